This is an optimization exercise on Yosys and OpenROAD, whose aim is small area, a short achievable clock period and few clock cycles, not a production implementation.
RTL that was checked went through simulation tests only; none was proved equivalent to the original.
Runs are listed by start time; runs that overlapped did not see each other's results, and the first one shown may already differ from the original design.
Not every run is shown, and edits may drop behaviour that the tests do not exercise.
For runs 2 to 9, only the layout was checked, not whether the RTL still works.

==> flow/design.v <==
module LASER (
    input        CLK,
    input        RST,
    input  [3:0] X,
    input  [3:0] Y,
    output [3:0] C1X,
    output [3:0] C1Y,
    output [3:0] C2X,
    output [3:0] C2Y,
    output DONE
);
integer i;
genvar j;
parameter S_IN  = 0;
parameter S_TRV = 1;
parameter S_NEW = 2;
parameter S_END = 3;
parameter TS_R = 0;
parameter TS_L = 1;
parameter TS_D = 2;
parameter TS_CALC = 3;
parameter TS_END  = 4;
reg  [1:0] state, next_state;
reg  [2:0] trv_state, next_trv_state;
wire converge;
wire calc_end, trv_end;
reg  [5:0] in_count, next_in_count;
reg  [1:0] cvg_count, next_cvg_count;
reg  [3:0] points_x [0:39], next_points_x [0:39];
reg  [3:0] points_y [0:39], next_points_y [0:39];
reg  is_valid [0:39], next_is_valid [0:39];
reg  [3:0] x, next_x;
reg  [3:0] y, next_y;
reg  [5:0] cover_num, next_cover_num;
wire [3:0] calc_tmp;
reg  [2:0] calc_count, next_calc_count;
reg  [5:0] max_cover, next_max_cover;
reg  [3:0] max_x, next_max_x;
reg  [3:0] max_y, next_max_y;
wire cv_out [0:7];
reg  valid_cv_out [0:7];
wire [3:0] cv_cx, cv_cy;
reg  [3:0] cx1, next_cx1;
reg  [3:0] cy1, next_cy1;
reg  [3:0] cx2, next_cx2;
reg  [3:0] cy2, next_cy2;
assign C1X = cx1;
assign C1Y = cy1;
assign C2X = cx2;
assign C2Y = cy2;
assign DONE = (state == S_END);
assign cv_cx = (state == S_TRV) ? x : max_x;
assign cv_cy = (state == S_TRV) ? y : max_y;
generate
    for (j = 0; j < 8; j = j + 1) begin
        is_covered cv0 (
            .ci(cv_cx), .cj(cv_cy), 
            .pi(points_x[j]), .pj(points_y[j]), 
            .covered(cv_out[j])
            );
    end
endgenerate
always @(*) begin
    case (state)
        S_IN : next_state = (in_count == 39) ? S_TRV : S_IN;
        S_TRV: next_state = (trv_end) ? S_NEW : S_TRV;
        S_NEW: begin
            if (calc_end) begin
                next_state = (converge && cvg_count >= 2) ? S_END : S_TRV;
            end
            else begin
                next_state = S_NEW;
            end
        end
        S_END: next_state = S_IN;
        default: next_state = S_IN;
    endcase
    if (state == S_TRV) begin
        case (trv_state)
            TS_R: next_trv_state = TS_CALC;
            TS_L: next_trv_state = TS_CALC;
            TS_D: next_trv_state = TS_CALC;
            TS_CALC: next_trv_state = (calc_end) ? TS_END : TS_CALC;
            TS_END: begin
                if (y[0]) begin   
                    if (x == 0) next_trv_state = TS_D;
                    else        next_trv_state = TS_L;
                end
                else begin   
                    if (x == 15) next_trv_state = TS_D;
                    else         next_trv_state = TS_R;
                end
            end
            default: next_trv_state = TS_CALC;
        endcase
    end
    else begin
        next_trv_state = TS_CALC;
    end
end
always @(posedge CLK or posedge RST) begin
    if (RST) begin
        state <= S_IN;
        trv_state <= TS_CALC;
    end
    else begin
        state <= next_state;
        trv_state <= next_trv_state;
    end
end
assign converge = (state == S_NEW && max_x == cx1 && max_y == cy1);
assign calc_end = (calc_count == 4);
assign trv_end = (x == 0 && y == 15 && trv_state == TS_END);
always @(*) begin
    if (state == S_IN) begin
        next_in_count = in_count + 1;
    end
    else begin
        next_in_count = 0;
    end
    if (state == S_IN) begin
        next_cvg_count = 0;
    end
    else if (trv_end && cvg_count < 2) begin
        next_cvg_count = cvg_count + 1;
    end
    else begin
        next_cvg_count = cvg_count;
    end
end
always @(*) begin
    case (state)
        S_IN: begin
            next_points_x[0] = X;
            next_points_y[0] = Y;
            for (i = 1; i < 40; i = i + 1) begin
                next_points_x[i] = points_x[i-1];
                next_points_y[i] = points_y[i-1];
            end
            for (i = 0; i < 40; i = i + 1) begin
                next_is_valid[i] = 1;
            end
        end
        S_TRV: begin
            if (trv_state == TS_CALC) begin
                for (i = 0; i < 8; i = i + 1) begin
                    next_points_x[i] = points_x[i+32];
                    next_points_y[i] = points_y[i+32];
                    next_is_valid[i] = is_valid[i+32];
                end
                for (i = 8; i < 40; i = i + 1) begin
                    next_points_x[i] = points_x[i-8];
                    next_points_y[i] = points_y[i-8];
                    next_is_valid[i] = is_valid[i-8];
                end
            end
            else begin
                for (i = 0; i < 40; i = i + 1) begin
                    next_points_x[i] = points_x[i];
                    next_points_y[i] = points_y[i];
                    next_is_valid[i] = is_valid[i];
                end
            end
        end
        S_NEW: begin
            for (i = 0; i < 8; i = i + 1) begin
                next_points_x[i] = points_x[i+32];
                next_points_y[i] = points_y[i+32];
            end
            for (i = 8; i < 40; i = i + 1) begin
                next_points_x[i] = points_x[i-8];
                next_points_y[i] = points_y[i-8];
            end
            for (i = 0; i < 8; i = i + 1) begin
                next_is_valid[i] = is_valid[i+32];
            end
            for (i = 8; i < 16; i = i + 1) begin
                next_is_valid[i] = ~cv_out[i-8];
            end
            for (i = 16; i < 40; i = i + 1) begin
                next_is_valid[i] = is_valid[i-8];
            end
        end
        default: begin
            for (i = 0; i < 40; i = i + 1) begin
                next_points_x[i] = points_x[i];
                next_points_y[i] = points_y[i];
                next_is_valid[i] = is_valid[i];
            end
        end
    endcase
end
always @(*) begin
    for (i = 0; i < 8; i = i + 1) begin
        valid_cv_out[i] = cv_out[i] & is_valid[i];
    end
end
assign calc_tmp = valid_cv_out[0] + valid_cv_out[1] 
                + valid_cv_out[2] + valid_cv_out[3] 
                + valid_cv_out[4] + valid_cv_out[5] 
                + valid_cv_out[6] + valid_cv_out[7];
always @(*) begin
    if (state == S_TRV) begin
        case (trv_state)
            TS_R: begin
                next_x = x + 1;
                next_y = y;
            end
            TS_L: begin
                next_x = x - 1;
                next_y = y;
            end
            TS_D: begin
                next_x = x;
                next_y = y + 1;
            end
            default: begin
                next_x = x;
                next_y = y;
            end
        endcase
    end
    else begin
        next_x = 0;
        next_y = 0;
    end
    if (state == S_TRV) begin
        case (trv_state)
            TS_CALC: next_calc_count = calc_count + 1;
            TS_END : next_calc_count = 0;
            default: next_calc_count = calc_count;
        endcase
    end
    else if (state == S_NEW) begin
        next_calc_count = (calc_end) ? 0 : calc_count + 1;
    end
    else begin
        next_calc_count = 0;
    end
    if (state == S_TRV) begin
        case (trv_state)
            TS_CALC: next_cover_num = cover_num + calc_tmp;
            TS_END : next_cover_num = 0;
            default: next_cover_num = cover_num;
        endcase
    end
    else begin
        next_cover_num = 0;
    end
    case (state)
        S_TRV: begin
            if (trv_state == TS_END) begin
                next_max_cover = (max_cover > cover_num) ? max_cover : cover_num;
                next_max_x = (max_cover > cover_num) ? max_x : x;
                next_max_y = (max_cover > cover_num) ? max_y : y;
            end
            else begin
                next_max_cover = max_cover;
                next_max_x = max_x;
                next_max_y = max_y;
            end
        end
        S_NEW: begin
            if (calc_end) begin
                next_max_cover = 0;
                next_max_x = 0;
                next_max_y = 0;
            end
            else begin
                next_max_cover = max_cover;
                next_max_x = max_x;
                next_max_y = max_y;
            end
        end
        default: begin
            next_max_cover = max_cover;
            next_max_x = max_x;
            next_max_y = max_y;
        end
    endcase
end
always @(*) begin
    case (state)
        S_IN: begin
            next_cx1 = 0;
            next_cy1 = 0;
            next_cx2 = 0;
            next_cy2 = 0;
        end
        S_NEW: begin
            if (calc_end) begin
                next_cx1 = cx2;
                next_cy1 = cy2;
                next_cx2 = max_x;
                next_cy2 = max_y;
            end
            else begin
                next_cx1 = cx1;
                next_cy1 = cy1;
                next_cx2 = cx2;
                next_cy2 = cy2;
            end
        end
        default: begin
            next_cx1 = cx1;
            next_cy1 = cy1;
            next_cx2 = cx2;
            next_cy2 = cy2;
        end
    endcase
end
always @(posedge CLK or posedge RST) begin
    if (RST) begin
        in_count <= 0;
        cvg_count <= 0;
        for (i = 0; i < 40; i = i + 1) begin
            points_x[i] <= 0;
            points_y[i] <= 0;
            is_valid[i] <= 0;
        end
        x <= 0; y <= 0;
        cover_num <= 0;
        calc_count <= 0;
        max_cover <= 0;
        max_x <= 0; max_y <= 0;
        cx1 <= 0; cy1 <= 0;
        cx2 <= 0; cy2 <= 0;
    end
    else begin
        in_count <= next_in_count;
        cvg_count <= next_cvg_count;
        for (i = 0; i < 40; i = i + 1) begin
            points_x[i] <= next_points_x[i];
            points_y[i] <= next_points_y[i];
            is_valid[i] <= next_is_valid[i];
        end
        x <= next_x; y <= next_y;
        cover_num <= next_cover_num;
        calc_count <= next_calc_count;
        max_cover <= next_max_cover;
        max_x <= next_max_x; max_y <= next_max_y;
        cx1 <= next_cx1; cy1 <= next_cy1;
        cx2 <= next_cx2; cy2 <= next_cy2;
    end
end
endmodule
module is_covered (
    input  [3:0] ci,
    input  [3:0] cj,
    input  [3:0] pi,
    input  [3:0] pj,
    output covered
);
wire [3:0] diff_i, diff_j;
wire [3:0] valid;
assign covered = |valid;
assign diff_i = (ci > pi) ? (ci - pi) : (pi - ci);
assign diff_j = (cj > pj) ? (cj - pj) : (pj - cj);
assign valid[0] = (diff_i == 0) & (diff_j <= 4);
assign valid[1] = (diff_i <= 2) & (diff_j <= 3);
assign valid[2] = (diff_i <= 3) & (diff_j <= 2);
assign valid[3] = (diff_i <= 4) & (diff_j == 0);
endmodule
==> flow/run.sh <==
#!/bin/bash
# synth_recipe.tcl (not shown) runs the flow's synth.tcl, then flattens the netlist and writes it again
# the make line also repeats each setting of config.mk as NAME=value (left out here)
make -C /OpenROAD-flow-scripts/flow DESIGN_CONFIG=/design/flow/config.mk WORK_HOME=/design/flow/orfs CLKGATE_MAP_FILE= SYNTH_SCRIPT=/design/flow/synth_recipe.tcl finish
==> flow/config.mk <==
export PLATFORM = sky130hd
export DESIGN_NAME = LASER
export DESIGN_NICKNAME = LASER
export VERILOG_FILES = /design/flow/design.v
export SDC_FILE = /design/flow/constraint.sdc
export NUM_CORES = 4
export LEC_CHECK = 0
export CAP_MARGIN = 20
export CORE_MARGIN = 2
export CORE_UTILIZATION = 40
export SLEW_MARGIN = 20
==> flow/constraint.sdc <==
create_clock -name core_clock -period 8.0 [get_ports {CLK}]
set_input_delay 1.6000 -clock core_clock [delete_from_list [all_inputs] [get_ports {CLK}]]
set_output_delay 1.6000 -clock core_clock [all_outputs]
set_load 0.01 [all_outputs]
==> results of run 1 <==
[per-stage QoR]
stage	hold slack [ns]	cell area [µm²]	setup WS [ns]	cells	util (%)
after floorplan	0.432	24200	0.736	2463	-
after global routing	0.474	26900	0.494	3240	44.7
final	0.466	26900	0.940	3241	44.7
after global placement	0.455	25200	1.17	3153	41.9
after detailed placement	0.455	25200	0.973	3153	41.9
after CTS	0.463	26800	0.950	3237	44.6
[final timing paths]
path | startpoint | to | slack (ns) | cells past startpoint
min reg2reg | in_count[0] | in_count[0] | 0.47 | 1
max reg2reg | state[1] | cover_num[5] | 0.94 | 26
min | in_count[0] | in_count[0] | 0.47 | 1
max in group asynchronous | RST | points_y[19][1] | 5.13 | 4
min in group asynchronous | RST | points_x[23][1] | 1.34 | 2
max | state[1] | cover_num[5] | 0.94 | 26
[layout make-up]
| type | count | area, µm² |
|---|---|---|
| flip-flops and latches | 420 | 10500 |
| clock buffers | 72 | 1440 |
| well taps | 782 | 978 |
| inverters | 168 | 637 |
| clock inverters | 12 | 169 |
| fillers | 5608 | 33300 |
| multi-input cells | 1743 | 12600 |
| repair buffers | 43 | 515 |
| diodes | 1 | 2.50 |
[flip-flops by register name (all words and copies together), names as in the netlist]
name / cells
calc_count: 3
cover_num: 6
cvg_count: 2
cx1: 4
cx2: 4
cy1: 4
cy2: 4
in_count: 6
is_valid: 40
max_cover: 6
max_x: 4
max_y: 4
points_x: 160
points_y: 160
state: 2
trv_state: 3
x: 4
y: 4
[kinds of logic (layout without fill, tap and decap cells)]
family	count (synthesis)	after routing
AOI/OAI and AO/OA	604	604
and+or+nand+nor	550	550
DFF	420	420
muxes	371	371
buffers and inverters	300	295
adders and majority gates	174	174
xor gates and xnor gates	44	44
other	0	1
[Yosys cell counts (all sizes together), types with 6 or more instances]
master    n
buf      19
nand2b    8
a31oi    35
clkbuf  113
mux2i   349
nor4      7
inv     168
and4     10
nand4     6
a21oi    80
o21ai   351
o211ai    7
nor3     11
nor3b    16
nor2     55
o22ai     9
and3     14
nor2b    24
ha      147
a21o     20
xnor2    28
nand3b   12
nand3    12
dfrtp   418
a211o     7
a22oi     6
and2      9
mux2     22
a22o     35
xor2     16
nand2   352
fa       26
[per-layer routing]
layer	wire [µm]	track usage, %	vias to the layer above	part of all wire [%]
met3	2120	3.19	86	3.9
li1	-	-	8513	-
met4	1730	6.26	0	3.2
met5	0	0	-	0
met1	26000	24.4	8353	47
met2	24900	27.6	268	46
[worst max-delay path, delay by kind of cell, from the launching register on]
kind            cells  cell delay [ns]
fa+ha+maj           7             2.96
mux                 2             0.79
buf+inv             4             0.46
compound gates      7             1.16
flops               1             0.38
simple gates        6             1.19
==> flow_metrics.py, run 1 <==
metrics = {
    "yosys": {
        "synth_xor_area_share_pct": 1.59,
        "synth_top_area_share_pct": 43.2,
        "synth_compound_area_share_pct": 14.8,
        "synth_fp_nets": 2646,
        "yosysUniqueCellTypes": 78,
        "ys_ff_latch": 420,
        "synthFlopType": "dfrtp_1",
        "synthAdderAreaFrac_pct": 9.78,
        "syn_inst": 2463,
        "yosysTopAreaCell": "dfrtp_1",
        "synth_top_family_by_area": "multiplexers",
        "synth_edf_count": 0,
        "ys_warn_count": 15,
        "synthTopCellsByArea": "dfrtp_1, mux2i_1, ha_1",
        "yosysSeqAreaShare_pct": 43.4,
        "synth-async-reset-ratio_pct": 100,
        "avgSynthCellArea_um2": 9.84,
        "muxShareOfSynthArea_pct": 15.5,
        "synthSimpleGateAreaFrac_pct": 10.2,
        "syn-cell-area_um2": 24200,
    },
    "critical_path": {
        "critPathSlowestCell": "fa_1",
        "critical_path_class": "flip-flop to flip-flop",
        "setup.worst_path.end_class": "flip-flop",
        "critPathMostFrequentCell": "fa_1",
        "cp_max_fo": 15,
        "crit_required_ns": 8.50,
        "critPathMaxStageDelay_ns": 0.53,
        "crit_arrival_ns": 7.56,
        "worstSetupStartpointType": "flip-flop",
    },
    "cts": {
        "cts_resized": 0,
        "post_cts.repair.setup_buffers": 0,
        "clk_pin_slew_ns": 0.06,
        "cts.sinks": 420,
        "cts_max_path_buffers": 3,
        "cts_root_buf": "clkbuf_16",
        "clk_latency_ns": 0.60,
        "cts_buffers": 48,
        "postCtsHoldBufs": 0,
        "cts_tree": "yes",
        "h-tree-depth": 2,
    },
    "job": {
        "cap_violations": 0,
    },
    "placed_design": {
        "post-dp-hpwl_um": 37600,
        "place.gp.congestion": 0.884,
        "io_buffers": 26,
    },
    "floorplanning": {
        "rows": 90,
        "die_x_um": 250,
        "floorplan.initialDensity_pct": 40.3,
        "io_pins": 27,
        "dieHeight_um": 250,
        "die_area_um2": 62600,
        "core_area_um2": 60100,
    },
    "sta": {
        "fin_crit_sh_pct": 88.2,
        "rsz0062_at_grt": "false",
        "hold_viol_final": 0,
        "relSlewSlack_pct": 25.3,
        "fmax_mhz": 142,
        "layout_min_cycle_time_ns": 7.06,
        "tns_ns": 0,
        "drv_slew": 0,
        "setup_viol": 0,
        "skew_ns": 0.0319,
        "worst_pin_slew_ns": 1.12,
    },
    "global_route": {
        "grt_max_degree": 293,
        "track_usage_pct": 17.6,
        "grt_pass1_vias": 16900,
        "overflow": 0,
        "grt_pass1_wl_um": 90300,
        "antenna_found_initial": 1,
    },
    "drt": {
        "via_per_inst": 5.31,
        "dr.pass1.iters": 9,
        "first_iter_violations": 1390,
        "wl_per_cell_um": 16.9,
        "ant_nets": 0,
        "vias": 17200,
        "drc": 0,
        "drt-total-wl_um": 54700,
    },
    "run_status": {
        "status": "complete, no violations",
    },
    "finish": {
        "layout_common_cells": "dfrtp_1, nand2_1, o21ai_0",
        "nets": 2607,
        "drive_gt1_share_pct": 5.90,
        "area_growth_pct": 10.9,
        "final_common_cell": "dfrtp_1",
    },
    "hold_path": {
        "hold_path.class": "flip-flop to flip-flop",
    },
}
Testbench counts, summed over its fixed seeds: cycles 956,644.
Power of run 1 is not shown: the default activity estimate is doubtful for this run.
==> run 2, diff against run 1 <==
==> flow/design.v (replaced) <==
module LASER (
    input        CLK,
    input        RST,
    input  [3:0] X,
    input  [3:0] Y,
    output [3:0] C1X,
    output [3:0] C1Y,
    output [3:0] C2X,
    output [3:0] C2Y,
    output       DONE
);
integer i;
localparam S_IN = 2'd0, S_RUN = 2'd1, S_DONE = 2'd2;
reg  [1:0] state;
reg  [5:0] in_cnt;
reg  [4:0] ph;         
reg        k2;         
reg        done_r;
reg  [3:0] px [0:39];
reg  [3:0] py [0:39];
reg        pv [0:39];
reg  [3:0] ax, ay, bx, by;
reg  [5:0] cnt_r [0:15];
reg  [3:0] y1;
reg  [5:0] best;
reg  [3:0] mx, my;
assign C1X  = ax;
assign C1Y  = ay;
assign C2X  = bx;
assign C2Y  = by;
assign DONE = done_r;
wire in_last  = (state == S_IN) && (in_cnt == 6'd39);
wire pass_end = (state == S_RUN) && (ph == 5'd17);
wire conv     = k2 && (mx == ax) && (my == ay);
function [3:0] absdiff;
    input [3:0] a, b;
    absdiff = (a > b) ? (a - b) : (b - a);
endfunction
function covered;
    input [3:0] cx, cy, qx, qy;
    reg [3:0] dx, dy;
    begin
        dx = absdiff(cx, qx);
        dy = absdiff(cy, qy);
        covered = ((dx == 0) && (dy <= 4)) || ((dx <= 2) && (dy <= 3)) ||
                  ((dx <= 3) && (dy <= 2)) || ((dx <= 4) && (dy == 0));
    end
endfunction
wire [3:0] cy = ph[3:0];
reg  [15:0] msk [0:39];
reg  [5:0]  cnt [0:15];
integer x;
always @(*) begin
    for (i = 0; i < 40; i = i + 1)
        for (x = 0; x < 16; x = x + 1)
            msk[i][x] = pv[i] & covered(x[3:0], cy, px[i], py[i]);
    for (x = 0; x < 16; x = x + 1) begin
        cnt[x] = 6'd0;
        for (i = 0; i < 40; i = i + 1)
            cnt[x] = cnt[x] + {5'd0, msk[i][x]};
    end
end
wire odd = y1[0];
reg  [5:0] l1c [0:7];  reg [0:0] l1x [0:7];
reg  [5:0] l2c [0:3];  reg [1:0] l2x [0:3];
reg  [5:0] l3c [0:1];  reg [2:0] l3x [0:1];
reg  [5:0] rc;         reg [3:0] rx;
reg        tr;
always @(*) begin
    for (i = 0; i < 8; i = i + 1) begin
        tr = odd ? (cnt_r[2*i+1] > cnt_r[2*i]) : (cnt_r[2*i+1] >= cnt_r[2*i]);
        l1c[i] = tr ? cnt_r[2*i+1] : cnt_r[2*i];
        l1x[i] = tr;
    end
    for (i = 0; i < 4; i = i + 1) begin
        tr = odd ? (l1c[2*i+1] > l1c[2*i]) : (l1c[2*i+1] >= l1c[2*i]);
        l2c[i] = tr ? l1c[2*i+1] : l1c[2*i];
        l2x[i] = tr ? {1'b1, l1x[2*i+1]} : {1'b0, l1x[2*i]};
    end
    for (i = 0; i < 2; i = i + 1) begin
        tr = odd ? (l2c[2*i+1] > l2c[2*i]) : (l2c[2*i+1] >= l2c[2*i]);
        l3c[i] = tr ? l2c[2*i+1] : l2c[2*i];
        l3x[i] = tr ? {1'b1, l2x[2*i+1]} : {1'b0, l2x[2*i]};
    end
    tr = odd ? (l3c[1] > l3c[0]) : (l3c[1] >= l3c[0]);
    rc = tr ? l3c[1] : l3c[0];
    rx = tr ? {1'b1, l3x[1]} : {1'b0, l3x[0]};
end
always @(posedge CLK or posedge RST) begin
    if (RST) begin
        state  <= S_IN;
        in_cnt <= 6'd0;
        ph     <= 5'd0;
        done_r <= 1'b0;
    end else begin
        done_r <= 1'b0;
        case (state)
            S_IN: begin
                in_cnt <= in_cnt + 6'd1;
                ph     <= 5'd0;
                if (in_last) state <= S_RUN;
            end
            S_RUN: begin
                in_cnt <= 6'd0;
                if (pass_end) begin
                    ph <= 5'd0;
                    if (conv) begin
                        state  <= S_DONE;
                        done_r <= 1'b1;
                    end
                end else begin
                    ph <= ph + 5'd1;
                end
            end
            default: begin
                state  <= S_IN;
                in_cnt <= 6'd0;
                ph     <= 5'd0;
            end
        endcase
    end
end
always @(posedge CLK) begin
    px[0] <= (state == S_IN) ? X : px[39];
    py[0] <= (state == S_IN) ? Y : py[39];
    for (i = 1; i < 40; i = i + 1) begin
        px[i] <= px[i-1];
        py[i] <= py[i-1];
    end
end
always @(posedge CLK) begin
    for (i = 0; i < 40; i = i + 1) begin
        if (state != S_RUN)
            pv[i] <= 1'b1;
        else if (pass_end)
            pv[i] <= ~covered(mx, my, px[(i+39)%40], py[(i+39)%40]);
        else
            pv[i] <= pv[(i+39)%40];
    end
end
always @(posedge CLK) begin
    for (x = 0; x < 16; x = x + 1)
        cnt_r[x] <= cnt[x];
    y1 <= cy;
end
always @(posedge CLK) begin
    if (state == S_IN) begin
        ax <= 4'd0; ay <= 4'd0;
        bx <= 4'd0; by <= 4'd0;
        k2 <= 1'b0;
    end else if (pass_end) begin
        ax <= bx; ay <= by;
        bx <= mx; by <= my;
        k2 <= 1'b1;
    end
    if (state == S_RUN && ph >= 5'd1 && ph <= 5'd16 &&
        (ph == 5'd1 || rc >= best)) begin
        best <= rc;
        mx   <= rx;
        my   <= y1;
    end
end
endmodule
==> flow_metrics.py, run 2 <==
metrics = {
    "yosys": {
        "syn_inst": 16000,
        "synth_top_area_share_pct": 19.0,
        "yosysSeqAreaShare_pct": 8.51,
        "yosysUniqueCellTypes": 102,
        "synth_edf_count": 14,
        "synth_common_cells": "ha_1, a21oi_1, o21ai_0, nand2_1, inv_1",
        "synthFlopType": "dfxtp_1",
        "synthTopCellsByArea": "ha_1, fa_1, dfxtp_1",
        "ys_warn_count": 13,
        "synth-async-reset-ratio_pct": 2.77,
        "avgSynthCellArea_um2": 7.60,
        "yosysTopAreaCell": "ha_1",
        "ys_ff_latch": 505,
        "yosysMostFrequentCell": "ha_1",
        "synth_fp_nets": 18600,
        "syn-cell-area_um2": 121000,
    },
    "sta": {
        "hold_viol_final": 0,
        "rsz0062_at_grt": "true",
        "worst_pin_slew_ns": 1.18,
        "skew_ns": 0.0478,
        "fmax_mhz": 114,
        "whs_ns": 0.351,
        "fin_ws_ns": -0.737,
        "tns_ns": -41.07,
        "setup_viol": 95,
        "drv_slew": 0,
        "relSlewSlack_pct": 21.2,
        "fin_crit_sh_pct": 109,
        "layout_min_cycle_time_ns": 8.74,
    },
    "drt": {
        "dr.pass1.iters": 7,
        "first_iter_violations": 14700,
        "drc": 0,
        "drt-total-wl_um": 562000,
        "wl_per_cell_um": 26.2,
        "vias": 128000,
        "ant_nets": 0,
        "via_per_inst": 5.97,
    },
    "cts": {
        "cts.sinks": 505,
        "cts_root_buf": "clkbuf_16",
        "cts_buffers": 84,
        "cts_tree": "yes",
        "clk_latency_ns": 0.85,
        "cts_max_path_buffers": 4,
        "postCtsHoldBufs": 0,
        "clk_pin_slew_ns": 0.06,
        "h-tree-depth": 3,
    },
    "critical_path": {
        "crit_required_ns": 8.70,
        "critPathTopFamily": "adder cells",
        "crit_buf_inv": 13,
        "cp_max_fo": 5,
        "critPathMostFrequentCell": "fa_2",
        "setup.worst_path.end_class": "flip-flop",
        "critPathMaxStageDelay_ns": 0.63,
        "critPathSlowestCell": "fa_2",
        "worstSetupStartpointType": "flip-flop",
        "critical_path_class": "flip-flop to flip-flop",
        "crit_arrival_ns": 9.43,
    },
    "hold_path": {
        "hold_path.class": "flip-flop to flip-flop",
    },
    "finish": {
        "final_common_cell": "buf_4",
        "layout.cells.non_filler": 21400,
        "layout_common_cells": "buf_4, ha_1, a21oi_1",
        "final_util_pct": 49.6,
        "nets": 20000,
        "drive_gt1_share_pct": 19.9,
        "area_growth_pct": 23.5,
    },
    "placed_design": {
        "post-dp-hpwl_um": 434000,
        "place.gp.congestion": 1.07,
        "placedCellCount": 21100,
        "io_buffers": 26,
    },
    "floorplanning": {
        "io_pins": 27,
        "floorplan.initialDensity_pct": 40.1,
        "core_area_um2": 302000,
        "die_area_um2": 308000,
        "die_x_um": 555,
        "dieHeight_um": 555,
        "rows": 202,
    },
    "global_route": {
        "grt_pass1_wl_um": 814000,
        "overflow": 0,
        "grt_pass1_vias": 120000,
        "antenna_found_initial": 29,
        "grt_max_degree": 47,
        "track_usage_pct": 35.0,
    },
    "run_status": {
        "status": "failed layout checks",
        "violatedChecks": "setup timing",
    },
    "job": {
        "cap_violations": 0,
    },
}
[run 2: cells by family (layout without fill, tap and decap cells)]
logic type / count (synthesis) / in the layout / share of synthesized area, %
simple gates: 3986 / 3986 / 14.9
flops: 505 / 505 / 8.51
fa+ha+maj: 2585 / 2585 / 31.2
buf+inv: 2074 / 3557 / 6.43
compound gates: 5003 / 5003 / 24.8
other cells: 0 / 11 / 0
mux: 931 / 931 / 7.74
xor+xnor: 887 / 887 / 6.40
[run 2: worst reg2reg max path: cells and delay by family, from the launching register on]
family	cells	cell delay (ns)
AND/OR/NAND/NOR	1	0.24
multiplexers	1	0.31
flip-flops	1	0.52
XOR/XNOR	2	0.29
AO/OA/AOI/OAI	7	1.22
adder cells (fa/ha/maj)	11	4.67
buffers and inverters	13	1.36
[run 2: stage by stage]
| stage | setup WS, ns | instance area [µm²] |
|---|---|---|
| 2_1_floorplan | -2.25 | 124000 |
| 3_3_place_gp | -0.857 | 142000 |
| 3_5_place_dp | -0.908 | 142000 |
| 4_1_cts | -0.609 | 148000 |
| 5_1_grt | -0.966 | 150000 |
| 6_report | -0.737 | 150000 |
[run 2: cell type report]
class                      instances  area, µm²
tap                             3978       4980
fill                           29500     152000
inverter                        1309       4990
sequential                       505      10300
antenna                           11       27.5
timing repair buffer            2102      17400
clock buffer                      99       2270
multi-input combinational      13400     109000
clock inverter                    47        457
[run 2: path summary, 6_finish.rpt]
kind / start / endpoint / slack [ns] / depth (start not counted)
worst max-delay path: ph[0] / cnt_r[8][4] / -0.74 / 35
worst min-delay path: py[10][3] / py[11][3] / 0.35 / 0
worst max register to register: ph[0] / cnt_r[8][4] / -0.74 / 35
worst min register to register: py[10][3] / py[11][3] / 0.35 / 0
max in group asynchronous: RST / ph[3] / 5.98 / 2
min in group asynchronous: RST / ph[4] / 1.38 / 2
[run 2: layer usage]
layer | share of wire (%) | up-vias | track usage (%)
li1 | - | 59100 | -
met5 | 0.0098 | - | 0
met2 | 41 | 6418 | 51.4
met3 | 10 | 1253 | 7.67
met1 | 42 | 61300 | 46.9
met4 | 7.1 | 8 | 20.3
[run 2: repair_timing]
item	CTS	global route
pin swaps	408	324
buffers inserted	124	82
gates cloned	2	0
gates resized for setup	687	378
setup endpoints to repair	107	108
Power of run 2 is not shown: the default activity estimate is doubtful for this run.
--- run 3: outline of the changes from run 2 ---
flow/design.v: 163 -> 3349 lines; modules unchanged: 0
  LASER: edited, 163 -> 3349 lines, shown in part
==> module LASER, changes in run 3, first 58 of 3359 lines <==
@@ -13,15 +13,15 @@
 localparam S_IN = 2'd0, S_RUN = 2'd1, S_DONE = 2'd2;
 reg  [1:0] state;
 reg  [5:0] in_cnt;
-reg  [4:0] ph;         
+reg  [4:0] ph;
 reg        k2;         
 reg        done_r;
 reg  [3:0] px [0:39];
 reg  [3:0] py [0:39];
-reg        pv [0:39];
+reg        pv [0:39];      
+reg        pk [0:39];      
+reg  [1:0] pr [0:39];      
 reg  [3:0] ax, ay, bx, by;
-reg  [5:0] cnt_r [0:15];
-reg  [3:0] y1;
 reg  [5:0] best;
 reg  [3:0] mx, my;
 assign C1X  = ax;
@@ -30,61 +30,3220 @@
 assign C2Y  = by;
 assign DONE = done_r;
 wire in_last  = (state == S_IN) && (in_cnt == 6'd39);
-wire pass_end = (state == S_RUN) && (ph == 5'd17);
+wire pass_end = (state == S_RUN) && (ph == 5'd18);
+wire vupd     = (state == S_RUN) && (ph == 5'd0) && k2;
 wire conv     = k2 && (mx == ax) && (my == ay);
-function [3:0] absdiff;
-    input [3:0] a, b;
-    absdiff = (a > b) ? (a - b) : (b - a);
-endfunction
-function covered;
-    input [3:0] cx, cy, qx, qy;
-    reg [3:0] dx, dy;
-    begin
-        dx = absdiff(cx, qx);
-        dy = absdiff(cy, qy);
-        covered = ((dx == 0) && (dy <= 4)) || ((dx <= 2) && (dy <= 3)) ||
-                  ((dx <= 3) && (dy <= 2)) || ((dx <= 4) && (dy == 0));
-    end
-endfunction
-wire [3:0] cy = ph[3:0];
-reg  [15:0] msk [0:39];
-reg  [5:0]  cnt [0:15];
-integer x;
-always @(*) begin
-    for (i = 0; i < 40; i = i + 1)
-        for (x = 0; x < 16; x = x + 1)
-            msk[i][x] = pv[i] & covered(x[3:0], cy, px[i], py[i]);
-    for (x = 0; x < 16; x = x + 1) begin
-        cnt[x] = 6'd0;
-        for (i = 0; i < 40; i = i + 1)
-            cnt[x] = cnt[x] + {5'd0, msk[i][x]};
-    end
+wire [3:0] cy = pass_end ? my : ph[3:0];
+wire [4:0] s0 = {1'b0, py[39]} - {1'b0, cy};
+wire [3:0] d0 = s0[4] ? (4'd0 - s0[3:0]) : s0[3:0];
==> flow_metrics.py, run 3 <==
metrics = {
    "placed_design": {
        "post-dp-hpwl_um": 186000,
        "io_buffers": 26,
        "placedCellCount": 9931,
        "place.gp.congestion": 1.08,
        "dpl_cell_area_um2": 71300,
        "pre_cts_ws_ns": -0.0339,
    },
    "global_route": {
        "overflow": 0,
        "track_usage_pct": 25.7,
        "top_usage_layer": "met2",
        "gr-usage-met2_pct": 39.8,
        "met1_usage_pct": 35.0,
        "use_met3_pct": 4.30,
        "grt_max_degree": 55,
        "grt_pass1_vias": 55700,
        "grt_pass1_wl_um": 339000,
        "antenna_found_initial": 7,
    },
    "drt": {
        "dr.pass1.iters": 8,
        "drc": 0,
        "first_iter_violations": 5498,
        "vias": 56200,
        "ant_nets": 0,
        "via_per_inst": 5.57,
        "drt-total-wl_um": 224000,
        "wl_per_cell_um": 22.2,
    },
    "cts": {
        "clk_pin_slew_ns": 0.06,
        "cts_tree": "yes",
        "postCtsHoldBufs": 0,
        "cts_buffers": 79,
        "clk_latency_ns": 0.73,
        "cts_max_path_buffers": 3,
        "cts_root_buf": "clkbuf_16",
        "h-tree-depth": 3,
        "cts.sinks": 621,
    },
    "yosys": {
        "yosysUniqueCellTypes": 83,
        "yosysTopAreaCell": "fa_1",
        "ys_warn_count": 15,
        "synth-async-reset-ratio_pct": 2.25,
        "synth_fp_nets": 9339,
        "synthTopCellsByArea": "fa_1, ha_1, dfxtp_1",
        "yosysSeqAreaShare_pct": 18.7,
        "synthFlopType": "dfxtp_1",
        "synth_common_cells": "inv_1, ha_1, fa_1, dfxtp_1, nor2_1",
        "avgSynthCellArea_um2": 8.80,
        "syn_inst": 7692,
        "syn-cell-area_um2": 67700,
        "synth_edf_count": 14,
        "yosysMostFrequentCell": "inv_1",
        "synth_top_area_share_pct": 19.2,
        "ys_ff_latch": 621,
    },
    "finish": {
        "nets": 9474,
        "area_growth_pct": 10.3,
        "n_fill_cell": 16300,
        "n_antenna_cell": 0,
        "final_common_cell": "inv_1",
        "layout_common_cells": "inv_1, ha_1, fa_1",
        "final_cell_area_um2": 74700,
        "layout.cells.non_filler": 10100,
        "drive_gt1_share_pct": 6.22,
    },
    "sta": {
        "fmax_mhz": 133,
        "setup_viol": 0,
        "fin_ws_ns": 0.476,
        "fin_crit_sh_pct": 94.0,
        "hold_viol_final": 0,
        "drv_slew": 0,
        "tns_ns": 0,
        "layout_min_cycle_time_ns": 7.52,
        "relSlewSlack_pct": 36.1,
        "skew_ns": 0.0575,
        "worst_pin_slew_ns": 0.958,
    },
    "critical_path": {
        "crit_required_ns": 8.45,
        "critPathSlowestCell": "or3_1",
        "critPathMaxStageDelay_ns": 0.41,
        "critical_path_class": "flip-flop to flip-flop",
        "worstSetupStartpointType": "flip-flop",
        "cp_max_fo": 7,
        "setup.worst_path.end_class": "flip-flop",
        "critPathMostFrequentCell": "buf_4",
        "crit_arrival_ns": 7.98,
    },
    "floorplanning": {
        "rows": 150,
        "io_pins": 27,
        "die_area_um2": 172000,
        "floorplan.initialDensity_pct": 40.4,
        "core_area_um2": 168000,
        "dieHeight_um": 415,
        "die_x_um": 415,
    },
    "job": {
        "cap_violations": 0,
    },
    "hold_path": {
        "hold_path.class": "flip-flop to flip-flop",
    },
    "run_status": {
        "status": "complete, no violations",
    },
}
## run 3: metal layers
metal | up-vias | routed length [µm]
met4 | 2 | 11200
met2 | 2131 | 96800
li1 | 26400 | -
met5 | - | 13
met1 | 27200 | 99300
met3 | 402 | 16500
## run 3: through the flow
step | hold WS [ns] | utilization, %
floorplan | 0.326 | -
global placement | 0.340 | 42.5
detailed placement | 0.341 | 42.6
CTS | 0.351 | 44.2
global route | 0.357 | 44.5
finish | 0.351 | 44.5
## run 3: cell type report
cell class | count | area [µm²] | share of cell area, %
sequential | 621 | 12600 | 16.9
tap | 2204 | 2760 | 3.69
inverter | 1273 | 4790 | 6.41
multi-input combinational | 5675 | 50200 | 67.3
timing repair buffer | 177 | 1450 | 1.94
clock inverter | 35 | 586 | 0.784
clock buffer | 107 | 2210 | 2.96
## run 3: path summary, 6_finish.rpt
kind | depth (start not counted) | slack, ns | end | start
min in group asynchronous | 2 | 1.26 | in_cnt[2] | RST
max in group asynchronous | 2 | 6.32 | state[1] | RST
worst max-delay path | 41 | 0.48 | best[4] | cnt_r[5][0]
worst min register to register | 0 | 0.35 | py[38][0] | py[37][0]
worst min-delay path | 0 | 0.35 | py[38][0] | py[37][0]
worst max register to register | 41 | 0.48 | best[4] | cnt_r[5][0]
## run 3: critical path, delay by kind of cell, from the launching register on
family | cells | cell delay [ns]
AO/OA/AOI/OAI | 15 | 2.43
AND/OR/NAND/NOR | 11 | 1.42
adder cells (fa/ha/maj) | 5 | 1.35
buffers and inverters | 8 | 1.09
multiplexers | 2 | 0.66
flip-flops | 1 | 0.31
## run 3: kinds of logic (layout without fill, tap and decap cells)
family / Yosys count / count (layout) / share of synthesized area (%)
buf+inv: 1397 / 1592 / 7.77
fa+ha+maj: 1637 / 1637 / 37.5
compound gates: 1753 / 1753 / 17.1
mux: 90 / 90 / 1.34
simple gates: 1857 / 1858 / 13.3
xor+xnor: 337 / 337 / 4.36
flops: 621 / 621 / 18.7
## run 3: repair_timing
item,4_1_cts,5_1_grt
cloned,0,2
resized for setup,1,91
setup endpoints to repair,14,14
pin swaps,0,28
setup buffers,1,16
Power of run 3 is not shown: the default activity estimate is doubtful for this run.
--- run 4: outline of the changes from run 3 ---
flow/design.v: 3349 -> 2618 lines; modules unchanged: 0
  LASER: edited, 3349 -> 2618 lines, shown in part
==> module LASER as of run 4, first 63 of 2618 lines <==
module LASER (
    input        CLK,
    input        RST,
    input  [3:0] X,
    input  [3:0] Y,
    output [3:0] C1X,
    output [3:0] C1Y,
    output [3:0] C2X,
    output [3:0] C2Y,
    output       DONE
);
integer i;
localparam S_IN = 2'd0, S_RUN = 2'd1, S_DONE = 2'd2;
reg  [1:0] state;
reg  [5:0] in_cnt;
reg  [4:0] ph;
reg        k2;         
reg        done_r;
reg  [3:0] px [0:39];
reg  [3:0] py [0:39];
reg        pv [0:39];      
reg        pk [0:39];      
reg  [1:0] pr [0:39];      
reg  [3:0] ax, ay, bx, by;
reg  [5:0] best;
reg  [3:0] mx, my;
assign C1X  = ax;
assign C1Y  = ay;
assign C2X  = bx;
assign C2Y  = by;
assign DONE = done_r;
wire in_last  = (state == S_IN) && (in_cnt == 6'd39);
wire pass_end = (state == S_RUN) && (ph == 5'd20);
wire vupd     = (state == S_RUN) && (ph == 5'd0) && k2;
wire conv     = k2 && (mx == ax) && (my == ay);
wire [3:0] cy = pass_end ? my : ph[3:0];
wire [4:0] ncy = 5'd0 - {1'b0, cy};
function [2:0] cls;
    input [4:0] s;
    case (s)
        5'd0:            cls = 3'b111;
        5'd1,  5'd2,
        5'd31, 5'd30:    cls = 3'b110;
        5'd3,  5'd29:    cls = 3'b101;
        5'd4,  5'd28:    cls = 3'b100;
        default:         cls = 3'b000;
    endcase
endfunction
wire [4:0] s0 = {1'b0, py[39]} + ncy;
wire [4:0] s1 = {1'b0, py[0]} + ncy;
wire [4:0] s2 = {1'b0, py[1]} + ncy;
wire [4:0] s3 = {1'b0, py[2]} + ncy;
wire [4:0] s4 = {1'b0, py[3]} + ncy;
wire [4:0] s5 = {1'b0, py[4]} + ncy;
wire [4:0] s6 = {1'b0, py[5]} + ncy;
wire [4:0] s7 = {1'b0, py[6]} + ncy;
wire [4:0] s8 = {1'b0, py[7]} + ncy;
wire [4:0] s9 = {1'b0, py[8]} + ncy;
wire [4:0] s10 = {1'b0, py[9]} + ncy;
wire [4:0] s11 = {1'b0, py[10]} + ncy;
wire [4:0] s12 = {1'b0, py[11]} + ncy;
wire [4:0] s13 = {1'b0, py[12]} + ncy;
wire [4:0] s14 = {1'b0, py[13]} + ncy;
==> flow_metrics.py, run 4 <==
metrics = {
    "drt": {
        "drc": 0,
        "dr.pass1.iters": 7,
        "via_per_inst": 6.38,
        "drt-total-wl_um": 344000,
        "ant_nets": 0,
        "wl_per_cell_um": 29.3,
        "first_iter_violations": 11300,
        "vias": 75100,
    },
    "yosys": {
        "synth_compound_area_share_pct": 25.5,
        "synth_fp_nets": 10600,
        "synth_top_family_by_area": "compound AO/OA/AOI/OAI gates",
        "syn-cell-area_um2": 76900,
        "synth-async-reset-ratio_pct": 1.63,
        "yosysSeqAreaShare_pct": 22.7,
        "ys_ff_latch": 861,
        "synth_edf_count": 14,
        "muxShareOfSynthArea_pct": 1.85,
        "yosysMostFrequentCell": "inv_1",
        "avgSynthCellArea_um2": 8.04,
        "synthAdderAreaFrac_pct": 22.0,
        "syn_inst": 9560,
        "yosysUniqueCellTypes": 112,
        "ys_warn_count": 15,
        "synth_common_cells": "inv_1, dfxtp_1, o21ai_0, nand2_1, a21oi_1",
        "synth_xor_area_share_pct": 2.16,
        "synth_top_area_share_pct": 21.7,
        "synthTopCellsByArea": "dfxtp_1, fa_1, ha_1",
        "synthFlopType": "dfxtp_1",
        "synthSimpleGateAreaFrac_pct": 17.5,
        "yosysTopAreaCell": "dfxtp_1",
    },
    "cts": {
        "clk_pin_slew_ns": 0.07,
        "cts_resized": 0,
        "postCtsHoldBufs": 0,
        "cts.sinks": 861,
        "post_cts.repair.setup_buffers": 0,
        "cts_max_path_buffers": 3,
        "cts_tree": "yes",
        "cts_buffers": 104,
        "h-tree-depth": 3,
        "cts_root_buf": "clkbuf_16",
        "clk_latency_ns": 0.83,
    },
    "sta": {
        "layout_min_cycle_time_ns": 5.78,
        "relSlewSlack_pct": 14.7,
        "fmax_mhz": 173,
        "skew_ns": 0.0666,
        "drv_slew": 0,
        "fin_crit_sh_pct": 72.2,
        "tns_ns": 0,
        "setup_viol": 0,
        "rsz0062_at_grt": "false",
        "hold_viol_final": 0,
        "worst_pin_slew_ns": 1.27,
    },
    "floorplanning": {
        "floorplan.initialDensity_pct": 40.3,
        "die_area_um2": 196000,
        "rows": 160,
        "die_x_um": 442,
        "io_pins": 27,
        "dieHeight_um": 442,
        "core_area_um2": 191000,
    },
    "finish": {
        "nets": 10200,
        "area_growth_pct": 7.65,
        "n_fill_cell": 18900,
        "layout.area.seq_um2": 17400,
        "layout_common_cells": "inv_1, dfxtp_1, o21ai_0",
        "final_common_cell": "inv_1",
        "drive_gt1_share_pct": 5.13,
        "multi_input_area_um2": 53300,
    },
    "global_route": {
        "grt_pass1_wl_um": 492000,
        "antenna_found_initial": 31,
        "grt_pass1_vias": 69300,
        "grt_max_degree": 35,
        "overflow": 0,
        "track_usage_pct": 34.0,
    },
    "critical_path": {
        "critPathSlowestCell": "a2111oi_1",
        "cp_max_fo": 28,
        "crit_buf_inv": 4,
        "critPathMaxStageDelay_ns": 1.01,
        "reg2reg_from": "ph[0]",
        "critPathTopFamily": "adder cells",
        "setup.worst_path.end_class": "flip-flop",
        "crit_required_ns": 8.70,
        "worstSetupStartpointType": "flip-flop",
        "reg2reg_to": "col2_61r",
        "r2r_slack_ns": 2.22,
        "r2r.worst_path.cells": 12,
        "critical_path_class": "flip-flop to flip-flop",
        "path_cells": "inv_1 -> ha_1 -> nand4b_1 -> nor2_4 -> buf_4 -> o21ai_2 -> a2111oi_1 -> fa_1 -> inv_1 -> fa_1 -> inv_1 -> fa_1",
        "crit_arrival_ns": 6.47,
    },
    "hold_path": {
        "hold-path-endpoint": "py[25][0]",
        "hold_path.class": "flip-flop to flip-flop",
        "min_path_cells": 0,
        "min_from": "py[24][0]",
    },
    "placed_design": {
        "post-dp-hpwl_um": 263000,
        "place.gp.congestion": 1.07,
        "io_buffers": 26,
    },
    "job": {
        "cap_violations": 0,
    },
    "run_status": {
        "status": "complete, no violations",
    },
}
-- run 4: cell count changes after synthesis, moves of 142 or more --
cell and delta:
o21ai_0 +362, o22ai_1 +149, nor2_1 +142, dfxtp_1 +240, ha_1 -558, clkbuf_1 +437
nand2_1 +225, a21oi_1 +245, inv_1 -293
-- run 4: cell families after synthesis --
family,Yosys count
xor gates and xnor gates,190
DFF,861
buffers and inverters,1661
adders and majority gates,1017
AOI/OAI and AO/OA,2988
and+or+nand+nor,2702
muxes,141
-- run 4: through the flow --
step / utilization, % / std cells / worst slack (ns) / hold slack (ns) / cell area [µm²]
final: 43.4 / 11800 / 2.22 / 0.341 / 82800
after global placement: 41.4 / 11600 / 2.10 / 0.345 / 78800
after global routing: 43.4 / 11800 / 2.21 / 0.344 / 82700
after floorplan: - / 9560 / 2.77 / 0.326 / 76900
after detailed placement: 41.4 / 11600 / 2.51 / 0.346 / 78800
after CTS: 43.4 / 11800 / 2.47 / 0.357 / 82700
-- run 4: worst max path at each step --
stage | startpoint | to | slack (ns) | cells after the start
floorplan | ph[0] | pr[10][1] | 2.77 | 18
global placement | q2c[0][3] | my[2] | 2.10 | 26
detailed placement | ph[0] | col8_55r | 2.51 | 12
CTS | ph[0] | col8_55r | 2.47 | 12
global route | q2c[0][3] | best[1] | 2.21 | 26
finish | ph[0] | col2_61r | 2.22 | 12
-- run 4: final cells by class --
class / instances / area share [%]
Antenna cell: 12 / 0.0363
Clock buffer: 132 / 3.43
Clock inverter: 61 / 1.30
Inverter: 1002 / 4.54
Multi-Input combinational cell: 7038 / 64.4
Sequential cell: 861 / 21.1
Tap cell: 2511 / 3.80
Timing Repair Buffer: 145 / 1.44
-- run 4: metal layers --
| layer | track usage [%] | vias to the layer above | wire length, µm |
|---|---|---|---|
| li1 | - | 32900 | - |
| met1 | 45.4 | 36300 | 138000 |
| met2 | 49.1 | 4885 | 142000 |
| met3 | 8.70 | 994 | 40300 |
| met4 | 20.2 | 4 | 24300 |
| met5 | 0 | - | 27 |
Power of run 4 is not shown: the default activity estimate is doubtful for this run.
==> run 5, diff against run 4 <==
--- a/flow/design.v
+++ b/flow/design.v
@@ -30,7 +30,7 @@
 assign C2Y  = by;
 assign DONE = done_r;
 wire in_last  = (state == S_IN) && (in_cnt == 6'd39);
-wire pass_end = (state == S_RUN) && (ph == 5'd20);
+wire pass_end = (state == S_RUN) && (ph == 5'd18);
 wire vupd     = (state == S_RUN) && (ph == 5'd0) && k2;
 wire conv     = k2 && (mx == ax) && (my == ay);
 wire [3:0] cy = pass_end ? my : ph[3:0];
@@ -967,19 +967,6 @@
 wire m39_14 = A39[3] & F39[2] | A39[2] & F39[6];
 wire m39_15 = A39[3] & F39[3] | A39[2] & F39[7];
 wire c39 = |({m39_15, m39_14, m39_13, m39_12, m39_11, m39_10, m39_9, m39_8, m39_7, m39_6, m39_5, m39_4, m39_3, m39_2, m39_1, m39_0} & mxo);
-reg col0_55r;
-reg col0_56r;
-reg col0_57r;
-reg col0_58r;
-reg col0_59r;
-reg col0_60r;
-reg col0_61r;
-reg col0_62r;
-reg col0_63r;
-reg col0_64r;
-reg col0_65r;
-reg col0_66r;
-reg col0_67r;
 wire col0_1 = m0_0 ^ m1_0 ^ m2_0;
 wire col0_2 = (m0_0 & m1_0) | (m0_0 & m2_0) | (m1_0 & m2_0);
 wire col0_3 = m3_0 ^ m4_0 ^ m5_0;
@@ -1034,32 +1021,19 @@
 wire col0_52 = (col0_39 & col0_41) | (col0_39 & col0_26) | (col0_41 & col0_26);
 wire col0_53 = col0_36 ^ col0_38 ^ col0_40;
 wire col0_54 = (col0_36 & col0_38) | (col0_36 & col0_40) | (col0_38 & col0_40);
-wire col0_68 = col0_57r ^ col0_58r ^ col0_59r;
-wire col0_69 = (col0_57r & col0_58r) | (col0_57r & col0_59r) | (col0_58r & col0_59r);
-wire col0_70 = col0_62r ^ col0_63r ^ col0_64r;
-wire col0_71 = (col0_62r & col0_63r) | (col0_62r & col0_64r) | (col0_63r & col0_64r);
-wire col0_72 = col0_68 ^ col0_60r ^ col0_61r;
-wire col0_73 = (col0_68 & col0_60r) | (col0_68 & col0_61r) | (col0_60r & col0_61r);
-wire col0_74 = col0_69 ^ col0_70 ^ col0_65r;
-wire col0_75 = (col0_69 & col0_70) | (col0_69 & col0_65r) | (col0_70 & col0_65r);
-wire col0_76 = col0_73 ^ col0_74 ^ col0_66r;
-wire col0_77 = (col0_73 & col0_74) | (col0_73 & col0_66r) | (col0_74 & col0_66r);
-wire col0_78 = col0_75 ^ col0_71 ^ col0_67r;
-wire col0_79 = (col0_75 & col0_71) | (col0_75 & col0_67r) | (col0_71 & col0_67r);
-wire [5:0] col0 = {1'b0, col0_79, col0_77, col0_76, col0_72, col0_55r} + {1'b0, 1'b0, col0_78, 1'b0, 1'b0, col0_56r};
-reg col1_55r;
-reg col1_56r;
-reg col1_57r;
-reg col1_58r;
-reg col1_59r;
-reg col1_60r;
-reg col1_61r;
-reg col1_62r;
-reg col1_63r;
-reg col1_64r;
-reg col1_65r;
-reg col1_66r;
-reg col1_67r;
+wire col0_55 = col0_44 ^ col0_46 ^ col0_47;
+wire col0_56 = (col0_44 & col0_46) | (col0_44 & col0_47) | (col0_46 & col0_47);
+wire col0_57 = col0_48 ^ col0_50 ^ col0_52;
+wire col0_58 = (col0_48 & col0_50) | (col0_48 & col0_52) | (col0_50 & col0_52);
+wire col0_59 = col0_55 ^ col0_49 ^ col0_51;
+wire col0_60 = (col0_55 & col0_49) | (col0_55 & col0_51) | (col0_49 & col0_51);
+wire col0_61 = col0_56 ^ col0_57 ^ col0_53;
+wire col0_62 = (col0_56 & col0_57) | (col0_56 & col0_53) | (col0_57 & col0_53);
+wire col0_63 = col0_60 ^ col0_61 ^ col0_42;
+wire col0_64 = (col0_60 & col0_61) | (col0_60 & col0_42) | (col0_61 & col0_42);
+wire col0_65 = col0_62 ^ col0_58 ^ col0_54;
+wire col0_66 = (col0_62 & col0_58) | (col0_62 & col0_54) | (col0_58 & col0_54);
+wire [5:0] col0 = {1'b0, col0_66, col0_64, col0_63, col0_59, col0_43} + {1'b0, 1'b0, col0_65, 1'b0, 1'b0, col0_45};
 wire col1_1 = m0_1 ^ m1_1 ^ m2_1;
 wire col1_2 = (m0_1 & m1_1) | (m0_1 & m2_1) | (m1_1 & m2_1);
 wire col1_3 = m3_1 ^ m4_1 ^ m5_1;
@@ -1114,32 +1088,19 @@
 wire col1_52 = (col1_39 & col1_41) | (col1_39 & col1_26) | (col1_41 & col1_26);
 wire col1_53 = col1_36 ^ col1_38 ^ col1_40;
 wire col1_54 = (col1_36 & col1_38) | (col1_36 & col1_40) | (col1_38 & col1_40);
-wire col1_68 = col1_57r ^ col1_58r ^ col1_59r;
-wire col1_69 = (col1_57r & col1_58r) | (col1_57r & col1_59r) | (col1_58r & col1_59r);
-wire col1_70 = col1_62r ^ col1_63r ^ col1_64r;
-wire col1_71 = (col1_62r & col1_63r) | (col1_62r & col1_64r) | (col1_63r & col1_64r);
-wire col1_72 = col1_68 ^ col1_60r ^ col1_61r;
-wire col1_73 = (col1_68 & col1_60r) | (col1_68 & col1_61r) | (col1_60r & col1_61r);
-wire col1_74 = col1_69 ^ col1_70 ^ col1_65r;
-wire col1_75 = (col1_69 & col1_70) | (col1_69 & col1_65r) | (col1_70 & col1_65r);
-wire col1_76 = col1_73 ^ col1_74 ^ col1_66r;
-wire col1_77 = (col1_73 & col1_74) | (col1_73 & col1_66r) | (col1_74 & col1_66r);
-wire col1_78 = col1_75 ^ col1_71 ^ col1_67r;
-wire col1_79 = (col1_75 & col1_71) | (col1_75 & col1_67r) | (col1_71 & col1_67r);
-wire [5:0] col1 = {1'b0, col1_79, col1_77, col1_76, col1_72, col1_55r} + {1'b0, 1'b0, col1_78, 1'b0, 1'b0, col1_56r};
-reg col2_55r;
-reg col2_56r;
-reg col2_57r;
-reg col2_58r;
-reg col2_59r;
-reg col2_60r;
-reg col2_61r;
-reg col2_62r;
-reg col2_63r;
-reg col2_64r;
-reg col2_65r;
-reg col2_66r;
-reg col2_67r;
+wire col1_55 = col1_44 ^ col1_46 ^ col1_47;
+wire col1_56 = (col1_44 & col1_46) | (col1_44 & col1_47) | (col1_46 & col1_47);
+wire col1_57 = col1_48 ^ col1_50 ^ col1_52;
+wire col1_58 = (col1_48 & col1_50) | (col1_48 & col1_52) | (col1_50 & col1_52);
+wire col1_59 = col1_55 ^ col1_49 ^ col1_51;
+wire col1_60 = (col1_55 & col1_49) | (col1_55 & col1_51) | (col1_49 & col1_51);
+wire col1_61 = col1_56 ^ col1_57 ^ col1_53;
+wire col1_62 = (col1_56 & col1_57) | (col1_56 & col1_53) | (col1_57 & col1_53);
+wire col1_63 = col1_60 ^ col1_61 ^ col1_42;
+wire col1_64 = (col1_60 & col1_61) | (col1_60 & col1_42) | (col1_61 & col1_42);
+wire col1_65 = col1_62 ^ col1_58 ^ col1_54;
+wire col1_66 = (col1_62 & col1_58) | (col1_62 & col1_54) | (col1_58 & col1_54);
+wire [5:0] col1 = {1'b0, col1_66, col1_64, col1_63, col1_59, col1_43} + {1'b0, 1'b0, col1_65, 1'b0, 1'b0, col1_45};
 wire col2_1 = m0_2 ^ m1_2 ^ m2_2;
 wire col2_2 = (m0_2 & m1_2) | (m0_2 & m2_2) | (m1_2 & m2_2);
 wire col2_3 = m3_2 ^ m4_2 ^ m5_2;
@@ -1194,32 +1155,19 @@
 wire col2_52 = (col2_39 & col2_41) | (col2_39 & col2_26) | (col2_41 & col2_26);
 wire col2_53 = col2_36 ^ col2_38 ^ col2_40;
 wire col2_54 = (col2_36 & col2_38) | (col2_36 & col2_40) | (col2_38 & col2_40);
-wire col2_68 = col2_57r ^ col2_58r ^ col2_59r;
-wire col2_69 = (col2_57r & col2_58r) | (col2_57r & col2_59r) | (col2_58r & col2_59r);
-wire col2_70 = col2_62r ^ col2_63r ^ col2_64r;
-wire col2_71 = (col2_62r & col2_63r) | (col2_62r & col2_64r) | (col2_63r & col2_64r);
-wire col2_72 = col2_68 ^ col2_60r ^ col2_61r;
-wire col2_73 = (col2_68 & col2_60r) | (col2_68 & col2_61r) | (col2_60r & col2_61r);
-wire col2_74 = col2_69 ^ col2_70 ^ col2_65r;
-wire col2_75 = (col2_69 & col2_70) | (col2_69 & col2_65r) | (col2_70 & col2_65r);
-wire col2_76 = col2_73 ^ col2_74 ^ col2_66r;
-wire col2_77 = (col2_73 & col2_74) | (col2_73 & col2_66r) | (col2_74 & col2_66r);
-wire col2_78 = col2_75 ^ col2_71 ^ col2_67r;
-wire col2_79 = (col2_75 & col2_71) | (col2_75 & col2_67r) | (col2_71 & col2_67r);
-wire [5:0] col2 = {1'b0, col2_79, col2_77, col2_76, col2_72, col2_55r} + {1'b0, 1'b0, col2_78, 1'b0, 1'b0, col2_56r};
-reg col3_55r;
-reg col3_56r;
-reg col3_57r;
-reg col3_58r;
-reg col3_59r;
-reg col3_60r;
-reg col3_61r;
-reg col3_62r;
-reg col3_63r;
-reg col3_64r;
-reg col3_65r;
-reg col3_66r;
-reg col3_67r;
+wire col2_55 = col2_44 ^ col2_46 ^ col2_47;
+wire col2_56 = (col2_44 & col2_46) | (col2_44 & col2_47) | (col2_46 & col2_47);
+wire col2_57 = col2_48 ^ col2_50 ^ col2_52;
+wire col2_58 = (col2_48 & col2_50) | (col2_48 & col2_52) | (col2_50 & col2_52);
+wire col2_59 = col2_55 ^ col2_49 ^ col2_51;
+wire col2_60 = (col2_55 & col2_49) | (col2_55 & col2_51) | (col2_49 & col2_51);
+wire col2_61 = col2_56 ^ col2_57 ^ col2_53;
+wire col2_62 = (col2_56 & col2_57) | (col2_56 & col2_53) | (col2_57 & col2_53);
+wire col2_63 = col2_60 ^ col2_61 ^ col2_42;
+wire col2_64 = (col2_60 & col2_61) | (col2_60 & col2_42) | (col2_61 & col2_42);
+wire col2_65 = col2_62 ^ col2_58 ^ col2_54;
+wire col2_66 = (col2_62 & col2_58) | (col2_62 & col2_54) | (col2_58 & col2_54);
+wire [5:0] col2 = {1'b0, col2_66, col2_64, col2_63, col2_59, col2_43} + {1'b0, 1'b0, col2_65, 1'b0, 1'b0, col2_45};
 wire col3_1 = m0_3 ^ m1_3 ^ m2_3;
 wire col3_2 = (m0_3 & m1_3) | (m0_3 & m2_3) | (m1_3 & m2_3);
 wire col3_3 = m3_3 ^ m4_3 ^ m5_3;
@@ -1274,32 +1222,19 @@
 wire col3_52 = (col3_39 & col3_41) | (col3_39 & col3_26) | (col3_41 & col3_26);
 wire col3_53 = col3_36 ^ col3_38 ^ col3_40;
 wire col3_54 = (col3_36 & col3_38) | (col3_36 & col3_40) | (col3_38 & col3_40);
-wire col3_68 = col3_57r ^ col3_58r ^ col3_59r;
-wire col3_69 = (col3_57r & col3_58r) | (col3_57r & col3_59r) | (col3_58r & col3_59r);
-wire col3_70 = col3_62r ^ col3_63r ^ col3_64r;
-wire col3_71 = (col3_62r & col3_63r) | (col3_62r & col3_64r) | (col3_63r & col3_64r);
-wire col3_72 = col3_68 ^ col3_60r ^ col3_61r;
-wire col3_73 = (col3_68 & col3_60r) | (col3_68 & col3_61r) | (col3_60r & col3_61r);
-wire col3_74 = col3_69 ^ col3_70 ^ col3_65r;
-wire col3_75 = (col3_69 & col3_70) | (col3_69 & col3_65r) | (col3_70 & col3_65r);
-wire col3_76 = col3_73 ^ col3_74 ^ col3_66r;
-wire col3_77 = (col3_73 & col3_74) | (col3_73 & col3_66r) | (col3_74 & col3_66r);
-wire col3_78 = col3_75 ^ col3_71 ^ col3_67r;
-wire col3_79 = (col3_75 & col3_71) | (col3_75 & col3_67r) | (col3_71 & col3_67r);
-wire [5:0] col3 = {1'b0, col3_79, col3_77, col3_76, col3_72, col3_55r} + {1'b0, 1'b0, col3_78, 1'b0, 1'b0, col3_56r};
-reg col4_55r;
-reg col4_56r;
-reg col4_57r;
-reg col4_58r;
-reg col4_59r;
-reg col4_60r;
-reg col4_61r;
-reg col4_62r;
-reg col4_63r;
-reg col4_64r;
-reg col4_65r;
-reg col4_66r;
-reg col4_67r;
+wire col3_55 = col3_44 ^ col3_46 ^ col3_47;
+wire col3_56 = (col3_44 & col3_46) | (col3_44 & col3_47) | (col3_46 & col3_47);
+wire col3_57 = col3_48 ^ col3_50 ^ col3_52;
+wire col3_58 = (col3_48 & col3_50) | (col3_48 & col3_52) | (col3_50 & col3_52);
+wire col3_59 = col3_55 ^ col3_49 ^ col3_51;
+wire col3_60 = (col3_55 & col3_49) | (col3_55 & col3_51) | (col3_49 & col3_51);
+wire col3_61 = col3_56 ^ col3_57 ^ col3_53;
+wire col3_62 = (col3_56 & col3_57) | (col3_56 & col3_53) | (col3_57 & col3_53);
+wire col3_63 = col3_60 ^ col3_61 ^ col3_42;
+wire col3_64 = (col3_60 & col3_61) | (col3_60 & col3_42) | (col3_61 & col3_42);
+wire col3_65 = col3_62 ^ col3_58 ^ col3_54;
+wire col3_66 = (col3_62 & col3_58) | (col3_62 & col3_54) | (col3_58 & col3_54);
+wire [5:0] col3 = {1'b0, col3_66, col3_64, col3_63, col3_59, col3_43} + {1'b0, 1'b0, col3_65, 1'b0, 1'b0, col3_45};
 wire col4_1 = m0_4 ^ m1_4 ^ m2_4;
 wire col4_2 = (m0_4 & m1_4) | (m0_4 & m2_4) | (m1_4 & m2_4);
 wire col4_3 = m3_4 ^ m4_4 ^ m5_4;
@@ -1354,32 +1289,19 @@
 wire col4_52 = (col4_39 & col4_41) | (col4_39 & col4_26) | (col4_41 & col4_26);
 wire col4_53 = col4_36 ^ col4_38 ^ col4_40;
 wire col4_54 = (col4_36 & col4_38) | (col4_36 & col4_40) | (col4_38 & col4_40);
-wire col4_68 = col4_57r ^ col4_58r ^ col4_59r;
-wire col4_69 = (col4_57r & col4_58r) | (col4_57r & col4_59r) | (col4_58r & col4_59r);
-wire col4_70 = col4_62r ^ col4_63r ^ col4_64r;
-wire col4_71 = (col4_62r & col4_63r) | (col4_62r & col4_64r) | (col4_63r & col4_64r);
-wire col4_72 = col4_68 ^ col4_60r ^ col4_61r;
-wire col4_73 = (col4_68 & col4_60r) | (col4_68 & col4_61r) | (col4_60r & col4_61r);
-wire col4_74 = col4_69 ^ col4_70 ^ col4_65r;
-wire col4_75 = (col4_69 & col4_70) | (col4_69 & col4_65r) | (col4_70 & col4_65r);
-wire col4_76 = col4_73 ^ col4_74 ^ col4_66r;
-wire col4_77 = (col4_73 & col4_74) | (col4_73 & col4_66r) | (col4_74 & col4_66r);
-wire col4_78 = col4_75 ^ col4_71 ^ col4_67r;
-wire col4_79 = (col4_75 & col4_71) | (col4_75 & col4_67r) | (col4_71 & col4_67r);
-wire [5:0] col4 = {1'b0, col4_79, col4_77, col4_76, col4_72, col4_55r} + {1'b0, 1'b0, col4_78, 1'b0, 1'b0, col4_56r};
-reg col5_55r;
-reg col5_56r;
-reg col5_57r;
-reg col5_58r;
-reg col5_59r;
-reg col5_60r;
-reg col5_61r;
-reg col5_62r;
-reg col5_63r;
-reg col5_64r;
-reg col5_65r;
-reg col5_66r;
-reg col5_67r;
+wire col4_55 = col4_44 ^ col4_46 ^ col4_47;
+wire col4_56 = (col4_44 & col4_46) | (col4_44 & col4_47) | (col4_46 & col4_47);
+wire col4_57 = col4_48 ^ col4_50 ^ col4_52;
+wire col4_58 = (col4_48 & col4_50) | (col4_48 & col4_52) | (col4_50 & col4_52);
+wire col4_59 = col4_55 ^ col4_49 ^ col4_51;
+wire col4_60 = (col4_55 & col4_49) | (col4_55 & col4_51) | (col4_49 & col4_51);
+wire col4_61 = col4_56 ^ col4_57 ^ col4_53;
+wire col4_62 = (col4_56 & col4_57) | (col4_56 & col4_53) | (col4_57 & col4_53);
+wire col4_63 = col4_60 ^ col4_61 ^ col4_42;
+wire col4_64 = (col4_60 & col4_61) | (col4_60 & col4_42) | (col4_61 & col4_42);
+wire col4_65 = col4_62 ^ col4_58 ^ col4_54;
+wire col4_66 = (col4_62 & col4_58) | (col4_62 & col4_54) | (col4_58 & col4_54);
+wire [5:0] col4 = {1'b0, col4_66, col4_64, col4_63, col4_59, col4_43} + {1'b0, 1'b0, col4_65, 1'b0, 1'b0, col4_45};
 wire col5_1 = m0_5 ^ m1_5 ^ m2_5;
 wire col5_2 = (m0_5 & m1_5) | (m0_5 & m2_5) | (m1_5 & m2_5);
 wire col5_3 = m3_5 ^ m4_5 ^ m5_5;
@@ -1434,32 +1356,19 @@
 wire col5_52 = (col5_39 & col5_41) | (col5_39 & col5_26) | (col5_41 & col5_26);
 wire col5_53 = col5_36 ^ col5_38 ^ col5_40;
 wire col5_54 = (col5_36 & col5_38) | (col5_36 & col5_40) | (col5_38 & col5_40);
-wire col5_68 = col5_57r ^ col5_58r ^ col5_59r;
-wire col5_69 = (col5_57r & col5_58r) | (col5_57r & col5_59r) | (col5_58r & col5_59r);
-wire col5_70 = col5_62r ^ col5_63r ^ col5_64r;
-wire col5_71 = (col5_62r & col5_63r) | (col5_62r & col5_64r) | (col5_63r & col5_64r);
-wire col5_72 = col5_68 ^ col5_60r ^ col5_61r;
-wire col5_73 = (col5_68 & col5_60r) | (col5_68 & col5_61r) | (col5_60r & col5_61r);
-wire col5_74 = col5_69 ^ col5_70 ^ col5_65r;
-wire col5_75 = (col5_69 & col5_70) | (col5_69 & col5_65r) | (col5_70 & col5_65r);
-wire col5_76 = col5_73 ^ col5_74 ^ col5_66r;
-wire col5_77 = (col5_73 & col5_74) | (col5_73 & col5_66r) | (col5_74 & col5_66r);
-wire col5_78 = col5_75 ^ col5_71 ^ col5_67r;
-wire col5_79 = (col5_75 & col5_71) | (col5_75 & col5_67r) | (col5_71 & col5_67r);
-wire [5:0] col5 = {1'b0, col5_79, col5_77, col5_76, col5_72, col5_55r} + {1'b0, 1'b0, col5_78, 1'b0, 1'b0, col5_56r};
-reg col6_55r;
-reg col6_56r;
-reg col6_57r;
-reg col6_58r;
-reg col6_59r;
-reg col6_60r;
-reg col6_61r;
-reg col6_62r;
-reg col6_63r;
-reg col6_64r;
-reg col6_65r;
-reg col6_66r;
-reg col6_67r;
+wire col5_55 = col5_44 ^ col5_46 ^ col5_47;
+wire col5_56 = (col5_44 & col5_46) | (col5_44 & col5_47) | (col5_46 & col5_47);
+wire col5_57 = col5_48 ^ col5_50 ^ col5_52;
+wire col5_58 = (col5_48 & col5_50) | (col5_48 & col5_52) | (col5_50 & col5_52);
+wire col5_59 = col5_55 ^ col5_49 ^ col5_51;
+wire col5_60 = (col5_55 & col5_49) | (col5_55 & col5_51) | (col5_49 & col5_51);
+wire col5_61 = col5_56 ^ col5_57 ^ col5_53;
+wire col5_62 = (col5_56 & col5_57) | (col5_56 & col5_53) | (col5_57 & col5_53);
+wire col5_63 = col5_60 ^ col5_61 ^ col5_42;
+wire col5_64 = (col5_60 & col5_61) | (col5_60 & col5_42) | (col5_61 & col5_42);
+wire col5_65 = col5_62 ^ col5_58 ^ col5_54;
+wire col5_66 = (col5_62 & col5_58) | (col5_62 & col5_54) | (col5_58 & col5_54);
+wire [5:0] col5 = {1'b0, col5_66, col5_64, col5_63, col5_59, col5_43} + {1'b0, 1'b0, col5_65, 1'b0, 1'b0, col5_45};
 wire col6_1 = m0_6 ^ m1_6 ^ m2_6;
 wire col6_2 = (m0_6 & m1_6) | (m0_6 & m2_6) | (m1_6 & m2_6);
 wire col6_3 = m3_6 ^ m4_6 ^ m5_6;
@@ -1514,32 +1423,19 @@
 wire col6_52 = (col6_39 & col6_41) | (col6_39 & col6_26) | (col6_41 & col6_26);
 wire col6_53 = col6_36 ^ col6_38 ^ col6_40;
 wire col6_54 = (col6_36 & col6_38) | (col6_36 & col6_40) | (col6_38 & col6_40);
-wire col6_68 = col6_57r ^ col6_58r ^ col6_59r;
-wire col6_69 = (col6_57r & col6_58r) | (col6_57r & col6_59r) | (col6_58r & col6_59r);
-wire col6_70 = col6_62r ^ col6_63r ^ col6_64r;
-wire col6_71 = (col6_62r & col6_63r) | (col6_62r & col6_64r) | (col6_63r & col6_64r);
-wire col6_72 = col6_68 ^ col6_60r ^ col6_61r;
-wire col6_73 = (col6_68 & col6_60r) | (col6_68 & col6_61r) | (col6_60r & col6_61r);
-wire col6_74 = col6_69 ^ col6_70 ^ col6_65r;
-wire col6_75 = (col6_69 & col6_70) | (col6_69 & col6_65r) | (col6_70 & col6_65r);
-wire col6_76 = col6_73 ^ col6_74 ^ col6_66r;
-wire col6_77 = (col6_73 & col6_74) | (col6_73 & col6_66r) | (col6_74 & col6_66r);
-wire col6_78 = col6_75 ^ col6_71 ^ col6_67r;
-wire col6_79 = (col6_75 & col6_71) | (col6_75 & col6_67r) | (col6_71 & col6_67r);
-wire [5:0] col6 = {1'b0, col6_79, col6_77, col6_76, col6_72, col6_55r} + {1'b0, 1'b0, col6_78, 1'b0, 1'b0, col6_56r};
-reg col7_55r;
-reg col7_56r;
-reg col7_57r;
-reg col7_58r;
-reg col7_59r;
-reg col7_60r;
-reg col7_61r;
-reg col7_62r;
-reg col7_63r;
-reg col7_64r;
-reg col7_65r;
-reg col7_66r;
-reg col7_67r;
+wire col6_55 = col6_44 ^ col6_46 ^ col6_47;
+wire col6_56 = (col6_44 & col6_46) | (col6_44 & col6_47) | (col6_46 & col6_47);
+wire col6_57 = col6_48 ^ col6_50 ^ col6_52;
+wire col6_58 = (col6_48 & col6_50) | (col6_48 & col6_52) | (col6_50 & col6_52);
+wire col6_59 = col6_55 ^ col6_49 ^ col6_51;
+wire col6_60 = (col6_55 & col6_49) | (col6_55 & col6_51) | (col6_49 & col6_51);
+wire col6_61 = col6_56 ^ col6_57 ^ col6_53;
+wire col6_62 = (col6_56 & col6_57) | (col6_56 & col6_53) | (col6_57 & col6_53);
+wire col6_63 = col6_60 ^ col6_61 ^ col6_42;
+wire col6_64 = (col6_60 & col6_61) | (col6_60 & col6_42) | (col6_61 & col6_42);
+wire col6_65 = col6_62 ^ col6_58 ^ col6_54;
+wire col6_66 = (col6_62 & col6_58) | (col6_62 & col6_54) | (col6_58 & col6_54);
+wire [5:0] col6 = {1'b0, col6_66, col6_64, col6_63, col6_59, col6_43} + {1'b0, 1'b0, col6_65, 1'b0, 1'b0, col6_45};
 wire col7_1 = m0_7 ^ m1_7 ^ m2_7;
 wire col7_2 = (m0_7 & m1_7) | (m0_7 & m2_7) | (m1_7 & m2_7);
 wire col7_3 = m3_7 ^ m4_7 ^ m5_7;
@@ -1594,32 +1490,19 @@
 wire col7_52 = (col7_39 & col7_41) | (col7_39 & col7_26) | (col7_41 & col7_26);
 wire col7_53 = col7_36 ^ col7_38 ^ col7_40;
 wire col7_54 = (col7_36 & col7_38) | (col7_36 & col7_40) | (col7_38 & col7_40);
-wire col7_68 = col7_57r ^ col7_58r ^ col7_59r;
-wire col7_69 = (col7_57r & col7_58r) | (col7_57r & col7_59r) | (col7_58r & col7_59r);
-wire col7_70 = col7_62r ^ col7_63r ^ col7_64r;
-wire col7_71 = (col7_62r & col7_63r) | (col7_62r & col7_64r) | (col7_63r & col7_64r);
-wire col7_72 = col7_68 ^ col7_60r ^ col7_61r;
-wire col7_73 = (col7_68 & col7_60r) | (col7_68 & col7_61r) | (col7_60r & col7_61r);
-wire col7_74 = col7_69 ^ col7_70 ^ col7_65r;
-wire col7_75 = (col7_69 & col7_70) | (col7_69 & col7_65r) | (col7_70 & col7_65r);
-wire col7_76 = col7_73 ^ col7_74 ^ col7_66r;
-wire col7_77 = (col7_73 & col7_74) | (col7_73 & col7_66r) | (col7_74 & col7_66r);
-wire col7_78 = col7_75 ^ col7_71 ^ col7_67r;
-wire col7_79 = (col7_75 & col7_71) | (col7_75 & col7_67r) | (col7_71 & col7_67r);
-wire [5:0] col7 = {1'b0, col7_79, col7_77, col7_76, col7_72, col7_55r} + {1'b0, 1'b0, col7_78, 1'b0, 1'b0, col7_56r};
-reg col8_55r;
-reg col8_56r;
-reg col8_57r;
-reg col8_58r;
-reg col8_59r;
-reg col8_60r;
-reg col8_61r;
-reg col8_62r;
-reg col8_63r;
-reg col8_64r;
-reg col8_65r;
-reg col8_66r;
-reg col8_67r;
+wire col7_55 = col7_44 ^ col7_46 ^ col7_47;
+wire col7_56 = (col7_44 & col7_46) | (col7_44 & col7_47) | (col7_46 & col7_47);
+wire col7_57 = col7_48 ^ col7_50 ^ col7_52;
+wire col7_58 = (col7_48 & col7_50) | (col7_48 & col7_52) | (col7_50 & col7_52);
+wire col7_59 = col7_55 ^ col7_49 ^ col7_51;
+wire col7_60 = (col7_55 & col7_49) | (col7_55 & col7_51) | (col7_49 & col7_51);
+wire col7_61 = col7_56 ^ col7_57 ^ col7_53;
+wire col7_62 = (col7_56 & col7_57) | (col7_56 & col7_53) | (col7_57 & col7_53);
+wire col7_63 = col7_60 ^ col7_61 ^ col7_42;
+wire col7_64 = (col7_60 & col7_61) | (col7_60 & col7_42) | (col7_61 & col7_42);
+wire col7_65 = col7_62 ^ col7_58 ^ col7_54;
+wire col7_66 = (col7_62 & col7_58) | (col7_62 & col7_54) | (col7_58 & col7_54);
+wire [5:0] col7 = {1'b0, col7_66, col7_64, col7_63, col7_59, col7_43} + {1'b0, 1'b0, col7_65, 1'b0, 1'b0, col7_45};
 wire col8_1 = m0_8 ^ m1_8 ^ m2_8;
 wire col8_2 = (m0_8 & m1_8) | (m0_8 & m2_8) | (m1_8 & m2_8);
 wire col8_3 = m3_8 ^ m4_8 ^ m5_8;
@@ -1674,32 +1557,19 @@
 wire col8_52 = (col8_39 & col8_41) | (col8_39 & col8_26) | (col8_41 & col8_26);
 wire col8_53 = col8_36 ^ col8_38 ^ col8_40;
 wire col8_54 = (col8_36 & col8_38) | (col8_36 & col8_40) | (col8_38 & col8_40);
-wire col8_68 = col8_57r ^ col8_58r ^ col8_59r;
-wire col8_69 = (col8_57r & col8_58r) | (col8_57r & col8_59r) | (col8_58r & col8_59r);
-wire col8_70 = col8_62r ^ col8_63r ^ col8_64r;
-wire col8_71 = (col8_62r & col8_63r) | (col8_62r & col8_64r) | (col8_63r & col8_64r);
-wire col8_72 = col8_68 ^ col8_60r ^ col8_61r;
-wire col8_73 = (col8_68 & col8_60r) | (col8_68 & col8_61r) | (col8_60r & col8_61r);
-wire col8_74 = col8_69 ^ col8_70 ^ col8_65r;
-wire col8_75 = (col8_69 & col8_70) | (col8_69 & col8_65r) | (col8_70 & col8_65r);
-wire col8_76 = col8_73 ^ col8_74 ^ col8_66r;
-wire col8_77 = (col8_73 & col8_74) | (col8_73 & col8_66r) | (col8_74 & col8_66r);
-wire col8_78 = col8_75 ^ col8_71 ^ col8_67r;
-wire col8_79 = (col8_75 & col8_71) | (col8_75 & col8_67r) | (col8_71 & col8_67r);
-wire [5:0] col8 = {1'b0, col8_79, col8_77, col8_76, col8_72, col8_55r} + {1'b0, 1'b0, col8_78, 1'b0, 1'b0, col8_56r};
-reg col9_55r;
-reg col9_56r;
-reg col9_57r;
-reg col9_58r;
-reg col9_59r;
-reg col9_60r;
-reg col9_61r;
-reg col9_62r;
-reg col9_63r;
-reg col9_64r;
-reg col9_65r;
-reg col9_66r;
-reg col9_67r;
+wire col8_55 = col8_44 ^ col8_46 ^ col8_47;
+wire col8_56 = (col8_44 & col8_46) | (col8_44 & col8_47) | (col8_46 & col8_47);
+wire col8_57 = col8_48 ^ col8_50 ^ col8_52;
+wire col8_58 = (col8_48 & col8_50) | (col8_48 & col8_52) | (col8_50 & col8_52);
+wire col8_59 = col8_55 ^ col8_49 ^ col8_51;
+wire col8_60 = (col8_55 & col8_49) | (col8_55 & col8_51) | (col8_49 & col8_51);
+wire col8_61 = col8_56 ^ col8_57 ^ col8_53;
+wire col8_62 = (col8_56 & col8_57) | (col8_56 & col8_53) | (col8_57 & col8_53);
+wire col8_63 = col8_60 ^ col8_61 ^ col8_42;
+wire col8_64 = (col8_60 & col8_61) | (col8_60 & col8_42) | (col8_61 & col8_42);
+wire col8_65 = col8_62 ^ col8_58 ^ col8_54;
+wire col8_66 = (col8_62 & col8_58) | (col8_62 & col8_54) | (col8_58 & col8_54);
+wire [5:0] col8 = {1'b0, col8_66, col8_64, col8_63, col8_59, col8_43} + {1'b0, 1'b0, col8_65, 1'b0, 1'b0, col8_45};
 wire col9_1 = m0_9 ^ m1_9 ^ m2_9;
 wire col9_2 = (m0_9 & m1_9) | (m0_9 & m2_9) | (m1_9 & m2_9);
 wire col9_3 = m3_9 ^ m4_9 ^ m5_9;
@@ -1754,32 +1624,19 @@
 wire col9_52 = (col9_39 & col9_41) | (col9_39 & col9_26) | (col9_41 & col9_26);
 wire col9_53 = col9_36 ^ col9_38 ^ col9_40;
 wire col9_54 = (col9_36 & col9_38) | (col9_36 & col9_40) | (col9_38 & col9_40);
-wire col9_68 = col9_57r ^ col9_58r ^ col9_59r;
-wire col9_69 = (col9_57r & col9_58r) | (col9_57r & col9_59r) | (col9_58r & col9_59r);
-wire col9_70 = col9_62r ^ col9_63r ^ col9_64r;
-wire col9_71 = (col9_62r & col9_63r) | (col9_62r & col9_64r) | (col9_63r & col9_64r);
-wire col9_72 = col9_68 ^ col9_60r ^ col9_61r;
-wire col9_73 = (col9_68 & col9_60r) | (col9_68 & col9_61r) | (col9_60r & col9_61r);
-wire col9_74 = col9_69 ^ col9_70 ^ col9_65r;
-wire col9_75 = (col9_69 & col9_70) | (col9_69 & col9_65r) | (col9_70 & col9_65r);
-wire col9_76 = col9_73 ^ col9_74 ^ col9_66r;
-wire col9_77 = (col9_73 & col9_74) | (col9_73 & col9_66r) | (col9_74 & col9_66r);
-wire col9_78 = col9_75 ^ col9_71 ^ col9_67r;
-wire col9_79 = (col9_75 & col9_71) | (col9_75 & col9_67r) | (col9_71 & col9_67r);
-wire [5:0] col9 = {1'b0, col9_79, col9_77, col9_76, col9_72, col9_55r} + {1'b0, 1'b0, col9_78, 1'b0, 1'b0, col9_56r};
-reg col10_55r;
-reg col10_56r;
-reg col10_57r;
-reg col10_58r;
-reg col10_59r;
-reg col10_60r;
-reg col10_61r;
-reg col10_62r;
-reg col10_63r;
-reg col10_64r;
-reg col10_65r;
-reg col10_66r;
-reg col10_67r;
+wire col9_55 = col9_44 ^ col9_46 ^ col9_47;
+wire col9_56 = (col9_44 & col9_46) | (col9_44 & col9_47) | (col9_46 & col9_47);
+wire col9_57 = col9_48 ^ col9_50 ^ col9_52;
+wire col9_58 = (col9_48 & col9_50) | (col9_48 & col9_52) | (col9_50 & col9_52);
+wire col9_59 = col9_55 ^ col9_49 ^ col9_51;
+wire col9_60 = (col9_55 & col9_49) | (col9_55 & col9_51) | (col9_49 & col9_51);
+wire col9_61 = col9_56 ^ col9_57 ^ col9_53;
+wire col9_62 = (col9_56 & col9_57) | (col9_56 & col9_53) | (col9_57 & col9_53);
+wire col9_63 = col9_60 ^ col9_61 ^ col9_42;
+wire col9_64 = (col9_60 & col9_61) | (col9_60 & col9_42) | (col9_61 & col9_42);
+wire col9_65 = col9_62 ^ col9_58 ^ col9_54;
+wire col9_66 = (col9_62 & col9_58) | (col9_62 & col9_54) | (col9_58 & col9_54);
+wire [5:0] col9 = {1'b0, col9_66, col9_64, col9_63, col9_59, col9_43} + {1'b0, 1'b0, col9_65, 1'b0, 1'b0, col9_45};
 wire col10_1 = m0_10 ^ m1_10 ^ m2_10;
 wire col10_2 = (m0_10 & m1_10) | (m0_10 & m2_10) | (m1_10 & m2_10);
 wire col10_3 = m3_10 ^ m4_10 ^ m5_10;
@@ -1834,32 +1691,19 @@
 wire col10_52 = (col10_39 & col10_41) | (col10_39 & col10_26) | (col10_41 & col10_26);
 wire col10_53 = col10_36 ^ col10_38 ^ col10_40;
 wire col10_54 = (col10_36 & col10_38) | (col10_36 & col10_40) | (col10_38 & col10_40);
-wire col10_68 = col10_57r ^ col10_58r ^ col10_59r;
-wire col10_69 = (col10_57r & col10_58r) | (col10_57r & col10_59r) | (col10_58r & col10_59r);
-wire col10_70 = col10_62r ^ col10_63r ^ col10_64r;
-wire col10_71 = (col10_62r & col10_63r) | (col10_62r & col10_64r) | (col10_63r & col10_64r);
-wire col10_72 = col10_68 ^ col10_60r ^ col10_61r;
-wire col10_73 = (col10_68 & col10_60r) | (col10_68 & col10_61r) | (col10_60r & col10_61r);
-wire col10_74 = col10_69 ^ col10_70 ^ col10_65r;
-wire col10_75 = (col10_69 & col10_70) | (col10_69 & col10_65r) | (col10_70 & col10_65r);
-wire col10_76 = col10_73 ^ col10_74 ^ col10_66r;
-wire col10_77 = (col10_73 & col10_74) | (col10_73 & col10_66r) | (col10_74 & col10_66r);
-wire col10_78 = col10_75 ^ col10_71 ^ col10_67r;
-wire col10_79 = (col10_75 & col10_71) | (col10_75 & col10_67r) | (col10_71 & col10_67r);
-wire [5:0] col10 = {1'b0, col10_79, col10_77, col10_76, col10_72, col10_55r} + {1'b0, 1'b0, col10_78, 1'b0, 1'b0, col10_56r};
-reg col11_55r;
-reg col11_56r;
-reg col11_57r;
-reg col11_58r;
-reg col11_59r;
-reg col11_60r;
-reg col11_61r;
-reg col11_62r;
-reg col11_63r;
-reg col11_64r;
-reg col11_65r;
-reg col11_66r;
-reg col11_67r;
+wire col10_55 = col10_44 ^ col10_46 ^ col10_47;
+wire col10_56 = (col10_44 & col10_46) | (col10_44 & col10_47) | (col10_46 & col10_47);
+wire col10_57 = col10_48 ^ col10_50 ^ col10_52;
+wire col10_58 = (col10_48 & col10_50) | (col10_48 & col10_52) | (col10_50 & col10_52);
+wire col10_59 = col10_55 ^ col10_49 ^ col10_51;
+wire col10_60 = (col10_55 & col10_49) | (col10_55 & col10_51) | (col10_49 & col10_51);
+wire col10_61 = col10_56 ^ col10_57 ^ col10_53;
+wire col10_62 = (col10_56 & col10_57) | (col10_56 & col10_53) | (col10_57 & col10_53);
+wire col10_63 = col10_60 ^ col10_61 ^ col10_42;
+wire col10_64 = (col10_60 & col10_61) | (col10_60 & col10_42) | (col10_61 & col10_42);
+wire col10_65 = col10_62 ^ col10_58 ^ col10_54;
+wire col10_66 = (col10_62 & col10_58) | (col10_62 & col10_54) | (col10_58 & col10_54);
+wire [5:0] col10 = {1'b0, col10_66, col10_64, col10_63, col10_59, col10_43} + {1'b0, 1'b0, col10_65, 1'b0, 1'b0, col10_45};
 wire col11_1 = m0_11 ^ m1_11 ^ m2_11;
 wire col11_2 = (m0_11 & m1_11) | (m0_11 & m2_11) | (m1_11 & m2_11);
 wire col11_3 = m3_11 ^ m4_11 ^ m5_11;
@@ -1914,32 +1758,19 @@
 wire col11_52 = (col11_39 & col11_41) | (col11_39 & col11_26) | (col11_41 & col11_26);
 wire col11_53 = col11_36 ^ col11_38 ^ col11_40;
 wire col11_54 = (col11_36 & col11_38) | (col11_36 & col11_40) | (col11_38 & col11_40);
-wire col11_68 = col11_57r ^ col11_58r ^ col11_59r;
-wire col11_69 = (col11_57r & col11_58r) | (col11_57r & col11_59r) | (col11_58r & col11_59r);
-wire col11_70 = col11_62r ^ col11_63r ^ col11_64r;
-wire col11_71 = (col11_62r & col11_63r) | (col11_62r & col11_64r) | (col11_63r & col11_64r);
-wire col11_72 = col11_68 ^ col11_60r ^ col11_61r;
-wire col11_73 = (col11_68 & col11_60r) | (col11_68 & col11_61r) | (col11_60r & col11_61r);
-wire col11_74 = col11_69 ^ col11_70 ^ col11_65r;
-wire col11_75 = (col11_69 & col11_70) | (col11_69 & col11_65r) | (col11_70 & col11_65r);
-wire col11_76 = col11_73 ^ col11_74 ^ col11_66r;
-wire col11_77 = (col11_73 & col11_74) | (col11_73 & col11_66r) | (col11_74 & col11_66r);
-wire col11_78 = col11_75 ^ col11_71 ^ col11_67r;
-wire col11_79 = (col11_75 & col11_71) | (col11_75 & col11_67r) | (col11_71 & col11_67r);
-wire [5:0] col11 = {1'b0, col11_79, col11_77, col11_76, col11_72, col11_55r} + {1'b0, 1'b0, col11_78, 1'b0, 1'b0, col11_56r};
-reg col12_55r;
-reg col12_56r;
-reg col12_57r;
-reg col12_58r;
-reg col12_59r;
-reg col12_60r;
-reg col12_61r;
-reg col12_62r;
-reg col12_63r;
-reg col12_64r;
-reg col12_65r;
-reg col12_66r;
-reg col12_67r;
+wire col11_55 = col11_44 ^ col11_46 ^ col11_47;
+wire col11_56 = (col11_44 & col11_46) | (col11_44 & col11_47) | (col11_46 & col11_47);
+wire col11_57 = col11_48 ^ col11_50 ^ col11_52;
+wire col11_58 = (col11_48 & col11_50) | (col11_48 & col11_52) | (col11_50 & col11_52);
+wire col11_59 = col11_55 ^ col11_49 ^ col11_51;
+wire col11_60 = (col11_55 & col11_49) | (col11_55 & col11_51) | (col11_49 & col11_51);
+wire col11_61 = col11_56 ^ col11_57 ^ col11_53;
+wire col11_62 = (col11_56 & col11_57) | (col11_56 & col11_53) | (col11_57 & col11_53);
+wire col11_63 = col11_60 ^ col11_61 ^ col11_42;
+wire col11_64 = (col11_60 & col11_61) | (col11_60 & col11_42) | (col11_61 & col11_42);
+wire col11_65 = col11_62 ^ col11_58 ^ col11_54;
+wire col11_66 = (col11_62 & col11_58) | (col11_62 & col11_54) | (col11_58 & col11_54);
+wire [5:0] col11 = {1'b0, col11_66, col11_64, col11_63, col11_59, col11_43} + {1'b0, 1'b0, col11_65, 1'b0, 1'b0, col11_45};
 wire col12_1 = m0_12 ^ m1_12 ^ m2_12;
 wire col12_2 = (m0_12 & m1_12) | (m0_12 & m2_12) | (m1_12 & m2_12);
 wire col12_3 = m3_12 ^ m4_12 ^ m5_12;
@@ -1994,32 +1825,19 @@
 wire col12_52 = (col12_39 & col12_41) | (col12_39 & col12_26) | (col12_41 & col12_26);
 wire col12_53 = col12_36 ^ col12_38 ^ col12_40;
 wire col12_54 = (col12_36 & col12_38) | (col12_36 & col12_40) | (col12_38 & col12_40);
-wire col12_68 = col12_57r ^ col12_58r ^ col12_59r;
-wire col12_69 = (col12_57r & col12_58r) | (col12_57r & col12_59r) | (col12_58r & col12_59r);
-wire col12_70 = col12_62r ^ col12_63r ^ col12_64r;
-wire col12_71 = (col12_62r & col12_63r) | (col12_62r & col12_64r) | (col12_63r & col12_64r);
-wire col12_72 = col12_68 ^ col12_60r ^ col12_61r;
-wire col12_73 = (col12_68 & col12_60r) | (col12_68 & col12_61r) | (col12_60r & col12_61r);
-wire col12_74 = col12_69 ^ col12_70 ^ col12_65r;
-wire col12_75 = (col12_69 & col12_70) | (col12_69 & col12_65r) | (col12_70 & col12_65r);
-wire col12_76 = col12_73 ^ col12_74 ^ col12_66r;
-wire col12_77 = (col12_73 & col12_74) | (col12_73 & col12_66r) | (col12_74 & col12_66r);
-wire col12_78 = col12_75 ^ col12_71 ^ col12_67r;
-wire col12_79 = (col12_75 & col12_71) | (col12_75 & col12_67r) | (col12_71 & col12_67r);
-wire [5:0] col12 = {1'b0, col12_79, col12_77, col12_76, col12_72, col12_55r} + {1'b0, 1'b0, col12_78, 1'b0, 1'b0, col12_56r};
-reg col13_55r;
-reg col13_56r;
-reg col13_57r;
-reg col13_58r;
-reg col13_59r;
-reg col13_60r;
-reg col13_61r;
-reg col13_62r;
-reg col13_63r;
-reg col13_64r;
-reg col13_65r;
-reg col13_66r;
-reg col13_67r;
+wire col12_55 = col12_44 ^ col12_46 ^ col12_47;
+wire col12_56 = (col12_44 & col12_46) | (col12_44 & col12_47) | (col12_46 & col12_47);
+wire col12_57 = col12_48 ^ col12_50 ^ col12_52;
+wire col12_58 = (col12_48 & col12_50) | (col12_48 & col12_52) | (col12_50 & col12_52);
+wire col12_59 = col12_55 ^ col12_49 ^ col12_51;
+wire col12_60 = (col12_55 & col12_49) | (col12_55 & col12_51) | (col12_49 & col12_51);
+wire col12_61 = col12_56 ^ col12_57 ^ col12_53;
+wire col12_62 = (col12_56 & col12_57) | (col12_56 & col12_53) | (col12_57 & col12_53);
+wire col12_63 = col12_60 ^ col12_61 ^ col12_42;
+wire col12_64 = (col12_60 & col12_61) | (col12_60 & col12_42) | (col12_61 & col12_42);
+wire col12_65 = col12_62 ^ col12_58 ^ col12_54;
+wire col12_66 = (col12_62 & col12_58) | (col12_62 & col12_54) | (col12_58 & col12_54);
+wire [5:0] col12 = {1'b0, col12_66, col12_64, col12_63, col12_59, col12_43} + {1'b0, 1'b0, col12_65, 1'b0, 1'b0, col12_45};
 wire col13_1 = m0_13 ^ m1_13 ^ m2_13;
 wire col13_2 = (m0_13 & m1_13) | (m0_13 & m2_13) | (m1_13 & m2_13);
 wire col13_3 = m3_13 ^ m4_13 ^ m5_13;
@@ -2074,32 +1892,19 @@
 wire col13_52 = (col13_39 & col13_41) | (col13_39 & col13_26) | (col13_41 & col13_26);
 wire col13_53 = col13_36 ^ col13_38 ^ col13_40;
 wire col13_54 = (col13_36 & col13_38) | (col13_36 & col13_40) | (col13_38 & col13_40);
-wire col13_68 = col13_57r ^ col13_58r ^ col13_59r;
-wire col13_69 = (col13_57r & col13_58r) | (col13_57r & col13_59r) | (col13_58r & col13_59r);
-wire col13_70 = col13_62r ^ col13_63r ^ col13_64r;
-wire col13_71 = (col13_62r & col13_63r) | (col13_62r & col13_64r) | (col13_63r & col13_64r);
-wire col13_72 = col13_68 ^ col13_60r ^ col13_61r;
-wire col13_73 = (col13_68 & col13_60r) | (col13_68 & col13_61r) | (col13_60r & col13_61r);
-wire col13_74 = col13_69 ^ col13_70 ^ col13_65r;
-wire col13_75 = (col13_69 & col13_70) | (col13_69 & col13_65r) | (col13_70 & col13_65r);
-wire col13_76 = col13_73 ^ col13_74 ^ col13_66r;
-wire col13_77 = (col13_73 & col13_74) | (col13_73 & col13_66r) | (col13_74 & col13_66r);
-wire col13_78 = col13_75 ^ col13_71 ^ col13_67r;
-wire col13_79 = (col13_75 & col13_71) | (col13_75 & col13_67r) | (col13_71 & col13_67r);
-wire [5:0] col13 = {1'b0, col13_79, col13_77, col13_76, col13_72, col13_55r} + {1'b0, 1'b0, col13_78, 1'b0, 1'b0, col13_56r};
-reg col14_55r;
-reg col14_56r;
-reg col14_57r;
-reg col14_58r;
-reg col14_59r;
-reg col14_60r;
-reg col14_61r;
-reg col14_62r;
-reg col14_63r;
-reg col14_64r;
-reg col14_65r;
-reg col14_66r;
-reg col14_67r;
+wire col13_55 = col13_44 ^ col13_46 ^ col13_47;
+wire col13_56 = (col13_44 & col13_46) | (col13_44 & col13_47) | (col13_46 & col13_47);
+wire col13_57 = col13_48 ^ col13_50 ^ col13_52;
+wire col13_58 = (col13_48 & col13_50) | (col13_48 & col13_52) | (col13_50 & col13_52);
+wire col13_59 = col13_55 ^ col13_49 ^ col13_51;
+wire col13_60 = (col13_55 & col13_49) | (col13_55 & col13_51) | (col13_49 & col13_51);
+wire col13_61 = col13_56 ^ col13_57 ^ col13_53;
+wire col13_62 = (col13_56 & col13_57) | (col13_56 & col13_53) | (col13_57 & col13_53);
+wire col13_63 = col13_60 ^ col13_61 ^ col13_42;
+wire col13_64 = (col13_60 & col13_61) | (col13_60 & col13_42) | (col13_61 & col13_42);
+wire col13_65 = col13_62 ^ col13_58 ^ col13_54;
+wire col13_66 = (col13_62 & col13_58) | (col13_62 & col13_54) | (col13_58 & col13_54);
+wire [5:0] col13 = {1'b0, col13_66, col13_64, col13_63, col13_59, col13_43} + {1'b0, 1'b0, col13_65, 1'b0, 1'b0, col13_45};
 wire col14_1 = m0_14 ^ m1_14 ^ m2_14;
 wire col14_2 = (m0_14 & m1_14) | (m0_14 & m2_14) | (m1_14 & m2_14);
 wire col14_3 = m3_14 ^ m4_14 ^ m5_14;
@@ -2154,32 +1959,19 @@
 wire col14_52 = (col14_39 & col14_41) | (col14_39 & col14_26) | (col14_41 & col14_26);
 wire col14_53 = col14_36 ^ col14_38 ^ col14_40;
 wire col14_54 = (col14_36 & col14_38) | (col14_36 & col14_40) | (col14_38 & col14_40);
-wire col14_68 = col14_57r ^ col14_58r ^ col14_59r;
-wire col14_69 = (col14_57r & col14_58r) | (col14_57r & col14_59r) | (col14_58r & col14_59r);
-wire col14_70 = col14_62r ^ col14_63r ^ col14_64r;
-wire col14_71 = (col14_62r & col14_63r) | (col14_62r & col14_64r) | (col14_63r & col14_64r);
-wire col14_72 = col14_68 ^ col14_60r ^ col14_61r;
-wire col14_73 = (col14_68 & col14_60r) | (col14_68 & col14_61r) | (col14_60r & col14_61r);
-wire col14_74 = col14_69 ^ col14_70 ^ col14_65r;
-wire col14_75 = (col14_69 & col14_70) | (col14_69 & col14_65r) | (col14_70 & col14_65r);
-wire col14_76 = col14_73 ^ col14_74 ^ col14_66r;
-wire col14_77 = (col14_73 & col14_74) | (col14_73 & col14_66r) | (col14_74 & col14_66r);
-wire col14_78 = col14_75 ^ col14_71 ^ col14_67r;
-wire col14_79 = (col14_75 & col14_71) | (col14_75 & col14_67r) | (col14_71 & col14_67r);
-wire [5:0] col14 = {1'b0, col14_79, col14_77, col14_76, col14_72, col14_55r} + {1'b0, 1'b0, col14_78, 1'b0, 1'b0, col14_56r};
-reg col15_55r;
-reg col15_56r;
-reg col15_57r;
-reg col15_58r;
-reg col15_59r;
-reg col15_60r;
-reg col15_61r;
-reg col15_62r;
-reg col15_63r;
-reg col15_64r;
-reg col15_65r;
-reg col15_66r;
-reg col15_67r;
+wire col14_55 = col14_44 ^ col14_46 ^ col14_47;
+wire col14_56 = (col14_44 & col14_46) | (col14_44 & col14_47) | (col14_46 & col14_47);
+wire col14_57 = col14_48 ^ col14_50 ^ col14_52;
+wire col14_58 = (col14_48 & col14_50) | (col14_48 & col14_52) | (col14_50 & col14_52);
+wire col14_59 = col14_55 ^ col14_49 ^ col14_51;
+wire col14_60 = (col14_55 & col14_49) | (col14_55 & col14_51) | (col14_49 & col14_51);
+wire col14_61 = col14_56 ^ col14_57 ^ col14_53;
+wire col14_62 = (col14_56 & col14_57) | (col14_56 & col14_53) | (col14_57 & col14_53);
+wire col14_63 = col14_60 ^ col14_61 ^ col14_42;
+wire col14_64 = (col14_60 & col14_61) | (col14_60 & col14_42) | (col14_61 & col14_42);
+wire col14_65 = col14_62 ^ col14_58 ^ col14_54;
+wire col14_66 = (col14_62 & col14_58) | (col14_62 & col14_54) | (col14_58 & col14_54);
+wire [5:0] col14 = {1'b0, col14_66, col14_64, col14_63, col14_59, col14_43} + {1'b0, 1'b0, col14_65, 1'b0, 1'b0, col14_45};
 wire col15_1 = m0_15 ^ m1_15 ^ m2_15;
 wire col15_2 = (m0_15 & m1_15) | (m0_15 & m2_15) | (m1_15 & m2_15);
 wire col15_3 = m3_15 ^ m4_15 ^ m5_15;
@@ -2234,229 +2026,19 @@
 wire col15_52 = (col15_39 & col15_41) | (col15_39 & col15_26) | (col15_41 & col15_26);
 wire col15_53 = col15_36 ^ col15_38 ^ col15_40;
 wire col15_54 = (col15_36 & col15_38) | (col15_36 & col15_40) | (col15_38 & col15_40);
-wire col15_68 = col15_57r ^ col15_58r ^ col15_59r;
-wire col15_69 = (col15_57r & col15_58r) | (col15_57r & col15_59r) | (col15_58r & col15_59r);
-wire col15_70 = col15_62r ^ col15_63r ^ col15_64r;
-wire col15_71 = (col15_62r & col15_63r) | (col15_62r & col15_64r) | (col15_63r & col15_64r);
-wire col15_72 = col15_68 ^ col15_60r ^ col15_61r;
-wire col15_73 = (col15_68 & col15_60r) | (col15_68 & col15_61r) | (col15_60r & col15_61r);
-wire col15_74 = col15_69 ^ col15_70 ^ col15_65r;
-wire col15_75 = (col15_69 & col15_70) | (col15_69 & col15_65r) | (col15_70 & col15_65r);
-wire col15_76 = col15_73 ^ col15_74 ^ col15_66r;
-wire col15_77 = (col15_73 & col15_74) | (col15_73 & col15_66r) | (col15_74 & col15_66r);
-wire col15_78 = col15_75 ^ col15_71 ^ col15_67r;
-wire col15_79 = (col15_75 & col15_71) | (col15_75 & col15_67r) | (col15_71 & col15_67r);
-wire [5:0] col15 = {1'b0, col15_79, col15_77, col15_76, col15_72, col15_55r} + {1'b0, 1'b0, col15_78, 1'b0, 1'b0, col15_56r};
-always @(posedge CLK) begin
-    col0_55r <= col0_43;
-    col0_56r <= col0_45;
-    col0_57r <= col0_44;
-    col0_58r <= col0_46;
-    col0_59r <= col0_47;
-    col0_60r <= col0_49;
-    col0_61r <= col0_51;
-    col0_62r <= col0_48;
-    col0_63r <= col0_50;
-    col0_64r <= col0_52;
-    col0_65r <= col0_53;
-    col0_66r <= col0_42;
-    col0_67r <= col0_54;
-    col1_55r <= col1_43;
-    col1_56r <= col1_45;
-    col1_57r <= col1_44;
-    col1_58r <= col1_46;
-    col1_59r <= col1_47;
-    col1_60r <= col1_49;
-    col1_61r <= col1_51;
-    col1_62r <= col1_48;
-    col1_63r <= col1_50;
-    col1_64r <= col1_52;
-    col1_65r <= col1_53;
-    col1_66r <= col1_42;
-    col1_67r <= col1_54;
-    col2_55r <= col2_43;
-    col2_56r <= col2_45;
-    col2_57r <= col2_44;
-    col2_58r <= col2_46;
-    col2_59r <= col2_47;
-    col2_60r <= col2_49;
-    col2_61r <= col2_51;
-    col2_62r <= col2_48;
-    col2_63r <= col2_50;
-    col2_64r <= col2_52;
-    col2_65r <= col2_53;
-    col2_66r <= col2_42;
-    col2_67r <= col2_54;
-    col3_55r <= col3_43;
-    col3_56r <= col3_45;
-    col3_57r <= col3_44;
-    col3_58r <= col3_46;
-    col3_59r <= col3_47;
-    col3_60r <= col3_49;
-    col3_61r <= col3_51;
-    col3_62r <= col3_48;
-    col3_63r <= col3_50;
-    col3_64r <= col3_52;
-    col3_65r <= col3_53;
-    col3_66r <= col3_42;
-    col3_67r <= col3_54;
-    col4_55r <= col4_43;
-    col4_56r <= col4_45;
-    col4_57r <= col4_44;
-    col4_58r <= col4_46;
-    col4_59r <= col4_47;
-    col4_60r <= col4_49;
-    col4_61r <= col4_51;
-    col4_62r <= col4_48;
-    col4_63r <= col4_50;
-    col4_64r <= col4_52;
-    col4_65r <= col4_53;
-    col4_66r <= col4_42;
-    col4_67r <= col4_54;
-    col5_55r <= col5_43;
-    col5_56r <= col5_45;
-    col5_57r <= col5_44;
-    col5_58r <= col5_46;
-    col5_59r <= col5_47;
-    col5_60r <= col5_49;
-    col5_61r <= col5_51;
-    col5_62r <= col5_48;
-    col5_63r <= col5_50;
-    col5_64r <= col5_52;
-    col5_65r <= col5_53;
-    col5_66r <= col5_42;
-    col5_67r <= col5_54;
-    col6_55r <= col6_43;
-    col6_56r <= col6_45;
-    col6_57r <= col6_44;
-    col6_58r <= col6_46;
-    col6_59r <= col6_47;
-    col6_60r <= col6_49;
-    col6_61r <= col6_51;
-    col6_62r <= col6_48;
-    col6_63r <= col6_50;
-    col6_64r <= col6_52;
-    col6_65r <= col6_53;
-    col6_66r <= col6_42;
-    col6_67r <= col6_54;
-    col7_55r <= col7_43;
-    col7_56r <= col7_45;
-    col7_57r <= col7_44;
-    col7_58r <= col7_46;
-    col7_59r <= col7_47;
-    col7_60r <= col7_49;
-    col7_61r <= col7_51;
-    col7_62r <= col7_48;
-    col7_63r <= col7_50;
-    col7_64r <= col7_52;
-    col7_65r <= col7_53;
-    col7_66r <= col7_42;
-    col7_67r <= col7_54;
-    col8_55r <= col8_43;
-    col8_56r <= col8_45;
-    col8_57r <= col8_44;
-    col8_58r <= col8_46;
-    col8_59r <= col8_47;
-    col8_60r <= col8_49;
-    col8_61r <= col8_51;
-    col8_62r <= col8_48;
-    col8_63r <= col8_50;
-    col8_64r <= col8_52;
-    col8_65r <= col8_53;
-    col8_66r <= col8_42;
-    col8_67r <= col8_54;
-    col9_55r <= col9_43;
-    col9_56r <= col9_45;
-    col9_57r <= col9_44;
-    col9_58r <= col9_46;
-    col9_59r <= col9_47;
-    col9_60r <= col9_49;
-    col9_61r <= col9_51;
-    col9_62r <= col9_48;
-    col9_63r <= col9_50;
-    col9_64r <= col9_52;
-    col9_65r <= col9_53;
-    col9_66r <= col9_42;
-    col9_67r <= col9_54;
-    col10_55r <= col10_43;
-    col10_56r <= col10_45;
-    col10_57r <= col10_44;
-    col10_58r <= col10_46;
-    col10_59r <= col10_47;
-    col10_60r <= col10_49;
-    col10_61r <= col10_51;
-    col10_62r <= col10_48;
-    col10_63r <= col10_50;
-    col10_64r <= col10_52;
-    col10_65r <= col10_53;
-    col10_66r <= col10_42;
-    col10_67r <= col10_54;
-    col11_55r <= col11_43;
-    col11_56r <= col11_45;
-    col11_57r <= col11_44;
-    col11_58r <= col11_46;
-    col11_59r <= col11_47;
-    col11_60r <= col11_49;
-    col11_61r <= col11_51;
-    col11_62r <= col11_48;
-    col11_63r <= col11_50;
-    col11_64r <= col11_52;
-    col11_65r <= col11_53;
-    col11_66r <= col11_42;
-    col11_67r <= col11_54;
-    col12_55r <= col12_43;
-    col12_56r <= col12_45;
-    col12_57r <= col12_44;
-    col12_58r <= col12_46;
-    col12_59r <= col12_47;
-    col12_60r <= col12_49;
-    col12_61r <= col12_51;
-    col12_62r <= col12_48;
-    col12_63r <= col12_50;
-    col12_64r <= col12_52;
-    col12_65r <= col12_53;
-    col12_66r <= col12_42;
-    col12_67r <= col12_54;
-    col13_55r <= col13_43;
-    col13_56r <= col13_45;
-    col13_57r <= col13_44;
-    col13_58r <= col13_46;
-    col13_59r <= col13_47;
-    col13_60r <= col13_49;
-    col13_61r <= col13_51;
-    col13_62r <= col13_48;
-    col13_63r <= col13_50;
-    col13_64r <= col13_52;
-    col13_65r <= col13_53;
-    col13_66r <= col13_42;
-    col13_67r <= col13_54;
-    col14_55r <= col14_43;
-    col14_56r <= col14_45;
-    col14_57r <= col14_44;
-    col14_58r <= col14_46;
-    col14_59r <= col14_47;
-    col14_60r <= col14_49;
-    col14_61r <= col14_51;
-    col14_62r <= col14_48;
-    col14_63r <= col14_50;
-    col14_64r <= col14_52;
-    col14_65r <= col14_53;
-    col14_66r <= col14_42;
-    col14_67r <= col14_54;
-    col15_55r <= col15_43;
-    col15_56r <= col15_45;
-    col15_57r <= col15_44;
-    col15_58r <= col15_46;
-    col15_59r <= col15_47;
-    col15_60r <= col15_49;
-    col15_61r <= col15_51;
-    col15_62r <= col15_48;
-    col15_63r <= col15_50;
-    col15_64r <= col15_52;
-    col15_65r <= col15_53;
-    col15_66r <= col15_42;
-    col15_67r <= col15_54;
-end
+wire col15_55 = col15_44 ^ col15_46 ^ col15_47;
+wire col15_56 = (col15_44 & col15_46) | (col15_44 & col15_47) | (col15_46 & col15_47);
+wire col15_57 = col15_48 ^ col15_50 ^ col15_52;
+wire col15_58 = (col15_48 & col15_50) | (col15_48 & col15_52) | (col15_50 & col15_52);
+wire col15_59 = col15_55 ^ col15_49 ^ col15_51;
+wire col15_60 = (col15_55 & col15_49) | (col15_55 & col15_51) | (col15_49 & col15_51);
+wire col15_61 = col15_56 ^ col15_57 ^ col15_53;
+wire col15_62 = (col15_56 & col15_57) | (col15_56 & col15_53) | (col15_57 & col15_53);
+wire col15_63 = col15_60 ^ col15_61 ^ col15_42;
+wire col15_64 = (col15_60 & col15_61) | (col15_60 & col15_42) | (col15_61 & col15_42);
+wire col15_65 = col15_62 ^ col15_58 ^ col15_54;
+wire col15_66 = (col15_62 & col15_58) | (col15_62 & col15_54) | (col15_58 & col15_54);
+wire [5:0] col15 = {1'b0, col15_66, col15_64, col15_63, col15_59, col15_43} + {1'b0, 1'b0, col15_65, 1'b0, 1'b0, col15_45};
 reg [5:0] cnt_r [0:15];
 always @(posedge CLK) begin
     cnt_r[0] <= col0;
@@ -2476,8 +2058,8 @@
     cnt_r[14] <= col14;
     cnt_r[15] <= col15;
 end
-wire [4:0] rowA = ph - 5'd3;    
-wire [4:0] rowB = ph - 5'd4;         
+wire [4:0] rowA = ph - 5'd2;    
+wire [4:0] rowB = ph - 5'd2;         
 wire oddA = rowA[0];
 wire oddB = rowB[0];
 reg  [5:0] l1c [0:7];  reg [0:0] l1x [0:7];
@@ -2498,10 +2080,10 @@
         l2x[i] = t2 ? {1'b1, l1x[2*i+1]} : {1'b0, l1x[2*i]};
     end
 end
-always @(posedge CLK) begin
+always @(*) begin
     for (i = 0; i < 4; i = i + 1) begin
-        q2c[i] <= l2c[i];
-        q2x[i] <= l2x[i];
+        q2c[i] = l2c[i];
+        q2x[i] = l2x[i];
     end
 end
 always @(*) begin
@@ -2608,8 +2190,8 @@
         bx <= mx; by <= my;
         k2 <= 1'b1;
     end
-    if (state == S_RUN && ph >= 5'd4 && ph <= 5'd19 &&
-        (ph == 5'd4 || rc >= best)) begin
+    if (state == S_RUN && ph >= 5'd2 && ph <= 5'd17 &&
+        (ph == 5'd2 || rc >= best)) begin
         best <= rc;
         mx   <= rx;
         my   <= rowB[3:0];
==> flow_metrics.py, run 5 <==
metrics = {
    "cts": {
        "postCtsHoldBufs": 0,
        "h-tree-depth": 3,
        "cts_buffers": 82,
        "cts_root_buf": "clkbuf_16",
        "clk_pin_slew_ns": 0.07,
        "cts_max_path_buffers": 3,
        "cts.sinks": 621,
        "cts_tree": "yes",
        "clk_latency_ns": 0.76,
    },
    "sta": {
        "whs_ns": 0.341,
        "setup_viol": 14,
        "skew_ns": 0.0611,
        "fin_ws_ns": -0.0488,
        "relSlewSlack_pct": 21.3,
        "worst_pin_slew_ns": 1.18,
        "rsz0062_at_grt": "true",
        "layout_min_cycle_time_ns": 8.05,
        "fmax_mhz": 124,
        "fin_crit_sh_pct": 101,
        "drv_slew": 0,
        "hold_viol_final": 0,
    },
    "yosys": {
        "synth_top_area_share_pct": 17.8,
        "ys_warn_count": 15,
        "synth_fp_nets": 9746,
        "yosysTopAreaCell": "dfxtp_1",
        "yosysUniqueCellTypes": 94,
        "avgSynthCellArea_um2": 7.62,
        "syn_inst": 8744,
        "synthTopCellsByArea": "dfxtp_1, fa_1, ha_1",
        "synth-async-reset-ratio_pct": 2.25,
        "syn-cell-area_um2": 66600,
        "yosysSeqAreaShare_pct": 19.0,
        "synth_edf_count": 14,
        "yosysMostFrequentCell": "inv_1",
        "synthFlopType": "dfxtp_1",
        "synth_common_cells": "inv_1, nor2_1, nand2_1, a21oi_1, o21ai_0",
        "ys_ff_latch": 621,
    },
    "finish": {
        "nets": 9679,
        "area_growth_pct": 11.1,
        "layout_common_cells": "inv_1, nor2_1, nand2_1",
        "layout.cells.non_filler": 10900,
        "final_common_cell": "inv_1",
        "n_fill_cell": 16600,
        "drive_gt1_share_pct": 8.36,
        "final_cell_area_um2": 74000,
    },
    "critical_path": {
        "cp_max_fo": 7,
        "worstSetupStartpointType": "flip-flop",
        "r2r_slack_ns": -0.05,
        "setup.worst_path.end_class": "flip-flop",
        "crit_path_end": "my[2]",
        "reg2reg_from": "cnt_r[6][0]",
        "critPathMostFrequentCell": "a21oi_2",
        "critPathMaxStageDelay_ns": 0.47,
        "r2r.worst_path.cells": 43,
        "reg2reg_to": "my[2]",
        "crit_arrival_ns": 8.57,
        "critPathSlowestCell": "or4_1",
        "critical_path_class": "flip-flop to flip-flop",
        "crit_required_ns": 8.52,
        "crit_start": "cnt_r[6][0]",
    },
    "placed_design": {
        "io_buffers": 26,
        "pre_cts_ws_ns": -0.622,
        "dpl_cell_area_um2": 70200,
        "placedCellCount": 10700,
        "post-dp-hpwl_um": 219000,
        "place.gp.congestion": 1.05,
    },
    "drt": {
        "dr.pass1.iters": 7,
        "vias": 66800,
        "wl_per_cell_um": 25.5,
        "drc": 0,
        "drt-total-wl_um": 279000,
        "first_iter_violations": 9591,
        "ant_nets": 0,
        "via_per_inst": 6.11,
    },
    "global_route": {
        "overflow": 0,
        "grt_max_degree": 43,
        "antenna_found_initial": 10,
        "track_usage_pct": 31.9,
        "grt_pass1_wl_um": 408000,
        "grt_pass1_vias": 62200,
    },
    "floorplanning": {
        "rows": 149,
        "core_area_um2": 165000,
        "floorplan.initialDensity_pct": 40.3,
        "die_x_um": 412,
        "die_area_um2": 170000,
        "dieHeight_um": 412,
        "io_pins": 27,
    },
    "hold_path": {
        "hold_path.class": "flip-flop to flip-flop",
        "min_from": "py[9][2]",
    },
    "run_status": {
        "violatedChecks": "setup timing",
        "status": "failed layout checks",
    },
    "job": {
        "cap_violations": 0,
    },
}
-- run 5: cell types whose count changed after synthesis, sizes merged, moves of 100 or more --
cell,previous run,this run
nand2,689,811
nor2,627,874
nand2b,184,84
nor2b,166,63
o22ai,184,285
a21oi,674,796
nand3,234,134
dfxtp,833,593
-- run 5: final cells by class --
cell class              count  area [µm²]  area share [%]
multi-input cells        6512       48600            65.7
flip-flops and latches    621       12600            17.1
inverters                1081        4060            5.49
repair buffers            379        2970            4.02
well taps                2189        2740            3.70
clock buffers             114        2330            3.15
clock inverters            36         599           0.810
diodes                      5        12.5          0.0169
-- run 5: logic make-up after synthesis --
| logic type | count (synthesis) | synth area share [%] |
|---|---|---|
| AO/OA/AOI/OAI | 2823 | 27.0 |
| adder cells (fa/ha/maj) | 997 | 25.1 |
| AND/OR/NAND/NOR | 2433 | 16.2 |
| flip-flops | 621 | 19.0 |
| buffers and inverters | 1611 | 9.13 |
| XOR/XNOR | 188 | 2.47 |
| multiplexers | 71 | 1.10 |
-- run 5: worst min-delay path by stage --
stage,to,cells after the start
6_report,py[10][2],0
5_1_grt,py[10][2],0
4_1_cts,py[10][2],0
3_5_place_dp,py[12][0],0
3_3_place_gp,py[11][3],0
2_1_floorplan,px[10][2],0
-- run 5: worst max-delay path, delay by kind of cell, from the launching register on --
family	cells	cell delay (ns)
fa+ha+maj	6	1.66
flops	1	0.34
buf+inv	3	0.35
mux	2	0.66
compound gates	20	3.16
simple gates	12	1.58
-- run 5: through the flow --
stage / util, % / setup TNS (ns)
3_3_place_gp: 42.5 / -7.41
5_1_grt: 44.8 / -5.87
6_report: 44.8 / -0.588
4_1_cts: 44.5 / 0
3_5_place_dp: 42.5 / -8.70
2_1_floorplan: - / 0
-- run 5: what timing repair did --
action / 4_1_cts / 5_1_grt
setup endpoints to repair: 14 / 15
gates resized for setup: 35 / 73
cloned: 1 / 0
setup buffers: 28 / 10
pin swaps: 37 / 54
-- run 5: metal layers --
layer  wire length (µm)  global-route usage [%]  up-vias
met5                 13                       0        -
met4              15600                    15.4        2
met3              29900                    8.32      700
met2             117000                    47.1     3973
met1             116000                    43.2    31800
li1                   -                       -    30300
Power of run 5 is not shown: the default activity estimate is doubtful for this run.
==> run 6: too many edits to list; what changed since run 5 <==
flow/design.v: 2200 -> 2704 lines; modules unchanged: 0
  LASER: edited, 2200 -> 2704 lines, shown in part
==> module LASER, changes in run 6, first 79 of 1632 lines <==
@@ -30,10 +30,52 @@
 assign C2Y  = by;
 assign DONE = done_r;
 wire in_last  = (state == S_IN) && (in_cnt == 6'd39);
-wire pass_end = (state == S_RUN) && (ph == 5'd18);
-wire vupd     = (state == S_RUN) && (ph == 5'd0) && k2;
+reg  pe_r;      
+reg  vu_r;      
+wire pass_end = pe_r;
+wire vupd     = vu_r;
 wire conv     = k2 && (mx == ax) && (my == ay);
 wire [3:0] cy = pass_end ? my : ph[3:0];
+wire pvn0;
+wire pvn1;
+wire pvn2;
+wire pvn3;
+wire pvn4;
+wire pvn5;
+wire pvn6;
+wire pvn7;
+wire pvn8;
+wire pvn9;
+wire pvn10;
+wire pvn11;
+wire pvn12;
+wire pvn13;
+wire pvn14;
+wire pvn15;
+wire pvn16;
+wire pvn17;
+wire pvn18;
+wire pvn19;
+wire pvn20;
+wire pvn21;
+wire pvn22;
+wire pvn23;
+wire pvn24;
+wire pvn25;
+wire pvn26;
+wire pvn27;
+wire pvn28;
+wire pvn29;
+wire pvn30;
+wire pvn31;
+wire pvn32;
+wire pvn33;
+wire pvn34;
+wire pvn35;
+wire pvn36;
+wire pvn37;
+wire pvn38;
+wire pvn39;
 wire [4:0] ncy = 5'd0 - {1'b0, cy};
 function [2:0] cls;
     input [4:0] s;
@@ -87,46 +129,46 @@
 wire [4:0] s38 = {1'b0, py[37]} + ncy;
 wire [4:0] s39 = {1'b0, py[38]} + ncy;
 always @(posedge CLK) begin
-    {pk[0], pr[0]} <= cls(s0);
-    {pk[1], pr[1]} <= cls(s1);
-    {pk[2], pr[2]} <= cls(s2);
-    {pk[3], pr[3]} <= cls(s3);
-    {pk[4], pr[4]} <= cls(s4);
-    {pk[5], pr[5]} <= cls(s5);
-    {pk[6], pr[6]} <= cls(s6);
-    {pk[7], pr[7]} <= cls(s7);
-    {pk[8], pr[8]} <= cls(s8);
-    {pk[9], pr[9]} <= cls(s9);
-    {pk[10], pr[10]} <= cls(s10);
-    {pk[11], pr[11]} <= cls(s11);
-    {pk[12], pr[12]} <= cls(s12);
-    {pk[13], pr[13]} <= cls(s13);
-    {pk[14], pr[14]} <= cls(s14);
-    {pk[15], pr[15]} <= cls(s15);
-    {pk[16], pr[16]} <= cls(s16);
-    {pk[17], pr[17]} <= cls(s17);
-    {pk[18], pr[18]} <= cls(s18);
-    {pk[19], pr[19]} <= cls(s19);
==> flow_metrics.py, run 6 <==
metrics = {
    "critical_path": {
        "worstSetupStartpointType": "flip-flop",
        "setup.worst_path.end_class": "flip-flop",
        "critical_path_class": "flip-flop to flip-flop",
        "crit_arrival_ns": 6.45,
        "crit_required_ns": 8.72,
        "cp_max_fo": 39,
    },
    "drt": {
        "drt-total-wl_um": 284000,
        "via_per_inst": 5.87,
        "dr.pass1.iters": 7,
        "vias": 61100,
        "drc": 0,
        "ant_nets": 0,
        "wl_per_cell_um": 27.3,
        "first_iter_violations": 6978,
    },
    "yosys": {
        "yosysSeqAreaShare_pct": 33.2,
        "syn_inst": 7805,
        "synthFlopType": "dfxtp_1",
        "ys_ff_latch": 1263,
        "synth_top_area_share_pct": 32.1,
        "synth_fp_nets": 8814,
        "ys_warn_count": 15,
        "synth-async-reset-ratio_pct": 1.27,
        "synthTopCellsByArea": "dfxtp_1, fa_1, ha_1",
        "synth_edf_count": 14,
        "yosysTopAreaCell": "dfxtp_1",
        "yosysMostFrequentCell": "dfxtp_1",
        "yosysUniqueCellTypes": 98,
        "synth_common_cells": "dfxtp_1, inv_1, fa_1, nand2_1, ha_1",
        "avgSynthCellArea_um2": 9.84,
        "syn-cell-area_um2": 76800,
    },
    "placed_design": {
        "io_buffers": 26,
        "pre_cts_ws_ns": 2.29,
        "post-dp-hpwl_um": 222000,
        "place.gp.congestion": 1.08,
    },
    "cts": {
        "cts_resized": 0,
        "cts_buffers": 144,
        "h-tree-depth": 4,
        "cts_max_path_buffers": 3,
        "post_cts.repair.setup_buffers": 0,
        "cts_root_buf": "clkbuf_16",
        "postCtsHoldBufs": 0,
        "cts.sinks": 1263,
        "clk_pin_slew_ns": 0.06,
        "cts_tree": "yes",
        "clk_latency_ns": 0.81,
    },
    "global_route": {
        "grt_max_degree": 40,
        "track_usage_pct": 28.4,
        "antenna_found_initial": 20,
        "overflow": 0,
        "grt_pass1_vias": 59100,
        "grt_pass1_wl_um": 407000,
    },
    "floorplanning": {
        "die_area_um2": 195000,
        "floorplan.initialDensity_pct": 40.3,
        "core_area_um2": 190000,
        "io_pins": 27,
        "dieHeight_um": 442,
        "die_x_um": 442,
        "rows": 160,
    },
    "finish": {
        "final_common_cell": "dfxtp_1",
        "drive_gt1_share_pct": 10.1,
        "area_growth_pct": 10.2,
        "layout_common_cells": "dfxtp_1, inv_1, fa_1",
        "n_fill_cell": 17800,
        "nets": 8788,
    },
    "sta": {
        "fin_ws_ns": 2.27,
        "rsz0062_at_grt": "false",
        "whs_ns": 0.354,
        "fmax_mhz": 174,
        "hold_viol_final": 0,
        "relSlewSlack_pct": 15.4,
        "skew_ns": 0.0302,
        "tns_ns": 0,
        "drv_slew": 0,
        "setup_viol": 0,
        "worst_pin_slew_ns": 1.26,
        "fin_crit_sh_pct": 71.7,
        "layout_min_cycle_time_ns": 5.73,
    },
    "job": {
        "cap_violations": 0,
    },
    "hold_path": {
        "hold_path.class": "flip-flop to flip-flop",
    },
    "run_status": {
        "status": "complete, no violations",
    },
}
[run 6: cell count changes after synthesis, moves of 292 or more]
| cell | previous run | this run |
|---|---|---|
| a21oi_1 | 796 | 226 |
| dfxtp_1 | 593 | 1233 |
| clkbuf_1 | 485 | 193 |
| nand2_1 | 811 | 446 |
| nor2_1 | 873 | 350 |
| o21ai_0 | 648 | 231 |
[run 6: worst max-delay path, stage by stage (launching register included)]
cell and delay (ns):
dfrtp_4 0.69, buf_4 0.73, mux2i_1 0.51, nand3_1 0.19, xnor2_2 0.16, buf_4 0.42
buf_4 0.76, ha_1 0.30, nor2_1 0.05, a21oi_1 0.23, xor2_1 0.39, mux2i_1 0.54
nor3_1 0.20, a311oi_1 0.26
[run 6: area by class of cell]
type	count	area (µm²)	area share, %
inverter	945	3550	4.19
timing repair buffer	88	751	0.887
tap	2511	3140	3.71
multi-input combinational	5337	46700	55.2
antenna	9	22.5	0.0266
clock inverter	66	856	1.01
sequential	1263	25500	30.1
clock buffer	194	4120	4.86
[run 6: metrics by stage]
step	cells	area [µm²]	util [%]
CTS	10400	84600	44.4
finish	10400	84600	44.4
floorplan	7805	76800	-
global placement	10100	79600	41.8
detailed placement	10100	79600	41.8
global route	10400	84600	44.4
[run 6: final timing paths]
check	cells after the start	slack, ns	endpoint	start
min in group asynchronous	2	1.21	ph[4]	RST
max reg2reg	13	2.27	F0[11]	pe_r
min	0	0.35	py[37][2]	py[36][2]
min reg2reg	0	0.35	py[37][2]	py[36][2]
max	13	2.27	F0[11]	pe_r
max in group asynchronous	2	6.26	pe_r	RST
[run 6: per-layer routing]
layer / routed length [µm] / GRT usage, % / up-vias
met5: 259 / 0 / -
li1: - / - / 27500
met1: 117000 / 37.2 / 29900
met4: 15800 / 13.6 / 18
met3: 27900 / 7.46 / 764
met2: 123000 / 43.5 / 3034
[run 6: kinds of logic (layout without fill, tap and decap cells)]
group	count (synthesis)	in the layout	synth area share, %
AOI/OAI and AO/OA	1454	1454	13.6
other	0	9	0
and+or+nand+nor	2160	2160	15.4
xor gates and xnor gates	208	208	2.61
muxes	498	498	6.94
DFF	1263	1263	33.2
buffers and inverters	1205	1293	6.14
adders and majority gates	1017	1017	22.1
Power of run 6 is not shown: the default activity estimate is doubtful for this run.
==> run 7, diff against run 6 <==
--- a/flow/design.v
+++ b/flow/design.v
@@ -1009,10 +1009,6 @@
 wire m39_14 = A39[3] & F39[2] | A39[2] & F39[6];
 wire m39_15 = A39[3] & F39[3] | A39[2] & F39[7];
 wire c39 = |({m39_15, m39_14, m39_13, m39_12, m39_11, m39_10, m39_9, m39_8, m39_7, m39_6, m39_5, m39_4, m39_3, m39_2, m39_1, m39_0} & mxo);
-reg col0_55r;
-reg col0_56r;
-reg col0_57r;
-reg col0_58r;
 reg col0_59r;
 reg col0_60r;
 reg col0_61r;
@@ -1022,6 +1018,8 @@
 reg col0_65r;
 reg col0_66r;
 reg col0_67r;
+reg col0_68r;
+reg col0_69r;
 wire col0_1 = m0_0 ^ m1_0 ^ m2_0;
 wire col0_2 = (m0_0 & m1_0) | (m0_0 & m2_0) | (m1_0 & m2_0);
 wire col0_3 = m3_0 ^ m4_0 ^ m5_0;
@@ -1076,23 +1074,19 @@
 wire col0_52 = (col0_39 & col0_41) | (col0_39 & col0_26) | (col0_41 & col0_26);
 wire col0_53 = col0_36 ^ col0_38 ^ col0_40;
 wire col0_54 = (col0_36 & col0_38) | (col0_36 & col0_40) | (col0_38 & col0_40);
-wire col0_68 = col0_57r ^ col0_58r ^ col0_59r;
-wire col0_69 = (col0_57r & col0_58r) | (col0_57r & col0_59r) | (col0_58r & col0_59r);
-wire col0_70 = col0_62r ^ col0_63r ^ col0_64r;
-wire col0_71 = (col0_62r & col0_63r) | (col0_62r & col0_64r) | (col0_63r & col0_64r);
-wire col0_72 = col0_68 ^ col0_60r ^ col0_61r;
-wire col0_73 = (col0_68 & col0_60r) | (col0_68 & col0_61r) | (col0_60r & col0_61r);
-wire col0_74 = col0_69 ^ col0_70 ^ col0_65r;
-wire col0_75 = (col0_69 & col0_70) | (col0_69 & col0_65r) | (col0_70 & col0_65r);
-wire col0_76 = col0_73 ^ col0_74 ^ col0_66r;
-wire col0_77 = (col0_73 & col0_74) | (col0_73 & col0_66r) | (col0_74 & col0_66r);
-wire col0_78 = col0_75 ^ col0_71 ^ col0_67r;
-wire col0_79 = (col0_75 & col0_71) | (col0_75 & col0_67r) | (col0_71 & col0_67r);
-wire [5:0] col0 = {1'b0, col0_79, col0_77, col0_76, col0_72, col0_55r} + {1'b0, 1'b0, col0_78, 1'b0, 1'b0, col0_56r};
-reg col1_55r;
-reg col1_56r;
-reg col1_57r;
-reg col1_58r;
+wire col0_55 = col0_44 ^ col0_46 ^ col0_47;
+wire col0_56 = (col0_44 & col0_46) | (col0_44 & col0_47) | (col0_46 & col0_47);
+wire col0_57 = col0_48 ^ col0_50 ^ col0_52;
+wire col0_58 = (col0_48 & col0_50) | (col0_48 & col0_52) | (col0_50 & col0_52);
+wire col0_70 = col0_61r ^ col0_62r ^ col0_63r;
+wire col0_71 = (col0_61r & col0_62r) | (col0_61r & col0_63r) | (col0_62r & col0_63r);
+wire col0_72 = col0_64r ^ col0_65r ^ col0_66r;
+wire col0_73 = (col0_64r & col0_65r) | (col0_64r & col0_66r) | (col0_65r & col0_66r);
+wire col0_74 = col0_71 ^ col0_72 ^ col0_67r;
+wire col0_75 = (col0_71 & col0_72) | (col0_71 & col0_67r) | (col0_72 & col0_67r);
+wire col0_76 = col0_73 ^ col0_68r ^ col0_69r;
+wire col0_77 = (col0_73 & col0_68r) | (col0_73 & col0_69r) | (col0_68r & col0_69r);
+wire [5:0] col0 = {1'b0, col0_77, col0_75, col0_74, col0_70, col0_59r} + {1'b0, 1'b0, col0_76, 1'b0, 1'b0, col0_60r};
 reg col1_59r;
 reg col1_60r;
 reg col1_61r;
@@ -1102,6 +1096,8 @@
 reg col1_65r;
 reg col1_66r;
 reg col1_67r;
+reg col1_68r;
+reg col1_69r;
 wire col1_1 = m0_1 ^ m1_1 ^ m2_1;
 wire col1_2 = (m0_1 & m1_1) | (m0_1 & m2_1) | (m1_1 & m2_1);
 wire col1_3 = m3_1 ^ m4_1 ^ m5_1;
@@ -1156,23 +1152,19 @@
 wire col1_52 = (col1_39 & col1_41) | (col1_39 & col1_26) | (col1_41 & col1_26);
 wire col1_53 = col1_36 ^ col1_38 ^ col1_40;
 wire col1_54 = (col1_36 & col1_38) | (col1_36 & col1_40) | (col1_38 & col1_40);
-wire col1_68 = col1_57r ^ col1_58r ^ col1_59r;
-wire col1_69 = (col1_57r & col1_58r) | (col1_57r & col1_59r) | (col1_58r & col1_59r);
-wire col1_70 = col1_62r ^ col1_63r ^ col1_64r;
-wire col1_71 = (col1_62r & col1_63r) | (col1_62r & col1_64r) | (col1_63r & col1_64r);
-wire col1_72 = col1_68 ^ col1_60r ^ col1_61r;
-wire col1_73 = (col1_68 & col1_60r) | (col1_68 & col1_61r) | (col1_60r & col1_61r);
-wire col1_74 = col1_69 ^ col1_70 ^ col1_65r;
-wire col1_75 = (col1_69 & col1_70) | (col1_69 & col1_65r) | (col1_70 & col1_65r);
-wire col1_76 = col1_73 ^ col1_74 ^ col1_66r;
-wire col1_77 = (col1_73 & col1_74) | (col1_73 & col1_66r) | (col1_74 & col1_66r);
-wire col1_78 = col1_75 ^ col1_71 ^ col1_67r;
-wire col1_79 = (col1_75 & col1_71) | (col1_75 & col1_67r) | (col1_71 & col1_67r);
-wire [5:0] col1 = {1'b0, col1_79, col1_77, col1_76, col1_72, col1_55r} + {1'b0, 1'b0, col1_78, 1'b0, 1'b0, col1_56r};
-reg col2_55r;
-reg col2_56r;
-reg col2_57r;
-reg col2_58r;
+wire col1_55 = col1_44 ^ col1_46 ^ col1_47;
+wire col1_56 = (col1_44 & col1_46) | (col1_44 & col1_47) | (col1_46 & col1_47);
+wire col1_57 = col1_48 ^ col1_50 ^ col1_52;
+wire col1_58 = (col1_48 & col1_50) | (col1_48 & col1_52) | (col1_50 & col1_52);
+wire col1_70 = col1_61r ^ col1_62r ^ col1_63r;
+wire col1_71 = (col1_61r & col1_62r) | (col1_61r & col1_63r) | (col1_62r & col1_63r);
+wire col1_72 = col1_64r ^ col1_65r ^ col1_66r;
+wire col1_73 = (col1_64r & col1_65r) | (col1_64r & col1_66r) | (col1_65r & col1_66r);
+wire col1_74 = col1_71 ^ col1_72 ^ col1_67r;
+wire col1_75 = (col1_71 & col1_72) | (col1_71 & col1_67r) | (col1_72 & col1_67r);
+wire col1_76 = col1_73 ^ col1_68r ^ col1_69r;
+wire col1_77 = (col1_73 & col1_68r) | (col1_73 & col1_69r) | (col1_68r & col1_69r);
+wire [5:0] col1 = {1'b0, col1_77, col1_75, col1_74, col1_70, col1_59r} + {1'b0, 1'b0, col1_76, 1'b0, 1'b0, col1_60r};
 reg col2_59r;
 reg col2_60r;
 reg col2_61r;
@@ -1182,6 +1174,8 @@
 reg col2_65r;
 reg col2_66r;
 reg col2_67r;
+reg col2_68r;
+reg col2_69r;
 wire col2_1 = m0_2 ^ m1_2 ^ m2_2;
 wire col2_2 = (m0_2 & m1_2) | (m0_2 & m2_2) | (m1_2 & m2_2);
 wire col2_3 = m3_2 ^ m4_2 ^ m5_2;
@@ -1236,23 +1230,19 @@
 wire col2_52 = (col2_39 & col2_41) | (col2_39 & col2_26) | (col2_41 & col2_26);
 wire col2_53 = col2_36 ^ col2_38 ^ col2_40;
 wire col2_54 = (col2_36 & col2_38) | (col2_36 & col2_40) | (col2_38 & col2_40);
-wire col2_68 = col2_57r ^ col2_58r ^ col2_59r;
-wire col2_69 = (col2_57r & col2_58r) | (col2_57r & col2_59r) | (col2_58r & col2_59r);
-wire col2_70 = col2_62r ^ col2_63r ^ col2_64r;
-wire col2_71 = (col2_62r & col2_63r) | (col2_62r & col2_64r) | (col2_63r & col2_64r);
-wire col2_72 = col2_68 ^ col2_60r ^ col2_61r;
-wire col2_73 = (col2_68 & col2_60r) | (col2_68 & col2_61r) | (col2_60r & col2_61r);
-wire col2_74 = col2_69 ^ col2_70 ^ col2_65r;
-wire col2_75 = (col2_69 & col2_70) | (col2_69 & col2_65r) | (col2_70 & col2_65r);
-wire col2_76 = col2_73 ^ col2_74 ^ col2_66r;
-wire col2_77 = (col2_73 & col2_74) | (col2_73 & col2_66r) | (col2_74 & col2_66r);
-wire col2_78 = col2_75 ^ col2_71 ^ col2_67r;
-wire col2_79 = (col2_75 & col2_71) | (col2_75 & col2_67r) | (col2_71 & col2_67r);
-wire [5:0] col2 = {1'b0, col2_79, col2_77, col2_76, col2_72, col2_55r} + {1'b0, 1'b0, col2_78, 1'b0, 1'b0, col2_56r};
-reg col3_55r;
-reg col3_56r;
-reg col3_57r;
-reg col3_58r;
+wire col2_55 = col2_44 ^ col2_46 ^ col2_47;
+wire col2_56 = (col2_44 & col2_46) | (col2_44 & col2_47) | (col2_46 & col2_47);
+wire col2_57 = col2_48 ^ col2_50 ^ col2_52;
+wire col2_58 = (col2_48 & col2_50) | (col2_48 & col2_52) | (col2_50 & col2_52);
+wire col2_70 = col2_61r ^ col2_62r ^ col2_63r;
+wire col2_71 = (col2_61r & col2_62r) | (col2_61r & col2_63r) | (col2_62r & col2_63r);
+wire col2_72 = col2_64r ^ col2_65r ^ col2_66r;
+wire col2_73 = (col2_64r & col2_65r) | (col2_64r & col2_66r) | (col2_65r & col2_66r);
+wire col2_74 = col2_71 ^ col2_72 ^ col2_67r;
+wire col2_75 = (col2_71 & col2_72) | (col2_71 & col2_67r) | (col2_72 & col2_67r);
+wire col2_76 = col2_73 ^ col2_68r ^ col2_69r;
+wire col2_77 = (col2_73 & col2_68r) | (col2_73 & col2_69r) | (col2_68r & col2_69r);
+wire [5:0] col2 = {1'b0, col2_77, col2_75, col2_74, col2_70, col2_59r} + {1'b0, 1'b0, col2_76, 1'b0, 1'b0, col2_60r};
 reg col3_59r;
 reg col3_60r;
 reg col3_61r;
@@ -1262,6 +1252,8 @@
 reg col3_65r;
 reg col3_66r;
 reg col3_67r;
+reg col3_68r;
+reg col3_69r;
 wire col3_1 = m0_3 ^ m1_3 ^ m2_3;
 wire col3_2 = (m0_3 & m1_3) | (m0_3 & m2_3) | (m1_3 & m2_3);
 wire col3_3 = m3_3 ^ m4_3 ^ m5_3;
@@ -1316,23 +1308,19 @@
 wire col3_52 = (col3_39 & col3_41) | (col3_39 & col3_26) | (col3_41 & col3_26);
 wire col3_53 = col3_36 ^ col3_38 ^ col3_40;
 wire col3_54 = (col3_36 & col3_38) | (col3_36 & col3_40) | (col3_38 & col3_40);
-wire col3_68 = col3_57r ^ col3_58r ^ col3_59r;
-wire col3_69 = (col3_57r & col3_58r) | (col3_57r & col3_59r) | (col3_58r & col3_59r);
-wire col3_70 = col3_62r ^ col3_63r ^ col3_64r;
-wire col3_71 = (col3_62r & col3_63r) | (col3_62r & col3_64r) | (col3_63r & col3_64r);
-wire col3_72 = col3_68 ^ col3_60r ^ col3_61r;
-wire col3_73 = (col3_68 & col3_60r) | (col3_68 & col3_61r) | (col3_60r & col3_61r);
-wire col3_74 = col3_69 ^ col3_70 ^ col3_65r;
-wire col3_75 = (col3_69 & col3_70) | (col3_69 & col3_65r) | (col3_70 & col3_65r);
-wire col3_76 = col3_73 ^ col3_74 ^ col3_66r;
-wire col3_77 = (col3_73 & col3_74) | (col3_73 & col3_66r) | (col3_74 & col3_66r);
-wire col3_78 = col3_75 ^ col3_71 ^ col3_67r;
-wire col3_79 = (col3_75 & col3_71) | (col3_75 & col3_67r) | (col3_71 & col3_67r);
-wire [5:0] col3 = {1'b0, col3_79, col3_77, col3_76, col3_72, col3_55r} + {1'b0, 1'b0, col3_78, 1'b0, 1'b0, col3_56r};
-reg col4_55r;
-reg col4_56r;
-reg col4_57r;
-reg col4_58r;
+wire col3_55 = col3_44 ^ col3_46 ^ col3_47;
+wire col3_56 = (col3_44 & col3_46) | (col3_44 & col3_47) | (col3_46 & col3_47);
+wire col3_57 = col3_48 ^ col3_50 ^ col3_52;
+wire col3_58 = (col3_48 & col3_50) | (col3_48 & col3_52) | (col3_50 & col3_52);
+wire col3_70 = col3_61r ^ col3_62r ^ col3_63r;
+wire col3_71 = (col3_61r & col3_62r) | (col3_61r & col3_63r) | (col3_62r & col3_63r);
+wire col3_72 = col3_64r ^ col3_65r ^ col3_66r;
+wire col3_73 = (col3_64r & col3_65r) | (col3_64r & col3_66r) | (col3_65r & col3_66r);
+wire col3_74 = col3_71 ^ col3_72 ^ col3_67r;
+wire col3_75 = (col3_71 & col3_72) | (col3_71 & col3_67r) | (col3_72 & col3_67r);
+wire col3_76 = col3_73 ^ col3_68r ^ col3_69r;
+wire col3_77 = (col3_73 & col3_68r) | (col3_73 & col3_69r) | (col3_68r & col3_69r);
+wire [5:0] col3 = {1'b0, col3_77, col3_75, col3_74, col3_70, col3_59r} + {1'b0, 1'b0, col3_76, 1'b0, 1'b0, col3_60r};
 reg col4_59r;
 reg col4_60r;
 reg col4_61r;
@@ -1342,6 +1330,8 @@
 reg col4_65r;
 reg col4_66r;
 reg col4_67r;
+reg col4_68r;
+reg col4_69r;
 wire col4_1 = m0_4 ^ m1_4 ^ m2_4;
 wire col4_2 = (m0_4 & m1_4) | (m0_4 & m2_4) | (m1_4 & m2_4);
 wire col4_3 = m3_4 ^ m4_4 ^ m5_4;
@@ -1396,23 +1386,19 @@
 wire col4_52 = (col4_39 & col4_41) | (col4_39 & col4_26) | (col4_41 & col4_26);
 wire col4_53 = col4_36 ^ col4_38 ^ col4_40;
 wire col4_54 = (col4_36 & col4_38) | (col4_36 & col4_40) | (col4_38 & col4_40);
-wire col4_68 = col4_57r ^ col4_58r ^ col4_59r;
-wire col4_69 = (col4_57r & col4_58r) | (col4_57r & col4_59r) | (col4_58r & col4_59r);
-wire col4_70 = col4_62r ^ col4_63r ^ col4_64r;
-wire col4_71 = (col4_62r & col4_63r) | (col4_62r & col4_64r) | (col4_63r & col4_64r);
-wire col4_72 = col4_68 ^ col4_60r ^ col4_61r;
-wire col4_73 = (col4_68 & col4_60r) | (col4_68 & col4_61r) | (col4_60r & col4_61r);
-wire col4_74 = col4_69 ^ col4_70 ^ col4_65r;
-wire col4_75 = (col4_69 & col4_70) | (col4_69 & col4_65r) | (col4_70 & col4_65r);
-wire col4_76 = col4_73 ^ col4_74 ^ col4_66r;
-wire col4_77 = (col4_73 & col4_74) | (col4_73 & col4_66r) | (col4_74 & col4_66r);
-wire col4_78 = col4_75 ^ col4_71 ^ col4_67r;
-wire col4_79 = (col4_75 & col4_71) | (col4_75 & col4_67r) | (col4_71 & col4_67r);
-wire [5:0] col4 = {1'b0, col4_79, col4_77, col4_76, col4_72, col4_55r} + {1'b0, 1'b0, col4_78, 1'b0, 1'b0, col4_56r};
-reg col5_55r;
-reg col5_56r;
-reg col5_57r;
-reg col5_58r;
+wire col4_55 = col4_44 ^ col4_46 ^ col4_47;
+wire col4_56 = (col4_44 & col4_46) | (col4_44 & col4_47) | (col4_46 & col4_47);
+wire col4_57 = col4_48 ^ col4_50 ^ col4_52;
+wire col4_58 = (col4_48 & col4_50) | (col4_48 & col4_52) | (col4_50 & col4_52);
+wire col4_70 = col4_61r ^ col4_62r ^ col4_63r;
+wire col4_71 = (col4_61r & col4_62r) | (col4_61r & col4_63r) | (col4_62r & col4_63r);
+wire col4_72 = col4_64r ^ col4_65r ^ col4_66r;
+wire col4_73 = (col4_64r & col4_65r) | (col4_64r & col4_66r) | (col4_65r & col4_66r);
+wire col4_74 = col4_71 ^ col4_72 ^ col4_67r;
+wire col4_75 = (col4_71 & col4_72) | (col4_71 & col4_67r) | (col4_72 & col4_67r);
+wire col4_76 = col4_73 ^ col4_68r ^ col4_69r;
+wire col4_77 = (col4_73 & col4_68r) | (col4_73 & col4_69r) | (col4_68r & col4_69r);
+wire [5:0] col4 = {1'b0, col4_77, col4_75, col4_74, col4_70, col4_59r} + {1'b0, 1'b0, col4_76, 1'b0, 1'b0, col4_60r};
 reg col5_59r;
 reg col5_60r;
 reg col5_61r;
@@ -1422,6 +1408,8 @@
 reg col5_65r;
 reg col5_66r;
 reg col5_67r;
+reg col5_68r;
+reg col5_69r;
 wire col5_1 = m0_5 ^ m1_5 ^ m2_5;
 wire col5_2 = (m0_5 & m1_5) | (m0_5 & m2_5) | (m1_5 & m2_5);
 wire col5_3 = m3_5 ^ m4_5 ^ m5_5;
@@ -1476,23 +1464,19 @@
 wire col5_52 = (col5_39 & col5_41) | (col5_39 & col5_26) | (col5_41 & col5_26);
 wire col5_53 = col5_36 ^ col5_38 ^ col5_40;
 wire col5_54 = (col5_36 & col5_38) | (col5_36 & col5_40) | (col5_38 & col5_40);
-wire col5_68 = col5_57r ^ col5_58r ^ col5_59r;
-wire col5_69 = (col5_57r & col5_58r) | (col5_57r & col5_59r) | (col5_58r & col5_59r);
-wire col5_70 = col5_62r ^ col5_63r ^ col5_64r;
-wire col5_71 = (col5_62r & col5_63r) | (col5_62r & col5_64r) | (col5_63r & col5_64r);
-wire col5_72 = col5_68 ^ col5_60r ^ col5_61r;
-wire col5_73 = (col5_68 & col5_60r) | (col5_68 & col5_61r) | (col5_60r & col5_61r);
-wire col5_74 = col5_69 ^ col5_70 ^ col5_65r;
-wire col5_75 = (col5_69 & col5_70) | (col5_69 & col5_65r) | (col5_70 & col5_65r);
-wire col5_76 = col5_73 ^ col5_74 ^ col5_66r;
-wire col5_77 = (col5_73 & col5_74) | (col5_73 & col5_66r) | (col5_74 & col5_66r);
-wire col5_78 = col5_75 ^ col5_71 ^ col5_67r;
-wire col5_79 = (col5_75 & col5_71) | (col5_75 & col5_67r) | (col5_71 & col5_67r);
-wire [5:0] col5 = {1'b0, col5_79, col5_77, col5_76, col5_72, col5_55r} + {1'b0, 1'b0, col5_78, 1'b0, 1'b0, col5_56r};
-reg col6_55r;
-reg col6_56r;
-reg col6_57r;
-reg col6_58r;
+wire col5_55 = col5_44 ^ col5_46 ^ col5_47;
+wire col5_56 = (col5_44 & col5_46) | (col5_44 & col5_47) | (col5_46 & col5_47);
+wire col5_57 = col5_48 ^ col5_50 ^ col5_52;
+wire col5_58 = (col5_48 & col5_50) | (col5_48 & col5_52) | (col5_50 & col5_52);
+wire col5_70 = col5_61r ^ col5_62r ^ col5_63r;
+wire col5_71 = (col5_61r & col5_62r) | (col5_61r & col5_63r) | (col5_62r & col5_63r);
+wire col5_72 = col5_64r ^ col5_65r ^ col5_66r;
+wire col5_73 = (col5_64r & col5_65r) | (col5_64r & col5_66r) | (col5_65r & col5_66r);
+wire col5_74 = col5_71 ^ col5_72 ^ col5_67r;
+wire col5_75 = (col5_71 & col5_72) | (col5_71 & col5_67r) | (col5_72 & col5_67r);
+wire col5_76 = col5_73 ^ col5_68r ^ col5_69r;
+wire col5_77 = (col5_73 & col5_68r) | (col5_73 & col5_69r) | (col5_68r & col5_69r);
+wire [5:0] col5 = {1'b0, col5_77, col5_75, col5_74, col5_70, col5_59r} + {1'b0, 1'b0, col5_76, 1'b0, 1'b0, col5_60r};
 reg col6_59r;
 reg col6_60r;
 reg col6_61r;
@@ -1502,6 +1486,8 @@
 reg col6_65r;
 reg col6_66r;
 reg col6_67r;
+reg col6_68r;
+reg col6_69r;
 wire col6_1 = m0_6 ^ m1_6 ^ m2_6;
 wire col6_2 = (m0_6 & m1_6) | (m0_6 & m2_6) | (m1_6 & m2_6);
 wire col6_3 = m3_6 ^ m4_6 ^ m5_6;
@@ -1556,23 +1542,19 @@
 wire col6_52 = (col6_39 & col6_41) | (col6_39 & col6_26) | (col6_41 & col6_26);
 wire col6_53 = col6_36 ^ col6_38 ^ col6_40;
 wire col6_54 = (col6_36 & col6_38) | (col6_36 & col6_40) | (col6_38 & col6_40);
-wire col6_68 = col6_57r ^ col6_58r ^ col6_59r;
-wire col6_69 = (col6_57r & col6_58r) | (col6_57r & col6_59r) | (col6_58r & col6_59r);
-wire col6_70 = col6_62r ^ col6_63r ^ col6_64r;
-wire col6_71 = (col6_62r & col6_63r) | (col6_62r & col6_64r) | (col6_63r & col6_64r);
-wire col6_72 = col6_68 ^ col6_60r ^ col6_61r;
-wire col6_73 = (col6_68 & col6_60r) | (col6_68 & col6_61r) | (col6_60r & col6_61r);
-wire col6_74 = col6_69 ^ col6_70 ^ col6_65r;
-wire col6_75 = (col6_69 & col6_70) | (col6_69 & col6_65r) | (col6_70 & col6_65r);
-wire col6_76 = col6_73 ^ col6_74 ^ col6_66r;
-wire col6_77 = (col6_73 & col6_74) | (col6_73 & col6_66r) | (col6_74 & col6_66r);
-wire col6_78 = col6_75 ^ col6_71 ^ col6_67r;
-wire col6_79 = (col6_75 & col6_71) | (col6_75 & col6_67r) | (col6_71 & col6_67r);
-wire [5:0] col6 = {1'b0, col6_79, col6_77, col6_76, col6_72, col6_55r} + {1'b0, 1'b0, col6_78, 1'b0, 1'b0, col6_56r};
-reg col7_55r;
-reg col7_56r;
-reg col7_57r;
-reg col7_58r;
+wire col6_55 = col6_44 ^ col6_46 ^ col6_47;
+wire col6_56 = (col6_44 & col6_46) | (col6_44 & col6_47) | (col6_46 & col6_47);
+wire col6_57 = col6_48 ^ col6_50 ^ col6_52;
+wire col6_58 = (col6_48 & col6_50) | (col6_48 & col6_52) | (col6_50 & col6_52);
+wire col6_70 = col6_61r ^ col6_62r ^ col6_63r;
+wire col6_71 = (col6_61r & col6_62r) | (col6_61r & col6_63r) | (col6_62r & col6_63r);
+wire col6_72 = col6_64r ^ col6_65r ^ col6_66r;
+wire col6_73 = (col6_64r & col6_65r) | (col6_64r & col6_66r) | (col6_65r & col6_66r);
+wire col6_74 = col6_71 ^ col6_72 ^ col6_67r;
+wire col6_75 = (col6_71 & col6_72) | (col6_71 & col6_67r) | (col6_72 & col6_67r);
+wire col6_76 = col6_73 ^ col6_68r ^ col6_69r;
+wire col6_77 = (col6_73 & col6_68r) | (col6_73 & col6_69r) | (col6_68r & col6_69r);
+wire [5:0] col6 = {1'b0, col6_77, col6_75, col6_74, col6_70, col6_59r} + {1'b0, 1'b0, col6_76, 1'b0, 1'b0, col6_60r};
 reg col7_59r;
 reg col7_60r;
 reg col7_61r;
@@ -1582,6 +1564,8 @@
 reg col7_65r;
 reg col7_66r;
 reg col7_67r;
+reg col7_68r;
+reg col7_69r;
 wire col7_1 = m0_7 ^ m1_7 ^ m2_7;
 wire col7_2 = (m0_7 & m1_7) | (m0_7 & m2_7) | (m1_7 & m2_7);
 wire col7_3 = m3_7 ^ m4_7 ^ m5_7;
@@ -1636,23 +1620,19 @@
 wire col7_52 = (col7_39 & col7_41) | (col7_39 & col7_26) | (col7_41 & col7_26);
 wire col7_53 = col7_36 ^ col7_38 ^ col7_40;
 wire col7_54 = (col7_36 & col7_38) | (col7_36 & col7_40) | (col7_38 & col7_40);
-wire col7_68 = col7_57r ^ col7_58r ^ col7_59r;
-wire col7_69 = (col7_57r & col7_58r) | (col7_57r & col7_59r) | (col7_58r & col7_59r);
-wire col7_70 = col7_62r ^ col7_63r ^ col7_64r;
-wire col7_71 = (col7_62r & col7_63r) | (col7_62r & col7_64r) | (col7_63r & col7_64r);
-wire col7_72 = col7_68 ^ col7_60r ^ col7_61r;
-wire col7_73 = (col7_68 & col7_60r) | (col7_68 & col7_61r) | (col7_60r & col7_61r);
-wire col7_74 = col7_69 ^ col7_70 ^ col7_65r;
-wire col7_75 = (col7_69 & col7_70) | (col7_69 & col7_65r) | (col7_70 & col7_65r);
-wire col7_76 = col7_73 ^ col7_74 ^ col7_66r;
-wire col7_77 = (col7_73 & col7_74) | (col7_73 & col7_66r) | (col7_74 & col7_66r);
-wire col7_78 = col7_75 ^ col7_71 ^ col7_67r;
-wire col7_79 = (col7_75 & col7_71) | (col7_75 & col7_67r) | (col7_71 & col7_67r);
-wire [5:0] col7 = {1'b0, col7_79, col7_77, col7_76, col7_72, col7_55r} + {1'b0, 1'b0, col7_78, 1'b0, 1'b0, col7_56r};
-reg col8_55r;
-reg col8_56r;
-reg col8_57r;
-reg col8_58r;
+wire col7_55 = col7_44 ^ col7_46 ^ col7_47;
+wire col7_56 = (col7_44 & col7_46) | (col7_44 & col7_47) | (col7_46 & col7_47);
+wire col7_57 = col7_48 ^ col7_50 ^ col7_52;
+wire col7_58 = (col7_48 & col7_50) | (col7_48 & col7_52) | (col7_50 & col7_52);
+wire col7_70 = col7_61r ^ col7_62r ^ col7_63r;
+wire col7_71 = (col7_61r & col7_62r) | (col7_61r & col7_63r) | (col7_62r & col7_63r);
+wire col7_72 = col7_64r ^ col7_65r ^ col7_66r;
+wire col7_73 = (col7_64r & col7_65r) | (col7_64r & col7_66r) | (col7_65r & col7_66r);
+wire col7_74 = col7_71 ^ col7_72 ^ col7_67r;
+wire col7_75 = (col7_71 & col7_72) | (col7_71 & col7_67r) | (col7_72 & col7_67r);
+wire col7_76 = col7_73 ^ col7_68r ^ col7_69r;
+wire col7_77 = (col7_73 & col7_68r) | (col7_73 & col7_69r) | (col7_68r & col7_69r);
+wire [5:0] col7 = {1'b0, col7_77, col7_75, col7_74, col7_70, col7_59r} + {1'b0, 1'b0, col7_76, 1'b0, 1'b0, col7_60r};
 reg col8_59r;
 reg col8_60r;
 reg col8_61r;
@@ -1662,6 +1642,8 @@
 reg col8_65r;
 reg col8_66r;
 reg col8_67r;
+reg col8_68r;
+reg col8_69r;
 wire col8_1 = m0_8 ^ m1_8 ^ m2_8;
 wire col8_2 = (m0_8 & m1_8) | (m0_8 & m2_8) | (m1_8 & m2_8);
 wire col8_3 = m3_8 ^ m4_8 ^ m5_8;
@@ -1716,23 +1698,19 @@
 wire col8_52 = (col8_39 & col8_41) | (col8_39 & col8_26) | (col8_41 & col8_26);
 wire col8_53 = col8_36 ^ col8_38 ^ col8_40;
 wire col8_54 = (col8_36 & col8_38) | (col8_36 & col8_40) | (col8_38 & col8_40);
-wire col8_68 = col8_57r ^ col8_58r ^ col8_59r;
-wire col8_69 = (col8_57r & col8_58r) | (col8_57r & col8_59r) | (col8_58r & col8_59r);
-wire col8_70 = col8_62r ^ col8_63r ^ col8_64r;
-wire col8_71 = (col8_62r & col8_63r) | (col8_62r & col8_64r) | (col8_63r & col8_64r);
-wire col8_72 = col8_68 ^ col8_60r ^ col8_61r;
-wire col8_73 = (col8_68 & col8_60r) | (col8_68 & col8_61r) | (col8_60r & col8_61r);
-wire col8_74 = col8_69 ^ col8_70 ^ col8_65r;
-wire col8_75 = (col8_69 & col8_70) | (col8_69 & col8_65r) | (col8_70 & col8_65r);
-wire col8_76 = col8_73 ^ col8_74 ^ col8_66r;
-wire col8_77 = (col8_73 & col8_74) | (col8_73 & col8_66r) | (col8_74 & col8_66r);
-wire col8_78 = col8_75 ^ col8_71 ^ col8_67r;
-wire col8_79 = (col8_75 & col8_71) | (col8_75 & col8_67r) | (col8_71 & col8_67r);
-wire [5:0] col8 = {1'b0, col8_79, col8_77, col8_76, col8_72, col8_55r} + {1'b0, 1'b0, col8_78, 1'b0, 1'b0, col8_56r};
-reg col9_55r;
-reg col9_56r;
-reg col9_57r;
-reg col9_58r;
+wire col8_55 = col8_44 ^ col8_46 ^ col8_47;
+wire col8_56 = (col8_44 & col8_46) | (col8_44 & col8_47) | (col8_46 & col8_47);
+wire col8_57 = col8_48 ^ col8_50 ^ col8_52;
+wire col8_58 = (col8_48 & col8_50) | (col8_48 & col8_52) | (col8_50 & col8_52);
+wire col8_70 = col8_61r ^ col8_62r ^ col8_63r;
+wire col8_71 = (col8_61r & col8_62r) | (col8_61r & col8_63r) | (col8_62r & col8_63r);
+wire col8_72 = col8_64r ^ col8_65r ^ col8_66r;
+wire col8_73 = (col8_64r & col8_65r) | (col8_64r & col8_66r) | (col8_65r & col8_66r);
+wire col8_74 = col8_71 ^ col8_72 ^ col8_67r;
+wire col8_75 = (col8_71 & col8_72) | (col8_71 & col8_67r) | (col8_72 & col8_67r);
+wire col8_76 = col8_73 ^ col8_68r ^ col8_69r;
+wire col8_77 = (col8_73 & col8_68r) | (col8_73 & col8_69r) | (col8_68r & col8_69r);
+wire [5:0] col8 = {1'b0, col8_77, col8_75, col8_74, col8_70, col8_59r} + {1'b0, 1'b0, col8_76, 1'b0, 1'b0, col8_60r};
 reg col9_59r;
 reg col9_60r;
 reg col9_61r;
@@ -1742,6 +1720,8 @@
 reg col9_65r;
 reg col9_66r;
 reg col9_67r;
+reg col9_68r;
+reg col9_69r;
 wire col9_1 = m0_9 ^ m1_9 ^ m2_9;
 wire col9_2 = (m0_9 & m1_9) | (m0_9 & m2_9) | (m1_9 & m2_9);
 wire col9_3 = m3_9 ^ m4_9 ^ m5_9;
@@ -1796,23 +1776,19 @@
 wire col9_52 = (col9_39 & col9_41) | (col9_39 & col9_26) | (col9_41 & col9_26);
 wire col9_53 = col9_36 ^ col9_38 ^ col9_40;
 wire col9_54 = (col9_36 & col9_38) | (col9_36 & col9_40) | (col9_38 & col9_40);
-wire col9_68 = col9_57r ^ col9_58r ^ col9_59r;
-wire col9_69 = (col9_57r & col9_58r) | (col9_57r & col9_59r) | (col9_58r & col9_59r);
-wire col9_70 = col9_62r ^ col9_63r ^ col9_64r;
-wire col9_71 = (col9_62r & col9_63r) | (col9_62r & col9_64r) | (col9_63r & col9_64r);
-wire col9_72 = col9_68 ^ col9_60r ^ col9_61r;
-wire col9_73 = (col9_68 & col9_60r) | (col9_68 & col9_61r) | (col9_60r & col9_61r);
-wire col9_74 = col9_69 ^ col9_70 ^ col9_65r;
-wire col9_75 = (col9_69 & col9_70) | (col9_69 & col9_65r) | (col9_70 & col9_65r);
-wire col9_76 = col9_73 ^ col9_74 ^ col9_66r;
-wire col9_77 = (col9_73 & col9_74) | (col9_73 & col9_66r) | (col9_74 & col9_66r);
-wire col9_78 = col9_75 ^ col9_71 ^ col9_67r;
-wire col9_79 = (col9_75 & col9_71) | (col9_75 & col9_67r) | (col9_71 & col9_67r);
-wire [5:0] col9 = {1'b0, col9_79, col9_77, col9_76, col9_72, col9_55r} + {1'b0, 1'b0, col9_78, 1'b0, 1'b0, col9_56r};
-reg col10_55r;
-reg col10_56r;
-reg col10_57r;
-reg col10_58r;
+wire col9_55 = col9_44 ^ col9_46 ^ col9_47;
+wire col9_56 = (col9_44 & col9_46) | (col9_44 & col9_47) | (col9_46 & col9_47);
+wire col9_57 = col9_48 ^ col9_50 ^ col9_52;
+wire col9_58 = (col9_48 & col9_50) | (col9_48 & col9_52) | (col9_50 & col9_52);
+wire col9_70 = col9_61r ^ col9_62r ^ col9_63r;
+wire col9_71 = (col9_61r & col9_62r) | (col9_61r & col9_63r) | (col9_62r & col9_63r);
+wire col9_72 = col9_64r ^ col9_65r ^ col9_66r;
+wire col9_73 = (col9_64r & col9_65r) | (col9_64r & col9_66r) | (col9_65r & col9_66r);
+wire col9_74 = col9_71 ^ col9_72 ^ col9_67r;
+wire col9_75 = (col9_71 & col9_72) | (col9_71 & col9_67r) | (col9_72 & col9_67r);
+wire col9_76 = col9_73 ^ col9_68r ^ col9_69r;
+wire col9_77 = (col9_73 & col9_68r) | (col9_73 & col9_69r) | (col9_68r & col9_69r);
+wire [5:0] col9 = {1'b0, col9_77, col9_75, col9_74, col9_70, col9_59r} + {1'b0, 1'b0, col9_76, 1'b0, 1'b0, col9_60r};
 reg col10_59r;
 reg col10_60r;
 reg col10_61r;
@@ -1822,6 +1798,8 @@
 reg col10_65r;
 reg col10_66r;
 reg col10_67r;
+reg col10_68r;
+reg col10_69r;
 wire col10_1 = m0_10 ^ m1_10 ^ m2_10;
 wire col10_2 = (m0_10 & m1_10) | (m0_10 & m2_10) | (m1_10 & m2_10);
 wire col10_3 = m3_10 ^ m4_10 ^ m5_10;
@@ -1876,23 +1854,19 @@
 wire col10_52 = (col10_39 & col10_41) | (col10_39 & col10_26) | (col10_41 & col10_26);
 wire col10_53 = col10_36 ^ col10_38 ^ col10_40;
 wire col10_54 = (col10_36 & col10_38) | (col10_36 & col10_40) | (col10_38 & col10_40);
-wire col10_68 = col10_57r ^ col10_58r ^ col10_59r;
-wire col10_69 = (col10_57r & col10_58r) | (col10_57r & col10_59r) | (col10_58r & col10_59r);
-wire col10_70 = col10_62r ^ col10_63r ^ col10_64r;
-wire col10_71 = (col10_62r & col10_63r) | (col10_62r & col10_64r) | (col10_63r & col10_64r);
-wire col10_72 = col10_68 ^ col10_60r ^ col10_61r;
-wire col10_73 = (col10_68 & col10_60r) | (col10_68 & col10_61r) | (col10_60r & col10_61r);
-wire col10_74 = col10_69 ^ col10_70 ^ col10_65r;
-wire col10_75 = (col10_69 & col10_70) | (col10_69 & col10_65r) | (col10_70 & col10_65r);
-wire col10_76 = col10_73 ^ col10_74 ^ col10_66r;
-wire col10_77 = (col10_73 & col10_74) | (col10_73 & col10_66r) | (col10_74 & col10_66r);
-wire col10_78 = col10_75 ^ col10_71 ^ col10_67r;
-wire col10_79 = (col10_75 & col10_71) | (col10_75 & col10_67r) | (col10_71 & col10_67r);
-wire [5:0] col10 = {1'b0, col10_79, col10_77, col10_76, col10_72, col10_55r} + {1'b0, 1'b0, col10_78, 1'b0, 1'b0, col10_56r};
-reg col11_55r;
-reg col11_56r;
-reg col11_57r;
-reg col11_58r;
+wire col10_55 = col10_44 ^ col10_46 ^ col10_47;
+wire col10_56 = (col10_44 & col10_46) | (col10_44 & col10_47) | (col10_46 & col10_47);
+wire col10_57 = col10_48 ^ col10_50 ^ col10_52;
+wire col10_58 = (col10_48 & col10_50) | (col10_48 & col10_52) | (col10_50 & col10_52);
+wire col10_70 = col10_61r ^ col10_62r ^ col10_63r;
+wire col10_71 = (col10_61r & col10_62r) | (col10_61r & col10_63r) | (col10_62r & col10_63r);
+wire col10_72 = col10_64r ^ col10_65r ^ col10_66r;
+wire col10_73 = (col10_64r & col10_65r) | (col10_64r & col10_66r) | (col10_65r & col10_66r);
+wire col10_74 = col10_71 ^ col10_72 ^ col10_67r;
+wire col10_75 = (col10_71 & col10_72) | (col10_71 & col10_67r) | (col10_72 & col10_67r);
+wire col10_76 = col10_73 ^ col10_68r ^ col10_69r;
+wire col10_77 = (col10_73 & col10_68r) | (col10_73 & col10_69r) | (col10_68r & col10_69r);
+wire [5:0] col10 = {1'b0, col10_77, col10_75, col10_74, col10_70, col10_59r} + {1'b0, 1'b0, col10_76, 1'b0, 1'b0, col10_60r};
 reg col11_59r;
 reg col11_60r;
 reg col11_61r;
@@ -1902,6 +1876,8 @@
 reg col11_65r;
 reg col11_66r;
 reg col11_67r;
+reg col11_68r;
+reg col11_69r;
 wire col11_1 = m0_11 ^ m1_11 ^ m2_11;
 wire col11_2 = (m0_11 & m1_11) | (m0_11 & m2_11) | (m1_11 & m2_11);
 wire col11_3 = m3_11 ^ m4_11 ^ m5_11;
@@ -1956,23 +1932,19 @@
 wire col11_52 = (col11_39 & col11_41) | (col11_39 & col11_26) | (col11_41 & col11_26);
 wire col11_53 = col11_36 ^ col11_38 ^ col11_40;
 wire col11_54 = (col11_36 & col11_38) | (col11_36 & col11_40) | (col11_38 & col11_40);
-wire col11_68 = col11_57r ^ col11_58r ^ col11_59r;
-wire col11_69 = (col11_57r & col11_58r) | (col11_57r & col11_59r) | (col11_58r & col11_59r);
-wire col11_70 = col11_62r ^ col11_63r ^ col11_64r;
-wire col11_71 = (col11_62r & col11_63r) | (col11_62r & col11_64r) | (col11_63r & col11_64r);
-wire col11_72 = col11_68 ^ col11_60r ^ col11_61r;
-wire col11_73 = (col11_68 & col11_60r) | (col11_68 & col11_61r) | (col11_60r & col11_61r);
-wire col11_74 = col11_69 ^ col11_70 ^ col11_65r;
-wire col11_75 = (col11_69 & col11_70) | (col11_69 & col11_65r) | (col11_70 & col11_65r);
-wire col11_76 = col11_73 ^ col11_74 ^ col11_66r;
-wire col11_77 = (col11_73 & col11_74) | (col11_73 & col11_66r) | (col11_74 & col11_66r);
-wire col11_78 = col11_75 ^ col11_71 ^ col11_67r;
-wire col11_79 = (col11_75 & col11_71) | (col11_75 & col11_67r) | (col11_71 & col11_67r);
-wire [5:0] col11 = {1'b0, col11_79, col11_77, col11_76, col11_72, col11_55r} + {1'b0, 1'b0, col11_78, 1'b0, 1'b0, col11_56r};
-reg col12_55r;
-reg col12_56r;
-reg col12_57r;
-reg col12_58r;
+wire col11_55 = col11_44 ^ col11_46 ^ col11_47;
+wire col11_56 = (col11_44 & col11_46) | (col11_44 & col11_47) | (col11_46 & col11_47);
+wire col11_57 = col11_48 ^ col11_50 ^ col11_52;
+wire col11_58 = (col11_48 & col11_50) | (col11_48 & col11_52) | (col11_50 & col11_52);
+wire col11_70 = col11_61r ^ col11_62r ^ col11_63r;
+wire col11_71 = (col11_61r & col11_62r) | (col11_61r & col11_63r) | (col11_62r & col11_63r);
+wire col11_72 = col11_64r ^ col11_65r ^ col11_66r;
+wire col11_73 = (col11_64r & col11_65r) | (col11_64r & col11_66r) | (col11_65r & col11_66r);
+wire col11_74 = col11_71 ^ col11_72 ^ col11_67r;
+wire col11_75 = (col11_71 & col11_72) | (col11_71 & col11_67r) | (col11_72 & col11_67r);
+wire col11_76 = col11_73 ^ col11_68r ^ col11_69r;
+wire col11_77 = (col11_73 & col11_68r) | (col11_73 & col11_69r) | (col11_68r & col11_69r);
+wire [5:0] col11 = {1'b0, col11_77, col11_75, col11_74, col11_70, col11_59r} + {1'b0, 1'b0, col11_76, 1'b0, 1'b0, col11_60r};
 reg col12_59r;
 reg col12_60r;
 reg col12_61r;
@@ -1982,6 +1954,8 @@
 reg col12_65r;
 reg col12_66r;
 reg col12_67r;
+reg col12_68r;
+reg col12_69r;
 wire col12_1 = m0_12 ^ m1_12 ^ m2_12;
 wire col12_2 = (m0_12 & m1_12) | (m0_12 & m2_12) | (m1_12 & m2_12);
 wire col12_3 = m3_12 ^ m4_12 ^ m5_12;
@@ -2036,23 +2010,19 @@
 wire col12_52 = (col12_39 & col12_41) | (col12_39 & col12_26) | (col12_41 & col12_26);
 wire col12_53 = col12_36 ^ col12_38 ^ col12_40;
 wire col12_54 = (col12_36 & col12_38) | (col12_36 & col12_40) | (col12_38 & col12_40);
-wire col12_68 = col12_57r ^ col12_58r ^ col12_59r;
-wire col12_69 = (col12_57r & col12_58r) | (col12_57r & col12_59r) | (col12_58r & col12_59r);
-wire col12_70 = col12_62r ^ col12_63r ^ col12_64r;
-wire col12_71 = (col12_62r & col12_63r) | (col12_62r & col12_64r) | (col12_63r & col12_64r);
-wire col12_72 = col12_68 ^ col12_60r ^ col12_61r;
-wire col12_73 = (col12_68 & col12_60r) | (col12_68 & col12_61r) | (col12_60r & col12_61r);
-wire col12_74 = col12_69 ^ col12_70 ^ col12_65r;
-wire col12_75 = (col12_69 & col12_70) | (col12_69 & col12_65r) | (col12_70 & col12_65r);
-wire col12_76 = col12_73 ^ col12_74 ^ col12_66r;
-wire col12_77 = (col12_73 & col12_74) | (col12_73 & col12_66r) | (col12_74 & col12_66r);
-wire col12_78 = col12_75 ^ col12_71 ^ col12_67r;
-wire col12_79 = (col12_75 & col12_71) | (col12_75 & col12_67r) | (col12_71 & col12_67r);
-wire [5:0] col12 = {1'b0, col12_79, col12_77, col12_76, col12_72, col12_55r} + {1'b0, 1'b0, col12_78, 1'b0, 1'b0, col12_56r};
-reg col13_55r;
-reg col13_56r;
-reg col13_57r;
-reg col13_58r;
+wire col12_55 = col12_44 ^ col12_46 ^ col12_47;
+wire col12_56 = (col12_44 & col12_46) | (col12_44 & col12_47) | (col12_46 & col12_47);
+wire col12_57 = col12_48 ^ col12_50 ^ col12_52;
+wire col12_58 = (col12_48 & col12_50) | (col12_48 & col12_52) | (col12_50 & col12_52);
+wire col12_70 = col12_61r ^ col12_62r ^ col12_63r;
+wire col12_71 = (col12_61r & col12_62r) | (col12_61r & col12_63r) | (col12_62r & col12_63r);
+wire col12_72 = col12_64r ^ col12_65r ^ col12_66r;
+wire col12_73 = (col12_64r & col12_65r) | (col12_64r & col12_66r) | (col12_65r & col12_66r);
+wire col12_74 = col12_71 ^ col12_72 ^ col12_67r;
+wire col12_75 = (col12_71 & col12_72) | (col12_71 & col12_67r) | (col12_72 & col12_67r);
+wire col12_76 = col12_73 ^ col12_68r ^ col12_69r;
+wire col12_77 = (col12_73 & col12_68r) | (col12_73 & col12_69r) | (col12_68r & col12_69r);
+wire [5:0] col12 = {1'b0, col12_77, col12_75, col12_74, col12_70, col12_59r} + {1'b0, 1'b0, col12_76, 1'b0, 1'b0, col12_60r};
 reg col13_59r;
 reg col13_60r;
 reg col13_61r;
@@ -2062,6 +2032,8 @@
 reg col13_65r;
 reg col13_66r;
 reg col13_67r;
+reg col13_68r;
+reg col13_69r;
 wire col13_1 = m0_13 ^ m1_13 ^ m2_13;
 wire col13_2 = (m0_13 & m1_13) | (m0_13 & m2_13) | (m1_13 & m2_13);
 wire col13_3 = m3_13 ^ m4_13 ^ m5_13;
@@ -2116,23 +2088,19 @@
 wire col13_52 = (col13_39 & col13_41) | (col13_39 & col13_26) | (col13_41 & col13_26);
 wire col13_53 = col13_36 ^ col13_38 ^ col13_40;
 wire col13_54 = (col13_36 & col13_38) | (col13_36 & col13_40) | (col13_38 & col13_40);
-wire col13_68 = col13_57r ^ col13_58r ^ col13_59r;
-wire col13_69 = (col13_57r & col13_58r) | (col13_57r & col13_59r) | (col13_58r & col13_59r);
-wire col13_70 = col13_62r ^ col13_63r ^ col13_64r;
-wire col13_71 = (col13_62r & col13_63r) | (col13_62r & col13_64r) | (col13_63r & col13_64r);
-wire col13_72 = col13_68 ^ col13_60r ^ col13_61r;
-wire col13_73 = (col13_68 & col13_60r) | (col13_68 & col13_61r) | (col13_60r & col13_61r);
-wire col13_74 = col13_69 ^ col13_70 ^ col13_65r;
-wire col13_75 = (col13_69 & col13_70) | (col13_69 & col13_65r) | (col13_70 & col13_65r);
-wire col13_76 = col13_73 ^ col13_74 ^ col13_66r;
-wire col13_77 = (col13_73 & col13_74) | (col13_73 & col13_66r) | (col13_74 & col13_66r);
-wire col13_78 = col13_75 ^ col13_71 ^ col13_67r;
-wire col13_79 = (col13_75 & col13_71) | (col13_75 & col13_67r) | (col13_71 & col13_67r);
-wire [5:0] col13 = {1'b0, col13_79, col13_77, col13_76, col13_72, col13_55r} + {1'b0, 1'b0, col13_78, 1'b0, 1'b0, col13_56r};
-reg col14_55r;
-reg col14_56r;
-reg col14_57r;
-reg col14_58r;
+wire col13_55 = col13_44 ^ col13_46 ^ col13_47;
+wire col13_56 = (col13_44 & col13_46) | (col13_44 & col13_47) | (col13_46 & col13_47);
+wire col13_57 = col13_48 ^ col13_50 ^ col13_52;
+wire col13_58 = (col13_48 & col13_50) | (col13_48 & col13_52) | (col13_50 & col13_52);
+wire col13_70 = col13_61r ^ col13_62r ^ col13_63r;
+wire col13_71 = (col13_61r & col13_62r) | (col13_61r & col13_63r) | (col13_62r & col13_63r);
+wire col13_72 = col13_64r ^ col13_65r ^ col13_66r;
+wire col13_73 = (col13_64r & col13_65r) | (col13_64r & col13_66r) | (col13_65r & col13_66r);
+wire col13_74 = col13_71 ^ col13_72 ^ col13_67r;
+wire col13_75 = (col13_71 & col13_72) | (col13_71 & col13_67r) | (col13_72 & col13_67r);
+wire col13_76 = col13_73 ^ col13_68r ^ col13_69r;
+wire col13_77 = (col13_73 & col13_68r) | (col13_73 & col13_69r) | (col13_68r & col13_69r);
+wire [5:0] col13 = {1'b0, col13_77, col13_75, col13_74, col13_70, col13_59r} + {1'b0, 1'b0, col13_76, 1'b0, 1'b0, col13_60r};
 reg col14_59r;
 reg col14_60r;
 reg col14_61r;
@@ -2142,6 +2110,8 @@
 reg col14_65r;
 reg col14_66r;
 reg col14_67r;
+reg col14_68r;
+reg col14_69r;
 wire col14_1 = m0_14 ^ m1_14 ^ m2_14;
 wire col14_2 = (m0_14 & m1_14) | (m0_14 & m2_14) | (m1_14 & m2_14);
 wire col14_3 = m3_14 ^ m4_14 ^ m5_14;
@@ -2196,23 +2166,19 @@
 wire col14_52 = (col14_39 & col14_41) | (col14_39 & col14_26) | (col14_41 & col14_26);
 wire col14_53 = col14_36 ^ col14_38 ^ col14_40;
 wire col14_54 = (col14_36 & col14_38) | (col14_36 & col14_40) | (col14_38 & col14_40);
-wire col14_68 = col14_57r ^ col14_58r ^ col14_59r;
-wire col14_69 = (col14_57r & col14_58r) | (col14_57r & col14_59r) | (col14_58r & col14_59r);
-wire col14_70 = col14_62r ^ col14_63r ^ col14_64r;
-wire col14_71 = (col14_62r & col14_63r) | (col14_62r & col14_64r) | (col14_63r & col14_64r);
-wire col14_72 = col14_68 ^ col14_60r ^ col14_61r;
-wire col14_73 = (col14_68 & col14_60r) | (col14_68 & col14_61r) | (col14_60r & col14_61r);
-wire col14_74 = col14_69 ^ col14_70 ^ col14_65r;
-wire col14_75 = (col14_69 & col14_70) | (col14_69 & col14_65r) | (col14_70 & col14_65r);
-wire col14_76 = col14_73 ^ col14_74 ^ col14_66r;
-wire col14_77 = (col14_73 & col14_74) | (col14_73 & col14_66r) | (col14_74 & col14_66r);
-wire col14_78 = col14_75 ^ col14_71 ^ col14_67r;
-wire col14_79 = (col14_75 & col14_71) | (col14_75 & col14_67r) | (col14_71 & col14_67r);
-wire [5:0] col14 = {1'b0, col14_79, col14_77, col14_76, col14_72, col14_55r} + {1'b0, 1'b0, col14_78, 1'b0, 1'b0, col14_56r};
-reg col15_55r;
-reg col15_56r;
-reg col15_57r;
-reg col15_58r;
+wire col14_55 = col14_44 ^ col14_46 ^ col14_47;
+wire col14_56 = (col14_44 & col14_46) | (col14_44 & col14_47) | (col14_46 & col14_47);
+wire col14_57 = col14_48 ^ col14_50 ^ col14_52;
+wire col14_58 = (col14_48 & col14_50) | (col14_48 & col14_52) | (col14_50 & col14_52);
+wire col14_70 = col14_61r ^ col14_62r ^ col14_63r;
+wire col14_71 = (col14_61r & col14_62r) | (col14_61r & col14_63r) | (col14_62r & col14_63r);
+wire col14_72 = col14_64r ^ col14_65r ^ col14_66r;
+wire col14_73 = (col14_64r & col14_65r) | (col14_64r & col14_66r) | (col14_65r & col14_66r);
+wire col14_74 = col14_71 ^ col14_72 ^ col14_67r;
+wire col14_75 = (col14_71 & col14_72) | (col14_71 & col14_67r) | (col14_72 & col14_67r);
+wire col14_76 = col14_73 ^ col14_68r ^ col14_69r;
+wire col14_77 = (col14_73 & col14_68r) | (col14_73 & col14_69r) | (col14_68r & col14_69r);
+wire [5:0] col14 = {1'b0, col14_77, col14_75, col14_74, col14_70, col14_59r} + {1'b0, 1'b0, col14_76, 1'b0, 1'b0, col14_60r};
 reg col15_59r;
 reg col15_60r;
 reg col15_61r;
@@ -2222,6 +2188,8 @@
 reg col15_65r;
 reg col15_66r;
 reg col15_67r;
+reg col15_68r;
+reg col15_69r;
 wire col15_1 = m0_15 ^ m1_15 ^ m2_15;
 wire col15_2 = (m0_15 & m1_15) | (m0_15 & m2_15) | (m1_15 & m2_15);
 wire col15_3 = m3_15 ^ m4_15 ^ m5_15;
@@ -2276,228 +2244,196 @@
 wire col15_52 = (col15_39 & col15_41) | (col15_39 & col15_26) | (col15_41 & col15_26);
 wire col15_53 = col15_36 ^ col15_38 ^ col15_40;
 wire col15_54 = (col15_36 & col15_38) | (col15_36 & col15_40) | (col15_38 & col15_40);
-wire col15_68 = col15_57r ^ col15_58r ^ col15_59r;
-wire col15_69 = (col15_57r & col15_58r) | (col15_57r & col15_59r) | (col15_58r & col15_59r);
-wire col15_70 = col15_62r ^ col15_63r ^ col15_64r;
-wire col15_71 = (col15_62r & col15_63r) | (col15_62r & col15_64r) | (col15_63r & col15_64r);
-wire col15_72 = col15_68 ^ col15_60r ^ col15_61r;
-wire col15_73 = (col15_68 & col15_60r) | (col15_68 & col15_61r) | (col15_60r & col15_61r);
-wire col15_74 = col15_69 ^ col15_70 ^ col15_65r;
-wire col15_75 = (col15_69 & col15_70) | (col15_69 & col15_65r) | (col15_70 & col15_65r);
-wire col15_76 = col15_73 ^ col15_74 ^ col15_66r;
-wire col15_77 = (col15_73 & col15_74) | (col15_73 & col15_66r) | (col15_74 & col15_66r);
-wire col15_78 = col15_75 ^ col15_71 ^ col15_67r;
-wire col15_79 = (col15_75 & col15_71) | (col15_75 & col15_67r) | (col15_71 & col15_67r);
-wire [5:0] col15 = {1'b0, col15_79, col15_77, col15_76, col15_72, col15_55r} + {1'b0, 1'b0, col15_78, 1'b0, 1'b0, col15_56r};
+wire col15_55 = col15_44 ^ col15_46 ^ col15_47;
+wire col15_56 = (col15_44 & col15_46) | (col15_44 & col15_47) | (col15_46 & col15_47);
+wire col15_57 = col15_48 ^ col15_50 ^ col15_52;
+wire col15_58 = (col15_48 & col15_50) | (col15_48 & col15_52) | (col15_50 & col15_52);
+wire col15_70 = col15_61r ^ col15_62r ^ col15_63r;
+wire col15_71 = (col15_61r & col15_62r) | (col15_61r & col15_63r) | (col15_62r & col15_63r);
+wire col15_72 = col15_64r ^ col15_65r ^ col15_66r;
+wire col15_73 = (col15_64r & col15_65r) | (col15_64r & col15_66r) | (col15_65r & col15_66r);
+wire col15_74 = col15_71 ^ col15_72 ^ col15_67r;
+wire col15_75 = (col15_71 & col15_72) | (col15_71 & col15_67r) | (col15_72 & col15_67r);
+wire col15_76 = col15_73 ^ col15_68r ^ col15_69r;
+wire col15_77 = (col15_73 & col15_68r) | (col15_73 & col15_69r) | (col15_68r & col15_69r);
+wire [5:0] col15 = {1'b0, col15_77, col15_75, col15_74, col15_70, col15_59r} + {1'b0, 1'b0, col15_76, 1'b0, 1'b0, col15_60r};
 always @(posedge CLK) begin
-    col0_55r <= col0_43;
-    col0_56r <= col0_45;
-    col0_57r <= col0_44;
-    col0_58r <= col0_46;
-    col0_59r <= col0_47;
-    col0_60r <= col0_49;
-    col0_61r <= col0_51;
-    col0_62r <= col0_48;
-    col0_63r <= col0_50;
-    col0_64r <= col0_52;
-    col0_65r <= col0_53;
-    col0_66r <= col0_42;
-    col0_67r <= col0_54;
-    col1_55r <= col1_43;
-    col1_56r <= col1_45;
-    col1_57r <= col1_44;
-    col1_58r <= col1_46;
-    col1_59r <= col1_47;
-    col1_60r <= col1_49;
-    col1_61r <= col1_51;
-    col1_62r <= col1_48;
-    col1_63r <= col1_50;
-    col1_64r <= col1_52;
-    col1_65r <= col1_53;
-    col1_66r <= col1_42;
-    col1_67r <= col1_54;
-    col2_55r <= col2_43;
-    col2_56r <= col2_45;
-    col2_57r <= col2_44;
-    col2_58r <= col2_46;
-    col2_59r <= col2_47;
-    col2_60r <= col2_49;
-    col2_61r <= col2_51;
-    col2_62r <= col2_48;
-    col2_63r <= col2_50;
-    col2_64r <= col2_52;
-    col2_65r <= col2_53;
-    col2_66r <= col2_42;
-    col2_67r <= col2_54;
-    col3_55r <= col3_43;
-    col3_56r <= col3_45;
-    col3_57r <= col3_44;
-    col3_58r <= col3_46;
-    col3_59r <= col3_47;
-    col3_60r <= col3_49;
-    col3_61r <= col3_51;
-    col3_62r <= col3_48;
-    col3_63r <= col3_50;
-    col3_64r <= col3_52;
-    col3_65r <= col3_53;
-    col3_66r <= col3_42;
-    col3_67r <= col3_54;
-    col4_55r <= col4_43;
-    col4_56r <= col4_45;
-    col4_57r <= col4_44;
-    col4_58r <= col4_46;
-    col4_59r <= col4_47;
-    col4_60r <= col4_49;
-    col4_61r <= col4_51;
-    col4_62r <= col4_48;
-    col4_63r <= col4_50;
-    col4_64r <= col4_52;
-    col4_65r <= col4_53;
-    col4_66r <= col4_42;
-    col4_67r <= col4_54;
-    col5_55r <= col5_43;
-    col5_56r <= col5_45;
-    col5_57r <= col5_44;
-    col5_58r <= col5_46;
-    col5_59r <= col5_47;
-    col5_60r <= col5_49;
-    col5_61r <= col5_51;
-    col5_62r <= col5_48;
-    col5_63r <= col5_50;
-    col5_64r <= col5_52;
-    col5_65r <= col5_53;
-    col5_66r <= col5_42;
-    col5_67r <= col5_54;
-    col6_55r <= col6_43;
-    col6_56r <= col6_45;
-    col6_57r <= col6_44;
-    col6_58r <= col6_46;
-    col6_59r <= col6_47;
-    col6_60r <= col6_49;
-    col6_61r <= col6_51;
-    col6_62r <= col6_48;
-    col6_63r <= col6_50;
-    col6_64r <= col6_52;
-    col6_65r <= col6_53;
-    col6_66r <= col6_42;
-    col6_67r <= col6_54;
-    col7_55r <= col7_43;
-    col7_56r <= col7_45;
-    col7_57r <= col7_44;
-    col7_58r <= col7_46;
-    col7_59r <= col7_47;
-    col7_60r <= col7_49;
-    col7_61r <= col7_51;
-    col7_62r <= col7_48;
-    col7_63r <= col7_50;
-    col7_64r <= col7_52;
-    col7_65r <= col7_53;
-    col7_66r <= col7_42;
-    col7_67r <= col7_54;
-    col8_55r <= col8_43;
-    col8_56r <= col8_45;
-    col8_57r <= col8_44;
-    col8_58r <= col8_46;
-    col8_59r <= col8_47;
-    col8_60r <= col8_49;
-    col8_61r <= col8_51;
-    col8_62r <= col8_48;
-    col8_63r <= col8_50;
-    col8_64r <= col8_52;
-    col8_65r <= col8_53;
-    col8_66r <= col8_42;
-    col8_67r <= col8_54;
-    col9_55r <= col9_43;
-    col9_56r <= col9_45;
-    col9_57r <= col9_44;
-    col9_58r <= col9_46;
-    col9_59r <= col9_47;
-    col9_60r <= col9_49;
-    col9_61r <= col9_51;
-    col9_62r <= col9_48;
-    col9_63r <= col9_50;
-    col9_64r <= col9_52;
-    col9_65r <= col9_53;
-    col9_66r <= col9_42;
-    col9_67r <= col9_54;
-    col10_55r <= col10_43;
-    col10_56r <= col10_45;
-    col10_57r <= col10_44;
-    col10_58r <= col10_46;
-    col10_59r <= col10_47;
-    col10_60r <= col10_49;
-    col10_61r <= col10_51;
-    col10_62r <= col10_48;
-    col10_63r <= col10_50;
-    col10_64r <= col10_52;
-    col10_65r <= col10_53;
-    col10_66r <= col10_42;
-    col10_67r <= col10_54;
-    col11_55r <= col11_43;
-    col11_56r <= col11_45;
-    col11_57r <= col11_44;
-    col11_58r <= col11_46;
-    col11_59r <= col11_47;
-    col11_60r <= col11_49;
-    col11_61r <= col11_51;
-    col11_62r <= col11_48;
-    col11_63r <= col11_50;
-    col11_64r <= col11_52;
-    col11_65r <= col11_53;
-    col11_66r <= col11_42;
-    col11_67r <= col11_54;
-    col12_55r <= col12_43;
-    col12_56r <= col12_45;
-    col12_57r <= col12_44;
-    col12_58r <= col12_46;
-    col12_59r <= col12_47;
-    col12_60r <= col12_49;
-    col12_61r <= col12_51;
-    col12_62r <= col12_48;
-    col12_63r <= col12_50;
-    col12_64r <= col12_52;
-    col12_65r <= col12_53;
-    col12_66r <= col12_42;
-    col12_67r <= col12_54;
-    col13_55r <= col13_43;
-    col13_56r <= col13_45;
-    col13_57r <= col13_44;
-    col13_58r <= col13_46;
-    col13_59r <= col13_47;
-    col13_60r <= col13_49;
-    col13_61r <= col13_51;
-    col13_62r <= col13_48;
-    col13_63r <= col13_50;
-    col13_64r <= col13_52;
-    col13_65r <= col13_53;
-    col13_66r <= col13_42;
-    col13_67r <= col13_54;
-    col14_55r <= col14_43;
-    col14_56r <= col14_45;
-    col14_57r <= col14_44;
-    col14_58r <= col14_46;
-    col14_59r <= col14_47;
-    col14_60r <= col14_49;
-    col14_61r <= col14_51;
-    col14_62r <= col14_48;
-    col14_63r <= col14_50;
-    col14_64r <= col14_52;
-    col14_65r <= col14_53;
-    col14_66r <= col14_42;
-    col14_67r <= col14_54;
-    col15_55r <= col15_43;
-    col15_56r <= col15_45;
-    col15_57r <= col15_44;
-    col15_58r <= col15_46;
-    col15_59r <= col15_47;
-    col15_60r <= col15_49;
-    col15_61r <= col15_51;
-    col15_62r <= col15_48;
-    col15_63r <= col15_50;
-    col15_64r <= col15_52;
-    col15_65r <= col15_53;
-    col15_66r <= col15_42;
-    col15_67r <= col15_54;
+    col0_59r <= col0_43;
+    col0_60r <= col0_45;
+    col0_61r <= col0_55;
+    col0_62r <= col0_49;
+    col0_63r <= col0_51;
+    col0_64r <= col0_56;
+    col0_65r <= col0_57;
+    col0_66r <= col0_53;
+    col0_67r <= col0_42;
+    col0_68r <= col0_58;
+    col0_69r <= col0_54;
+    col1_59r <= col1_43;
+    col1_60r <= col1_45;
+    col1_61r <= col1_55;
+    col1_62r <= col1_49;
+    col1_63r <= col1_51;
+    col1_64r <= col1_56;
+    col1_65r <= col1_57;
+    col1_66r <= col1_53;
+    col1_67r <= col1_42;
+    col1_68r <= col1_58;
+    col1_69r <= col1_54;
+    col2_59r <= col2_43;
+    col2_60r <= col2_45;
+    col2_61r <= col2_55;
+    col2_62r <= col2_49;
+    col2_63r <= col2_51;
+    col2_64r <= col2_56;
+    col2_65r <= col2_57;
+    col2_66r <= col2_53;
+    col2_67r <= col2_42;
+    col2_68r <= col2_58;
+    col2_69r <= col2_54;
+    col3_59r <= col3_43;
+    col3_60r <= col3_45;
+    col3_61r <= col3_55;
+    col3_62r <= col3_49;
+    col3_63r <= col3_51;
+    col3_64r <= col3_56;
+    col3_65r <= col3_57;
+    col3_66r <= col3_53;
+    col3_67r <= col3_42;
+    col3_68r <= col3_58;
+    col3_69r <= col3_54;
+    col4_59r <= col4_43;
+    col4_60r <= col4_45;
+    col4_61r <= col4_55;
+    col4_62r <= col4_49;
+    col4_63r <= col4_51;
+    col4_64r <= col4_56;
+    col4_65r <= col4_57;
+    col4_66r <= col4_53;
+    col4_67r <= col4_42;
+    col4_68r <= col4_58;
+    col4_69r <= col4_54;
+    col5_59r <= col5_43;
+    col5_60r <= col5_45;
+    col5_61r <= col5_55;
+    col5_62r <= col5_49;
+    col5_63r <= col5_51;
+    col5_64r <= col5_56;
+    col5_65r <= col5_57;
+    col5_66r <= col5_53;
+    col5_67r <= col5_42;
+    col5_68r <= col5_58;
+    col5_69r <= col5_54;
+    col6_59r <= col6_43;
+    col6_60r <= col6_45;
+    col6_61r <= col6_55;
+    col6_62r <= col6_49;
+    col6_63r <= col6_51;
+    col6_64r <= col6_56;
+    col6_65r <= col6_57;
+    col6_66r <= col6_53;
+    col6_67r <= col6_42;
+    col6_68r <= col6_58;
+    col6_69r <= col6_54;
+    col7_59r <= col7_43;
+    col7_60r <= col7_45;
+    col7_61r <= col7_55;
+    col7_62r <= col7_49;
+    col7_63r <= col7_51;
+    col7_64r <= col7_56;
+    col7_65r <= col7_57;
+    col7_66r <= col7_53;
+    col7_67r <= col7_42;
+    col7_68r <= col7_58;
+    col7_69r <= col7_54;
+    col8_59r <= col8_43;
+    col8_60r <= col8_45;
+    col8_61r <= col8_55;
+    col8_62r <= col8_49;
+    col8_63r <= col8_51;
+    col8_64r <= col8_56;
+    col8_65r <= col8_57;
+    col8_66r <= col8_53;
+    col8_67r <= col8_42;
+    col8_68r <= col8_58;
+    col8_69r <= col8_54;
+    col9_59r <= col9_43;
+    col9_60r <= col9_45;
+    col9_61r <= col9_55;
+    col9_62r <= col9_49;
+    col9_63r <= col9_51;
+    col9_64r <= col9_56;
+    col9_65r <= col9_57;
+    col9_66r <= col9_53;
+    col9_67r <= col9_42;
+    col9_68r <= col9_58;
+    col9_69r <= col9_54;
+    col10_59r <= col10_43;
+    col10_60r <= col10_45;
+    col10_61r <= col10_55;
+    col10_62r <= col10_49;
+    col10_63r <= col10_51;
+    col10_64r <= col10_56;
+    col10_65r <= col10_57;
+    col10_66r <= col10_53;
+    col10_67r <= col10_42;
+    col10_68r <= col10_58;
+    col10_69r <= col10_54;
+    col11_59r <= col11_43;
+    col11_60r <= col11_45;
+    col11_61r <= col11_55;
+    col11_62r <= col11_49;
+    col11_63r <= col11_51;
+    col11_64r <= col11_56;
+    col11_65r <= col11_57;
+    col11_66r <= col11_53;
+    col11_67r <= col11_42;
+    col11_68r <= col11_58;
+    col11_69r <= col11_54;
+    col12_59r <= col12_43;
+    col12_60r <= col12_45;
+    col12_61r <= col12_55;
+    col12_62r <= col12_49;
+    col12_63r <= col12_51;
+    col12_64r <= col12_56;
+    col12_65r <= col12_57;
+    col12_66r <= col12_53;
+    col12_67r <= col12_42;
+    col12_68r <= col12_58;
+    col12_69r <= col12_54;
+    col13_59r <= col13_43;
+    col13_60r <= col13_45;
+    col13_61r <= col13_55;
+    col13_62r <= col13_49;
+    col13_63r <= col13_51;
+    col13_64r <= col13_56;
+    col13_65r <= col13_57;
+    col13_66r <= col13_53;
+    col13_67r <= col13_42;
+    col13_68r <= col13_58;
+    col13_69r <= col13_54;
+    col14_59r <= col14_43;
+    col14_60r <= col14_45;
+    col14_61r <= col14_55;
+    col14_62r <= col14_49;
+    col14_63r <= col14_51;
+    col14_64r <= col14_56;
+    col14_65r <= col14_57;
+    col14_66r <= col14_53;
+    col14_67r <= col14_42;
+    col14_68r <= col14_58;
+    col14_69r <= col14_54;
+    col15_59r <= col15_43;
+    col15_60r <= col15_45;
+    col15_61r <= col15_55;
+    col15_62r <= col15_49;
+    col15_63r <= col15_51;
+    col15_64r <= col15_56;
+    col15_65r <= col15_57;
+    col15_66r <= col15_53;
+    col15_67r <= col15_42;
+    col15_68r <= col15_58;
+    col15_69r <= col15_54;
 end
 reg [5:0] cnt_r [0:15];
 always @(posedge CLK) begin
==> flow_metrics.py, run 7 <==
metrics = {
    "run_status": {
        "status": "complete, no violations",
    },
    "critical_path": {
        "crit_buf_inv": 2,
        "path_cells": "mux2i_1 -> ha_4 -> xor2_4 -> buf_4 -> ha_1 -> xnor2_1 -> inv_1 -> or3_1 -> nor3_1 -> nor2_1 -> a211oi_1",
        "cp_max_fo": 20,
        "critPathTopFamily": "XOR/XNOR gates",
        "critPathMaxStageDelay_ns": 0.85,
        "reg2reg_from": "pe_r",
        "worstSetupStartpointType": "flip-flop",
        "crit_required_ns": 8.72,
        "setup.worst_path.end_class": "flip-flop",
        "critical_path_class": "flip-flop to flip-flop",
        "crit_start": "pe_r",
        "critPathSlowestCell": "xor2_4",
        "crit_arrival_ns": 6.27,
    },
    "cts": {
        "clk_latency_ns": 0.82,
        "post_cts.repair.setup_buffers": 0,
        "clk_pin_slew_ns": 0.06,
        "h-tree-depth": 4,
        "cts_tree": "yes",
        "postCtsHoldBufs": 0,
        "cts_max_path_buffers": 3,
        "cts_buffers": 142,
        "cts_resized": 0,
        "cts.sinks": 1231,
        "cts_root_buf": "clkbuf_16",
    },
    "yosys": {
        "synth_top_area_share_pct": 31.6,
        "synth_common_cells": "dfxtp_1, inv_1, fa_1, nand2_1, ha_1",
        "syn_inst": 7871,
        "yosysSeqAreaShare_pct": 32.7,
        "synthFlopType": "dfxtp_1",
        "ys_warn_count": 15,
        "synthTopCellsByArea": "dfxtp_1, fa_1, ha_1",
        "muxShareOfSynthArea_pct": 6.96,
        "synthSimpleGateAreaFrac_pct": 15.8,
        "synth_compound_area_share_pct": 13.3,
        "yosysUniqueCellTypes": 88,
        "synthAdderAreaFrac_pct": 22.5,
        "syn-cell-area_um2": 76000,
        "synth_top_family_by_area": "adder cells",
        "ys_ff_latch": 1231,
        "synth_xor_area_share_pct": 2.51,
        "yosysMostFrequentCell": "dfxtp_1",
        "synth_fp_nets": 8880,
        "avgSynthCellArea_um2": 9.65,
        "synth-async-reset-ratio_pct": 1.30,
        "synth_edf_count": 14,
        "yosysTopAreaCell": "dfxtp_1",
    },
    "finish": {
        "layout_common_cells": "dfxtp_1, inv_1, fa_1",
        "layout.cells.non_filler": 10500,
        "nets": 8849,
        "area_growth_pct": 10.5,
        "drive_gt1_share_pct": 8.70,
        "layout.area.seq_um2": 24900,
        "n_fill_cell": 17900,
        "final_common_cell": "dfxtp_1",
        "final_cell_area_um2": 83900,
        "multi_input_area_um2": 46500,
    },
    "hold_path": {
        "hold_path.class": "flip-flop to flip-flop",
        "min_from": "py[38][0]",
    },
    "placed_design": {
        "placedCellCount": 10200,
        "place.gp.congestion": 1.07,
        "io_buffers": 26,
        "dpl_cell_area_um2": 78900,
        "post-dp-hpwl_um": 215000,
    },
    "sta": {
        "skew_ns": 0.0339,
        "fin_crit_sh_pct": 69.4,
        "worst_pin_slew_ns": 1.29,
        "hold_viol_final": 0,
        "rsz0062_at_grt": "false",
        "setup_viol": 0,
        "relSlewSlack_pct": 14.3,
        "fmax_mhz": 180,
        "tns_ns": 0,
        "whs_ns": 0.346,
        "layout_min_cycle_time_ns": 5.55,
        "drv_slew": 0,
    },
    "drt": {
        "ant_nets": 0,
        "drt-total-wl_um": 275000,
        "via_per_inst": 5.84,
        "vias": 61100,
        "wl_per_cell_um": 26.3,
        "drc": 0,
        "dr.pass1.iters": 7,
        "first_iter_violations": 6857,
    },
    "floorplanning": {
        "dieHeight_um": 440,
        "floorplan.initialDensity_pct": 40.4,
        "io_pins": 27,
        "rows": 159,
        "die_x_um": 440,
        "core_area_um2": 188000,
        "die_area_um2": 193000,
    },
    "global_route": {
        "grt_pass1_vias": 58700,
        "grt_pass1_wl_um": 393000,
        "overflow": 0,
        "antenna_found_initial": 14,
        "track_usage_pct": 27.8,
        "grt_max_degree": 75,
    },
    "job": {
        "cap_violations": 0,
    },
}
run 7: cells by family (layout without fill, tap and decap cells):
family          count (synthesis)  count (layout)
simple gates                 2253            2253
fa+ha+maj                    1030            1030
buf+inv                      1232            1315
xor+xnor                      213             213
flops                        1231            1231
other cells                     0               3
compound gates               1408            1408
mux                           504             504
run 7: stage by stage:
step | utilization, % | worst slack, ns
6_report | 44.6 | 2.45
3_3_place_gp | 41.9 | 1.97
4_1_cts | 44.6 | 1.90
5_1_grt | 44.6 | 2.10
2_1_floorplan | - | 1.90
3_5_place_dp | 41.9 | 1.94
run 7: cell type report:
class,instances,area share [%]
diodes,3,0.00895
clock buffers,184,4.77
clock inverters,74,1.23
inverters,967,4.33
multi-input cells,5408,55.4
flip-flops and latches,1231,29.6
well taps,2495,3.72
repair buffers,90,0.912
run 7: path summary, 6_finish.rpt:
check | to | slack, ns | cells after the start
min reg2reg | py[39][0] | 0.35 | 0
min | py[39][0] | 0.35 | 0
max | F17[11] | 2.45 | 11
min in group asynchronous | in_cnt[4] | 1.23 | 2
max reg2reg | F17[11] | 2.45 | 11
max in group asynchronous | pe_r | 6.22 | 2
run 7: layer usage:
metal	GRT usage (%)	part of all wire [%]	vias up
li1	-	-	27600
met2	40.6	42	3145
met5	0	0.019	-
met4	15.6	6.3	8
met3	7.55	10	655
met1	37.1	42	29700
Power of run 7 is not shown: the default activity estimate is doubtful for this run.
==> run 8, diff against run 7 <==
--- a/flow/design.v
+++ b/flow/design.v
@@ -35,7 +35,7 @@
 wire pass_end = pe_r;
 wire vupd     = vu_r;
 wire conv     = k2 && (mx == ax) && (my == ay);
-wire [3:0] cy = pass_end ? my : ph[3:0];
+reg  [3:0] cy;      
 wire pvn0;
 wire pvn1;
 wire pvn2;
@@ -79,14 +79,12 @@
 wire [4:0] ncy = 5'd0 - {1'b0, cy};
 function [2:0] cls;
     input [4:0] s;
-    case (s)
-        5'd0:            cls = 3'b111;
-        5'd1,  5'd2,
-        5'd31, 5'd30:    cls = 3'b110;
-        5'd3,  5'd29:    cls = 3'b101;
-        5'd4,  5'd28:    cls = 3'b100;
-        default:         cls = 3'b000;
-    endcase
+    begin
+        cls[2] = (s == 5'd0) | (s == 5'd1) | (s == 5'd2) | (s == 5'd3) | (s == 5'd4) |
+                 (s == 5'd31) | (s == 5'd30) | (s == 5'd29) | (s == 5'd28);
+        cls[1] = (s == 5'd0) | (s == 5'd1) | (s == 5'd2) | (s == 5'd31) | (s == 5'd30);
+        cls[0] = (s == 5'd0) | (s == 5'd3) | (s == 5'd29);
+    end
 endfunction
 wire [4:0] s0 = {1'b0, py[39]} + ncy;
 wire [4:0] s1 = {1'b0, py[0]} + ncy;
@@ -172,25 +170,20 @@
 end
 function [11:0] ftab;    
     input [3:0] rb;
-    case (rb)
-        4'd0: ftab = {4'd0, 4'd0, 4'd1};
-        4'd1: ftab = {4'd0, 4'd0, 4'd2};
-        4'd2: ftab = {4'd0, 4'd0, 4'd4};
-        4'd3: ftab = {4'd0, 4'd0, 4'd8};
-        4'd4: ftab = {4'd12, 4'd0, 4'd7};
-        4'd5: ftab = {4'd8, 4'd0, 4'd15};
-        4'd6: ftab = {4'd0, 4'd1, 4'd15};
-        4'd7: ftab = {4'd0, 4'd3, 4'd14};
-        4'd8: ftab = {4'd14, 4'd0, 4'd15};
-        4'd9: ftab = {4'd12, 4'd1, 4'd15};
-        4'd10: ftab = {4'd8, 4'd3, 4'd15};
-        4'd11: ftab = {4'd0, 4'd7, 4'd15};
-        4'd12: ftab = {4'd15, 4'd1, 4'd15};
-        4'd13: ftab = {4'd14, 4'd3, 4'd15};
-        4'd14: ftab = {4'd12, 4'd7, 4'd15};
-        4'd15: ftab = {4'd8, 4'd15, 4'd15};
-        default: ftab = 12'd0;
-    endcase
+    begin
+        ftab[0] = (rb == 4'd0) | (rb == 4'd4) | (rb == 4'd5) | (rb == 4'd6) | (rb == 4'd8) | (rb == 4'd9) | (rb == 4'd10) | (rb == 4'd11) | (rb == 4'd12) | (rb == 4'd13) | (rb == 4'd14) | (rb == 4'd15);
+        ftab[1] = (rb == 4'd1) | (rb == 4'd4) | (rb == 4'd5) | (rb == 4'd6) | (rb == 4'd7) | (rb == 4'd8) | (rb == 4'd9) | (rb == 4'd10) | (rb == 4'd11) | (rb == 4'd12) | (rb == 4'd13) | (rb == 4'd14) | (rb == 4'd15);
+        ftab[2] = (rb == 4'd2) | (rb == 4'd4) | (rb == 4'd5) | (rb == 4'd6) | (rb == 4'd7) | (rb == 4'd8) | (rb == 4'd9) | (rb == 4'd10) | (rb == 4'd11) | (rb == 4'd12) | (rb == 4'd13) | (rb == 4'd14) | (rb == 4'd15);
+        ftab[3] = (rb == 4'd3) | (rb == 4'd5) | (rb == 4'd6) | (rb == 4'd7) | (rb == 4'd8) | (rb == 4'd9) | (rb == 4'd10) | (rb == 4'd11) | (rb == 4'd12) | (rb == 4'd13) | (rb == 4'd14) | (rb == 4'd15);
+        ftab[4] = (rb == 4'd6) | (rb == 4'd7) | (rb == 4'd9) | (rb == 4'd10) | (rb == 4'd11) | (rb == 4'd12) | (rb == 4'd13) | (rb == 4'd14) | (rb == 4'd15);
+        ftab[5] = (rb == 4'd7) | (rb == 4'd10) | (rb == 4'd11) | (rb == 4'd13) | (rb == 4'd14) | (rb == 4'd15);
+        ftab[6] = (rb == 4'd11) | (rb == 4'd14) | (rb == 4'd15);
+        ftab[7] = (rb == 4'd15);
+        ftab[8] = (rb == 4'd12);
+        ftab[9] = (rb == 4'd8) | (rb == 4'd12) | (rb == 4'd13);
+        ftab[10] = (rb == 4'd4) | (rb == 4'd8) | (rb == 4'd9) | (rb == 4'd12) | (rb == 4'd13) | (rb == 4'd14);
+        ftab[11] = (rb == 4'd4) | (rb == 4'd5) | (rb == 4'd8) | (rb == 4'd9) | (rb == 4'd10) | (rb == 4'd12) | (rb == 4'd13) | (rb == 4'd14) | (rb == 4'd15);
+    end
 endfunction
 wire [15:0] mxo;
 assign mxo[0] = ~mx[3] & ~mx[2] & ~mx[1] & ~mx[0];
@@ -2492,6 +2485,9 @@
     rc = t4 ? l3c[1] : l3c[0];
     rx = t4 ? {1'b1, l3x[1]} : {1'b0, l3x[0]};
 end
+wire mwin = state == S_RUN && ph >= 5'd4 && ph <= 5'd19 &&
+            (ph == 5'd4 || rc >= best);
+wire [3:0] my_d = mwin ? rowB[3:0] : my;
 always @(posedge CLK or posedge RST) begin
     if (RST) begin
         state  <= S_IN;
@@ -2630,11 +2626,12 @@
         bx <= mx; by <= my;
         k2 <= 1'b1;
     end
-    if (state == S_RUN && ph >= 5'd4 && ph <= 5'd19 &&
-        (ph == 5'd4 || rc >= best)) begin
+    if (mwin) begin
         best <= rc;
         mx   <= rx;
         my   <= rowB[3:0];
     end
+    cy <= (state == S_RUN && ph == 5'd19) ? my_d :
+          (state == S_RUN && !pass_end) ? ph[3:0] + 4'd1 : 4'd0;
 end
 endmodule
==> flow_metrics.py, run 8 <==
metrics = {
    "placed_design": {
        "io_buffers": 26,
        "post-dp-hpwl_um": 268000,
        "place.gp.congestion": 1.07,
    },
    "global_route": {
        "antenna_found_initial": 26,
        "grt_max_degree": 38,
        "grt_pass1_vias": 70900,
        "overflow": 0,
        "grt_pass1_wl_um": 508000,
        "track_usage_pct": 35.2,
    },
    "sta": {
        "worst_pin_slew_ns": 1.22,
        "fmax_mhz": 180,
        "rsz0062_at_grt": "false",
        "relSlewSlack_pct": 18.1,
        "hold_viol_final": 0,
        "tns_ns": 0,
        "drv_slew": 0,
        "fin_crit_sh_pct": 69.4,
        "skew_ns": 0.0628,
        "layout_min_cycle_time_ns": 5.55,
        "setup_viol": 0,
    },
    "cts": {
        "h-tree-depth": 3,
        "clk_latency_ns": 0.81,
        "cts_max_path_buffers": 3,
        "cts_tree": "yes",
        "clk_pin_slew_ns": 0.06,
        "cts_resized": 0,
        "postCtsHoldBufs": 0,
        "cts_buffers": 106,
        "cts.sinks": 835,
        "cts_root_buf": "clkbuf_16",
        "post_cts.repair.setup_buffers": 0,
    },
    "run_status": {
        "status": "complete, no violations",
    },
    "critical_path": {
        "r2r_slack_ns": 2.45,
        "r2r.worst_path.cells": 25,
        "crit_start": "q2c[3][0]",
        "worstSetupStartpointType": "flip-flop",
        "crit_arrival_ns": 6.23,
        "reg2reg_from": "q2c[3][0]",
        "crit_required_ns": 8.68,
        "setup.worst_path.end_class": "flip-flop",
        "reg2reg_to": "cy[1]",
        "critical_path_class": "flip-flop to flip-flop",
        "cp_max_fo": 17,
        "crit_path_end": "cy[1]",
    },
    "yosys": {
        "syn-cell-area_um2": 77100,
        "avgSynthCellArea_um2": 7.80,
        "yosysUniqueCellTypes": 110,
        "synth_fp_nets": 10800,
        "yosysTopAreaCell": "dfxtp_1",
        "yosysMostFrequentCell": "nand2_1",
        "ys_ff_latch": 835,
        "synth_common_cells": "nand2_1, inv_1, dfxtp_1, nor2_1, o21ai_0",
        "synth_top_area_share_pct": 21.0,
        "synth_edf_count": 10,
        "synthFlopType": "dfxtp_1",
        "synthTopCellsByArea": "dfxtp_1, fa_1, ha_1",
        "yosysSeqAreaShare_pct": 21.9,
        "ys_warn_count": 15,
        "syn_inst": 9885,
        "synth-async-reset-ratio_pct": 1.92,
    },
    "finish": {
        "layout_common_cells": "nand2_1, inv_1, dfxtp_1",
        "final_common_cell": "nand2_1",
        "area_growth_pct": 6.63,
        "drive_gt1_share_pct": 4.87,
        "nets": 10300,
    },
    "floorplanning": {
        "core_area_um2": 192000,
        "rows": 161,
        "floorplan.initialDensity_pct": 40.2,
        "die_x_um": 443,
        "die_area_um2": 196000,
        "dieHeight_um": 443,
        "io_pins": 27,
    },
    "drt": {
        "drc": 0,
        "via_per_inst": 6.41,
        "first_iter_violations": 13300,
        "wl_per_cell_um": 29.8,
        "dr.pass1.iters": 8,
        "vias": 77100,
        "drt-total-wl_um": 358000,
        "ant_nets": 0,
    },
    "hold_path": {
        "hold_path.class": "flip-flop to flip-flop",
    },
    "job": {
        "cap_violations": 0,
    },
}
==> run 8: cell types whose count changed after synthesis, moves of 146 or more <==
cell,delta
nand2_1,+399
nor2_1,+384
dfxtp_1,-392
clkbuf_1,+304
mux2i_1,-207
nor2b_1,+188
o21ai_0,+564
mux2_2,-146
a21oi_1,+545
nor3_1,-209
==> run 8: area by class of cell <==
class	count	area (µm²)
multi-input combinational	7461	54100
sequential	835	16900
clock buffer	138	2920
fill	19200	110000
tap	2526	3160
inverter	874	3280
timing repair buffer	130	1040
antenna	6	15.0
clock inverter	57	790
==> run 8: how the worst min path moves through the flow <==
stage               startpoint         to  slack [ns]  cells past startpoint
detailed placement   py[14][3]  py[15][3]        0.35                      0
finish                py[3][3]   py[4][3]        0.35                      0
floorplan            px[14][1]  px[15][1]        0.33                      0
CTS                   py[3][2]   py[4][2]        0.36                      0
global placement     py[24][0]  py[25][0]        0.34                      0
global route         py[12][2]  py[13][2]        0.36                      0
==> run 8: worst max-delay path, cell delays in order (launching register included) <==
cell and delay (ns):
dfxtp_1 0.32, inv_1 0.04, ha_1 0.28, nand2b_1 0.15
a21o_1 0.17, a21oi_1 0.13, o21ai_0 0.08, o21ai_1 0.44
mux2i_1 0.35, ha_1 0.29, nand2b_1 0.14, a21o_1 0.18
a21oi_1 0.15, o21ai_0 0.11, o21ai_2 0.27, inv_1 0.17
o21ai_0 0.24, ha_1 0.26, nand2b_1 0.14, a21o_1 0.18
a21o_1 0.18, a21oi_1 0.15, o221ai_1 0.12, nand3_1 0.25
mux2_2 0.38, mux2_2 0.26
==> run 8: logic make-up after synthesis <==
kind of cell	Yosys count	synth area share, %
flops	835	21.9
buf+inv	1589	8.14
compound gates	3165	26.4
fa+ha+maj	921	20.3
simple gates	3020	18.8
xor+xnor	203	2.31
mux	152	2.07
==> run 8: stage by stage <==
step	hold WS [ns]	cells	instance area (µm²)	setup slack [ns]	utilization, %
CTS	0.356	12000	82200	2.05	42.8
global placement	0.342	11800	78500	1.73	40.9
detailed placement	0.345	11800	78500	2.09	40.9
finish	0.352	12000	82200	2.45	42.8
global route	0.359	12000	82200	1.85	42.8
floorplan	0.326	9885	77100	2.94	-
==> run 8: routing by layer <==
metal  global-route usage (%)  vias up  routed length (µm)
met5                        0        -                  85
met4                     22.0       12               26600
met3                     9.17     1158               43000
met2                     49.1     5228              143000
met1                     48.1    36900              145000
li1                         -    33800                   -
Power of run 8 is not shown: the default activity estimate is doubtful for this run.
==> run 9, diff against run 8 <==
--- a/flow/design.v
+++ b/flow/design.v
@@ -1002,6 +1002,10 @@
 wire m39_14 = A39[3] & F39[2] | A39[2] & F39[6];
 wire m39_15 = A39[3] & F39[3] | A39[2] & F39[7];
 wire c39 = |({m39_15, m39_14, m39_13, m39_12, m39_11, m39_10, m39_9, m39_8, m39_7, m39_6, m39_5, m39_4, m39_3, m39_2, m39_1, m39_0} & mxo);
+reg col0_55r;
+reg col0_56r;
+reg col0_57r;
+reg col0_58r;
 reg col0_59r;
 reg col0_60r;
 reg col0_61r;
@@ -1011,8 +1015,6 @@
 reg col0_65r;
 reg col0_66r;
 reg col0_67r;
-reg col0_68r;
-reg col0_69r;
 wire col0_1 = m0_0 ^ m1_0 ^ m2_0;
 wire col0_2 = (m0_0 & m1_0) | (m0_0 & m2_0) | (m1_0 & m2_0);
 wire col0_3 = m3_0 ^ m4_0 ^ m5_0;
@@ -1067,19 +1069,23 @@
 wire col0_52 = (col0_39 & col0_41) | (col0_39 & col0_26) | (col0_41 & col0_26);
 wire col0_53 = col0_36 ^ col0_38 ^ col0_40;
 wire col0_54 = (col0_36 & col0_38) | (col0_36 & col0_40) | (col0_38 & col0_40);
-wire col0_55 = col0_44 ^ col0_46 ^ col0_47;
-wire col0_56 = (col0_44 & col0_46) | (col0_44 & col0_47) | (col0_46 & col0_47);
-wire col0_57 = col0_48 ^ col0_50 ^ col0_52;
-wire col0_58 = (col0_48 & col0_50) | (col0_48 & col0_52) | (col0_50 & col0_52);
-wire col0_70 = col0_61r ^ col0_62r ^ col0_63r;
-wire col0_71 = (col0_61r & col0_62r) | (col0_61r & col0_63r) | (col0_62r & col0_63r);
-wire col0_72 = col0_64r ^ col0_65r ^ col0_66r;
-wire col0_73 = (col0_64r & col0_65r) | (col0_64r & col0_66r) | (col0_65r & col0_66r);
-wire col0_74 = col0_71 ^ col0_72 ^ col0_67r;
-wire col0_75 = (col0_71 & col0_72) | (col0_71 & col0_67r) | (col0_72 & col0_67r);
-wire col0_76 = col0_73 ^ col0_68r ^ col0_69r;
-wire col0_77 = (col0_73 & col0_68r) | (col0_73 & col0_69r) | (col0_68r & col0_69r);
-wire [5:0] col0 = {1'b0, col0_77, col0_75, col0_74, col0_70, col0_59r} + {1'b0, 1'b0, col0_76, 1'b0, 1'b0, col0_60r};
+wire col0_68 = col0_57r ^ col0_58r ^ col0_59r;
+wire col0_69 = (col0_57r & col0_58r) | (col0_57r & col0_59r) | (col0_58r & col0_59r);
+wire col0_70 = col0_62r ^ col0_63r ^ col0_64r;
+wire col0_71 = (col0_62r & col0_63r) | (col0_62r & col0_64r) | (col0_63r & col0_64r);
+wire col0_72 = col0_68 ^ col0_60r ^ col0_61r;
+wire col0_73 = (col0_68 & col0_60r) | (col0_68 & col0_61r) | (col0_60r & col0_61r);
+wire col0_74 = col0_69 ^ col0_70 ^ col0_65r;
+wire col0_75 = (col0_69 & col0_70) | (col0_69 & col0_65r) | (col0_70 & col0_65r);
+wire col0_76 = col0_73 ^ col0_74 ^ col0_66r;
+wire col0_77 = (col0_73 & col0_74) | (col0_73 & col0_66r) | (col0_74 & col0_66r);
+wire col0_78 = col0_75 ^ col0_71 ^ col0_67r;
+wire col0_79 = (col0_75 & col0_71) | (col0_75 & col0_67r) | (col0_71 & col0_67r);
+wire [5:0] col0 = {1'b0, col0_79, col0_77, col0_76, col0_72, col0_55r} + {1'b0, 1'b0, col0_78, 1'b0, 1'b0, col0_56r};
+reg col1_55r;
+reg col1_56r;
+reg col1_57r;
+reg col1_58r;
 reg col1_59r;
 reg col1_60r;
 reg col1_61r;
@@ -1089,8 +1095,6 @@
 reg col1_65r;
 reg col1_66r;
 reg col1_67r;
-reg col1_68r;
-reg col1_69r;
 wire col1_1 = m0_1 ^ m1_1 ^ m2_1;
 wire col1_2 = (m0_1 & m1_1) | (m0_1 & m2_1) | (m1_1 & m2_1);
 wire col1_3 = m3_1 ^ m4_1 ^ m5_1;
@@ -1145,19 +1149,23 @@
 wire col1_52 = (col1_39 & col1_41) | (col1_39 & col1_26) | (col1_41 & col1_26);
 wire col1_53 = col1_36 ^ col1_38 ^ col1_40;
 wire col1_54 = (col1_36 & col1_38) | (col1_36 & col1_40) | (col1_38 & col1_40);
-wire col1_55 = col1_44 ^ col1_46 ^ col1_47;
-wire col1_56 = (col1_44 & col1_46) | (col1_44 & col1_47) | (col1_46 & col1_47);
-wire col1_57 = col1_48 ^ col1_50 ^ col1_52;
-wire col1_58 = (col1_48 & col1_50) | (col1_48 & col1_52) | (col1_50 & col1_52);
-wire col1_70 = col1_61r ^ col1_62r ^ col1_63r;
-wire col1_71 = (col1_61r & col1_62r) | (col1_61r & col1_63r) | (col1_62r & col1_63r);
-wire col1_72 = col1_64r ^ col1_65r ^ col1_66r;
-wire col1_73 = (col1_64r & col1_65r) | (col1_64r & col1_66r) | (col1_65r & col1_66r);
-wire col1_74 = col1_71 ^ col1_72 ^ col1_67r;
-wire col1_75 = (col1_71 & col1_72) | (col1_71 & col1_67r) | (col1_72 & col1_67r);
-wire col1_76 = col1_73 ^ col1_68r ^ col1_69r;
-wire col1_77 = (col1_73 & col1_68r) | (col1_73 & col1_69r) | (col1_68r & col1_69r);
-wire [5:0] col1 = {1'b0, col1_77, col1_75, col1_74, col1_70, col1_59r} + {1'b0, 1'b0, col1_76, 1'b0, 1'b0, col1_60r};
+wire col1_68 = col1_57r ^ col1_58r ^ col1_59r;
+wire col1_69 = (col1_57r & col1_58r) | (col1_57r & col1_59r) | (col1_58r & col1_59r);
+wire col1_70 = col1_62r ^ col1_63r ^ col1_64r;
+wire col1_71 = (col1_62r & col1_63r) | (col1_62r & col1_64r) | (col1_63r & col1_64r);
+wire col1_72 = col1_68 ^ col1_60r ^ col1_61r;
+wire col1_73 = (col1_68 & col1_60r) | (col1_68 & col1_61r) | (col1_60r & col1_61r);
+wire col1_74 = col1_69 ^ col1_70 ^ col1_65r;
+wire col1_75 = (col1_69 & col1_70) | (col1_69 & col1_65r) | (col1_70 & col1_65r);
+wire col1_76 = col1_73 ^ col1_74 ^ col1_66r;
+wire col1_77 = (col1_73 & col1_74) | (col1_73 & col1_66r) | (col1_74 & col1_66r);
+wire col1_78 = col1_75 ^ col1_71 ^ col1_67r;
+wire col1_79 = (col1_75 & col1_71) | (col1_75 & col1_67r) | (col1_71 & col1_67r);
+wire [5:0] col1 = {1'b0, col1_79, col1_77, col1_76, col1_72, col1_55r} + {1'b0, 1'b0, col1_78, 1'b0, 1'b0, col1_56r};
+reg col2_55r;
+reg col2_56r;
+reg col2_57r;
+reg col2_58r;
 reg col2_59r;
 reg col2_60r;
 reg col2_61r;
@@ -1167,8 +1175,6 @@
 reg col2_65r;
 reg col2_66r;
 reg col2_67r;
-reg col2_68r;
-reg col2_69r;
 wire col2_1 = m0_2 ^ m1_2 ^ m2_2;
 wire col2_2 = (m0_2 & m1_2) | (m0_2 & m2_2) | (m1_2 & m2_2);
 wire col2_3 = m3_2 ^ m4_2 ^ m5_2;
@@ -1223,19 +1229,23 @@
 wire col2_52 = (col2_39 & col2_41) | (col2_39 & col2_26) | (col2_41 & col2_26);
 wire col2_53 = col2_36 ^ col2_38 ^ col2_40;
 wire col2_54 = (col2_36 & col2_38) | (col2_36 & col2_40) | (col2_38 & col2_40);
-wire col2_55 = col2_44 ^ col2_46 ^ col2_47;
-wire col2_56 = (col2_44 & col2_46) | (col2_44 & col2_47) | (col2_46 & col2_47);
-wire col2_57 = col2_48 ^ col2_50 ^ col2_52;
-wire col2_58 = (col2_48 & col2_50) | (col2_48 & col2_52) | (col2_50 & col2_52);
-wire col2_70 = col2_61r ^ col2_62r ^ col2_63r;
-wire col2_71 = (col2_61r & col2_62r) | (col2_61r & col2_63r) | (col2_62r & col2_63r);
-wire col2_72 = col2_64r ^ col2_65r ^ col2_66r;
-wire col2_73 = (col2_64r & col2_65r) | (col2_64r & col2_66r) | (col2_65r & col2_66r);
-wire col2_74 = col2_71 ^ col2_72 ^ col2_67r;
-wire col2_75 = (col2_71 & col2_72) | (col2_71 & col2_67r) | (col2_72 & col2_67r);
-wire col2_76 = col2_73 ^ col2_68r ^ col2_69r;
-wire col2_77 = (col2_73 & col2_68r) | (col2_73 & col2_69r) | (col2_68r & col2_69r);
-wire [5:0] col2 = {1'b0, col2_77, col2_75, col2_74, col2_70, col2_59r} + {1'b0, 1'b0, col2_76, 1'b0, 1'b0, col2_60r};
+wire col2_68 = col2_57r ^ col2_58r ^ col2_59r;
+wire col2_69 = (col2_57r & col2_58r) | (col2_57r & col2_59r) | (col2_58r & col2_59r);
+wire col2_70 = col2_62r ^ col2_63r ^ col2_64r;
+wire col2_71 = (col2_62r & col2_63r) | (col2_62r & col2_64r) | (col2_63r & col2_64r);
+wire col2_72 = col2_68 ^ col2_60r ^ col2_61r;
+wire col2_73 = (col2_68 & col2_60r) | (col2_68 & col2_61r) | (col2_60r & col2_61r);
+wire col2_74 = col2_69 ^ col2_70 ^ col2_65r;
+wire col2_75 = (col2_69 & col2_70) | (col2_69 & col2_65r) | (col2_70 & col2_65r);
+wire col2_76 = col2_73 ^ col2_74 ^ col2_66r;
+wire col2_77 = (col2_73 & col2_74) | (col2_73 & col2_66r) | (col2_74 & col2_66r);
+wire col2_78 = col2_75 ^ col2_71 ^ col2_67r;
+wire col2_79 = (col2_75 & col2_71) | (col2_75 & col2_67r) | (col2_71 & col2_67r);
+wire [5:0] col2 = {1'b0, col2_79, col2_77, col2_76, col2_72, col2_55r} + {1'b0, 1'b0, col2_78, 1'b0, 1'b0, col2_56r};
+reg col3_55r;
+reg col3_56r;
+reg col3_57r;
+reg col3_58r;
 reg col3_59r;
 reg col3_60r;
 reg col3_61r;
@@ -1245,8 +1255,6 @@
 reg col3_65r;
 reg col3_66r;
 reg col3_67r;
-reg col3_68r;
-reg col3_69r;
 wire col3_1 = m0_3 ^ m1_3 ^ m2_3;
 wire col3_2 = (m0_3 & m1_3) | (m0_3 & m2_3) | (m1_3 & m2_3);
 wire col3_3 = m3_3 ^ m4_3 ^ m5_3;
@@ -1301,19 +1309,23 @@
 wire col3_52 = (col3_39 & col3_41) | (col3_39 & col3_26) | (col3_41 & col3_26);
 wire col3_53 = col3_36 ^ col3_38 ^ col3_40;
 wire col3_54 = (col3_36 & col3_38) | (col3_36 & col3_40) | (col3_38 & col3_40);
-wire col3_55 = col3_44 ^ col3_46 ^ col3_47;
-wire col3_56 = (col3_44 & col3_46) | (col3_44 & col3_47) | (col3_46 & col3_47);
-wire col3_57 = col3_48 ^ col3_50 ^ col3_52;
-wire col3_58 = (col3_48 & col3_50) | (col3_48 & col3_52) | (col3_50 & col3_52);
-wire col3_70 = col3_61r ^ col3_62r ^ col3_63r;
-wire col3_71 = (col3_61r & col3_62r) | (col3_61r & col3_63r) | (col3_62r & col3_63r);
-wire col3_72 = col3_64r ^ col3_65r ^ col3_66r;
-wire col3_73 = (col3_64r & col3_65r) | (col3_64r & col3_66r) | (col3_65r & col3_66r);
-wire col3_74 = col3_71 ^ col3_72 ^ col3_67r;
-wire col3_75 = (col3_71 & col3_72) | (col3_71 & col3_67r) | (col3_72 & col3_67r);
-wire col3_76 = col3_73 ^ col3_68r ^ col3_69r;
-wire col3_77 = (col3_73 & col3_68r) | (col3_73 & col3_69r) | (col3_68r & col3_69r);
-wire [5:0] col3 = {1'b0, col3_77, col3_75, col3_74, col3_70, col3_59r} + {1'b0, 1'b0, col3_76, 1'b0, 1'b0, col3_60r};
+wire col3_68 = col3_57r ^ col3_58r ^ col3_59r;
+wire col3_69 = (col3_57r & col3_58r) | (col3_57r & col3_59r) | (col3_58r & col3_59r);
+wire col3_70 = col3_62r ^ col3_63r ^ col3_64r;
+wire col3_71 = (col3_62r & col3_63r) | (col3_62r & col3_64r) | (col3_63r & col3_64r);
+wire col3_72 = col3_68 ^ col3_60r ^ col3_61r;
+wire col3_73 = (col3_68 & col3_60r) | (col3_68 & col3_61r) | (col3_60r & col3_61r);
+wire col3_74 = col3_69 ^ col3_70 ^ col3_65r;
+wire col3_75 = (col3_69 & col3_70) | (col3_69 & col3_65r) | (col3_70 & col3_65r);
+wire col3_76 = col3_73 ^ col3_74 ^ col3_66r;
+wire col3_77 = (col3_73 & col3_74) | (col3_73 & col3_66r) | (col3_74 & col3_66r);
+wire col3_78 = col3_75 ^ col3_71 ^ col3_67r;
+wire col3_79 = (col3_75 & col3_71) | (col3_75 & col3_67r) | (col3_71 & col3_67r);
+wire [5:0] col3 = {1'b0, col3_79, col3_77, col3_76, col3_72, col3_55r} + {1'b0, 1'b0, col3_78, 1'b0, 1'b0, col3_56r};
+reg col4_55r;
+reg col4_56r;
+reg col4_57r;
+reg col4_58r;
 reg col4_59r;
 reg col4_60r;
 reg col4_61r;
@@ -1323,8 +1335,6 @@
 reg col4_65r;
 reg col4_66r;
 reg col4_67r;
-reg col4_68r;
-reg col4_69r;
 wire col4_1 = m0_4 ^ m1_4 ^ m2_4;
 wire col4_2 = (m0_4 & m1_4) | (m0_4 & m2_4) | (m1_4 & m2_4);
 wire col4_3 = m3_4 ^ m4_4 ^ m5_4;
@@ -1379,19 +1389,23 @@
 wire col4_52 = (col4_39 & col4_41) | (col4_39 & col4_26) | (col4_41 & col4_26);
 wire col4_53 = col4_36 ^ col4_38 ^ col4_40;
 wire col4_54 = (col4_36 & col4_38) | (col4_36 & col4_40) | (col4_38 & col4_40);
-wire col4_55 = col4_44 ^ col4_46 ^ col4_47;
-wire col4_56 = (col4_44 & col4_46) | (col4_44 & col4_47) | (col4_46 & col4_47);
-wire col4_57 = col4_48 ^ col4_50 ^ col4_52;
-wire col4_58 = (col4_48 & col4_50) | (col4_48 & col4_52) | (col4_50 & col4_52);
-wire col4_70 = col4_61r ^ col4_62r ^ col4_63r;
-wire col4_71 = (col4_61r & col4_62r) | (col4_61r & col4_63r) | (col4_62r & col4_63r);
-wire col4_72 = col4_64r ^ col4_65r ^ col4_66r;
-wire col4_73 = (col4_64r & col4_65r) | (col4_64r & col4_66r) | (col4_65r & col4_66r);
-wire col4_74 = col4_71 ^ col4_72 ^ col4_67r;
-wire col4_75 = (col4_71 & col4_72) | (col4_71 & col4_67r) | (col4_72 & col4_67r);
-wire col4_76 = col4_73 ^ col4_68r ^ col4_69r;
-wire col4_77 = (col4_73 & col4_68r) | (col4_73 & col4_69r) | (col4_68r & col4_69r);
-wire [5:0] col4 = {1'b0, col4_77, col4_75, col4_74, col4_70, col4_59r} + {1'b0, 1'b0, col4_76, 1'b0, 1'b0, col4_60r};
+wire col4_68 = col4_57r ^ col4_58r ^ col4_59r;
+wire col4_69 = (col4_57r & col4_58r) | (col4_57r & col4_59r) | (col4_58r & col4_59r);
+wire col4_70 = col4_62r ^ col4_63r ^ col4_64r;
+wire col4_71 = (col4_62r & col4_63r) | (col4_62r & col4_64r) | (col4_63r & col4_64r);
+wire col4_72 = col4_68 ^ col4_60r ^ col4_61r;
+wire col4_73 = (col4_68 & col4_60r) | (col4_68 & col4_61r) | (col4_60r & col4_61r);
+wire col4_74 = col4_69 ^ col4_70 ^ col4_65r;
+wire col4_75 = (col4_69 & col4_70) | (col4_69 & col4_65r) | (col4_70 & col4_65r);
+wire col4_76 = col4_73 ^ col4_74 ^ col4_66r;
+wire col4_77 = (col4_73 & col4_74) | (col4_73 & col4_66r) | (col4_74 & col4_66r);
+wire col4_78 = col4_75 ^ col4_71 ^ col4_67r;
+wire col4_79 = (col4_75 & col4_71) | (col4_75 & col4_67r) | (col4_71 & col4_67r);
+wire [5:0] col4 = {1'b0, col4_79, col4_77, col4_76, col4_72, col4_55r} + {1'b0, 1'b0, col4_78, 1'b0, 1'b0, col4_56r};
+reg col5_55r;
+reg col5_56r;
+reg col5_57r;
+reg col5_58r;
 reg col5_59r;
 reg col5_60r;
 reg col5_61r;
@@ -1401,8 +1415,6 @@
 reg col5_65r;
 reg col5_66r;
 reg col5_67r;
-reg col5_68r;
-reg col5_69r;
 wire col5_1 = m0_5 ^ m1_5 ^ m2_5;
 wire col5_2 = (m0_5 & m1_5) | (m0_5 & m2_5) | (m1_5 & m2_5);
 wire col5_3 = m3_5 ^ m4_5 ^ m5_5;
@@ -1457,19 +1469,23 @@
 wire col5_52 = (col5_39 & col5_41) | (col5_39 & col5_26) | (col5_41 & col5_26);
 wire col5_53 = col5_36 ^ col5_38 ^ col5_40;
 wire col5_54 = (col5_36 & col5_38) | (col5_36 & col5_40) | (col5_38 & col5_40);
-wire col5_55 = col5_44 ^ col5_46 ^ col5_47;
-wire col5_56 = (col5_44 & col5_46) | (col5_44 & col5_47) | (col5_46 & col5_47);
-wire col5_57 = col5_48 ^ col5_50 ^ col5_52;
-wire col5_58 = (col5_48 & col5_50) | (col5_48 & col5_52) | (col5_50 & col5_52);
-wire col5_70 = col5_61r ^ col5_62r ^ col5_63r;
-wire col5_71 = (col5_61r & col5_62r) | (col5_61r & col5_63r) | (col5_62r & col5_63r);
-wire col5_72 = col5_64r ^ col5_65r ^ col5_66r;
-wire col5_73 = (col5_64r & col5_65r) | (col5_64r & col5_66r) | (col5_65r & col5_66r);
-wire col5_74 = col5_71 ^ col5_72 ^ col5_67r;
-wire col5_75 = (col5_71 & col5_72) | (col5_71 & col5_67r) | (col5_72 & col5_67r);
-wire col5_76 = col5_73 ^ col5_68r ^ col5_69r;
-wire col5_77 = (col5_73 & col5_68r) | (col5_73 & col5_69r) | (col5_68r & col5_69r);
-wire [5:0] col5 = {1'b0, col5_77, col5_75, col5_74, col5_70, col5_59r} + {1'b0, 1'b0, col5_76, 1'b0, 1'b0, col5_60r};
+wire col5_68 = col5_57r ^ col5_58r ^ col5_59r;
+wire col5_69 = (col5_57r & col5_58r) | (col5_57r & col5_59r) | (col5_58r & col5_59r);
+wire col5_70 = col5_62r ^ col5_63r ^ col5_64r;
+wire col5_71 = (col5_62r & col5_63r) | (col5_62r & col5_64r) | (col5_63r & col5_64r);
+wire col5_72 = col5_68 ^ col5_60r ^ col5_61r;
+wire col5_73 = (col5_68 & col5_60r) | (col5_68 & col5_61r) | (col5_60r & col5_61r);
+wire col5_74 = col5_69 ^ col5_70 ^ col5_65r;
+wire col5_75 = (col5_69 & col5_70) | (col5_69 & col5_65r) | (col5_70 & col5_65r);
+wire col5_76 = col5_73 ^ col5_74 ^ col5_66r;
+wire col5_77 = (col5_73 & col5_74) | (col5_73 & col5_66r) | (col5_74 & col5_66r);
+wire col5_78 = col5_75 ^ col5_71 ^ col5_67r;
+wire col5_79 = (col5_75 & col5_71) | (col5_75 & col5_67r) | (col5_71 & col5_67r);
+wire [5:0] col5 = {1'b0, col5_79, col5_77, col5_76, col5_72, col5_55r} + {1'b0, 1'b0, col5_78, 1'b0, 1'b0, col5_56r};
+reg col6_55r;
+reg col6_56r;
+reg col6_57r;
+reg col6_58r;
 reg col6_59r;
 reg col6_60r;
 reg col6_61r;
@@ -1479,8 +1495,6 @@
 reg col6_65r;
 reg col6_66r;
 reg col6_67r;
-reg col6_68r;
-reg col6_69r;
 wire col6_1 = m0_6 ^ m1_6 ^ m2_6;
 wire col6_2 = (m0_6 & m1_6) | (m0_6 & m2_6) | (m1_6 & m2_6);
 wire col6_3 = m3_6 ^ m4_6 ^ m5_6;
@@ -1535,19 +1549,23 @@
 wire col6_52 = (col6_39 & col6_41) | (col6_39 & col6_26) | (col6_41 & col6_26);
 wire col6_53 = col6_36 ^ col6_38 ^ col6_40;
 wire col6_54 = (col6_36 & col6_38) | (col6_36 & col6_40) | (col6_38 & col6_40);
-wire col6_55 = col6_44 ^ col6_46 ^ col6_47;
-wire col6_56 = (col6_44 & col6_46) | (col6_44 & col6_47) | (col6_46 & col6_47);
-wire col6_57 = col6_48 ^ col6_50 ^ col6_52;
-wire col6_58 = (col6_48 & col6_50) | (col6_48 & col6_52) | (col6_50 & col6_52);
-wire col6_70 = col6_61r ^ col6_62r ^ col6_63r;
-wire col6_71 = (col6_61r & col6_62r) | (col6_61r & col6_63r) | (col6_62r & col6_63r);
-wire col6_72 = col6_64r ^ col6_65r ^ col6_66r;
-wire col6_73 = (col6_64r & col6_65r) | (col6_64r & col6_66r) | (col6_65r & col6_66r);
-wire col6_74 = col6_71 ^ col6_72 ^ col6_67r;
-wire col6_75 = (col6_71 & col6_72) | (col6_71 & col6_67r) | (col6_72 & col6_67r);
-wire col6_76 = col6_73 ^ col6_68r ^ col6_69r;
-wire col6_77 = (col6_73 & col6_68r) | (col6_73 & col6_69r) | (col6_68r & col6_69r);
-wire [5:0] col6 = {1'b0, col6_77, col6_75, col6_74, col6_70, col6_59r} + {1'b0, 1'b0, col6_76, 1'b0, 1'b0, col6_60r};
+wire col6_68 = col6_57r ^ col6_58r ^ col6_59r;
+wire col6_69 = (col6_57r & col6_58r) | (col6_57r & col6_59r) | (col6_58r & col6_59r);
+wire col6_70 = col6_62r ^ col6_63r ^ col6_64r;
+wire col6_71 = (col6_62r & col6_63r) | (col6_62r & col6_64r) | (col6_63r & col6_64r);
+wire col6_72 = col6_68 ^ col6_60r ^ col6_61r;
+wire col6_73 = (col6_68 & col6_60r) | (col6_68 & col6_61r) | (col6_60r & col6_61r);
+wire col6_74 = col6_69 ^ col6_70 ^ col6_65r;
+wire col6_75 = (col6_69 & col6_70) | (col6_69 & col6_65r) | (col6_70 & col6_65r);
+wire col6_76 = col6_73 ^ col6_74 ^ col6_66r;
+wire col6_77 = (col6_73 & col6_74) | (col6_73 & col6_66r) | (col6_74 & col6_66r);
+wire col6_78 = col6_75 ^ col6_71 ^ col6_67r;
+wire col6_79 = (col6_75 & col6_71) | (col6_75 & col6_67r) | (col6_71 & col6_67r);
+wire [5:0] col6 = {1'b0, col6_79, col6_77, col6_76, col6_72, col6_55r} + {1'b0, 1'b0, col6_78, 1'b0, 1'b0, col6_56r};
+reg col7_55r;
+reg col7_56r;
+reg col7_57r;
+reg col7_58r;
 reg col7_59r;
 reg col7_60r;
 reg col7_61r;
@@ -1557,8 +1575,6 @@
 reg col7_65r;
 reg col7_66r;
 reg col7_67r;
-reg col7_68r;
-reg col7_69r;
 wire col7_1 = m0_7 ^ m1_7 ^ m2_7;
 wire col7_2 = (m0_7 & m1_7) | (m0_7 & m2_7) | (m1_7 & m2_7);
 wire col7_3 = m3_7 ^ m4_7 ^ m5_7;
@@ -1613,19 +1629,23 @@
 wire col7_52 = (col7_39 & col7_41) | (col7_39 & col7_26) | (col7_41 & col7_26);
 wire col7_53 = col7_36 ^ col7_38 ^ col7_40;
 wire col7_54 = (col7_36 & col7_38) | (col7_36 & col7_40) | (col7_38 & col7_40);
-wire col7_55 = col7_44 ^ col7_46 ^ col7_47;
-wire col7_56 = (col7_44 & col7_46) | (col7_44 & col7_47) | (col7_46 & col7_47);
-wire col7_57 = col7_48 ^ col7_50 ^ col7_52;
-wire col7_58 = (col7_48 & col7_50) | (col7_48 & col7_52) | (col7_50 & col7_52);
-wire col7_70 = col7_61r ^ col7_62r ^ col7_63r;
-wire col7_71 = (col7_61r & col7_62r) | (col7_61r & col7_63r) | (col7_62r & col7_63r);
-wire col7_72 = col7_64r ^ col7_65r ^ col7_66r;
-wire col7_73 = (col7_64r & col7_65r) | (col7_64r & col7_66r) | (col7_65r & col7_66r);
-wire col7_74 = col7_71 ^ col7_72 ^ col7_67r;
-wire col7_75 = (col7_71 & col7_72) | (col7_71 & col7_67r) | (col7_72 & col7_67r);
-wire col7_76 = col7_73 ^ col7_68r ^ col7_69r;
-wire col7_77 = (col7_73 & col7_68r) | (col7_73 & col7_69r) | (col7_68r & col7_69r);
-wire [5:0] col7 = {1'b0, col7_77, col7_75, col7_74, col7_70, col7_59r} + {1'b0, 1'b0, col7_76, 1'b0, 1'b0, col7_60r};
+wire col7_68 = col7_57r ^ col7_58r ^ col7_59r;
+wire col7_69 = (col7_57r & col7_58r) | (col7_57r & col7_59r) | (col7_58r & col7_59r);
+wire col7_70 = col7_62r ^ col7_63r ^ col7_64r;
+wire col7_71 = (col7_62r & col7_63r) | (col7_62r & col7_64r) | (col7_63r & col7_64r);
+wire col7_72 = col7_68 ^ col7_60r ^ col7_61r;
+wire col7_73 = (col7_68 & col7_60r) | (col7_68 & col7_61r) | (col7_60r & col7_61r);
+wire col7_74 = col7_69 ^ col7_70 ^ col7_65r;
+wire col7_75 = (col7_69 & col7_70) | (col7_69 & col7_65r) | (col7_70 & col7_65r);
+wire col7_76 = col7_73 ^ col7_74 ^ col7_66r;
+wire col7_77 = (col7_73 & col7_74) | (col7_73 & col7_66r) | (col7_74 & col7_66r);
+wire col7_78 = col7_75 ^ col7_71 ^ col7_67r;
+wire col7_79 = (col7_75 & col7_71) | (col7_75 & col7_67r) | (col7_71 & col7_67r);
+wire [5:0] col7 = {1'b0, col7_79, col7_77, col7_76, col7_72, col7_55r} + {1'b0, 1'b0, col7_78, 1'b0, 1'b0, col7_56r};
+reg col8_55r;
+reg col8_56r;
+reg col8_57r;
+reg col8_58r;
 reg col8_59r;
 reg col8_60r;
 reg col8_61r;
@@ -1635,8 +1655,6 @@
 reg col8_65r;
 reg col8_66r;
 reg col8_67r;
-reg col8_68r;
-reg col8_69r;
 wire col8_1 = m0_8 ^ m1_8 ^ m2_8;
 wire col8_2 = (m0_8 & m1_8) | (m0_8 & m2_8) | (m1_8 & m2_8);
 wire col8_3 = m3_8 ^ m4_8 ^ m5_8;
@@ -1691,19 +1709,23 @@
 wire col8_52 = (col8_39 & col8_41) | (col8_39 & col8_26) | (col8_41 & col8_26);
 wire col8_53 = col8_36 ^ col8_38 ^ col8_40;
 wire col8_54 = (col8_36 & col8_38) | (col8_36 & col8_40) | (col8_38 & col8_40);
-wire col8_55 = col8_44 ^ col8_46 ^ col8_47;
-wire col8_56 = (col8_44 & col8_46) | (col8_44 & col8_47) | (col8_46 & col8_47);
-wire col8_57 = col8_48 ^ col8_50 ^ col8_52;
-wire col8_58 = (col8_48 & col8_50) | (col8_48 & col8_52) | (col8_50 & col8_52);
-wire col8_70 = col8_61r ^ col8_62r ^ col8_63r;
-wire col8_71 = (col8_61r & col8_62r) | (col8_61r & col8_63r) | (col8_62r & col8_63r);
-wire col8_72 = col8_64r ^ col8_65r ^ col8_66r;
-wire col8_73 = (col8_64r & col8_65r) | (col8_64r & col8_66r) | (col8_65r & col8_66r);
-wire col8_74 = col8_71 ^ col8_72 ^ col8_67r;
-wire col8_75 = (col8_71 & col8_72) | (col8_71 & col8_67r) | (col8_72 & col8_67r);
-wire col8_76 = col8_73 ^ col8_68r ^ col8_69r;
-wire col8_77 = (col8_73 & col8_68r) | (col8_73 & col8_69r) | (col8_68r & col8_69r);
-wire [5:0] col8 = {1'b0, col8_77, col8_75, col8_74, col8_70, col8_59r} + {1'b0, 1'b0, col8_76, 1'b0, 1'b0, col8_60r};
+wire col8_68 = col8_57r ^ col8_58r ^ col8_59r;
+wire col8_69 = (col8_57r & col8_58r) | (col8_57r & col8_59r) | (col8_58r & col8_59r);
+wire col8_70 = col8_62r ^ col8_63r ^ col8_64r;
+wire col8_71 = (col8_62r & col8_63r) | (col8_62r & col8_64r) | (col8_63r & col8_64r);
+wire col8_72 = col8_68 ^ col8_60r ^ col8_61r;
+wire col8_73 = (col8_68 & col8_60r) | (col8_68 & col8_61r) | (col8_60r & col8_61r);
+wire col8_74 = col8_69 ^ col8_70 ^ col8_65r;
+wire col8_75 = (col8_69 & col8_70) | (col8_69 & col8_65r) | (col8_70 & col8_65r);
+wire col8_76 = col8_73 ^ col8_74 ^ col8_66r;
+wire col8_77 = (col8_73 & col8_74) | (col8_73 & col8_66r) | (col8_74 & col8_66r);
+wire col8_78 = col8_75 ^ col8_71 ^ col8_67r;
+wire col8_79 = (col8_75 & col8_71) | (col8_75 & col8_67r) | (col8_71 & col8_67r);
+wire [5:0] col8 = {1'b0, col8_79, col8_77, col8_76, col8_72, col8_55r} + {1'b0, 1'b0, col8_78, 1'b0, 1'b0, col8_56r};
+reg col9_55r;
+reg col9_56r;
+reg col9_57r;
+reg col9_58r;
 reg col9_59r;
 reg col9_60r;
 reg col9_61r;
@@ -1713,8 +1735,6 @@
 reg col9_65r;
 reg col9_66r;
 reg col9_67r;
-reg col9_68r;
-reg col9_69r;
 wire col9_1 = m0_9 ^ m1_9 ^ m2_9;
 wire col9_2 = (m0_9 & m1_9) | (m0_9 & m2_9) | (m1_9 & m2_9);
 wire col9_3 = m3_9 ^ m4_9 ^ m5_9;
@@ -1769,19 +1789,23 @@
 wire col9_52 = (col9_39 & col9_41) | (col9_39 & col9_26) | (col9_41 & col9_26);
 wire col9_53 = col9_36 ^ col9_38 ^ col9_40;
 wire col9_54 = (col9_36 & col9_38) | (col9_36 & col9_40) | (col9_38 & col9_40);
-wire col9_55 = col9_44 ^ col9_46 ^ col9_47;
-wire col9_56 = (col9_44 & col9_46) | (col9_44 & col9_47) | (col9_46 & col9_47);
-wire col9_57 = col9_48 ^ col9_50 ^ col9_52;
-wire col9_58 = (col9_48 & col9_50) | (col9_48 & col9_52) | (col9_50 & col9_52);
-wire col9_70 = col9_61r ^ col9_62r ^ col9_63r;
-wire col9_71 = (col9_61r & col9_62r) | (col9_61r & col9_63r) | (col9_62r & col9_63r);
-wire col9_72 = col9_64r ^ col9_65r ^ col9_66r;
-wire col9_73 = (col9_64r & col9_65r) | (col9_64r & col9_66r) | (col9_65r & col9_66r);
-wire col9_74 = col9_71 ^ col9_72 ^ col9_67r;
-wire col9_75 = (col9_71 & col9_72) | (col9_71 & col9_67r) | (col9_72 & col9_67r);
-wire col9_76 = col9_73 ^ col9_68r ^ col9_69r;
-wire col9_77 = (col9_73 & col9_68r) | (col9_73 & col9_69r) | (col9_68r & col9_69r);
-wire [5:0] col9 = {1'b0, col9_77, col9_75, col9_74, col9_70, col9_59r} + {1'b0, 1'b0, col9_76, 1'b0, 1'b0, col9_60r};
+wire col9_68 = col9_57r ^ col9_58r ^ col9_59r;
+wire col9_69 = (col9_57r & col9_58r) | (col9_57r & col9_59r) | (col9_58r & col9_59r);
+wire col9_70 = col9_62r ^ col9_63r ^ col9_64r;
+wire col9_71 = (col9_62r & col9_63r) | (col9_62r & col9_64r) | (col9_63r & col9_64r);
+wire col9_72 = col9_68 ^ col9_60r ^ col9_61r;
+wire col9_73 = (col9_68 & col9_60r) | (col9_68 & col9_61r) | (col9_60r & col9_61r);
+wire col9_74 = col9_69 ^ col9_70 ^ col9_65r;
+wire col9_75 = (col9_69 & col9_70) | (col9_69 & col9_65r) | (col9_70 & col9_65r);
+wire col9_76 = col9_73 ^ col9_74 ^ col9_66r;
+wire col9_77 = (col9_73 & col9_74) | (col9_73 & col9_66r) | (col9_74 & col9_66r);
+wire col9_78 = col9_75 ^ col9_71 ^ col9_67r;
+wire col9_79 = (col9_75 & col9_71) | (col9_75 & col9_67r) | (col9_71 & col9_67r);
+wire [5:0] col9 = {1'b0, col9_79, col9_77, col9_76, col9_72, col9_55r} + {1'b0, 1'b0, col9_78, 1'b0, 1'b0, col9_56r};
+reg col10_55r;
+reg col10_56r;
+reg col10_57r;
+reg col10_58r;
 reg col10_59r;
 reg col10_60r;
 reg col10_61r;
@@ -1791,8 +1815,6 @@
 reg col10_65r;
 reg col10_66r;
 reg col10_67r;
-reg col10_68r;
-reg col10_69r;
 wire col10_1 = m0_10 ^ m1_10 ^ m2_10;
 wire col10_2 = (m0_10 & m1_10) | (m0_10 & m2_10) | (m1_10 & m2_10);
 wire col10_3 = m3_10 ^ m4_10 ^ m5_10;
@@ -1847,19 +1869,23 @@
 wire col10_52 = (col10_39 & col10_41) | (col10_39 & col10_26) | (col10_41 & col10_26);
 wire col10_53 = col10_36 ^ col10_38 ^ col10_40;
 wire col10_54 = (col10_36 & col10_38) | (col10_36 & col10_40) | (col10_38 & col10_40);
-wire col10_55 = col10_44 ^ col10_46 ^ col10_47;
-wire col10_56 = (col10_44 & col10_46) | (col10_44 & col10_47) | (col10_46 & col10_47);
-wire col10_57 = col10_48 ^ col10_50 ^ col10_52;
-wire col10_58 = (col10_48 & col10_50) | (col10_48 & col10_52) | (col10_50 & col10_52);
-wire col10_70 = col10_61r ^ col10_62r ^ col10_63r;
-wire col10_71 = (col10_61r & col10_62r) | (col10_61r & col10_63r) | (col10_62r & col10_63r);
-wire col10_72 = col10_64r ^ col10_65r ^ col10_66r;
-wire col10_73 = (col10_64r & col10_65r) | (col10_64r & col10_66r) | (col10_65r & col10_66r);
-wire col10_74 = col10_71 ^ col10_72 ^ col10_67r;
-wire col10_75 = (col10_71 & col10_72) | (col10_71 & col10_67r) | (col10_72 & col10_67r);
-wire col10_76 = col10_73 ^ col10_68r ^ col10_69r;
-wire col10_77 = (col10_73 & col10_68r) | (col10_73 & col10_69r) | (col10_68r & col10_69r);
-wire [5:0] col10 = {1'b0, col10_77, col10_75, col10_74, col10_70, col10_59r} + {1'b0, 1'b0, col10_76, 1'b0, 1'b0, col10_60r};
+wire col10_68 = col10_57r ^ col10_58r ^ col10_59r;
+wire col10_69 = (col10_57r & col10_58r) | (col10_57r & col10_59r) | (col10_58r & col10_59r);
+wire col10_70 = col10_62r ^ col10_63r ^ col10_64r;
+wire col10_71 = (col10_62r & col10_63r) | (col10_62r & col10_64r) | (col10_63r & col10_64r);
+wire col10_72 = col10_68 ^ col10_60r ^ col10_61r;
+wire col10_73 = (col10_68 & col10_60r) | (col10_68 & col10_61r) | (col10_60r & col10_61r);
+wire col10_74 = col10_69 ^ col10_70 ^ col10_65r;
+wire col10_75 = (col10_69 & col10_70) | (col10_69 & col10_65r) | (col10_70 & col10_65r);
+wire col10_76 = col10_73 ^ col10_74 ^ col10_66r;
+wire col10_77 = (col10_73 & col10_74) | (col10_73 & col10_66r) | (col10_74 & col10_66r);
+wire col10_78 = col10_75 ^ col10_71 ^ col10_67r;
+wire col10_79 = (col10_75 & col10_71) | (col10_75 & col10_67r) | (col10_71 & col10_67r);
+wire [5:0] col10 = {1'b0, col10_79, col10_77, col10_76, col10_72, col10_55r} + {1'b0, 1'b0, col10_78, 1'b0, 1'b0, col10_56r};
+reg col11_55r;
+reg col11_56r;
+reg col11_57r;
+reg col11_58r;
 reg col11_59r;
 reg col11_60r;
 reg col11_61r;
@@ -1869,8 +1895,6 @@
 reg col11_65r;
 reg col11_66r;
 reg col11_67r;
-reg col11_68r;
-reg col11_69r;
 wire col11_1 = m0_11 ^ m1_11 ^ m2_11;
 wire col11_2 = (m0_11 & m1_11) | (m0_11 & m2_11) | (m1_11 & m2_11);
 wire col11_3 = m3_11 ^ m4_11 ^ m5_11;
@@ -1925,19 +1949,23 @@
 wire col11_52 = (col11_39 & col11_41) | (col11_39 & col11_26) | (col11_41 & col11_26);
 wire col11_53 = col11_36 ^ col11_38 ^ col11_40;
 wire col11_54 = (col11_36 & col11_38) | (col11_36 & col11_40) | (col11_38 & col11_40);
-wire col11_55 = col11_44 ^ col11_46 ^ col11_47;
-wire col11_56 = (col11_44 & col11_46) | (col11_44 & col11_47) | (col11_46 & col11_47);
-wire col11_57 = col11_48 ^ col11_50 ^ col11_52;
-wire col11_58 = (col11_48 & col11_50) | (col11_48 & col11_52) | (col11_50 & col11_52);
-wire col11_70 = col11_61r ^ col11_62r ^ col11_63r;
-wire col11_71 = (col11_61r & col11_62r) | (col11_61r & col11_63r) | (col11_62r & col11_63r);
-wire col11_72 = col11_64r ^ col11_65r ^ col11_66r;
-wire col11_73 = (col11_64r & col11_65r) | (col11_64r & col11_66r) | (col11_65r & col11_66r);
-wire col11_74 = col11_71 ^ col11_72 ^ col11_67r;
-wire col11_75 = (col11_71 & col11_72) | (col11_71 & col11_67r) | (col11_72 & col11_67r);
-wire col11_76 = col11_73 ^ col11_68r ^ col11_69r;
-wire col11_77 = (col11_73 & col11_68r) | (col11_73 & col11_69r) | (col11_68r & col11_69r);
-wire [5:0] col11 = {1'b0, col11_77, col11_75, col11_74, col11_70, col11_59r} + {1'b0, 1'b0, col11_76, 1'b0, 1'b0, col11_60r};
+wire col11_68 = col11_57r ^ col11_58r ^ col11_59r;
+wire col11_69 = (col11_57r & col11_58r) | (col11_57r & col11_59r) | (col11_58r & col11_59r);
+wire col11_70 = col11_62r ^ col11_63r ^ col11_64r;
+wire col11_71 = (col11_62r & col11_63r) | (col11_62r & col11_64r) | (col11_63r & col11_64r);
+wire col11_72 = col11_68 ^ col11_60r ^ col11_61r;
+wire col11_73 = (col11_68 & col11_60r) | (col11_68 & col11_61r) | (col11_60r & col11_61r);
+wire col11_74 = col11_69 ^ col11_70 ^ col11_65r;
+wire col11_75 = (col11_69 & col11_70) | (col11_69 & col11_65r) | (col11_70 & col11_65r);
+wire col11_76 = col11_73 ^ col11_74 ^ col11_66r;
+wire col11_77 = (col11_73 & col11_74) | (col11_73 & col11_66r) | (col11_74 & col11_66r);
+wire col11_78 = col11_75 ^ col11_71 ^ col11_67r;
+wire col11_79 = (col11_75 & col11_71) | (col11_75 & col11_67r) | (col11_71 & col11_67r);
+wire [5:0] col11 = {1'b0, col11_79, col11_77, col11_76, col11_72, col11_55r} + {1'b0, 1'b0, col11_78, 1'b0, 1'b0, col11_56r};
+reg col12_55r;
+reg col12_56r;
+reg col12_57r;
+reg col12_58r;
 reg col12_59r;
 reg col12_60r;
 reg col12_61r;
@@ -1947,8 +1975,6 @@
 reg col12_65r;
 reg col12_66r;
 reg col12_67r;
-reg col12_68r;
-reg col12_69r;
 wire col12_1 = m0_12 ^ m1_12 ^ m2_12;
 wire col12_2 = (m0_12 & m1_12) | (m0_12 & m2_12) | (m1_12 & m2_12);
 wire col12_3 = m3_12 ^ m4_12 ^ m5_12;
@@ -2003,19 +2029,23 @@
 wire col12_52 = (col12_39 & col12_41) | (col12_39 & col12_26) | (col12_41 & col12_26);
 wire col12_53 = col12_36 ^ col12_38 ^ col12_40;
 wire col12_54 = (col12_36 & col12_38) | (col12_36 & col12_40) | (col12_38 & col12_40);
-wire col12_55 = col12_44 ^ col12_46 ^ col12_47;
-wire col12_56 = (col12_44 & col12_46) | (col12_44 & col12_47) | (col12_46 & col12_47);
-wire col12_57 = col12_48 ^ col12_50 ^ col12_52;
-wire col12_58 = (col12_48 & col12_50) | (col12_48 & col12_52) | (col12_50 & col12_52);
-wire col12_70 = col12_61r ^ col12_62r ^ col12_63r;
-wire col12_71 = (col12_61r & col12_62r) | (col12_61r & col12_63r) | (col12_62r & col12_63r);
-wire col12_72 = col12_64r ^ col12_65r ^ col12_66r;
-wire col12_73 = (col12_64r & col12_65r) | (col12_64r & col12_66r) | (col12_65r & col12_66r);
-wire col12_74 = col12_71 ^ col12_72 ^ col12_67r;
-wire col12_75 = (col12_71 & col12_72) | (col12_71 & col12_67r) | (col12_72 & col12_67r);
-wire col12_76 = col12_73 ^ col12_68r ^ col12_69r;
-wire col12_77 = (col12_73 & col12_68r) | (col12_73 & col12_69r) | (col12_68r & col12_69r);
-wire [5:0] col12 = {1'b0, col12_77, col12_75, col12_74, col12_70, col12_59r} + {1'b0, 1'b0, col12_76, 1'b0, 1'b0, col12_60r};
+wire col12_68 = col12_57r ^ col12_58r ^ col12_59r;
+wire col12_69 = (col12_57r & col12_58r) | (col12_57r & col12_59r) | (col12_58r & col12_59r);
+wire col12_70 = col12_62r ^ col12_63r ^ col12_64r;
+wire col12_71 = (col12_62r & col12_63r) | (col12_62r & col12_64r) | (col12_63r & col12_64r);
+wire col12_72 = col12_68 ^ col12_60r ^ col12_61r;
+wire col12_73 = (col12_68 & col12_60r) | (col12_68 & col12_61r) | (col12_60r & col12_61r);
+wire col12_74 = col12_69 ^ col12_70 ^ col12_65r;
+wire col12_75 = (col12_69 & col12_70) | (col12_69 & col12_65r) | (col12_70 & col12_65r);
+wire col12_76 = col12_73 ^ col12_74 ^ col12_66r;
+wire col12_77 = (col12_73 & col12_74) | (col12_73 & col12_66r) | (col12_74 & col12_66r);
+wire col12_78 = col12_75 ^ col12_71 ^ col12_67r;
+wire col12_79 = (col12_75 & col12_71) | (col12_75 & col12_67r) | (col12_71 & col12_67r);
+wire [5:0] col12 = {1'b0, col12_79, col12_77, col12_76, col12_72, col12_55r} + {1'b0, 1'b0, col12_78, 1'b0, 1'b0, col12_56r};
+reg col13_55r;
+reg col13_56r;
+reg col13_57r;
+reg col13_58r;
 reg col13_59r;
 reg col13_60r;
 reg col13_61r;
@@ -2025,8 +2055,6 @@
 reg col13_65r;
 reg col13_66r;
 reg col13_67r;
-reg col13_68r;
-reg col13_69r;
 wire col13_1 = m0_13 ^ m1_13 ^ m2_13;
 wire col13_2 = (m0_13 & m1_13) | (m0_13 & m2_13) | (m1_13 & m2_13);
 wire col13_3 = m3_13 ^ m4_13 ^ m5_13;
@@ -2081,19 +2109,23 @@
 wire col13_52 = (col13_39 & col13_41) | (col13_39 & col13_26) | (col13_41 & col13_26);
 wire col13_53 = col13_36 ^ col13_38 ^ col13_40;
 wire col13_54 = (col13_36 & col13_38) | (col13_36 & col13_40) | (col13_38 & col13_40);
-wire col13_55 = col13_44 ^ col13_46 ^ col13_47;
-wire col13_56 = (col13_44 & col13_46) | (col13_44 & col13_47) | (col13_46 & col13_47);
-wire col13_57 = col13_48 ^ col13_50 ^ col13_52;
-wire col13_58 = (col13_48 & col13_50) | (col13_48 & col13_52) | (col13_50 & col13_52);
-wire col13_70 = col13_61r ^ col13_62r ^ col13_63r;
-wire col13_71 = (col13_61r & col13_62r) | (col13_61r & col13_63r) | (col13_62r & col13_63r);
-wire col13_72 = col13_64r ^ col13_65r ^ col13_66r;
-wire col13_73 = (col13_64r & col13_65r) | (col13_64r & col13_66r) | (col13_65r & col13_66r);
-wire col13_74 = col13_71 ^ col13_72 ^ col13_67r;
-wire col13_75 = (col13_71 & col13_72) | (col13_71 & col13_67r) | (col13_72 & col13_67r);
-wire col13_76 = col13_73 ^ col13_68r ^ col13_69r;
-wire col13_77 = (col13_73 & col13_68r) | (col13_73 & col13_69r) | (col13_68r & col13_69r);
-wire [5:0] col13 = {1'b0, col13_77, col13_75, col13_74, col13_70, col13_59r} + {1'b0, 1'b0, col13_76, 1'b0, 1'b0, col13_60r};
+wire col13_68 = col13_57r ^ col13_58r ^ col13_59r;
+wire col13_69 = (col13_57r & col13_58r) | (col13_57r & col13_59r) | (col13_58r & col13_59r);
+wire col13_70 = col13_62r ^ col13_63r ^ col13_64r;
+wire col13_71 = (col13_62r & col13_63r) | (col13_62r & col13_64r) | (col13_63r & col13_64r);
+wire col13_72 = col13_68 ^ col13_60r ^ col13_61r;
+wire col13_73 = (col13_68 & col13_60r) | (col13_68 & col13_61r) | (col13_60r & col13_61r);
+wire col13_74 = col13_69 ^ col13_70 ^ col13_65r;
+wire col13_75 = (col13_69 & col13_70) | (col13_69 & col13_65r) | (col13_70 & col13_65r);
+wire col13_76 = col13_73 ^ col13_74 ^ col13_66r;
+wire col13_77 = (col13_73 & col13_74) | (col13_73 & col13_66r) | (col13_74 & col13_66r);
+wire col13_78 = col13_75 ^ col13_71 ^ col13_67r;
+wire col13_79 = (col13_75 & col13_71) | (col13_75 & col13_67r) | (col13_71 & col13_67r);
+wire [5:0] col13 = {1'b0, col13_79, col13_77, col13_76, col13_72, col13_55r} + {1'b0, 1'b0, col13_78, 1'b0, 1'b0, col13_56r};
+reg col14_55r;
+reg col14_56r;
+reg col14_57r;
+reg col14_58r;
 reg col14_59r;
 reg col14_60r;
 reg col14_61r;
@@ -2103,8 +2135,6 @@
 reg col14_65r;
 reg col14_66r;
 reg col14_67r;
-reg col14_68r;
-reg col14_69r;
 wire col14_1 = m0_14 ^ m1_14 ^ m2_14;
 wire col14_2 = (m0_14 & m1_14) | (m0_14 & m2_14) | (m1_14 & m2_14);
 wire col14_3 = m3_14 ^ m4_14 ^ m5_14;
@@ -2159,19 +2189,23 @@
 wire col14_52 = (col14_39 & col14_41) | (col14_39 & col14_26) | (col14_41 & col14_26);
 wire col14_53 = col14_36 ^ col14_38 ^ col14_40;
 wire col14_54 = (col14_36 & col14_38) | (col14_36 & col14_40) | (col14_38 & col14_40);
-wire col14_55 = col14_44 ^ col14_46 ^ col14_47;
-wire col14_56 = (col14_44 & col14_46) | (col14_44 & col14_47) | (col14_46 & col14_47);
-wire col14_57 = col14_48 ^ col14_50 ^ col14_52;
-wire col14_58 = (col14_48 & col14_50) | (col14_48 & col14_52) | (col14_50 & col14_52);
-wire col14_70 = col14_61r ^ col14_62r ^ col14_63r;
-wire col14_71 = (col14_61r & col14_62r) | (col14_61r & col14_63r) | (col14_62r & col14_63r);
-wire col14_72 = col14_64r ^ col14_65r ^ col14_66r;
-wire col14_73 = (col14_64r & col14_65r) | (col14_64r & col14_66r) | (col14_65r & col14_66r);
-wire col14_74 = col14_71 ^ col14_72 ^ col14_67r;
-wire col14_75 = (col14_71 & col14_72) | (col14_71 & col14_67r) | (col14_72 & col14_67r);
-wire col14_76 = col14_73 ^ col14_68r ^ col14_69r;
-wire col14_77 = (col14_73 & col14_68r) | (col14_73 & col14_69r) | (col14_68r & col14_69r);
-wire [5:0] col14 = {1'b0, col14_77, col14_75, col14_74, col14_70, col14_59r} + {1'b0, 1'b0, col14_76, 1'b0, 1'b0, col14_60r};
+wire col14_68 = col14_57r ^ col14_58r ^ col14_59r;
+wire col14_69 = (col14_57r & col14_58r) | (col14_57r & col14_59r) | (col14_58r & col14_59r);
+wire col14_70 = col14_62r ^ col14_63r ^ col14_64r;
+wire col14_71 = (col14_62r & col14_63r) | (col14_62r & col14_64r) | (col14_63r & col14_64r);
+wire col14_72 = col14_68 ^ col14_60r ^ col14_61r;
+wire col14_73 = (col14_68 & col14_60r) | (col14_68 & col14_61r) | (col14_60r & col14_61r);
+wire col14_74 = col14_69 ^ col14_70 ^ col14_65r;
+wire col14_75 = (col14_69 & col14_70) | (col14_69 & col14_65r) | (col14_70 & col14_65r);
+wire col14_76 = col14_73 ^ col14_74 ^ col14_66r;
+wire col14_77 = (col14_73 & col14_74) | (col14_73 & col14_66r) | (col14_74 & col14_66r);
+wire col14_78 = col14_75 ^ col14_71 ^ col14_67r;
+wire col14_79 = (col14_75 & col14_71) | (col14_75 & col14_67r) | (col14_71 & col14_67r);
+wire [5:0] col14 = {1'b0, col14_79, col14_77, col14_76, col14_72, col14_55r} + {1'b0, 1'b0, col14_78, 1'b0, 1'b0, col14_56r};
+reg col15_55r;
+reg col15_56r;
+reg col15_57r;
+reg col15_58r;
 reg col15_59r;
 reg col15_60r;
 reg col15_61r;
@@ -2181,8 +2215,6 @@
 reg col15_65r;
 reg col15_66r;
 reg col15_67r;
-reg col15_68r;
-reg col15_69r;
 wire col15_1 = m0_15 ^ m1_15 ^ m2_15;
 wire col15_2 = (m0_15 & m1_15) | (m0_15 & m2_15) | (m1_15 & m2_15);
 wire col15_3 = m3_15 ^ m4_15 ^ m5_15;
@@ -2237,196 +2269,228 @@
 wire col15_52 = (col15_39 & col15_41) | (col15_39 & col15_26) | (col15_41 & col15_26);
 wire col15_53 = col15_36 ^ col15_38 ^ col15_40;
 wire col15_54 = (col15_36 & col15_38) | (col15_36 & col15_40) | (col15_38 & col15_40);
-wire col15_55 = col15_44 ^ col15_46 ^ col15_47;
-wire col15_56 = (col15_44 & col15_46) | (col15_44 & col15_47) | (col15_46 & col15_47);
-wire col15_57 = col15_48 ^ col15_50 ^ col15_52;
-wire col15_58 = (col15_48 & col15_50) | (col15_48 & col15_52) | (col15_50 & col15_52);
-wire col15_70 = col15_61r ^ col15_62r ^ col15_63r;
-wire col15_71 = (col15_61r & col15_62r) | (col15_61r & col15_63r) | (col15_62r & col15_63r);
-wire col15_72 = col15_64r ^ col15_65r ^ col15_66r;
-wire col15_73 = (col15_64r & col15_65r) | (col15_64r & col15_66r) | (col15_65r & col15_66r);
-wire col15_74 = col15_71 ^ col15_72 ^ col15_67r;
-wire col15_75 = (col15_71 & col15_72) | (col15_71 & col15_67r) | (col15_72 & col15_67r);
-wire col15_76 = col15_73 ^ col15_68r ^ col15_69r;
-wire col15_77 = (col15_73 & col15_68r) | (col15_73 & col15_69r) | (col15_68r & col15_69r);
-wire [5:0] col15 = {1'b0, col15_77, col15_75, col15_74, col15_70, col15_59r} + {1'b0, 1'b0, col15_76, 1'b0, 1'b0, col15_60r};
+wire col15_68 = col15_57r ^ col15_58r ^ col15_59r;
+wire col15_69 = (col15_57r & col15_58r) | (col15_57r & col15_59r) | (col15_58r & col15_59r);
+wire col15_70 = col15_62r ^ col15_63r ^ col15_64r;
+wire col15_71 = (col15_62r & col15_63r) | (col15_62r & col15_64r) | (col15_63r & col15_64r);
+wire col15_72 = col15_68 ^ col15_60r ^ col15_61r;
+wire col15_73 = (col15_68 & col15_60r) | (col15_68 & col15_61r) | (col15_60r & col15_61r);
+wire col15_74 = col15_69 ^ col15_70 ^ col15_65r;
+wire col15_75 = (col15_69 & col15_70) | (col15_69 & col15_65r) | (col15_70 & col15_65r);
+wire col15_76 = col15_73 ^ col15_74 ^ col15_66r;
+wire col15_77 = (col15_73 & col15_74) | (col15_73 & col15_66r) | (col15_74 & col15_66r);
+wire col15_78 = col15_75 ^ col15_71 ^ col15_67r;
+wire col15_79 = (col15_75 & col15_71) | (col15_75 & col15_67r) | (col15_71 & col15_67r);
+wire [5:0] col15 = {1'b0, col15_79, col15_77, col15_76, col15_72, col15_55r} + {1'b0, 1'b0, col15_78, 1'b0, 1'b0, col15_56r};
 always @(posedge CLK) begin
-    col0_59r <= col0_43;
-    col0_60r <= col0_45;
-    col0_61r <= col0_55;
-    col0_62r <= col0_49;
-    col0_63r <= col0_51;
-    col0_64r <= col0_56;
-    col0_65r <= col0_57;
-    col0_66r <= col0_53;
-    col0_67r <= col0_42;
-    col0_68r <= col0_58;
-    col0_69r <= col0_54;
-    col1_59r <= col1_43;
-    col1_60r <= col1_45;
-    col1_61r <= col1_55;
-    col1_62r <= col1_49;
-    col1_63r <= col1_51;
-    col1_64r <= col1_56;
-    col1_65r <= col1_57;
-    col1_66r <= col1_53;
-    col1_67r <= col1_42;
-    col1_68r <= col1_58;
-    col1_69r <= col1_54;
-    col2_59r <= col2_43;
-    col2_60r <= col2_45;
-    col2_61r <= col2_55;
-    col2_62r <= col2_49;
-    col2_63r <= col2_51;
-    col2_64r <= col2_56;
-    col2_65r <= col2_57;
-    col2_66r <= col2_53;
-    col2_67r <= col2_42;
-    col2_68r <= col2_58;
-    col2_69r <= col2_54;
-    col3_59r <= col3_43;
-    col3_60r <= col3_45;
-    col3_61r <= col3_55;
-    col3_62r <= col3_49;
-    col3_63r <= col3_51;
-    col3_64r <= col3_56;
-    col3_65r <= col3_57;
-    col3_66r <= col3_53;
-    col3_67r <= col3_42;
-    col3_68r <= col3_58;
-    col3_69r <= col3_54;
-    col4_59r <= col4_43;
-    col4_60r <= col4_45;
-    col4_61r <= col4_55;
-    col4_62r <= col4_49;
-    col4_63r <= col4_51;
-    col4_64r <= col4_56;
-    col4_65r <= col4_57;
-    col4_66r <= col4_53;
-    col4_67r <= col4_42;
-    col4_68r <= col4_58;
-    col4_69r <= col4_54;
-    col5_59r <= col5_43;
-    col5_60r <= col5_45;
-    col5_61r <= col5_55;
-    col5_62r <= col5_49;
-    col5_63r <= col5_51;
-    col5_64r <= col5_56;
-    col5_65r <= col5_57;
-    col5_66r <= col5_53;
-    col5_67r <= col5_42;
-    col5_68r <= col5_58;
-    col5_69r <= col5_54;
-    col6_59r <= col6_43;
-    col6_60r <= col6_45;
-    col6_61r <= col6_55;
-    col6_62r <= col6_49;
-    col6_63r <= col6_51;
-    col6_64r <= col6_56;
-    col6_65r <= col6_57;
-    col6_66r <= col6_53;
-    col6_67r <= col6_42;
-    col6_68r <= col6_58;
-    col6_69r <= col6_54;
-    col7_59r <= col7_43;
-    col7_60r <= col7_45;
-    col7_61r <= col7_55;
-    col7_62r <= col7_49;
-    col7_63r <= col7_51;
-    col7_64r <= col7_56;
-    col7_65r <= col7_57;
-    col7_66r <= col7_53;
-    col7_67r <= col7_42;
-    col7_68r <= col7_58;
-    col7_69r <= col7_54;
-    col8_59r <= col8_43;
-    col8_60r <= col8_45;
-    col8_61r <= col8_55;
-    col8_62r <= col8_49;
-    col8_63r <= col8_51;
-    col8_64r <= col8_56;
-    col8_65r <= col8_57;
-    col8_66r <= col8_53;
-    col8_67r <= col8_42;
-    col8_68r <= col8_58;
-    col8_69r <= col8_54;
-    col9_59r <= col9_43;
-    col9_60r <= col9_45;
-    col9_61r <= col9_55;
-    col9_62r <= col9_49;
-    col9_63r <= col9_51;
-    col9_64r <= col9_56;
-    col9_65r <= col9_57;
-    col9_66r <= col9_53;
-    col9_67r <= col9_42;
-    col9_68r <= col9_58;
-    col9_69r <= col9_54;
-    col10_59r <= col10_43;
-    col10_60r <= col10_45;
-    col10_61r <= col10_55;
-    col10_62r <= col10_49;
-    col10_63r <= col10_51;
-    col10_64r <= col10_56;
-    col10_65r <= col10_57;
-    col10_66r <= col10_53;
-    col10_67r <= col10_42;
-    col10_68r <= col10_58;
-    col10_69r <= col10_54;
-    col11_59r <= col11_43;
-    col11_60r <= col11_45;
-    col11_61r <= col11_55;
-    col11_62r <= col11_49;
-    col11_63r <= col11_51;
-    col11_64r <= col11_56;
-    col11_65r <= col11_57;
-    col11_66r <= col11_53;
-    col11_67r <= col11_42;
-    col11_68r <= col11_58;
-    col11_69r <= col11_54;
-    col12_59r <= col12_43;
-    col12_60r <= col12_45;
-    col12_61r <= col12_55;
-    col12_62r <= col12_49;
-    col12_63r <= col12_51;
-    col12_64r <= col12_56;
-    col12_65r <= col12_57;
-    col12_66r <= col12_53;
-    col12_67r <= col12_42;
-    col12_68r <= col12_58;
-    col12_69r <= col12_54;
-    col13_59r <= col13_43;
-    col13_60r <= col13_45;
-    col13_61r <= col13_55;
-    col13_62r <= col13_49;
-    col13_63r <= col13_51;
-    col13_64r <= col13_56;
-    col13_65r <= col13_57;
-    col13_66r <= col13_53;
-    col13_67r <= col13_42;
-    col13_68r <= col13_58;
-    col13_69r <= col13_54;
-    col14_59r <= col14_43;
-    col14_60r <= col14_45;
-    col14_61r <= col14_55;
-    col14_62r <= col14_49;
-    col14_63r <= col14_51;
-    col14_64r <= col14_56;
-    col14_65r <= col14_57;
-    col14_66r <= col14_53;
-    col14_67r <= col14_42;
-    col14_68r <= col14_58;
-    col14_69r <= col14_54;
-    col15_59r <= col15_43;
-    col15_60r <= col15_45;
-    col15_61r <= col15_55;
-    col15_62r <= col15_49;
-    col15_63r <= col15_51;
-    col15_64r <= col15_56;
-    col15_65r <= col15_57;
-    col15_66r <= col15_53;
-    col15_67r <= col15_42;
-    col15_68r <= col15_58;
-    col15_69r <= col15_54;
+    col0_55r <= col0_43;
+    col0_56r <= col0_45;
+    col0_57r <= col0_44;
+    col0_58r <= col0_46;
+    col0_59r <= col0_47;
+    col0_60r <= col0_49;
+    col0_61r <= col0_51;
+    col0_62r <= col0_48;
+    col0_63r <= col0_50;
+    col0_64r <= col0_52;
+    col0_65r <= col0_53;
+    col0_66r <= col0_42;
+    col0_67r <= col0_54;
+    col1_55r <= col1_43;
+    col1_56r <= col1_45;
+    col1_57r <= col1_44;
+    col1_58r <= col1_46;
+    col1_59r <= col1_47;
+    col1_60r <= col1_49;
+    col1_61r <= col1_51;
+    col1_62r <= col1_48;
+    col1_63r <= col1_50;
+    col1_64r <= col1_52;
+    col1_65r <= col1_53;
+    col1_66r <= col1_42;
+    col1_67r <= col1_54;
+    col2_55r <= col2_43;
+    col2_56r <= col2_45;
+    col2_57r <= col2_44;
+    col2_58r <= col2_46;
+    col2_59r <= col2_47;
+    col2_60r <= col2_49;
+    col2_61r <= col2_51;
+    col2_62r <= col2_48;
+    col2_63r <= col2_50;
+    col2_64r <= col2_52;
+    col2_65r <= col2_53;
+    col2_66r <= col2_42;
+    col2_67r <= col2_54;
+    col3_55r <= col3_43;
+    col3_56r <= col3_45;
+    col3_57r <= col3_44;
+    col3_58r <= col3_46;
+    col3_59r <= col3_47;
+    col3_60r <= col3_49;
+    col3_61r <= col3_51;
+    col3_62r <= col3_48;
+    col3_63r <= col3_50;
+    col3_64r <= col3_52;
+    col3_65r <= col3_53;
+    col3_66r <= col3_42;
+    col3_67r <= col3_54;
+    col4_55r <= col4_43;
+    col4_56r <= col4_45;
+    col4_57r <= col4_44;
+    col4_58r <= col4_46;
+    col4_59r <= col4_47;
+    col4_60r <= col4_49;
+    col4_61r <= col4_51;
+    col4_62r <= col4_48;
+    col4_63r <= col4_50;
+    col4_64r <= col4_52;
+    col4_65r <= col4_53;
+    col4_66r <= col4_42;
+    col4_67r <= col4_54;
+    col5_55r <= col5_43;
+    col5_56r <= col5_45;
+    col5_57r <= col5_44;
+    col5_58r <= col5_46;
+    col5_59r <= col5_47;
+    col5_60r <= col5_49;
+    col5_61r <= col5_51;
+    col5_62r <= col5_48;
+    col5_63r <= col5_50;
+    col5_64r <= col5_52;
+    col5_65r <= col5_53;
+    col5_66r <= col5_42;
+    col5_67r <= col5_54;
+    col6_55r <= col6_43;
+    col6_56r <= col6_45;
+    col6_57r <= col6_44;
+    col6_58r <= col6_46;
+    col6_59r <= col6_47;
+    col6_60r <= col6_49;
+    col6_61r <= col6_51;
+    col6_62r <= col6_48;
+    col6_63r <= col6_50;
+    col6_64r <= col6_52;
+    col6_65r <= col6_53;
+    col6_66r <= col6_42;
+    col6_67r <= col6_54;
+    col7_55r <= col7_43;
+    col7_56r <= col7_45;
+    col7_57r <= col7_44;
+    col7_58r <= col7_46;
+    col7_59r <= col7_47;
+    col7_60r <= col7_49;
+    col7_61r <= col7_51;
+    col7_62r <= col7_48;
+    col7_63r <= col7_50;
+    col7_64r <= col7_52;
+    col7_65r <= col7_53;
+    col7_66r <= col7_42;
+    col7_67r <= col7_54;
+    col8_55r <= col8_43;
+    col8_56r <= col8_45;
+    col8_57r <= col8_44;
+    col8_58r <= col8_46;
+    col8_59r <= col8_47;
+    col8_60r <= col8_49;
+    col8_61r <= col8_51;
+    col8_62r <= col8_48;
+    col8_63r <= col8_50;
+    col8_64r <= col8_52;
+    col8_65r <= col8_53;
+    col8_66r <= col8_42;
+    col8_67r <= col8_54;
+    col9_55r <= col9_43;
+    col9_56r <= col9_45;
+    col9_57r <= col9_44;
+    col9_58r <= col9_46;
+    col9_59r <= col9_47;
+    col9_60r <= col9_49;
+    col9_61r <= col9_51;
+    col9_62r <= col9_48;
+    col9_63r <= col9_50;
+    col9_64r <= col9_52;
+    col9_65r <= col9_53;
+    col9_66r <= col9_42;
+    col9_67r <= col9_54;
+    col10_55r <= col10_43;
+    col10_56r <= col10_45;
+    col10_57r <= col10_44;
+    col10_58r <= col10_46;
+    col10_59r <= col10_47;
+    col10_60r <= col10_49;
+    col10_61r <= col10_51;
+    col10_62r <= col10_48;
+    col10_63r <= col10_50;
+    col10_64r <= col10_52;
+    col10_65r <= col10_53;
+    col10_66r <= col10_42;
+    col10_67r <= col10_54;
+    col11_55r <= col11_43;
+    col11_56r <= col11_45;
+    col11_57r <= col11_44;
+    col11_58r <= col11_46;
+    col11_59r <= col11_47;
+    col11_60r <= col11_49;
+    col11_61r <= col11_51;
+    col11_62r <= col11_48;
+    col11_63r <= col11_50;
+    col11_64r <= col11_52;
+    col11_65r <= col11_53;
+    col11_66r <= col11_42;
+    col11_67r <= col11_54;
+    col12_55r <= col12_43;
+    col12_56r <= col12_45;
+    col12_57r <= col12_44;
+    col12_58r <= col12_46;
+    col12_59r <= col12_47;
+    col12_60r <= col12_49;
+    col12_61r <= col12_51;
+    col12_62r <= col12_48;
+    col12_63r <= col12_50;
+    col12_64r <= col12_52;
+    col12_65r <= col12_53;
+    col12_66r <= col12_42;
+    col12_67r <= col12_54;
+    col13_55r <= col13_43;
+    col13_56r <= col13_45;
+    col13_57r <= col13_44;
+    col13_58r <= col13_46;
+    col13_59r <= col13_47;
+    col13_60r <= col13_49;
+    col13_61r <= col13_51;
+    col13_62r <= col13_48;
+    col13_63r <= col13_50;
+    col13_64r <= col13_52;
+    col13_65r <= col13_53;
+    col13_66r <= col13_42;
+    col13_67r <= col13_54;
+    col14_55r <= col14_43;
+    col14_56r <= col14_45;
+    col14_57r <= col14_44;
+    col14_58r <= col14_46;
+    col14_59r <= col14_47;
+    col14_60r <= col14_49;
+    col14_61r <= col14_51;
+    col14_62r <= col14_48;
+    col14_63r <= col14_50;
+    col14_64r <= col14_52;
+    col14_65r <= col14_53;
+    col14_66r <= col14_42;
+    col14_67r <= col14_54;
+    col15_55r <= col15_43;
+    col15_56r <= col15_45;
+    col15_57r <= col15_44;
+    col15_58r <= col15_46;
+    col15_59r <= col15_47;
+    col15_60r <= col15_49;
+    col15_61r <= col15_51;
+    col15_62r <= col15_48;
+    col15_63r <= col15_50;
+    col15_64r <= col15_52;
+    col15_65r <= col15_53;
+    col15_66r <= col15_42;
+    col15_67r <= col15_54;
 end
 reg [5:0] cnt_r [0:15];
 always @(posedge CLK) begin
==> flow_metrics.py, run 9 <==
metrics = {
    "floorplanning": {
        "floorplan.initialDensity_pct": 40.3,
        "core_area_um2": 191000,
        "die_x_um": 442,
        "rows": 160,
        "die_area_um2": 196000,
        "io_pins": 27,
        "dieHeight_um": 442,
    },
    "yosys": {
        "synth_fp_nets": 10700,
        "avgSynthCellArea_um2": 7.87,
        "yosysUniqueCellTypes": 103,
        "ys_warn_count": 15,
        "synthFlopType": "dfxtp_1",
        "ys_ff_latch": 867,
        "synth_edf_count": 10,
        "syn_inst": 9770,
        "synthTopCellsByArea": "dfxtp_1, fa_1, ha_1",
        "yosysTopAreaCell": "dfxtp_1",
        "synth-async-reset-ratio_pct": 1.85,
        "yosysMostFrequentCell": "nand2_1",
        "yosysSeqAreaShare_pct": 22.8,
        "synth_common_cells": "nand2_1, inv_1, dfxtp_1, o21ai_0, nor2_1",
        "syn-cell-area_um2": 76900,
        "synth_top_area_share_pct": 21.9,
    },
    "sta": {
        "fmax_mhz": 183,
        "tns_ns": 0,
        "relSlewSlack_pct": 18.7,
        "rsz0062_at_grt": "false",
        "fin_crit_sh_pct": 68.4,
        "hold_viol_final": 0,
        "setup_viol": 0,
        "skew_ns": 0.0894,
        "worst_pin_slew_ns": 1.22,
        "drv_slew": 0,
        "layout_min_cycle_time_ns": 5.47,
    },
    "critical_path": {
        "setup.worst_path.end_class": "flip-flop",
        "cp_max_fo": 16,
        "critical_path_class": "flip-flop to flip-flop",
        "worstSetupStartpointType": "flip-flop",
        "crit_arrival_ns": 6.15,
        "crit_required_ns": 8.67,
    },
    "cts": {
        "cts.sinks": 867,
        "clk_pin_slew_ns": 0.06,
        "cts_tree": "yes",
        "cts_resized": 0,
        "h-tree-depth": 3,
        "cts_root_buf": "clkbuf_16",
        "clk_latency_ns": 0.81,
        "post_cts.repair.setup_buffers": 0,
        "cts_buffers": 105,
        "cts_max_path_buffers": 3,
        "postCtsHoldBufs": 0,
    },
    "placed_design": {
        "post-dp-hpwl_um": 279000,
        "place.gp.congestion": 1.09,
        "io_buffers": 26,
    },
    "drt": {
        "drt-total-wl_um": 370000,
        "dr.pass1.iters": 7,
        "first_iter_violations": 12600,
        "ant_nets": 0,
        "drc": 0,
        "vias": 77500,
        "via_per_inst": 6.48,
        "wl_per_cell_um": 30.9,
    },
    "global_route": {
        "overflow": 0,
        "grt_pass1_vias": 70800,
        "grt_pass1_wl_um": 520000,
        "grt_max_degree": 45,
        "track_usage_pct": 36.4,
        "antenna_found_initial": 29,
    },
    "finish": {
        "final_common_cell": "nand2_1",
        "drive_gt1_share_pct": 5.05,
        "n_fill_cell": 19200,
        "layout_common_cells": "nand2_1, inv_1, dfxtp_1",
        "nets": 10200,
        "area_growth_pct": 7.60,
    },
    "job": {
        "cap_violations": 0,
    },
    "run_status": {
        "status": "complete, no violations",
    },
    "hold_path": {
        "hold_path.class": "flip-flop to flip-flop",
    },
}
-- run 9: cell count changes after synthesis, moves of 34 or more --
cell	delta
a211oi_1	-48
a21oi_1	-99
buf_2	-54
clkbuf_1	+34
inv_1	+58
nand2_1	+54
nor2_1	-120
o21ai_1	-34
xnor2_1	+47
-- run 9: kinds of logic (layout without fill, tap and decap cells) --
family	after synthesis	after routing	synth area share, %
AND/OR/NAND/NOR	2998	2998	18.9
AO/OA/AOI/OAI	2994	2994	25.3
XOR/XNOR	222	222	2.53
other	0	28	0
multiplexers	151	151	2.04
adder cells (fa/ha/maj)	921	921	20.3
flip-flops	867	867	22.8
buffers and inverters	1617	1279	8.08
-- run 9: area by class of cell --
cell class	instances	area (µm²)	share of cell area, %
diodes	28	70.1	0.0847
clock buffers	140	2990	3.61
clock inverters	58	913	1.10
inverters	930	3490	4.22
multi-input cells	7286	53300	64.4
flip-flops and latches	867	17500	21.2
well taps	2511	3140	3.80
repair buffers	151	1270	1.53
-- run 9: path summary, 6_finish.rpt --
kind,startpoint,to,slack [ns],cells past startpoint
worst min register to register,py[3][2],py[4][2],0.35,0
worst min-delay path,py[3][2],py[4][2],0.35,0
max in group asynchronous,RST,ph[3],6.45,3
min in group asynchronous,RST,done_r,1.19,3
worst max-delay path,ph[0],cy[1],2.53,19
worst max register to register,ph[0],cy[1],2.53,19
-- run 9: through the flow --
stage / util, % / hold WS (ns) / setup WS (ns) / std cells / area (µm²)
3_3_place_gp: 41.3 / 0.344 / 2.23 / 11700 / 78700
2_1_floorplan: - / 0.326 / 1.60 / 9770 / 76900
4_1_cts: 43.4 / 0.355 / 2.42 / 11900 / 82700
3_5_place_dp: 41.3 / 0.345 / 2.47 / 11700 / 78800
6_report: 43.4 / 0.354 / 2.53 / 12000 / 82700
5_1_grt: 43.4 / 0.359 / 1.99 / 11900 / 82700
-- run 9: layer usage --
metal / share of wire [%] / global-route usage (%) / vias to the layer above
met5: 0.016 / 0 / -
met4: 7.1 / 22.3 / 8
met3: 12 / 9.32 / 1086
met2: 41 / 51.6 / 5396
met1: 41 / 49.3 / 37400
li1: - / - / 33600
-- run 9: worst max-delay path: stages, from the launching register on --
cell and delay (ns):
dfrtp_1 0.76, nand4_1 0.17, o21ai_1 0.76, mux2i_1 0.37, ha_1 0.29, nand2b_1 0.14
a21o_1 0.17, a21oi_1 0.13, o21ai_0 0.08, o21ai_1 0.11, buf_4 0.24, nor2_1 0.07
a21oi_1 0.22, ha_1 0.18, nand2_1 0.05, o21ai_0 0.22, a31oi_1 0.15, a2111oi_2 0.55
mux2_2 0.42, mux2_2 0.26
Power of run 9 is not shown: the default activity estimate is doubtful for this run.
==> run 10, diff against run 9 <==
--- a/flow/design.v
+++ b/flow/design.v
@@ -2511,8 +2511,11 @@
     cnt_r[14] <= col14;
     cnt_r[15] <= col15;
 end
-wire [4:0] rowA = ph - 5'd3;    
-wire [4:0] rowB = ph - 5'd4;         
+reg  [4:0] rowA;       
+reg  [4:0] rowB;       
+reg        mact;       
+reg        mfst;       
+reg        lmrg;       
 wire oddA = rowA[0];
 wire oddB = rowB[0];
 reg  [5:0] l1c [0:7];  reg [0:0] l1x [0:7];
@@ -2549,8 +2552,24 @@
     rc = t4 ? l3c[1] : l3c[0];
     rx = t4 ? {1'b1, l3x[1]} : {1'b0, l3x[0]};
 end
-wire mwin = state == S_RUN && ph >= 5'd4 && ph <= 5'd19 &&
-            (ph == 5'd4 || rc >= best);
+wire mwin = mact && (mfst || rc >= best);
+wire       run_nx = (state == S_IN && in_last) || (state == S_RUN && !(pass_end && conv));
+wire [4:0] ph_nx  = (state == S_RUN && !pass_end) ? ph + 5'd1 : 5'd0;
+always @(posedge CLK or posedge RST) begin
+    if (RST) begin
+        rowA <= 5'd0;
+        rowB <= 5'd0;
+        mact <= 1'b0;
+        mfst <= 1'b0;
+        lmrg <= 1'b0;
+    end else begin
+        rowA <= ph_nx - 5'd3;
+        rowB <= ph_nx - 5'd4;
+        mact <= run_nx && ph_nx >= 5'd4 && ph_nx <= 5'd19;
+        mfst <= run_nx && ph_nx == 5'd4;
+        lmrg <= run_nx && ph_nx == 5'd19;
+    end
+end
 wire [3:0] my_d = mwin ? rowB[3:0] : my;
 always @(posedge CLK or posedge RST) begin
     if (RST) begin
@@ -2562,7 +2581,7 @@
         vu_r   <= 1'b0;
     end else begin
         done_r <= 1'b0;
-        pe_r   <= (state == S_RUN) && (ph == 5'd19);
+        pe_r   <= lmrg;
         vu_r   <= pass_end && !conv;
         case (state)
             S_IN: begin
@@ -2695,7 +2714,6 @@
         mx   <= rx;
         my   <= rowB[3:0];
     end
-    cy <= (state == S_RUN && ph == 5'd19) ? my_d :
-          (state == S_RUN && !pass_end) ? ph[3:0] + 4'd1 : 4'd0;
+    cy <= lmrg ? my_d : ph_nx[3:0];
 end
 endmodule
==> flow_metrics.py, run 10 <==
metrics = {
    "cts": {
        "cts_tree": "yes",
        "cts_buffers": 108,
        "cts_max_path_buffers": 3,
        "cts_resized": 0,
        "clk_latency_ns": 0.81,
        "cts.sinks": 875,
        "postCtsHoldBufs": 0,
        "cts_root_buf": "clkbuf_16",
        "post_cts.repair.setup_buffers": 0,
        "clk_pin_slew_ns": 0.06,
        "h-tree-depth": 3,
    },
    "job": {
        "cap_violations": 0,
    },
    "drt": {
        "drc": 0,
        "ant_nets": 0,
        "vias": 79400,
        "via_per_inst": 6.47,
        "wl_per_cell_um": 30.8,
        "first_iter_violations": 13100,
        "dr.pass1.iters": 7,
        "drt-total-wl_um": 378000,
    },
    "critical_path": {
        "reg2reg_to": "cy[0]",
        "r2r.worst_path.cells": 25,
        "cp_max_fo": 14,
        "reg2reg_from": "q2c[3][0]",
        "setup.worst_path.end_class": "flip-flop",
        "worstSetupStartpointType": "flip-flop",
        "crit_required_ns": 8.68,
        "crit_arrival_ns": 5.98,
        "critical_path_class": "flip-flop to flip-flop",
        "r2r_slack_ns": 2.70,
    },
    "yosys": {
        "syn-cell-area_um2": 79500,
        "synthFlopType": "dfxtp_1",
        "avgSynthCellArea_um2": 7.96,
        "synth_common_cells": "inv_1, dfxtp_1, nand2_1, o21ai_0, clkbuf_1",
        "syn_inst": 9985,
        "yosysMostFrequentCell": "inv_1",
        "ys_ff_latch": 875,
        "synth_fp_nets": 10900,
        "synthTopCellsByArea": "dfxtp_1, fa_1, ha_1",
        "synth_top_family_by_area": "compound AO/OA/AOI/OAI gates",
        "synth_compound_area_share_pct": 25.0,
        "synthSimpleGateAreaFrac_pct": 19.9,
        "yosysSeqAreaShare_pct": 22.3,
        "synth_top_area_share_pct": 21.2,
        "yosysUniqueCellTypes": 100,
        "synth-async-reset-ratio_pct": 2.74,
        "synthAdderAreaFrac_pct": 19.7,
        "yosysTopAreaCell": "dfxtp_1",
        "ys_warn_count": 15,
        "synth_xor_area_share_pct": 2.44,
        "synth_edf_count": 10,
        "muxShareOfSynthArea_pct": 2.46,
    },
    "global_route": {
        "grt_pass1_wl_um": 536000,
        "grt_max_degree": 56,
        "overflow": 0,
        "grt_pass1_vias": 73400,
        "antenna_found_initial": 29,
        "track_usage_pct": 36.0,
    },
    "sta": {
        "layout_min_cycle_time_ns": 5.30,
        "setup_viol": 0,
        "fmax_mhz": 189,
        "tns_ns": 0,
        "skew_ns": 0.0614,
        "whs_ns": 0.316,
        "rsz0062_at_grt": "false",
        "fin_crit_sh_pct": 66.3,
        "relSlewSlack_pct": 26.3,
        "drv_slew": 0,
        "hold_viol_final": 0,
        "worst_pin_slew_ns": 1.10,
    },
    "finish": {
        "layout_common_cells": "inv_1, dfxtp_1, nand2_1",
        "nets": 10400,
        "layout.area.seq_um2": 17700,
        "drive_gt1_share_pct": 5.06,
        "multi_input_area_um2": 55500,
        "n_fill_cell": 20000,
        "area_growth_pct": 7.39,
        "final_common_cell": "inv_1",
    },
    "run_status": {
        "status": "complete, no violations",
    },
    "placed_design": {
        "place.gp.congestion": 1.06,
        "post-dp-hpwl_um": 281000,
        "io_buffers": 26,
    },
    "floorplanning": {
        "die_area_um2": 202000,
        "floorplan.initialDensity_pct": 40.3,
        "rows": 163,
        "die_x_um": 450,
        "core_area_um2": 197000,
        "io_pins": 27,
        "dieHeight_um": 450,
    },
    "hold_path": {
        "hold_path.class": "flip-flop to flip-flop",
        "min_from": "py[6][3]",
        "hold-path-endpoint": "py[7][3]",
        "min_path_cells": 0,
    },
}
==> run 10: cell types whose count changed after synthesis, moves of 44 or more <==
cell	before	now
nand2_1	916	778
clkbuf_1	539	622
o21ai_0	747	666
mux2i_1	103	182
nor2_1	687	615
nand2b_1	220	285
a21oi_1	657	598
o22ai_1	263	204
a211oi_1	58	105
nand3b_1	25	69
==> run 10: stage by stage <==
stage | area (µm²) | worst slack (ns) | util [%] | cells
final | 85300 | 2.70 | 43.2 | 12300
after detailed placement | 81400 | 2.67 | 41.2 | 12000
after global routing | 85300 | 2.23 | 43.2 | 12200
after global placement | 81400 | 2.44 | 41.2 | 12000
after floorplan | 79500 | 2.63 | - | 9985
after CTS | 85300 | 2.62 | 43.2 | 12200
==> run 10: area by class of cell <==
cell class / count / area share [%]
Antenna cell: 15 / 0.0440
Clock inverter: 66 / 1.02
Sequential cell: 875 / 20.8
Clock buffer: 137 / 3.50
Multi-Input combinational cell: 7413 / 65.0
Inverter: 952 / 4.19
Timing Repair Buffer: 163 / 1.59
Tap cell: 2640 / 3.87
==> run 10: cells by family (layout without fill, tap and decap cells) <==
kind of cell | count (synthesis) | count (layout)
AO/OA/AOI/OAI | 2977 | 2977
XOR/XNOR | 221 | 221
other | 0 | 15
AND/OR/NAND/NOR | 3095 | 3095
adder cells (fa/ha/maj) | 926 | 926
buffers and inverters | 1697 | 1318
multiplexers | 194 | 194
flip-flops | 875 | 875
==> run 10: worst max path at each step <==
stage | from | to
2_1_floorplan | q2c[1][0] | cy[0]
3_3_place_gp | q2c[3][0] | cy[0]
3_5_place_dp | q2c[3][0] | cy[3]
4_1_cts | q2c[3][0] | cy[0]
5_1_grt | q2c[3][0] | cy[0]
6_report | q2c[3][0] | cy[0]
==> run 10: layer usage <==
layer	wire (µm)	track usage (%)	vias up
met5	79	0	-
met4	29400	23.9	10
met3	43200	8.54	1142
met2	154000	51.6	5391
met1	151000	48.0	38300
li1	-	-	34500
==> run 10: worst max-delay path, stage by stage (launching register included) <==
cell,delay [ns]
dfxtp_1,0.33
inv_1,0.05
ha_1,0.28
nand2b_1,0.14
a21o_1,0.17
a21oi_1,0.13
o21ai_0,0.08
o21ai_0,0.25
buf_4,0.28
mux2i_1,0.27
inv_1,0.07
ha_1,0.31
nand3_1,0.09
o21ai_0,0.15
o21ai_0,0.16
inv_2,0.26
mux2_2,0.37
ha_1,0.26
nand2b_1,0.14
a21o_1,0.18
a21o_1,0.18
a21oi_1,0.17
o21ai_1,0.09
buf_4,0.20
mux2_2,0.29
mux2_2,0.27
Testbench counts for the RTL of run 10, summed over its fixed seeds: cycles 17,669.
Power of run 10 is not shown: the default activity estimate is doubtful for this run.
==> run 11, diff against run 10 <==
--- a/flow/config.mk
+++ b/flow/config.mk
@@ -8,4 +8,5 @@
 export CAP_MARGIN = 20
 export CORE_MARGIN = 2
 export CORE_UTILIZATION = 40
+export SETUP_SLACK_MARGIN = 3.5
 export SLEW_MARGIN = 20
==> flow_metrics.py, run 11 <==
metrics = {
    "run_status": {
        "status": "complete, no violations",
    },
    "cts": {
        "cts_tree": "yes",
        "cts.sinks": 875,
        "clk_pin_slew_ns": 0.06,
        "cts_max_path_buffers": 3,
        "cts_root_buf": "clkbuf_16",
        "clk_latency_ns": 0.83,
        "cts_buffers": 110,
        "h-tree-depth": 3,
        "postCtsHoldBufs": 0,
    },
    "sta": {
        "hold_viol_final": 0,
        "worst_pin_slew_ns": 1.16,
        "whs_ns": 0.332,
        "drv_slew": 0,
        "fmax_mhz": 219,
        "tns_ns": 0,
        "setup_viol": 0,
        "rsz0062_at_grt": "true",
        "skew_ns": 0.0585,
        "fin_crit_sh_pct": 57.0,
        "relSlewSlack_pct": 22.6,
        "layout_min_cycle_time_ns": 4.56,
    },
    "hold_path": {
        "hold_path.class": "flip-flop to flip-flop",
        "min_path_cells": 0,
        "min_from": "py[7][2]",
        "hold-path-endpoint": "py[8][2]",
    },
    "finish": {
        "nets": 10400,
        "multi_input_area_um2": 55800,
        "layout_common_cells": "inv_1, dfxtp_1, nand2_1",
        "final_common_cell": "inv_1",
        "layout.area.seq_um2": 17800,
        "n_fill_cell": 19700,
        "drive_gt1_share_pct": 5.79,
        "area_growth_pct": 8.06,
    },
    "drt": {
        "dr.pass1.iters": 12,
        "wl_per_cell_um": 30.7,
        "drc": 0,
        "ant_nets": 0,
        "via_per_inst": 6.48,
        "vias": 79700,
        "first_iter_violations": 14100,
        "drt-total-wl_um": 377000,
    },
    "critical_path": {
        "r2r_slack_ns": 3.44,
        "worstSetupStartpointType": "flip-flop",
        "r2r.worst_path.cells": 26,
        "crit_required_ns": 8.68,
        "cp_max_fo": 6,
        "reg2reg_to": "cy[1]",
        "crit_arrival_ns": 5.24,
        "reg2reg_from": "q2c[3][0]",
        "setup.worst_path.end_class": "flip-flop",
        "critical_path_class": "flip-flop to flip-flop",
    },
    "yosys": {
        "ys_warn_count": 15,
        "avgSynthCellArea_um2": 7.96,
        "syn_inst": 9985,
        "synthFlopType": "dfxtp_1",
        "synth_fp_nets": 10900,
        "synth_common_cells": "inv_1, dfxtp_1, nand2_1, o21ai_0, clkbuf_1",
        "yosysSeqAreaShare_pct": 22.3,
        "yosysTopAreaCell": "dfxtp_1",
        "yosysMostFrequentCell": "inv_1",
        "yosysUniqueCellTypes": 100,
        "ys_ff_latch": 875,
        "synth_edf_count": 10,
        "synth-async-reset-ratio_pct": 2.74,
        "syn-cell-area_um2": 79500,
        "synth_top_area_share_pct": 21.2,
        "synthTopCellsByArea": "dfxtp_1, fa_1, ha_1",
    },
    "floorplanning": {
        "die_x_um": 450,
        "io_pins": 27,
        "die_area_um2": 202000,
        "floorplan.initialDensity_pct": 40.3,
        "rows": 163,
        "dieHeight_um": 450,
        "core_area_um2": 197000,
    },
    "global_route": {
        "track_usage_pct": 35.9,
        "antenna_found_initial": 36,
        "grt_max_degree": 53,
        "overflow": 0,
        "grt_pass1_wl_um": 534000,
        "grt_pass1_vias": 73300,
    },
    "job": {
        "cap_violations": 0,
    },
    "placed_design": {
        "place.gp.congestion": 1.05,
        "post-dp-hpwl_um": 279000,
        "io_buffers": 26,
    },
}
==> run 11: cell count changes in the layout (fill, tap and decap cells not counted), moves of 8 or more <==
cell	previous run	this run
buf_4	131	155
dfxtp_1	839	831
dfxtp_2	2	10
ha_1	308	300
ha_4	0	8
mux2_2	12	4
mux2_4	0	8
mux2i_1	182	173
==> run 11: cell type report <==
type	count	area share [%]
Clock buffer	139	3.51
Timing Repair Buffer	189	1.79
Clock inverter	66	0.991
Inverter	952	4.17
Tap cell	2640	3.85
Multi-Input combinational cell	7413	65.0
Sequential cell	875	20.7
Antenna cell	21	0.0612
==> run 11: repair_timing <==
item                                    in CTS  in global routing
pin swaps                                   18                 12
endpoints found under the setup margin      21                 26
hold endpoints to repair                     0                  0
buffers inserted                            22                  6
resized for setup                           39                 20
==> run 11: kinds of logic (layout without fill, tap and decap cells) <==
logic type / Yosys count / in the layout / synth area share, %
other cells: 0 / 21 / 0
simple gates: 3095 / 3095 / 19.9
mux: 194 / 194 / 2.46
xor+xnor: 221 / 221 / 2.44
fa+ha+maj: 926 / 926 / 19.7
compound gates: 2977 / 2977 / 25.0
flops: 875 / 875 / 22.3
buf+inv: 1697 / 1346 / 8.15
==> run 11: critical path: stages, from the launching register on <==
cell and delay, ns:
dfxtp_2 0.33, inv_2 0.04, ha_4 0.20, nand2b_4 0.13
a21o_1 0.15, a21oi_1 0.15, o21ai_1 0.09, o21ai_2 0.12
buf_6 0.18, mux2i_2 0.24, inv_1 0.10, ha_4 0.25
a21o_1 0.17, a21oi_2 0.16, o21ai_2 0.08, o21ai_2 0.08
inv_2 0.08, mux2_4 0.31, ha_4 0.21, nand2b_4 0.13
a21o_1 0.15, a21o_1 0.16, a21oi_2 0.16, o21ai_4 0.07
buf_12 0.14, mux2_4 0.30, mux2_4 0.25
==> run 11: how the worst max path moves through the flow <==
stage	start	endpoint	slack (ns)	depth (start not counted)
final	q2c[3][0]	cy[1]	3.44	26
after CTS	q2c[1][0]	cy[2]	3.38	26
after global routing	q2c[3][0]	cy[1]	3.29	26
after global placement	q2c[1][0]	cy[2]	2.45	25
after floorplan	q2c[1][0]	cy[0]	3.36	26
after detailed placement	q2c[1][0]	cy[2]	2.51	25
==> run 11: per-layer routing <==
| layer | wire length [µm] | GRT usage, % |
|---|---|---|
| met2 | 152000 | 50.6 |
| met3 | 44800 | 9.23 |
| met1 | 150000 | 47.8 |
| met5 | 163 | 0 |
| met4 | 30300 | 24.2 |
==> run 11: metrics by stage <==
stage	instance area [µm²]	utilization, %	setup slack (ns)	std cells
global route	85800	43.5	3.29	12300
finish	85900	43.5	3.44	12300
detailed placement	81500	41.3	2.51	12000
floorplan	79500	-	3.36	9985
global placement	81400	41.2	2.45	12000
CTS	85700	43.4	3.38	12300
Power of run 11 is not shown: the default activity estimate is doubtful for this run.
==> run 12, diff against run 11 <==
--- a/flow/design.v
+++ b/flow/design.v
@@ -30,11 +30,15 @@
 assign C2Y  = by;
 assign DONE = done_r;
 wire in_last  = (state == S_IN) && (in_cnt == 6'd39);
-reg  pe_r;      
 reg  vu_r;      
-wire pass_end = pe_r;
+reg  g0_r;      
+reg  prev;      
+reg  rd;        
+reg  [3:0] gx, gy;    
 wire vupd     = vu_r;
+wire chk      = (state == S_RUN) && !rd && prev && (ph == 5'd3);
 wire conv     = k2 && (mx == ax) && (my == ay);
+wire miss     = (mx != gx) || (my != gy);
 reg  [3:0] cy;      
 wire pvn0;
 wire pvn1;
@@ -127,46 +131,46 @@
 wire [4:0] s38 = {1'b0, py[37]} + ncy;
 wire [4:0] s39 = {1'b0, py[38]} + ncy;
 always @(posedge CLK) begin
-    {pk[0], pr[0]} <= cls(s0) & {pass_end | pvn0, 2'b11};
-    {pk[1], pr[1]} <= cls(s1) & {pass_end | pvn1, 2'b11};
-    {pk[2], pr[2]} <= cls(s2) & {pass_end | pvn2, 2'b11};
-    {pk[3], pr[3]} <= cls(s3) & {pass_end | pvn3, 2'b11};
-    {pk[4], pr[4]} <= cls(s4) & {pass_end | pvn4, 2'b11};
-    {pk[5], pr[5]} <= cls(s5) & {pass_end | pvn5, 2'b11};
-    {pk[6], pr[6]} <= cls(s6) & {pass_end | pvn6, 2'b11};
-    {pk[7], pr[7]} <= cls(s7) & {pass_end | pvn7, 2'b11};
-    {pk[8], pr[8]} <= cls(s8) & {pass_end | pvn8, 2'b11};
-    {pk[9], pr[9]} <= cls(s9) & {pass_end | pvn9, 2'b11};
-    {pk[10], pr[10]} <= cls(s10) & {pass_end | pvn10, 2'b11};
-    {pk[11], pr[11]} <= cls(s11) & {pass_end | pvn11, 2'b11};
-    {pk[12], pr[12]} <= cls(s12) & {pass_end | pvn12, 2'b11};
-    {pk[13], pr[13]} <= cls(s13) & {pass_end | pvn13, 2'b11};
-    {pk[14], pr[14]} <= cls(s14) & {pass_end | pvn14, 2'b11};
-    {pk[15], pr[15]} <= cls(s15) & {pass_end | pvn15, 2'b11};
-    {pk[16], pr[16]} <= cls(s16) & {pass_end | pvn16, 2'b11};
-    {pk[17], pr[17]} <= cls(s17) & {pass_end | pvn17, 2'b11};
-    {pk[18], pr[18]} <= cls(s18) & {pass_end | pvn18, 2'b11};
-    {pk[19], pr[19]} <= cls(s19) & {pass_end | pvn19, 2'b11};
-    {pk[20], pr[20]} <= cls(s20) & {pass_end | pvn20, 2'b11};
-    {pk[21], pr[21]} <= cls(s21) & {pass_end | pvn21, 2'b11};
-    {pk[22], pr[22]} <= cls(s22) & {pass_end | pvn22, 2'b11};
-    {pk[23], pr[23]} <= cls(s23) & {pass_end | pvn23, 2'b11};
-    {pk[24], pr[24]} <= cls(s24) & {pass_end | pvn24, 2'b11};
-    {pk[25], pr[25]} <= cls(s25) & {pass_end | pvn25, 2'b11};
-    {pk[26], pr[26]} <= cls(s26) & {pass_end | pvn26, 2'b11};
-    {pk[27], pr[27]} <= cls(s27) & {pass_end | pvn27, 2'b11};
-    {pk[28], pr[28]} <= cls(s28) & {pass_end | pvn28, 2'b11};
-    {pk[29], pr[29]} <= cls(s29) & {pass_end | pvn29, 2'b11};
-    {pk[30], pr[30]} <= cls(s30) & {pass_end | pvn30, 2'b11};
-    {pk[31], pr[31]} <= cls(s31) & {pass_end | pvn31, 2'b11};
-    {pk[32], pr[32]} <= cls(s32) & {pass_end | pvn32, 2'b11};
-    {pk[33], pr[33]} <= cls(s33) & {pass_end | pvn33, 2'b11};
-    {pk[34], pr[34]} <= cls(s34) & {pass_end | pvn34, 2'b11};
-    {pk[35], pr[35]} <= cls(s35) & {pass_end | pvn35, 2'b11};
-    {pk[36], pr[36]} <= cls(s36) & {pass_end | pvn36, 2'b11};
-    {pk[37], pr[37]} <= cls(s37) & {pass_end | pvn37, 2'b11};
-    {pk[38], pr[38]} <= cls(s38) & {pass_end | pvn38, 2'b11};
-    {pk[39], pr[39]} <= cls(s39) & {pass_end | pvn39, 2'b11};
+    {pk[0], pr[0]} <= cls(s0) & {g0_r | pvn0, 2'b11};
+    {pk[1], pr[1]} <= cls(s1) & {g0_r | pvn1, 2'b11};
+    {pk[2], pr[2]} <= cls(s2) & {g0_r | pvn2, 2'b11};
+    {pk[3], pr[3]} <= cls(s3) & {g0_r | pvn3, 2'b11};
+    {pk[4], pr[4]} <= cls(s4) & {g0_r | pvn4, 2'b11};
+    {pk[5], pr[5]} <= cls(s5) & {g0_r | pvn5, 2'b11};
+    {pk[6], pr[6]} <= cls(s6) & {g0_r | pvn6, 2'b11};
+    {pk[7], pr[7]} <= cls(s7) & {g0_r | pvn7, 2'b11};
+    {pk[8], pr[8]} <= cls(s8) & {g0_r | pvn8, 2'b11};
+    {pk[9], pr[9]} <= cls(s9) & {g0_r | pvn9, 2'b11};
+    {pk[10], pr[10]} <= cls(s10) & {g0_r | pvn10, 2'b11};
+    {pk[11], pr[11]} <= cls(s11) & {g0_r | pvn11, 2'b11};
+    {pk[12], pr[12]} <= cls(s12) & {g0_r | pvn12, 2'b11};
+    {pk[13], pr[13]} <= cls(s13) & {g0_r | pvn13, 2'b11};
+    {pk[14], pr[14]} <= cls(s14) & {g0_r | pvn14, 2'b11};
+    {pk[15], pr[15]} <= cls(s15) & {g0_r | pvn15, 2'b11};
+    {pk[16], pr[16]} <= cls(s16) & {g0_r | pvn16, 2'b11};
+    {pk[17], pr[17]} <= cls(s17) & {g0_r | pvn17, 2'b11};
+    {pk[18], pr[18]} <= cls(s18) & {g0_r | pvn18, 2'b11};
+    {pk[19], pr[19]} <= cls(s19) & {g0_r | pvn19, 2'b11};
+    {pk[20], pr[20]} <= cls(s20) & {g0_r | pvn20, 2'b11};
+    {pk[21], pr[21]} <= cls(s21) & {g0_r | pvn21, 2'b11};
+    {pk[22], pr[22]} <= cls(s22) & {g0_r | pvn22, 2'b11};
+    {pk[23], pr[23]} <= cls(s23) & {g0_r | pvn23, 2'b11};
+    {pk[24], pr[24]} <= cls(s24) & {g0_r | pvn24, 2'b11};
+    {pk[25], pr[25]} <= cls(s25) & {g0_r | pvn25, 2'b11};
+    {pk[26], pr[26]} <= cls(s26) & {g0_r | pvn26, 2'b11};
+    {pk[27], pr[27]} <= cls(s27) & {g0_r | pvn27, 2'b11};
+    {pk[28], pr[28]} <= cls(s28) & {g0_r | pvn28, 2'b11};
+    {pk[29], pr[29]} <= cls(s29) & {g0_r | pvn29, 2'b11};
+    {pk[30], pr[30]} <= cls(s30) & {g0_r | pvn30, 2'b11};
+    {pk[31], pr[31]} <= cls(s31) & {g0_r | pvn31, 2'b11};
+    {pk[32], pr[32]} <= cls(s32) & {g0_r | pvn32, 2'b11};
+    {pk[33], pr[33]} <= cls(s33) & {g0_r | pvn33, 2'b11};
+    {pk[34], pr[34]} <= cls(s34) & {g0_r | pvn34, 2'b11};
+    {pk[35], pr[35]} <= cls(s35) & {g0_r | pvn35, 2'b11};
+    {pk[36], pr[36]} <= cls(s36) & {g0_r | pvn36, 2'b11};
+    {pk[37], pr[37]} <= cls(s37) & {g0_r | pvn37, 2'b11};
+    {pk[38], pr[38]} <= cls(s38) & {g0_r | pvn38, 2'b11};
+    {pk[39], pr[39]} <= cls(s39) & {g0_r | pvn39, 2'b11};
 end
 function [11:0] ftab;    
     input [3:0] rb;
@@ -186,22 +190,22 @@
     end
 endfunction
 wire [15:0] mxo;
-assign mxo[0] = ~mx[3] & ~mx[2] & ~mx[1] & ~mx[0];
-assign mxo[1] = ~mx[3] & ~mx[2] & ~mx[1] & mx[0];
-assign mxo[2] = ~mx[3] & ~mx[2] & mx[1] & ~mx[0];
-assign mxo[3] = ~mx[3] & ~mx[2] & mx[1] & mx[0];
-assign mxo[4] = ~mx[3] & mx[2] & ~mx[1] & ~mx[0];
-assign mxo[5] = ~mx[3] & mx[2] & ~mx[1] & mx[0];
-assign mxo[6] = ~mx[3] & mx[2] & mx[1] & ~mx[0];
-assign mxo[7] = ~mx[3] & mx[2] & mx[1] & mx[0];
-assign mxo[8] = mx[3] & ~mx[2] & ~mx[1] & ~mx[0];
-assign mxo[9] = mx[3] & ~mx[2] & ~mx[1] & mx[0];
-assign mxo[10] = mx[3] & ~mx[2] & mx[1] & ~mx[0];
-assign mxo[11] = mx[3] & ~mx[2] & mx[1] & mx[0];
-assign mxo[12] = mx[3] & mx[2] & ~mx[1] & ~mx[0];
-assign mxo[13] = mx[3] & mx[2] & ~mx[1] & mx[0];
-assign mxo[14] = mx[3] & mx[2] & mx[1] & ~mx[0];
-assign mxo[15] = mx[3] & mx[2] & mx[1] & mx[0];
+assign mxo[0] = ~gx[3] & ~gx[2] & ~gx[1] & ~gx[0];
+assign mxo[1] = ~gx[3] & ~gx[2] & ~gx[1] & gx[0];
+assign mxo[2] = ~gx[3] & ~gx[2] & gx[1] & ~gx[0];
+assign mxo[3] = ~gx[3] & ~gx[2] & gx[1] & gx[0];
+assign mxo[4] = ~gx[3] & gx[2] & ~gx[1] & ~gx[0];
+assign mxo[5] = ~gx[3] & gx[2] & ~gx[1] & gx[0];
+assign mxo[6] = ~gx[3] & gx[2] & gx[1] & ~gx[0];
+assign mxo[7] = ~gx[3] & gx[2] & gx[1] & gx[0];
+assign mxo[8] = gx[3] & ~gx[2] & ~gx[1] & ~gx[0];
+assign mxo[9] = gx[3] & ~gx[2] & ~gx[1] & gx[0];
+assign mxo[10] = gx[3] & ~gx[2] & gx[1] & ~gx[0];
+assign mxo[11] = gx[3] & ~gx[2] & gx[1] & gx[0];
+assign mxo[12] = gx[3] & gx[2] & ~gx[1] & ~gx[0];
+assign mxo[13] = gx[3] & gx[2] & ~gx[1] & gx[0];
+assign mxo[14] = gx[3] & gx[2] & gx[1] & ~gx[0];
+assign mxo[15] = gx[3] & gx[2] & gx[1] & gx[0];
 wire e0 = pk[0];
 wire [3:0] A0 = {e0 & px[0][3] & px[0][2], e0 & px[0][3] & ~px[0][2], e0 & ~px[0][3] & px[0][2], e0 & ~px[0][3] & ~px[0][2]};
 wire [11:0] F0 = ftab({pr[0], px[0][1:0]});
@@ -2553,8 +2557,34 @@
     rx = t4 ? {1'b1, l3x[1]} : {1'b0, l3x[0]};
 end
 wire mwin = mact && (mfst || rc >= best);
-wire       run_nx = (state == S_IN && in_last) || (state == S_RUN && !(pass_end && conv));
-wire [4:0] ph_nx  = (state == S_RUN && !pass_end) ? ph + 5'd1 : 5'd0;
+reg        run_nx, rd_nx, prev_nx, done_nx;
+reg  [4:0] ph_nx;
+always @(*) begin
+    run_nx  = 1'b0;
+    rd_nx   = 1'b0;
+    prev_nx = 1'b0;
+    done_nx = 1'b0;
+    ph_nx   = 5'd0;
+    case (state)
+        S_IN:  run_nx = in_last;
+        S_RUN: begin
+            if (rd) begin
+                run_nx = 1'b1;
+            end else if (chk && conv) begin
+                done_nx = 1'b1;
+            end else if (chk && miss) begin
+                run_nx = 1'b1;
+                rd_nx  = 1'b1;
+            end else begin
+                run_nx  = 1'b1;
+                ph_nx   = (ph == 5'd16) ? 5'd0 : ph + 5'd1;
+                prev_nx = (ph == 5'd16) ? 1'b1 : prev;
+            end
+        end
+        default: ;
+    endcase
+end
+wire nrow = run_nx && !rd_nx;
 always @(posedge CLK or posedge RST) begin
     if (RST) begin
         rowA <= 5'd0;
@@ -2563,13 +2593,14 @@
         mfst <= 1'b0;
         lmrg <= 1'b0;
     end else begin
-        rowA <= ph_nx - 5'd3;
-        rowB <= ph_nx - 5'd4;
-        mact <= run_nx && ph_nx >= 5'd4 && ph_nx <= 5'd19;
-        mfst <= run_nx && ph_nx == 5'd4;
-        lmrg <= run_nx && ph_nx == 5'd19;
+        rowA <= (ph_nx >= 5'd3) ? ph_nx - 5'd3 : ph_nx + 5'd14;
+        rowB <= (ph_nx >= 5'd4) ? ph_nx - 5'd4 : ph_nx + 5'd13;
+        mact <= nrow && (ph_nx >= 5'd4 || (prev_nx && ph_nx <= 5'd2));
+        mfst <= nrow && ph_nx == 5'd4;
+        lmrg <= nrow && ph_nx == 5'd15;
     end
 end
+wire [3:0] mx_d = mwin ? rx : mx;
 wire [3:0] my_d = mwin ? rowB[3:0] : my;
 always @(posedge CLK or posedge RST) begin
     if (RST) begin
@@ -2577,36 +2608,19 @@
         in_cnt <= 6'd0;
         ph     <= 5'd0;
         done_r <= 1'b0;
-        pe_r   <= 1'b0;
         vu_r   <= 1'b0;
+        g0_r   <= 1'b0;
+        prev   <= 1'b0;
+        rd     <= 1'b0;
     end else begin
-        done_r <= 1'b0;
-        pe_r   <= lmrg;
-        vu_r   <= pass_end && !conv;
-        case (state)
-            S_IN: begin
-                in_cnt <= in_cnt + 6'd1;
-                ph     <= 5'd0;
-                if (in_last) state <= S_RUN;
-            end
-            S_RUN: begin
-                in_cnt <= 6'd0;
-                if (pass_end) begin
-                    ph <= 5'd0;
-                    if (conv) begin
-                        state  <= S_DONE;
-                        done_r <= 1'b1;
-                    end
-                end else begin
-                    ph <= ph + 5'd1;
-                end
-            end
-            default: begin
-                state  <= S_IN;
-                in_cnt <= 6'd0;
-                ph     <= 5'd0;
-            end
-        endcase
+        done_r <= done_nx;
+        vu_r   <= run_nx && (rd || (state == S_RUN && ph == 5'd16));
+        g0_r   <= rd_nx || (nrow && ph_nx == 5'd16);
+        prev   <= prev_nx;
+        rd     <= rd_nx;
+        ph     <= ph_nx;
+        in_cnt <= (state == S_IN) ? in_cnt + 6'd1 : 6'd0;
+        state  <= run_nx ? S_RUN : done_nx ? S_DONE : S_IN;
     end
 end
 always @(posedge CLK) begin
@@ -2704,7 +2718,7 @@
         ax <= 4'd0; ay <= 4'd0;
         bx <= 4'd0; by <= 4'd0;
         k2 <= 1'b0;
-    end else if (pass_end) begin
+    end else if (chk) begin
         ax <= bx; ay <= by;
         bx <= mx; by <= my;
         k2 <= 1'b1;
@@ -2714,6 +2728,13 @@
         mx   <= rx;
         my   <= rowB[3:0];
     end
-    cy <= lmrg ? my_d : ph_nx[3:0];
+    cy <= rd_nx ? my : lmrg ? my_d : ph_nx[3:0];
+    if (rd_nx) begin
+        gx <= mx;
+        gy <= my;
+    end else if (lmrg) begin
+        gx <= mx_d;
+        gy <= my_d;
+    end
 end
 endmodule
--- a/flow/config.mk
+++ b/flow/config.mk
@@ -8,5 +8,5 @@
 export CAP_MARGIN = 20
 export CORE_MARGIN = 2
 export CORE_UTILIZATION = 40
-export SETUP_SLACK_MARGIN = 3.5
+export SETUP_SLACK_MARGIN = 4.5
 export SLEW_MARGIN = 20
==> flow_metrics.py, run 12 <==
metrics = {
    "yosys": {
        "yosysMostFrequentCell": "inv_1",
        "ys_warn_count": 15,
        "synth_top_area_share_pct": 21.0,
        "syn-cell-area_um2": 80400,
        "yosysSeqAreaShare_pct": 22.4,
        "synthFlopType": "dfxtp_1",
        "synth_edf_count": 14,
        "yosysUniqueCellTypes": 113,
        "yosysTopAreaCell": "dfxtp_1",
        "ys_ff_latch": 885,
        "synth_fp_nets": 10900,
        "avgSynthCellArea_um2": 8.03,
        "synth_common_cells": "inv_1, dfxtp_1, nand2_1, o21ai_0, nor2_1",
        "syn_inst": 10000,
        "synth-async-reset-ratio_pct": 2.94,
        "synthTopCellsByArea": "dfxtp_1, fa_1, ha_1",
    },
    "drt": {
        "dr.pass1.iters": 9,
        "vias": 80800,
        "ant_nets": 0,
        "first_iter_violations": 12900,
        "wl_per_cell_um": 30.8,
        "via_per_inst": 6.49,
        "drt-total-wl_um": 383000,
        "drc": 0,
    },
    "sta": {
        "fin_crit_sh_pct": 60.0,
        "fmax_mhz": 208,
        "worst_pin_slew_ns": 1.26,
        "layout_min_cycle_time_ns": 4.80,
        "skew_ns": 0.101,
        "rsz0062_at_grt": "true",
        "setup_viol": 0,
        "drv_slew": 0,
        "tns_ns": 0,
        "relSlewSlack_pct": 16.3,
        "hold_viol_final": 0,
    },
    "global_route": {
        "track_usage_pct": 35.9,
        "antenna_found_initial": 27,
        "grt_pass1_wl_um": 538000,
        "grt_pass1_vias": 74400,
        "overflow": 0,
        "grt_max_degree": 53,
    },
    "finish": {
        "final_common_cell": "inv_1",
        "n_fill_cell": 19700,
        "nets": 10600,
        "multi_input_area_um2": 57800,
        "area_growth_pct": 11.9,
        "layout.area.seq_um2": 18600,
        "layout.cells.non_filler": 12400,
        "layout_common_cells": "inv_1, nand2_1, dfxtp_1",
        "drive_gt1_share_pct": 12.0,
    },
    "cts": {
        "cts_root_buf": "clkbuf_16",
        "clk_pin_slew_ns": 0.06,
        "cts.sinks": 885,
        "clk_latency_ns": 0.84,
        "postCtsHoldBufs": 0,
        "cts_tree": "yes",
        "cts_max_path_buffers": 3,
        "h-tree-depth": 3,
        "cts_buffers": 107,
    },
    "critical_path": {
        "cp_max_fo": 7,
        "crit_arrival_ns": 5.35,
        "critical_path_class": "flip-flop to flip-flop",
        "worstSetupStartpointType": "flip-flop",
        "r2r_slack_ns": 3.20,
        "setup.worst_path.end_class": "flip-flop",
        "crit_required_ns": 8.55,
    },
    "floorplanning": {
        "core_area_um2": 200000,
        "rows": 164,
        "floorplan.initialDensity_pct": 40.2,
        "die_area_um2": 205000,
        "dieHeight_um": 452,
        "io_pins": 27,
        "die_x_um": 452,
    },
    "hold_path": {
        "hold_path.class": "flip-flop to flip-flop",
    },
    "job": {
        "cap_violations": 0,
    },
    "placed_design": {
        "place.gp.congestion": 1.07,
        "post-dp-hpwl_um": 281000,
        "io_buffers": 26,
        "placedCellCount": 12100,
    },
    "run_status": {
        "status": "complete, no violations",
    },
}
[run 12: through the flow]
step	utilization, %	area [µm²]	setup WS (ns)	hold slack, ns
after detailed placement	41.2	82400	2.45	0.343
after global routing	45.0	90000	3.01	0.343
after CTS	44.1	88100	3.23	0.348
after global placement	41.2	82300	2.33	0.344
after floorplan	-	80700	3.37	0.326
final	45.0	90000	3.20	0.347
[run 12: layer usage]
| layer | global-route usage (%) | vias up | share of wire [%] |
|---|---|---|---|
| met2 | 51.2 | 5532 | 40 |
| li1 | - | 35000 | - |
| met5 | 0 | - | 0.024 |
| met3 | 9.86 | 1254 | 12 |
| met4 | 22.5 | 14 | 8.0 |
| met1 | 47.8 | 39000 | 39 |
[run 12: cell families (layout without fill, tap and decap cells)]
family | count (synthesis) | after routing | share of synthesized area [%]
AO/OA/AOI/OAI | 3034 | 3034 | 25.4
XOR/XNOR | 214 | 214 | 2.33
adder cells (fa/ha/maj) | 940 | 940 | 19.7
buffers and inverters | 1696 | 1450 | 8.20
flip-flops | 885 | 885 | 22.4
multiplexers | 203 | 203 | 2.56
other | 0 | 15 | 0
AND/OR/NAND/NOR | 3048 | 3049 | 19.4
[run 12: path summary, 6_finish.rpt]
kind	cells after the start	end	startpoint
worst max-delay path	23	gy[1]	q2c[3][4]
worst min-delay path	0	py[8][3]	py[7][3]
worst max register to register	23	gy[1]	q2c[3][4]
worst min register to register	0	py[8][3]	py[7][3]
max in group asynchronous	2	rowA[0]	RST
min in group asynchronous	2	done_r	RST
[run 12: area by class of cell]
class	count	area share (%)
multi-input cells	7440	64.2
clock inverters	73	1.05
flip-flops and latches	885	20.7
repair inverters	2	0.0111
well taps	2656	3.69
repair buffers	297	3.13
clock buffers	128	3.20
diodes	15	0.0417
inverters	950	4.05
[run 12: timing repair]
action	4_1_cts	5_1_grt
endpoints found under the setup margin	408	218
cloned	1	3
buffers inserted	75	74
pin swaps	28	39
resized for setup	450	377
[run 12: critical path: stages, from the launching register on]
cell and delay [ns]:
dfxtp_4 0.36, ha_4 0.24, a21o_1 0.16, a21oi_2 0.18, a21oi_4 0.08, buf_6 0.14
buf_4 0.16, a21oi_4 0.17, inv_2 0.07, ha_4 0.27, and3_4 0.20, and3_4 0.21
o21ai_4 0.07, a32oi_4 0.27, buf_6 0.15, mux2i_4 0.23, ha_1 0.25, a21o_1 0.18
a21o_1 0.16, a211oi_2 0.19, nor3b_2 0.08, buf_6 0.15, mux2_4 0.31, mux2_4 0.27
Testbench counts for the RTL of run 12, summed over its fixed seeds: cycles 16,723.
Power of run 12 is not shown: the default activity estimate is doubtful for this run.
==> run 13, diff against run 12 <==
--- a/flow/config.mk
+++ b/flow/config.mk
@@ -8,5 +8,5 @@
 export CAP_MARGIN = 20
 export CORE_MARGIN = 2
 export CORE_UTILIZATION = 40
-export SETUP_SLACK_MARGIN = 4.5
+export SETUP_SLACK_MARGIN = 3.5
 export SLEW_MARGIN = 20
==> flow_metrics.py, run 13 <==
metrics = {
    "run_status": {
        "status": "complete, no violations",
    },
    "drt": {
        "ant_nets": 0,
        "vias": 80100,
        "via_per_inst": 6.51,
        "first_iter_violations": 13600,
        "wl_per_cell_um": 30.3,
        "dr.pass1.iters": 9,
        "drt-total-wl_um": 372000,
        "drc": 0,
    },
    "placed_design": {
        "post-dp-hpwl_um": 274000,
        "io_buffers": 26,
        "place.gp.congestion": 1.06,
        "pre_cts_ws_ns": 2.30,
    },
    "sta": {
        "skew_ns": 0.0668,
        "tns_ns": 0,
        "fin_crit_sh_pct": 61.0,
        "relSlewSlack_pct": 17.6,
        "drv_slew": 0,
        "hold_viol_final": 0,
        "rsz0062_at_grt": "true",
        "layout_min_cycle_time_ns": 4.88,
        "worst_pin_slew_ns": 1.23,
        "fmax_mhz": 205,
        "setup_viol": 0,
        "fin_ws_ns": 3.12,
    },
    "finish": {
        "n_fill_cell": 19800,
        "drive_gt1_share_pct": 5.60,
        "layout_common_cells": "inv_1, dfxtp_1, nand2_1",
        "area_growth_pct": 7.48,
        "final_util_pct": 43.2,
        "nets": 10400,
        "final_common_cell": "inv_1",
    },
    "critical_path": {
        "reg2reg_from": "q2c[1][0]",
        "crit_arrival_ns": 5.43,
        "crit_required_ns": 8.55,
        "cp_max_fo": 7,
        "critPathSlowestCell": "a32oi_4",
        "critical_path_class": "flip-flop to flip-flop",
        "worstSetupStartpointType": "flip-flop",
        "setup.worst_path.end_class": "flip-flop",
        "crit_start": "q2c[1][0]",
        "path_cells": "inv_1 -> ha_1 -> nand2b_1 -> nand3_1 -> a21o_1 -> a21oi_4 -> buf_4 -> nor2_1 -> a21oi_2 -> ha_1 -> and3_4 -> a32oi_4 -> mux2i_2 -> ha_1 -> a21o_1 -> a21o_1 -> a211oi_2 -> nor3b_4 -> buf_12 -> mux2_2 -> mux2_2",
        "critPathMaxStageDelay_ns": 0.38,
    },
    "yosys": {
        "synth-async-reset-ratio_pct": 2.94,
        "synth_compound_area_share_pct": 25.4,
        "synth_top_area_share_pct": 21.0,
        "synth_xor_area_share_pct": 2.33,
        "yosysUniqueCellTypes": 113,
        "syn-cell-area_um2": 80400,
        "synthSimpleGateAreaFrac_pct": 19.4,
        "yosysSeqAreaShare_pct": 22.4,
        "synth_fp_nets": 10900,
        "synth_common_cells": "inv_1, dfxtp_1, nand2_1, o21ai_0, nor2_1",
        "synth_edf_count": 14,
        "muxShareOfSynthArea_pct": 2.56,
        "synth_top_family_by_area": "compound AO/OA/AOI/OAI gates",
        "ys_warn_count": 15,
        "synthTopCellsByArea": "dfxtp_1, fa_1, ha_1",
        "yosysTopAreaCell": "dfxtp_1",
        "synthAdderAreaFrac_pct": 19.7,
        "synthFlopType": "dfxtp_1",
        "syn_inst": 10000,
        "avgSynthCellArea_um2": 8.03,
        "ys_ff_latch": 885,
        "yosysMostFrequentCell": "inv_1",
    },
    "hold_path": {
        "hold_path.class": "flip-flop to flip-flop",
        "min_from": "py[6][0]",
    },
    "global_route": {
        "grt_max_degree": 52,
        "grt_pass1_wl_um": 528000,
        "grt_pass1_vias": 73900,
        "overflow": 0,
        "track_usage_pct": 35.1,
        "antenna_found_initial": 26,
    },
    "floorplanning": {
        "floorplan.initialDensity_pct": 40.2,
        "io_pins": 27,
        "dieHeight_um": 452,
        "die_area_um2": 205000,
        "rows": 164,
        "die_x_um": 452,
        "core_area_um2": 200000,
    },
    "cts": {
        "clk_latency_ns": 0.82,
        "h-tree-depth": 3,
        "cts_tree": "yes",
        "cts_root_buf": "clkbuf_16",
        "cts_buffers": 106,
        "cts_max_path_buffers": 3,
        "cts.sinks": 885,
        "clk_pin_slew_ns": 0.06,
    },
    "job": {
        "cap_violations": 0,
    },
}
[run 13: cell counts after synthesis]
No cell type changed its count.
[run 13: per-stage QoR]
stage                     cells  hold slack, ns  area, µm²
final                     12300           0.356      86400
after global routing      12300           0.361      86400
after CTS                 12300           0.355      86300
after detailed placement  12100           0.346      82200
after global placement    12100           0.342      82200
after floorplan           10000           0.326      80500
[run 13: final cells by class]
class	count	area, µm²	share of cell area (%)
Inverter	950	3570	4.13
Timing Repair Buffer	165	1470	1.70
Sequential cell	885	18000	20.8
Clock inverter	61	749	0.867
Antenna cell	10	25.0	0.0290
Tap cell	2656	3320	3.84
Multi-Input combinational cell	7440	56300	65.2
Clock buffer	132	2960	3.43
[run 13: worst max-delay path, delay by kind of cell, from the launching register on]
family / cells / cell delay (ns)
AO/OA/AOI/OAI: 7 / 1.65
adder cells (fa/ha/maj): 3 / 0.82
buffers and inverters: 3 / 0.39
flip-flops: 1 / 0.33
AND/OR/NAND/NOR: 5 / 0.53
multiplexers: 3 / 0.90
[run 13: final timing paths]
path / slack [ns] / cells after the start / endpoint
hold reg to reg: 0.36 / 0 / py[7][0]
max in group asynchronous: 6.39 / 3 / rowB[3]
setup reg to reg: 3.12 / 21 / gy[2]
hold / removal: 0.36 / 0 / py[7][0]
min in group asynchronous: 1.11 / 2 / done_r
setup / recovery: 3.12 / 21 / gy[2]
[run 13: routing by layer]
layer | vias up | GRT usage, % | share of wire, % | wire, µm
met1 | 38500 | 46.8 | 39 | 146000
met4 | 6 | 22.7 | 7.7 | 28700
met3 | 1215 | 9.50 | 13 | 47400
met2 | 5659 | 49.7 | 40 | 150000
met5 | - | 0 | 0.012 | 44
li1 | 34700 | - | - | -
[run 13: repair_timing]
action,4_1_cts,5_1_grt
cloned,1,0
buffers inserted,22,2
resized for setup,36,7
endpoints found under the setup margin,93,34
hold buffers,0,0
pin swaps,11,6
[run 13: kinds of logic after synthesis]
logic type | count (synthesis)
simple gates | 3048
compound gates | 3034
buf+inv | 1696
fa+ha+maj | 940
flops | 885
xor+xnor | 214
mux | 203
Power of run 13 is not shown: the default activity estimate is doubtful for this run.
==> run 14, diff against run 13 <==
--- a/flow/design.v
+++ b/flow/design.v
@@ -189,23 +189,7 @@
         ftab[11] = (rb == 4'd4) | (rb == 4'd5) | (rb == 4'd8) | (rb == 4'd9) | (rb == 4'd10) | (rb == 4'd12) | (rb == 4'd13) | (rb == 4'd14) | (rb == 4'd15);
     end
 endfunction
-wire [15:0] mxo;
-assign mxo[0] = ~gx[3] & ~gx[2] & ~gx[1] & ~gx[0];
-assign mxo[1] = ~gx[3] & ~gx[2] & ~gx[1] & gx[0];
-assign mxo[2] = ~gx[3] & ~gx[2] & gx[1] & ~gx[0];
-assign mxo[3] = ~gx[3] & ~gx[2] & gx[1] & gx[0];
-assign mxo[4] = ~gx[3] & gx[2] & ~gx[1] & ~gx[0];
-assign mxo[5] = ~gx[3] & gx[2] & ~gx[1] & gx[0];
-assign mxo[6] = ~gx[3] & gx[2] & gx[1] & ~gx[0];
-assign mxo[7] = ~gx[3] & gx[2] & gx[1] & gx[0];
-assign mxo[8] = gx[3] & ~gx[2] & ~gx[1] & ~gx[0];
-assign mxo[9] = gx[3] & ~gx[2] & ~gx[1] & gx[0];
-assign mxo[10] = gx[3] & ~gx[2] & gx[1] & ~gx[0];
-assign mxo[11] = gx[3] & ~gx[2] & gx[1] & gx[0];
-assign mxo[12] = gx[3] & gx[2] & ~gx[1] & ~gx[0];
-assign mxo[13] = gx[3] & gx[2] & ~gx[1] & gx[0];
-assign mxo[14] = gx[3] & gx[2] & gx[1] & ~gx[0];
-assign mxo[15] = gx[3] & gx[2] & gx[1] & gx[0];
+reg  [15:0] mxo;      
 wire e0 = pk[0];
 wire [3:0] A0 = {e0 & px[0][3] & px[0][2], e0 & px[0][3] & ~px[0][2], e0 & ~px[0][3] & px[0][2], e0 & ~px[0][3] & ~px[0][2]};
 wire [11:0] F0 = ftab({pr[0], px[0][1:0]});
@@ -2496,65 +2480,74 @@
     col15_66r <= col15_42;
     col15_67r <= col15_54;
 end
-reg [5:0] cnt_r [0:15];
-always @(posedge CLK) begin
-    cnt_r[0] <= col0;
-    cnt_r[1] <= col1;
-    cnt_r[2] <= col2;
-    cnt_r[3] <= col3;
-    cnt_r[4] <= col4;
-    cnt_r[5] <= col5;
-    cnt_r[6] <= col6;
-    cnt_r[7] <= col7;
-    cnt_r[8] <= col8;
-    cnt_r[9] <= col9;
-    cnt_r[10] <= col10;
-    cnt_r[11] <= col11;
-    cnt_r[12] <= col12;
-    cnt_r[13] <= col13;
-    cnt_r[14] <= col14;
-    cnt_r[15] <= col15;
-end
+reg  [4:0] rowC;       
 reg  [4:0] rowA;       
 reg  [4:0] rowB;       
 reg        mact;       
 reg        mfst;       
 reg        lmrg;       
+wire oddC = rowC[0];
 wire oddA = rowA[0];
 wire oddB = rowB[0];
+wire [5:0] cs [0:15];
 reg  [5:0] l1c [0:7];  reg [0:0] l1x [0:7];
+reg  [5:0] q1c [0:7];  reg [0:0] q1x [0:7];
 reg  [5:0] l2c [0:3];  reg [1:0] l2x [0:3];
-reg  [5:0] q2c [0:3];  reg [1:0] q2x [0:3];
 reg  [5:0] l3c [0:1];  reg [2:0] l3x [0:1];
+reg  [5:0] q3c [0:1];  reg [2:0] q3x [0:1];
 reg  [5:0] rc;         reg [3:0] rx;
 reg        t1, t2, t3, t4;
+assign cs[0] = col0;
+assign cs[1] = col1;
+assign cs[2] = col2;
+assign cs[3] = col3;
+assign cs[4] = col4;
+assign cs[5] = col5;
+assign cs[6] = col6;
+assign cs[7] = col7;
+assign cs[8] = col8;
+assign cs[9] = col9;
+assign cs[10] = col10;
+assign cs[11] = col11;
+assign cs[12] = col12;
+assign cs[13] = col13;
+assign cs[14] = col14;
+assign cs[15] = col15;
 always @(*) begin
     for (i = 0; i < 8; i = i + 1) begin
-        t1 = oddA ? (cnt_r[2*i+1] > cnt_r[2*i]) : (cnt_r[2*i+1] >= cnt_r[2*i]);
-        l1c[i] = t1 ? cnt_r[2*i+1] : cnt_r[2*i];
+        t1 = oddC ? (cs[2*i+1] > cs[2*i]) : (cs[2*i+1] >= cs[2*i]);
+        l1c[i] = t1 ? cs[2*i+1] : cs[2*i];
         l1x[i] = t1;
     end
-    for (i = 0; i < 4; i = i + 1) begin
-        t2 = oddA ? (l1c[2*i+1] > l1c[2*i]) : (l1c[2*i+1] >= l1c[2*i]);
-        l2c[i] = t2 ? l1c[2*i+1] : l1c[2*i];
-        l2x[i] = t2 ? {1'b1, l1x[2*i+1]} : {1'b0, l1x[2*i]};
-    end
 end
 always @(posedge CLK) begin
-    for (i = 0; i < 4; i = i + 1) begin
-        q2c[i] <= l2c[i];
-        q2x[i] <= l2x[i];
+    for (i = 0; i < 8; i = i + 1) begin
+        q1c[i] <= l1c[i];
+        q1x[i] <= l1x[i];
     end
 end
 always @(*) begin
+    for (i = 0; i < 4; i = i + 1) begin
+        t2 = oddA ? (q1c[2*i+1] > q1c[2*i]) : (q1c[2*i+1] >= q1c[2*i]);
+        l2c[i] = t2 ? q1c[2*i+1] : q1c[2*i];
+        l2x[i] = t2 ? {1'b1, q1x[2*i+1]} : {1'b0, q1x[2*i]};
+    end
     for (i = 0; i < 2; i = i + 1) begin
-        t3 = oddB ? (q2c[2*i+1] > q2c[2*i]) : (q2c[2*i+1] >= q2c[2*i]);
-        l3c[i] = t3 ? q2c[2*i+1] : q2c[2*i];
-        l3x[i] = t3 ? {1'b1, q2x[2*i+1]} : {1'b0, q2x[2*i]};
+        t3 = oddA ? (l2c[2*i+1] > l2c[2*i]) : (l2c[2*i+1] >= l2c[2*i]);
+        l3c[i] = t3 ? l2c[2*i+1] : l2c[2*i];
+        l3x[i] = t3 ? {1'b1, l2x[2*i+1]} : {1'b0, l2x[2*i]};
     end
-    t4 = oddB ? (l3c[1] > l3c[0]) : (l3c[1] >= l3c[0]);
-    rc = t4 ? l3c[1] : l3c[0];
-    rx = t4 ? {1'b1, l3x[1]} : {1'b0, l3x[0]};
+end
+always @(posedge CLK) begin
+    for (i = 0; i < 2; i = i + 1) begin
+        q3c[i] <= l3c[i];
+        q3x[i] <= l3x[i];
+    end
+end
+always @(*) begin
+    t4 = oddB ? (q3c[1] > q3c[0]) : (q3c[1] >= q3c[0]);
+    rc = t4 ? q3c[1] : q3c[0];
+    rx = t4 ? {1'b1, q3x[1]} : {1'b0, q3x[0]};
 end
 wire mwin = mact && (mfst || rc >= best);
 reg        run_nx, rd_nx, prev_nx, done_nx;
@@ -2587,12 +2580,14 @@
 wire nrow = run_nx && !rd_nx;
 always @(posedge CLK or posedge RST) begin
     if (RST) begin
+        rowC <= 5'd0;
         rowA <= 5'd0;
         rowB <= 5'd0;
         mact <= 1'b0;
         mfst <= 1'b0;
         lmrg <= 1'b0;
     end else begin
+        rowC <= (ph_nx >= 5'd2) ? ph_nx - 5'd2 : ph_nx + 5'd15;
         rowA <= (ph_nx >= 5'd3) ? ph_nx - 5'd3 : ph_nx + 5'd14;
         rowB <= (ph_nx >= 5'd4) ? ph_nx - 5'd4 : ph_nx + 5'd13;
         mact <= nrow && (ph_nx >= 5'd4 || (prev_nx && ph_nx <= 5'd2));
@@ -2730,11 +2725,13 @@
     end
     cy <= rd_nx ? my : lmrg ? my_d : ph_nx[3:0];
     if (rd_nx) begin
-        gx <= mx;
-        gy <= my;
+        gx  <= mx;
+        gy  <= my;
+        mxo <= 16'd1 << mx;
     end else if (lmrg) begin
-        gx <= mx_d;
-        gy <= my_d;
+        gx  <= mx_d;
+        gy  <= my_d;
+        mxo <= 16'd1 << mx_d;
     end
 end
 endmodule
==> flow_metrics.py, run 14 <==
metrics = {
    "yosys": {
        "yosysUniqueCellTypes": 106,
        "ys_warn_count": 16,
        "syn-cell-area_um2": 81900,
        "synth_common_cells": "inv_1, nand2_1, dfxtp_1, o21ai_0, a21oi_1",
        "synthTopCellsByArea": "dfxtp_1, fa_1, ha_1",
        "synth_edf_count": 30,
        "yosysSeqAreaShare_pct": 21.3,
        "avgSynthCellArea_um2": 7.80,
        "synth_fp_nets": 11400,
        "syn_inst": 10500,
        "synthFlopType": "dfxtp_1",
        "ys_ff_latch": 848,
        "synth_top_area_share_pct": 19.3,
        "yosysTopAreaCell": "dfxtp_1",
        "synth-async-reset-ratio_pct": 3.18,
        "yosysMostFrequentCell": "inv_1",
    },
    "sta": {
        "fin_crit_sh_pct": 54.8,
        "whs_ns": 0.343,
        "hold_viol_final": 0,
        "relSlewSlack_pct": 17.6,
        "layout_min_cycle_time_ns": 4.38,
        "fin_ws_ns": 3.62,
        "drv_slew": 0,
        "tns_ns": 0,
        "worst_pin_slew_ns": 1.23,
        "setup_viol": 0,
        "rsz0062_at_grt": "false",
        "fmax_mhz": 228,
        "skew_ns": 0.0606,
    },
    "hold_path": {
        "hold_path.class": "flip-flop to flip-flop",
    },
    "floorplanning": {
        "core_area_um2": 204000,
        "die_x_um": 457,
        "floorplan.initialDensity_pct": 40.1,
        "rows": 166,
        "dieHeight_um": 457,
        "io_pins": 27,
        "die_area_um2": 208000,
    },
    "global_route": {
        "grt_pass1_wl_um": 535000,
        "overflow": 0,
        "antenna_found_initial": 25,
        "grt_pass1_vias": 76200,
        "grt_max_degree": 63,
        "track_usage_pct": 34.5,
    },
    "finish": {
        "layout.area.seq_um2": 17400,
        "drive_gt1_share_pct": 5.29,
        "multi_input_area_um2": 57800,
        "n_fill_cell": 20400,
        "area_growth_pct": 6.84,
        "nets": 10800,
        "final_common_cell": "inv_1",
        "layout_common_cells": "inv_1, nand2_1, dfxtp_1",
    },
    "critical_path": {
        "crit_arrival_ns": 5.03,
        "worstSetupStartpointType": "flip-flop",
        "crit_required_ns": 8.65,
        "critical_path_class": "flip-flop to flip-flop",
        "cp_max_fo": 28,
        "setup.worst_path.end_class": "flip-flop",
    },
    "cts": {
        "post_cts.repair.setup_buffers": 0,
        "cts_max_path_buffers": 3,
        "cts.sinks": 848,
        "h-tree-depth": 3,
        "postCtsHoldBufs": 0,
        "cts_tree": "yes",
        "clk_latency_ns": 0.81,
        "clk_pin_slew_ns": 0.06,
        "cts_resized": 0,
        "cts_buffers": 107,
        "cts_root_buf": "clkbuf_16",
    },
    "drt": {
        "ant_nets": 0,
        "drt-total-wl_um": 374000,
        "first_iter_violations": 14200,
        "via_per_inst": 6.48,
        "dr.pass1.iters": 15,
        "drc": 0,
        "wl_per_cell_um": 29.3,
        "vias": 82600,
    },
    "placed_design": {
        "io_buffers": 26,
        "pre_cts_ws_ns": 3.65,
        "post-dp-hpwl_um": 276000,
        "place.gp.congestion": 1.06,
    },
    "run_status": {
        "status": "complete, no violations",
    },
    "job": {
        "cap_violations": 0,
    },
}
## run 14: cell types whose count changed in the layout (fill, tap and decap cells not counted), moves of 48 or more
| cell | change |
|---|---|
| o22ai_1 | -55 |
| a21oi_1 | +122 |
| nand2_1 | +126 |
| dfxtp_1 | -48 |
| nor2b_1 | +73 |
| o21ai_0 | +131 |
| and2_1 | -64 |
## run 14: kinds of logic after synthesis
kind of cell | Yosys count | synth area share, %
muxes | 216 | 2.71
AOI/OAI and AO/OA | 3285 | 26.6
buffers and inverters | 1787 | 8.32
and+or+nand+nor | 3223 | 19.8
adders and majority gates | 912 | 18.9
xor gates and xnor gates | 226 | 2.42
DFF | 848 | 21.3
## run 14: worst paths after layout
kind / start / endpoint / slack (ns) / depth (start not counted)
worst max register to register: pr[13][1] / col9_55r / 3.62 / 7
worst min register to register: py[2][3] / py[3][3] / 0.34 / 0
worst max-delay path: pr[13][1] / col9_55r / 3.62 / 7
worst min-delay path: py[2][3] / py[3][3] / 0.34 / 0
min in group asynchronous: RST / done_r / 1.17 / 3
max in group asynchronous: RST / vu_r / 6.51 / 3
## run 14: layer usage
metal,vias to the layer above,global-route usage [%],part of all wire (%)
met5,-,0.459,0.073
met4,22,20.6,7.0
met3,1152,8.87,12
met2,5459,49.8,41
met1,39800,46.2,40
li1,36200,-,-
## run 14: final cells by class
class	count	area share (%)
inverters	970	4.16
multi-input cells	7862	66.0
diodes	9	0.0257
well taps	2688	3.84
repair buffers	178	1.62
flip-flops and latches	848	19.9
clock buffers	141	3.49
clock inverters	62	0.953
## run 14: per-stage QoR
stage / std cells / util (%) / area (µm²)
after floorplan: 10500 / - / 81900
after global placement: 12500 / 40.9 / 83600
after detailed placement: 12500 / 40.9 / 83600
after CTS: 12700 / 42.9 / 87500
after global routing: 12800 / 42.9 / 87500
final: 12800 / 42.9 / 87500
## run 14: critical path, cell delays in order, from the launching register on
cell,delay [ns]
dfxtp_1,0.98
o21ai_0,0.39
a221oi_1,0.69
a21oi_1,0.18
nor2b_1,0.20
fa_1,0.58
fa_1,0.77
fa_1,0.48
Testbench counts for the RTL of run 14, summed over its fixed seeds: cycles 16,723.
Power of run 14 is not shown: the default activity estimate is doubtful for this run.
==> run 15, diff against run 14 <==
--- a/flow/config.mk
+++ b/flow/config.mk
@@ -7,6 +7,6 @@
 export LEC_CHECK = 0
 export CAP_MARGIN = 20
 export CORE_MARGIN = 2
-export CORE_UTILIZATION = 40
+export CORE_UTILIZATION = 55
 export SETUP_SLACK_MARGIN = 3.5
 export SLEW_MARGIN = 20
==> flow_metrics.py, run 15 <==
metrics = {
    "yosys": {
        "synth_edf_count": 30,
        "ys_warn_count": 16,
        "synthFlopType": "dfxtp_1",
        "avgSynthCellArea_um2": 7.80,
        "synth-async-reset-ratio_pct": 3.18,
        "synthTopCellsByArea": "dfxtp_1, fa_1, ha_1",
        "yosysMostFrequentCell": "inv_1",
        "synth_top_area_share_pct": 19.3,
        "syn-cell-area_um2": 81900,
        "synth_fp_nets": 11400,
        "synth_common_cells": "inv_1, nand2_1, dfxtp_1, o21ai_0, a21oi_1",
        "syn_inst": 10500,
        "yosysUniqueCellTypes": 106,
        "yosysSeqAreaShare_pct": 21.3,
        "yosysTopAreaCell": "dfxtp_1",
        "ys_ff_latch": 848,
    },
    "job": {
        "cap_violations": 0,
    },
    "drt": {
        "drc": 0,
        "ant_nets": 0,
        "wl_met2_um": 143000,
        "highest_layer": "met5",
        "wl_met1_um": 136000,
        "dr.pass1.iters": 10,
        "via_per_inst": 6.98,
        "wl_met3_um": 52600,
        "vias": 83700,
        "drt-total-wl_um": 360000,
        "wl_per_cell_um": 30.0,
        "first_iter_violations": 14200,
    },
    "sta": {
        "fin_crit_sh_pct": 54.4,
        "hold_viol_final": 0,
        "setup_viol": 0,
        "fin_ws_ns": 3.65,
        "skew_ns": 0.0377,
        "rsz0062_at_grt": "false",
        "relSlewSlack_pct": 15.9,
        "worst_pin_slew_ns": 1.26,
        "tns_ns": 0,
        "fmax_mhz": 230,
        "layout_min_cycle_time_ns": 4.35,
        "drv_slew": 0,
    },
    "finish": {
        "final_util_pct": 58.3,
        "n_fill_cell": 13600,
        "layout_common_cells": "inv_1, nand2_1, dfxtp_1",
        "final_common_cell": "inv_1",
        "area_growth_pct": 5.21,
        "final_cell_area_um2": 86200,
        "nets": 10800,
        "drive_gt1_share_pct": 5.01,
    },
    "cts": {
        "cts.sinks": 848,
        "clk_pin_slew_ns": 0.06,
        "h-tree-depth": 3,
        "cts_root_buf": "clkbuf_16",
        "cts_tree": "yes",
        "clk_latency_ns": 0.76,
        "cts_max_path_buffers": 3,
        "postCtsHoldBufs": 0,
        "cts_buffers": 101,
    },
    "global_route": {
        "antenna_found_initial": 22,
        "grt_max_degree": 67,
        "track_usage_pct": 45.9,
        "grt_pass1_wl_um": 516000,
        "grt_pass1_vias": 76000,
        "overflow": 0,
    },
    "placed_design": {
        "io_buffers": 26,
        "place.gp.congestion": 1.09,
        "dpl_cell_area_um2": 82500,
        "post-dp-hpwl_um": 264000,
        "pre_cts_ws_ns": 2.87,
    },
    "run_status": {
        "status": "complete, no violations",
    },
    "floorplanning": {
        "core_area_um2": 148000,
        "dieHeight_um": 390,
        "die_x_um": 390,
        "rows": 141,
        "io_pins": 27,
        "die_area_um2": 152000,
        "floorplan.initialDensity_pct": 55.4,
    },
    "critical_path": {
        "worstSetupStartpointType": "flip-flop",
        "cp_max_fo": 26,
        "critical_path_class": "flip-flop to flip-flop",
        "crit_start": "pr[33][0]",
        "setup.worst_path.end_class": "flip-flop",
        "reg2reg_from": "pr[33][0]",
        "crit_required_ns": 8.59,
        "crit_arrival_ns": 4.94,
    },
    "hold_path": {
        "hold_path.class": "flip-flop to flip-flop",
        "min_from": "py[12][0]",
    },
}
[run 15: logic make-up (layout without fill, tap and decap cells)]
| kind of cell | after synthesis | count (layout) | share of synthesized area (%) |
|---|---|---|---|
| muxes | 216 | 216 | 2.71 |
| DFF | 848 | 848 | 21.3 |
| AOI/OAI and AO/OA | 3285 | 3285 | 26.6 |
| buffers and inverters | 1787 | 1321 | 8.32 |
| adders and majority gates | 912 | 912 | 18.9 |
| and+or+nand+nor | 3223 | 3223 | 19.8 |
| xor gates and xnor gates | 226 | 226 | 2.42 |
| other | 0 | 27 | 0 |
[run 15: layout make-up]
type	count	area [µm²]	share of cell area [%]
inverters	970	3640	4.23
repair buffers	163	1320	1.54
clock inverters	55	692	0.803
diodes	27	67.6	0.0784
clock buffers	133	2850	3.31
well taps	1930	2410	2.80
flip-flops and latches	848	17400	20.2
multi-input cells	7862	57800	67.0
[run 15: repair_timing]
action	in CTS	in global routing
hold endpoints to repair	0	0
gates resized for setup	0	4
buffers inserted	2	0
cloned	0	0
setup endpoints to repair	113	5
[run 15: path summary, 6_finish.rpt]
kind                             end  cells past startpoint  slack (ns)
setup reg to reg            col6_58r                      7        3.65
hold / removal             py[13][0]                      0        0.36
max in group asynchronous       vu_r                      2        6.30
hold reg to reg            py[13][0]                      0        0.36
setup / recovery            col6_58r                      7        3.65
min in group asynchronous  in_cnt[5]                      2        1.25
[run 15: metal layers]
metal / track usage [%] / up-vias
met5: 0 / -
met4: 30.8 / 21
met2: 63.2 / 6332
met3: 15.5 / 1477
li1: - / 36200
met1: 60.3 / 39700
[run 15: worst max-delay path: stages (launching register included)]
cell,delay [ns]
dfxtp_1,1.06
or2_0,0.42
and2_1,0.26
o221ai_1,0.18
o21ai_0,0.53
fa_1,0.68
fa_1,0.53
fa_1,0.52
[run 15: stage by stage]
stage / std cells / hold WS [ns]
floorplan: 10500 / 0.326
global placement: 11800 / 0.342
detailed placement: 11800 / 0.343
CTS: 12000 / 0.356
global route: 12000 / 0.361
finish: 12000 / 0.356
Power of run 15 is not shown: the default activity estimate is doubtful for this run.

[what the ideal ports hide]
The flow's constraints put no driver on any port. The routed layouts listed below were extracted and timed again, unchanged, in two steps. Step 1: set_driving_cell puts a clkbuf_16 on CLK and a buf_2 on each other input, an assumption about the parent block. Step 2 also shifts input and output timing later by t, the mid clock arrival at the registers, as if the neighbouring blocks saw the same clock. Three values: ideal ports, drivers, drivers and shift; two values: the first two.
run | shift t [ns] | slack for setup (ns) | clock arrival spread, ns | cell pins on the clock port's net
run 1 | 0.644 | 0.940 / 0.940 / 0.940 | 0.032 / 0.032 | 1
run 2 | 0.930 | -0.737 / -0.737 / -0.737 | 0.052 / 0.052 | 1
run 3 | 0.776 | 0.476 / 0.476 / 0.476 | 0.057 / 0.057 | 1
run 4 | 0.879 | 2.221 / 2.221 / 2.221 | 0.070 / 0.070 | 1
run 5 | 0.819 | -0.049 / -0.049 / -0.049 | 0.073 / 0.074 | 1
run 6 | 0.888 | 2.266 / 2.266 / 2.266 | 0.033 / 0.034 | 1
run 7 | 0.893 | 2.447 / 2.447 / 2.447 | 0.037 / 0.036 | 1
run 8 | 0.873 | 2.452 / 2.452 / 2.452 | 0.064 / 0.065 | 1
run 9 | 0.849 | 2.525 / 2.525 / 2.525 | 0.090 / 0.090 | 1
run 10 | 0.879 | 2.697 / 2.697 / 2.697 | 0.068 / 0.068 | 1
run 11 | 0.886 | 3.440 / 3.440 / 3.440 | 0.062 / 0.062 | 1
run 12 | 0.879 | 3.199 / 3.199 / 3.199 | 0.103 / 0.102 | 1
run 13 | 0.865 | 3.121 / 3.121 / 3.121 | 0.071 / 0.071 | 1
run 14 | 0.865 | 3.618 / 3.618 / 3.618 | 0.068 / 0.068 | 1
run 15 | 0.824 | 3.650 / 3.650 / 3.650 | 0.038 / 0.038 | 1
